Context: an optimization exercise on an open-source flow, tuned for small area and a short achievable clock period. The choices shown serve that exercise and are no tape-out recipe. Where RTL was checked, it was by simulation tests only, not by an equivalence proof against the original. The runs stand in the order in which they began. Some may have run side by side, so a run need not build on the results above it, and the first need not be the original design. Not every run is shown, and edits may drop behaviour that the tests do not exercise. For runs 1 to 5 and 7 to 15, only the layout was checked, not whether the RTL still works.

==> design/flow/design.v <==
`timescale 1ns / 1ps
module display_comb(
	input wire [3:0] digit,
	output wire [7:0] segCode
);
reg[7:0]seven;
always @ (*) begin
	if(digit == 4'h0)
		seven = 8'b11000000;
	else if (digit == 4'h1)
		seven = 8'b11111001;
	else if (digit == 4'h2)
		seven = 8'b10100100;
	else if (digit == 4'h3)
		seven = 8'b10110000;
	else if (digit == 4'h4)
		seven = 8'b10011001;
	else if (digit == 4'h5)
		seven =8'b10010010;
	else if (digit == 4'h6)
		seven = 8'b10000010;
	else if (digit == 4'h7)
		seven = 8'b11111000;
	else if (digit == 4'h8)
		seven = 8'b10000000;
	else if (digit == 4'h9)
		seven = 8'b10010000;
	else
		seven=8'b11111111;
end
assign segCode = seven; 
endmodule
`timescale 1ns / 1ps
module scoreConverter( input wire [13:0] score,
	output wire [7:0] onesDis,
	output wire [7:0] tensDis,
	output wire [7:0] hundredsDis,
	output wire [7:0] thousandsDis
    );
reg [7:0] onesTemp;
reg [7:0] tensTemp;
reg [7:0] hundredsTemp;
reg [7:0] thousandsTemp;
reg [13:0] scoreTemp;
always @ (*)
begin
	thousandsTemp = score / 1000;
	scoreTemp = score - thousandsTemp*1000;
	hundredsTemp = scoreTemp/100;
	scoreTemp = scoreTemp - hundredsTemp*100;
	tensTemp = scoreTemp/10;
	onesTemp = scoreTemp - tensTemp * 10;
end
	assign onesDis = onesTemp;
	assign tensDis = tensTemp;
	assign hundredsDis = hundredsTemp;
	assign thousandsDis = thousandsTemp;
endmodule
`timescale 1ns / 1ps
module vga640x480(
	input wire clk,			 
	input wire reset,			 
	input wire [3:0] CatX,
	input wire [3:0] CatY,
	input wire [3:0] MouseX,
	input wire [3:0] MouseY,
	input wire [3:0] GoalX,
	input wire [3:0] GoalY,
	input wire GameOver,
	output wire hsync,		 
	output wire vsync,		 
	output reg [2:0] red,	 
	output reg [2:0] green,  
	output reg [1:0] blue	 
	);
parameter hpixels = 800; 
parameter vlines = 521;  
parameter hpulse = 96; 	 
parameter vpulse = 2; 	 
parameter hbp = 144; 	 
parameter hfp = 784; 	 
parameter vbp = 31; 		 
parameter vfp = 511; 	 
reg [9:0] hc;
reg [9:0] vc;
function [15:0] map_row;
	input [3:0] r;
	case (r)
		4'd0:  map_row = 16'b1111111111111111;
		4'd1:  map_row = 16'b1000000110000011;
		4'd2:  map_row = 16'b1100110000110001;
		4'd3:  map_row = 16'b1001100000011101;
		4'd4:  map_row = 16'b1000001011000001;
		4'd5:  map_row = 16'b1010100000010101;
		4'd6:  map_row = 16'b1000101001010001;
		4'd7:  map_row = 16'b1010100000010101;
		4'd8:  map_row = 16'b1000001101000001;
		4'd9:  map_row = 16'b1011100000011101;
		4'd10: map_row = 16'b1000100000110001;
		4'd11: map_row = 16'b1100000110000011;
		default: map_row = 16'b1111111111111111;
	endcase
endfunction
function map_bit;
	input [3:0] r;
	input [3:0] c;
	reg [15:0] row;
	begin
		row = map_row(r);
		map_bit = row[c];
	end
endfunction
always @(posedge clk or posedge reset)
begin
	if (reset == 1)
	begin
		hc <= 0;
		vc <= 0;
	end
	else
	begin
		if (hc < hpixels - 1)
			hc <= hc + 1;
		else
		begin
			hc <= 0;
			if (vc < vlines - 1)
				vc <= vc + 1;
			else
				vc <= 0;
		end
	end
end
assign hsync = (hc < hpulse) ? 0:1;
assign vsync = (vc < vpulse) ? 0:1;
always @(*)
begin
	if (vc >= vbp && vc < vfp)
	begin
		if(hc >= hbp || hc >= hfp)
			begin
				red = 3'b000;
				green = 3'b000;
				blue = 2'b00;
			end
		if(hc >= hbp && hc < (hbp+640)   && (hc-hbp)/40 == MouseX && vc/40 == MouseY)
		begin
			red = 3'b000;
			green = 3'b111;
			blue = 2'b00;
		end
		else if(hc >= hbp && hc < (hbp+640)   && (hc-hbp)/40 == CatX && vc/40 == CatY)
		begin
			red = 3'b111;
			green = 3'b000;
			blue = 2'b00;
		end
		else if(hc >= hbp && hc < (hbp+640)   && (hc-hbp)/40 == GoalX && vc/40 == GoalY)
		begin
			red = 3'b111;
			green = 3'b111;
			blue = 2'b00;
		end
		else if(hc >= hbp && hc < (hbp+640) && map_bit((vc)/40, (hc-hbp)/40) == 0)
		begin
		if(GameOver)
			begin
				red = 3'b111;
				green = 3'b000;
				blue = 2'b00;
			end
		else
			begin
				red = 3'b111;
				green = 3'b111;
				blue = 2'b11;
			end
		end
		else if(hc >= hbp && hc < (hbp+640) && map_bit((vc)/40, (hc-hbp)/40) == 1)
		begin
			red = 3'b000;
			green = 3'b000;
			blue = 2'b11;
		end
		else
			begin
			red = 0;
			green = 0;
			blue = 0;
			end
	end
	else
		begin
			red = 0;
			green = 0;
			blue = 0;
		end
end
endmodule
`timescale 1ns / 1ps
module Location( input wire rightBtn,
input wire leftBtn,
input wire upBtn,
input wire downBtn,
input wire crightBtn,
input wire cleftBtn,
input wire cupBtn,
input wire cdownBtn,
	input wire clock,
	input wire reset,
	output wire [3:0]CatX,
	output wire [3:0] CatY,
	output wire [3:0]MouseX,
	output wire [3:0] MouseY,
	output wire [3:0] GoalX,
	output wire [3:0] GoalY,
	output wire [13:0] Score,
	output wire GameOver
    );
reg[3:0] catX;
reg[3:0] catY;
reg[3:0] mouseX;
reg[3:0] mouseY;
reg[13:0] score;
reg gameOver;
reg[3:0] goalX;
reg[3:0] goalY;
reg[5:0] cheeseCount;
reg[32:0] count;
reg[3:0] catX_q;
reg[3:0] catY_q;
reg[3:0] mouseX_q;
reg[3:0] mouseY_q;
reg[13:0] score_q;
reg gameOver_q;
reg[3:0] goalX_q;
reg[3:0] goalY_q;
reg[5:0] cheeseCount_q;
function [15:0] map_row;
	input [3:0] r;
	case (r)
		4'd0:  map_row = 16'b1111111111111111;
		4'd1:  map_row = 16'b1000000110000011;
		4'd2:  map_row = 16'b1100110000110001;
		4'd3:  map_row = 16'b1001100000011101;
		4'd4:  map_row = 16'b1000001011000001;
		4'd5:  map_row = 16'b1010100000010101;
		4'd6:  map_row = 16'b1000101001010001;
		4'd7:  map_row = 16'b1010100000010101;
		4'd8:  map_row = 16'b1000001101000001;
		4'd9:  map_row = 16'b1011100000011101;
		4'd10: map_row = 16'b1000100000110001;
		4'd11: map_row = 16'b1100000110000011;
		default: map_row = 16'b1111111111111111;
	endcase
endfunction
function map_bit;
	input [3:0] r;
	input [3:0] c;
	reg [15:0] row;
	begin
		row = map_row(r);
		map_bit = row[c];
	end
endfunction
always @(posedge clock or posedge reset)
	begin
		if(reset)
		begin
			mouseX = 5;
			mouseY = 3;
			catX = 9;
			catY = 11;
			goalX = 14;
			goalY = 10;
			count <= 0;
			cheeseCount = 0;
			gameOver = 0;
			score = 0;
			mouseX_q <= mouseX;
			mouseY_q <= mouseY;
			catX_q <= catX;
			catY_q <= catY;
			goalX_q <= goalX;
			goalY_q <= goalY;
			cheeseCount_q <= cheeseCount;
			gameOver_q <= gameOver;
			score_q <= score;
		end
		else
			begin
				mouseX = mouseX_q;
				mouseY = mouseY_q;
				catX = catX_q;
				catY = catY_q;
				goalX = goalX_q;
				goalY = goalY_q;
				cheeseCount = cheeseCount_q;
				gameOver = gameOver_q;
				score = score_q;
				if (!gameOver)
					begin
					if(count%(cheeseCount+65) == 0)
							begin
								if(score > 0) 
									score = score -1;
								if(upBtn)
									begin
										if(!map_bit(mouseY-1, mouseX))
											begin
												mouseY = mouseY - 1;
											end
									end
								else if(rightBtn)
									begin
										if(!map_bit(mouseY, mouseX+1))
											begin
												mouseX = mouseX + 1;
											end
									end
								else if(downBtn)
									begin
										if(!map_bit(mouseY+1, mouseX))
											begin
												mouseY = mouseY + 1;
											end
										end
								else if(leftBtn)
									begin
										if(!map_bit(mouseY, mouseX-1))
											begin
												mouseX = mouseX - 1;
											end
									end
								else  
									begin
										if(score > 0)
											score = score +1; 
									end
							end	
						if(count%(65 - cheeseCount) == 0)
							begin
								if(cupBtn)
									begin
									if(!map_bit(catY-1, catX))
										begin
											catY = catY - 1;
										end
									end
								else if(crightBtn)
									begin 
									if(!map_bit(catY, catX+1))
										begin
											catX = catX + 1;
										end
									end
								else if(cdownBtn)
									begin
									if(!map_bit(catY+1, catX))
										begin
											catY = catY + 1;
										end
										end
								else if(cleftBtn)
									begin
									if(!map_bit(catY, catX-1))
										begin
											catX = catX - 1;
										end
									end
								else  
									begin
										score = score;
									end
								if(catX == mouseX && mouseY == catY)
										gameOver = 1;
									end
							end
						if((catX <= goalX+1 || goalX+1 < goalX) && (catX >= goalX-1 || goalX<goalX-1)  && (catY <= goalY +1 || goalY > goalY +1) && (catY >= goalY-1 || goalY  < goalY-1))
							begin
								goalX = count%15;
								goalY = count%12;
							end
						if(mouseX == goalX && mouseY == goalY)
							begin
								score = 50+score+goalX+goalY;
								if(cheeseCount < 64)
									cheeseCount = cheeseCount + 1;
								goalX = count%15;
								goalY = count%12;
							end
						if(map_bit(goalY, goalX))  
							begin
								goalX = count%15;
								goalY = count%12;
							end
						count <= count+1;
				mouseX_q <= mouseX;
				mouseY_q <= mouseY;
				catX_q <= catX;
				catY_q <= catY;
				goalX_q <= goalX;
				goalY_q <= goalY;
				cheeseCount_q <= cheeseCount;
				gameOver_q <= gameOver;
				score_q <= score;
			end
	end
	assign CatX = catX_q;
	assign  CatY = catY_q;
	assign MouseX = mouseX_q;
	assign  MouseY = mouseY_q;
	assign GoalX = goalX_q;
	assign  GoalY = goalY_q;
	assign Score = score_q;
	assign GameOver = gameOver_q;
endmodule
`timescale 1ns / 1ps
module top_fsm(
	input clk,
	input reset,
	input rightBtn,
	input leftBtn,
	input upBtn,
	input downBtn,
	input crightBtn,
	input cleftBtn,
	input cupBtn,
	input cdownBtn,
	output reg [7:0] segCode,
	output reg [3:0] an,
	output wire [2:0] red,	 
	output wire [2:0] green, 
	output wire [1:0] blue,	 
	output wire hsync,		 
	output wire vsync,
	output wire [3:0] catX,
	output wire [3:0] catY,
	output wire [3:0] mouseX,
	output wire [3:0] mouseY,
	output wire [3:0] goalX,
	output wire [3:0] goalY,
	output wire [13:0] score,
	output wire gameOver
);
wire [3:0] thousands;
wire [3:0] hundreds;
wire [3:0] tens;
wire [3:0] ones;
wire [7:0] thousandsDis;
wire [7:0] hundredsDis;
wire [7:0] tensDis;
wire [7:0] onesDis;
wire [3:0]CatX;
wire [3:0] CatY;
wire [3:0]MouseX;
wire [3:0] MouseY;
wire [3:0] GoalX;
wire [3:0] GoalY;
wire [13:0] Score;
wire GameOver;
Location locate(
	.rightBtn(rightBtn),
	.leftBtn(leftBtn),
	.upBtn(upBtn),
	.downBtn(downBtn),
	.crightBtn(crightBtn),
	.cleftBtn(cleftBtn),
	.cupBtn(cupBtn),
	.cdownBtn(cdownBtn),
	.clock(clk),
	.reset(reset),
	.CatX(CatX),
	.CatY(CatY),
	.MouseX(MouseX),
	.MouseY(MouseY),
	.GoalX(GoalX),
	.GoalY(GoalY),
	.Score(Score),
	.GameOver(GameOver)
);
assign catX = CatX;
assign catY = CatY;
assign mouseX = MouseX;
assign mouseY = MouseY;
assign goalX = GoalX;
assign goalY = GoalY;
assign score = Score;
assign gameOver = GameOver;
wire [7:0] ones8, tens8, hundreds8, thousands8;
scoreConverter converter(
	.score(Score),
	.onesDis(ones8),
	.tensDis(tens8),
	.hundredsDis(hundreds8),
	.thousandsDis(thousands8)
	);
assign ones = ones8[3:0];
assign tens = tens8[3:0];
assign hundreds = hundreds8[3:0];
assign thousands = thousands8[3:0];
display_comb thousandsPlace(
	.digit(thousands),
	.segCode(thousandsDis)
	);
display_comb hundredsPlace(
	.digit(hundreds),
	.segCode(hundredsDis)
	);
display_comb tensPlace(
	.digit(tens),
	.segCode(tensDis)
	);
display_comb onesPlace(
	.digit(ones),
	.segCode(onesDis)
	);
vga640x480 drawScreen(
	.clk(clk),
	.reset(reset),
	.CatX(CatX),
	.CatY(CatY),
	.MouseX(MouseX),
	.MouseY(MouseY),
	.GoalX(GoalX),
	.GoalY(GoalY),
	.GameOver(GameOver),
	.hsync(hsync),
	.vsync(vsync),
	.red(red),
	.green(green),
	.blue(blue)
);	
reg [1:0] count;
always @ (posedge clk or posedge reset)
begin
	if (reset)
		count <= 2'b00;
	else
		count <= count + 1;
end
always @ (posedge clk)
begin
	if (count == 0) begin
		an <= 4'b1110;
		segCode = onesDis;
	end
	else if (count == 1) begin
		an <= 4'b1101;
		segCode = tensDis;
	end
	else if (count == 2) begin
		an <= 4'b1011;
		segCode = hundredsDis;
	end
	else begin
		an <= 4'b0111;
		segCode = thousandsDis;
	end		
end
endmodule
==> design/flow/run.sh <==
#!/bin/bash
# synth_recipe.tcl (not shown) runs the flow's synth.tcl, then flattens the netlist and writes it again
# the make line also repeats each setting of config.mk as NAME=value (left out here)
make -C /OpenROAD-flow-scripts/flow DESIGN_CONFIG=/design/flow/config.mk WORK_HOME=/design/flow/orfs CLKGATE_MAP_FILE= SYNTH_SCRIPT=/design/flow/synth_recipe.tcl finish
==> design/flow/config.mk <==
export PLATFORM = sky130hd
export DESIGN_NAME = top_fsm
export DESIGN_NICKNAME = top_fsm
export VERILOG_FILES = /design/flow/design.v
export SDC_FILE = /design/flow/constraint.sdc
export NUM_CORES = 4
export LEC_CHECK = 0
export CAP_MARGIN = 20
export CORE_MARGIN = 2
export CORE_UTILIZATION = 40
export SLEW_MARGIN = 20
==> design/flow/constraint.sdc <==
create_clock -name core_clock -period 90.0 [get_ports {clk}]
set_input_delay 18.0000 -clock core_clock [delete_from_list [all_inputs] [get_ports {clk}]]
set_output_delay 18.0000 -clock core_clock [all_outputs]
set_load 0.01 [all_outputs]
==> run_results.csv, run 1 <==
group,metric,value,unit
run_status,status,"finished clean",
layout,drive_gt1_share,9.823,%
sta,drv_slew,0,
die,die_height,400.2,µm
yosys,synth.area.top_cells,"ha_1, xnor2_1, nor2_1",
grt,overflow,0,
yosys,yosysWarnings,5,
sta,holdWs,477.2,ps
hold_path,hold-path-cell-count,1,
sta,finalClockSkew,20.37,ps
routing,drt_iter0_markers,5818,
clock_network,h-tree-depth,3,
critical_path,rr_worst_depth,418,
die,ioPinCount,71,
yosys,synth-async-reset-ratio,90.09,%
yosys,synth_edf_count,0,
grt,grt_pass1_wl,323.8,mm
critical_path,path_delay_family,"compound AO/OA/AOI/OAI gates",
clock_network,numCtsBuffers,9,
yosys,synth_most_common_cell,"nor2_1",
layout,fin_nets,9793,
critical_path,cp_slowest_cell,"or4_4",
layout,area_growth,7.988,%
critical_path,worstPathRequired,90340,ps
clock_network,cts_tree,"built",
grt,grt_usage,23.56,%
clock_network,ctsLongestPathBuffers,2,
yosys,ys.flop_type,"dfrtp_1",
routing,wirelength,199.3,mm
routing,drc_errors,0,
die,core,156000,µm²
critical_path,rr_startpoint,"locate.count[1]",
clock_network,cts.sinks,111,
yosys,yosys.cell_types.count,147,
clock_network,ctsHoldBuffers,0,
die,row_count,145,
clock_network,cts_root_buf,"clkbuf_16",
routing,routed-wl-met3,8.756,mm
sta,max_freq,11.92,MHz
critical_path,crit_start,"locate.count[1]",
yosys,yosysSeqAreaShare,4.365,%
run,maxCapViolations,0,
yosys,synth_top_cell_area_share,12.26,%
critical_path,path_max_fanout,19,
hold_path,hp-class,"flip-flop to flip-flop",
sta,slew_headroom,26.14,%
grt,grt_pass1_vias,63900,
critical_path,max_stage_delay,570,ps
yosys,synth_area_leader_cell,"ha_1",
yosys,syn-cell-area,62780,µm²
sta,worst_pin_slew,1098,ps
routing,first_pass_iters,6,
routing,vias_per_cell,6.213,
sta,hold_viol,0,
routing,detail-route-antenna-nets,0,
routing,drt-wirelength-per-cell,17.78,µm
critical_path,path_depth,418,
die,start_util,40.24,%
die,die_area,160100,µm²
yosys,avgSynthCellArea,6.833,µm²
placement,dp_hpwl,159.2,mm
critical_path,cp-start-kind,"flip-flop",
sta,period_minus_slack,83880,ps
die,die_x,400.2,µm
hold_path,hold_start,"count[0]",
yosys,synth_common_cells,"nor2_1, nand2_1, ha_1",
routing,highest_layer,"met4",
clock_network,clkTransAtPathRegs,100,ps
yosys,synthCells,9188,
grt,grt_max_degree,62,
critical_path,critPathMostFrequentCell,"o21a_1",
yosys,synth-seq-cells,111,
critical_path,arrival,84230,ps
routing,via_count,69660,
grt,antenna_found_initial,1,
critical_path,path_buf_inv,16,
routing,met2_length,91.58,mm
clock_network,clkLatencyLatePin,430,ps
placement,placement.io_buffers,69,
sta,final-setup-viol-count,0,
placement,globalplace.congestion,0.9644,
routing,met1_length,95.73,mm
critical_path,critPathKind,"flip-flop to flip-flop",
sta,period_share,93.20,%
critical_path,critPathCaptureType,"flip-flop",
-- worst register-to-register path, delay by kind of cell (launching register included) --
kind / cells / cell delay (ps)
buf+inv: 16 / 2440
flops: 1 / 400
simple gates: 149 / 29120
compound gates: 204 / 37380
fa+ha+maj: 35 / 10440
xor+xnor: 1 / 200
mux: 13 / 3890
-- kinds of logic (layout without fill, tap and decap cells) --
group | count (synthesis) | after routing | share of synthesized area (%)
AOI/OAI and AO/OA | 2921 | 2921 | 31.90
xor gates and xnor gates | 683 | 683 | 9.599
adders and majority gates | 664 | 664 | 13.37
buffers and inverters | 702 | 665 | 4.405
DFF | 111 | 111 | 4.365
muxes | 325 | 325 | 5.680
other | 1 | 3 | 0.005973
and+or+nand+nor | 3781 | 3781 | 30.68
-- sequential cells by signal, summed over array words and instances, names as in the netlist --
register              count
count                     2
drawScreen.vc            10
locate.mouseY_q           4
locate.mouseX_q           4
locate.score_q           14
locate.goalX_q            4
segCode                   7
locate.catY_q             4
locate.gameOver_q         1
locate.goalY_q            4
locate.catX_q             4
an                        4
locate.cheeseCount_q      6
locate.count             33
drawScreen.hc            10
-- layout make-up --
cell class / instances / area (µm²)
clock buffers: 9 / 225.2
repair buffers: 341 / 2784
inverters: 308 / 1170
clock inverters: 7 / 76.32
diodes: 1 / 2.502
fillers: 16200 / 88230
well taps: 2058 / 2575
flip-flops and latches: 111 / 2745
multi-input cells: 8376 / 58210
-- timing repair --
item | in CTS | in global routing
pin swaps | 3 | 32
gates resized for setup | 11 | 204
setup buffers | 5 | 64
endpoints found under the setup margin | 28 | 45
-- layout by cell type, fill, tap and decap left out, types with 86 or more instances in the layout --
cell type	synthesis	routed
nand3_1	296	288
nor4_1	93	86
mux2_2	125	125
mux2i_1	179	171
xnor2_1	433	429
nor2b_1	104	97
o21a_1	329	327
a21o_1	149	149
ha_1	615	615
nor3_1	508	500
o31ai_1	139	139
nand2_1	812	805
nor2_1	926	905
inv_1	289	283
a31oi_1	114	114
o21ai_0	520	507
o211ai_1	116	116
xor2_1	246	242
nand2b_1	128	125
a21oi_1	606	578
and2_1	133	134
and3_1	109	106
buf_4	20	264
a211oi_1	107	99
or2_2	112	112
or3_1	108	104
nand4_1	130	130
-- worst paths after layout --
kind | end | slack (ps)
worst max-delay path | locate.goalY_q[3] | 6120
worst min-delay path | count[0] | 480
worst max register to register | locate.goalY_q[3] | 6120
worst min register to register | count[0] | 480
max in group asynchronous | count[0] | 70590
min in group asynchronous | locate.cheeseCount_q[5] | 18060
-- metrics by stage --
stage / std cells / setup WS, ps / util, % / TNS [ps] / instance area (µm²)
detailed placement: 11130 / -1823 / 42.37 / -20620 / 66100
floorplan: 9189 / 1628 / - / 0 / 62780
CTS: 11150 / 24.05 / 42.62 / 0 / 66500
finish: 11210 / 6117 / 43.45 / 0 / 67790
global route: 11210 / -533.3 / 43.45 / -4316 / 67790
global placement: 11130 / 176.2 / 42.37 / 0 / 66100
-- per-layer routing --
metal  track usage, %  vias up
met5                0        -
met4            4.782        0
met3            1.276      223
met2            39.89     1880
met1            32.87    32950
li1                 -    34610
Power of run 1 is not shown: default switching activity piles up to over one toggle a cycle in this logic, so the estimate is an artifact.
==> run 2: changes to the inputs <==
==> design/flow/design.v (replaced) <==
module display_comb(
	input wire [3:0] digit,
	output reg [7:0] segCode
);
always @(*) begin
	case (digit)
		4'h0: segCode = 8'b11000000;
		4'h1: segCode = 8'b11111001;
		4'h2: segCode = 8'b10100100;
		4'h3: segCode = 8'b10110000;
		4'h4: segCode = 8'b10011001;
		4'h5: segCode = 8'b10010010;
		4'h6: segCode = 8'b10000010;
		4'h7: segCode = 8'b11111000;
		4'h8: segCode = 8'b10000000;
		4'h9: segCode = 8'b10010000;
		default: segCode = 8'b11111111;
	endcase
end
endmodule
module scoreConverter(
	input wire [13:0] score,
	output wire [3:0] ones,
	output wire [3:0] tens,
	output wire [3:0] hundreds,
	output wire [3:0] thousands
);
reg [17:0] bcd;
integer i;
always @(*) begin
	bcd = 18'd0;
	for (i = 13; i >= 0; i = i - 1) begin
		if (bcd[3:0] >= 4'd5) bcd[3:0] = bcd[3:0] + 4'd3;
		if (bcd[7:4] >= 4'd5) bcd[7:4] = bcd[7:4] + 4'd3;
		if (bcd[11:8] >= 4'd5) bcd[11:8] = bcd[11:8] + 4'd3;
		if (bcd[15:12] >= 4'd5) bcd[15:12] = bcd[15:12] + 4'd3;
		bcd = {bcd[16:0], score[i]};
	end
end
assign ones = bcd[3:0];
assign tens = bcd[7:4];
assign hundreds = bcd[11:8];
assign thousands = bcd[16] ? bcd[15:12] + 4'd10 : bcd[15:12];
endmodule
module vga640x480(
	input wire clk,
	input wire reset,
	input wire [3:0] CatX,
	input wire [3:0] CatY,
	input wire [3:0] MouseX,
	input wire [3:0] MouseY,
	input wire [3:0] GoalX,
	input wire [3:0] GoalY,
	input wire GameOver,
	output wire hsync,
	output wire vsync,
	output reg [2:0] red,
	output reg [2:0] green,
	output reg [1:0] blue
);
reg [4:0] hcol;
reg [5:0] hsub;
reg [3:0] vrow;
reg [5:0] vsub;
function [15:0] map_row;
	input [3:0] r;
	case (r)
		4'd0:  map_row = 16'b1111111111111111;
		4'd1:  map_row = 16'b1000000110000011;
		4'd2:  map_row = 16'b1100110000110001;
		4'd3:  map_row = 16'b1001100000011101;
		4'd4:  map_row = 16'b1000001011000001;
		4'd5:  map_row = 16'b1010100000010101;
		4'd6:  map_row = 16'b1000101001010001;
		4'd7:  map_row = 16'b1010100000010101;
		4'd8:  map_row = 16'b1000001101000001;
		4'd9:  map_row = 16'b1011100000011101;
		4'd10: map_row = 16'b1000100000110001;
		4'd11: map_row = 16'b1100000110000011;
		default: map_row = 16'b1111111111111111;
	endcase
endfunction
wire hsub_end = (hsub == 6'd39);
wire line_end = (hcol == 5'd16) & (hsub == 6'd15);    
wire vsub_end = (vsub == 6'd39);
wire frame_end = (vrow == 4'd13);                       
always @(posedge clk or posedge reset) begin
	if (reset) begin
		hcol <= 5'd16;
		hsub <= 6'd16;
		vrow <= 4'd0;
		vsub <= 6'd0;
	end else begin
		if (hsub_end) begin
			hsub <= 6'd0;
			hcol <= (hcol == 5'd19) ? 5'd0 : hcol + 5'd1;
		end else
			hsub <= hsub + 6'd1;
		if (line_end) begin
			if (frame_end) begin
				vrow <= 4'd0;
				vsub <= 6'd0;
			end else if (vsub_end) begin
				vrow <= vrow + 4'd1;
				vsub <= 6'd0;
			end else
				vsub <= vsub + 6'd1;
		end
	end
end
assign hsync = ~(((hcol == 5'd16) & (hsub >= 6'd16)) | (hcol == 5'd17) |
                 ((hcol == 5'd18) & (hsub < 6'd32)));
assign vsync = ~((vrow == 4'd0) & (vsub < 6'd2));
wire vact = ~((vrow == 4'd0) & (vsub < 6'd31)) & ~((vrow == 4'd12) & (vsub >= 6'd31)) & (vrow != 4'd13);
wire hact = ~hcol[4];
wire [3:0] col = hcol[3:0];
wire [15:0] mrow = map_row(vrow);
wire wallpix = mrow[col];
always @(*) begin
	red = 3'b000;
	green = 3'b000;
	blue = 2'b00;
	if (vact & hact) begin
		if (col == MouseX && vrow == MouseY) begin
			green = 3'b111;
		end else if (col == CatX && vrow == CatY) begin
			red = 3'b111;
		end else if (col == GoalX && vrow == GoalY) begin
			red = 3'b111;
			green = 3'b111;
		end else if (!wallpix) begin
			if (GameOver) begin
				red = 3'b111;
			end else begin
				red = 3'b111;
				green = 3'b111;
				blue = 2'b11;
			end
		end else begin
			blue = 2'b11;
		end
	end
end
endmodule
module step_slots(
	input wire clk,
	input wire reset,
	input wire [5:0] cc,
	output wire mslot,
	output wire cslot,
	output reg [3:0] r15,
	output reg [3:0] r12
);
reg [6:0] b2;
reg [1:0] d3_0;
reg [1:0] d3_1;
reg [1:0] d3_2;
reg [1:0] d3_3;
reg [2:0] d5_0;
reg [2:0] d5_1;
reg [2:0] d5_2;
reg [2:0] d7_0;
reg [2:0] d7_1;
reg [3:0] d11_0;
reg [3:0] d11_1;
reg [3:0] q13;
reg [4:0] q17;
reg [4:0] q19;
reg [4:0] q23;
reg [4:0] q29;
reg [4:0] q31;
reg [5:0] q37;
reg [5:0] q41;
reg [5:0] q43;
reg [5:0] q47;
reg [5:0] q53;
reg [5:0] q59;
reg [5:0] q61;
reg [6:0] q67;
reg [6:0] q71;
reg [6:0] q73;
reg [6:0] q79;
reg [6:0] q83;
reg [6:0] q89;
reg [6:0] q97;
reg [6:0] q101;
reg [6:0] q103;
reg [6:0] q107;
reg [6:0] q109;
reg [6:0] q113;
reg [6:0] q127;
wire wrap = (b2 == 7'd127) & (d3_0 == 2'd1) & (d3_1 == 2'd2) & (d3_2 == 2'd1) & (d3_3 == 2'd0) & (d5_0 == 3'd1) & (d5_1 == 3'd3) & (d5_2 == 3'd3) & (d7_0 == 3'd0) & (d7_1 == 3'd4) & (d11_0 == 4'd7) & (d11_1 == 4'd10) & (q13 == 4'd4);
always @(posedge clk or posedge reset) begin
	if (reset) begin
		b2 <= 0;
		d3_0 <= 0;
		d3_1 <= 0;
		d3_2 <= 0;
		d3_3 <= 0;
		d5_0 <= 0;
		d5_1 <= 0;
		d5_2 <= 0;
		d7_0 <= 0;
		d7_1 <= 0;
		d11_0 <= 0;
		d11_1 <= 0;
		q13 <= 0;
		q17 <= 0;
		q19 <= 0;
		q23 <= 0;
		q29 <= 0;
		q31 <= 0;
		q37 <= 0;
		q41 <= 0;
		q43 <= 0;
		q47 <= 0;
		q53 <= 0;
		q59 <= 0;
		q61 <= 0;
		q67 <= 0;
		q71 <= 0;
		q73 <= 0;
		q79 <= 0;
		q83 <= 0;
		q89 <= 0;
		q97 <= 0;
		q101 <= 0;
		q103 <= 0;
		q107 <= 0;
		q109 <= 0;
		q113 <= 0;
		q127 <= 0;
	end else if (wrap) begin
		b2 <= 0;
		d3_0 <= 0;
		d3_1 <= 0;
		d3_2 <= 0;
		d3_3 <= 0;
		d5_0 <= 0;
		d5_1 <= 0;
		d5_2 <= 0;
		d7_0 <= 0;
		d7_1 <= 0;
		d11_0 <= 0;
		d11_1 <= 0;
		q13 <= 0;
		q17 <= 0;
		q19 <= 0;
		q23 <= 0;
		q29 <= 0;
		q31 <= 0;
		q37 <= 0;
		q41 <= 0;
		q43 <= 0;
		q47 <= 0;
		q53 <= 0;
		q59 <= 0;
		q61 <= 0;
		q67 <= 0;
		q71 <= 0;
		q73 <= 0;
		q79 <= 0;
		q83 <= 0;
		q89 <= 0;
		q97 <= 0;
		q101 <= 0;
		q103 <= 0;
		q107 <= 0;
		q109 <= 0;
		q113 <= 0;
		q127 <= 0;
	end else begin
		b2 <= b2 + 7'd1;
		if (1'b1) d3_0 <= (d3_0 == 2'd2) ? 2'd0 : d3_0 + 2'd1;
		if ((d3_0 == 2'd2)) d3_1 <= (d3_1 == 2'd2) ? 2'd0 : d3_1 + 2'd1;
		if ((d3_0 == 2'd2) & (d3_1 == 2'd2)) d3_2 <= (d3_2 == 2'd2) ? 2'd0 : d3_2 + 2'd1;
		if ((d3_0 == 2'd2) & (d3_1 == 2'd2) & (d3_2 == 2'd2)) d3_3 <= (d3_3 == 2'd2) ? 2'd0 : d3_3 + 2'd1;
		if (1'b1) d5_0 <= (d5_0 == 3'd4) ? 3'd0 : d5_0 + 3'd1;
		if ((d5_0 == 3'd4)) d5_1 <= (d5_1 == 3'd4) ? 3'd0 : d5_1 + 3'd1;
		if ((d5_0 == 3'd4) & (d5_1 == 3'd4)) d5_2 <= (d5_2 == 3'd4) ? 3'd0 : d5_2 + 3'd1;
		if (1'b1) d7_0 <= (d7_0 == 3'd6) ? 3'd0 : d7_0 + 3'd1;
		if ((d7_0 == 3'd6)) d7_1 <= (d7_1 == 3'd6) ? 3'd0 : d7_1 + 3'd1;
		if (1'b1) d11_0 <= (d11_0 == 4'd10) ? 4'd0 : d11_0 + 4'd1;
		if ((d11_0 == 4'd10)) d11_1 <= (d11_1 == 4'd10) ? 4'd0 : d11_1 + 4'd1;
		q13 <= (q13 == 4'd12) ? 4'd0 : q13 + 4'd1;
		q17 <= (q17 == 5'd16) ? 5'd0 : q17 + 5'd1;
		q19 <= (q19 == 5'd18) ? 5'd0 : q19 + 5'd1;
		q23 <= (q23 == 5'd22) ? 5'd0 : q23 + 5'd1;
		q29 <= (q29 == 5'd28) ? 5'd0 : q29 + 5'd1;
		q31 <= (q31 == 5'd30) ? 5'd0 : q31 + 5'd1;
		q37 <= (q37 == 6'd36) ? 6'd0 : q37 + 6'd1;
		q41 <= (q41 == 6'd40) ? 6'd0 : q41 + 6'd1;
		q43 <= (q43 == 6'd42) ? 6'd0 : q43 + 6'd1;
		q47 <= (q47 == 6'd46) ? 6'd0 : q47 + 6'd1;
		q53 <= (q53 == 6'd52) ? 6'd0 : q53 + 6'd1;
		q59 <= (q59 == 6'd58) ? 6'd0 : q59 + 6'd1;
		q61 <= (q61 == 6'd60) ? 6'd0 : q61 + 6'd1;
		q67 <= (q67 == 7'd66) ? 7'd0 : q67 + 7'd1;
		q71 <= (q71 == 7'd70) ? 7'd0 : q71 + 7'd1;
		q73 <= (q73 == 7'd72) ? 7'd0 : q73 + 7'd1;
		q79 <= (q79 == 7'd78) ? 7'd0 : q79 + 7'd1;
		q83 <= (q83 == 7'd82) ? 7'd0 : q83 + 7'd1;
		q89 <= (q89 == 7'd88) ? 7'd0 : q89 + 7'd1;
		q97 <= (q97 == 7'd96) ? 7'd0 : q97 + 7'd1;
		q101 <= (q101 == 7'd100) ? 7'd0 : q101 + 7'd1;
		q103 <= (q103 == 7'd102) ? 7'd0 : q103 + 7'd1;
		q107 <= (q107 == 7'd106) ? 7'd0 : q107 + 7'd1;
		q109 <= (q109 == 7'd108) ? 7'd0 : q109 + 7'd1;
		q113 <= (q113 == 7'd112) ? 7'd0 : q113 + 7'd1;
		q127 <= (q127 == 7'd126) ? 7'd0 : q127 + 7'd1;
	end
end
reg ms, cs;
always @(*) begin
	case (cc)
		6'd0: begin ms = ((d5_0 == 0)) & (q13 == 0); cs = ((d5_0 == 0)) & (q13 == 0); end
		6'd1: begin ms = (b2[0:0] == 0) & ((d3_0 == 0)) & ((d11_0 == 0)); cs = (b2[5:0] == 0); end
		6'd2: begin ms = (q67 == 0); cs = ((d3_0 == 0) & (d3_1 == 0)) & ((d7_0 == 0)); end
		6'd3: begin ms = (b2[1:0] == 0) & (q17 == 0); cs = (b2[0:0] == 0) & (q31 == 0); end
		6'd4: begin ms = ((d3_0 == 0)) & (q23 == 0); cs = (q61 == 0); end
		6'd5: begin ms = (b2[0:0] == 0) & ((d5_0 == 0)) & ((d7_0 == 0)); cs = (b2[1:0] == 0) & ((d3_0 == 0)) & ((d5_0 == 0)); end
		6'd6: begin ms = (q71 == 0); cs = (q59 == 0); end
		6'd7: begin ms = (b2[2:0] == 0) & ((d3_0 == 0) & (d3_1 == 0)); cs = (b2[0:0] == 0) & (q29 == 0); end
		6'd8: begin ms = (q73 == 0); cs = ((d3_0 == 0)) & (q19 == 0); end
		6'd9: begin ms = (b2[0:0] == 0) & (q37 == 0); cs = (b2[2:0] == 0) & ((d7_0 == 0)); end
		6'd10: begin ms = ((d3_0 == 0)) & ((d5_0 == 0) & (d5_1 == 0)); cs = ((d5_0 == 0)) & ((d11_0 == 0)); end
		6'd11: begin ms = (b2[1:0] == 0) & (q19 == 0); cs = (b2[0:0] == 0) & ((d3_0 == 0) & (d3_1 == 0) & (d3_2 == 0)); end
		6'd12: begin ms = ((d7_0 == 0)) & ((d11_0 == 0)); cs = (q53 == 0); end
		6'd13: begin ms = (b2[0:0] == 0) & ((d3_0 == 0)) & (q13 == 0); cs = (b2[1:0] == 0) & (q13 == 0); end
		6'd14: begin ms = (q79 == 0); cs = ((d3_0 == 0)) & (q17 == 0); end
		6'd15: begin ms = (b2[3:0] == 0) & ((d5_0 == 0)); cs = (b2[0:0] == 0) & ((d5_0 == 0) & (d5_1 == 0)); end
		6'd16: begin ms = ((d3_0 == 0) & (d3_1 == 0) & (d3_2 == 0) & (d3_3 == 0)); cs = ((d7_0 == 0) & (d7_1 == 0)); end
		6'd17: begin ms = (b2[0:0] == 0) & (q41 == 0); cs = (b2[3:0] == 0) & ((d3_0 == 0)); end
		6'd18: begin ms = (q83 == 0); cs = (q47 == 0); end
		6'd19: begin ms = (b2[1:0] == 0) & ((d3_0 == 0)) & ((d7_0 == 0)); cs = (b2[0:0] == 0) & (q23 == 0); end
		6'd20: begin ms = ((d5_0 == 0)) & (q17 == 0); cs = ((d3_0 == 0) & (d3_1 == 0)) & ((d5_0 == 0)); end
		6'd21: begin ms = (b2[0:0] == 0) & (q43 == 0); cs = (b2[1:0] == 0) & ((d11_0 == 0)); end
		6'd22: begin ms = ((d3_0 == 0)) & (q29 == 0); cs = (q43 == 0); end
		6'd23: begin ms = (b2[2:0] == 0) & ((d11_0 == 0)); cs = (b2[0:0] == 0) & ((d3_0 == 0)) & ((d7_0 == 0)); end
		6'd24: begin ms = (q89 == 0); cs = (q41 == 0); end
		6'd25: begin ms = (b2[0:0] == 0) & ((d3_0 == 0) & (d3_1 == 0)) & ((d5_0 == 0)); cs = (b2[2:0] == 0) & ((d5_0 == 0)); end
		6'd26: begin ms = ((d7_0 == 0)) & (q13 == 0); cs = ((d3_0 == 0)) & (q13 == 0); end
		6'd27: begin ms = (b2[1:0] == 0) & (q23 == 0); cs = (b2[0:0] == 0) & (q19 == 0); end
		6'd28: begin ms = ((d3_0 == 0)) & (q31 == 0); cs = (q37 == 0); end
		6'd29: begin ms = (b2[0:0] == 0) & (q47 == 0); cs = (b2[1:0] == 0) & ((d3_0 == 0) & (d3_1 == 0)); end
		6'd30: begin ms = ((d5_0 == 0)) & (q19 == 0); cs = ((d5_0 == 0)) & ((d7_0 == 0)); end
		6'd31: begin ms = (b2[4:0] == 0) & ((d3_0 == 0)); cs = (b2[0:0] == 0) & (q17 == 0); end
		6'd32: begin ms = (q97 == 0); cs = ((d3_0 == 0)) & ((d11_0 == 0)); end
		6'd33: begin ms = (b2[0:0] == 0) & ((d7_0 == 0) & (d7_1 == 0)); cs = (b2[4:0] == 0); end
		6'd34: begin ms = ((d3_0 == 0) & (d3_1 == 0)) & ((d11_0 == 0)); cs = (q31 == 0); end
		6'd35: begin ms = (b2[1:0] == 0) & ((d5_0 == 0) & (d5_1 == 0)); cs = (b2[0:0] == 0) & ((d3_0 == 0)) & ((d5_0 == 0)); end
		6'd36: begin ms = (q101 == 0); cs = (q29 == 0); end
		6'd37: begin ms = (b2[0:0] == 0) & ((d3_0 == 0)) & (q17 == 0); cs = (b2[1:0] == 0) & ((d7_0 == 0)); end
		6'd38: begin ms = (q103 == 0); cs = ((d3_0 == 0) & (d3_1 == 0) & (d3_2 == 0)); end
		6'd39: begin ms = (b2[2:0] == 0) & (q13 == 0); cs = (b2[0:0] == 0) & (q13 == 0); end
		6'd40: begin ms = ((d3_0 == 0)) & ((d5_0 == 0)) & ((d7_0 == 0)); cs = ((d5_0 == 0) & (d5_1 == 0)); end
		6'd41: begin ms = (b2[0:0] == 0) & (q53 == 0); cs = (b2[2:0] == 0) & ((d3_0 == 0)); end
		6'd42: begin ms = (q107 == 0); cs = (q23 == 0); end
		6'd43: begin ms = (b2[1:0] == 0) & ((d3_0 == 0) & (d3_1 == 0) & (d3_2 == 0)); cs = (b2[0:0] == 0) & ((d11_0 == 0)); end
		6'd44: begin ms = (q109 == 0); cs = ((d3_0 == 0)) & ((d7_0 == 0)); end
		6'd45: begin ms = (b2[0:0] == 0) & ((d5_0 == 0)) & ((d11_0 == 0)); cs = (b2[1:0] == 0) & ((d5_0 == 0)); end
		6'd46: begin ms = ((d3_0 == 0)) & (q37 == 0); cs = (q19 == 0); end
		6'd47: begin ms = (b2[3:0] == 0) & ((d7_0 == 0)); cs = (b2[0:0] == 0) & ((d3_0 == 0) & (d3_1 == 0)); end
		6'd48: begin ms = (q113 == 0); cs = (q17 == 0); end
		6'd49: begin ms = (b2[0:0] == 0) & ((d3_0 == 0)) & (q19 == 0); cs = (b2[3:0] == 0); end
		6'd50: begin ms = ((d5_0 == 0)) & (q23 == 0); cs = ((d3_0 == 0)) & ((d5_0 == 0)); end
		6'd51: begin ms = (b2[1:0] == 0) & (q29 == 0); cs = (b2[0:0] == 0) & ((d7_0 == 0)); end
		6'd52: begin ms = ((d3_0 == 0) & (d3_1 == 0)) & (q13 == 0); cs = (q13 == 0); end
		6'd53: begin ms = (b2[0:0] == 0) & (q59 == 0); cs = (b2[1:0] == 0) & ((d3_0 == 0)); end
		6'd54: begin ms = ((d7_0 == 0)) & (q17 == 0); cs = ((d11_0 == 0)); end
		6'd55: begin ms = (b2[2:0] == 0) & ((d3_0 == 0)) & ((d5_0 == 0)); cs = (b2[0:0] == 0) & ((d5_0 == 0)); end
		6'd56: begin ms = ((d11_0 == 0) & (d11_1 == 0)); cs = ((d3_0 == 0) & (d3_1 == 0)); end
		6'd57: begin ms = (b2[0:0] == 0) & (q61 == 0); cs = (b2[2:0] == 0); end
		6'd58: begin ms = ((d3_0 == 0)) & (q41 == 0); cs = ((d7_0 == 0)); end
		6'd59: begin ms = (b2[1:0] == 0) & (q31 == 0); cs = (b2[0:0] == 0) & ((d3_0 == 0)); end
		6'd60: begin ms = ((d5_0 == 0) & (d5_1 == 0) & (d5_2 == 0)); cs = ((d5_0 == 0)); end
		6'd61: begin ms = (b2[0:0] == 0) & ((d3_0 == 0) & (d3_1 == 0)) & ((d7_0 == 0)); cs = (b2[1:0] == 0); end
		6'd62: begin ms = (q127 == 0); cs = ((d3_0 == 0)); end
		6'd63: begin ms = (b2[6:0] == 0); cs = (b2[0:0] == 0); end
		default: begin ms = 1'b0; cs = 1'b0; end
	endcase
end
assign mslot = ms;
assign cslot = cs;
always @(*) begin
	case ({d3_0, d5_0})
		{2'd0, 3'd0}: r15 = 4'd0;
		{2'd0, 3'd1}: r15 = 4'd6;
		{2'd0, 3'd2}: r15 = 4'd12;
		{2'd0, 3'd3}: r15 = 4'd3;
		{2'd0, 3'd4}: r15 = 4'd9;
		{2'd1, 3'd0}: r15 = 4'd10;
		{2'd1, 3'd1}: r15 = 4'd1;
		{2'd1, 3'd2}: r15 = 4'd7;
		{2'd1, 3'd3}: r15 = 4'd13;
		{2'd1, 3'd4}: r15 = 4'd4;
		{2'd2, 3'd0}: r15 = 4'd5;
		{2'd2, 3'd1}: r15 = 4'd11;
		{2'd2, 3'd2}: r15 = 4'd2;
		{2'd2, 3'd3}: r15 = 4'd8;
		{2'd2, 3'd4}: r15 = 4'd14;
		default: r15 = 4'd0;
	endcase
	case ({d3_0, b2[1:0]})
		{2'd0, 2'd0}: r12 = 4'd0;
		{2'd0, 2'd1}: r12 = 4'd9;
		{2'd0, 2'd2}: r12 = 4'd6;
		{2'd0, 2'd3}: r12 = 4'd3;
		{2'd1, 2'd0}: r12 = 4'd4;
		{2'd1, 2'd1}: r12 = 4'd1;
		{2'd1, 2'd2}: r12 = 4'd10;
		{2'd1, 2'd3}: r12 = 4'd7;
		{2'd2, 2'd0}: r12 = 4'd8;
		{2'd2, 2'd1}: r12 = 4'd5;
		{2'd2, 2'd2}: r12 = 4'd2;
		{2'd2, 2'd3}: r12 = 4'd11;
		default: r12 = 4'd0;
	endcase
end
endmodule
module Location(
	input wire rightBtn,
	input wire leftBtn,
	input wire upBtn,
	input wire downBtn,
	input wire crightBtn,
	input wire cleftBtn,
	input wire cupBtn,
	input wire cdownBtn,
	input wire clock,
	input wire reset,
	output wire [3:0] CatX,
	output wire [3:0] CatY,
	output wire [3:0] MouseX,
	output wire [3:0] MouseY,
	output wire [3:0] GoalX,
	output wire [3:0] GoalY,
	output wire [13:0] Score,
	output wire GameOver
);
reg [3:0] mx, my, cx, cy, gx, gy;
reg [13:0] sc;
reg go;
reg [5:0] cc;
wire mslot, cslot;
wire [3:0] r15, r12;
step_slots steps(
	.clk(clock),
	.reset(reset),
	.cc(cc),
	.mslot(mslot),
	.cslot(cslot),
	.r15(r15),
	.r12(r12)
);
function [15:0] map_row;
	input [3:0] r;
	case (r)
		4'd0:  map_row = 16'b1111111111111111;
		4'd1:  map_row = 16'b1000000110000011;
		4'd2:  map_row = 16'b1100110000110001;
		4'd3:  map_row = 16'b1001100000011101;
		4'd4:  map_row = 16'b1000001011000001;
		4'd5:  map_row = 16'b1010100000010101;
		4'd6:  map_row = 16'b1000101001010001;
		4'd7:  map_row = 16'b1010100000010101;
		4'd8:  map_row = 16'b1000001101000001;
		4'd9:  map_row = 16'b1011100000011101;
		4'd10: map_row = 16'b1000100000110001;
		4'd11: map_row = 16'b1100000110000011;
		default: map_row = 16'b1111111111111111;
	endcase
endfunction
function map_bit;
	input [3:0] r;
	input [3:0] c;
	reg [15:0] row;
	begin
		row = map_row(r);
		map_bit = row[c];
	end
endfunction
wire mact = mslot & ~go;
wire [3:0] myU = my - 4'd1, myD = my + 4'd1, mxR = mx + 4'd1, mxL = mx - 4'd1;
wire mokU = ~map_bit(myU, mx);
wire mokR = ~map_bit(my, mxR);
wire mokD = ~map_bit(myD, mx);
wire mokL = ~map_bit(my, mxL);
wire mbtn = upBtn | rightBtn | downBtn | leftBtn;
wire mgoU = mact & upBtn & mokU;
wire mgoR = mact & ~upBtn & rightBtn & mokR;
wire mgoD = mact & ~upBtn & ~rightBtn & downBtn & mokD;
wire mgoL = mact & ~upBtn & ~rightBtn & ~downBtn & leftBtn & mokL;
wire [3:0] mxn = mgoR ? mxR : (mgoL ? mxL : mx);
wire [3:0] myn = mgoU ? myU : (mgoD ? myD : my);
wire cact = cslot & ~go;
wire [3:0] cyU = cy - 4'd1, cyD = cy + 4'd1, cxR = cx + 4'd1, cxL = cx - 4'd1;
wire cokU = ~map_bit(cyU, cx);
wire cokR = ~map_bit(cy, cxR);
wire cokD = ~map_bit(cyD, cx);
wire cokL = ~map_bit(cy, cxL);
wire cgoU = cact & cupBtn & cokU;
wire cgoR = cact & ~cupBtn & crightBtn & cokR;
wire cgoD = cact & ~cupBtn & ~crightBtn & cdownBtn & cokD;
wire cgoL = cact & ~cupBtn & ~crightBtn & ~cdownBtn & cleftBtn & cokL;
wire [3:0] cxn = cgoR ? cxR : (cgoL ? cxL : cx);
wire [3:0] cyn = cgoU ? cyU : (cgoD ? cyD : cy);
wire caught = cact & (cxn == mxn) & (cyn == myn);
wire near = ({1'b0, cxn} <= {1'b0, gx} + 5'd1) & ({1'b0, cxn} + 5'd1 >= {1'b0, gx}) &
            ({1'b0, cyn} <= {1'b0, gy} + 5'd1) & ({1'b0, cyn} + 5'd1 >= {1'b0, gy});
wire [3:0] g1x = near ? r15 : gx;
wire [3:0] g1y = near ? r12 : gy;
wire eat = (mxn == g1x) & (myn == g1y);
wire dec = mact & (sc != 14'd0) & (mbtn | (sc == 14'd1));
wire [13:0] sc1 = sc - {13'd0, dec};
wire [13:0] sc2 = eat ? sc1 + 14'd50 + {10'd0, g1x} + {10'd0, g1y} : sc1;
wire gmove = near | eat | map_bit(gy, gx);
always @(posedge clock or posedge reset) begin
	if (reset) begin
		mx <= 4'd5;
		my <= 4'd3;
		cx <= 4'd9;
		cy <= 4'd11;
		gx <= 4'd14;
		gy <= 4'd10;
		sc <= 14'd0;
		go <= 1'b0;
		cc <= 6'd0;
	end else begin
		mx <= mxn;
		my <= myn;
		cx <= cxn;
		cy <= cyn;
		if (gmove) begin
			gx <= r15;
			gy <= r12;
		end
		sc <= sc2;
		go <= go | caught;
		cc <= cc + {5'd0, eat};
	end
end
assign CatX = cx;
assign CatY = cy;
assign MouseX = mx;
assign MouseY = my;
assign GoalX = gx;
assign GoalY = gy;
assign Score = sc;
assign GameOver = go;
endmodule
module top_fsm(
	input clk,
	input reset,
	input rightBtn,
	input leftBtn,
	input upBtn,
	input downBtn,
	input crightBtn,
	input cleftBtn,
	input cupBtn,
	input cdownBtn,
	output reg [7:0] segCode,
	output wire [3:0] an,
	output wire [2:0] red,
	output wire [2:0] green,
	output wire [1:0] blue,
	output wire hsync,
	output wire vsync,
	output wire [3:0] catX,
	output wire [3:0] catY,
	output wire [3:0] mouseX,
	output wire [3:0] mouseY,
	output wire [3:0] goalX,
	output wire [3:0] goalY,
	output wire [13:0] score,
	output wire gameOver
);
Location locate(
	.rightBtn(rightBtn),
	.leftBtn(leftBtn),
	.upBtn(upBtn),
	.downBtn(downBtn),
	.crightBtn(crightBtn),
	.cleftBtn(cleftBtn),
	.cupBtn(cupBtn),
	.cdownBtn(cdownBtn),
	.clock(clk),
	.reset(reset),
	.CatX(catX),
	.CatY(catY),
	.MouseX(mouseX),
	.MouseY(mouseY),
	.GoalX(goalX),
	.GoalY(goalY),
	.Score(score),
	.GameOver(gameOver)
);
wire [3:0] ones, tens, hundreds, thousands;
scoreConverter converter(
	.score(score),
	.ones(ones),
	.tens(tens),
	.hundreds(hundreds),
	.thousands(thousands)
);
vga640x480 drawScreen(
	.clk(clk),
	.reset(reset),
	.CatX(catX),
	.CatY(catY),
	.MouseX(mouseX),
	.MouseY(mouseY),
	.GoalX(goalX),
	.GoalY(goalY),
	.GameOver(gameOver),
	.hsync(hsync),
	.vsync(vsync),
	.red(red),
	.green(green),
	.blue(blue)
);
reg [1:0] count;
always @(posedge clk or posedge reset) begin
	if (reset)
		count <= 2'b00;
	else
		count <= count + 2'b01;
end
reg [3:0] digit;
always @(*) begin
	case (count)
		2'd0: digit = ones;
		2'd1: digit = tens;
		2'd2: digit = hundreds;
		default: digit = thousands;
	endcase
end
wire [7:0] seg;
display_comb decode(
	.digit(digit),
	.segCode(seg)
);
reg [1:0] shown;
always @(posedge clk) begin
	segCode <= seg;
	shown <= count;
end
assign an = (shown == 2'd0) ? 4'b1110 :
            (shown == 2'd1) ? 4'b1101 :
            (shown == 2'd2) ? 4'b1011 : 4'b0111;
endmodule
==> run_results.csv, run 2 <==
group,metric,value,unit
run_status,status,"finished clean",
sta,worst_pin_slew,1029,ps
clock_network,cts_root_buf,"clkbuf_16",
die,die_area,62440,µm²
routing,detail-route-antenna-nets,0,
clock_network,cts_resized,0,
yosys,synth_top_family_by_area,"simple AND/OR/NAND/NOR gates",
routing,drc_errors,0,
yosys,syn-cell-area,24180,µm²
layout,final_cell_mix,"nor2_1, dfrtp_1, nand2_1",
grt,grt_pass1_vias,20520,
yosys,yosys.cell_types.count,115,
critical_path,path_max_fanout,16,
yosys,yosysWarnings,6,
critical_path,max_stage_delay,850,ps
critical_path,rr_startpoint,"locate.sc[12]",
yosys,synthAdderAreaFrac,10.21,%
grt,overflow,0,
yosys,synth_area_leader_cell,"dfrtp_1",
yosys,synth-seq-cells,277,
die,die_x,249.9,µm
yosys,synthSimpleGateAreaFrac,23.35,%
routing,drt-wirelength-per-cell,16.83,µm
sta,setup_tns,0,ps
routing,highest_layer,"met4",
yosys,synth_most_common_cell,"nor2_1",
clock_network,cts_tree,"built",
layout,largest_register,"locate.sc",
critical_path,cp-start-kind,"primary input",
grt,grt_max_degree,143,
critical_path,arrival,24640,ps
die,ioPinCount,71,
layout,drive_gt1_share,6.319,%
layout,diodes,0,
yosys,avgSynthCellArea,8.117,µm²
grt,antenna_found_initial,0,
yosys,ys.flop_type,"dfrtp_1",
grt,grt_usage,19.84,%
sta,drv_slew,0,
routing,met2_length,29.96,mm
yosys,synth-async-reset-ratio,96.75,%
routing,first_pass_iters,5,
yosys,yosysSeqAreaShare,28.56,%
yosys,synth.area.top_cells,"dfrtp_1, ha_1, nor2_1",
sta,hold_viol,0,
routing,vias_per_cell,5.747,
yosys,synth_compound_area_share,19.46,%
routing,routed-wl-met3,2.891,mm
yosys,synth_mux_area_share,4.388,%
sta,finalClockSkew,40.92,ps
placement,dp_hpwl,45.90,mm
hold_path,hold_start,"count[0]",
die,die_height,249.9,µm
critical_path,worstPathRequired,90420,ps
critical_path,critPathMostFrequentCell,"a21oi_1",
die,core,60020,µm²
layout,area_growth,9.262,%
routing,drt_iter0_markers,1543,
die,start_util,40.29,%
sta,max_freq,41.30,MHz
clock_network,ctsLongestPathBuffers,3,
yosys,synth_edf_count,0,
sta,period_share,26.91,%
critical_path,crit_start,"cupBtn",
clock_network,clkTransAtPathRegs,60,ps
sta,rsz0062_at_grt,"no",
critical_path,critPathCaptureType,"flip-flop",
yosys,synthCells,2979,
routing,wirelength,63.23,mm
layout,post-route-util,44.02,%
clock_network,h-tree-depth,1,
clock_network,numCtsBuffers,30,
placement,placement.io_buffers,69,
layout,largest_reg_flops,14,
critical_path,critPathKind,"primary input to flip-flop",
clock_network,ctsHoldBuffers,0,
sta,slew_headroom,31.42,%
grt,grt_pass1_wl,105.3,mm
clock_network,cts.sinks,277,
layout,fin_nets,3158,
sta,final-setup-viol-count,0,
routing,via_count,21590,
yosys,synth-xor-area-share,8.475,%
hold_path,hp-class,"flip-flop to flip-flop",
layout,n_fill_cell,5893,
yosys,synth_common_cells,"nor2_1, dfrtp_1, nand2_1",
yosys,synth_top_cell_area_share,26.08,%
critical_path,cp_slowest_cell,"a221oi_2",
layout,final_common_cell,"nor2_1",
run,maxCapViolations,0,
die,row_count,90,
placement,globalplace.congestion,0.9383,
clock_network,cts_setup_buffers,0,
routing,met1_length,29.01,mm
sta,period_minus_slack,24220,ps
clock_network,clkLatencyLatePin,600,ps
[run 2: critical path, delay by kind of cell]
family	cells	cell delay (ps)
compound gates	13	3170
fa+ha+maj	4	1450
simple gates	5	720
xor+xnor	2	690
buf+inv	2	600
[run 2: cells by family after synthesis]
family / count (synthesis)
AO/OA/AOI/OAI: 707
adder cells (fa/ha/maj): 195
multiplexers: 86
buffers and inverters: 346
AND/OR/NAND/NOR: 1138
other: 1
XOR/XNOR: 229
flip-flops: 277
[run 2: routing by layer]
| layer | GRT usage [%] | vias to the layer above |
|---|---|---|
| met2 | 33.82 | 510 |
| met1 | 26.99 | 10420 |
| li1 | - | 10570 |
| met4 | 4.836 | 0 |
| met3 | 1.929 | 101 |
| met5 | 0 | - |
[run 2: layout make-up]
type	count	area, µm²	area share [%]
multi-input cells	2356	15940	60.33
flip-flops and latches	277	6907	26.14
well taps	782	978.4	3.703
repair buffers	89	860.8	3.258
clock buffers	46	850.8	3.220
inverters	199	754.5	2.856
clock inverters	8	130.1	0.4925
[run 2: worst paths after layout]
check,to,slack [ps],cells after the start
min in group asynchronous,locate.steps.q67[4],17790,2
min,shown[0],440,0
max reg2reg,segCode[6],76790,56
min reg2reg,shown[0],440,0
max,locate.sc[8],65780,26
max in group asynchronous,count[0],70240,4
[run 2: metrics by stage]
step	setup slack, ps	instance area (µm²)	hold slack [ps]	std cells
3_5_place_dp	65330	25410	430.4	3702
2_1_floorplan	64640	24180	394.6	2979
6_report	65780	26420	441.1	3757
3_3_place_gp	65510	25410	421.8	3702
5_1_grt	65320	26420	459.3	3757
4_1_cts	65880	26390	447.2	3756
Power of run 2 is not shown: the default activity estimate is doubtful for this run.
==> run 3: changes to the inputs <==
==> design/flow/design.v (replaced) <==
module display_comb(
	input wire [3:0] digit,
	output reg [7:0] segCode
);
always @(*) begin
	case (digit)
		4'h0: segCode = 8'b11000000;
		4'h1: segCode = 8'b11111001;
		4'h2: segCode = 8'b10100100;
		4'h3: segCode = 8'b10110000;
		4'h4: segCode = 8'b10011001;
		4'h5: segCode = 8'b10010010;
		4'h6: segCode = 8'b10000010;
		4'h7: segCode = 8'b11111000;
		4'h8: segCode = 8'b10000000;
		4'h9: segCode = 8'b10010000;
		default: segCode = 8'b11111111;
	endcase
end
endmodule
module scoreConverter(
	input wire [13:0] score,
	output wire [3:0] ones,
	output wire [3:0] tens,
	output wire [3:0] hundreds,
	output wire [3:0] thousands
);
function [3:0] add3;
	input [3:0] d;
	case (d)
		4'd5: add3 = 4'd8;
		4'd6: add3 = 4'd9;
		4'd7: add3 = 4'd10;
		4'd8: add3 = 4'd11;
		4'd9: add3 = 4'd12;
		4'd10: add3 = 4'd13;
		4'd11: add3 = 4'd14;
		4'd12: add3 = 4'd15;
		4'd13: add3 = 4'd0;
		4'd14: add3 = 4'd1;
		4'd15: add3 = 4'd2;
		default: add3 = d;
	endcase
endfunction
reg [17:0] bcd;
integer i;
always @(*) begin
	bcd = 18'd0;
	for (i = 13; i >= 0; i = i - 1) begin
		bcd[3:0] = add3(bcd[3:0]);
		bcd[7:4] = add3(bcd[7:4]);
		bcd[11:8] = add3(bcd[11:8]);
		bcd[15:12] = add3(bcd[15:12]);
		bcd = {bcd[16:0], score[i]};
	end
end
assign ones = bcd[3:0];
assign tens = bcd[7:4];
assign hundreds = bcd[11:8];
reg [3:0] th10;
always @(*) begin
	case (bcd[15:12])
		4'd0: th10 = 4'd10;
		4'd1: th10 = 4'd11;
		4'd2: th10 = 4'd12;
		4'd3: th10 = 4'd13;
		4'd4: th10 = 4'd14;
		4'd5: th10 = 4'd15;
		4'd6: th10 = 4'd0;
		4'd7: th10 = 4'd1;
		4'd8: th10 = 4'd2;
		default: th10 = 4'd3;
	endcase
end
assign thousands = bcd[16] ? th10 : bcd[15:12];
endmodule
module vga640x480(
	input wire clk,
	input wire reset,
	input wire [3:0] CatX,
	input wire [3:0] CatY,
	input wire [3:0] MouseX,
	input wire [3:0] MouseY,
	input wire [3:0] GoalX,
	input wire [3:0] GoalY,
	input wire GameOver,
	output wire hsync,
	output wire vsync,
	output reg [2:0] red,
	output reg [2:0] green,
	output reg [1:0] blue
);
reg [4:0] hcol;
reg [5:0] hsub;
reg [3:0] vrow;
reg [5:0] vsub;
function [15:0] map_row;
	input [3:0] r;
	case (r)
		4'd0:  map_row = 16'b1111111111111111;
		4'd1:  map_row = 16'b1000000110000011;
		4'd2:  map_row = 16'b1100110000110001;
		4'd3:  map_row = 16'b1001100000011101;
		4'd4:  map_row = 16'b1000001011000001;
		4'd5:  map_row = 16'b1010100000010101;
		4'd6:  map_row = 16'b1000101001010001;
		4'd7:  map_row = 16'b1010100000010101;
		4'd8:  map_row = 16'b1000001101000001;
		4'd9:  map_row = 16'b1011100000011101;
		4'd10: map_row = 16'b1000100000110001;
		4'd11: map_row = 16'b1100000110000011;
		default: map_row = 16'b1111111111111111;
	endcase
endfunction
function [5:0] inc6;
	input [5:0] a;
	inc6 = a ^ {&a[4:0], &a[3:0], &a[2:0], &a[1:0], a[0], 1'b1};
endfunction
wire hsub_end = (hsub == 6'd39);
wire line_end = (hcol == 5'd16) & (hsub == 6'd15);    
wire vsub_end = (vsub == 6'd39);
wire frame_end = (vrow == 4'd13);                       
always @(posedge clk or posedge reset) begin
	if (reset) begin
		hcol <= 5'd16;
		hsub <= 6'd16;
		vrow <= 4'd0;
		vsub <= 6'd0;
	end else begin
		if (hsub_end) begin
			hsub <= 6'd0;
			hcol <= (hcol == 5'd19) ? 5'd0 : hcol ^ {&hcol[3:0], &hcol[2:0], &hcol[1:0], hcol[0], 1'b1};
		end else
			hsub <= inc6(hsub);
		if (line_end) begin
			if (frame_end) begin
				vrow <= 4'd0;
				vsub <= 6'd0;
			end else if (vsub_end) begin
				vrow <= vrow ^ {&vrow[2:0], &vrow[1:0], vrow[0], 1'b1};
				vsub <= 6'd0;
			end else
				vsub <= inc6(vsub);
		end
	end
end
assign hsync = ~(((hcol == 5'd16) & (hsub[5] | hsub[4])) | (hcol == 5'd17) |
                 ((hcol == 5'd18) & ~hsub[5]));
assign vsync = ~((vrow == 4'd0) & (vsub[5:1] == 5'd0));
wire vsub_ge31 = vsub[5] | (&vsub[4:0]);
wire vact = ~((vrow == 4'd0) & ~vsub_ge31) & ~((vrow == 4'd12) & vsub_ge31) & (vrow != 4'd13);
wire hact = ~hcol[4];
wire [3:0] col = hcol[3:0];
wire [15:0] mrow = map_row(vrow);
wire wallpix = mrow[col];
always @(*) begin
	red = 3'b000;
	green = 3'b000;
	blue = 2'b00;
	if (vact & hact) begin
		if (col == MouseX && vrow == MouseY) begin
			green = 3'b111;
		end else if (col == CatX && vrow == CatY) begin
			red = 3'b111;
		end else if (col == GoalX && vrow == GoalY) begin
			red = 3'b111;
			green = 3'b111;
		end else if (!wallpix) begin
			if (GameOver) begin
				red = 3'b111;
			end else begin
				red = 3'b111;
				green = 3'b111;
				blue = 2'b11;
			end
		end else begin
			blue = 2'b11;
		end
	end
end
endmodule
module step_slots(
	input wire clk,
	input wire reset,
	input wire [5:0] cc,
	output wire mslot,
	output wire cslot,
	output reg [3:0] r15,
	output reg [3:0] r12
);
reg [6:0] b2;
reg [1:0] d3_0;
reg [1:0] d3_1;
reg [1:0] d3_2;
reg [1:0] d3_3;
reg [2:0] d5_0;
reg [2:0] d5_1;
reg [2:0] d5_2;
reg [2:0] d7_0;
reg [2:0] d7_1;
reg [3:0] d11_0;
reg [3:0] d11_1;
reg [3:0] q13;
wire q13_fb = ~(q13[3] ^ q13[2]) ^ (q13 == 4'd2);
reg [4:0] q17;
wire q17_fb = ~(q17[4] ^ q17[3]) ^ (q17 == 5'd30);
reg [4:0] q19;
wire q19_fb = ~(q19[4] ^ q19[3]) ^ (q19 == 5'd26);
reg [4:0] q23;
wire q23_fb = ~(q23[4] ^ q23[2]) ^ (q23 == 5'd12);
reg [4:0] q29;
wire q29_fb = ~(q29[4] ^ q29[2]) ^ (q29 == 5'd5);
reg [4:0] q31;
wire q31_fb = ~(q31[4] ^ q31[2]);
reg [5:0] q37;
wire q37_fb = ~(q37[5] ^ q37[4]) ^ (q37 == 6'd16);
reg [5:0] q41;
wire q41_fb = ~(q41[5] ^ q41[4]) ^ (q41 == 6'd58);
reg [5:0] q43;
wire q43_fb = ~(q43[5] ^ q43[4]) ^ (q43 == 6'd55);
reg [5:0] q47;
wire q47_fb = ~(q47[5] ^ q47[4]) ^ (q47 == 6'd6);
reg [5:0] q53;
wire q53_fb = ~(q53[5] ^ q53[4]) ^ (q53 == 6'd61);
reg [5:0] q59;
wire q59_fb = ~(q59[5] ^ q59[4]) ^ (q59 == 6'd36);
reg [5:0] q61;
wire q61_fb = ~(q61[5] ^ q61[4]) ^ (q61 == 6'd10);
reg [6:0] q67;
wire q67_fb = ~(q67[6] ^ q67[5]) ^ (q67 == 7'd123);
reg [6:0] q71;
wire q71_fb = ~(q71[6] ^ q71[3]) ^ (q71 == 7'd60);
reg [6:0] q73;
wire q73_fb = ~(q73[6] ^ q73[5]) ^ (q73 == 7'd1);
reg [6:0] q79;
wire q79_fb = ~(q79[6] ^ q79[5]) ^ (q79 == 7'd124);
reg [6:0] q83;
wire q83_fb = ~(q83[6] ^ q83[5]) ^ (q83 == 7'd105);
reg [6:0] q89;
wire q89_fb = ~(q89[6] ^ q89[5]) ^ (q89 == 7'd89);
reg [6:0] q97;
wire q97_fb = ~(q97[6] ^ q97[5]) ^ (q97 == 7'd109);
reg [6:0] q101;
wire q101_fb = ~(q101[6] ^ q101[5]) ^ (q101 == 7'd107);
reg [6:0] q103;
wire q103_fb = ~(q103[6] ^ q103[5]) ^ (q103 == 7'd119);
reg [6:0] q107;
wire q107_fb = ~(q107[6] ^ q107[5]) ^ (q107 == 7'd49);
reg [6:0] q109;
wire q109_fb = ~(q109[6] ^ q109[5]) ^ (q109 == 7'd37);
reg [6:0] q113;
wire q113_fb = ~(q113[6] ^ q113[5]) ^ (q113 == 7'd15);
reg [6:0] q127;
wire q127_fb = ~(q127[6] ^ q127[5]);
function [1:0] next3;
	input [1:0] d;
	case (d)
		2'd0: next3 = 2'd1;
		2'd1: next3 = 2'd2;
		2'd2: next3 = 2'd0;
		default: next3 = 2'd0;
	endcase
endfunction
function [2:0] next5;
	input [2:0] d;
	case (d)
		3'd0: next5 = 3'd1;
		3'd1: next5 = 3'd2;
		3'd2: next5 = 3'd3;
		3'd3: next5 = 3'd4;
		3'd4: next5 = 3'd0;
		default: next5 = 3'd0;
	endcase
endfunction
function [2:0] next7;
	input [2:0] d;
	case (d)
		3'd0: next7 = 3'd1;
		3'd1: next7 = 3'd2;
		3'd2: next7 = 3'd3;
		3'd3: next7 = 3'd4;
		3'd4: next7 = 3'd5;
		3'd5: next7 = 3'd6;
		3'd6: next7 = 3'd0;
		default: next7 = 3'd0;
	endcase
endfunction
function [3:0] next11;
	input [3:0] d;
	case (d)
		4'd0: next11 = 4'd1;
		4'd1: next11 = 4'd2;
		4'd2: next11 = 4'd3;
		4'd3: next11 = 4'd4;
		4'd4: next11 = 4'd5;
		4'd5: next11 = 4'd6;
		4'd6: next11 = 4'd7;
		4'd7: next11 = 4'd8;
		4'd8: next11 = 4'd9;
		4'd9: next11 = 4'd10;
		4'd10: next11 = 4'd0;
		default: next11 = 4'd0;
	endcase
endfunction
wire wrap = (b2 == 7'd127) & (d3_0 == 2'd1) & (d3_1 == 2'd2) & (d3_2 == 2'd1) & (d3_3 == 2'd0) & (d5_0 == 3'd1) & (d5_1 == 3'd3) & (d5_2 == 3'd3) & (d7_0 == 3'd0) & (d7_1 == 3'd4) & (d11_0 == 4'd7) & (d11_1 == 4'd10) & (q13 == 4'd14);
always @(posedge clk or posedge reset) begin
	if (reset) begin
		b2 <= 7'd0;
		d3_0 <= 2'd0;
		d3_1 <= 2'd0;
		d3_2 <= 2'd0;
		d3_3 <= 2'd0;
		d5_0 <= 3'd0;
		d5_1 <= 3'd0;
		d5_2 <= 3'd0;
		d7_0 <= 3'd0;
		d7_1 <= 3'd0;
		d11_0 <= 4'd0;
		d11_1 <= 4'd0;
		q13 <= 4'd0;
		q17 <= 5'd0;
		q19 <= 5'd0;
		q23 <= 5'd4;
		q29 <= 5'd0;
		q31 <= 5'd0;
		q37 <= 6'd2;
		q41 <= 6'd0;
		q43 <= 6'd0;
		q47 <= 6'd0;
		q53 <= 6'd0;
		q59 <= 6'd0;
		q61 <= 6'd0;
		q67 <= 7'd0;
		q71 <= 7'd0;
		q73 <= 7'd0;
		q79 <= 7'd0;
		q83 <= 7'd0;
		q89 <= 7'd0;
		q97 <= 7'd0;
		q101 <= 7'd0;
		q103 <= 7'd0;
		q107 <= 7'd0;
		q109 <= 7'd0;
		q113 <= 7'd0;
		q127 <= 7'd0;
	end else if (wrap) begin
		b2 <= 7'd0;
		d3_0 <= 2'd0;
		d3_1 <= 2'd0;
		d3_2 <= 2'd0;
		d3_3 <= 2'd0;
		d5_0 <= 3'd0;
		d5_1 <= 3'd0;
		d5_2 <= 3'd0;
		d7_0 <= 3'd0;
		d7_1 <= 3'd0;
		d11_0 <= 4'd0;
		d11_1 <= 4'd0;
		q13 <= 4'd0;
		q17 <= 5'd0;
		q19 <= 5'd0;
		q23 <= 5'd4;
		q29 <= 5'd0;
		q31 <= 5'd0;
		q37 <= 6'd2;
		q41 <= 6'd0;
		q43 <= 6'd0;
		q47 <= 6'd0;
		q53 <= 6'd0;
		q59 <= 6'd0;
		q61 <= 6'd0;
		q67 <= 7'd0;
		q71 <= 7'd0;
		q73 <= 7'd0;
		q79 <= 7'd0;
		q83 <= 7'd0;
		q89 <= 7'd0;
		q97 <= 7'd0;
		q101 <= 7'd0;
		q103 <= 7'd0;
		q107 <= 7'd0;
		q109 <= 7'd0;
		q113 <= 7'd0;
		q127 <= 7'd0;
	end else begin
		b2 <= b2 ^ {&b2[5:0], &b2[4:0], &b2[3:0], &b2[2:0], &b2[1:0], b2[0], 1'b1};
		d3_0 <= next3(d3_0);
		if ((d3_0 == 2'd2)) d3_1 <= next3(d3_1);
		if ((d3_0 == 2'd2) & (d3_1 == 2'd2)) d3_2 <= next3(d3_2);
		if ((d3_0 == 2'd2) & (d3_1 == 2'd2) & (d3_2 == 2'd2)) d3_3 <= next3(d3_3);
		d5_0 <= next5(d5_0);
		if ((d5_0 == 3'd4)) d5_1 <= next5(d5_1);
		if ((d5_0 == 3'd4) & (d5_1 == 3'd4)) d5_2 <= next5(d5_2);
		d7_0 <= next7(d7_0);
		if ((d7_0 == 3'd6)) d7_1 <= next7(d7_1);
		d11_0 <= next11(d11_0);
		if ((d11_0 == 4'd10)) d11_1 <= next11(d11_1);
		q13 <= {q13[2:0], q13_fb};
		q17 <= {q17[3:0], q17_fb};
		q19 <= {q19[3:0], q19_fb};
		q23 <= {q23[3:0], q23_fb};
		q29 <= {q29[3:0], q29_fb};
		q31 <= {q31[3:0], q31_fb};
		q37 <= {q37[4:0], q37_fb};
		q41 <= {q41[4:0], q41_fb};
		q43 <= {q43[4:0], q43_fb};
		q47 <= {q47[4:0], q47_fb};
		q53 <= {q53[4:0], q53_fb};
		q59 <= {q59[4:0], q59_fb};
		q61 <= {q61[4:0], q61_fb};
		q67 <= {q67[5:0], q67_fb};
		q71 <= {q71[5:0], q71_fb};
		q73 <= {q73[5:0], q73_fb};
		q79 <= {q79[5:0], q79_fb};
		q83 <= {q83[5:0], q83_fb};
		q89 <= {q89[5:0], q89_fb};
		q97 <= {q97[5:0], q97_fb};
		q101 <= {q101[5:0], q101_fb};
		q103 <= {q103[5:0], q103_fb};
		q107 <= {q107[5:0], q107_fb};
		q109 <= {q109[5:0], q109_fb};
		q113 <= {q113[5:0], q113_fb};
		q127 <= {q127[5:0], q127_fb};
	end
end
reg ms, cs;
always @(*) begin
	case (cc)
		6'd0: begin ms = ((d5_0 == 3'd0)) & (q13 == 4'd0); cs = ((d5_0 == 3'd0)) & (q13 == 4'd0); end
		6'd1: begin ms = (b2[0:0] == 1'd0) & ((d3_0 == 2'd0)) & ((d11_0 == 4'd0)); cs = (b2[5:0] == 6'd0); end
		6'd2: begin ms = (q67 == 7'd0); cs = ((d3_0 == 2'd0) & (d3_1 == 2'd0)) & ((d7_0 == 3'd0)); end
		6'd3: begin ms = (b2[1:0] == 2'd0) & (q17 == 5'd0); cs = (b2[0:0] == 1'd0) & (q31 == 5'd0); end
		6'd4: begin ms = ((d3_0 == 2'd0)) & (q23 == 5'd4); cs = (q61 == 6'd0); end
		6'd5: begin ms = (b2[0:0] == 1'd0) & ((d5_0 == 3'd0)) & ((d7_0 == 3'd0)); cs = (b2[1:0] == 2'd0) & ((d3_0 == 2'd0)) & ((d5_0 == 3'd0)); end
		6'd6: begin ms = (q71 == 7'd0); cs = (q59 == 6'd0); end
		6'd7: begin ms = (b2[2:0] == 3'd0) & ((d3_0 == 2'd0) & (d3_1 == 2'd0)); cs = (b2[0:0] == 1'd0) & (q29 == 5'd0); end
		6'd8: begin ms = (q73 == 7'd0); cs = ((d3_0 == 2'd0)) & (q19 == 5'd0); end
		6'd9: begin ms = (b2[0:0] == 1'd0) & (q37 == 6'd2); cs = (b2[2:0] == 3'd0) & ((d7_0 == 3'd0)); end
		6'd10: begin ms = ((d3_0 == 2'd0)) & ((d5_0 == 3'd0) & (d5_1 == 3'd0)); cs = ((d5_0 == 3'd0)) & ((d11_0 == 4'd0)); end
		6'd11: begin ms = (b2[1:0] == 2'd0) & (q19 == 5'd0); cs = (b2[0:0] == 1'd0) & ((d3_0 == 2'd0) & (d3_1 == 2'd0) & (d3_2 == 2'd0)); end
		6'd12: begin ms = ((d7_0 == 3'd0)) & ((d11_0 == 4'd0)); cs = (q53 == 6'd0); end
		6'd13: begin ms = (b2[0:0] == 1'd0) & ((d3_0 == 2'd0)) & (q13 == 4'd0); cs = (b2[1:0] == 2'd0) & (q13 == 4'd0); end
		6'd14: begin ms = (q79 == 7'd0); cs = ((d3_0 == 2'd0)) & (q17 == 5'd0); end
		6'd15: begin ms = (b2[3:0] == 4'd0) & ((d5_0 == 3'd0)); cs = (b2[0:0] == 1'd0) & ((d5_0 == 3'd0) & (d5_1 == 3'd0)); end
		6'd16: begin ms = ((d3_0 == 2'd0) & (d3_1 == 2'd0) & (d3_2 == 2'd0) & (d3_3 == 2'd0)); cs = ((d7_0 == 3'd0) & (d7_1 == 3'd0)); end
		6'd17: begin ms = (b2[0:0] == 1'd0) & (q41 == 6'd0); cs = (b2[3:0] == 4'd0) & ((d3_0 == 2'd0)); end
		6'd18: begin ms = (q83 == 7'd0); cs = (q47 == 6'd0); end
		6'd19: begin ms = (b2[1:0] == 2'd0) & ((d3_0 == 2'd0)) & ((d7_0 == 3'd0)); cs = (b2[0:0] == 1'd0) & (q23 == 5'd4); end
		6'd20: begin ms = ((d5_0 == 3'd0)) & (q17 == 5'd0); cs = ((d3_0 == 2'd0) & (d3_1 == 2'd0)) & ((d5_0 == 3'd0)); end
		6'd21: begin ms = (b2[0:0] == 1'd0) & (q43 == 6'd0); cs = (b2[1:0] == 2'd0) & ((d11_0 == 4'd0)); end
		6'd22: begin ms = ((d3_0 == 2'd0)) & (q29 == 5'd0); cs = (q43 == 6'd0); end
		6'd23: begin ms = (b2[2:0] == 3'd0) & ((d11_0 == 4'd0)); cs = (b2[0:0] == 1'd0) & ((d3_0 == 2'd0)) & ((d7_0 == 3'd0)); end
		6'd24: begin ms = (q89 == 7'd0); cs = (q41 == 6'd0); end
		6'd25: begin ms = (b2[0:0] == 1'd0) & ((d3_0 == 2'd0) & (d3_1 == 2'd0)) & ((d5_0 == 3'd0)); cs = (b2[2:0] == 3'd0) & ((d5_0 == 3'd0)); end
		6'd26: begin ms = ((d7_0 == 3'd0)) & (q13 == 4'd0); cs = ((d3_0 == 2'd0)) & (q13 == 4'd0); end
		6'd27: begin ms = (b2[1:0] == 2'd0) & (q23 == 5'd4); cs = (b2[0:0] == 1'd0) & (q19 == 5'd0); end
		6'd28: begin ms = ((d3_0 == 2'd0)) & (q31 == 5'd0); cs = (q37 == 6'd2); end
		6'd29: begin ms = (b2[0:0] == 1'd0) & (q47 == 6'd0); cs = (b2[1:0] == 2'd0) & ((d3_0 == 2'd0) & (d3_1 == 2'd0)); end
		6'd30: begin ms = ((d5_0 == 3'd0)) & (q19 == 5'd0); cs = ((d5_0 == 3'd0)) & ((d7_0 == 3'd0)); end
		6'd31: begin ms = (b2[4:0] == 5'd0) & ((d3_0 == 2'd0)); cs = (b2[0:0] == 1'd0) & (q17 == 5'd0); end
		6'd32: begin ms = (q97 == 7'd0); cs = ((d3_0 == 2'd0)) & ((d11_0 == 4'd0)); end
		6'd33: begin ms = (b2[0:0] == 1'd0) & ((d7_0 == 3'd0) & (d7_1 == 3'd0)); cs = (b2[4:0] == 5'd0); end
		6'd34: begin ms = ((d3_0 == 2'd0) & (d3_1 == 2'd0)) & ((d11_0 == 4'd0)); cs = (q31 == 5'd0); end
		6'd35: begin ms = (b2[1:0] == 2'd0) & ((d5_0 == 3'd0) & (d5_1 == 3'd0)); cs = (b2[0:0] == 1'd0) & ((d3_0 == 2'd0)) & ((d5_0 == 3'd0)); end
		6'd36: begin ms = (q101 == 7'd0); cs = (q29 == 5'd0); end
		6'd37: begin ms = (b2[0:0] == 1'd0) & ((d3_0 == 2'd0)) & (q17 == 5'd0); cs = (b2[1:0] == 2'd0) & ((d7_0 == 3'd0)); end
		6'd38: begin ms = (q103 == 7'd0); cs = ((d3_0 == 2'd0) & (d3_1 == 2'd0) & (d3_2 == 2'd0)); end
		6'd39: begin ms = (b2[2:0] == 3'd0) & (q13 == 4'd0); cs = (b2[0:0] == 1'd0) & (q13 == 4'd0); end
		6'd40: begin ms = ((d3_0 == 2'd0)) & ((d5_0 == 3'd0)) & ((d7_0 == 3'd0)); cs = ((d5_0 == 3'd0) & (d5_1 == 3'd0)); end
		6'd41: begin ms = (b2[0:0] == 1'd0) & (q53 == 6'd0); cs = (b2[2:0] == 3'd0) & ((d3_0 == 2'd0)); end
		6'd42: begin ms = (q107 == 7'd0); cs = (q23 == 5'd4); end
		6'd43: begin ms = (b2[1:0] == 2'd0) & ((d3_0 == 2'd0) & (d3_1 == 2'd0) & (d3_2 == 2'd0)); cs = (b2[0:0] == 1'd0) & ((d11_0 == 4'd0)); end
		6'd44: begin ms = (q109 == 7'd0); cs = ((d3_0 == 2'd0)) & ((d7_0 == 3'd0)); end
		6'd45: begin ms = (b2[0:0] == 1'd0) & ((d5_0 == 3'd0)) & ((d11_0 == 4'd0)); cs = (b2[1:0] == 2'd0) & ((d5_0 == 3'd0)); end
		6'd46: begin ms = ((d3_0 == 2'd0)) & (q37 == 6'd2); cs = (q19 == 5'd0); end
		6'd47: begin ms = (b2[3:0] == 4'd0) & ((d7_0 == 3'd0)); cs = (b2[0:0] == 1'd0) & ((d3_0 == 2'd0) & (d3_1 == 2'd0)); end
		6'd48: begin ms = (q113 == 7'd0); cs = (q17 == 5'd0); end
		6'd49: begin ms = (b2[0:0] == 1'd0) & ((d3_0 == 2'd0)) & (q19 == 5'd0); cs = (b2[3:0] == 4'd0); end
		6'd50: begin ms = ((d5_0 == 3'd0)) & (q23 == 5'd4); cs = ((d3_0 == 2'd0)) & ((d5_0 == 3'd0)); end
		6'd51: begin ms = (b2[1:0] == 2'd0) & (q29 == 5'd0); cs = (b2[0:0] == 1'd0) & ((d7_0 == 3'd0)); end
		6'd52: begin ms = ((d3_0 == 2'd0) & (d3_1 == 2'd0)) & (q13 == 4'd0); cs = (q13 == 4'd0); end
		6'd53: begin ms = (b2[0:0] == 1'd0) & (q59 == 6'd0); cs = (b2[1:0] == 2'd0) & ((d3_0 == 2'd0)); end
		6'd54: begin ms = ((d7_0 == 3'd0)) & (q17 == 5'd0); cs = ((d11_0 == 4'd0)); end
		6'd55: begin ms = (b2[2:0] == 3'd0) & ((d3_0 == 2'd0)) & ((d5_0 == 3'd0)); cs = (b2[0:0] == 1'd0) & ((d5_0 == 3'd0)); end
		6'd56: begin ms = ((d11_0 == 4'd0) & (d11_1 == 4'd0)); cs = ((d3_0 == 2'd0) & (d3_1 == 2'd0)); end
		6'd57: begin ms = (b2[0:0] == 1'd0) & (q61 == 6'd0); cs = (b2[2:0] == 3'd0); end
		6'd58: begin ms = ((d3_0 == 2'd0)) & (q41 == 6'd0); cs = ((d7_0 == 3'd0)); end
		6'd59: begin ms = (b2[1:0] == 2'd0) & (q31 == 5'd0); cs = (b2[0:0] == 1'd0) & ((d3_0 == 2'd0)); end
		6'd60: begin ms = ((d5_0 == 3'd0) & (d5_1 == 3'd0) & (d5_2 == 3'd0)); cs = ((d5_0 == 3'd0)); end
		6'd61: begin ms = (b2[0:0] == 1'd0) & ((d3_0 == 2'd0) & (d3_1 == 2'd0)) & ((d7_0 == 3'd0)); cs = (b2[1:0] == 2'd0); end
		6'd62: begin ms = (q127 == 7'd0); cs = ((d3_0 == 2'd0)); end
		6'd63: begin ms = (b2[6:0] == 7'd0); cs = (b2[0:0] == 1'd0); end
		default: begin ms = 1'b0; cs = 1'b0; end
	endcase
end
assign mslot = ms;
assign cslot = cs;
always @(*) begin
	case ({d3_0, d5_0})
		{2'd0, 3'd0}: r15 = 4'd0;
		{2'd0, 3'd1}: r15 = 4'd6;
		{2'd0, 3'd2}: r15 = 4'd12;
		{2'd0, 3'd3}: r15 = 4'd3;
		{2'd0, 3'd4}: r15 = 4'd9;
		{2'd1, 3'd0}: r15 = 4'd10;
		{2'd1, 3'd1}: r15 = 4'd1;
		{2'd1, 3'd2}: r15 = 4'd7;
		{2'd1, 3'd3}: r15 = 4'd13;
		{2'd1, 3'd4}: r15 = 4'd4;
		{2'd2, 3'd0}: r15 = 4'd5;
		{2'd2, 3'd1}: r15 = 4'd11;
		{2'd2, 3'd2}: r15 = 4'd2;
		{2'd2, 3'd3}: r15 = 4'd8;
		{2'd2, 3'd4}: r15 = 4'd14;
		default: r15 = 4'd0;
	endcase
	case ({d3_0, b2[1:0]})
		{2'd0, 2'd0}: r12 = 4'd0;
		{2'd0, 2'd1}: r12 = 4'd9;
		{2'd0, 2'd2}: r12 = 4'd6;
		{2'd0, 2'd3}: r12 = 4'd3;
		{2'd1, 2'd0}: r12 = 4'd4;
		{2'd1, 2'd1}: r12 = 4'd1;
		{2'd1, 2'd2}: r12 = 4'd10;
		{2'd1, 2'd3}: r12 = 4'd7;
		{2'd2, 2'd0}: r12 = 4'd8;
		{2'd2, 2'd1}: r12 = 4'd5;
		{2'd2, 2'd2}: r12 = 4'd2;
		{2'd2, 2'd3}: r12 = 4'd11;
		default: r12 = 4'd0;
	endcase
end
endmodule
module Location(
	input wire rightBtn,
	input wire leftBtn,
	input wire upBtn,
	input wire downBtn,
	input wire crightBtn,
	input wire cleftBtn,
	input wire cupBtn,
	input wire cdownBtn,
	input wire clock,
	input wire reset,
	output wire [3:0] CatX,
	output wire [3:0] CatY,
	output wire [3:0] MouseX,
	output wire [3:0] MouseY,
	output wire [3:0] GoalX,
	output wire [3:0] GoalY,
	output wire [13:0] Score,
	output wire GameOver
);
reg [3:0] mx, my, cx, cy, gx, gy;
reg [13:0] sc;
reg go;
reg [5:0] cc;
wire mslot, cslot;
wire [3:0] r15, r12;
step_slots steps(
	.clk(clock),
	.reset(reset),
	.cc(cc),
	.mslot(mslot),
	.cslot(cslot),
	.r15(r15),
	.r12(r12)
);
function [15:0] map_row;
	input [3:0] r;
	case (r)
		4'd0:  map_row = 16'b1111111111111111;
		4'd1:  map_row = 16'b1000000110000011;
		4'd2:  map_row = 16'b1100110000110001;
		4'd3:  map_row = 16'b1001100000011101;
		4'd4:  map_row = 16'b1000001011000001;
		4'd5:  map_row = 16'b1010100000010101;
		4'd6:  map_row = 16'b1000101001010001;
		4'd7:  map_row = 16'b1010100000010101;
		4'd8:  map_row = 16'b1000001101000001;
		4'd9:  map_row = 16'b1011100000011101;
		4'd10: map_row = 16'b1000100000110001;
		4'd11: map_row = 16'b1100000110000011;
		default: map_row = 16'b1111111111111111;
	endcase
endfunction
function map_bit;
	input [3:0] r;
	input [3:0] c;
	reg [15:0] row;
	begin
		row = map_row(r);
		map_bit = row[c];
	end
endfunction
function [3:0] inc4;
	input [3:0] a;
	inc4 = a ^ {&a[2:0], &a[1:0], a[0], 1'b1};
endfunction
function [3:0] dec4;
	input [3:0] a;
	dec4 = a ^ {~|a[2:0], ~|a[1:0], ~a[0], 1'b1};
endfunction
function [13:0] add14;
	input [13:0] a;
	input [13:0] b;
	integer i;
	reg c;
	begin
		c = 1'b0;
		for (i = 0; i < 14; i = i + 1) begin
			add14[i] = a[i] ^ b[i] ^ c;
			c = (a[i] & b[i]) | (c & (a[i] ^ b[i]));
		end
	end
endfunction
function [13:0] dec14;
	input [13:0] a;
	integer i;
	reg b;
	begin
		b = 1'b1;
		for (i = 0; i < 14; i = i + 1) begin
			dec14[i] = a[i] ^ b;
			b = b & ~a[i];
		end
	end
endfunction
function [13:0] bonus;
	input [3:0] x;
	input [3:0] y;
	bonus = add14(add14(14'd50, {10'd0, x}), {10'd0, y});
endfunction
wire mact = mslot & ~go;
wire [3:0] myU = dec4(my), myD = inc4(my), mxR = inc4(mx), mxL = dec4(mx);
wire mokU = ~map_bit(myU, mx);
wire mokR = ~map_bit(my, mxR);
wire mokD = ~map_bit(myD, mx);
wire mokL = ~map_bit(my, mxL);
wire mbtn = upBtn | rightBtn | downBtn | leftBtn;
wire mgoU = mact & upBtn & mokU;
wire mgoR = mact & ~upBtn & rightBtn & mokR;
wire mgoD = mact & ~upBtn & ~rightBtn & downBtn & mokD;
wire mgoL = mact & ~upBtn & ~rightBtn & ~downBtn & leftBtn & mokL;
wire mstx = ~(mgoR | mgoL);
wire msty = ~(mgoU | mgoD);
wire [3:0] mxn = mgoR ? mxR : (mgoL ? mxL : mx);
wire [3:0] myn = mgoU ? myU : (mgoD ? myD : my);
wire cact = cslot & ~go;
wire [3:0] cyU = dec4(cy), cyD = inc4(cy), cxR = inc4(cx), cxL = dec4(cx);
wire cokU = ~map_bit(cyU, cx);
wire cokR = ~map_bit(cy, cxR);
wire cokD = ~map_bit(cyD, cx);
wire cokL = ~map_bit(cy, cxL);
wire cgoU = cact & cupBtn & cokU;
wire cgoR = cact & ~cupBtn & crightBtn & cokR;
wire cgoD = cact & ~cupBtn & ~crightBtn & cdownBtn & cokD;
wire cgoL = cact & ~cupBtn & ~crightBtn & ~cdownBtn & cleftBtn & cokL;
wire cstx = ~(cgoR | cgoL);
wire csty = ~(cgoU | cgoD);
wire [3:0] cxn = cgoR ? cxR : (cgoL ? cxL : cx);
wire [3:0] cyn = cgoU ? cyU : (cgoD ? cyD : cy);
wire eqx = ((mstx & cstx | mgoR & cgoR | mgoL & cgoL) & (mx == cx)) |
           (mstx & cgoR & (mx == cxR)) | (mgoL & cstx & (mxL == cx)) | (mgoL & cgoR & (mxL == cxR)) |
           (mstx & cgoL & (mx == cxL)) | (mgoR & cstx & (mxR == cx)) | (mgoR & cgoL & (mxR == cxL));
wire eqy = ((msty & csty | mgoD & cgoD | mgoU & cgoU) & (my == cy)) |
           (msty & cgoD & (my == cyD)) | (mgoU & csty & (myU == cy)) | (mgoU & cgoD & (myU == cyD)) |
           (msty & cgoU & (my == cyU)) | (mgoD & csty & (myD == cy)) | (mgoD & cgoU & (myD == cyU));
wire caught = cact & eqx & eqy;
function within1;
	input [3:0] a;
	input [3:0] b;
	within1 = (a == b) | ((a == inc4(b)) & (b != 4'd15)) | ((inc4(a) == b) & (a != 4'd15));
endfunction
wire nearx = (cstx & within1(cx, gx)) | (cgoR & within1(cxR, gx)) | (cgoL & within1(cxL, gx));
wire neary = (csty & within1(cy, gy)) | (cgoU & within1(cyU, gy)) | (cgoD & within1(cyD, gy));
wire near = nearx & neary;
wire eatgx = (mstx & (mx == gx)) | (mgoR & (mxR == gx)) | (mgoL & (mxL == gx));
wire eatgy = (msty & (my == gy)) | (mgoU & (myU == gy)) | (mgoD & (myD == gy));
wire eatrx = (mstx & (mx == r15)) | (mgoR & (mxR == r15)) | (mgoL & (mxL == r15));
wire eatry = (msty & (my == r12)) | (mgoU & (myU == r12)) | (mgoD & (myD == r12));
wire eat = near ? (eatrx & eatry) : (eatgx & eatgy);
wire dec = mact & (|sc) & (mbtn | (sc == 14'd1));
wire [13:0] scm1 = dec14(sc);
wire [13:0] addg = add14(sc, bonus(gx, gy));
wire [13:0] addr = add14(sc, bonus(r15, r12));
wire [13:0] addg1 = dec14(addg);
wire [13:0] addr1 = dec14(addr);
wire [13:0] sc2 = eat ? (near ? (dec ? addr1 : addr) : (dec ? addg1 : addg)) : (dec ? scm1 : sc);
wire gmove = near | eat | map_bit(gy, gx);
always @(posedge clock or posedge reset) begin
	if (reset) begin
		mx <= 4'd5;
		my <= 4'd3;
		cx <= 4'd9;
		cy <= 4'd11;
		gx <= 4'd14;
		gy <= 4'd10;
		sc <= 14'd0;
		go <= 1'b0;
		cc <= 6'd0;
	end else begin
		mx <= mxn;
		my <= myn;
		cx <= cxn;
		cy <= cyn;
		if (gmove) begin
			gx <= r15;
			gy <= r12;
		end
		sc <= sc2;
		go <= go | caught;
		if (eat) cc <= cc ^ {&cc[4:0], &cc[3:0], &cc[2:0], &cc[1:0], cc[0], 1'b1};
	end
end
assign CatX = cx;
assign CatY = cy;
assign MouseX = mx;
assign MouseY = my;
assign GoalX = gx;
assign GoalY = gy;
assign Score = sc;
assign GameOver = go;
endmodule
module top_fsm(
	input clk,
	input reset,
	input rightBtn,
	input leftBtn,
	input upBtn,
	input downBtn,
	input crightBtn,
	input cleftBtn,
	input cupBtn,
	input cdownBtn,
	output reg [7:0] segCode,
	output wire [3:0] an,
	output wire [2:0] red,
	output wire [2:0] green,
	output wire [1:0] blue,
	output wire hsync,
	output wire vsync,
	output wire [3:0] catX,
	output wire [3:0] catY,
	output wire [3:0] mouseX,
	output wire [3:0] mouseY,
	output wire [3:0] goalX,
	output wire [3:0] goalY,
	output wire [13:0] score,
	output wire gameOver
);
Location locate(
	.rightBtn(rightBtn),
	.leftBtn(leftBtn),
	.upBtn(upBtn),
	.downBtn(downBtn),
	.crightBtn(crightBtn),
	.cleftBtn(cleftBtn),
	.cupBtn(cupBtn),
	.cdownBtn(cdownBtn),
	.clock(clk),
	.reset(reset),
	.CatX(catX),
	.CatY(catY),
	.MouseX(mouseX),
	.MouseY(mouseY),
	.GoalX(goalX),
	.GoalY(goalY),
	.Score(score),
	.GameOver(gameOver)
);
wire [3:0] ones, tens, hundreds, thousands;
scoreConverter converter(
	.score(score),
	.ones(ones),
	.tens(tens),
	.hundreds(hundreds),
	.thousands(thousands)
);
vga640x480 drawScreen(
	.clk(clk),
	.reset(reset),
	.CatX(catX),
	.CatY(catY),
	.MouseX(mouseX),
	.MouseY(mouseY),
	.GoalX(goalX),
	.GoalY(goalY),
	.GameOver(gameOver),
	.hsync(hsync),
	.vsync(vsync),
	.red(red),
	.green(green),
	.blue(blue)
);
reg [1:0] count;
always @(posedge clk or posedge reset) begin
	if (reset)
		count <= 2'b00;
	else
		count <= {count[1] ^ count[0], ~count[0]};
end
reg [3:0] digit;
always @(*) begin
	case (count)
		2'd0: digit = ones;
		2'd1: digit = tens;
		2'd2: digit = hundreds;
		default: digit = thousands;
	endcase
end
wire [7:0] seg;
display_comb decode(
	.digit(digit),
	.segCode(seg)
);
reg [1:0] shown;
always @(posedge clk) begin
	segCode <= seg;
	shown <= count;
end
assign an = (shown == 2'd0) ? 4'b1110 :
            (shown == 2'd1) ? 4'b1101 :
            (shown == 2'd2) ? 4'b1011 : 4'b0111;
endmodule
==> run_results.csv, run 3 <==
group,metric,value,unit
clock_network,h-tree-depth,1,
sta,period_share,24.45,%
clock_network,cts.sinks,277,
run_status,status,"finished clean",
clock_network,cts_resized,0,
yosys,synth_most_common_cell,"dfrtp_1",
clock_network,ctsHoldBuffers,0,
sta,setup_tns,0,ps
routing,detail-route-antenna-nets,0,
sta,final-setup-viol-count,0,
layout,largest_reg_flops,14,
critical_path,cp-start-kind,"flip-flop",
routing,drc_errors,0,
placement,globalplace.congestion,0.9512,
sta,holdWs,434.9,ps
placement,place_area,25160,µm²
die,ioPinCount,71,
grt,grtUsageMet2,35.08,%
clock_network,numCtsBuffers,31,
grt,grt_max_degree,131,
sta,rsz0062_at_grt,"no",
critical_path,critPathKind,"flip-flop to output port",
yosys,yosysSeqAreaShare,28.72,%
grt,busiest_layer,"met2",
grt,grt_usage,21.83,%
grt,use_met3,2.602,%
sta,finalClockSkew,24.07,ps
run,maxCapViolations,0,
clock_network,clkTransAtPathRegs,50,ps
yosys,synth-seq-cells,277,
clock_network,clkLatencyLatePin,610,ps
critical_path,critPathCaptureType,"output port",
routing,drt-wirelength-per-cell,19.16,µm
die,row_count,89,
critical_path,arrival,4000,ps
grt,grt.met1_usage,30.99,%
yosys,synth_top_cell_area_share,26.01,%
routing,drt_iter0_markers,1639,
layout,largest_register,"locate.sc",
layout,n_fill_cell,5854,
yosys,synth_edf_count,0,
critical_path,rr_startpoint,"locate.steps.d5_0[0]",
yosys,synthCells,2895,
grt,grt_pass1_vias,20710,
hold_path,hold-path-cell-count,0,
grt,antenna_found_initial,1,
layout,final_cell_mix,"dfrtp_1, nor2_1, nand2_1",
yosys,synth_common_cells,"dfrtp_1, nor2_1, nand2_1",
sta,drv_slew,0,
sta,period_minus_slack,22000,ps
layout,multi_input_area,15740,µm²
sta,slew_headroom,26.80,%
critical_path,r2r_slack,82920,ps
yosys,synth_area_leader_cell,"dfrtp_1",
hold_path,hold_start,"count[1]",
layout,diodes,0,
yosys,yosysWarnings,6,
clock_network,ctsLongestPathBuffers,3,
clock_network,cts_setup_buffers,0,
die,start_util,40.61,%
grt,grt_pass1_wl,113.1,mm
clock_network,cts_root_buf,"clkbuf_16",
yosys,syn-cell-area,24060,µm²
die,die_area,62120,µm²
placement,dp_hpwl,49.20,mm
routing,vias_per_cell,5.941,
layout,design_area,26100,µm²
die,die_height,249.2,µm
clock_network,cts_tree,"built",
layout,area_growth,8.509,%
layout,final_common_cell,"dfrtp_1",
critical_path,regToRegEndpoint,"locate.sc[12]",
hold_path,hp-class,"flip-flop to flip-flop",
critical_path,path_max_fanout,12,
sta,hold_viol,0,
yosys,synth.area.top_cells,"dfrtp_1, ha_1, xnor2_1",
routing,first_pass_iters,5,
yosys,ys.flop_type,"dfrtp_1",
placement,placement.io_buffers,69,
die,core,59240,µm²
routing,wirelength,69.48,mm
hold_path,hold_end,"shown[1]",
die,die_x,249.2,µm
grt,overflow,0,
layout,fin_nets,3033,
critical_path,rr_worst_depth,25,
yosys,avgSynthCellArea,8.310,µm²
yosys,yosys.cell_types.count,116,
sta,worst_pin_slew,1090,ps
routing,via_count,21540,
layout,drive_gt1_share,7.010,%
sta,max_freq,45.45,MHz
yosys,synth-async-reset-ratio,96.75,%
layout,seq_area,6909,µm²
critical_path,worstPathRequired,72000,ps
run 3: cell families (layout without fill, tap and decap cells):
group / count (synthesis) / in the layout / share of synthesized area (%)
other cells: 1 / 1 / 0.01559
fa+ha+maj: 200 / 200 / 10.97
mux: 85 / 85 / 4.228
simple gates: 1066 / 1066 / 22.99
flops: 277 / 277 / 28.72
buf+inv: 358 / 316 / 6.038
compound gates: 713 / 713 / 19.94
xor+xnor: 195 / 195 / 7.099
run 3: how the worst max path moves through the flow:
stage	cells after the start	end	slack, ps	from
after floorplan	1	count[0]	64650	reset
after global placement	10	locate.cc[1]	68480	upBtn
after detailed placement	10	locate.cc[1]	68340	upBtn
after CTS	13	green[2]	67940	drawScreen.vrow[0]
after global routing	13	blue[1]	67590	drawScreen.vrow[0]
final	13	green[2]	68000	drawScreen.vrow[0]
run 3: area by class of cell:
cell class                      count  area share, %
Clock buffer                       47          3.317
Clock inverter                     10         0.2924
Timing Repair Buffer              105          3.681
Multi-Input combinational cell   2260          60.29
Sequential cell                   277          26.47
Tap cell                          773          3.705
Inverter                          154          2.243
run 3: metal layers:
metal | wire length, µm | up-vias | share of wire [%]
li1 | - | 10230 | -
met1 | 32370 | 10550 | 47
met2 | 31670 | 659 | 46
met3 | 3715 | 103 | 5.3
met4 | 1720 | 0 | 2.5
met5 | 0 | - | 0
run 3: stage by stage:
stage | cells | utilization, % | worst slack, ps
3_5_place_dp | 3569 | 42.47 | 68340
2_1_floorplan | 2895 | - | 64650
4_1_cts | 3626 | 44.06 | 67940
3_3_place_gp | 3569 | 42.47 | 68480
6_report | 3626 | 44.06 | 68000
5_1_grt | 3626 | 44.06 | 67590
run 3: critical path, cell delays in order, from the launching register on:
cell	delay (ps)
dfrtp_1	640
inv_1	160
ha_1	370
nand2b_1	180
a21oi_1	150
a31o_2	140
o21ai_0	70
mux4_2	460
nor2_1	100
a21oi_1	90
o21ai_0	210
a22oi_1	90
nor2_1	180
clkdlybuf4s50_1	570
Power of run 3 is not shown: the default activity estimate is doubtful for this run.
==> run 4: changes to the inputs <==
--- a/design/flow/design.v
+++ b/design/flow/design.v
@@ -86,7 +86,7 @@
 	input wire GameOver,
-	output wire hsync,
-	output wire vsync,
-	output reg [2:0] red,
-	output reg [2:0] green,
-	output reg [1:0] blue
+	output reg hsync,
+	output reg vsync,
+	output wire [2:0] red,
+	output wire [2:0] green,
+	output wire [1:0] blue
 );
@@ -122,2 +122,38 @@
 wire frame_end = (vrow == 4'd13);                       
+wire [5:0] nhsub = hsub_end ? 6'd0 : inc6(hsub);
+wire [4:0] nhcol = ~hsub_end ? hcol : (hcol == 5'd19) ? 5'd0 : hcol ^ {&hcol[3:0], &hcol[2:0], &hcol[1:0], hcol[0], 1'b1};
+wire [5:0] nvsub = ~line_end ? vsub : (frame_end | vsub_end) ? 6'd0 : inc6(vsub);
+wire [3:0] nvrow = ~line_end ? vrow : frame_end ? 4'd0 : vsub_end ? vrow ^ {&vrow[2:0], &vrow[1:0], vrow[0], 1'b1} : vrow;
+wire nhsync = ~(((nhcol == 5'd16) & (nhsub[5] | nhsub[4])) | (nhcol == 5'd17) |
+                ((nhcol == 5'd18) & ~nhsub[5]));
+wire nvsync = ~((nvrow == 4'd0) & (nvsub[5:1] == 5'd0));
+wire nvsub_ge31 = nvsub[5] | (&nvsub[4:0]);
+wire nvact = ~((nvrow == 4'd0) & ~nvsub_ge31) & ~((nvrow == 4'd12) & nvsub_ge31) & (nvrow != 4'd13);
+wire nhact = ~nhcol[4];
+wire [3:0] ncol = nhcol[3:0];
+wire [15:0] nmrow = map_row(nvrow);
+wire nwallpix = nmrow[ncol];
+reg r, g, b;
+always @(*) begin
+	r = 1'b0;
+	g = 1'b0;
+	b = 1'b0;
+	if (nvact & nhact) begin
+		if (ncol == MouseX && nvrow == MouseY) begin
+			g = 1'b1;
+		end else if (ncol == CatX && nvrow == CatY) begin
+			r = 1'b1;
+		end else if (ncol == GoalX && nvrow == GoalY) begin
+			r = 1'b1;
+			g = 1'b1;
+		end else if (!nwallpix) begin
+			r = 1'b1;
+			g = ~GameOver;
+			b = ~GameOver;
+		end else begin
+			b = 1'b1;
+		end
+	end
+end
+reg red1, green1, blue1;
 always @(posedge clk or posedge reset) begin
@@ -128,54 +164,22 @@
 		vsub <= 6'd0;
+		hsync <= 1'b0;
+		vsync <= 1'b0;
+		red1 <= 1'b0;
+		green1 <= 1'b0;
+		blue1 <= 1'b0;
 	end else begin
-		if (hsub_end) begin
-			hsub <= 6'd0;
-			hcol <= (hcol == 5'd19) ? 5'd0 : hcol ^ {&hcol[3:0], &hcol[2:0], &hcol[1:0], hcol[0], 1'b1};
-		end else
-			hsub <= inc6(hsub);
-		if (line_end) begin
-			if (frame_end) begin
-				vrow <= 4'd0;
-				vsub <= 6'd0;
-			end else if (vsub_end) begin
-				vrow <= vrow ^ {&vrow[2:0], &vrow[1:0], vrow[0], 1'b1};
-				vsub <= 6'd0;
-			end else
-				vsub <= inc6(vsub);
-		end
-	end
-end
-assign hsync = ~(((hcol == 5'd16) & (hsub[5] | hsub[4])) | (hcol == 5'd17) |
-                 ((hcol == 5'd18) & ~hsub[5]));
-assign vsync = ~((vrow == 4'd0) & (vsub[5:1] == 5'd0));
-wire vsub_ge31 = vsub[5] | (&vsub[4:0]);
-wire vact = ~((vrow == 4'd0) & ~vsub_ge31) & ~((vrow == 4'd12) & vsub_ge31) & (vrow != 4'd13);
-wire hact = ~hcol[4];
-wire [3:0] col = hcol[3:0];
-wire [15:0] mrow = map_row(vrow);
-wire wallpix = mrow[col];
-always @(*) begin
-	red = 3'b000;
-	green = 3'b000;
-	blue = 2'b00;
-	if (vact & hact) begin
-		if (col == MouseX && vrow == MouseY) begin
-			green = 3'b111;
-		end else if (col == CatX && vrow == CatY) begin
-			red = 3'b111;
-		end else if (col == GoalX && vrow == GoalY) begin
-			red = 3'b111;
-			green = 3'b111;
-		end else if (!wallpix) begin
-			if (GameOver) begin
-				red = 3'b111;
-			end else begin
-				red = 3'b111;
-				green = 3'b111;
-				blue = 2'b11;
-			end
-		end else begin
-			blue = 2'b11;
-		end
+		hcol <= nhcol;
+		hsub <= nhsub;
+		vrow <= nvrow;
+		vsub <= nvsub;
+		hsync <= nhsync;
+		vsync <= nvsync;
+		red1 <= r;
+		green1 <= g;
+		blue1 <= b;
 	end
 end
+assign red = {3{red1}};
+assign green = {3{green1}};
+assign blue = {2{blue1}};
 endmodule
@@ -551,3 +555,10 @@
 	output wire [13:0] Score,
-	output wire GameOver
+	output wire GameOver,
+	output wire [3:0] nCatX,
+	output wire [3:0] nCatY,
+	output wire [3:0] nMouseX,
+	output wire [3:0] nMouseY,
+	output wire [3:0] nGoalX,
+	output wire [3:0] nGoalY,
+	output wire nGameOver
 );
@@ -723,2 +734,9 @@
 assign GameOver = go;
+assign nCatX = cxn;
+assign nCatY = cyn;
+assign nMouseX = mxn;
+assign nMouseY = myn;
+assign nGoalX = gmove ? r15 : gx;
+assign nGoalY = gmove ? r12 : gy;
+assign nGameOver = go | caught;
 endmodule
@@ -751,2 +769,4 @@
 );
+wire [3:0] nCatX, nCatY, nMouseX, nMouseY, nGoalX, nGoalY;
+wire nGameOver;
 Location locate(
@@ -769,3 +789,10 @@
 	.Score(score),
-	.GameOver(gameOver)
+	.GameOver(gameOver),
+	.nCatX(nCatX),
+	.nCatY(nCatY),
+	.nMouseX(nMouseX),
+	.nMouseY(nMouseY),
+	.nGoalX(nGoalX),
+	.nGoalY(nGoalY),
+	.nGameOver(nGameOver)
 );
@@ -782,9 +809,9 @@
 	.reset(reset),
-	.CatX(catX),
-	.CatY(catY),
-	.MouseX(mouseX),
-	.MouseY(mouseY),
-	.GoalX(goalX),
-	.GoalY(goalY),
-	.GameOver(gameOver),
+	.CatX(nCatX),
+	.CatY(nCatY),
+	.MouseX(nMouseX),
+	.MouseY(nMouseY),
+	.GoalX(nGoalX),
+	.GoalY(nGoalY),
+	.GameOver(nGameOver),
 	.hsync(hsync),
--- a/design/flow/config.mk
+++ b/design/flow/config.mk
@@ -7,2 +7,3 @@
 export LEC_CHECK = 0
+export ABC_AREA = 1
 export CAP_MARGIN = 20
==> run_results.csv, run 4 <==
group,metric,value,unit
clock_network,h-tree-depth,2,
yosys,syn-cell-area,23070,µm²
grt,grt_usage,21.37,%
layout,final_common_cell,"nand2_1",
grt,overflow,0,
sta,period_share,23.79,%
critical_path,critPathCaptureType,"flip-flop",
yosys,synth_top_cell_area_share,27.66,%
routing,drc_errors,0,
sta,rsz0062_at_grt,"no",
yosys,synth.area.top_cells,"dfrtp_1, ha_1, nand2_1",
sta,hold_viol,0,
layout,post-route-util,44.74,%
routing,drt-wirelength-per-cell,15.80,µm
routing,drt_iter0_markers,1517,
die,row_count,88,
sta,drv_slew,0,
yosys,yosys.cell_types.count,74,
layout,diodes,0,
yosys,ys.flop_type,"dfrtp_1",
sta,holdWs,408.5,ps
routing,first_pass_iters,6,
hold_path,hp-class,"flip-flop to flip-flop",
placement,globalplace.congestion,0.9675,
sta,period_minus_slack,21410,ps
sta,slew_headroom,33.60,%
clock_network,cts_tree,"built",
run_status,status,"finished clean",
layout,largest_reg_flops,14,
critical_path,cp-start-kind,"primary input",
yosys,avgSynthCellArea,7.097,µm²
grt,grt_pass1_wl,104.8,mm
yosys,yosysWarnings,6,
sta,finalClockSkew,48.75,ps
die,die_x,244.2,µm
clock_network,cts_root_buf,"clkbuf_16",
yosys,synth_edf_count,0,
placement,place_area,24440,µm²
clock_network,cts.sinks,282,
die,die_area,59620,µm²
routing,via_count,21480,
clock_network,clkLatencyLatePin,570,ps
clock_network,ctsLongestPathBuffers,3,
layout,fin_nets,3475,
placement,placement.io_buffers,69,
grt,grt_pass1_vias,20150,
clock_network,cts_resized,0,
sta,final-setup-viol-count,0,
layout,drive_gt1_share,6.883,%
yosys,synthCells,3251,
routing,detail-route-antenna-nets,0,
sta,worst_pin_slew,996.0,ps
yosys,synth_area_leader_cell,"dfrtp_1",
layout,area_growth,11.24,%
routing,vias_per_cell,5.287,
run,maxCapViolations,0,
die,ioPinCount,71,
clock_network,clkTransAtPathRegs,60,ps
layout,largest_register,"locate.sc",
critical_path,worstPathRequired,90420,ps
sta,setup_tns,0,ps
grt,grt_max_degree,86,
clock_network,cts_setup_buffers,0,
critical_path,arrival,21830,ps
clock_network,numCtsBuffers,36,
layout,final_cell_mix,"nand2_1, inv_1, nor2_1",
critical_path,critPathKind,"primary input to flip-flop",
clock_network,ctsHoldBuffers,0,
yosys,synth-async-reset-ratio,96.81,%
critical_path,path_max_fanout,35,
layout,design_area,25670,µm²
yosys,synth-seq-cells,282,
yosys,synth_most_common_cell,"nand2_1",
die,die_height,244.2,µm
die,core,57370,µm²
routing,wirelength,64.21,mm
die,start_util,40.22,%
grt,antenna_found_initial,0,
placement,dp_hpwl,48.34,mm
sta,max_freq,46.71,MHz
yosys,yosysSeqAreaShare,30.49,%
yosys,synth_common_cells,"nand2_1, inv_1, nor2_1",
[run 4: cell types whose count changed after synthesis, sizes merged, moves of 24 or more]
| cell | change |
|---|---|
| nand4 | +24 |
| nor2 | +199 |
| nand2b | -33 |
| buf | -31 |
| mux2i | -50 |
| xnor2 | -64 |
| inv | +384 |
| and2 | -139 |
| nand3 | +192 |
| a211oi | -27 |
| clkbuf | -71 |
| a21oi | -61 |
| nand2 | +365 |
| nor2b | -29 |
[run 4: kinds of logic (layout without fill, tap and decap cells)]
family / after synthesis / after routing / share of synthesized area [%]
AND/OR/NAND/NOR: 1508 / 1508 / 29.30
buffers and inverters: 645 / 692 / 10.70
AO/OA/AOI/OAI: 484 / 484 / 13.15
flip-flops: 282 / 282 / 30.49
adder cells (fa/ha/maj): 192 / 192 / 11.06
XOR/XNOR: 138 / 138 / 5.238
other: 1 / 1 / 0.01625
multiplexers: 1 / 1 / 0.04338
[run 4: per-stage QoR]
step / setup slack, ps / cells
floorplan: 64510 / 3251
global placement: 68170 / 4000
detailed placement: 68080 / 4000
CTS: 68640 / 4063
global route: 68150 / 4063
finish: 68590 / 4063
[run 4: path summary, 6_finish.rpt]
kind                                      startpoint                  end  slack, ps  depth (start not counted)
worst min-delay path             locate.steps.q13[0]  locate.steps.q13[1]        410                          0
min in group asynchronous                      reset  locate.steps.q19[1]      17870                          2
max in group asynchronous                      reset         locate.my[2]      70000                          4
worst max-delay path                          cupBtn        locate.sc[13]      68590                         12
worst min register to register   locate.steps.q13[0]  locate.steps.q13[1]        410                          0
worst max register to register  locate.steps.d5_0[0]        locate.sc[13]      83030                         27
[run 4: cell type report]
cell class / instances / area (µm²)
multi-input cells: 2324 / 13570
flip-flops and latches: 282 / 7034
inverters: 543 / 2054
clock buffers: 53 / 1045
clock inverters: 10 / 182.7
repair buffers: 86 / 818.3
fillers: 5837 / 31700
well taps: 765 / 957.2
[run 4: critical path, stage by stage]
cell and delay (ps):
clkdlybuf4s50_1 560, inv_1 60, a211oi_1 260, nand2_1 210, nand3_1 160, o211ai_2 340, nand2_2 430, nand2_1 180
nand2_1 220, clkinv_1 730, o311ai_0 580, inv_1 70
[run 4: layer usage]
metal / routed length [µm] / vias to the layer above / GRT usage [%]
met5: 0 / - / 0
met4: 2341 / 0 / 8.232
met3: 3883 / 164 / 2.963
met2: 28400 / 695 / 34.23
met1: 29590 / 9912 / 29.19
li1: - / 10710 / -
Power of run 4 is left out: the tool's default activity adds up to more than one toggle a clock period on the data nets, which glitch-free logic cannot reach.
==> run 5: changes to the inputs <==
--- a/design/flow/config.mk
+++ b/design/flow/config.mk
@@ -7,3 +7,2 @@
 export LEC_CHECK = 0
-export ABC_AREA = 1
 export CAP_MARGIN = 20
==> run_results.csv, run 5 <==
group,metric,value,unit
run_status,status,"finished clean",
critical_path,critPathCaptureType,"flip-flop",
sta,drv_slew,0,
die,ioPinCount,71,
placement,place_area,26120,µm²
yosys,synth-seq-cells,282,
sta,finalClockSkew,29.71,ps
die,die_area,64250,µm²
critical_path,cp_slowest_cell,"clkdlybuf4s50_1",
critical_path,path_max_fanout,33,
critical_path,worstPathRequired,90500,ps
routing,drc_errors,0,
grt,grt_pass1_wl,119.8,mm
critical_path,path_buf_inv,3,
placement,dp_hpwl,52.54,mm
sta,period_share,23.60,%
yosys,synth-async-reset-ratio,96.81,%
grt,grt_usage,22.78,%
placement,place_worst_setup_slack,68180,ps
die,core,61600,µm²
routing,first_pass_iters,6,
sta,max_freq,47.08,MHz
die,row_count,91,
hold_path,hp-class,"flip-flop to flip-flop",
yosys,synth_common_cells,"dfrtp_1, nor2_1, nand2_1",
sta,final-setup-viol-count,0,
layout,final_cell_mix,"dfrtp_1, nor2_1, nand2_1",
critical_path,cp_cell_sequence,"clkdlybuf4s50_1 > inv_1 > a311oi_1 > o21ai_0 > o21a_1 > o22ai_2 > buf_4 > nand2_1 > a21oi_2 > mux2_2 > xnor2_1 > nor4_1 > nand4_1 > nor4bb_1",
grt,overflow,0,
routing,drt-wirelength-per-cell,19.70,µm
yosys,synthCells,2992,
layout,largest_register,"locate.sc",
layout,final_common_cell,"dfrtp_1",
yosys,syn-cell-area,24900,µm²
sta,worst_pin_slew,1051,ps
routing,wirelength,74.74,mm
routing,detail-route-antenna-nets,0,
die,start_util,40.42,%
clock_network,numCtsBuffers,31,
sta,period_minus_slack,21240,ps
yosys,synth_area_leader_cell,"dfrtp_1",
clock_network,h-tree-depth,1,
clock_network,cts_resized,0,
clock_network,cts_tree,"built",
clock_network,ctsHoldBuffers,0,
layout,post-route-util,44.11,%
yosys,ys.flop_type,"dfrtp_1",
critical_path,cp-start-kind,"primary input",
layout,largest_reg_flops,14,
sta,slew_headroom,29.45,%
yosys,synth_top_cell_area_share,25.63,%
critical_path,arrival,21740,ps
critical_path,path_delay_family,"compound AO/OA/AOI/OAI gates",
sta,layout_setup_ws,68760,ps
placement,placement.io_buffers,69,
placement,globalplace.congestion,0.9527,
layout,drive_gt1_share,8.085,%
routing,via_count,22730,
sta,setup_tns,0,ps
clock_network,clkTransAtPathRegs,60,ps
die,die_x,253.5,µm
layout,area_growth,9.141,%
yosys,synth_edf_count,0,
routing,drt_iter0_markers,2006,
grt,grt_pass1_vias,21530,
clock_network,cts_setup_buffers,0,
yosys,yosys.cell_types.count,117,
layout,design_area,27170,µm²
sta,rsz0062_at_grt,"no",
yosys,yosysWarnings,6,
clock_network,cts.sinks,282,
die,die_height,253.5,µm
critical_path,max_stage_delay,470,ps
yosys,yosysSeqAreaShare,28.25,%
clock_network,clkLatencyLatePin,620,ps
clock_network,cts_root_buf,"clkbuf_16",
routing,vias_per_cell,5.992,
layout,diodes,0,
yosys,avgSynthCellArea,8.321,µm²
layout,fin_nets,3133,
grt,grt_max_degree,133,
yosys,synth_most_common_cell,"dfrtp_1",
sta,hold_viol,0,
yosys,synth.area.top_cells,"dfrtp_1, ha_1, xnor2_1",
run,maxCapViolations,0,
clock_network,ctsLongestPathBuffers,3,
critical_path,critPathKind,"primary input to flip-flop",
grt,antenna_found_initial,0,
==> run 5: final cells by class <==
| cell class | count | area, µm² |
|---|---|---|
| Fill cell | 6026 | 34420 |
| Multi-Input combinational cell | 2333 | 16360 |
| Sequential cell | 282 | 7034 |
| Timing Repair Buffer | 117 | 1075 |
| Tap cell | 837 | 1047 |
| Clock buffer | 42 | 877.1 |
| Inverter | 166 | 630.6 |
| Clock inverter | 16 | 146.4 |
==> run 5: through the flow <==
step           hold slack, ps  instances
2_1_floorplan           394.6       2992
3_3_place_gp            422.0       3734
3_5_place_dp            426.9       3734
4_1_cts                 434.7       3792
5_1_grt                 466.2       3793
6_report                428.9       3793
==> run 5: logic make-up (layout without fill, tap and decap cells) <==
logic type / Yosys count / after routing / share of synthesized area [%]
buffers and inverters: 377 / 341 / 6.216
AND/OR/NAND/NOR: 1120 / 1120 / 23.70
AO/OA/AOI/OAI: 761 / 761 / 21.27
flip-flops: 282 / 282 / 28.25
multiplexers: 71 / 71 / 3.669
adder cells (fa/ha/maj): 193 / 193 / 10.30
XOR/XNOR: 187 / 187 / 6.578
other: 1 / 1 / 0.01506
==> run 5: final timing paths <==
check / slack, ps / cells after the start / from / to
min in group asynchronous: 18020 / 2 / reset / locate.steps.q59[2]
hold / removal: 430 / 1 / drawScreen.hsub[0] / drawScreen.hsub[0]
hold reg to reg: 430 / 1 / drawScreen.hsub[0] / drawScreen.hsub[0]
setup reg to reg: 82640 / 25 / locate.steps.d5_0[0] / locate.sc[13]
max in group asynchronous: 70580 / 3 / reset / locate.steps.d5_1[0]
setup / recovery: 68760 / 14 / cupBtn / drawScreen.blue1
==> run 5: per-layer routing <==
layer,wire length (µm),track usage (%)
met3,4139,1.997
met5,0,0
met2,34200,36.53
met1,34630,32.71
met4,1770,6.407
==> run 5: worst register-to-register path, stage by stage (launching register included) <==
cell	delay, ps
dfrtp_1	460
inv_1	130
ha_1	270
nand2_1	240
o21ai_0	160
a21oi_1	90
o22ai_1	510
inv_1	160
fa_1	540
fa_1	450
fa_1	410
fa_1	400
fa_1	410
fa_1	400
fa_1	390
fa_1	510
inv_1	50
ha_1	190
ha_1	210
ha_1	210
ha_1	200
ha_1	200
ha_1	200
a211o_1	270
nand4_1	90
o21ai_0	80
Power of run 5 is not shown: the default activity estimate is doubtful for this run.
==> run 6: changes to the inputs <==
--- a/design/flow/design.v
+++ b/design/flow/design.v
@@ -209,5 +209,5 @@
 reg [4:0] q17;
-wire q17_fb = ~(q17[4] ^ q17[3]) ^ (q17 == 5'd30);
+wire q17_fb = ~(q17[4] ^ q17[2]) ^ (q17 == 5'd14);
 reg [4:0] q19;
-wire q19_fb = ~(q19[4] ^ q19[3]) ^ (q19 == 5'd26);
+wire q19_fb = ~(q19[4] ^ q19[2]) ^ (q19 == 5'd9);
 reg [4:0] q23;
@@ -221,5 +221,5 @@
 reg [5:0] q41;
-wire q41_fb = ~(q41[5] ^ q41[4]) ^ (q41 == 6'd58);
+wire q41_fb = ~(q41[5] ^ q41[0]) ^ (q41 == 6'd11);
 reg [5:0] q43;
-wire q43_fb = ~(q43[5] ^ q43[4]) ^ (q43 == 6'd55);
+wire q43_fb = ~(q43[5] ^ q43[0]) ^ (q43 == 6'd29);
 reg [5:0] q47;
@@ -227,3 +227,3 @@
 reg [5:0] q53;
-wire q53_fb = ~(q53[5] ^ q53[4]) ^ (q53 == 6'd61);
+wire q53_fb = ~(q53[5] ^ q53[0]) ^ (q53 == 6'd23);
 reg [5:0] q59;
@@ -233,5 +233,5 @@
 reg [6:0] q67;
-wire q67_fb = ~(q67[6] ^ q67[5]) ^ (q67 == 7'd123);
+wire q67_fb = ~(q67[6] ^ q67[4]) ^ (q67 == 7'd102);
 reg [6:0] q71;
-wire q71_fb = ~(q71[6] ^ q71[3]) ^ (q71 == 7'd60);
+wire q71_fb = ~(q71[6] ^ q71[5]) ^ (q71 == 7'd32);
 reg [6:0] q73;
@@ -239,15 +239,15 @@
 reg [6:0] q79;
-wire q79_fb = ~(q79[6] ^ q79[5]) ^ (q79 == 7'd124);
+wire q79_fb = ~(q79[6] ^ q79[4]) ^ (q79 == 7'd43);
 reg [6:0] q83;
-wire q83_fb = ~(q83[6] ^ q83[5]) ^ (q83 == 7'd105);
+wire q83_fb = ~(q83[6] ^ q83[3]) ^ (q83 == 7'd38);
 reg [6:0] q89;
-wire q89_fb = ~(q89[6] ^ q89[5]) ^ (q89 == 7'd89);
+wire q89_fb = ~(q89[6] ^ q89[4]) ^ (q89 == 7'd98);
 reg [6:0] q97;
-wire q97_fb = ~(q97[6] ^ q97[5]) ^ (q97 == 7'd109);
+wire q97_fb = ~(q97[6] ^ q97[0]) ^ (q97 == 7'd45);
 reg [6:0] q101;
-wire q101_fb = ~(q101[6] ^ q101[5]) ^ (q101 == 7'd107);
+wire q101_fb = ~(q101[6] ^ q101[3]) ^ (q101 == 7'd65);
 reg [6:0] q103;
-wire q103_fb = ~(q103[6] ^ q103[5]) ^ (q103 == 7'd119);
+wire q103_fb = ~(q103[6] ^ q103[3]) ^ (q103 == 7'd32);
 reg [6:0] q107;
-wire q107_fb = ~(q107[6] ^ q107[5]) ^ (q107 == 7'd49);
+wire q107_fb = ~(q107[6] ^ q107[3]) ^ (q107 == 7'd66);
 reg [6:0] q109;
@@ -308,3 +308,3 @@
 endfunction
-wire wrap = (b2 == 7'd127) & (d3_0 == 2'd1) & (d3_1 == 2'd2) & (d3_2 == 2'd1) & (d3_3 == 2'd0) & (d5_0 == 3'd1) & (d5_1 == 3'd3) & (d5_2 == 3'd3) & (d7_0 == 3'd0) & (d7_1 == 3'd4) & (d11_0 == 4'd7) & (d11_1 == 4'd10) & (q13 == 4'd14);
+wire wrap = (b2 == 7'd127) & (d3_0 == 2'd1) & (d3_1 == 2'd2) & (d3_2 == 2'd1) & (d3_3 == 2'd0) & (d5_0 == 3'd1) & (d5_1 == 3'd3) & (d5_2 == 3'd3) & (d7_0 == 3'd0) & (d7_1 == 3'd4) & (d11_0 == 4'd7) & (d11_1 == 4'd10) & (q13 == 4'd1);
 always @(posedge clk or posedge reset) begin
@@ -323,27 +323,27 @@
 		d11_1 <= 4'd0;
-		q13 <= 4'd0;
-		q17 <= 5'd0;
-		q19 <= 5'd0;
-		q23 <= 5'd4;
-		q29 <= 5'd0;
+		q13 <= 4'd2;
+		q17 <= 5'd14;
+		q19 <= 5'd9;
+		q23 <= 5'd12;
+		q29 <= 5'd5;
 		q31 <= 5'd0;
-		q37 <= 6'd2;
-		q41 <= 6'd0;
-		q43 <= 6'd0;
-		q47 <= 6'd0;
-		q53 <= 6'd0;
-		q59 <= 6'd0;
-		q61 <= 6'd0;
-		q67 <= 7'd0;
-		q71 <= 7'd0;
-		q73 <= 7'd0;
-		q79 <= 7'd0;
-		q83 <= 7'd0;
-		q89 <= 7'd0;
-		q97 <= 7'd0;
-		q101 <= 7'd0;
-		q103 <= 7'd0;
-		q107 <= 7'd0;
-		q109 <= 7'd0;
-		q113 <= 7'd0;
+		q37 <= 6'd16;
+		q41 <= 6'd11;
+		q43 <= 6'd29;
+		q47 <= 6'd6;
+		q53 <= 6'd23;
+		q59 <= 6'd36;
+		q61 <= 6'd10;
+		q67 <= 7'd102;
+		q71 <= 7'd32;
+		q73 <= 7'd1;
+		q79 <= 7'd43;
+		q83 <= 7'd38;
+		q89 <= 7'd98;
+		q97 <= 7'd45;
+		q101 <= 7'd65;
+		q103 <= 7'd32;
+		q107 <= 7'd66;
+		q109 <= 7'd37;
+		q113 <= 7'd15;
 		q127 <= 7'd0;
@@ -362,27 +362,27 @@
 		d11_1 <= 4'd0;
-		q13 <= 4'd0;
-		q17 <= 5'd0;
-		q19 <= 5'd0;
-		q23 <= 5'd4;
-		q29 <= 5'd0;
+		q13 <= 4'd2;
+		q17 <= 5'd14;
+		q19 <= 5'd9;
+		q23 <= 5'd12;
+		q29 <= 5'd5;
 		q31 <= 5'd0;
-		q37 <= 6'd2;
-		q41 <= 6'd0;
-		q43 <= 6'd0;
-		q47 <= 6'd0;
-		q53 <= 6'd0;
-		q59 <= 6'd0;
-		q61 <= 6'd0;
-		q67 <= 7'd0;
-		q71 <= 7'd0;
-		q73 <= 7'd0;
-		q79 <= 7'd0;
-		q83 <= 7'd0;
-		q89 <= 7'd0;
-		q97 <= 7'd0;
-		q101 <= 7'd0;
-		q103 <= 7'd0;
-		q107 <= 7'd0;
-		q109 <= 7'd0;
-		q113 <= 7'd0;
+		q37 <= 6'd16;
+		q41 <= 6'd11;
+		q43 <= 6'd29;
+		q47 <= 6'd6;
+		q53 <= 6'd23;
+		q59 <= 6'd36;
+		q61 <= 6'd10;
+		q67 <= 7'd102;
+		q71 <= 7'd32;
+		q73 <= 7'd1;
+		q79 <= 7'd43;
+		q83 <= 7'd38;
+		q89 <= 7'd98;
+		q97 <= 7'd45;
+		q101 <= 7'd65;
+		q103 <= 7'd32;
+		q107 <= 7'd66;
+		q109 <= 7'd37;
+		q113 <= 7'd15;
 		q127 <= 7'd0;
@@ -432,35 +432,35 @@
 	case (cc)
-		6'd0: begin ms = ((d5_0 == 3'd0)) & (q13 == 4'd0); cs = ((d5_0 == 3'd0)) & (q13 == 4'd0); end
+		6'd0: begin ms = ((d5_0 == 3'd0)) & (q13 == 4'd2); cs = ((d5_0 == 3'd0)) & (q13 == 4'd2); end
 		6'd1: begin ms = (b2[0:0] == 1'd0) & ((d3_0 == 2'd0)) & ((d11_0 == 4'd0)); cs = (b2[5:0] == 6'd0); end
-		6'd2: begin ms = (q67 == 7'd0); cs = ((d3_0 == 2'd0) & (d3_1 == 2'd0)) & ((d7_0 == 3'd0)); end
-		6'd3: begin ms = (b2[1:0] == 2'd0) & (q17 == 5'd0); cs = (b2[0:0] == 1'd0) & (q31 == 5'd0); end
-		6'd4: begin ms = ((d3_0 == 2'd0)) & (q23 == 5'd4); cs = (q61 == 6'd0); end
+		6'd2: begin ms = (q67 == 7'd102); cs = ((d3_0 == 2'd0) & (d3_1 == 2'd0)) & ((d7_0 == 3'd0)); end
+		6'd3: begin ms = (b2[1:0] == 2'd0) & (q17 == 5'd14); cs = (b2[0:0] == 1'd0) & (q31 == 5'd0); end
+		6'd4: begin ms = ((d3_0 == 2'd0)) & (q23 == 5'd12); cs = (q61 == 6'd10); end
 		6'd5: begin ms = (b2[0:0] == 1'd0) & ((d5_0 == 3'd0)) & ((d7_0 == 3'd0)); cs = (b2[1:0] == 2'd0) & ((d3_0 == 2'd0)) & ((d5_0 == 3'd0)); end
-		6'd6: begin ms = (q71 == 7'd0); cs = (q59 == 6'd0); end
-		6'd7: begin ms = (b2[2:0] == 3'd0) & ((d3_0 == 2'd0) & (d3_1 == 2'd0)); cs = (b2[0:0] == 1'd0) & (q29 == 5'd0); end
-		6'd8: begin ms = (q73 == 7'd0); cs = ((d3_0 == 2'd0)) & (q19 == 5'd0); end
-		6'd9: begin ms = (b2[0:0] == 1'd0) & (q37 == 6'd2); cs = (b2[2:0] == 3'd0) & ((d7_0 == 3'd0)); end
+		6'd6: begin ms = (q71 == 7'd32); cs = (q59 == 6'd36); end
+		6'd7: begin ms = (b2[2:0] == 3'd0) & ((d3_0 == 2'd0) & (d3_1 == 2'd0)); cs = (b2[0:0] == 1'd0) & (q29 == 5'd5); end
+		6'd8: begin ms = (q73 == 7'd1); cs = ((d3_0 == 2'd0)) & (q19 == 5'd9); end
+		6'd9: begin ms = (b2[0:0] == 1'd0) & (q37 == 6'd16); cs = (b2[2:0] == 3'd0) & ((d7_0 == 3'd0)); end
 		6'd10: begin ms = ((d3_0 == 2'd0)) & ((d5_0 == 3'd0) & (d5_1 == 3'd0)); cs = ((d5_0 == 3'd0)) & ((d11_0 == 4'd0)); end
-		6'd11: begin ms = (b2[1:0] == 2'd0) & (q19 == 5'd0); cs = (b2[0:0] == 1'd0) & ((d3_0 == 2'd0) & (d3_1 == 2'd0) & (d3_2 == 2'd0)); end
-		6'd12: begin ms = ((d7_0 == 3'd0)) & ((d11_0 == 4'd0)); cs = (q53 == 6'd0); end
-		6'd13: begin ms = (b2[0:0] == 1'd0) & ((d3_0 == 2'd0)) & (q13 == 4'd0); cs = (b2[1:0] == 2'd0) & (q13 == 4'd0); end
-		6'd14: begin ms = (q79 == 7'd0); cs = ((d3_0 == 2'd0)) & (q17 == 5'd0); end
+		6'd11: begin ms = (b2[1:0] == 2'd0) & (q19 == 5'd9); cs = (b2[0:0] == 1'd0) & ((d3_0 == 2'd0) & (d3_1 == 2'd0) & (d3_2 == 2'd0)); end
+		6'd12: begin ms = ((d7_0 == 3'd0)) & ((d11_0 == 4'd0)); cs = (q53 == 6'd23); end
+		6'd13: begin ms = (b2[0:0] == 1'd0) & ((d3_0 == 2'd0)) & (q13 == 4'd2); cs = (b2[1:0] == 2'd0) & (q13 == 4'd2); end
+		6'd14: begin ms = (q79 == 7'd43); cs = ((d3_0 == 2'd0)) & (q17 == 5'd14); end
 		6'd15: begin ms = (b2[3:0] == 4'd0) & ((d5_0 == 3'd0)); cs = (b2[0:0] == 1'd0) & ((d5_0 == 3'd0) & (d5_1 == 3'd0)); end
 		6'd16: begin ms = ((d3_0 == 2'd0) & (d3_1 == 2'd0) & (d3_2 == 2'd0) & (d3_3 == 2'd0)); cs = ((d7_0 == 3'd0) & (d7_1 == 3'd0)); end
-		6'd17: begin ms = (b2[0:0] == 1'd0) & (q41 == 6'd0); cs = (b2[3:0] == 4'd0) & ((d3_0 == 2'd0)); end
-		6'd18: begin ms = (q83 == 7'd0); cs = (q47 == 6'd0); end
-		6'd19: begin ms = (b2[1:0] == 2'd0) & ((d3_0 == 2'd0)) & ((d7_0 == 3'd0)); cs = (b2[0:0] == 1'd0) & (q23 == 5'd4); end
-		6'd20: begin ms = ((d5_0 == 3'd0)) & (q17 == 5'd0); cs = ((d3_0 == 2'd0) & (d3_1 == 2'd0)) & ((d5_0 == 3'd0)); end
-		6'd21: begin ms = (b2[0:0] == 1'd0) & (q43 == 6'd0); cs = (b2[1:0] == 2'd0) & ((d11_0 == 4'd0)); end
-		6'd22: begin ms = ((d3_0 == 2'd0)) & (q29 == 5'd0); cs = (q43 == 6'd0); end
+		6'd17: begin ms = (b2[0:0] == 1'd0) & (q41 == 6'd11); cs = (b2[3:0] == 4'd0) & ((d3_0 == 2'd0)); end
+		6'd18: begin ms = (q83 == 7'd38); cs = (q47 == 6'd6); end
+		6'd19: begin ms = (b2[1:0] == 2'd0) & ((d3_0 == 2'd0)) & ((d7_0 == 3'd0)); cs = (b2[0:0] == 1'd0) & (q23 == 5'd12); end
+		6'd20: begin ms = ((d5_0 == 3'd0)) & (q17 == 5'd14); cs = ((d3_0 == 2'd0) & (d3_1 == 2'd0)) & ((d5_0 == 3'd0)); end
+		6'd21: begin ms = (b2[0:0] == 1'd0) & (q43 == 6'd29); cs = (b2[1:0] == 2'd0) & ((d11_0 == 4'd0)); end
+		6'd22: begin ms = ((d3_0 == 2'd0)) & (q29 == 5'd5); cs = (q43 == 6'd29); end
 		6'd23: begin ms = (b2[2:0] == 3'd0) & ((d11_0 == 4'd0)); cs = (b2[0:0] == 1'd0) & ((d3_0 == 2'd0)) & ((d7_0 == 3'd0)); end
-		6'd24: begin ms = (q89 == 7'd0); cs = (q41 == 6'd0); end
+		6'd24: begin ms = (q89 == 7'd98); cs = (q41 == 6'd11); end
 		6'd25: begin ms = (b2[0:0] == 1'd0) & ((d3_0 == 2'd0) & (d3_1 == 2'd0)) & ((d5_0 == 3'd0)); cs = (b2[2:0] == 3'd0) & ((d5_0 == 3'd0)); end
-		6'd26: begin ms = ((d7_0 == 3'd0)) & (q13 == 4'd0); cs = ((d3_0 == 2'd0)) & (q13 == 4'd0); end
-		6'd27: begin ms = (b2[1:0] == 2'd0) & (q23 == 5'd4); cs = (b2[0:0] == 1'd0) & (q19 == 5'd0); end
-		6'd28: begin ms = ((d3_0 == 2'd0)) & (q31 == 5'd0); cs = (q37 == 6'd2); end
-		6'd29: begin ms = (b2[0:0] == 1'd0) & (q47 == 6'd0); cs = (b2[1:0] == 2'd0) & ((d3_0 == 2'd0) & (d3_1 == 2'd0)); end
-		6'd30: begin ms = ((d5_0 == 3'd0)) & (q19 == 5'd0); cs = ((d5_0 == 3'd0)) & ((d7_0 == 3'd0)); end
-		6'd31: begin ms = (b2[4:0] == 5'd0) & ((d3_0 == 2'd0)); cs = (b2[0:0] == 1'd0) & (q17 == 5'd0); end
-		6'd32: begin ms = (q97 == 7'd0); cs = ((d3_0 == 2'd0)) & ((d11_0 == 4'd0)); end
+		6'd26: begin ms = ((d7_0 == 3'd0)) & (q13 == 4'd2); cs = ((d3_0 == 2'd0)) & (q13 == 4'd2); end
+		6'd27: begin ms = (b2[1:0] == 2'd0) & (q23 == 5'd12); cs = (b2[0:0] == 1'd0) & (q19 == 5'd9); end
+		6'd28: begin ms = ((d3_0 == 2'd0)) & (q31 == 5'd0); cs = (q37 == 6'd16); end
+		6'd29: begin ms = (b2[0:0] == 1'd0) & (q47 == 6'd6); cs = (b2[1:0] == 2'd0) & ((d3_0 == 2'd0) & (d3_1 == 2'd0)); end
+		6'd30: begin ms = ((d5_0 == 3'd0)) & (q19 == 5'd9); cs = ((d5_0 == 3'd0)) & ((d7_0 == 3'd0)); end
+		6'd31: begin ms = (b2[4:0] == 5'd0) & ((d3_0 == 2'd0)); cs = (b2[0:0] == 1'd0) & (q17 == 5'd14); end
+		6'd32: begin ms = (q97 == 7'd45); cs = ((d3_0 == 2'd0)) & ((d11_0 == 4'd0)); end
 		6'd33: begin ms = (b2[0:0] == 1'd0) & ((d7_0 == 3'd0) & (d7_1 == 3'd0)); cs = (b2[4:0] == 5'd0); end
@@ -468,25 +468,25 @@
 		6'd35: begin ms = (b2[1:0] == 2'd0) & ((d5_0 == 3'd0) & (d5_1 == 3'd0)); cs = (b2[0:0] == 1'd0) & ((d3_0 == 2'd0)) & ((d5_0 == 3'd0)); end
-		6'd36: begin ms = (q101 == 7'd0); cs = (q29 == 5'd0); end
-		6'd37: begin ms = (b2[0:0] == 1'd0) & ((d3_0 == 2'd0)) & (q17 == 5'd0); cs = (b2[1:0] == 2'd0) & ((d7_0 == 3'd0)); end
-		6'd38: begin ms = (q103 == 7'd0); cs = ((d3_0 == 2'd0) & (d3_1 == 2'd0) & (d3_2 == 2'd0)); end
-		6'd39: begin ms = (b2[2:0] == 3'd0) & (q13 == 4'd0); cs = (b2[0:0] == 1'd0) & (q13 == 4'd0); end
+		6'd36: begin ms = (q101 == 7'd65); cs = (q29 == 5'd5); end
+		6'd37: begin ms = (b2[0:0] == 1'd0) & ((d3_0 == 2'd0)) & (q17 == 5'd14); cs = (b2[1:0] == 2'd0) & ((d7_0 == 3'd0)); end
+		6'd38: begin ms = (q103 == 7'd32); cs = ((d3_0 == 2'd0) & (d3_1 == 2'd0) & (d3_2 == 2'd0)); end
+		6'd39: begin ms = (b2[2:0] == 3'd0) & (q13 == 4'd2); cs = (b2[0:0] == 1'd0) & (q13 == 4'd2); end
 		6'd40: begin ms = ((d3_0 == 2'd0)) & ((d5_0 == 3'd0)) & ((d7_0 == 3'd0)); cs = ((d5_0 == 3'd0) & (d5_1 == 3'd0)); end
-		6'd41: begin ms = (b2[0:0] == 1'd0) & (q53 == 6'd0); cs = (b2[2:0] == 3'd0) & ((d3_0 == 2'd0)); end
-		6'd42: begin ms = (q107 == 7'd0); cs = (q23 == 5'd4); end
+		6'd41: begin ms = (b2[0:0] == 1'd0) & (q53 == 6'd23); cs = (b2[2:0] == 3'd0) & ((d3_0 == 2'd0)); end
+		6'd42: begin ms = (q107 == 7'd66); cs = (q23 == 5'd12); end
 		6'd43: begin ms = (b2[1:0] == 2'd0) & ((d3_0 == 2'd0) & (d3_1 == 2'd0) & (d3_2 == 2'd0)); cs = (b2[0:0] == 1'd0) & ((d11_0 == 4'd0)); end
-		6'd44: begin ms = (q109 == 7'd0); cs = ((d3_0 == 2'd0)) & ((d7_0 == 3'd0)); end
+		6'd44: begin ms = (q109 == 7'd37); cs = ((d3_0 == 2'd0)) & ((d7_0 == 3'd0)); end
 		6'd45: begin ms = (b2[0:0] == 1'd0) & ((d5_0 == 3'd0)) & ((d11_0 == 4'd0)); cs = (b2[1:0] == 2'd0) & ((d5_0 == 3'd0)); end
-		6'd46: begin ms = ((d3_0 == 2'd0)) & (q37 == 6'd2); cs = (q19 == 5'd0); end
+		6'd46: begin ms = ((d3_0 == 2'd0)) & (q37 == 6'd16); cs = (q19 == 5'd9); end
 		6'd47: begin ms = (b2[3:0] == 4'd0) & ((d7_0 == 3'd0)); cs = (b2[0:0] == 1'd0) & ((d3_0 == 2'd0) & (d3_1 == 2'd0)); end
-		6'd48: begin ms = (q113 == 7'd0); cs = (q17 == 5'd0); end
-		6'd49: begin ms = (b2[0:0] == 1'd0) & ((d3_0 == 2'd0)) & (q19 == 5'd0); cs = (b2[3:0] == 4'd0); end
-		6'd50: begin ms = ((d5_0 == 3'd0)) & (q23 == 5'd4); cs = ((d3_0 == 2'd0)) & ((d5_0 == 3'd0)); end
-		6'd51: begin ms = (b2[1:0] == 2'd0) & (q29 == 5'd0); cs = (b2[0:0] == 1'd0) & ((d7_0 == 3'd0)); end
-		6'd52: begin ms = ((d3_0 == 2'd0) & (d3_1 == 2'd0)) & (q13 == 4'd0); cs = (q13 == 4'd0); end
-		6'd53: begin ms = (b2[0:0] == 1'd0) & (q59 == 6'd0); cs = (b2[1:0] == 2'd0) & ((d3_0 == 2'd0)); end
-		6'd54: begin ms = ((d7_0 == 3'd0)) & (q17 == 5'd0); cs = ((d11_0 == 4'd0)); end
+		6'd48: begin ms = (q113 == 7'd15); cs = (q17 == 5'd14); end
+		6'd49: begin ms = (b2[0:0] == 1'd0) & ((d3_0 == 2'd0)) & (q19 == 5'd9); cs = (b2[3:0] == 4'd0); end
+		6'd50: begin ms = ((d5_0 == 3'd0)) & (q23 == 5'd12); cs = ((d3_0 == 2'd0)) & ((d5_0 == 3'd0)); end
+		6'd51: begin ms = (b2[1:0] == 2'd0) & (q29 == 5'd5); cs = (b2[0:0] == 1'd0) & ((d7_0 == 3'd0)); end
+		6'd52: begin ms = ((d3_0 == 2'd0) & (d3_1 == 2'd0)) & (q13 == 4'd2); cs = (q13 == 4'd2); end
+		6'd53: begin ms = (b2[0:0] == 1'd0) & (q59 == 6'd36); cs = (b2[1:0] == 2'd0) & ((d3_0 == 2'd0)); end
+		6'd54: begin ms = ((d7_0 == 3'd0)) & (q17 == 5'd14); cs = ((d11_0 == 4'd0)); end
 		6'd55: begin ms = (b2[2:0] == 3'd0) & ((d3_0 == 2'd0)) & ((d5_0 == 3'd0)); cs = (b2[0:0] == 1'd0) & ((d5_0 == 3'd0)); end
 		6'd56: begin ms = ((d11_0 == 4'd0) & (d11_1 == 4'd0)); cs = ((d3_0 == 2'd0) & (d3_1 == 2'd0)); end
-		6'd57: begin ms = (b2[0:0] == 1'd0) & (q61 == 6'd0); cs = (b2[2:0] == 3'd0); end
-		6'd58: begin ms = ((d3_0 == 2'd0)) & (q41 == 6'd0); cs = ((d7_0 == 3'd0)); end
+		6'd57: begin ms = (b2[0:0] == 1'd0) & (q61 == 6'd10); cs = (b2[2:0] == 3'd0); end
+		6'd58: begin ms = ((d3_0 == 2'd0)) & (q41 == 6'd11); cs = ((d7_0 == 3'd0)); end
 		6'd59: begin ms = (b2[1:0] == 2'd0) & (q31 == 5'd0); cs = (b2[0:0] == 1'd0) & ((d3_0 == 2'd0)); end
@@ -537,2 +537,22 @@
 endmodule
+module walls4(
+	input wire [3:0] x,
+	input wire [3:0] y,
+	output wire wU,
+	output wire wR,
+	output wire wD,
+	output wire wL
+);
+assign wU = ~((x[0] & ~x[1] & ~x[3] & y[2]) | (~x[0] & x[3] & y[0] & y[2]) | (~x[0] & x[1] & x[3] & ~y[0]) | (x[0] & ~x[3] & ~y[1] & y[3]) | (~x[1] & x[3] & y[0] & y[1] & ~y[2]) | (x[1] & ~x[3] & y[0] & y[1] & ~y[2]) | (x[0] & ~x[3] & y[1] & y[2]) | (~x[0] & x[1] & x[3] & y[3]) | (~x[1] & ~x[2] & y[1] & y[3]) | (~x[0] & x[2] & ~y[0] & y[1] & ~y[3]) | (~x[1] & ~x[2] & ~y[0] & y[2]) | (x[1] & x[2] & y[1] & y[3]) | (x[1] & ~x[2] & ~y[0] & ~y[2] & ~y[3]) | (x[0] & x[3] & ~y[0] & ~y[2] & ~y[3]) | (~x[2] & ~x[3] & y[0] & y[1]) | (~x[2] & ~x[3] & y[0] & y[2]) | (x[0] & x[2] & ~y[0] & ~y[1] & ~y[3]) | (~x[0] & x[2] & x[3] & ~y[1] & y[3]));
+assign wR = ~((~x[0] & ~x[1] & ~y[2]) | (x[0] & x[2] & ~x[3] & y[0]) | (x[0] & x[3] & ~y[1]) | (~x[0] & ~x[3] & ~y[0]) | (~x[1] & ~x[2] & x[3] & y[0]) | (~x[1] & ~x[2] & ~x[3] & ~y[0]) | (~x[2] & y[0] & y[1] & y[3]) | (x[1] & ~x[2] & ~y[0] & ~y[1]) | (x[1] & x[2] & ~x[3] & y[1] & ~y[3]) | (~x[2] & ~y[1] & ~y[2] & ~y[3]) | (~x[1] & x[2] & x[3] & ~y[0] & y[2]) | (x[0] & x[3] & ~y[0] & y[3]) | (~x[0] & ~x[3] & y[2]) | (x[0] & x[1] & x[2] & y[1]) | (~x[0] & ~x[3] & ~y[1] & y[3]) | (x[0] & x[2] & y[0] & ~y[3]));
+assign wD = (y[0] & y[1] & y[3]) | (x[0] & x[3] & y[2]) | (~x[0] & ~x[3] & y[2]) | (x[1] & x[3] & ~y[1] & ~y[2] & ~y[3]) | (~x[1] & x[2] & ~x[3] & y[0] & ~y[1] & ~y[2]) | (x[0] & x[3] & ~y[0] & ~y[1]) | (~x[0] & ~x[3] & ~y[0] & ~y[1]) | (x[1] & ~x[2] & ~y[0] & ~y[2] & ~y[3]) | (x[1] & ~x[3] & y[0] & y[1] & ~y[2]) | (~x[1] & ~x[3] & y[1] & y[3]) | (x[0] & x[1] & x[2] & y[1] & y[3]) | (~x[0] & ~x[1] & x[2] & ~y[1] & y[3]) | (x[1] & x[2] & x[3] & y[1] & y[3]) | (~x[0] & ~x[1] & ~x[2] & y[1] & y[3]) | (x[0] & ~x[2] & x[3] & y[0] & y[1]) | (x[1] & ~x[2] & ~x[3] & ~y[1] & y[3]) | (~x[1] & ~x[2] & x[3] & y[0] & y[1] & y[2]) | (~x[0] & x[2] & x[3] & ~y[0] & ~y[2] & ~y[3]);
+assign wL = ~((x[1] & ~x[2] & ~x[3] & ~y[0]) | (~x[0] & ~x[2] & x[3] & y[0]) | (x[1] & x[2] & ~x[3] & y[0]) | (x[0] & x[3] & ~y[0]) | (~x[1] & x[2] & ~y[0] & ~y[1]) | (x[2] & ~y[1] & ~y[2] & ~y[3]) | (x[0] & x[1] & ~x[2] & ~y[2]) | (x[2] & y[0] & y[1] & y[3]) | (x[1] & x[2] & x[3] & ~y[0]) | (~x[1] & ~x[2] & x[3] & y[1] & ~y[3]) | (x[0] & x[1] & y[1] & ~y[2]) | (x[1] & x[3] & y[1] & ~y[2]) | (x[0] & x[3] & y[2]) | (~x[1] & x[3] & ~y[1] & y[3]) | (~x[0] & ~x[1] & ~x[2] & y[3]));
+endmodule
+module wallg(
+	input wire [3:0] x,
+	input wire [3:0] y,
+	output wire w
+);
+assign w = ~((~x[0] & x[3] & y[2]) | (x[0] & ~x[1] & ~x[3] & y[2]) | (x[0] & ~x[1] & x[3] & y[1] & ~y[2]) | (x[1] & ~x[3] & ~y[0] & y[1] & ~y[2]) | (~x[0] & x[1] & x[2] & ~x[3] & y[0]) | (x[2] & x[3] & ~y[0] & y[3]) | (x[0] & ~x[3] & y[0] & y[2]) | (x[0] & ~x[1] & ~x[2] & x[3] & y[0]) | (~x[0] & x[1] & x[3] & y[0] & ~y[3]) | (~x[0] & x[1] & ~x[2] & x[3] & y[3]) | (x[0] & ~x[1] & ~x[3] & ~y[1] & y[3]) | (x[1] & ~x[2] & ~x[3] & ~y[0] & y[2]) | (~x[1] & x[2] & y[0] & ~y[1] & ~y[2] & ~y[3]) | (~x[1] & x[2] & y[0] & y[1] & y[3]) | (~x[0] & ~x[1] & x[3] & ~y[0] & y[1]) | (x[0] & x[1] & ~y[0] & ~y[1] & y[3]) | (x[1] & ~x[2] & y[0] & y[1] & y[3]) | (x[1] & ~x[2] & y[0] & ~y[1] & ~y[2] & ~y[3]) | (x[2] & x[3] & ~y[0] & y[2]) | (x[0] & x[1] & x[2] & y[1] & ~y[3]) | (x[0] & ~x[2] & ~x[3] & ~y[0] & y[1]) | (x[1] & x[2] & y[0] & ~y[1] & y[3]) | (x[0] & ~x[1] & ~x[3] & y[0] & y[1] & ~y[3]) | (x[1] & ~x[2] & ~x[3] & ~y[0] & y[3]) | (x[1] & ~x[2] & ~y[0] & ~y[1] & y[2]) | (~x[1] & x[2] & ~y[0] & ~y[1] & y[3]) | (~x[1] & x[2] & ~y[0] & ~y[1] & y[2]) | (~x[1] & ~x[2] & x[3] & y[1] & ~y[2] & ~y[3]) | (~x[1] & ~x[2] & x[3] & y[0] & ~y[1] & y[3]));
+endmodule
 module Location(
@@ -579,29 +599,2 @@
 );
-function [15:0] map_row;
-	input [3:0] r;
-	case (r)
-		4'd0:  map_row = 16'b1111111111111111;
-		4'd1:  map_row = 16'b1000000110000011;
-		4'd2:  map_row = 16'b1100110000110001;
-		4'd3:  map_row = 16'b1001100000011101;
-		4'd4:  map_row = 16'b1000001011000001;
-		4'd5:  map_row = 16'b1010100000010101;
-		4'd6:  map_row = 16'b1000101001010001;
-		4'd7:  map_row = 16'b1010100000010101;
-		4'd8:  map_row = 16'b1000001101000001;
-		4'd9:  map_row = 16'b1011100000011101;
-		4'd10: map_row = 16'b1000100000110001;
-		4'd11: map_row = 16'b1100000110000011;
-		default: map_row = 16'b1111111111111111;
-	endcase
-endfunction
-function map_bit;
-	input [3:0] r;
-	input [3:0] c;
-	reg [15:0] row;
-	begin
-		row = map_row(r);
-		map_bit = row[c];
-	end
-endfunction
 function [3:0] inc4;
@@ -646,6 +639,5 @@
 wire [3:0] myU = dec4(my), myD = inc4(my), mxR = inc4(mx), mxL = dec4(mx);
-wire mokU = ~map_bit(myU, mx);
-wire mokR = ~map_bit(my, mxR);
-wire mokD = ~map_bit(myD, mx);
-wire mokL = ~map_bit(my, mxL);
+wire mwU, mwR, mwD, mwL;
+walls4 mwalls(.x(mx), .y(my), .wU(mwU), .wR(mwR), .wD(mwD), .wL(mwL));
+wire mokU = ~mwU, mokR = ~mwR, mokD = ~mwD, mokL = ~mwL;
 wire mbtn = upBtn | rightBtn | downBtn | leftBtn;
@@ -661,6 +653,5 @@
 wire [3:0] cyU = dec4(cy), cyD = inc4(cy), cxR = inc4(cx), cxL = dec4(cx);
-wire cokU = ~map_bit(cyU, cx);
-wire cokR = ~map_bit(cy, cxR);
-wire cokD = ~map_bit(cyD, cx);
-wire cokL = ~map_bit(cy, cxL);
+wire cwU, cwR, cwD, cwL;
+walls4 cwalls(.x(cx), .y(cy), .wU(cwU), .wR(cwR), .wD(cwD), .wL(cwL));
+wire cokU = ~cwU, cokR = ~cwR, cokD = ~cwD, cokL = ~cwL;
 wire cgoU = cact & cupBtn & cokU;
@@ -700,3 +691,5 @@
 wire [13:0] sc2 = eat ? (near ? (dec ? addr1 : addr) : (dec ? addg1 : addg)) : (dec ? scm1 : sc);
-wire gmove = near | eat | map_bit(gy, gx);
+wire gwall;
+wallg gwalls(.x(gx), .y(gy), .w(gwall));
+wire gmove = near | eat | gwall;
 always @(posedge clock or posedge reset) begin
--- a/design/flow/config.mk
+++ b/design/flow/config.mk
@@ -7,2 +7,3 @@
 export LEC_CHECK = 0
+export ABC_AREA = 1
 export CAP_MARGIN = 20
==> run_results.csv, run 6 <==
group,metric,value,unit
yosys,syn-cell-area,21930,µm²
die,core,54030,µm²
clock_network,cts_root_buf,"clkbuf_16",
yosys,yosys.cell_types.count,72,
layout,final_common_cell,"nand2_1",
yosys,synth_top_cell_area_share,22.48,%
layout,diodes,0,
grt,grt_pass1_vias,20100,
yosys,synth_edf_count,0,
sta,slew_headroom,34.95,%
sta,drv_slew,0,
placement,globalplace.congestion,0.9938,
sta,finalClockSkew,30.19,ps
yosys,yosysWarnings,6,
routing,drt_iter0_markers,1792,
sta,final-setup-viol-count,0,
yosys,ys.flop_type,"dfrtp_1",
routing,detail-route-antenna-nets,0,
grt,grt_pass1_wl,106.3,mm
clock_network,cts_tree,"built",
yosys,synth-async-reset-ratio,96.81,%
routing,drc_errors,0,
clock_network,cts_resized,0,
layout,n_fill_cell,5432,
grt,overflow,0,
critical_path,worstPathRequired,90450,ps
sta,max_freq,46.94,MHz
routing,via_count,20440,
critical_path,critPathCaptureType,"flip-flop",
yosys,yosysSeqAreaShare,32.41,%
layout,largest_reg_flops,14,
placement,dp_cells,3723,
clock_network,cts_setup_buffers,0,
die,die_area,56710,µm²
yosys,synth-seq-cells,282,
sta,hold_viol,0,
clock_network,numCtsBuffers,37,
placement,placement.io_buffers,69,
clock_network,clkLatencyLatePin,570,ps
critical_path,path_max_fanout,13,
sta,setup_tns,0,ps
routing,first_pass_iters,6,
layout,drive_gt1_share,10.02,%
hold_path,hp-class,"flip-flop to flip-flop",
layout,fin_nets,3256,
die,row_count,85,
layout,final_cell_mix,"nand2_1, inv_1, nor2_1",
yosys,avgSynthCellArea,7.223,µm²
die,die_height,238.1,µm
die,die_x,238.1,µm
layout,largest_register,"locate.sc",
yosys,synth_common_cells,"nand2_1, inv_1, nor2_1",
run_status,status,"finished clean",
sta,period_minus_slack,21300,ps
yosys,synth_area_leader_cell,"dfrtp_1",
placement,dp_hpwl,48.66,mm
clock_network,ctsLongestPathBuffers,3,
placement,place_worst_setup_slack,68320,ps
critical_path,arrival,21750,ps
yosys,synthCells,3036,
clock_network,clkTransAtPathRegs,60,ps
clock_network,h-tree-depth,2,
routing,wirelength,64.82,mm
grt,antenna_found_initial,0,
critical_path,cp-start-kind,"primary input",
sta,period_share,23.67,%
critical_path,critPathKind,"primary input to flip-flop",
die,ioPinCount,71,
sta,layout_setup_ws,68700,ps
clock_network,ctsHoldBuffers,0,
layout,fin_cells,3791,
sta,worst_pin_slew,975.8,ps
clock_network,cts.sinks,282,
layout,area_growth,11.92,%
layout,post-route-util,45.43,%
grt,grt_max_degree,135,
routing,vias_per_cell,5.393,
run,maxCapViolations,0,
yosys,synth.area.top_cells,"dfrtp_1, nand2_1, ha_1",
grt,grt_usage,23.13,%
yosys,synth_most_common_cell,"nand2_1",
die,start_util,40.59,%
sta,rsz0062_at_grt,"no",
routing,drt-wirelength-per-cell,17.10,µm
run 6: changes by cell type in the layout (fill, tap and decap cells not counted), sizes merged, moves of 58 or more:
| cell | delta |
|---|---|
| and2 | -148 |
| xnor2 | -72 |
| dfstp | +58 |
| nand2 | +406 |
| inv | +300 |
| nor2 | +155 |
| a21oi | -75 |
| dfrtp | -58 |
| nand3 | +127 |
run 6: worst max-delay path: stages:
cell and delay [ps]:
clkdlybuf4s50_1 450, or2_2 320, nor3b_1 210, o2111ai_1 160, a2111oi_0 350, nand2_1 300
inv_2 160, nor2_2 90, nand2_1 70, nand3_1 70, o21ai_0 230, nand3_2 390
o21ai_2 270, xor2_1 170, nand2_1 80, nor2_1 110, nand2_1 110, and3_1 190
run 6: worst paths after layout:
| path | from | end | slack [ps] | depth (start not counted) |
|---|---|---|---|---|
| min reg2reg | locate.steps.q13[1] | locate.steps.q13[2] | 410 | 0 |
| min | locate.steps.q13[1] | locate.steps.q13[2] | 410 | 0 |
| max reg2reg | locate.steps.d3_0[1] | locate.sc[13] | 83050 | 24 |
| min in group asynchronous | reset | locate.steps.q79[2] | 18030 | 2 |
| max in group asynchronous | reset | locate.steps.q37[2] | 69640 | 4 |
| max | upBtn | drawScreen.blue1 | 68700 | 18 |
run 6: metrics by stage:
step,hold WS (ps),instance area (µm²)
after CTS,411.7,24540
after global placement,391.3,23210
after global routing,411.5,24540
final,408.2,24540
after detailed placement,402.8,23220
after floorplan,394.6,21930
run 6: layer usage:
metal | share of wire [%] | GRT usage, % | up-vias
met3 | 6.0 | 3.124 | 137
li1 | - | - | 9943
met1 | 45 | 31.43 | 9716
met4 | 3.1 | 7.879 | 0
met5 | 0 | 0 | -
met2 | 46 | 37.89 | 648
run 6: final cells by class:
cell class / instances / area (µm²) / area share [%]
Timing Repair Buffer: 85 / 810.8 / 3.303
Tap cell: 696 / 870.8 / 3.548
Clock buffer: 51 / 1070 / 4.359
Multi-Input combinational cell: 2190 / 12650 / 51.55
Inverter: 470 / 1777 / 7.239
Sequential cell: 282 / 7107 / 28.96
Clock inverter: 17 / 255.2 / 1.040
run 6: cell families (layout without fill, tap and decap cells):
logic type	after synthesis	in the layout	share of synthesized area (%)
adder cells (fa/ha/maj)	180	180	10.95
flip-flops	282	282	32.41
buffers and inverters	564	623	9.962
AO/OA/AOI/OAI	410	410	11.55
AND/OR/NAND/NOR	1453	1453	29.28
XOR/XNOR	146	146	5.831
other	1	1	0.01710
Power of run 6 is not shown: the default activity estimate is doubtful for this run.
==> run 7: changes to the inputs <==
--- a/design/flow/design.v
+++ b/design/flow/design.v
@@ -664,9 +664,3 @@
 wire [3:0] cyn = cgoU ? cyU : (cgoD ? cyD : cy);
-wire eqx = ((mstx & cstx | mgoR & cgoR | mgoL & cgoL) & (mx == cx)) |
-           (mstx & cgoR & (mx == cxR)) | (mgoL & cstx & (mxL == cx)) | (mgoL & cgoR & (mxL == cxR)) |
-           (mstx & cgoL & (mx == cxL)) | (mgoR & cstx & (mxR == cx)) | (mgoR & cgoL & (mxR == cxL));
-wire eqy = ((msty & csty | mgoD & cgoD | mgoU & cgoU) & (my == cy)) |
-           (msty & cgoD & (my == cyD)) | (mgoU & csty & (myU == cy)) | (mgoU & cgoD & (myU == cyD)) |
-           (msty & cgoU & (my == cyU)) | (mgoD & csty & (myD == cy)) | (mgoD & cgoU & (myD == cyU));
-wire caught = cact & eqx & eqy;
+wire caught = cact & (cxn == mxn) & (cyn == myn);
 function within1;
@@ -676,10 +670,4 @@
 endfunction
-wire nearx = (cstx & within1(cx, gx)) | (cgoR & within1(cxR, gx)) | (cgoL & within1(cxL, gx));
-wire neary = (csty & within1(cy, gy)) | (cgoU & within1(cyU, gy)) | (cgoD & within1(cyD, gy));
-wire near = nearx & neary;
-wire eatgx = (mstx & (mx == gx)) | (mgoR & (mxR == gx)) | (mgoL & (mxL == gx));
-wire eatgy = (msty & (my == gy)) | (mgoU & (myU == gy)) | (mgoD & (myD == gy));
-wire eatrx = (mstx & (mx == r15)) | (mgoR & (mxR == r15)) | (mgoL & (mxL == r15));
-wire eatry = (msty & (my == r12)) | (mgoU & (myU == r12)) | (mgoD & (myD == r12));
-wire eat = near ? (eatrx & eatry) : (eatgx & eatgy);
+wire near = within1(cxn, gx) & within1(cyn, gy);
+wire eat = near ? ((mxn == r15) & (myn == r12)) : ((mxn == gx) & (myn == gy));
 wire dec = mact & (|sc) & (mbtn | (sc == 14'd1));
==> run_results.csv, run 7 <==
group,metric,value,unit
clock_network,numCtsBuffers,34,
yosys,synth_top_cell_area_share,23.72,%
die,ioPinCount,71,
layout,final_cell_mix,"nand2_1, inv_1, nor2_1",
yosys,synthCells,2860,
sta,drv_slew,0,
yosys,syn-cell-area,20780,µm²
sta,slew_headroom,26.57,%
run,maxCapViolations,0,
grt,grt_max_degree,144,
yosys,synth_most_common_cell,"nand2_1",
layout,n_fill_cell,5204,
hold_path,hp-class,"flip-flop to flip-flop",
die,die_area,53790,µm²
routing,drc_errors,0,
routing,wirelength,58.48,mm
clock_network,cts.sinks,282,
clock_network,ctsHoldBuffers,0,
clock_network,cts_root_buf,"clkbuf_16",
layout,largest_reg_flops,14,
yosys,synth_area_leader_cell,"dfrtp_1",
placement,place_area,22060,µm²
layout,seq_area,7107,µm²
grt,grt_usage,21.92,%
die,core,51300,µm²
sta,period_minus_slack,22140,ps
routing,drt_iter0_markers,1243,
yosys,synth-async-reset-ratio,96.81,%
critical_path,critPathMostFrequentCell,"nand2_1",
grt,overflow,0,
placement,placement.io_buffers,69,
sta,worst_pin_slew,1091,ps
layout,multi_input_area,11570,µm²
layout,area_growth,12.19,%
sta,hold_viol,0,
yosys,ys.flop_type,"dfrtp_1",
routing,vias_per_cell,5.326,
critical_path,cp-start-kind,"primary input",
critical_path,critPathCaptureType,"flip-flop",
routing,first_pass_iters,6,
layout,diodes,0,
critical_path,critPathKind,"primary input to flip-flop",
layout,largest_register,"locate.sc",
placement,globalplace.congestion,0.9729,
routing,drt-wirelength-per-cell,16.22,µm
critical_path,rr_startpoint,"locate.steps.b2[0]",
critical_path,rr_worst_depth,35,
placement,dp_hpwl,43.78,mm
yosys,synth_common_cells,"nand2_1, inv_1, nor2_1",
yosys,synth-seq-cells,282,
sta,holdWs,412.2,ps
clock_network,cts_tree,"built",
yosys,synth_edf_count,0,
clock_network,cts_setup_buffers,0,
yosys,yosysWarnings,6,
critical_path,path_delay_family,"buffers and inverters",
critical_path,path_buf_inv,6,
grt,grt_pass1_wl,96.10,mm
clock_network,clkLatencyLatePin,540,ps
layout,drive_gt1_share,9.915,%
critical_path,max_stage_delay,490,ps
critical_path,r2r_slack,82900,ps
layout,design_area,23310,µm²
layout,final_common_cell,"nand2_1",
clock_network,cts_resized,0,
sta,rsz0062_at_grt,"no",
die,die_height,231.9,µm
critical_path,crit_end,"locate.cc[4]",
routing,detail-route-antenna-nets,0,
yosys,synth.area.top_cells,"dfrtp_1, nand2_1, dfstp_2",
grt,antenna_found_initial,0,
sta,setup_tns,0,ps
critical_path,regToRegEndpoint,"locate.cc[4]",
die,die_x,231.9,µm
run_status,status,"finished clean",
critical_path,path_max_fanout,38,
yosys,yosysSeqAreaShare,34.20,%
critical_path,path_depth,25,
sta,period_share,24.59,%
yosys,yosys.cell_types.count,68,
grt,grt_pass1_vias,18740,
critical_path,cp_slowest_cell,"clkdlybuf4s50_1",
sta,max_freq,45.18,MHz
routing,via_count,19200,
clock_network,h-tree-depth,2,
sta,finalClockSkew,14.30,ps
die,start_util,40.51,%
yosys,avgSynthCellArea,7.266,µm²
clock_network,clkTransAtPathRegs,60,ps
clock_network,ctsLongestPathBuffers,3,
critical_path,arrival,22550,ps
sta,final-setup-viol-count,0,
critical_path,crit_start,"cdownBtn",
die,row_count,83,
critical_path,worstPathRequired,90410,ps
layout,fin_nets,3085,
-- run 7: cells by family (layout without fill, tap and decap cells) --
family	after synthesis	count (layout)	synth area share, %
AND/OR/NAND/NOR	1443	1443	30.95
buffers and inverters	546	611	10.19
AO/OA/AOI/OAI	357	357	10.99
flip-flops	282	282	34.20
adder cells (fa/ha/maj)	176	176	11.32
XOR/XNOR	53	53	2.234
multiplexers	2	2	0.1084
other	1	1	0.01805
-- run 7: how the worst min path moves through the flow --
stage / from / end / slack (ps) / cells past startpoint
final: locate.steps.q13[1] / locate.steps.q13[2] / 410 / 0
after global routing: locate.steps.q13[0] / locate.steps.q13[1] / 420 / 0
after CTS: locate.steps.q13[1] / locate.steps.q13[2] / 410 / 0
after detailed placement: locate.steps.q13[0] / locate.steps.q13[1] / 390 / 0
after global placement: locate.steps.q13[0] / locate.steps.q13[1] / 390 / 0
after floorplan: count[1] / shown[1] / 390 / 0
-- run 7: metrics by stage --
stage / utilization [%] / std cells / worst slack (ps)
after floorplan: - / 2860 / 64600
after global placement: 43.00 / 3542 / 67430
after detailed placement: 43.00 / 3542 / 67330
after CTS: 45.39 / 3604 / 67880
after global routing: 45.45 / 3605 / 67420
final: 45.45 / 3605 / 67860
-- run 7: cell type report --
type,count,share of cell area (%)
Tap cell,680,3.649
Sequential cell,282,30.48
Clock buffer,44,4.116
Multi-Input combinational cell,2032,49.61
Timing Repair Buffer,80,3.402
Inverter,469,7.583
Clock inverter,18,1.159
-- run 7: metal layers --
layer	wire [µm]	vias to the layer above	global-route usage [%]
li1	-	9415	-
met1	26490	9156	29.28
met2	27380	503	36.66
met3	2765	125	2.640
met4	1841	0	7.532
met5	0	-	0
Power of run 7 is not shown: the default activity estimate is doubtful for this run.
==> run 8: changes to the inputs <==
--- a/design/flow/design.v
+++ b/design/flow/design.v
@@ -209,5 +209,5 @@
 reg [4:0] q17;
-wire q17_fb = ~(q17[4] ^ q17[2]) ^ (q17 == 5'd14);
+wire q17_fb = ~(q17[4] ^ q17[0]) ^ (q17 == 5'd7);
 reg [4:0] q19;
-wire q19_fb = ~(q19[4] ^ q19[2]) ^ (q19 == 5'd9);
+wire q19_fb = ~(q19[4] ^ q19[1]) ^ (q19 == 5'd9);
 reg [4:0] q23;
@@ -221,3 +221,3 @@
 reg [5:0] q41;
-wire q41_fb = ~(q41[5] ^ q41[0]) ^ (q41 == 6'd11);
+wire q41_fb = ~(q41[5] ^ q41[4]) ^ (q41 == 6'd58);
 reg [5:0] q43;
@@ -229,13 +229,13 @@
 reg [5:0] q59;
-wire q59_fb = ~(q59[5] ^ q59[4]) ^ (q59 == 6'd36);
+wire q59_fb = ~(q59[5] ^ q59[0]) ^ (q59 == 6'd36);
 reg [5:0] q61;
-wire q61_fb = ~(q61[5] ^ q61[4]) ^ (q61 == 6'd10);
+wire q61_fb = ~(q61[5] ^ q61[0]) ^ (q61 == 6'd10);
 reg [6:0] q67;
-wire q67_fb = ~(q67[6] ^ q67[4]) ^ (q67 == 7'd102);
+wire q67_fb = ~(q67[6] ^ q67[5]) ^ (q67 == 7'd123);
 reg [6:0] q71;
-wire q71_fb = ~(q71[6] ^ q71[5]) ^ (q71 == 7'd32);
+wire q71_fb = ~(q71[6] ^ q71[4]) ^ (q71 == 7'd71);
 reg [6:0] q73;
-wire q73_fb = ~(q73[6] ^ q73[5]) ^ (q73 == 7'd1);
+wire q73_fb = ~(q73[6] ^ q73[1]) ^ (q73 == 7'd23);
 reg [6:0] q79;
-wire q79_fb = ~(q79[6] ^ q79[4]) ^ (q79 == 7'd43);
+wire q79_fb = ~(q79[6] ^ q79[3]) ^ (q79 == 7'd58);
 reg [6:0] q83;
@@ -243,17 +243,17 @@
 reg [6:0] q89;
-wire q89_fb = ~(q89[6] ^ q89[4]) ^ (q89 == 7'd98);
+wire q89_fb = ~(q89[6] ^ q89[5]) ^ (q89 == 7'd89);
 reg [6:0] q97;
-wire q97_fb = ~(q97[6] ^ q97[0]) ^ (q97 == 7'd45);
+wire q97_fb = ~(q97[6] ^ q97[3]) ^ (q97 == 7'd126);
 reg [6:0] q101;
-wire q101_fb = ~(q101[6] ^ q101[3]) ^ (q101 == 7'd65);
+wire q101_fb = ~(q101[6] ^ q101[2]) ^ (q101 == 7'd96);
 reg [6:0] q103;
-wire q103_fb = ~(q103[6] ^ q103[3]) ^ (q103 == 7'd32);
+wire q103_fb = ~(q103[6] ^ q103[0]) ^ (q103 == 7'd59);
 reg [6:0] q107;
-wire q107_fb = ~(q107[6] ^ q107[3]) ^ (q107 == 7'd66);
+wire q107_fb = ~(q107[6] ^ q107[0]) ^ (q107 == 7'd99);
 reg [6:0] q109;
-wire q109_fb = ~(q109[6] ^ q109[5]) ^ (q109 == 7'd37);
+wire q109_fb = ~(q109[6] ^ q109[2]) ^ (q109 == 7'd105);
 reg [6:0] q113;
-wire q113_fb = ~(q113[6] ^ q113[5]) ^ (q113 == 7'd15);
+wire q113_fb = ~(q113[6] ^ q113[0]) ^ (q113 == 7'd60);
 reg [6:0] q127;
-wire q127_fb = ~(q127[6] ^ q127[5]);
+wire q127_fb = ~(q127[6] ^ q127[2]);
 function [1:0] next3;
@@ -324,3 +324,3 @@
 		q13 <= 4'd2;
-		q17 <= 5'd14;
+		q17 <= 5'd0;
 		q19 <= 5'd9;
@@ -330,99 +330,60 @@
 		q37 <= 6'd16;
-		q41 <= 6'd11;
-		q43 <= 6'd29;
-		q47 <= 6'd6;
+		q41 <= 6'd58;
+		q43 <= 6'd8;
+		q47 <= 6'd22;
 		q53 <= 6'd23;
 		q59 <= 6'd36;
-		q61 <= 6'd10;
-		q67 <= 7'd102;
-		q71 <= 7'd32;
-		q73 <= 7'd1;
-		q79 <= 7'd43;
+		q61 <= 6'd33;
+		q67 <= 7'd0;
+		q71 <= 7'd71;
+		q73 <= 7'd23;
+		q79 <= 7'd58;
 		q83 <= 7'd38;
-		q89 <= 7'd98;
-		q97 <= 7'd45;
-		q101 <= 7'd65;
-		q103 <= 7'd32;
-		q107 <= 7'd66;
-		q109 <= 7'd37;
-		q113 <= 7'd15;
-		q127 <= 7'd0;
-	end else if (wrap) begin
-		b2 <= 7'd0;
-		d3_0 <= 2'd0;
-		d3_1 <= 2'd0;
-		d3_2 <= 2'd0;
-		d3_3 <= 2'd0;
-		d5_0 <= 3'd0;
-		d5_1 <= 3'd0;
-		d5_2 <= 3'd0;
-		d7_0 <= 3'd0;
-		d7_1 <= 3'd0;
-		d11_0 <= 4'd0;
-		d11_1 <= 4'd0;
-		q13 <= 4'd2;
-		q17 <= 5'd14;
-		q19 <= 5'd9;
-		q23 <= 5'd12;
-		q29 <= 5'd5;
-		q31 <= 5'd0;
-		q37 <= 6'd16;
-		q41 <= 6'd11;
-		q43 <= 6'd29;
-		q47 <= 6'd6;
-		q53 <= 6'd23;
-		q59 <= 6'd36;
-		q61 <= 6'd10;
-		q67 <= 7'd102;
-		q71 <= 7'd32;
-		q73 <= 7'd1;
-		q79 <= 7'd43;
-		q83 <= 7'd38;
-		q89 <= 7'd98;
-		q97 <= 7'd45;
-		q101 <= 7'd65;
-		q103 <= 7'd32;
-		q107 <= 7'd66;
-		q109 <= 7'd37;
-		q113 <= 7'd15;
-		q127 <= 7'd0;
+		q89 <= 7'd0;
+		q97 <= 7'd0;
+		q101 <= 7'd49;
+		q103 <= 7'd59;
+		q107 <= 7'd99;
+		q109 <= 7'd105;
+		q113 <= 7'd60;
+		q127 <= 7'd16;
 	end else begin
 		b2 <= b2 ^ {&b2[5:0], &b2[4:0], &b2[3:0], &b2[2:0], &b2[1:0], b2[0], 1'b1};
-		d3_0 <= next3(d3_0);
-		if ((d3_0 == 2'd2)) d3_1 <= next3(d3_1);
-		if ((d3_0 == 2'd2) & (d3_1 == 2'd2)) d3_2 <= next3(d3_2);
-		if ((d3_0 == 2'd2) & (d3_1 == 2'd2) & (d3_2 == 2'd2)) d3_3 <= next3(d3_3);
-		d5_0 <= next5(d5_0);
-		if ((d5_0 == 3'd4)) d5_1 <= next5(d5_1);
-		if ((d5_0 == 3'd4) & (d5_1 == 3'd4)) d5_2 <= next5(d5_2);
-		d7_0 <= next7(d7_0);
-		if ((d7_0 == 3'd6)) d7_1 <= next7(d7_1);
-		d11_0 <= next11(d11_0);
-		if ((d11_0 == 4'd10)) d11_1 <= next11(d11_1);
-		q13 <= {q13[2:0], q13_fb};
-		q17 <= {q17[3:0], q17_fb};
-		q19 <= {q19[3:0], q19_fb};
-		q23 <= {q23[3:0], q23_fb};
-		q29 <= {q29[3:0], q29_fb};
-		q31 <= {q31[3:0], q31_fb};
-		q37 <= {q37[4:0], q37_fb};
-		q41 <= {q41[4:0], q41_fb};
-		q43 <= {q43[4:0], q43_fb};
-		q47 <= {q47[4:0], q47_fb};
-		q53 <= {q53[4:0], q53_fb};
-		q59 <= {q59[4:0], q59_fb};
-		q61 <= {q61[4:0], q61_fb};
-		q67 <= {q67[5:0], q67_fb};
-		q71 <= {q71[5:0], q71_fb};
-		q73 <= {q73[5:0], q73_fb};
-		q79 <= {q79[5:0], q79_fb};
-		q83 <= {q83[5:0], q83_fb};
-		q89 <= {q89[5:0], q89_fb};
-		q97 <= {q97[5:0], q97_fb};
-		q101 <= {q101[5:0], q101_fb};
-		q103 <= {q103[5:0], q103_fb};
-		q107 <= {q107[5:0], q107_fb};
-		q109 <= {q109[5:0], q109_fb};
-		q113 <= {q113[5:0], q113_fb};
-		q127 <= {q127[5:0], q127_fb};
+		d3_0 <= next3(d3_0) ^ ({2{wrap}} & 2'd2);
+		d3_1 <= (((d3_0 == 2'd2)) ? next3(d3_1) : d3_1) ^ ({2{wrap}} & 2'd2);
+		d3_2 <= (((d3_0 == 2'd2) & (d3_1 == 2'd2)) ? next3(d3_2) : d3_2) ^ ({2{wrap}} & 2'd1);
+		d3_3 <= (((d3_0 == 2'd2) & (d3_1 == 2'd2) & (d3_2 == 2'd2)) ? next3(d3_3) : d3_3);
+		d5_0 <= next5(d5_0) ^ ({3{wrap}} & 3'd2);
+		d5_1 <= (((d5_0 == 3'd4)) ? next5(d5_1) : d5_1) ^ ({3{wrap}} & 3'd3);
+		d5_2 <= (((d5_0 == 3'd4) & (d5_1 == 3'd4)) ? next5(d5_2) : d5_2) ^ ({3{wrap}} & 3'd3);
+		d7_0 <= next7(d7_0) ^ ({3{wrap}} & 3'd1);
+		d7_1 <= (((d7_0 == 3'd6)) ? next7(d7_1) : d7_1) ^ ({3{wrap}} & 3'd4);
+		d11_0 <= next11(d11_0) ^ ({4{wrap}} & 4'd8);
+		d11_1 <= (((d11_0 == 4'd10)) ? next11(d11_1) : d11_1) ^ ({4{wrap}} & 4'd10);
+		q13 <= {q13[2:0], q13_fb} ^ ({4{wrap}} & 4'd1);
+		q17 <= {q17[3:0], q17_fb} ^ ({5{wrap}} & 5'd2);
+		q19 <= {q19[3:0], q19_fb} ^ ({5{wrap}} & 5'd28);
+		q23 <= {q23[3:0], q23_fb} ^ ({5{wrap}} & 5'd21);
+		q29 <= {q29[3:0], q29_fb} ^ ({5{wrap}} & 5'd10);
+		q31 <= {q31[3:0], q31_fb} ^ ({5{wrap}} & 5'd4);
+		q37 <= {q37[4:0], q37_fb} ^ ({6{wrap}} & 6'd38);
+		q41 <= {q41[4:0], q41_fb} ^ ({6{wrap}} & 6'd21);
+		q43 <= {q43[4:0], q43_fb} ^ ({6{wrap}} & 6'd2);
+		q47 <= {q47[4:0], q47_fb} ^ ({6{wrap}} & 6'd8);
+		q53 <= {q53[4:0], q53_fb} ^ ({6{wrap}} & 6'd1);
+		q59 <= {q59[4:0], q59_fb} ^ ({6{wrap}} & 6'd20);
+		q61 <= {q61[4:0], q61_fb} ^ ({6{wrap}} & 6'd2);
+		q67 <= {q67[5:0], q67_fb} ^ ({7{wrap}} & 7'd64);
+		q71 <= {q71[5:0], q71_fb} ^ ({7{wrap}} & 7'd10);
+		q73 <= {q73[5:0], q73_fb} ^ ({7{wrap}} & 7'd36);
+		q79 <= {q79[5:0], q79_fb} ^ ({7{wrap}} & 7'd3);
+		q83 <= {q83[5:0], q83_fb} ^ ({7{wrap}} & 7'd68);
+		q89 <= {q89[5:0], q89_fb} ^ ({7{wrap}} & 7'd1);
+		q97 <= {q97[5:0], q97_fb} ^ ({7{wrap}} & 7'd80);
+		q101 <= {q101[5:0], q101_fb} ^ ({7{wrap}} & 7'd8);
+		q103 <= {q103[5:0], q103_fb} ^ ({7{wrap}} & 7'd8);
+		q107 <= {q107[5:0], q107_fb} ^ ({7{wrap}} & 7'd5);
+		q109 <= {q109[5:0], q109_fb} ^ ({7{wrap}} & 7'd20);
+		q113 <= {q113[5:0], q113_fb} ^ ({7{wrap}} & 7'd8);
+		q127 <= {q127[5:0], q127_fb} ^ ({7{wrap}} & 7'd4);
 	end
@@ -434,9 +395,9 @@
 		6'd1: begin ms = (b2[0:0] == 1'd0) & ((d3_0 == 2'd0)) & ((d11_0 == 4'd0)); cs = (b2[5:0] == 6'd0); end
-		6'd2: begin ms = (q67 == 7'd102); cs = ((d3_0 == 2'd0) & (d3_1 == 2'd0)) & ((d7_0 == 3'd0)); end
-		6'd3: begin ms = (b2[1:0] == 2'd0) & (q17 == 5'd14); cs = (b2[0:0] == 1'd0) & (q31 == 5'd0); end
-		6'd4: begin ms = ((d3_0 == 2'd0)) & (q23 == 5'd12); cs = (q61 == 6'd10); end
+		6'd2: begin ms = (q67 == 7'd0); cs = ((d3_0 == 2'd0) & (d3_1 == 2'd0)) & ((d7_0 == 3'd0)); end
+		6'd3: begin ms = (b2[1:0] == 2'd0) & (q17 == 5'd0); cs = (b2[0:0] == 1'd0) & (q31 == 5'd0); end
+		6'd4: begin ms = ((d3_0 == 2'd0)) & (q23 == 5'd12); cs = (q61 == 6'd33); end
 		6'd5: begin ms = (b2[0:0] == 1'd0) & ((d5_0 == 3'd0)) & ((d7_0 == 3'd0)); cs = (b2[1:0] == 2'd0) & ((d3_0 == 2'd0)) & ((d5_0 == 3'd0)); end
-		6'd6: begin ms = (q71 == 7'd32); cs = (q59 == 6'd36); end
+		6'd6: begin ms = (q71 == 7'd71); cs = (q59 == 6'd36); end
 		6'd7: begin ms = (b2[2:0] == 3'd0) & ((d3_0 == 2'd0) & (d3_1 == 2'd0)); cs = (b2[0:0] == 1'd0) & (q29 == 5'd5); end
-		6'd8: begin ms = (q73 == 7'd1); cs = ((d3_0 == 2'd0)) & (q19 == 5'd9); end
+		6'd8: begin ms = (q73 == 7'd23); cs = ((d3_0 == 2'd0)) & (q19 == 5'd9); end
 		6'd9: begin ms = (b2[0:0] == 1'd0) & (q37 == 6'd16); cs = (b2[2:0] == 3'd0) & ((d7_0 == 3'd0)); end
@@ -446,13 +407,13 @@
 		6'd13: begin ms = (b2[0:0] == 1'd0) & ((d3_0 == 2'd0)) & (q13 == 4'd2); cs = (b2[1:0] == 2'd0) & (q13 == 4'd2); end
-		6'd14: begin ms = (q79 == 7'd43); cs = ((d3_0 == 2'd0)) & (q17 == 5'd14); end
+		6'd14: begin ms = (q79 == 7'd58); cs = ((d3_0 == 2'd0)) & (q17 == 5'd0); end
 		6'd15: begin ms = (b2[3:0] == 4'd0) & ((d5_0 == 3'd0)); cs = (b2[0:0] == 1'd0) & ((d5_0 == 3'd0) & (d5_1 == 3'd0)); end
 		6'd16: begin ms = ((d3_0 == 2'd0) & (d3_1 == 2'd0) & (d3_2 == 2'd0) & (d3_3 == 2'd0)); cs = ((d7_0 == 3'd0) & (d7_1 == 3'd0)); end
-		6'd17: begin ms = (b2[0:0] == 1'd0) & (q41 == 6'd11); cs = (b2[3:0] == 4'd0) & ((d3_0 == 2'd0)); end
-		6'd18: begin ms = (q83 == 7'd38); cs = (q47 == 6'd6); end
+		6'd17: begin ms = (b2[0:0] == 1'd0) & (q41 == 6'd58); cs = (b2[3:0] == 4'd0) & ((d3_0 == 2'd0)); end
+		6'd18: begin ms = (q83 == 7'd38); cs = (q47 == 6'd22); end
 		6'd19: begin ms = (b2[1:0] == 2'd0) & ((d3_0 == 2'd0)) & ((d7_0 == 3'd0)); cs = (b2[0:0] == 1'd0) & (q23 == 5'd12); end
-		6'd20: begin ms = ((d5_0 == 3'd0)) & (q17 == 5'd14); cs = ((d3_0 == 2'd0) & (d3_1 == 2'd0)) & ((d5_0 == 3'd0)); end
-		6'd21: begin ms = (b2[0:0] == 1'd0) & (q43 == 6'd29); cs = (b2[1:0] == 2'd0) & ((d11_0 == 4'd0)); end
-		6'd22: begin ms = ((d3_0 == 2'd0)) & (q29 == 5'd5); cs = (q43 == 6'd29); end
+		6'd20: begin ms = ((d5_0 == 3'd0)) & (q17 == 5'd0); cs = ((d3_0 == 2'd0) & (d3_1 == 2'd0)) & ((d5_0 == 3'd0)); end
+		6'd21: begin ms = (b2[0:0] == 1'd0) & (q43 == 6'd8); cs = (b2[1:0] == 2'd0) & ((d11_0 == 4'd0)); end
+		6'd22: begin ms = ((d3_0 == 2'd0)) & (q29 == 5'd5); cs = (q43 == 6'd8); end
 		6'd23: begin ms = (b2[2:0] == 3'd0) & ((d11_0 == 4'd0)); cs = (b2[0:0] == 1'd0) & ((d3_0 == 2'd0)) & ((d7_0 == 3'd0)); end
-		6'd24: begin ms = (q89 == 7'd98); cs = (q41 == 6'd11); end
+		6'd24: begin ms = (q89 == 7'd0); cs = (q41 == 6'd58); end
 		6'd25: begin ms = (b2[0:0] == 1'd0) & ((d3_0 == 2'd0) & (d3_1 == 2'd0)) & ((d5_0 == 3'd0)); cs = (b2[2:0] == 3'd0) & ((d5_0 == 3'd0)); end
@@ -461,6 +422,6 @@
 		6'd28: begin ms = ((d3_0 == 2'd0)) & (q31 == 5'd0); cs = (q37 == 6'd16); end
-		6'd29: begin ms = (b2[0:0] == 1'd0) & (q47 == 6'd6); cs = (b2[1:0] == 2'd0) & ((d3_0 == 2'd0) & (d3_1 == 2'd0)); end
+		6'd29: begin ms = (b2[0:0] == 1'd0) & (q47 == 6'd22); cs = (b2[1:0] == 2'd0) & ((d3_0 == 2'd0) & (d3_1 == 2'd0)); end
 		6'd30: begin ms = ((d5_0 == 3'd0)) & (q19 == 5'd9); cs = ((d5_0 == 3'd0)) & ((d7_0 == 3'd0)); end
-		6'd31: begin ms = (b2[4:0] == 5'd0) & ((d3_0 == 2'd0)); cs = (b2[0:0] == 1'd0) & (q17 == 5'd14); end
-		6'd32: begin ms = (q97 == 7'd45); cs = ((d3_0 == 2'd0)) & ((d11_0 == 4'd0)); end
+		6'd31: begin ms = (b2[4:0] == 5'd0) & ((d3_0 == 2'd0)); cs = (b2[0:0] == 1'd0) & (q17 == 5'd0); end
+		6'd32: begin ms = (q97 == 7'd0); cs = ((d3_0 == 2'd0)) & ((d11_0 == 4'd0)); end
 		6'd33: begin ms = (b2[0:0] == 1'd0) & ((d7_0 == 3'd0) & (d7_1 == 3'd0)); cs = (b2[4:0] == 5'd0); end
@@ -468,5 +429,5 @@
 		6'd35: begin ms = (b2[1:0] == 2'd0) & ((d5_0 == 3'd0) & (d5_1 == 3'd0)); cs = (b2[0:0] == 1'd0) & ((d3_0 == 2'd0)) & ((d5_0 == 3'd0)); end
-		6'd36: begin ms = (q101 == 7'd65); cs = (q29 == 5'd5); end
-		6'd37: begin ms = (b2[0:0] == 1'd0) & ((d3_0 == 2'd0)) & (q17 == 5'd14); cs = (b2[1:0] == 2'd0) & ((d7_0 == 3'd0)); end
-		6'd38: begin ms = (q103 == 7'd32); cs = ((d3_0 == 2'd0) & (d3_1 == 2'd0) & (d3_2 == 2'd0)); end
+		6'd36: begin ms = (q101 == 7'd49); cs = (q29 == 5'd5); end
+		6'd37: begin ms = (b2[0:0] == 1'd0) & ((d3_0 == 2'd0)) & (q17 == 5'd0); cs = (b2[1:0] == 2'd0) & ((d7_0 == 3'd0)); end
+		6'd38: begin ms = (q103 == 7'd59); cs = ((d3_0 == 2'd0) & (d3_1 == 2'd0) & (d3_2 == 2'd0)); end
 		6'd39: begin ms = (b2[2:0] == 3'd0) & (q13 == 4'd2); cs = (b2[0:0] == 1'd0) & (q13 == 4'd2); end
@@ -474,5 +435,5 @@
 		6'd41: begin ms = (b2[0:0] == 1'd0) & (q53 == 6'd23); cs = (b2[2:0] == 3'd0) & ((d3_0 == 2'd0)); end
-		6'd42: begin ms = (q107 == 7'd66); cs = (q23 == 5'd12); end
+		6'd42: begin ms = (q107 == 7'd99); cs = (q23 == 5'd12); end
 		6'd43: begin ms = (b2[1:0] == 2'd0) & ((d3_0 == 2'd0) & (d3_1 == 2'd0) & (d3_2 == 2'd0)); cs = (b2[0:0] == 1'd0) & ((d11_0 == 4'd0)); end
-		6'd44: begin ms = (q109 == 7'd37); cs = ((d3_0 == 2'd0)) & ((d7_0 == 3'd0)); end
+		6'd44: begin ms = (q109 == 7'd105); cs = ((d3_0 == 2'd0)) & ((d7_0 == 3'd0)); end
 		6'd45: begin ms = (b2[0:0] == 1'd0) & ((d5_0 == 3'd0)) & ((d11_0 == 4'd0)); cs = (b2[1:0] == 2'd0) & ((d5_0 == 3'd0)); end
@@ -480,3 +441,3 @@
 		6'd47: begin ms = (b2[3:0] == 4'd0) & ((d7_0 == 3'd0)); cs = (b2[0:0] == 1'd0) & ((d3_0 == 2'd0) & (d3_1 == 2'd0)); end
-		6'd48: begin ms = (q113 == 7'd15); cs = (q17 == 5'd14); end
+		6'd48: begin ms = (q113 == 7'd60); cs = (q17 == 5'd0); end
 		6'd49: begin ms = (b2[0:0] == 1'd0) & ((d3_0 == 2'd0)) & (q19 == 5'd9); cs = (b2[3:0] == 4'd0); end
@@ -486,7 +447,7 @@
 		6'd53: begin ms = (b2[0:0] == 1'd0) & (q59 == 6'd36); cs = (b2[1:0] == 2'd0) & ((d3_0 == 2'd0)); end
-		6'd54: begin ms = ((d7_0 == 3'd0)) & (q17 == 5'd14); cs = ((d11_0 == 4'd0)); end
+		6'd54: begin ms = ((d7_0 == 3'd0)) & (q17 == 5'd0); cs = ((d11_0 == 4'd0)); end
 		6'd55: begin ms = (b2[2:0] == 3'd0) & ((d3_0 == 2'd0)) & ((d5_0 == 3'd0)); cs = (b2[0:0] == 1'd0) & ((d5_0 == 3'd0)); end
 		6'd56: begin ms = ((d11_0 == 4'd0) & (d11_1 == 4'd0)); cs = ((d3_0 == 2'd0) & (d3_1 == 2'd0)); end
-		6'd57: begin ms = (b2[0:0] == 1'd0) & (q61 == 6'd10); cs = (b2[2:0] == 3'd0); end
-		6'd58: begin ms = ((d3_0 == 2'd0)) & (q41 == 6'd11); cs = ((d7_0 == 3'd0)); end
+		6'd57: begin ms = (b2[0:0] == 1'd0) & (q61 == 6'd33); cs = (b2[2:0] == 3'd0); end
+		6'd58: begin ms = ((d3_0 == 2'd0)) & (q41 == 6'd58); cs = ((d7_0 == 3'd0)); end
 		6'd59: begin ms = (b2[1:0] == 2'd0) & (q31 == 5'd0); cs = (b2[0:0] == 1'd0) & ((d3_0 == 2'd0)); end
@@ -494,3 +455,3 @@
 		6'd61: begin ms = (b2[0:0] == 1'd0) & ((d3_0 == 2'd0) & (d3_1 == 2'd0)) & ((d7_0 == 3'd0)); cs = (b2[1:0] == 2'd0); end
-		6'd62: begin ms = (q127 == 7'd0); cs = ((d3_0 == 2'd0)); end
+		6'd62: begin ms = (q127 == 7'd16); cs = ((d3_0 == 2'd0)); end
 		6'd63: begin ms = (b2[6:0] == 7'd0); cs = (b2[0:0] == 1'd0); end
@@ -664,10 +625,40 @@
 wire [3:0] cyn = cgoU ? cyU : (cgoD ? cyD : cy);
-wire caught = cact & (cxn == mxn) & (cyn == myn);
-function within1;
+function [4:0] diff;
 	input [3:0] a;
 	input [3:0] b;
-	within1 = (a == b) | ((a == inc4(b)) & (b != 4'd15)) | ((inc4(a) == b) & (a != 4'd15));
+	integer i;
+	reg c;
+	begin
+		c = 1'b1;
+		for (i = 0; i < 4; i = i + 1) begin
+			diff[i] = a[i] ^ ~b[i] ^ c;
+			c = (a[i] & ~b[i]) | (c & (a[i] ^ ~b[i]));
+		end
+		diff[4] = ~c;
+	end
 endfunction
-wire near = within1(cxn, gx) & within1(cyn, gy);
-wire eat = near ? ((mxn == r15) & (myn == r12)) : ((mxn == gx) & (myn == gy));
+wire [4:0] dmcx = diff(mx, cx), dmcy = diff(my, cy);
+wire eqx = (((mstx & cstx) | (mgoR & cgoR) | (mgoL & cgoL)) & (dmcx == 5'd0)) |
+           (((mstx & cgoR) | (mgoL & cstx)) & (dmcx == 5'd1)) |
+           (((mstx & cgoL) | (mgoR & cstx)) & (dmcx == 5'd31)) |
+           (mgoL & cgoR & (dmcx == 5'd2)) | (mgoR & cgoL & (dmcx == 5'd30));
+wire eqy = (((msty & csty) | (mgoD & cgoD) | (mgoU & cgoU)) & (dmcy == 5'd0)) |
+           (((msty & cgoD) | (mgoU & csty)) & (dmcy == 5'd1)) |
+           (((msty & cgoU) | (mgoD & csty)) & (dmcy == 5'd31)) |
+           (mgoU & cgoD & (dmcy == 5'd2)) | (mgoD & cgoU & (dmcy == 5'd30));
+wire caught = cact & eqx & eqy;
+wire [4:0] dcgx = diff(cx, gx), dcgy = diff(cy, gy);
+wire cg0x = (dcgx == 5'd0), cgpx = (dcgx == 5'd1), cgmx = (dcgx == 5'd31);
+wire cg0y = (dcgy == 5'd0), cgpy = (dcgy == 5'd1), cgmy = (dcgy == 5'd31);
+wire nearx = (cstx & (cg0x | cgpx | cgmx)) | (cgoR & (cg0x | cgmx | (dcgx == 5'd30))) |
+             (cgoL & (cg0x | cgpx | (dcgx == 5'd2)));
+wire neary = (csty & (cg0y | cgpy | cgmy)) | (cgoD & (cg0y | cgmy | (dcgy == 5'd30))) |
+             (cgoU & (cg0y | cgpy | (dcgy == 5'd2)));
+wire near = nearx & neary;
+wire [4:0] dmgx = diff(mx, gx), dmgy = diff(my, gy), dmrx = diff(mx, r15), dmry = diff(my, r12);
+wire eatgx = (mstx & (dmgx == 5'd0)) | (mgoR & (dmgx == 5'd31)) | (mgoL & (dmgx == 5'd1));
+wire eatgy = (msty & (dmgy == 5'd0)) | (mgoD & (dmgy == 5'd31)) | (mgoU & (dmgy == 5'd1));
+wire eatrx = (mstx & (dmrx == 5'd0)) | (mgoR & (dmrx == 5'd31)) | (mgoL & (dmrx == 5'd1));
+wire eatry = (msty & (dmry == 5'd0)) | (mgoD & (dmry == 5'd31)) | (mgoU & (dmry == 5'd1));
+wire eat = near ? (eatrx & eatry) : (eatgx & eatgy);
 wire dec = mact & (|sc) & (mbtn | (sc == 14'd1));
==> run_results.csv, run 8 <==
group,metric,value,unit
run_status,status,"finished clean",
critical_path,crit_end,"locate.sc[13]",
critical_path,cp_cell_sequence,"clkdlybuf4s50_1 > nand4_1 > a21oi_1 > o2111ai_1 > nor2_2 > nor2_1 > nand2_1 > nand3_1 > nand2_2 > clkinv_1 > nand2_1 > nand2_1 > inv_1 > o21ai_0 > o211ai_1 > inv_1",
yosys,yosys.cell_types.count,71,
run,maxCapViolations,0,
yosys,synth_area_leader_cell,"dfrtp_1",
layout,drive_gt1_share,10.48,%
clock_network,clkTransAtPathRegs,60,ps
yosys,synth_edf_count,0,
clock_network,cts_resized,0,
layout,final_cell_mix,"nand2_1, inv_1, nor2_1",
routing,wirelength,58.60,mm
critical_path,rr_worst_depth,32,
sta,period_share,23.74,%
critical_path,critPathCaptureType,"flip-flop",
clock_network,cts.sinks,282,
grt,grt_pass1_vias,17890,
placement,placement.io_buffers,69,
layout,final_common_cell,"nand2_1",
critical_path,r2r_slack,82730,ps
critical_path,critPathMostFrequentCell,"nand2_1",
clock_network,h-tree-depth,2,
yosys,synth-seq-cells,282,
layout,multi_input_area,11720,µm²
clock_network,numCtsBuffers,35,
critical_path,rr_startpoint,"locate.steps.d5_0[0]",
layout,largest_register,"locate.sc",
routing,detail-route-antenna-nets,0,
die,ioPinCount,71,
grt,grt_max_degree,120,
yosys,synthCells,2648,
yosys,synth_most_common_cell,"nand2_1",
critical_path,crit_start,"cdownBtn",
clock_network,ctsHoldBuffers,0,
yosys,yosysWarnings,6,
die,start_util,40.34,%
hold_path,hp-class,"flip-flop to flip-flop",
layout,diodes,0,
grt,overflow,0,
clock_network,cts_tree,"built",
critical_path,cp-start-kind,"primary input",
die,die_x,231.2,µm
critical_path,max_stage_delay,560,ps
critical_path,arrival,21800,ps
sta,setup_tns,0,ps
critical_path,path_delay_family,"buffers and inverters",
die,core,51200,µm²
yosys,syn-cell-area,20650,µm²
critical_path,path_max_fanout,18,
clock_network,cts_root_buf,"clkbuf_16",
grt,grt_usage,22.01,%
yosys,avgSynthCellArea,7.799,µm²
yosys,synth-async-reset-ratio,96.81,%
sta,period_minus_slack,21370,ps
critical_path,path_depth,16,
critical_path,regToRegEndpoint,"locate.sc[12]",
sta,finalClockSkew,21.25,ps
sta,worst_pin_slew,1207,ps
die,row_count,83,
critical_path,critPathKind,"primary input to flip-flop",
clock_network,ctsLongestPathBuffers,3,
routing,drc_errors,0,
layout,largest_reg_flops,14,
yosys,synth.area.top_cells,"dfrtp_1, dfstp_2, ha_1",
critical_path,worstPathRequired,90430,ps
sta,hold_viol,0,
hold_path,hold_start,"locate.steps.q53[1]",
routing,drt-wirelength-per-cell,17.14,µm
yosys,synth_top_cell_area_share,23.87,%
critical_path,path_buf_inv,4,
sta,slew_headroom,18.71,%
routing,drt_iter0_markers,1628,
sta,drv_slew,0,
die,die_height,231.2,µm
yosys,ys.flop_type,"dfrtp_1",
clock_network,cts_setup_buffers,0,
layout,area_growth,12.32,%
sta,rsz0062_at_grt,"no",
routing,vias_per_cell,5.407,
sta,max_freq,46.80,MHz
layout,seq_area,7107,µm²
placement,dp_hpwl,44.48,mm
layout,n_fill_cell,4996,
layout,fin_nets,2921,
routing,first_pass_iters,6,
grt,grt_pass1_wl,94.65,mm
yosys,synth_common_cells,"nand2_1, inv_1, nor2_1",
grt,antenna_found_initial,0,
yosys,yosysSeqAreaShare,34.41,%
clock_network,clkLatencyLatePin,560,ps
sta,final-setup-viol-count,0,
placement,globalplace.congestion,1.029,
die,die_area,53470,µm²
routing,via_count,18490,
critical_path,cp_slowest_cell,"inv_1",
-- run 8: stage by stage --
stage	area (µm²)	instances	util [%]	hold WS (ps)	setup slack (ps)
3_5_place_dp	22040	3355	43.05	356.6	68080
2_1_floorplan	20650	2648	-	347.1	64600
4_1_cts	23190	3419	45.30	364.5	68660
5_1_grt	23200	3419	45.31	367.4	68250
3_3_place_gp	22040	3355	43.05	352.6	68230
6_report	23200	3419	45.31	364.5	68630
-- run 8: worst min path at each step --
| stage | endpoint | slack [ps] | cells past startpoint |
|---|---|---|---|
| CTS | locate.steps.q109[6] | 360 | 0 |
| global placement | locate.steps.q29[2] | 350 | 0 |
| global route | locate.steps.q53[2] | 370 | 0 |
| finish | locate.steps.q53[2] | 360 | 0 |
| floorplan | locate.steps.q29[4] | 350 | 0 |
| detailed placement | locate.steps.q109[6] | 360 | 0 |
-- run 8: final cells by class --
type | instances | share of cell area (%)
clock inverters | 15 | 0.6634
flip-flops and latches | 282 | 30.64
multi-input cells | 1892 | 50.54
inverters | 422 | 6.872
clock buffers | 49 | 4.304
well taps | 680 | 3.668
repair buffers | 79 | 3.317
-- run 8: cell families after synthesis --
group | count (synthesis) | synth area share [%]
AO/OA/AOI/OAI | 384 | 11.92
XOR/XNOR | 95 | 4.029
adder cells (fa/ha/maj) | 199 | 13.66
buffers and inverters | 474 | 8.876
flip-flops | 282 | 34.41
multiplexers | 2 | 0.09694
other | 1 | 0.01816
AND/OR/NAND/NOR | 1211 | 26.99
-- run 8: layer usage --
layer | up-vias | global-route usage, % | share of wire (%) | wire length [µm]
met5 | - | 0 | 0 | 0
met4 | 0 | 8.065 | 3.4 | 1997
met3 | 149 | 3.162 | 6.4 | 3744
met2 | 640 | 34.96 | 45 | 26290
met1 | 8760 | 30.44 | 45 | 26570
li1 | 8937 | - | - | -
Power of run 8 is not shown: the default activity estimate is doubtful for this run.
==> run 9: changes to the inputs <==
==> design/flow/flow/run.sh (new file) <==
#!/bin/bash
# The standard layout (standard.sh, all steps), except that the
# ports are buffered with a plain buffer instead of ORFS's default pick, a
# delay cell. Every port still gets its own buffer.
set -euo pipefail
export BUFFER_PORTS_ARGS="-buffer_cell sky130_fd_sc_hd__buf_2"
bash standard.sh > standard.log 2>&1
==> design/flow/standard.sh (new file) <==
#!/bin/bash
# synth_recipe.tcl (not shown) runs the flow's synth.tcl, then flattens the netlist and writes it again
# the make line also repeats each setting of config.mk as NAME=value (left out here)
make -C /OpenROAD-flow-scripts/flow DESIGN_CONFIG=/design/flow/config.mk WORK_HOME=/design/flow/orfs CLKGATE_MAP_FILE= SYNTH_SCRIPT=/design/flow/synth_recipe.tcl "${@:-finish}"
removed: design/flow/run.sh
==> run_results.csv, run 9 <==
group,metric,value,unit
run_status,status,"finished clean",
die,die_x,231.2,µm
routing,detail-route-antenna-nets,0,
sta,period_share,23.26,%
yosys,syn-cell-area,20650,µm²
sta,slew_headroom,22.14,%
die,start_util,40.34,%
layout,multi_input_area,11720,µm²
grt,grt_usage,22.53,%
layout,area_growth,10.95,%
placement,dp_cells,3358,
yosys,synthCells,2648,
clock_network,cts_setup_buffers,0,
grt,antenna_found_initial,0,
die,die_area,53470,µm²
critical_path,cp-start-kind,"primary input",
hold_path,hold_start,"locate.steps.q103[3]",
sta,hold_viol,0,
clock_network,ctsLongestPathBuffers,3,
yosys,synth.area.top_cells,"dfrtp_1, dfstp_2, ha_1",
placement,globalplace.congestion,0.9688,
clock_network,numCtsBuffers,35,
clock_network,clkTransAtPathRegs,50,ps
run,maxCapViolations,0,
critical_path,critPathCaptureType,"flip-flop",
placement,dp_hpwl,45.21,mm
layout,diodes,0,
die,die_height,231.2,µm
clock_network,cts_resized,0,
routing,wirelength,59.51,mm
hold_path,hold_end,"locate.steps.q103[4]",
layout,largest_register,"locate.sc",
sta,setup_tns,0,ps
die,ioPinCount,71,
grt,grt_pass1_wl,96.74,mm
layout,fin_cells,3420,
layout,fin_nets,2924,
placement,placement.io_buffers,69,
sta,max_freq,47.77,MHz
yosys,ys.flop_type,"dfrtp_1",
clock_network,cts.sinks,282,
clock_network,h-tree-depth,2,
die,row_count,83,
routing,drt_iter0_markers,1726,
hold_path,hold-path-cell-count,0,
sta,period_minus_slack,20930,ps
critical_path,rr_startpoint,"locate.steps.d5_0[0]",
yosys,yosys.cell_types.count,71,
sta,rsz0062_at_grt,"no",
yosys,synth-async-reset-ratio,96.81,%
layout,drive_gt1_share,12.85,%
critical_path,worstPathRequired,90420,ps
yosys,avgSynthCellArea,7.799,µm²
yosys,synth_common_cells,"nand2_1, inv_1, nor2_1",
clock_network,cts_tree,"built",
yosys,synth_area_leader_cell,"dfrtp_1",
grt,grt_max_degree,137,
routing,via_count,18510,
routing,drt-wirelength-per-cell,17.40,µm
clock_network,cts_root_buf,"clkbuf_16",
layout,final_common_cell,"nand2_1",
layout,largest_reg_flops,14,
critical_path,rr_worst_depth,33,
critical_path,critPathKind,"primary input to flip-flop",
routing,first_pass_iters,7,
yosys,synth_edf_count,0,
sta,finalClockSkew,22.83,ps
grt,grt_pass1_vias,18040,
yosys,yosysWarnings,6,
yosys,synth_top_cell_area_share,23.87,%
critical_path,path_max_fanout,18,
routing,vias_per_cell,5.413,
layout,seq_area,7107,µm²
critical_path,arrival,21350,ps
sta,final-setup-viol-count,0,
critical_path,regToRegEndpoint,"locate.sc[13]",
routing,drc_errors,0,
layout,n_fill_cell,5061,
sta,worst_pin_slew,1156,ps
yosys,yosysSeqAreaShare,34.41,%
layout,final_cell_mix,"nand2_1, inv_1, nor2_1",
sta,drv_slew,0,
clock_network,ctsHoldBuffers,0,
yosys,synth_most_common_cell,"nand2_1",
yosys,synth-seq-cells,282,
grt,overflow,0,
clock_network,clkLatencyLatePin,550,ps
critical_path,r2r_slack,82750,ps
hold_path,hp-class,"flip-flop to flip-flop",
die,core,51200,µm²
[run 9: cell count changes in the layout (fill, tap and decap cells not counted)]
| cell | change |
|---|---|
| clkinv_4 | -1 |
| buf_2 | +69 |
| bufinv_16 | +3 |
| buf_4 | +4 |
| clkbuf_8 | -1 |
| clkbuf_1 | +5 |
| inv_6 | +1 |
| clkdlybuf4s50_1 | -69 |
| buf_6 | -1 |
| clkinvlp_4 | -3 |
| clkinv_2 | -6 |
[run 9: cells by family (layout without fill, tap and decap cells)]
logic type	Yosys count	in the layout	share of synthesized area, %
fa+ha+maj	199	199	13.66
simple gates	1211	1211	26.99
xor+xnor	95	95	4.029
other cells	1	1	0.01816
buf+inv	474	566	8.876
compound gates	384	384	11.92
flops	282	282	34.41
mux	2	2	0.09694
[run 9: stage by stage]
step	setup WS [ps]	utilization, %	area (µm²)	hold WS, ps
finish	69070	44.75	22910	364.8
global route	68640	44.75	22910	368.0
detailed placement	68550	42.42	21720	357.6
global placement	68660	42.42	21720	351.9
CTS	69090	44.75	22910	365.9
floorplan	64600	-	20650	347.1
[run 9: area by class of cell]
class | instances | share of cell area (%)
Multi-Input combinational cell | 1892 | 51.17
Tap cell | 680 | 3.713
Clock inverter | 9 | 0.8355
Inverter | 422 | 6.957
Sequential cell | 282 | 31.02
Timing Repair Buffer | 82 | 1.933
Clock buffer | 53 | 4.379
[run 9: critical path, stage by stage]
cell       delay, ps
buf_2             90
nand4_1           80
a21oi_1          150
o2111ai_1        150
nor2_2           280
nor2_1           130
nand2_1           80
nand3_1          100
nand2_2          320
clkinv_1         460
nand2_1          180
nand2_1          350
inv_1            550
o21ai_0          200
o211ai_1         140
inv_1             50
[run 9: routing by layer]
| layer | track usage (%) | vias to the layer above | wire [µm] | share of wire, % |
|---|---|---|---|---|
| met4 | 8.347 | 0 | 2163 | 3.6 |
| met5 | 0 | - | 0 | 0 |
| met3 | 3.482 | 146 | 3601 | 6.1 |
| met2 | 34.88 | 654 | 26140 | 44 |
| li1 | - | 8943 | - | - |
| met1 | 31.75 | 8768 | 27610 | 46 |
[run 9: how the worst max path moves through the flow]
stage | cells past startpoint | end | from
after floorplan | 1 | count[0] | reset
after global placement | 16 | locate.sc[13] | cdownBtn
after detailed placement | 16 | locate.sc[13] | cdownBtn
after CTS | 16 | locate.sc[13] | cdownBtn
after global routing | 16 | locate.sc[13] | cdownBtn
final | 16 | locate.sc[13] | cdownBtn
Power of run 9 is not shown: the default activity estimate is doubtful for this run.
==> run 10: changes to the inputs <==
==> design/flow/flow/run.sh (replaced) <==
#!/bin/bash
# The standard layout (standard.sh, all steps), with two changes in
# how it is made, not in what it is held to:
# - the ports are buffered with a plain buffer instead of ORFS's default
#   pick, a delay cell (every port still gets its own buffer);
# - ORFS's timing repair aims for 69.5 ns of setup slack at the design's
#   90 ns clock, so that it speeds up the paths that set the achieved period.
set -euo pipefail
export BUFFER_PORTS_ARGS="-buffer_cell sky130_fd_sc_hd__buf_2"
export SETUP_SLACK_MARGIN=69.5
bash standard.sh > standard.log 2>&1
==> run_results.csv, run 10 <==
group,metric,value,unit
critical_path,rr_startpoint,"locate.steps.d5_0[0]",
grt,grt_max_degree,149,
hold_path,hp-class,"flip-flop to flip-flop",
die,die_x,231.2,µm
placement,place_area,21710,µm²
clock_network,ctsLongestPathBuffers,3,
critical_path,cp_cell_sequence,"buf_2 > nand4_1 > a21oi_1 > o2111ai_1 > nor2_2 > nor2_1 > nand2_1 > nand3_1 > nand2_4 > nand3_2 > o21ai_0 > xor2_1 > nand2_1 > nor2_1 > nand2_1 > nand2_1 > a21oi_1 > nor2_1",
sta,final-setup-viol-count,0,
yosys,synthAdderAreaFrac,13.66,%
critical_path,worstPathRequired,90480,ps
layout,area_growth,11.04,%
clock_network,numCtsBuffers,35,
layout,fin_nets,2924,
critical_path,regToRegEndpoint,"locate.sc[13]",
layout,final_cell_mix,"nand2_1, inv_1, nor2_1",
die,core,51200,µm²
layout,design_area,22930,µm²
critical_path,cp-start-kind,"primary input",
yosys,synth_compound_area_share,11.92,%
placement,placement.io_buffers,69,
yosys,avgSynthCellArea,7.799,µm²
critical_path,r2r_slack,82670,ps
yosys,synth-async-reset-ratio,96.81,%
yosys,synth_common_cells,"nand2_1, inv_1, nor2_1",
placement,place_worst_setup_slack,68560,ps
sta,finalClockSkew,25.23,ps
routing,vias_per_cell,5.430,
sta,rsz0062_at_grt,"no",
yosys,yosys.cell_types.count,71,
yosys,synth_mux_area_share,0.09693,%
clock_network,cts.sinks,282,
layout,drive_gt1_share,13.38,%
yosys,yosysWarnings,6,
die,row_count,83,
routing,drc_errors,0,
sta,layout_setup_ws,69740,ps
die,die_height,231.2,µm
yosys,synth_area_leader_cell,"dfrtp_1",
yosys,synth-xor-area-share,4.029,%
layout,diodes,0,
yosys,synth_edf_count,0,
clock_network,clkLatencyLatePin,560,ps
grt,antenna_found_initial,0,
placement,dp_hpwl,45.30,mm
die,ioPinCount,71,
sta,worst_pin_slew,1092,ps
yosys,synthCells,2648,
sta,hold_viol,0,
hold_path,hold-path-cell-count,0,
yosys,synthSimpleGateAreaFrac,26.99,%
yosys,synth_top_cell_area_share,23.87,%
yosys,ys.flop_type,"dfrtp_1",
layout,final_common_cell,"nand2_1",
clock_network,cts_tree,"built",
clock_network,clkTransAtPathRegs,60,ps
layout,largest_register,"locate.sc",
run_status,status,"finished clean",
critical_path,arrival,20740,ps
clock_network,cts_root_buf,"clkbuf_16",
hold_path,hold_start,"locate.steps.q103[3]",
grt,grt_usage,22.52,%
routing,drt-wirelength-per-cell,17.46,µm
die,die_area,53470,µm²
yosys,synth_top_family_by_area,"simple AND/OR/NAND/NOR gates",
yosys,yosysSeqAreaShare,34.41,%
layout,largest_reg_flops,14,
yosys,syn-cell-area,20650,µm²
yosys,synth-seq-cells,282,
hold_path,hold_end,"locate.steps.q103[4]",
die,start_util,40.34,%
critical_path,critPathCaptureType,"flip-flop",
sta,drv_slew,0,
sta,slew_headroom,26.63,%
critical_path,critPathMostFrequentCell,"nand2_1",
critical_path,rr_worst_depth,33,
grt,grt_pass1_vias,18100,
sta,holdWs,358.2,ps
critical_path,critPathKind,"primary input to flip-flop",
run,maxCapViolations,0,
sta,setup_tns,0,ps
yosys,synth_most_common_cell,"nand2_1",
critical_path,max_stage_delay,350,ps
sta,period_share,22.52,%
critical_path,crit_start,"cdownBtn",
grt,grt_pass1_wl,96.82,mm
critical_path,path_max_fanout,16,
routing,first_pass_iters,6,
yosys,synth.area.top_cells,"dfrtp_1, dfstp_2, ha_1",
routing,wirelength,59.75,mm
placement,globalplace.congestion,0.9615,
routing,via_count,18580,
sta,period_minus_slack,20260,ps
critical_path,cp_slowest_cell,"o21ai_0",
grt,overflow,0,
routing,detail-route-antenna-nets,0,
routing,drt_iter0_markers,1708,
clock_network,h-tree-depth,2,
sta,max_freq,49.35,MHz
==> run 10: cell type report <==
type / count / area (µm²)
clock buffers: 48 / 1005
clock inverters: 16 / 163.9
fillers: 5041 / 28260
inverters: 422 / 1595
multi-input cells: 1892 / 11750
flip-flops and latches: 282 / 7107
well taps: 680 / 850.8
repair buffers: 82 / 465.4
==> run 10: worst max-delay path by stage <==
stage	end	slack [ps]	cells past startpoint
after floorplan	count[0]	68450	1
after global placement	locate.sc[13]	68690	16
after detailed placement	locate.sc[13]	68560	16
after CTS	locate.sc[7]	69510	16
after global routing	drawScreen.green1	69550	18
final	drawScreen.green1	69740	18
==> run 10: what timing repair did <==
item	4_1_cts	5_1_grt
hold endpoints to repair	0	0
hold buffers	0	0
gates resized for setup	2	6
buffers inserted	0	1
endpoints found under the setup margin	16	18
==> run 10: worst max-delay path: cells and delay by family <==
| family | cells | cell delay [ps] |
|---|---|---|
| xor gates and xnor gates | 1 | 180 |
| and+or+nand+nor | 12 | 1760 |
| AOI/OAI and AO/OA | 4 | 690 |
| buffers and inverters | 1 | 90 |
==> run 10: layer usage <==
metal / vias up / global-route usage (%) / part of all wire [%]
met2: 639 / 35.39 / 44
met3: 134 / 3.002 / 6.1
met1: 8882 / 31.78 / 46
met4: 0 / 7.923 / 3.1
li1: 8928 / - / -
met5: - / 0 / 0
==> run 10: through the flow <==
stage,cells,utilization [%]
5_1_grt,3422,44.79
4_1_cts,3420,44.70
6_report,3422,44.79
3_3_place_gp,3356,42.41
2_1_floorplan,2648,-
3_5_place_dp,3356,42.41
==> run 10: kinds of logic after synthesis <==
group | count (synthesis)
buffers and inverters | 474
and+or+nand+nor | 1211
other | 1
AOI/OAI and AO/OA | 384
adders and majority gates | 199
xor gates and xnor gates | 95
DFF | 282
muxes | 2
Power of run 10 is not shown: the default activity estimate is doubtful for this run.
==> run 11: changes to the inputs <==
--- a/design/flow/design.v
+++ b/design/flow/design.v
@@ -79,8 +79,7 @@
 	input wire reset,
-	input wire [3:0] CatX,
-	input wire [3:0] CatY,
-	input wire [3:0] MouseX,
-	input wire [3:0] MouseY,
-	input wire [3:0] GoalX,
-	input wire [3:0] GoalY,
+	output wire [3:0] pcol,
+	output wire [3:0] prow,
+	input wire pMouse,
+	input wire pCat,
+	input wire pGoal,
 	input wire GameOver,
@@ -133,2 +132,4 @@
 wire [3:0] ncol = nhcol[3:0];
+assign pcol = ncol;
+assign prow = nvrow;
 wire [15:0] nmrow = map_row(nvrow);
@@ -141,7 +142,7 @@
 	if (nvact & nhact) begin
-		if (ncol == MouseX && nvrow == MouseY) begin
+		if (pMouse) begin
 			g = 1'b1;
-		end else if (ncol == CatX && nvrow == CatY) begin
+		end else if (pCat) begin
 			r = 1'b1;
-		end else if (ncol == GoalX && nvrow == GoalY) begin
+		end else if (pGoal) begin
 			r = 1'b1;
@@ -537,8 +538,7 @@
 	output wire GameOver,
-	output wire [3:0] nCatX,
-	output wire [3:0] nCatY,
-	output wire [3:0] nMouseX,
-	output wire [3:0] nMouseY,
-	output wire [3:0] nGoalX,
-	output wire [3:0] nGoalY,
+	input wire [3:0] pcol,
+	input wire [3:0] prow,
+	output wire pMouse,
+	output wire pCat,
+	output wire pGoal,
 	output wire nGameOver
@@ -662,3 +662,4 @@
 wire eatry = (msty & (dmry == 5'd0)) | (mgoD & (dmry == 5'd31)) | (mgoU & (dmry == 5'd1));
-wire eat = near ? (eatrx & eatry) : (eatgx & eatgy);
+wire eatg = eatgx & eatgy, eatr = eatrx & eatry;
+wire eat = near ? eatr : eatg;
 wire dec = mact & (|sc) & (mbtn | (sc == 14'd1));
@@ -669,6 +670,7 @@
 wire [13:0] addr1 = dec14(addr);
-wire [13:0] sc2 = eat ? (near ? (dec ? addr1 : addr) : (dec ? addg1 : addg)) : (dec ? scm1 : sc);
+wire [13:0] scd = dec ? scm1 : sc;
+wire [13:0] sc2 = near ? (eatr ? (dec ? addr1 : addr) : scd) : (eatg ? (dec ? addg1 : addg) : scd);
 wire gwall;
 wallg gwalls(.x(gx), .y(gy), .w(gwall));
-wire gmove = near | eat | gwall;
+wire gmove = near | eatg | gwall;
 always @(posedge clock or posedge reset) begin
@@ -706,8 +708,8 @@
 assign GameOver = go;
-assign nCatX = cxn;
-assign nCatY = cyn;
-assign nMouseX = mxn;
-assign nMouseY = myn;
-assign nGoalX = gmove ? r15 : gx;
-assign nGoalY = gmove ? r12 : gy;
+wire [4:0] dpmx = diff(pcol, mx), dpmy = diff(prow, my), dpcx = diff(pcol, cx), dpcy = diff(prow, cy);
+assign pMouse = ((mstx & (dpmx == 5'd0)) | (mgoR & (dpmx == 5'd1)) | (mgoL & (dpmx == 5'd31))) &
+                ((msty & (dpmy == 5'd0)) | (mgoD & (dpmy == 5'd1)) | (mgoU & (dpmy == 5'd31)));
+assign pCat = ((cstx & (dpcx == 5'd0)) | (cgoR & (dpcx == 5'd1)) | (cgoL & (dpcx == 5'd31))) &
+              ((csty & (dpcy == 5'd0)) | (cgoD & (dpcy == 5'd1)) | (cgoU & (dpcy == 5'd31)));
+assign pGoal = gmove ? ((pcol == r15) & (prow == r12)) : ((pcol == gx) & (prow == gy));
 assign nGameOver = go | caught;
@@ -741,4 +743,4 @@
 );
-wire [3:0] nCatX, nCatY, nMouseX, nMouseY, nGoalX, nGoalY;
-wire nGameOver;
+wire [3:0] pcol, prow;
+wire pMouse, pCat, pGoal, nGameOver;
 Location locate(
@@ -762,8 +764,7 @@
 	.GameOver(gameOver),
-	.nCatX(nCatX),
-	.nCatY(nCatY),
-	.nMouseX(nMouseX),
-	.nMouseY(nMouseY),
-	.nGoalX(nGoalX),
-	.nGoalY(nGoalY),
+	.pcol(pcol),
+	.prow(prow),
+	.pMouse(pMouse),
+	.pCat(pCat),
+	.pGoal(pGoal),
 	.nGameOver(nGameOver)
@@ -781,8 +782,7 @@
 	.reset(reset),
-	.CatX(nCatX),
-	.CatY(nCatY),
-	.MouseX(nMouseX),
-	.MouseY(nMouseY),
-	.GoalX(nGoalX),
-	.GoalY(nGoalY),
+	.pcol(pcol),
+	.prow(prow),
+	.pMouse(pMouse),
+	.pCat(pCat),
+	.pGoal(pGoal),
 	.GameOver(nGameOver),
--- a/design/flow/flow/run.sh
+++ b/design/flow/flow/run.sh
@@ -5,3 +5,3 @@
 #   pick, a delay cell (every port still gets its own buffer);
-# - ORFS's timing repair aims for 69.5 ns of setup slack at the design's
+# - ORFS's timing repair aims for 70.2 ns of setup slack at the design's
 #   90 ns clock, so that it speeds up the paths that set the achieved period.
@@ -9,3 +9,3 @@
 export BUFFER_PORTS_ARGS="-buffer_cell sky130_fd_sc_hd__buf_2"
-export SETUP_SLACK_MARGIN=69.5
+export SETUP_SLACK_MARGIN=70.2
 bash standard.sh > standard.log 2>&1
==> run_results.csv, run 11 <==
group,metric,value,unit
die,die_x,230.2,µm
die,die_area,53000,µm²
critical_path,cp_slowest_cell,"mux2_4",
clock_network,numCtsBuffers,36,
routing,detail-route-antenna-nets,0,
layout,drive_gt1_share,13.92,%
yosys,synth_area_leader_cell,"dfrtp_1",
placement,dp_hpwl,44.16,mm
grt,grt_pass1_wl,96.52,mm
yosys,synth_edf_count,0,
critical_path,cp_cell_sequence,"buf_6 > or2_4 > nor3b_2 > nand3_1 > a211o_1 > nor2_4 > buf_4 > nand2_1 > nand3_1 > nand2_1 > inv_2 > nand2_8 > nand2_8 > mux2_4",
sta,finalClockSkew,39.77,ps
clock_network,cts.sinks,282,
yosys,synth_common_cells,"nand2_1, inv_1, nor2_1",
yosys,syn-cell-area,20470,µm²
run,maxCapViolations,0,
sta,slew_headroom,23.73,%
routing,drt-wirelength-per-cell,17.41,µm
yosys,synth_top_cell_area_share,24.08,%
die,row_count,82,
routing,wirelength,59.48,mm
sta,period_minus_slack,19760,ps
layout,fin_nets,2917,
sta,rsz0062_at_grt,"yes",
yosys,synthCells,2629,
sta,period_share,21.95,%
grt,grt_pass1_vias,17930,
critical_path,r2r_slack,82790,ps
critical_path,cp-start-kind,"primary input",
yosys,ys.flop_type,"dfrtp_1",
clock_network,cts_root_buf,"clkbuf_16",
critical_path,arrival,20190,ps
yosys,synth.area.top_cells,"dfrtp_1, dfstp_2, ha_1",
yosys,avgSynthCellArea,7.786,µm²
routing,vias_per_cell,5.447,
grt,overflow,0,
layout,area_growth,13.84,%
critical_path,max_stage_delay,300,ps
yosys,synth_most_common_cell,"nand2_1",
grt,antenna_found_initial,0,
yosys,yosysSeqAreaShare,34.72,%
routing,drt_iter0_markers,1745,
sta,final-setup-viol-count,0,
sta,drv_slew,0,
critical_path,critPathCaptureType,"flip-flop",
critical_path,path_delay_family,"simple AND/OR/NAND/NOR gates",
placement,globalplace.congestion,0.9771,
routing,drc_errors,0,
layout,final_common_cell,"nand2_1",
die,start_util,40.63,%
hold_path,hp-class,"flip-flop to flip-flop",
clock_network,h-tree-depth,2,
clock_network,clkLatencyLatePin,570,ps
sta,max_freq,50.62,MHz
sta,setup_tns,0,ps
critical_path,path_buf_inv,3,
yosys,synth-async-reset-ratio,96.81,%
grt,grt_max_degree,79,
critical_path,critPathKind,"primary input to flip-flop",
clock_network,clkTransAtPathRegs,60,ps
clock_network,cts_tree,"built",
layout,largest_reg_flops,14,
yosys,yosysWarnings,6,
yosys,yosys.cell_types.count,70,
die,ioPinCount,71,
layout,diodes,0,
critical_path,worstPathRequired,90440,ps
layout,n_fill_cell,4933,
grt,grt_usage,22.42,%
critical_path,path_max_fanout,12,
routing,first_pass_iters,6,
die,core,50380,µm²
yosys,synth-seq-cells,282,
sta,hold_viol,0,
layout,largest_register,"locate.sc",
clock_network,ctsLongestPathBuffers,3,
run_status,status,"finished clean",
layout,final_cell_mix,"nand2_1, inv_1, nor2_1",
placement,placement.io_buffers,69,
sta,worst_pin_slew,1132,ps
die,die_height,230.2,µm
routing,via_count,18610,
-- run 11: timing repair --
action	CTS	global route
pin swaps	9	10
endpoints found under the hold margin	0	0
hold buffers	0	0
buffers inserted	8	15
cloned	2	2
endpoints found under the setup margin	99	30
gates resized for setup	15	24
-- run 11: per-stage QoR --
stage	worst slack (ps)	hold WS (ps)	util [%]	cell area, µm²	std cells
finish	70240	361.4	46.26	23300	3417
CTS	70160	362.9	45.73	23040	3399
detailed placement	69020	355.0	42.91	21620	3323
global route	70110	368.4	46.26	23300	3417
floorplan	68450	346.5	-	20620	2629
global placement	69110	353.2	42.89	21610	3323
-- run 11: routing by layer --
metal / up-vias / wire, µm / global-route usage [%]
met5: - / 0 / 0
met4: 0 / 1630 / 6.855
met3: 117 / 3763 / 2.790
met1: 8916 / 26870 / 31.74
met2: 613 / 27210 / 35.75
li1: 8968 / - / -
-- run 11: cell families after synthesis --
group	count (synthesis)	share of synthesized area [%]
DFF	282	34.72
buffers and inverters	476	8.949
adders and majority gates	190	13.67
other	1	0.01832
xor gates and xnor gates	104	4.450
and+or+nand+nor	1216	26.92
AOI/OAI and AO/OA	358	11.17
muxes	2	0.1100
-- run 11: cell type report --
class	count	area, µm²	share of cell area [%]
multi-input combinational	1874	11830	50.78
sequential	282	7107	30.50
inverter	418	1582	6.787
clock buffer	52	1031	4.424
tap	672	840.8	3.608
timing repair buffer	105	703.2	3.018
clock inverter	14	205.2	0.8806
-- run 11: path summary, 6_finish.rpt --
check,end,start,depth (start not counted)
hold / removal,locate.steps.q109[6],locate.steps.q109[5],0
setup / recovery,locate.cc[4],rightBtn,14
max in group asynchronous,locate.sc[9],reset,4
setup reg to reg,locate.sc[13],locate.steps.d5_0[1],26
min in group asynchronous,locate.steps.q97[1],reset,2
hold reg to reg,locate.steps.q109[6],locate.steps.q109[5],0
Power of run 11 is not shown: the default activity estimate is doubtful for this run.
==> run 12: changes to the inputs <==
--- a/design/flow/flow/run.sh
+++ b/design/flow/flow/run.sh
@@ -5,3 +5,3 @@
 #   pick, a delay cell (every port still gets its own buffer);
-# - ORFS's timing repair aims for 70.2 ns of setup slack at the design's
+# - ORFS's timing repair aims for 69.8 ns of setup slack at the design's
 #   90 ns clock, so that it speeds up the paths that set the achieved period.
@@ -9,3 +9,3 @@
 export BUFFER_PORTS_ARGS="-buffer_cell sky130_fd_sc_hd__buf_2"
-export SETUP_SLACK_MARGIN=70.2
+export SETUP_SLACK_MARGIN=69.8
 bash standard.sh > standard.log 2>&1
==> run_results.csv, run 12 <==
group,metric,value,unit
routing,via_count,18410,
yosys,synth_common_cells,"nand2_1, inv_1, nor2_1",
grt,grt_pass1_vias,18110,
grt,grt_max_degree,174,
sta,slew_headroom,23.88,%
grt,overflow,0,
critical_path,rr_worst_depth,24,
run_status,status,"finished clean",
grt,grt_usage,21.49,%
yosys,yosysWarnings,6,
critical_path,rr_startpoint,"locate.steps.d3_0[0]",
grt,antenna_found_initial,0,
routing,drc_errors,0,
yosys,synth.area.top_cells,"dfrtp_1, dfstp_2, ha_1",
layout,fin_nets,2890,
sta,drv_slew,0,
hold_path,hold_start,"locate.steps.q113[4]",
layout,diodes,0,
run,maxCapViolations,0,
critical_path,critPathKind,"primary input to flip-flop",
clock_network,numCtsBuffers,35,
routing,detail-route-antenna-nets,0,
layout,largest_reg_flops,14,
hold_path,hp-class,"flip-flop to flip-flop",
yosys,yosysSeqAreaShare,34.72,%
critical_path,regToRegEndpoint,"locate.sc[13]",
die,die_x,230.2,µm
yosys,yosys.cell_types.count,70,
yosys,synth_top_cell_area_share,24.08,%
die,die_area,53000,µm²
routing,first_pass_iters,6,
critical_path,path_max_fanout,16,
die,core,50380,µm²
sta,final-setup-viol-count,0,
yosys,synth-seq-cells,282,
yosys,synthCells,2629,
yosys,synth-async-reset-ratio,96.81,%
grt,grt_pass1_wl,92.87,mm
clock_network,ctsLongestPathBuffers,3,
sta,rsz0062_at_grt,"no",
sta,hold_viol,0,
sta,worst_pin_slew,1138,ps
layout,final_common_cell,"nand2_1",
clock_network,cts.sinks,282,
die,ioPinCount,71,
layout,largest_register,"locate.sc",
critical_path,cp-start-kind,"primary input",
layout,drive_gt1_share,12.00,%
critical_path,arrival,20510,ps
critical_path,r2r_slack,82540,ps
clock_network,cts_root_buf,"clkbuf_16",
sta,setup_tns,0,ps
layout,final_cell_mix,"nand2_1, inv_1, nor2_1",
sta,period_minus_slack,20090,ps
routing,vias_per_cell,5.432,
yosys,avgSynthCellArea,7.786,µm²
routing,drt_iter0_markers,1380,
clock_network,h-tree-depth,2,
routing,drt-wirelength-per-cell,16.85,µm
yosys,synth_most_common_cell,"nand2_1",
clock_network,clkLatencyLatePin,540,ps
critical_path,worstPathRequired,90420,ps
yosys,ys.flop_type,"dfrtp_1",
clock_network,clkTransAtPathRegs,60,ps
placement,placement.io_buffers,69,
sta,finalClockSkew,15.93,ps
critical_path,critPathCaptureType,"flip-flop",
die,die_height,230.2,µm
yosys,synth_area_leader_cell,"dfrtp_1",
critical_path,crit_start,"rightBtn",
sta,max_freq,49.77,MHz
sta,period_share,22.33,%
routing,wirelength,57.12,mm
critical_path,crit_end,"locate.cc[4]",
yosys,syn-cell-area,20470,µm²
die,start_util,40.63,%
placement,globalplace.congestion,0.9809,
placement,dp_hpwl,42.62,mm
die,row_count,82,
layout,area_growth,11.71,%
yosys,synth_edf_count,0,
clock_network,cts_tree,"built",
run 12: cell counts after synthesis:
No cell type changed its count.
run 12: cells by family after synthesis:
kind of cell	count (synthesis)	share of synthesized area, %
xor+xnor	104	4.450
mux	2	0.1100
fa+ha+maj	190	13.67
simple gates	1216	26.92
other cells	1	0.01832
flops	282	34.72
buf+inv	476	8.949
compound gates	358	11.17
run 12: final cells by class:
| class | count | area, µm² |
|---|---|---|
| clock buffer | 50 | 993.5 |
| tap | 672 | 840.8 |
| sequential | 282 | 7107 |
| timing repair buffer | 81 | 447.9 |
| clock inverter | 14 | 229.0 |
| inverter | 418 | 1578 |
| fill | 4922 | 27510 |
| multi-input combinational | 1872 | 11670 |
run 12: worst min-delay path by stage:
stage	end	cells past startpoint
final	locate.steps.q113[5]	0
after global routing	locate.steps.q53[2]	0
after CTS	locate.steps.q53[2]	0
after detailed placement	locate.steps.q23[3]	0
after global placement	locate.steps.q103[5]	0
after floorplan	locate.steps.q59[5]	0
run 12: layer usage:
layer / part of all wire (%) / vias up / GRT usage, %
li1: - / 8882 / -
met1: 45 / 8749 / 29.16
met4: 3.3 / 0 / 7.964
met2: 45 / 646 / 34.34
met3: 6.3 / 132 / 3.708
met5: 0 / - / 0
run 12: repair_timing:
item	in CTS	in global routing
gates resized for setup	11	19
setup endpoints to repair	29	30
buffers inserted	1	3
hold endpoints to repair	0	0
pin swaps	3	8
gates cloned	1	0
hold buffers	0	0
run 12: stage by stage:
stage                     setup slack (ps)  area (µm²)  utilization (%)  std cells  hold WS, ps
after floorplan                      68450       20480                -       2629        346.5
final                                69910       22870            45.39       3389        363.1
after global placement               68590       21480            42.64       3320        355.6
after detailed placement             68520       21480            42.64       3320        357.7
after global routing                 69790       22870            45.39       3389        369.8
after CTS                            69800       22780            45.22       3386        367.0
run 12: critical path, cell delays in order:
cell and delay (ps):
buf_2 110, or2_4 260, nor3b_2 150, nand3_1 80
a211o_1 350, nor2_4 220, inv_4 80, o41ai_4 360
nand2_2 140, inv_4 130, nand2_8 130, nand2_8 160
mux2_1 330
Power of run 12 is not shown: the default activity estimate is doubtful for this run.
==> run 13: changes to the inputs <==
--- a/design/flow/flow/run.sh
+++ b/design/flow/flow/run.sh
@@ -5,3 +5,3 @@
 #   pick, a delay cell (every port still gets its own buffer);
-# - ORFS's timing repair aims for 69.8 ns of setup slack at the design's
+# - ORFS's timing repair aims for 69.9 ns of setup slack at the design's
 #   90 ns clock, so that it speeds up the paths that set the achieved period.
@@ -9,3 +9,3 @@
 export BUFFER_PORTS_ARGS="-buffer_cell sky130_fd_sc_hd__buf_2"
-export SETUP_SLACK_MARGIN=69.8
+export SETUP_SLACK_MARGIN=69.9
 bash standard.sh > standard.log 2>&1
--- a/design/flow/config.mk
+++ b/design/flow/config.mk
@@ -10,3 +10,3 @@
 export CORE_MARGIN = 2
-export CORE_UTILIZATION = 40
+export CORE_UTILIZATION = 65
 export SLEW_MARGIN = 20
==> run_results.csv, run 13 <==
group,metric,value,unit
run_status,status,"finished clean",
yosys,yosys.cell_types.count,70,
die,die_area,32930,µm²
clock_network,numCtsBuffers,31,
clock_network,h-tree-depth,1,
placement,dp_cells,3048,
critical_path,worstPathRequired,90460,ps
grt,overflow,0,
clock_network,clkLatencyLatePin,590,ps
die,row_count,64,
yosys,synth_edf_count,0,
yosys,synth_area_leader_cell,"dfrtp_1",
yosys,yosysWarnings,6,
yosys,synth_top_cell_area_share,24.08,%
sta,slew_headroom,26.68,%
sta,max_freq,50.05,MHz
clock_network,ctsLongestPathBuffers,3,
sta,setup_tns,0,ps
yosys,avgSynthCellArea,7.786,µm²
clock_network,cts.sinks,282,
critical_path,arrival,20440,ps
sta,drv_slew,0,
die,core,30830,µm²
yosys,synth.area.top_cells,"dfrtp_1, dfstp_2, ha_1",
clock_network,cts_root_buf,"clkbuf_16",
grt,grt_pass1_vias,18860,
routing,drc_errors,0,
yosys,yosysSeqAreaShare,34.72,%
sta,final-setup-viol-count,0,
yosys,synthCells,2629,
clock_network,clkTransAtPathRegs,60,ps
placement,dp_hpwl,42.84,mm
layout,final_cell_mix,"nand2_1, inv_1, nor2_1",
sta,hold_viol,0,
grt,busiest_layer,"met2",
clock_network,ctsHoldBuffers,0,
routing,vias_per_cell,6.123,
die,die_height,181.5,µm
layout,fin_cells,3109,
critical_path,critPathCaptureType,"flip-flop",
layout,area_growth,9.156,%
critical_path,cp-start-kind,"primary input",
critical_path,path_max_fanout,16,
layout,final_common_cell,"nand2_1",
routing,via_count,19040,
layout,fin_nets,2888,
die,die_x,181.5,µm
yosys,synth-seq-cells,282,
grt,grt_pass1_wl,94.10,mm
hold_path,hp-class,"flip-flop to flip-flop",
sta,worst_pin_slew,1096,ps
grt,antenna_found_initial,0,
routing,first_pass_iters,7,
grt,grt_max_degree,91,
sta,rsz0062_at_grt,"yes",
sta,period_minus_slack,19980,ps
yosys,synth_common_cells,"nand2_1, inv_1, nor2_1",
yosys,syn-cell-area,20470,µm²
routing,drt_iter0_markers,1719,
grt,grtUsageMet2,58.94,%
grt,grt.met1_usage,46.27,%
grt,grt_usage,35.13,%
yosys,synth-async-reset-ratio,96.81,%
yosys,ys.flop_type,"dfrtp_1",
sta,period_share,22.20,%
die,ioPinCount,71,
grt,use_met3,5.977,%
clock_network,cts_tree,"built",
layout,drive_gt1_share,12.05,%
layout,diodes,0,
routing,wirelength,57.48,mm
routing,drt-wirelength-per-cell,18.49,µm
sta,finalClockSkew,16.22,ps
run,maxCapViolations,0,
layout,largest_reg_flops,14,
placement,globalplace.congestion,1.075,
placement,placement.io_buffers,69,
die,start_util,66.40,%
routing,detail-route-antenna-nets,0,
layout,largest_register,"locate.sc",
yosys,synth_most_common_cell,"nand2_1",
critical_path,critPathKind,"primary input to flip-flop",
==> run 13: cell count changes in the layout (fill, tap and decap cells not counted), moves of 3 or more <==
cell,change
clkbuf_16,-5
clkinv_2,+4
bufinv_16,-3
clkinv_4,+7
clkbuf_1,-7
==> run 13: per-stage QoR <==
| stage | setup slack, ps | hold WS [ps] | instance area (µm²) | utilization (%) |
|---|---|---|---|---|
| 6_report | 70020 | 363.9 | 22340 | 72.48 |
| 5_1_grt | 69860 | 368.5 | 22340 | 72.48 |
| 4_1_cts | 69900 | 364.6 | 22280 | 72.26 |
| 3_5_place_dp | 68520 | 356.1 | 21190 | 68.74 |
| 3_3_place_gp | 68700 | 348.6 | 21190 | 68.74 |
| 2_1_floorplan | 68450 | 346.5 | 20520 | - |
==> run 13: cells by family after synthesis <==
group	synth area share, %
AOI/OAI and AO/OA	11.17
xor gates and xnor gates	4.450
adders and majority gates	13.67
buffers and inverters	8.949
DFF	34.72
muxes	0.1100
other	0.01832
and+or+nand+nor	26.92
==> run 13: critical path, stage by stage <==
cell	delay [ps]
buf_2	120
or2_4	280
nor3b_4	230
nand3_1	90
a211o_1	310
nor2_4	160
inv_2	110
o41ai_4	240
nand2_2	150
inv_4	130
nand2_8	120
nand2_8	150
mux2_1	330
==> run 13: what timing repair did <==
| item | in CTS | in global routing |
|---|---|---|
| setup endpoints to repair | 119 | 22 |
| setup buffers | 1 | 0 |
| gates cloned | 1 | 0 |
| gates resized for setup | 6 | 10 |
| pin swaps | 2 | 2 |
| hold endpoints to repair | 0 | 0 |
==> run 13: layout make-up <==
class | instances | area (µm²)
Fill cell | 2407 | 8486
Inverter | 418 | 1575
Clock inverter | 22 | 219.0
Sequential cell | 282 | 7107
Multi-Input combinational cell | 1872 | 11660
Clock buffer | 36 | 814.5
Timing Repair Buffer | 83 | 470.5
Tap cell | 396 | 495.5
==> run 13: worst paths after layout <==
kind	from	end	slack [ps]	cells past startpoint
max in group asynchronous	reset	locate.steps.q43[0]	70810	4
min in group asynchronous	reset	locate.steps.q67[2]	17390	2
max	rightBtn	locate.cc[4]	70020	13
max reg2reg	locate.steps.d3_0[0]	locate.sc[13]	82400	24
min	locate.steps.q103[3]	locate.steps.q103[4]	360	0
min reg2reg	locate.steps.q103[3]	locate.steps.q103[4]	360	0
==> run 13: per-layer routing <==
layer  vias up  share of wire (%)
met4         0                3.8
met1      9048                 41
met2       906                 47
li1       8884                  -
met5         -                  0
met3       199                8.5
Power of run 13 is not shown: the default activity estimate is doubtful for this run.
==> run 14: changes to the inputs <==
--- a/design/flow/config.mk
+++ b/design/flow/config.mk
@@ -11,2 +11,3 @@
 export CORE_UTILIZATION = 65
+export CTS_BUF_LIST = sky130_fd_sc_hd__clkbuf_4 sky130_fd_sc_hd__clkbuf_8
 export SLEW_MARGIN = 20
==> run_results.csv, run 14 <==
group,metric,value,unit
run_status,status,"finished clean",
critical_path,path_max_fanout,16,
grt,grt_pass1_wl,94.07,mm
critical_path,rr_worst_depth,24,
layout,diodes,0,
layout,final_common_cell,"nand2_1",
die,row_count,64,
sta,finalClockSkew,34.35,ps
layout,drive_gt1_share,13.12,%
sta,period_share,22.24,%
die,die_area,32930,µm²
sta,final-setup-viol-count,0,
yosys,synth_area_leader_cell,"dfrtp_1",
clock_network,cts_tree,"built",
sta,rsz0062_at_grt,"yes",
placement,globalplace.congestion,1.075,
critical_path,arrival,20460,ps
yosys,synth-seq-cells,282,
grt,antenna_found_initial,0,
routing,first_pass_iters,6,
critical_path,worstPathRequired,90440,ps
critical_path,critPathMostFrequentCell,"nand2_8",
yosys,syn-cell-area,20470,µm²
critical_path,r2r_slack,82420,ps
critical_path,cp-start-kind,"primary input",
die,start_util,66.40,%
clock_network,cts_root_buf,"clkbuf_8",
sta,period_minus_slack,20010,ps
critical_path,critPathKind,"primary input to flip-flop",
yosys,yosys.cell_types.count,70,
yosys,yosysWarnings,6,
hold_path,hold-path-cell-count,0,
yosys,synth_common_cells,"nand2_1, inv_1, nor2_1",
clock_network,ctsLongestPathBuffers,3,
routing,drc_errors,0,
routing,wirelength,57.50,mm
grt,overflow,0,
yosys,synth_most_common_cell,"nand2_1",
yosys,yosysSeqAreaShare,34.72,%
grt,grt_usage,35.27,%
yosys,ys.flop_type,"dfrtp_1",
routing,detail-route-antenna-nets,0,
sta,worst_pin_slew,1094,ps
layout,area_growth,9.407,%
routing,vias_per_cell,6.074,
die,die_x,181.5,µm
critical_path,critPathCaptureType,"flip-flop",
placement,placement.io_buffers,69,
layout,post-route-util,72.64,%
layout,largest_register,"locate.sc",
yosys,synthCells,2629,
routing,drt_iter0_markers,1962,
layout,final_cell_mix,"nand2_1, inv_1, nor2_1",
hold_path,hp-class,"flip-flop to flip-flop",
critical_path,regToRegEndpoint,"locate.sc[13]",
grt,grt_pass1_vias,18800,
critical_path,cp_cell_sequence,"buf_2 > or2_4 > nor3b_4 > nand3_1 > a211o_1 > nor2_4 > inv_2 > o41ai_4 > nand2_2 > inv_4 > nand2_8 > nand2_8 > mux2_1",
critical_path,rr_startpoint,"locate.steps.d3_0[0]",
yosys,synth_top_cell_area_share,24.08,%
sta,slew_headroom,26.82,%
layout,fin_nets,2904,
sta,drv_slew,0,
yosys,avgSynthCellArea,7.786,µm²
clock_network,ctsHoldBuffers,0,
sta,hold_viol,0,
yosys,synth.area.top_cells,"dfrtp_1, dfstp_2, ha_1",
clock_network,clkTransAtPathRegs,60,ps
die,ioPinCount,71,
grt,grt_max_degree,91,
placement,dp_hpwl,42.84,mm
critical_path,cp_slowest_cell,"a211o_1",
routing,drt-wirelength-per-cell,18.32,µm
layout,n_fill_cell,2409,
layout,largest_reg_flops,14,
routing,via_count,19070,
die,core,30830,µm²
clock_network,numCtsBuffers,47,
critical_path,max_stage_delay,320,ps
clock_network,cts.sinks,282,
yosys,synth_edf_count,0,
clock_network,h-tree-depth,2,
yosys,synth-async-reset-ratio,96.81,%
clock_network,clkLatencyLatePin,590,ps
sta,max_freq,49.97,MHz
die,die_height,181.5,µm
hold_path,hold_end,"locate.steps.q23[3]",
sta,setup_tns,0,ps
run,maxCapViolations,0,
hold_path,hold_start,"locate.steps.q23[2]",
## run 14: cell counts after synthesis
No cell type changed its count.
## run 14: worst max path at each step
stage / startpoint / endpoint / slack (ps) / cells after the start
after global routing: rightBtn / drawScreen.blue1 / 69890 / 16
after global placement: rightBtn / drawScreen.red1 / 68700 / 17
after CTS: rightBtn / drawScreen.blue1 / 69900 / 16
final: rightBtn / locate.cc[4] / 69990 / 13
after floorplan: reset / count[0] / 68450 / 1
after detailed placement: rightBtn / drawScreen.blue1 / 68520 / 16
## run 14: metal layers
layer / share of wire, % / GRT usage, % / up-vias / wire length (µm)
met5: 0 / 0 / - / 0
met4: 3.3 / 12.33 / 0 / 1893
met3: 8.6 / 6.318 / 165 / 4948
met2: 47 / 58.53 / 902 / 27110
met1: 41 / 46.83 / 9083 / 23550
li1: - / - / 8917 / -
## run 14: area by class of cell
| cell class | instances | area [µm²] | area share, % |
|---|---|---|---|
| Clock buffer | 74 | 905.9 | 4.045 |
| Clock inverter | 14 | 178.9 | 0.7989 |
| Inverter | 418 | 1575 | 7.034 |
| Multi-Input combinational cell | 1872 | 11660 | 52.08 |
| Sequential cell | 282 | 7107 | 31.73 |
| Tap cell | 396 | 495.5 | 2.212 |
| Timing Repair Buffer | 83 | 470.5 | 2.101 |
## run 14: critical path, delay by kind of cell
family | cells | cell delay (ps)
muxes | 1 | 320
AOI/OAI and AO/OA | 2 | 580
and+or+nand+nor | 7 | 1170
buffers and inverters | 3 | 360
## run 14: cell families (layout without fill, tap and decap cells)
logic type                 Yosys count  in the layout  synth area share [%]
DFF                                282            282                 34.72
xor gates and xnor gates           104            104                 4.450
AOI/OAI and AO/OA                  358            358                 11.17
buffers and inverters              476            589                 8.949
adders and majority gates          190            190                 13.67
other                                1              1               0.01832
muxes                                2              2                0.1100
and+or+nand+nor                   1216           1217                 26.92
## run 14: what timing repair did
action / 4_1_cts / 5_1_grt
gates cloned: 1 / 0
resized for setup: 8 / 8
setup buffers: 1 / 0
endpoints found under the setup margin: 119 / 21
pin swaps: 2 / 3
## run 14: metrics by stage
stage / std cells / setup WS, ps / hold slack, ps / area (µm²)
finish: 3139 / 69990 / 366.0 / 22400
global placement: 3048 / 68700 / 348.6 / 21190
CTS: 3138 / 69900 / 362.4 / 22340
global route: 3139 / 69890 / 369.3 / 22400
detailed placement: 3048 / 68520 / 356.1 / 21190
floorplan: 2629 / 68450 / 346.5 / 20520
Power of run 14 is not shown: the default activity estimate is doubtful for this run.
==> run 15: changes to the inputs <==
--- a/design/flow/config.mk
+++ b/design/flow/config.mk
@@ -11,3 +11,4 @@
 export CORE_UTILIZATION = 65
-export CTS_BUF_LIST = sky130_fd_sc_hd__clkbuf_4 sky130_fd_sc_hd__clkbuf_8
+export CTS_CLUSTER_DIAMETER = 80
+export CTS_CLUSTER_SIZE = 25
 export SLEW_MARGIN = 20
==> run_results.csv, run 15 <==
group,metric,value,unit
layout,final_cell_mix,"nand2_1, inv_1, nor2_1",
routing,drc_errors,0,
critical_path,cp-start-kind,"primary input",
run,maxCapViolations,0,
grt,grt_max_degree,91,
critical_path,cp_cell_sequence,"buf_6 > or2_4 > nor3b_4 > nand3_1 > a211o_1 > nor2_4 > inv_4 > o41ai_4 > nand2_2 > inv_4 > nor3_4 > inv_2 > nand2_2 > o21ai_4 > nand2_1 > nand2_1 > nand2_1",
sta,rsz0062_at_grt,"no",
yosys,yosys.cell_types.count,70,
routing,drt-wirelength-per-cell,18.35,µm
hold_path,hp-class,"flip-flop to flip-flop",
sta,max_freq,50.05,MHz
grt,grt_pass1_wl,92.57,mm
yosys,synth_edf_count,0,
placement,globalplace.congestion,1.075,
sta,hold_viol,0,
die,ioPinCount,71,
layout,area_growth,7.867,%
grt,grt_pass1_vias,18460,
sta,period_share,22.20,%
die,die_x,181.5,µm
clock_network,h-tree-depth,1,
layout,drive_gt1_share,11.67,%
critical_path,critPathMostFrequentCell,"nand2_1",
clock_network,clkLatencyLatePin,530,ps
run_status,status,"finished clean",
clock_network,cts_root_buf,"clkbuf_16",
yosys,ys.flop_type,"dfrtp_1",
routing,drt_iter0_markers,1861,
grt,overflow,0,
layout,diodes,0,
grt,antenna_found_initial,0,
routing,via_count,18920,
sta,setup_tns,0,ps
layout,fin_nets,2888,
sta,period_minus_slack,19980,ps
grt,grt_usage,34.48,%
yosys,synth_area_leader_cell,"dfrtp_1",
yosys,synth_top_cell_area_share,24.08,%
die,row_count,64,
critical_path,arrival,20390,ps
die,die_height,181.5,µm
yosys,avgSynthCellArea,7.786,µm²
yosys,yosysSeqAreaShare,34.72,%
routing,first_pass_iters,7,
yosys,syn-cell-area,20470,µm²
yosys,synth_common_cells,"nand2_1, inv_1, nor2_1",
sta,finalClockSkew,25.71,ps
clock_network,ctsHoldBuffers,0,
yosys,synth-async-reset-ratio,96.81,%
die,die_area,32930,µm²
routing,detail-route-antenna-nets,0,
die,start_util,66.40,%
clock_network,cts_tree,"built",
critical_path,cp_slowest_cell,"o41ai_4",
critical_path,max_stage_delay,330,ps
sta,drv_slew,0,
critical_path,path_max_fanout,7,
yosys,synthCells,2629,
yosys,synth.area.top_cells,"dfrtp_1, dfstp_2, ha_1",
layout,final_common_cell,"nand2_1",
clock_network,cts.sinks,282,
yosys,synth_most_common_cell,"nand2_1",
die,core,30830,µm²
clock_network,ctsLongestPathBuffers,3,
routing,wirelength,56.79,mm
critical_path,critPathKind,"primary input to flip-flop",
critical_path,critPathCaptureType,"flip-flop",
placement,placement.io_buffers,69,
yosys,yosysWarnings,6,
routing,vias_per_cell,6.113,
yosys,synth-seq-cells,282,
sta,worst_pin_slew,1065,ps
sta,final-setup-viol-count,0,
clock_network,clkTransAtPathRegs,90,ps
layout,largest_register,"locate.sc",
layout,largest_reg_flops,14,
sta,slew_headroom,28.76,%
critical_path,worstPathRequired,90410,ps
placement,dp_hpwl,42.84,mm
clock_network,numCtsBuffers,19,
==> run 15: logic make-up after synthesis <==
logic type | Yosys count | share of synthesized area (%)
simple gates | 1216 | 26.92
buf+inv | 476 | 8.949
compound gates | 358 | 11.17
flops | 282 | 34.72
fa+ha+maj | 190 | 13.67
xor+xnor | 104 | 4.450
mux | 2 | 0.1100
other cells | 1 | 0.01832
==> run 15: area by class of cell <==
type	count	area, µm²
well taps	396	495.5
flip-flops and latches	282	7107
multi-input cells	1872	11680
repair buffers	95	585.6
fillers	2450	8750
inverters	418	1578
clock buffers	23	490.5
clock inverters	9	141.4
==> run 15: worst paths after layout <==
kind	from	end	slack, ps	depth (start not counted)
worst min-delay path	locate.steps.q79[4]	locate.steps.q79[5]	360	0
worst min register to register	locate.steps.q79[4]	locate.steps.q79[5]	360	0
min in group asynchronous	reset	locate.steps.d7_0[0]	17440	2
worst max register to register	locate.steps.d3_0[0]	locate.sc[13]	82340	24
worst max-delay path	upBtn	drawScreen.green1	70020	17
max in group asynchronous	reset	locate.steps.q43[5]	70730	4
==> run 15: metal layers <==
layer	share of wire [%]	GRT usage, %
met1	41	46.41
met2	47	57.52
met3	8.5	5.215
met4	3.6	11.38
met5	0.041	0
==> run 15: timing repair <==
action | CTS | global route
setup buffers | 1 | 12
gates resized for setup | 11 | 14
endpoints found under the setup margin | 127 | 26
pin swaps | 3 | 14
cloned | 1 | 0
==> run 15: critical path: cells and delay by family <==
family	cells	cell delay [ps]
and+or+nand+nor	10	1250
AOI/OAI and AO/OA	3	680
buffers and inverters	4	460
==> run 15: per-stage QoR <==
step / area, µm² / cells / setup WS, ps / hold slack [ps] / utilization (%)
global route: 22080 / 3095 / 69890 / 372.6 / 71.62
finish: 22080 / 3095 / 70020 / 364.4 / 71.62
detailed placement: 21190 / 3048 / 68520 / 356.1 / 68.74
CTS: 21900 / 3082 / 69900 / 369.8 / 71.03
global placement: 21190 / 3048 / 68700 / 348.6 / 68.74
floorplan: 20520 / 2629 / 68450 / 346.5 / -
Power of run 15 is not shown: the default activity estimate is doubtful for this run.
==> run 16: changes to the inputs <==
--- a/design/flow/design.v
+++ b/design/flow/design.v
@@ -193,3 +193,4 @@
 	output reg [3:0] r15,
-	output reg [3:0] r12
+	output reg [3:0] r12,
+	output wire rwall
 );
@@ -498,2 +499,3 @@
 end
+wallr rwalls(.d3(d3_0), .d5(d5_0), .b4(b2[1:0]), .w(rwall));
 endmodule
@@ -512,8 +514,9 @@
 endmodule
-module wallg(
-	input wire [3:0] x,
-	input wire [3:0] y,
+module wallr(
+	input wire [1:0] d3,
+	input wire [2:0] d5,
+	input wire [1:0] b4,
 	output wire w
 );
-assign w = ~((~x[0] & x[3] & y[2]) | (x[0] & ~x[1] & ~x[3] & y[2]) | (x[0] & ~x[1] & x[3] & y[1] & ~y[2]) | (x[1] & ~x[3] & ~y[0] & y[1] & ~y[2]) | (~x[0] & x[1] & x[2] & ~x[3] & y[0]) | (x[2] & x[3] & ~y[0] & y[3]) | (x[0] & ~x[3] & y[0] & y[2]) | (x[0] & ~x[1] & ~x[2] & x[3] & y[0]) | (~x[0] & x[1] & x[3] & y[0] & ~y[3]) | (~x[0] & x[1] & ~x[2] & x[3] & y[3]) | (x[0] & ~x[1] & ~x[3] & ~y[1] & y[3]) | (x[1] & ~x[2] & ~x[3] & ~y[0] & y[2]) | (~x[1] & x[2] & y[0] & ~y[1] & ~y[2] & ~y[3]) | (~x[1] & x[2] & y[0] & y[1] & y[3]) | (~x[0] & ~x[1] & x[3] & ~y[0] & y[1]) | (x[0] & x[1] & ~y[0] & ~y[1] & y[3]) | (x[1] & ~x[2] & y[0] & y[1] & y[3]) | (x[1] & ~x[2] & y[0] & ~y[1] & ~y[2] & ~y[3]) | (x[2] & x[3] & ~y[0] & y[2]) | (x[0] & x[1] & x[2] & y[1] & ~y[3]) | (x[0] & ~x[2] & ~x[3] & ~y[0] & y[1]) | (x[1] & x[2] & y[0] & ~y[1] & y[3]) | (x[0] & ~x[1] & ~x[3] & y[0] & y[1] & ~y[3]) | (x[1] & ~x[2] & ~x[3] & ~y[0] & y[3]) | (x[1] & ~x[2] & ~y[0] & ~y[1] & y[2]) | (~x[1] & x[2] & ~y[0] & ~y[1] & y[3]) | (~x[1] & x[2] & ~y[0] & ~y[1] & y[2]) | (~x[1] & ~x[2] & x[3] & y[1] & ~y[2] & ~y[3]) | (~x[1] & ~x[2] & x[3] & y[0] & ~y[1] & y[3]));
+assign w = (~d3[0] & ~d3[1] & ~d5[1] & ~b4[0]) | (~d3[1] & ~d5[0] & d5[1] & ~b4[1]) | (d5[0] & d5[1] & b4[0] & b4[1]) | (d3[1] & ~d5[1] & ~b4[0] & b4[1]) | (~d3[0] & ~d3[1] & ~d5[0] & ~d5[2] & b4[0]) | (d3[0] & d5[2] & b4[1]) | (~d3[0] & ~d3[1] & d5[1] & ~b4[1]) | (d3[1] & d5[2] & b4[1]) | (~d5[0] & d5[1] & b4[0] & ~b4[1]) | (d3[0] & d5[0] & ~d5[1] & b4[0] & ~b4[1]) | (d3[1] & d5[0] & d5[1] & ~b4[0] & ~b4[1]) | (d3[1] & d5[0] & ~d5[1] & b4[0] & ~b4[1]);
 endmodule
@@ -551,2 +554,3 @@
 wire [3:0] r15, r12;
+wire rwall;
 step_slots steps(
@@ -558,3 +562,4 @@
 	.r15(r15),
-	.r12(r12)
+	.r12(r12),
+	.rwall(rwall)
 );
@@ -672,4 +677,4 @@
 wire [13:0] sc2 = near ? (eatr ? (dec ? addr1 : addr) : scd) : (eatg ? (dec ? addg1 : addg) : scd);
-wire gwall;
-wallg gwalls(.x(gx), .y(gy), .w(gwall));
+reg gw;
+wire gwall = gw;
 wire gmove = near | eatg | gwall;
@@ -685,2 +690,3 @@
 		go <= 1'b0;
+		gw <= 1'b0;
 		cc <= 6'd0;
@@ -693,2 +699,3 @@
 			gx <= r15;
+			gw <= rwall;
 			gy <= r12;
--- a/design/flow/config.mk
+++ b/design/flow/config.mk
@@ -11,4 +11,2 @@
 export CORE_UTILIZATION = 65
-export CTS_CLUSTER_DIAMETER = 80
-export CTS_CLUSTER_SIZE = 25
 export SLEW_MARGIN = 20
==> run_results.csv, run 16 <==
group,metric,value,unit
run_status,status,"finished clean",
critical_path,cp-start-kind,"primary input",
routing,drt-wirelength-per-cell,19.14,µm
sta,final-setup-viol-count,0,
yosys,synthCells,2582,
layout,final_cell_mix,"nand2_1, inv_1, nor2_1",
critical_path,cp_cell_sequence,"buf_2 > nand2_1 > nor4_1 > o221ai_1 > a21oi_1 > nand2_1 > inv_1 > nor2_1 > nand2_1 > nand3_1 > nand2_2 > clkinvlp_4 > nor2_4 > inv_2 > nand2_8 > nand2_1 > xor2_1",
clock_network,clkLatencyLatePin,580,ps
sta,max_freq,50.19,MHz
layout,drive_gt1_share,13.18,%
critical_path,cp_slowest_cell,"nor4_1",
critical_path,worstPathRequired,90460,ps
routing,via_count,19000,
critical_path,path_buf_inv,4,
sta,worst_pin_slew,1132,ps
yosys,yosys.cell_types.count,76,
die,start_util,66.11,%
grt,grt_max_degree,192,
clock_network,clkTransAtPathRegs,60,ps
run,maxCapViolations,0,
yosys,synth_common_cells,"nand2_1, inv_1, nor2_1",
sta,period_minus_slack,19930,ps
layout,post-route-util,72.41,%
clock_network,cts_tree,"built",
critical_path,arrival,20390,ps
placement,globalplace.congestion,1.034,
yosys,synth_most_common_cell,"nand2_1",
yosys,yosysWarnings,6,
die,ioPinCount,71,
yosys,ys.flop_type,"dfrtp_1",
sta,period_share,22.14,%
critical_path,critPathKind,"primary input to flip-flop",
die,die_height,180.6,µm
yosys,synth_edf_count,0,
placement,dp_cells,3007,
layout,largest_register,"locate.sc",
layout,largest_reg_flops,14,
grt,antenna_found_initial,0,
critical_path,path_max_fanout,18,
placement,dp_hpwl,42.91,mm
hold_path,hp-class,"flip-flop to flip-flop",
grt,grt_pass1_wl,95.14,mm
placement,placement.io_buffers,69,
layout,fin_cells,3082,
routing,wirelength,59.00,mm
clock_network,cts.sinks,283,
sta,hold_viol,0,
yosys,synth.area.top_cells,"dfrtp_1, dfstp_2, nand2_1",
yosys,syn-cell-area,20270,µm²
yosys,yosysSeqAreaShare,35.18,%
yosys,synth-seq-cells,283,
clock_network,ctsLongestPathBuffers,3,
clock_network,numCtsBuffers,31,
die,row_count,64,
yosys,avgSynthCellArea,7.852,µm²
layout,fin_nets,2858,
routing,drc_errors,0,
die,core,30670,µm²
critical_path,critPathMostFrequentCell,"nand2_1",
yosys,synth-async-reset-ratio,96.82,%
layout,diodes,0,
sta,drv_slew,0,
grt,grt_usage,35.79,%
yosys,synth_area_leader_cell,"dfrtp_1",
routing,first_pass_iters,7,
sta,slew_headroom,23.83,%
routing,drt_iter0_markers,1715,
grt,grt_pass1_vias,18790,
routing,detail-route-antenna-nets,0,
yosys,synth_top_cell_area_share,24.44,%
die,die_area,32620,µm²
critical_path,critPathCaptureType,"flip-flop",
sta,finalClockSkew,22.21,ps
die,die_x,180.6,µm
sta,rsz0062_at_grt,"no",
clock_network,cts_root_buf,"clkbuf_16",
sta,setup_tns,0,ps
routing,vias_per_cell,6.165,
clock_network,h-tree-depth,1,
layout,final_common_cell,"nand2_1",
critical_path,path_delay_family,"simple AND/OR/NAND/NOR gates",
layout,area_growth,9.541,%
grt,overflow,0,
critical_path,max_stage_delay,250,ps
run 16: cell type report:
type                    count  area (µm²)
clock buffers              39       825.8
clock inverters            19       183.9
fillers                  2261        8461
inverters                 411        1551
multi-input cells        1832       11390
flip-flops and latches    283        7132
well taps                 396       495.5
repair buffers            102       626.9
run 16: path summary, 6_finish.rpt:
check                                      from                   to  slack [ps]  cells after the start
hold / removal              locate.steps.q47[1]  locate.steps.q47[2]         360                      0
setup / recovery                       cdownBtn         locate.cc[5]       70070                     17
setup reg to reg           locate.steps.d5_0[0]        locate.sc[13]       82800                     26
max in group asynchronous                 reset         locate.gy[0]       70910                      5
hold reg to reg             locate.steps.q47[1]  locate.steps.q47[2]         360                      0
min in group asynchronous                 reset  locate.steps.q71[5]       17630                      3
run 16: cells by family after synthesis:
logic type                 after synthesis  share of synthesized area, %
adders and majority gates              187                         13.61
AOI/OAI and AO/OA                      382                         12.08
xor gates and xnor gates                97                         4.190
DFF                                    283                         35.18
buffers and inverters                  467                         8.887
other                                    1                       0.01850
and+or+nand+nor                       1163                         25.93
muxes                                    2                        0.1049
run 16: repair_timing:
item / in CTS / in global routing
hold endpoints to repair: 0 / 0
hold buffers: 0 / 0
resized for setup: 5 / 8
endpoints found under the setup margin: 18 / 22
pin swaps: 1 / 2
setup buffers: 0 / 16
run 16: through the flow:
stage / cell area, µm² / setup WS, ps / hold WS [ps]
final: 22210 / 70070 / 363.3
after global routing: 22210 / 69860 / 366.1
after CTS: 22030 / 69910 / 364.5
after detailed placement: 21000 / 68590 / 355.8
after global placement: 21000 / 68700 / 353.7
after floorplan: 20280 / 68440 / 350.8
run 16: metal layers:
layer / track usage [%] / vias up / wire length (µm)
met5: 0 / - / 0
met4: 12.52 / 0 / 2101
li1: - / 8781 / -
met1: 48.63 / 9018 / 24170
met2: 57.77 / 1001 / 27210
met3: 6.710 / 201 / 5513
Power of run 16 is not shown: the default activity estimate is doubtful for this run.
==> run 17: changes to the inputs <==
--- a/design/flow/flow/run.sh
+++ b/design/flow/flow/run.sh
@@ -1,4 +1,7 @@
 #!/bin/bash
-# The standard layout (standard.sh, all steps), with two changes in
-# how it is made, not in what it is held to:
+# The standard layout (standard.sh), with these changes in how it is
+# made, not in what it is held to:
+# - synthesis maps the logic with flow/abc_area.script, an area-oriented ABC
+#   script (registers are mapped before ABC, so they are as in the standard
+#   synthesis); the rest of the flow uses ORFS's own scripts unchanged;
 # - the ports are buffered with a plain buffer instead of ORFS's default
@@ -10,2 +13,6 @@
 export SETUP_SLACK_MARGIN=69.9
+rm -rf synth_scripts
+cp -r "$FLOW_HOME/scripts" synth_scripts
+cp flow/abc_area.script synth_scripts/abc_area.script
+SCRIPTS_DIR="$PWD/synth_scripts" bash standard.sh synth > synth.log 2>&1
 bash standard.sh > standard.log 2>&1
==> design/flow/flow/abc_area.script (new file) <==
strash
dc2
strash
dch -f
amap
mfs2
strash
dch -f
amap
topo
stime -c
--- a/design/flow/config.mk
+++ b/design/flow/config.mk
@@ -11,2 +11,4 @@
 export CORE_UTILIZATION = 65
+export CTS_CLUSTER_DIAMETER = 80
+export CTS_CLUSTER_SIZE = 25
 export SLEW_MARGIN = 20
==> run_results.csv, run 17 <==
group,metric,value,unit
run_status,status,"finished clean",
critical_path,cp-start-kind,"primary input",
routing,wirelength,52.38,mm
clock_network,cts_tree,"built",
critical_path,max_stage_delay,440,ps
layout,fin_cells,2771,
grt,grt_pass1_wl,86.13,mm
die,die_area,30250,µm²
die,row_count,62,
placement,dp_hpwl,39.00,mm
grt,use_met3,5.577,%
sta,worst_pin_slew,1002,ps
yosys,synth.area.top_cells,"dfrtp_1, dfstp_2, ha_1",
routing,via_count,17650,
clock_network,h-tree-depth,1,
grt,grt.met1_usage,44.80,%
yosys,yosysSeqAreaShare,38.00,%
yosys,synth_top_cell_area_share,26.40,%
routing,vias_per_cell,6.371,
sta,rsz0062_at_grt,"yes",
routing,first_pass_iters,7,
critical_path,path_max_fanout,2,
yosys,avgSynthCellArea,8.333,µm²
sta,final-setup-viol-count,0,
placement,place_worst_setup_slack,68970,ps
layout,largest_register,"locate.sc",
layout,final_cell_mix,"nor2_1, clkinv_1, dfrtp_1",
sta,hold_viol,0,
yosys,synth-async-reset-ratio,96.82,%
clock_network,cts.sinks,283,
clock_network,ctsHoldBuffers,0,
critical_path,cp_cell_sequence,"buf_8 > o211ai_1 > or4_4 > nor4_4 > buf_4 > nor2_4 > a222oi_1 > nor2_1 > a2111o_1 > a31oi_4 > clkinv_2 > a2111oi_4",
critical_path,critPathCaptureType,"flip-flop",
yosys,synth_most_common_cell,"nor2_1",
yosys,synth_area_leader_cell,"dfrtp_1",
grt,grtUsageMet2,59.40,%
sta,setup_tns,0,ps
layout,largest_reg_flops,14,
hold_path,hold_start,"locate.steps.q109[5]",
layout,area_growth,11.07,%
hold_path,hold-path-cell-count,0,
layout,fin_nets,2572,
sta,period_minus_slack,20070,ps
yosys,synth-seq-cells,283,
routing,drc_errors,0,
run,maxCapViolations,0,
die,die_height,173.9,µm
sta,slew_headroom,32.36,%
routing,drt_iter0_markers,1597,
layout,final_common_cell,"nor2_1",
grt,overflow,0,
die,core,28550,µm²
sta,drv_slew,0,
yosys,synth_edf_count,0,
placement,globalplace.congestion,1.040,
clock_network,clkLatencyLatePin,540,ps
layout,drive_gt1_share,10.98,%
critical_path,arrival,20490,ps
yosys,synthCells,2252,
sta,max_freq,49.82,MHz
yosys,ys.flop_type,"dfrtp_1",
placement,placement.io_buffers,69,
hold_path,hold_end,"locate.steps.q109[6]",
critical_path,regToRegEndpoint,"segCode[0]",
critical_path,worstPathRequired,90420,ps
yosys,syn-cell-area,18770,µm²
sta,period_share,22.30,%
routing,detail-route-antenna-nets,0,
layout,diodes,0,
critical_path,r2r_slack,79940,ps
die,start_util,65.74,%
yosys,yosys.cell_types.count,64,
grt,grt_usage,34.86,%
hold_path,hp-class,"flip-flop to flip-flop",
critical_path,cp_slowest_cell,"or4_4",
routing,drt-wirelength-per-cell,18.90,µm
clock_network,numCtsBuffers,18,
critical_path,rr_startpoint,"locate.sc[13]",
critical_path,critPathKind,"primary input to flip-flop",
yosys,synth_common_cells,"nor2_1, clkinv_1, dfrtp_1",
clock_network,clkTransAtPathRegs,90,ps
sta,layout_setup_ws,69930,ps
grt,busiest_layer,"met2",
grt,grt_max_degree,123,
grt,grt_pass1_vias,17180,
placement,dp_cells,2711,
sta,holdWs,369.0,ps
critical_path,rr_worst_depth,44,
grt,antenna_found_initial,0,
die,ioPinCount,71,
clock_network,ctsLongestPathBuffers,3,
clock_network,cts_root_buf,"clkbuf_16",
die,die_x,173.9,µm
sta,finalClockSkew,30.88,ps
yosys,yosysWarnings,6,
## run 17: worst max path at each step
stage | from | to | slack [ps] | cells past startpoint
2_1_floorplan | crightBtn | drawScreen.blue1 | 69660 | 12
3_3_place_gp | rightBtn | drawScreen.blue1 | 69010 | 11
3_5_place_dp | rightBtn | drawScreen.blue1 | 68970 | 11
4_1_cts | downBtn | drawScreen.blue1 | 69750 | 12
5_1_grt | downBtn | drawScreen.blue1 | 69800 | 12
6_report | downBtn | drawScreen.blue1 | 69930 | 12
## run 17: final cells by class
class	count	area [µm²]
flip-flops and latches	283	7132
repair buffers	112	694.4
multi-input cells	1622	10630
well taps	384	480.5
inverters	338	1310
clock buffers	24	483.0
fillers	2163	7702
clock inverters	8	120.1
## run 17: routing by layer
metal | vias to the layer above | wire [µm]
met4 | 0 | 2499
met3 | 214 | 4361
met5 | - | 0
met2 | 904 | 24930
li1 | 8216 | -
met1 | 8320 | 20590
## run 17: cell families (layout without fill, tap and decap cells)
kind of cell,count (synthesis),count (layout),synth area share (%)
AO/OA/AOI/OAI,569,569,19.33
buffers and inverters,347,482,7.120
adder cells (fa/ha/maj),187,187,14.71
flip-flops,283,283,38.00
XOR/XNOR,1,1,0.04668
AND/OR/NAND/NOR,864,864,20.77
other,1,1,0.01998
## run 17: per-stage QoR
| stage | util [%] | cell area (µm²) |
|---|---|---|
| 2_1_floorplan | - | 18950 |
| 3_3_place_gp | 69.51 | 19840 |
| 3_5_place_dp | 69.51 | 19840 |
| 4_1_cts | 72.35 | 20650 |
| 5_1_grt | 73.02 | 20850 |
| 6_report | 73.02 | 20850 |
## run 17: critical path: cells and delay by family
family | cells | cell delay [ps]
AND/OR/NAND/NOR | 4 | 770
AO/OA/AOI/OAI | 5 | 1340
buffers and inverters | 3 | 370
## run 17: timing repair
item,4_1_cts,5_1_grt
endpoints found under the setup margin,22,22
resized for setup,19,15
gates cloned,0,0
buffers inserted,13,15
pin swaps,14,18
Power of run 17 is not shown: default switching activity piles up to over one toggle a cycle in this logic, so the estimate is an artifact.
==> run 18: changes to the inputs <==
==> design/flow/flow/abc_area.script (replaced) <==
strash
dc2
strash
dch -f
amap
mfs2 -W 4 -M 5000
strash
dch -f
amap
topo
stime -c
--- a/design/flow/config.mk
+++ b/design/flow/config.mk
@@ -10,3 +10,3 @@
 export CORE_MARGIN = 2
-export CORE_UTILIZATION = 65
+export CORE_UTILIZATION = 72
 export CTS_CLUSTER_DIAMETER = 80
==> run_results.csv, run 18 <==
group,metric,value,unit
sta,period_share,22.35,%
yosys,synth_most_common_cell,"nor2_1",
routing,drc_errors,0,
layout,largest_reg_flops,14,
critical_path,cp_cell_sequence,"buf_2 > or3_4 > or4_4 > nand2_4 > o22ai_2 > o32ai_2 > buf_4 > inv_8 > nor2_4 > clkinv_4 > a221oi_1 > a21oi_1 > o21ai_0",
clock_network,numCtsBuffers,17,
yosys,synth-seq-cells,283,
yosys,yosysSeqAreaShare,38.20,%
clock_network,clkTransAtPathRegs,100,ps
die,start_util,73.72,%
grt,grt_pass1_wl,90.81,mm
yosys,synth.area.top_cells,"dfrtp_1, dfstp_2, ha_1",
yosys,synth_top_cell_area_share,26.54,%
grt,antenna_found_initial,1,
placement,place_area,19580,µm²
placement,place_worst_setup_slack,68800,ps
grt,overflow,0,
run_status,status,"finished clean",
yosys,ys.flop_type,"dfrtp_1",
yosys,synth_area_leader_cell,"dfrtp_1",
yosys,avgSynthCellArea,8.414,µm²
yosys,yosys.cell_types.count,65,
layout,fin_nets,2535,
grt,grt_usage,42.44,%
routing,wirelength,59.35,mm
yosys,syn-cell-area,18670,µm²
layout,diodes,0,
routing,first_pass_iters,18,
critical_path,max_stage_delay,480,ps
critical_path,critPathKind,"primary input to flip-flop",
yosys,synth_common_cells,"nor2_1, clkinv_1, dfrtp_1",
layout,area_growth,10.02,%
critical_path,cp_slowest_cell,"or4_4",
die,row_count,58,
clock_network,ctsLongestPathBuffers,3,
sta,worst_pin_slew,1226,ps
critical_path,cp-start-kind,"primary input",
run,maxCapViolations,0,
die,die_height,165.0,µm
hold_path,hp-class,"flip-flop to flip-flop",
clock_network,ctsHoldBuffers,0,
placement,globalplace.congestion,1.075,
die,die_x,165.0,µm
routing,drt-wirelength-per-cell,22.16,µm
clock_network,h-tree-depth,1,
grt,grt_pass1_vias,18230,
critical_path,path_max_fanout,13,
die,ioPinCount,71,
critical_path,arrival,20570,ps
layout,final_common_cell,"nor2_1",
critical_path,worstPathRequired,90450,ps
sta,rsz0062_at_grt,"no",
grt,grt_max_degree,198,
sta,drv_slew,0,
critical_path,critPathCaptureType,"flip-flop",
yosys,yosysWarnings,6,
clock_network,cts_root_buf,"clkbuf_16",
yosys,synth-async-reset-ratio,96.82,%
sta,period_minus_slack,20120,ps
yosys,synth_edf_count,0,
clock_network,cts_tree,"built",
sta,finalClockSkew,18.91,ps
critical_path,rr_worst_depth,42,
sta,hold_viol,0,
layout,post-route-util,81.11,%
clock_network,cts.sinks,283,
routing,drt_iter0_markers,2655,
layout,final_cell_mix,"nor2_1, clkinv_1, dfrtp_1",
die,core,25330,µm²
critical_path,regToRegEndpoint,"segCode[5]",
layout,drive_gt1_share,11.03,%
hold_path,hold_end,"locate.steps.q73[1]",
layout,design_area,20540,µm²
routing,vias_per_cell,7.078,
sta,max_freq,49.70,MHz
hold_path,hold-path-cell-count,0,
critical_path,r2r_slack,79910,ps
placement,placement.io_buffers,69,
die,die_area,27240,µm²
sta,final-setup-viol-count,0,
yosys,synthCells,2219,
layout,largest_register,"locate.sc",
routing,via_count,18960,
placement,dp_hpwl,40.29,mm
sta,setup_tns,0,ps
critical_path,path_buf_inv,4,
critical_path,path_delay_family,"simple AND/OR/NAND/NOR gates",
clock_network,clkLatencyLatePin,540,ps
hold_path,hold_start,"locate.steps.q73[0]",
sta,slew_headroom,17.51,%
sta,layout_setup_ws,69880,ps
routing,detail-route-antenna-nets,0,
critical_path,rr_startpoint,"locate.sc[13]",
==> run 18: routing by layer <==
| layer | up-vias | track usage [%] | wire length [µm] |
|---|---|---|---|
| met5 | - | 0 | 0 |
| li1 | 8153 | - | - |
| met2 | 1450 | 70.72 | 27790 |
| met4 | 0 | 25.49 | 4670 |
| met1 | 8853 | 51.83 | 20790 |
| met3 | 506 | 7.383 | 6104 |
==> run 18: how the worst max path moves through the flow <==
stage / from / endpoint / slack, ps / cells past startpoint
final: cupBtn / locate.sc[11] / 69880 / 13
after global placement: cdownBtn / locate.sc[12] / 68900 / 16
after detailed placement: cdownBtn / locate.sc[12] / 68800 / 16
after CTS: cupBtn / drawScreen.blue1 / 69880 / 13
after floorplan: cupBtn / locate.sc[10] / 69620 / 12
after global routing: cdownBtn / locate.sc[10] / 69810 / 17
==> run 18: cell type report <==
| cell class | instances | area, µm² |
|---|---|---|
| clock buffers | 24 | 451.7 |
| clock inverters | 6 | 106.4 |
| fillers | 1559 | 4785 |
| inverters | 319 | 1251 |
| multi-input cells | 1609 | 10530 |
| flip-flops and latches | 283 | 7132 |
| well taps | 330 | 412.9 |
| repair buffers | 108 | 661.9 |
==> run 18: cell families (layout without fill, tap and decap cells) <==
kind of cell | after synthesis | in the layout | synth area share, %
adder cells (fa/ha/maj) | 187 | 187 | 14.78
other | 1 | 1 | 0.02008
buffers and inverters | 328 | 457 | 6.775
flip-flops | 283 | 283 | 38.20
XOR/XNOR | 1 | 1 | 0.04692
AO/OA/AOI/OAI | 569 | 569 | 19.67
AND/OR/NAND/NOR | 850 | 851 | 20.51
==> run 18: metrics by stage <==
step | hold slack [ps] | instances
3_3_place_gp | 352.6 | 2620
3_5_place_dp | 357.0 | 2620
4_1_cts | 371.4 | 2663
6_report | 366.3 | 2679
5_1_grt | 372.0 | 2679
2_1_floorplan | 347.0 | 2219
==> run 18: what timing repair did <==
item / CTS / global route
buffers inserted: 12 / 15
resized for setup: 16 / 27
pin swaps: 6 / 8
setup endpoints to repair: 22 / 21
gates cloned: 1 / 0
Power of run 18 is left out for the same reason.
==> run 19: changes to the inputs <==
--- a/design/flow/flow/run.sh
+++ b/design/flow/flow/run.sh
@@ -3,5 +3,6 @@
 # made, not in what it is held to:
-# - synthesis maps the logic with flow/abc_area.script, an area-oriented ABC
-#   script (registers are mapped before ABC, so they are as in the standard
-#   synthesis); the rest of the flow uses ORFS's own scripts unchanged;
+# - synthesis leaves adders as plain gates for ABC (no full/half-adder cell
+#   extraction) and maps the logic with flow/abc_area.script, an
+#   area-oriented ABC script; registers are mapped before ABC, so they are as
+#   in the standard synthesis; the rest of the flow uses ORFS's own scripts;
 # - the ports are buffered with a plain buffer instead of ORFS's default
@@ -16,3 +17,3 @@
 cp flow/abc_area.script synth_scripts/abc_area.script
-SCRIPTS_DIR="$PWD/synth_scripts" bash standard.sh synth > synth.log 2>&1
+ADDER_MAP_FILE= SCRIPTS_DIR="$PWD/synth_scripts" bash standard.sh synth > synth.log 2>&1
 bash standard.sh > standard.log 2>&1
--- a/design/flow/config.mk
+++ b/design/flow/config.mk
@@ -10,3 +10,3 @@
 export CORE_MARGIN = 2
-export CORE_UTILIZATION = 72
+export CORE_UTILIZATION = 65
 export CTS_CLUSTER_DIAMETER = 80
==> run_results.csv, run 19 <==
group,metric,value,unit
yosys,synth-seq-cells,283,
yosys,synth_top_cell_area_share,28.64,%
yosys,avgSynthCellArea,7.447,µm²
yosys,syn-cell-area,17300,µm²
layout,fin_nets,2478,
run,maxCapViolations,0,
routing,vias_per_cell,6.583,
yosys,synth-xor-area-share,0,%
critical_path,critPathKind,"primary input to flip-flop",
yosys,synth_top_family_by_area,"simple AND/OR/NAND/NOR gates",
layout,largest_reg_flops,14,
layout,diodes,0,
grt,antenna_found_initial,0,
critical_path,rr_worst_depth,52,
layout,largest_register,"locate.sc",
placement,place_worst_setup_slack,68790,ps
critical_path,r2r_slack,81490,ps
clock_network,numCtsBuffers,17,
yosys,synth_mux_area_share,0,%
critical_path,path_max_fanout,4,
die,start_util,66.38,%
clock_network,cts_root_buf,"clkbuf_16",
routing,via_count,18520,
placement,globalplace.congestion,1.019,
yosys,synth_common_cells,"nor2_1, clkinv_1, o21ai_0",
clock_network,cts.sinks,283,
sta,drv_slew,0,
yosys,synthCells,2323,
yosys,synth_most_common_cell,"nor2_1",
yosys,yosys.cell_types.count,55,
routing,detail-route-antenna-nets,0,
layout,drive_gt1_share,12.51,%
yosys,synth_compound_area_share,25.01,%
grt,grt_usage,36.35,%
die,row_count,59,
critical_path,worstPathRequired,90430,ps
clock_network,ctsLongestPathBuffers,3,
sta,period_minus_slack,20180,ps
clock_network,cts_tree,"built",
run_status,status,"finished clean",
yosys,yosysSeqAreaShare,41.23,%
sta,rsz0062_at_grt,"yes",
routing,wirelength,51.99,mm
yosys,synth.area.top_cells,"dfrtp_1, dfstp_2, nor2_1",
critical_path,arrival,20610,ps
grt,overflow,0,
layout,area_growth,13.33,%
routing,drt_iter0_markers,2325,
die,die_x,167.1,µm
hold_path,hold-path-cell-count,0,
routing,drt-wirelength-per-cell,18.48,µm
critical_path,rr_startpoint,"locate.sc[13]",
sta,worst_pin_slew,1209,ps
critical_path,regToRegEndpoint,"segCode[3]",
yosys,synthAdderAreaFrac,0,%
grt,grt_pass1_vias,17380,
placement,dp_hpwl,36.29,mm
placement,placement.io_buffers,69,
sta,finalClockSkew,15.49,ps
layout,final_cell_mix,"nor2_1, clkinv_1, o21ai_0",
die,die_height,167.1,µm
sta,slew_headroom,19.39,%
routing,drc_errors,0,
critical_path,critPathCaptureType,"flip-flop",
yosys,synth_area_leader_cell,"dfrtp_1",
yosys,synth_edf_count,0,
hold_path,hold_end,"locate.steps.q103[5]",
routing,first_pass_iters,9,
sta,layout_setup_ws,69820,ps
sta,hold_viol,0,
grt,grt_pass1_wl,84.55,mm
hold_path,hp-class,"flip-flop to flip-flop",
die,die_area,27930,µm²
hold_path,hold_start,"locate.steps.q103[4]",
die,core,26060,µm²
yosys,yosysWarnings,6,
sta,period_share,22.42,%
sta,final-setup-viol-count,0,
clock_network,clkTransAtPathRegs,100,ps
clock_network,clkLatencyLatePin,510,ps
sta,setup_tns,0,ps
sta,max_freq,49.56,MHz
yosys,synthSimpleGateAreaFrac,27.43,%
yosys,synth-async-reset-ratio,96.82,%
grt,grt_max_degree,113,
die,ioPinCount,71,
yosys,ys.flop_type,"dfrtp_1",
critical_path,cp-start-kind,"primary input",
clock_network,h-tree-depth,1,
layout,final_common_cell,"nor2_1",
-- run 19: cell count changes in the layout (fill, tap and decap cells not counted), sizes merged, moves of 41 or more --
cell,before,now
clkinv,312,271
nor2,366,461
fa,56,0
nand2,177,224
o21ai,143,244
ha,131,0
-- run 19: metal layers --
| layer | track usage, % | part of all wire, % | vias to the layer above |
|---|---|---|---|
| met2 | 59.49 | 46 | 1078 |
| met3 | 5.483 | 9.8 | 277 |
| met4 | 14.75 | 5.1 | 0 |
| met1 | 49.04 | 39 | 8499 |
| met5 | 0 | 0 | - |
| li1 | - | - | 8663 |
-- run 19: cells by family after synthesis --
family	after synthesis
other	1
DFF	283
AOI/OAI and AO/OA	703
and+or+nand+nor	1054
buffers and inverters	282
-- run 19: how the worst max path moves through the flow --
stage	endpoint	slack (ps)	depth (start not counted)	startpoint
CTS	drawScreen.green1	69890	17	downBtn
global route	drawScreen.green1	69700	17	cdownBtn
detailed placement	drawScreen.green1	68790	16	downBtn
floorplan	drawScreen.green1	69610	13	crightBtn
global placement	drawScreen.green1	69000	17	downBtn
finish	drawScreen.green1	69820	14	cupBtn
-- run 19: through the flow --
stage	utilization (%)	cell area, µm²	instances	hold WS [ps]
floorplan	-	17550	2323	347.1
finish	75.23	19610	2813	364.9
global placement	70.41	18350	2730	349.2
detailed placement	70.41	18350	2730	354.5
CTS	73.86	19250	2792	363.8
global route	75.23	19610	2813	376.1
-- run 19: area by class of cell --
| cell class | count | area (µm²) |
|---|---|---|
| inverter | 273 | 1090 |
| tap | 335 | 419.2 |
| clock inverter | 5 | 85.08 |
| fill | 1940 | 6454 |
| clock buffer | 24 | 451.7 |
| timing repair buffer | 135 | 897.1 |
| multi-input combinational | 1758 | 9530 |
| sequential | 283 | 7132 |
-- run 19: what timing repair did --
item                                    CTS  global route
hold buffers                              0             0
gates cloned                              0             0
endpoints found under the setup margin   22            22
pin swaps                                22            32
resized for setup                        30            40
setup buffers                            33            21
-- run 19: worst max-delay path: stages --
cell	delay [ps]
buf_6	100
or3_4	410
nor2_2	220
o21ai_1	120
a22oi_2	250
a31oi_4	90
inv_4	130
nand2_8	60
nor2_4	200
o2111ai_4	140
o41ai_4	430
nand2b_1	230
a21oi_2	70
nor2_1	160
Power of run 19 is not shown: the default activity estimate is doubtful for this run.
==> run 20: changes to the inputs <==
--- a/design/flow/config.mk
+++ b/design/flow/config.mk
@@ -10,3 +10,3 @@
 export CORE_MARGIN = 2
-export CORE_UTILIZATION = 65
+export CORE_UTILIZATION = 72
 export CTS_CLUSTER_DIAMETER = 80
==> run_results.csv, run 20 <==
group,metric,value,unit
clock_network,h-tree-depth,1,
routing,vias_per_cell,6.897,
routing,via_count,19190,
clock_network,numCtsBuffers,18,
critical_path,r2r_slack,81230,ps
placement,globalplace.congestion,1.015,
layout,final_common_cell,"nor2_1",
yosys,synth_common_cells,"nor2_1, clkinv_1, o21ai_0",
routing,wirelength,55.36,mm
layout,largest_register,"locate.sc",
die,die_x,159.0,µm
yosys,synth_area_leader_cell,"dfrtp_1",
yosys,synth_top_cell_area_share,28.64,%
yosys,synth-async-reset-ratio,96.82,%
yosys,yosys.cell_types.count,55,
sta,max_freq,49.55,MHz
grt,grt_max_degree,193,
grt,overflow,0,
layout,post-route-util,82.45,%
grt,grt_usage,42.14,%
sta,worst_pin_slew,1179,ps
sta,rsz0062_at_grt,"yes",
sta,holdWs,374.7,ps
yosys,synthSimpleGateAreaFrac,27.43,%
yosys,ys.flop_type,"dfrtp_1",
die,row_count,56,
hold_path,hp-class,"flip-flop to flip-flop",
routing,drt-wirelength-per-cell,19.90,µm
routing,first_pass_iters,6,
run,maxCapViolations,0,
routing,drt_iter0_markers,2831,
yosys,synth_edf_count,0,
yosys,synth_compound_area_share,25.01,%
yosys,synth.area.top_cells,"dfrtp_1, dfstp_2, nor2_1",
critical_path,cp-start-kind,"primary input",
hold_path,hold-path-cell-count,0,
critical_path,rr_worst_depth,52,
sta,drv_slew,0,
clock_network,cts_root_buf,"clkbuf_16",
layout,drive_gt1_share,11.90,%
layout,diodes,0,
placement,dp_hpwl,38.46,mm
die,die_area,25280,µm²
sta,slew_headroom,19.38,%
die,core,23540,µm²
yosys,synth_mux_area_share,0,%
layout,fin_nets,2461,
clock_network,ctsHoldBuffers,0,
yosys,synth-seq-cells,283,
critical_path,critPathCaptureType,"flip-flop",
sta,period_minus_slack,20180,ps
hold_path,hold_start,"locate.steps.q53[1]",
critical_path,arrival,20630,ps
sta,setup_tns,0,ps
critical_path,path_max_fanout,7,
clock_network,clkLatencyLatePin,520,ps
grt,grt_pass1_vias,18230,
die,start_util,73.48,%
layout,largest_reg_flops,14,
die,die_height,159.0,µm
die,ioPinCount,71,
critical_path,regToRegEndpoint,"segCode[3]",
layout,area_growth,12.20,%
routing,detail-route-antenna-nets,0,
sta,final-setup-viol-count,0,
sta,finalClockSkew,20.96,ps
clock_network,clkTransAtPathRegs,100,ps
clock_network,cts.sinks,283,
yosys,synth_most_common_cell,"nor2_1",
yosys,synth_top_family_by_area,"simple AND/OR/NAND/NOR gates",
layout,final_cell_mix,"nor2_1, clkinv_1, o21ai_0",
run_status,status,"finished clean",
clock_network,ctsLongestPathBuffers,3,
critical_path,worstPathRequired,90450,ps
routing,drc_errors,0,
hold_path,hold_end,"locate.steps.q53[2]",
yosys,yosysWarnings,6,
yosys,synthCells,2323,
yosys,yosysSeqAreaShare,41.23,%
critical_path,rr_startpoint,"locate.sc[13]",
placement,dp_cells,2714,
clock_network,cts_tree,"built",
critical_path,critPathKind,"primary input to flip-flop",
layout,fin_cells,2782,
yosys,avgSynthCellArea,7.447,µm²
yosys,syn-cell-area,17300,µm²
sta,hold_viol,0,
grt,grt_pass1_wl,88.53,mm
sta,period_share,22.42,%
yosys,synthAdderAreaFrac,0,%
yosys,synth-xor-area-share,0,%
placement,placement.io_buffers,69,
grt,antenna_found_initial,0,
## run 20: cell counts after synthesis
Identical to the previous run, type by type.
## run 20: cells by family after synthesis
family,Yosys count
other cells,1
buf+inv,282
simple gates,1054
flops,283
compound gates,703
## run 20: what timing repair did
action | 4_1_cts | 5_1_grt
gates resized for setup | 30 | 31
pin swaps | 15 | 29
endpoints found under the setup margin | 22 | 22
setup buffers | 20 | 16
## run 20: layout make-up
type | count | area (µm²)
inverter | 273 | 1090
sequential | 283 | 7132
clock inverter | 7 | 101.3
tap | 319 | 399.1
timing repair buffer | 117 | 764.5
multi-input combinational | 1758 | 9425
clock buffer | 25 | 498.0
fill | 1496 | 4133
## run 20: worst max-delay path by stage
stage | cells after the start | to | slack [ps] | startpoint
3_3_place_gp | 17 | drawScreen.green1 | 69000 | downBtn
4_1_cts | 17 | locate.cc[3] | 69850 | cdownBtn
6_report | 13 | locate.sc[0] | 69820 | crightBtn
2_1_floorplan | 13 | drawScreen.green1 | 69610 | crightBtn
3_5_place_dp | 15 | locate.cc[3] | 68890 | upBtn
5_1_grt | 15 | drawScreen.green1 | 69770 | crightBtn
## run 20: per-stage QoR
stage	setup WS, ps	instance area (µm²)
6_report	69820	19410
5_1_grt	69770	19410
4_1_cts	69850	19190
3_5_place_dp	68890	18330
3_3_place_gp	69000	18330
2_1_floorplan	69610	17550
## run 20: worst max-delay path: stages
cell	delay, ps
buf_2	110
or3_4	420
a211oi_4	350
o21ai_1	140
a31oi_2	360
clkinv_2	160
buf_4	180
nor2_4	140
buf_4	180
clkinvlp_4	160
o22ai_2	200
nor2_1	80
a21oi_1	140
## run 20: per-layer routing
layer  track usage (%)  wire (µm)
met1             53.98      20380
met2             68.70      25580
met3             7.736       6129
met4             22.56       3268
met5                 0          0
Power of run 20 is left out: the tool's default activity adds up to more than one toggle a clock period on the data nets, which glitch-free logic cannot reach.
==> run 21: changes to the inputs <==
--- a/design/flow/design.v
+++ b/design/flow/design.v
@@ -392,74 +392,73 @@
 end
-reg ms, cs;
-always @(*) begin
-	case (cc)
-		6'd0: begin ms = ((d5_0 == 3'd0)) & (q13 == 4'd2); cs = ((d5_0 == 3'd0)) & (q13 == 4'd2); end
-		6'd1: begin ms = (b2[0:0] == 1'd0) & ((d3_0 == 2'd0)) & ((d11_0 == 4'd0)); cs = (b2[5:0] == 6'd0); end
-		6'd2: begin ms = (q67 == 7'd0); cs = ((d3_0 == 2'd0) & (d3_1 == 2'd0)) & ((d7_0 == 3'd0)); end
-		6'd3: begin ms = (b2[1:0] == 2'd0) & (q17 == 5'd0); cs = (b2[0:0] == 1'd0) & (q31 == 5'd0); end
-		6'd4: begin ms = ((d3_0 == 2'd0)) & (q23 == 5'd12); cs = (q61 == 6'd33); end
-		6'd5: begin ms = (b2[0:0] == 1'd0) & ((d5_0 == 3'd0)) & ((d7_0 == 3'd0)); cs = (b2[1:0] == 2'd0) & ((d3_0 == 2'd0)) & ((d5_0 == 3'd0)); end
-		6'd6: begin ms = (q71 == 7'd71); cs = (q59 == 6'd36); end
-		6'd7: begin ms = (b2[2:0] == 3'd0) & ((d3_0 == 2'd0) & (d3_1 == 2'd0)); cs = (b2[0:0] == 1'd0) & (q29 == 5'd5); end
-		6'd8: begin ms = (q73 == 7'd23); cs = ((d3_0 == 2'd0)) & (q19 == 5'd9); end
-		6'd9: begin ms = (b2[0:0] == 1'd0) & (q37 == 6'd16); cs = (b2[2:0] == 3'd0) & ((d7_0 == 3'd0)); end
-		6'd10: begin ms = ((d3_0 == 2'd0)) & ((d5_0 == 3'd0) & (d5_1 == 3'd0)); cs = ((d5_0 == 3'd0)) & ((d11_0 == 4'd0)); end
-		6'd11: begin ms = (b2[1:0] == 2'd0) & (q19 == 5'd9); cs = (b2[0:0] == 1'd0) & ((d3_0 == 2'd0) & (d3_1 == 2'd0) & (d3_2 == 2'd0)); end
-		6'd12: begin ms = ((d7_0 == 3'd0)) & ((d11_0 == 4'd0)); cs = (q53 == 6'd23); end
-		6'd13: begin ms = (b2[0:0] == 1'd0) & ((d3_0 == 2'd0)) & (q13 == 4'd2); cs = (b2[1:0] == 2'd0) & (q13 == 4'd2); end
-		6'd14: begin ms = (q79 == 7'd58); cs = ((d3_0 == 2'd0)) & (q17 == 5'd0); end
-		6'd15: begin ms = (b2[3:0] == 4'd0) & ((d5_0 == 3'd0)); cs = (b2[0:0] == 1'd0) & ((d5_0 == 3'd0) & (d5_1 == 3'd0)); end
-		6'd16: begin ms = ((d3_0 == 2'd0) & (d3_1 == 2'd0) & (d3_2 == 2'd0) & (d3_3 == 2'd0)); cs = ((d7_0 == 3'd0) & (d7_1 == 3'd0)); end
-		6'd17: begin ms = (b2[0:0] == 1'd0) & (q41 == 6'd58); cs = (b2[3:0] == 4'd0) & ((d3_0 == 2'd0)); end
-		6'd18: begin ms = (q83 == 7'd38); cs = (q47 == 6'd22); end
-		6'd19: begin ms = (b2[1:0] == 2'd0) & ((d3_0 == 2'd0)) & ((d7_0 == 3'd0)); cs = (b2[0:0] == 1'd0) & (q23 == 5'd12); end
-		6'd20: begin ms = ((d5_0 == 3'd0)) & (q17 == 5'd0); cs = ((d3_0 == 2'd0) & (d3_1 == 2'd0)) & ((d5_0 == 3'd0)); end
-		6'd21: begin ms = (b2[0:0] == 1'd0) & (q43 == 6'd8); cs = (b2[1:0] == 2'd0) & ((d11_0 == 4'd0)); end
-		6'd22: begin ms = ((d3_0 == 2'd0)) & (q29 == 5'd5); cs = (q43 == 6'd8); end
-		6'd23: begin ms = (b2[2:0] == 3'd0) & ((d11_0 == 4'd0)); cs = (b2[0:0] == 1'd0) & ((d3_0 == 2'd0)) & ((d7_0 == 3'd0)); end
-		6'd24: begin ms = (q89 == 7'd0); cs = (q41 == 6'd58); end
-		6'd25: begin ms = (b2[0:0] == 1'd0) & ((d3_0 == 2'd0) & (d3_1 == 2'd0)) & ((d5_0 == 3'd0)); cs = (b2[2:0] == 3'd0) & ((d5_0 == 3'd0)); end
-		6'd26: begin ms = ((d7_0 == 3'd0)) & (q13 == 4'd2); cs = ((d3_0 == 2'd0)) & (q13 == 4'd2); end
-		6'd27: begin ms = (b2[1:0] == 2'd0) & (q23 == 5'd12); cs = (b2[0:0] == 1'd0) & (q19 == 5'd9); end
-		6'd28: begin ms = ((d3_0 == 2'd0)) & (q31 == 5'd0); cs = (q37 == 6'd16); end
-		6'd29: begin ms = (b2[0:0] == 1'd0) & (q47 == 6'd22); cs = (b2[1:0] == 2'd0) & ((d3_0 == 2'd0) & (d3_1 == 2'd0)); end
-		6'd30: begin ms = ((d5_0 == 3'd0)) & (q19 == 5'd9); cs = ((d5_0 == 3'd0)) & ((d7_0 == 3'd0)); end
-		6'd31: begin ms = (b2[4:0] == 5'd0) & ((d3_0 == 2'd0)); cs = (b2[0:0] == 1'd0) & (q17 == 5'd0); end
-		6'd32: begin ms = (q97 == 7'd0); cs = ((d3_0 == 2'd0)) & ((d11_0 == 4'd0)); end
-		6'd33: begin ms = (b2[0:0] == 1'd0) & ((d7_0 == 3'd0) & (d7_1 == 3'd0)); cs = (b2[4:0] == 5'd0); end
-		6'd34: begin ms = ((d3_0 == 2'd0) & (d3_1 == 2'd0)) & ((d11_0 == 4'd0)); cs = (q31 == 5'd0); end
-		6'd35: begin ms = (b2[1:0] == 2'd0) & ((d5_0 == 3'd0) & (d5_1 == 3'd0)); cs = (b2[0:0] == 1'd0) & ((d3_0 == 2'd0)) & ((d5_0 == 3'd0)); end
-		6'd36: begin ms = (q101 == 7'd49); cs = (q29 == 5'd5); end
-		6'd37: begin ms = (b2[0:0] == 1'd0) & ((d3_0 == 2'd0)) & (q17 == 5'd0); cs = (b2[1:0] == 2'd0) & ((d7_0 == 3'd0)); end
-		6'd38: begin ms = (q103 == 7'd59); cs = ((d3_0 == 2'd0) & (d3_1 == 2'd0) & (d3_2 == 2'd0)); end
-		6'd39: begin ms = (b2[2:0] == 3'd0) & (q13 == 4'd2); cs = (b2[0:0] == 1'd0) & (q13 == 4'd2); end
-		6'd40: begin ms = ((d3_0 == 2'd0)) & ((d5_0 == 3'd0)) & ((d7_0 == 3'd0)); cs = ((d5_0 == 3'd0) & (d5_1 == 3'd0)); end
-		6'd41: begin ms = (b2[0:0] == 1'd0) & (q53 == 6'd23); cs = (b2[2:0] == 3'd0) & ((d3_0 == 2'd0)); end
-		6'd42: begin ms = (q107 == 7'd99); cs = (q23 == 5'd12); end
-		6'd43: begin ms = (b2[1:0] == 2'd0) & ((d3_0 == 2'd0) & (d3_1 == 2'd0) & (d3_2 == 2'd0)); cs = (b2[0:0] == 1'd0) & ((d11_0 == 4'd0)); end
-		6'd44: begin ms = (q109 == 7'd105); cs = ((d3_0 == 2'd0)) & ((d7_0 == 3'd0)); end
-		6'd45: begin ms = (b2[0:0] == 1'd0) & ((d5_0 == 3'd0)) & ((d11_0 == 4'd0)); cs = (b2[1:0] == 2'd0) & ((d5_0 == 3'd0)); end
-		6'd46: begin ms = ((d3_0 == 2'd0)) & (q37 == 6'd16); cs = (q19 == 5'd9); end
-		6'd47: begin ms = (b2[3:0] == 4'd0) & ((d7_0 == 3'd0)); cs = (b2[0:0] == 1'd0) & ((d3_0 == 2'd0) & (d3_1 == 2'd0)); end
-		6'd48: begin ms = (q113 == 7'd60); cs = (q17 == 5'd0); end
-		6'd49: begin ms = (b2[0:0] == 1'd0) & ((d3_0 == 2'd0)) & (q19 == 5'd9); cs = (b2[3:0] == 4'd0); end
-		6'd50: begin ms = ((d5_0 == 3'd0)) & (q23 == 5'd12); cs = ((d3_0 == 2'd0)) & ((d5_0 == 3'd0)); end
-		6'd51: begin ms = (b2[1:0] == 2'd0) & (q29 == 5'd5); cs = (b2[0:0] == 1'd0) & ((d7_0 == 3'd0)); end
-		6'd52: begin ms = ((d3_0 == 2'd0) & (d3_1 == 2'd0)) & (q13 == 4'd2); cs = (q13 == 4'd2); end
-		6'd53: begin ms = (b2[0:0] == 1'd0) & (q59 == 6'd36); cs = (b2[1:0] == 2'd0) & ((d3_0 == 2'd0)); end
-		6'd54: begin ms = ((d7_0 == 3'd0)) & (q17 == 5'd0); cs = ((d11_0 == 4'd0)); end
-		6'd55: begin ms = (b2[2:0] == 3'd0) & ((d3_0 == 2'd0)) & ((d5_0 == 3'd0)); cs = (b2[0:0] == 1'd0) & ((d5_0 == 3'd0)); end
-		6'd56: begin ms = ((d11_0 == 4'd0) & (d11_1 == 4'd0)); cs = ((d3_0 == 2'd0) & (d3_1 == 2'd0)); end
-		6'd57: begin ms = (b2[0:0] == 1'd0) & (q61 == 6'd33); cs = (b2[2:0] == 3'd0); end
-		6'd58: begin ms = ((d3_0 == 2'd0)) & (q41 == 6'd58); cs = ((d7_0 == 3'd0)); end
-		6'd59: begin ms = (b2[1:0] == 2'd0) & (q31 == 5'd0); cs = (b2[0:0] == 1'd0) & ((d3_0 == 2'd0)); end
-		6'd60: begin ms = ((d5_0 == 3'd0) & (d5_1 == 3'd0) & (d5_2 == 3'd0)); cs = ((d5_0 == 3'd0)); end
-		6'd61: begin ms = (b2[0:0] == 1'd0) & ((d3_0 == 2'd0) & (d3_1 == 2'd0)) & ((d7_0 == 3'd0)); cs = (b2[1:0] == 2'd0); end
-		6'd62: begin ms = (q127 == 7'd16); cs = ((d3_0 == 2'd0)); end
-		6'd63: begin ms = (b2[6:0] == 7'd0); cs = (b2[0:0] == 1'd0); end
-		default: begin ms = 1'b0; cs = 1'b0; end
-	endcase
-end
-assign mslot = ms;
-assign cslot = cs;
+assign mslot = (~((cc == 6'd1) | (cc == 6'd3) | (cc == 6'd5) | (cc == 6'd7) | (cc == 6'd9) | (cc == 6'd11) | (cc == 6'd13) | (cc == 6'd15) | (cc == 6'd17) | (cc == 6'd19) | (cc == 6'd21) | (cc == 6'd23) | (cc == 6'd25) | (cc == 6'd27) | (cc == 6'd29) | (cc == 6'd31) | (cc == 6'd33) | (cc == 6'd35) | (cc == 6'd37) | (cc == 6'd39) | (cc == 6'd41) | (cc == 6'd43) | (cc == 6'd45) | (cc == 6'd47) | (cc == 6'd49) | (cc == 6'd51) | (cc == 6'd53) | (cc == 6'd55) | (cc == 6'd57) | (cc == 6'd59) | (cc == 6'd61) | (cc == 6'd63)) | (b2[0:0] == 1'd0)) &
+	(~((cc == 6'd3) | (cc == 6'd7) | (cc == 6'd11) | (cc == 6'd15) | (cc == 6'd19) | (cc == 6'd23) | (cc == 6'd27) | (cc == 6'd31) | (cc == 6'd35) | (cc == 6'd39) | (cc == 6'd43) | (cc == 6'd47) | (cc == 6'd51) | (cc == 6'd55) | (cc == 6'd59) | (cc == 6'd63)) | (b2[1:0] == 2'd0)) &
+	(~((cc == 6'd7) | (cc == 6'd15) | (cc == 6'd23) | (cc == 6'd31) | (cc == 6'd39) | (cc == 6'd47) | (cc == 6'd55) | (cc == 6'd63)) | (b2[2:0] == 3'd0)) &
+	(~((cc == 6'd15) | (cc == 6'd31) | (cc == 6'd47) | (cc == 6'd63)) | (b2[3:0] == 4'd0)) &
+	(~((cc == 6'd31) | (cc == 6'd63)) | (b2[4:0] == 5'd0)) &
+	(~((cc == 6'd63)) | (b2[5:0] == 6'd0)) &
+	(~((cc == 6'd63)) | (b2[6:0] == 7'd0)) &
+	(~((cc == 6'd1) | (cc == 6'd4) | (cc == 6'd7) | (cc == 6'd10) | (cc == 6'd13) | (cc == 6'd16) | (cc == 6'd19) | (cc == 6'd22) | (cc == 6'd25) | (cc == 6'd28) | (cc == 6'd31) | (cc == 6'd34) | (cc == 6'd37) | (cc == 6'd40) | (cc == 6'd43) | (cc == 6'd46) | (cc == 6'd49) | (cc == 6'd52) | (cc == 6'd55) | (cc == 6'd58) | (cc == 6'd61)) | ((d3_0 == 2'd0))) &
+	(~((cc == 6'd7) | (cc == 6'd16) | (cc == 6'd25) | (cc == 6'd34) | (cc == 6'd43) | (cc == 6'd52) | (cc == 6'd61)) | ((d3_0 == 2'd0) & (d3_1 == 2'd0))) &
+	(~((cc == 6'd16) | (cc == 6'd43)) | ((d3_0 == 2'd0) & (d3_1 == 2'd0) & (d3_2 == 2'd0))) &
+	(~((cc == 6'd16)) | ((d3_0 == 2'd0) & (d3_1 == 2'd0) & (d3_2 == 2'd0) & (d3_3 == 2'd0))) &
+	(~((cc == 6'd0) | (cc == 6'd5) | (cc == 6'd10) | (cc == 6'd15) | (cc == 6'd20) | (cc == 6'd25) | (cc == 6'd30) | (cc == 6'd35) | (cc == 6'd40) | (cc == 6'd45) | (cc == 6'd50) | (cc == 6'd55) | (cc == 6'd60)) | ((d5_0 == 3'd0))) &
+	(~((cc == 6'd10) | (cc == 6'd35) | (cc == 6'd60)) | ((d5_0 == 3'd0) & (d5_1 == 3'd0))) &
+	(~((cc == 6'd60)) | ((d5_0 == 3'd0) & (d5_1 == 3'd0) & (d5_2 == 3'd0))) &
+	(~((cc == 6'd5) | (cc == 6'd12) | (cc == 6'd19) | (cc == 6'd26) | (cc == 6'd33) | (cc == 6'd40) | (cc == 6'd47) | (cc == 6'd54) | (cc == 6'd61)) | ((d7_0 == 3'd0))) &
+	(~((cc == 6'd33)) | ((d7_0 == 3'd0) & (d7_1 == 3'd0))) &
+	(~((cc == 6'd1) | (cc == 6'd12) | (cc == 6'd23) | (cc == 6'd34) | (cc == 6'd45) | (cc == 6'd56)) | ((d11_0 == 4'd0))) &
+	(~((cc == 6'd56)) | ((d11_0 == 4'd0) & (d11_1 == 4'd0))) &
+	(~((cc == 6'd0) | (cc == 6'd13) | (cc == 6'd26) | (cc == 6'd39) | (cc == 6'd52)) | (q13 == 4'd2)) &
+	(~((cc == 6'd3) | (cc == 6'd20) | (cc == 6'd37) | (cc == 6'd54)) | (q17 == 5'd0)) &
+	(~((cc == 6'd11) | (cc == 6'd30) | (cc == 6'd49)) | (q19 == 5'd9)) &
+	(~((cc == 6'd4) | (cc == 6'd27) | (cc == 6'd50)) | (q23 == 5'd12)) &
+	(~((cc == 6'd22) | (cc == 6'd51)) | (q29 == 5'd5)) &
+	(~((cc == 6'd28) | (cc == 6'd59)) | (q31 == 5'd0)) &
+	(~((cc == 6'd9) | (cc == 6'd46)) | (q37 == 6'd16)) &
+	(~((cc == 6'd17) | (cc == 6'd58)) | (q41 == 6'd58)) &
+	(~((cc == 6'd21)) | (q43 == 6'd8)) &
+	(~((cc == 6'd29)) | (q47 == 6'd22)) &
+	(~((cc == 6'd41)) | (q53 == 6'd23)) &
+	(~((cc == 6'd53)) | (q59 == 6'd36)) &
+	(~((cc == 6'd57)) | (q61 == 6'd33)) &
+	(~((cc == 6'd2)) | (q67 == 7'd0)) &
+	(~((cc == 6'd6)) | (q71 == 7'd71)) &
+	(~((cc == 6'd8)) | (q73 == 7'd23)) &
+	(~((cc == 6'd14)) | (q79 == 7'd58)) &
+	(~((cc == 6'd18)) | (q83 == 7'd38)) &
+	(~((cc == 6'd24)) | (q89 == 7'd0)) &
+	(~((cc == 6'd32)) | (q97 == 7'd0)) &
+	(~((cc == 6'd36)) | (q101 == 7'd49)) &
+	(~((cc == 6'd38)) | (q103 == 7'd59)) &
+	(~((cc == 6'd42)) | (q107 == 7'd99)) &
+	(~((cc == 6'd44)) | (q109 == 7'd105)) &
+	(~((cc == 6'd48)) | (q113 == 7'd60)) &
+	(~((cc == 6'd62)) | (q127 == 7'd16));
+assign cslot = (~((cc == 6'd1) | (cc == 6'd3) | (cc == 6'd5) | (cc == 6'd7) | (cc == 6'd9) | (cc == 6'd11) | (cc == 6'd13) | (cc == 6'd15) | (cc == 6'd17) | (cc == 6'd19) | (cc == 6'd21) | (cc == 6'd23) | (cc == 6'd25) | (cc == 6'd27) | (cc == 6'd29) | (cc == 6'd31) | (cc == 6'd33) | (cc == 6'd35) | (cc == 6'd37) | (cc == 6'd39) | (cc == 6'd41) | (cc == 6'd43) | (cc == 6'd45) | (cc == 6'd47) | (cc == 6'd49) | (cc == 6'd51) | (cc == 6'd53) | (cc == 6'd55) | (cc == 6'd57) | (cc == 6'd59) | (cc == 6'd61) | (cc == 6'd63)) | (b2[0:0] == 1'd0)) &
+	(~((cc == 6'd1) | (cc == 6'd5) | (cc == 6'd9) | (cc == 6'd13) | (cc == 6'd17) | (cc == 6'd21) | (cc == 6'd25) | (cc == 6'd29) | (cc == 6'd33) | (cc == 6'd37) | (cc == 6'd41) | (cc == 6'd45) | (cc == 6'd49) | (cc == 6'd53) | (cc == 6'd57) | (cc == 6'd61)) | (b2[1:0] == 2'd0)) &
+	(~((cc == 6'd1) | (cc == 6'd9) | (cc == 6'd17) | (cc == 6'd25) | (cc == 6'd33) | (cc == 6'd41) | (cc == 6'd49) | (cc == 6'd57)) | (b2[2:0] == 3'd0)) &
+	(~((cc == 6'd1) | (cc == 6'd17) | (cc == 6'd33) | (cc == 6'd49)) | (b2[3:0] == 4'd0)) &
+	(~((cc == 6'd1) | (cc == 6'd33)) | (b2[4:0] == 5'd0)) &
+	(~((cc == 6'd1)) | (b2[5:0] == 6'd0)) &
+	(~((cc == 6'd2) | (cc == 6'd5) | (cc == 6'd8) | (cc == 6'd11) | (cc == 6'd14) | (cc == 6'd17) | (cc == 6'd20) | (cc == 6'd23) | (cc == 6'd26) | (cc == 6'd29) | (cc == 6'd32) | (cc == 6'd35) | (cc == 6'd38) | (cc == 6'd41) | (cc == 6'd44) | (cc == 6'd47) | (cc == 6'd50) | (cc == 6'd53) | (cc == 6'd56) | (cc == 6'd59) | (cc == 6'd62)) | ((d3_0 == 2'd0))) &
+	(~((cc == 6'd2) | (cc == 6'd11) | (cc == 6'd20) | (cc == 6'd29) | (cc == 6'd38) | (cc == 6'd47) | (cc == 6'd56)) | ((d3_0 == 2'd0) & (d3_1 == 2'd0))) &
+	(~((cc == 6'd11) | (cc == 6'd38)) | ((d3_0 == 2'd0) & (d3_1 == 2'd0) & (d3_2 == 2'd0))) &
+	(~((cc == 6'd0) | (cc == 6'd5) | (cc == 6'd10) | (cc == 6'd15) | (cc == 6'd20) | (cc == 6'd25) | (cc == 6'd30) | (cc == 6'd35) | (cc == 6'd40) | (cc == 6'd45) | (cc == 6'd50) | (cc == 6'd55) | (cc == 6'd60)) | ((d5_0 == 3'd0))) &
+	(~((cc == 6'd15) | (cc == 6'd40)) | ((d5_0 == 3'd0) & (d5_1 == 3'd0))) &
+	(~((cc == 6'd2) | (cc == 6'd9) | (cc == 6'd16) | (cc == 6'd23) | (cc == 6'd30) | (cc == 6'd37) | (cc == 6'd44) | (cc == 6'd51) | (cc == 6'd58)) | ((d7_0 == 3'd0))) &
+	(~((cc == 6'd16)) | ((d7_0 == 3'd0) & (d7_1 == 3'd0))) &
+	(~((cc == 6'd10) | (cc == 6'd21) | (cc == 6'd32) | (cc == 6'd43) | (cc == 6'd54)) | ((d11_0 == 4'd0))) &
+	(~((cc == 6'd0) | (cc == 6'd13) | (cc == 6'd26) | (cc == 6'd39) | (cc == 6'd52)) | (q13 == 4'd2)) &
+	(~((cc == 6'd14) | (cc == 6'd31) | (cc == 6'd48)) | (q17 == 5'd0)) &
+	(~((cc == 6'd8) | (cc == 6'd27) | (cc == 6'd46)) | (q19 == 5'd9)) &
+	(~((cc == 6'd19) | (cc == 6'd42)) | (q23 == 5'd12)) &
+	(~((cc == 6'd7) | (cc == 6'd36)) | (q29 == 5'd5)) &
+	(~((cc == 6'd3) | (cc == 6'd34)) | (q31 == 5'd0)) &
+	(~((cc == 6'd28)) | (q37 == 6'd16)) &
+	(~((cc == 6'd24)) | (q41 == 6'd58)) &
+	(~((cc == 6'd22)) | (q43 == 6'd8)) &
+	(~((cc == 6'd18)) | (q47 == 6'd22)) &
+	(~((cc == 6'd12)) | (q53 == 6'd23)) &
+	(~((cc == 6'd6)) | (q59 == 6'd36)) &
+	(~((cc == 6'd4)) | (q61 == 6'd33));
 always @(*) begin
--- a/design/flow/config.mk
+++ b/design/flow/config.mk
@@ -10,3 +10,3 @@
 export CORE_MARGIN = 2
-export CORE_UTILIZATION = 72
+export CORE_UTILIZATION = 65
 export CTS_CLUSTER_DIAMETER = 80
==> run_results.csv, run 21 <==
group,metric,value,unit
run_status,status,"finished clean",
sta,finalClockSkew,23.29,ps
yosys,synth-async-reset-ratio,96.82,%
sta,slew_headroom,27.71,%
critical_path,critPathCaptureType,"flip-flop",
sta,setup_tns,0,ps
layout,largest_reg_flops,14,
die,die_height,165.9,µm
grt,antenna_found_initial,0,
clock_network,h-tree-depth,1,
layout,drive_gt1_share,12.56,%
die,die_x,165.9,µm
placement,dp_hpwl,37.88,mm
hold_path,hold-path-cell-count,0,
critical_path,cp_cell_sequence,"buf_6 > or3_4 > nor3_4 > buf_6 > nor2_4 > a32oi_1 > nand4b_1 > o41ai_2 > o211ai_1 > nand2_2 > nor2_4 > buf_12 > o22ai_4 > or2_1 > a211oi_2",
hold_path,hold_end,"locate.steps.q47[2]",
run,maxCapViolations,0,
layout,final_cell_mix,"nor2_1, clkinv_1, nand2_1",
die,row_count,59,
critical_path,arrival,20650,ps
critical_path,path_buf_inv,3,
grt,overflow,0,
yosys,synth_most_common_cell,"nor2_1",
routing,drt-wirelength-per-cell,19.45,µm
critical_path,max_stage_delay,410,ps
routing,wirelength,53.75,mm
routing,first_pass_iters,8,
die,ioPinCount,71,
grt,grt_max_degree,196,
sta,layout_setup_ws,69780,ps
layout,fin_nets,2429,
yosys,synth.area.top_cells,"dfrtp_1, dfstp_2, nor2_1",
routing,detail-route-antenna-nets,0,
yosys,synthCells,2282,
critical_path,rr_worst_depth,52,
routing,via_count,18430,
clock_network,ctsHoldBuffers,0,
grt,grt_pass1_vias,17180,
clock_network,cts_tree,"built",
sta,hold_viol,0,
yosys,ys.flop_type,"dfrtp_1",
critical_path,path_max_fanout,5,
clock_network,clkTransAtPathRegs,90,ps
layout,final_common_cell,"nor2_1",
routing,met2_length,24.74,mm
sta,period_minus_slack,20220,ps
routing,drt_iter0_markers,2452,
yosys,synth_top_cell_area_share,29.07,%
critical_path,regToRegEndpoint,"segCode[3]",
yosys,yosysWarnings,6,
yosys,yosys.cell_types.count,57,
routing,routed-wl-met3,5.538,mm
die,core,25910,µm²
hold_path,hp-class,"flip-flop to flip-flop",
placement,place_worst_setup_slack,69010,ps
critical_path,worstPathRequired,90430,ps
yosys,synth_edf_count,0,
sta,holdWs,366.4,ps
die,start_util,65.77,%
clock_network,numCtsBuffers,18,
routing,highest_layer,"met5",
placement,globalplace.congestion,1.009,
routing,vias_per_cell,6.668,
routing,met1_length,21.37,mm
critical_path,critPathKind,"primary input to flip-flop",
clock_network,clkLatencyLatePin,520,ps
grt,grt_pass1_wl,85.51,mm
routing,drc_errors,0,
clock_network,ctsLongestPathBuffers,3,
critical_path,r2r_slack,79900,ps
critical_path,cp-start-kind,"primary input",
critical_path,cp_slowest_cell,"or3_4",
sta,worst_pin_slew,1076,ps
yosys,syn-cell-area,17040,µm²
yosys,synth_area_leader_cell,"dfrtp_1",
layout,area_growth,13.05,%
grt,grt_usage,37.32,%
yosys,yosysSeqAreaShare,41.85,%
critical_path,path_delay_family,"simple AND/OR/NAND/NOR gates",
yosys,avgSynthCellArea,7.468,µm²
yosys,synth_common_cells,"nor2_1, clkinv_1, nand2_1",
sta,period_share,22.47,%
hold_path,hold_start,"locate.steps.q47[1]",
clock_network,cts.sinks,283,
sta,max_freq,49.46,MHz
sta,rsz0062_at_grt,"yes",
sta,final-setup-viol-count,0,
layout,diodes,0,
clock_network,cts_root_buf,"clkbuf_16",
layout,largest_register,"locate.sc",
placement,placement.io_buffers,69,
die,die_area,27530,µm²
critical_path,rr_startpoint,"locate.sc[13]",
yosys,synth-seq-cells,283,
sta,drv_slew,0,
[run 21: logic make-up (layout without fill, tap and decap cells)]
group,Yosys count,count (layout),synth area share [%]
buffers and inverters,260,407,5.925
xor gates and xnor gates,2,2,0.1028
other,1,1,0.02201
AOI/OAI and AO/OA,694,694,25.37
DFF,283,283,41.85
and+or+nand+nor,1042,1042,26.73
[run 21: cell type report]
class                      count  area [µm²]
clock buffer                  23       490.5
clock inverter                 7       105.1
fill                        1888        6646
inverter                     251       978.4
multi-input combinational   1739        9301
sequential                   283        7132
tap                          335       419.2
timing repair buffer         126       838.3
[run 21: timing repair]
item                                    CTS  global route
gates resized for setup                  14            39
setup buffers                            13            31
pin swaps                                10            28
endpoints found under the setup margin   21            22
[run 21: routing by layer]
metal	GRT usage, %	vias to the layer above
met5	0.8696	-
li1	-	8510
met3	6.387	234
met2	61.12	1148
met4	12.59	2
met1	50.71	8535
[run 21: worst max path at each step]
stage	from	to	slack, ps	cells past startpoint
floorplan	rightBtn	locate.cc[5]	69670	15
global placement	rightBtn	drawScreen.green1	69180	16
detailed placement	cdownBtn	drawScreen.blue1	69010	15
CTS	upBtn	locate.sc[0]	69900	12
global route	rightBtn	drawScreen.red1	69690	16
finish	rightBtn	drawScreen.blue1	69780	15
[run 21: per-stage QoR]
stage	cell area, µm²	instances	utilization, %
global route	19260	2764	74.35
CTS	18820	2732	72.64
global placement	18070	2689	69.73
finish	19260	2764	74.35
floorplan	17270	2282	-
detailed placement	18070	2689	69.73
[run 21: worst register-to-register path, delay by kind of cell, from the launching register on]
family,cells,cell delay [ps]
and+or+nand+nor,19,2770
buffers and inverters,11,1760
DFF,1,480
AOI/OAI and AO/OA,22,5020
Power of run 21 is left out for the same reason.
==> run 22: changes to the inputs <==
--- a/design/flow/config.mk
+++ b/design/flow/config.mk
@@ -10,3 +10,3 @@
 export CORE_MARGIN = 2
-export CORE_UTILIZATION = 65
+export CORE_UTILIZATION = 72
 export CTS_CLUSTER_DIAMETER = 80
==> run_results.csv, run 22 <==
group,metric,value,unit
sta,drv_slew,0,
critical_path,regToRegEndpoint,"segCode[5]",
layout,n_fill_cell,1448,
clock_network,clkTransAtPathRegs,100,ps
routing,wirelength,55.71,mm
routing,via_count,19310,
sta,setup_tns,0,ps
sta,final-setup-viol-count,0,
clock_network,ctsHoldBuffers,0,
sta,period_minus_slack,20210,ps
layout,area_growth,12.79,%
routing,drc_errors,0,
grt,grt_pass1_wl,86.65,mm
grt,antenna_found_initial,1,
critical_path,r2r_slack,79530,ps
yosys,avgSynthCellArea,7.468,µm²
yosys,synth_common_cells,"nor2_1, clkinv_1, nand2_1",
sta,rsz0062_at_grt,"yes",
grt,grt_max_degree,189,
yosys,synth_most_common_cell,"nor2_1",
clock_network,numCtsBuffers,18,
layout,drive_gt1_share,12.28,%
clock_network,cts.sinks,283,
routing,first_pass_iters,9,
placement,placement.io_buffers,69,
sta,finalClockSkew,16.49,ps
run,maxCapViolations,0,
hold_path,hold_start,"locate.steps.q103[3]",
sta,max_freq,49.49,MHz
routing,detail-route-antenna-nets,0,
clock_network,ctsLongestPathBuffers,3,
yosys,synth_edf_count,0,
placement,dp_hpwl,37.50,mm
routing,drt_iter0_markers,3278,
layout,final_common_cell,"nor2_1",
yosys,synthCells,2282,
yosys,ys.flop_type,"dfrtp_1",
yosys,synth-seq-cells,283,
layout,fin_nets,2424,
sta,slew_headroom,25.07,%
critical_path,rr_startpoint,"locate.sc[13]",
die,ioPinCount,71,
critical_path,worstPathRequired,90440,ps
sta,worst_pin_slew,1115,ps
critical_path,critPathKind,"primary input to flip-flop",
yosys,yosysWarnings,6,
sta,hold_viol,0,
die,die_height,157.8,µm
clock_network,cts_root_buf,"clkbuf_16",
grt,grt_usage,43.14,%
hold_path,hold-path-cell-count,0,
routing,drt-wirelength-per-cell,20.29,µm
hold_path,hp-class,"flip-flop to flip-flop",
yosys,synth_area_leader_cell,"dfrtp_1",
die,start_util,73.04,%
critical_path,rr_worst_depth,50,
yosys,yosysSeqAreaShare,41.85,%
yosys,synth-async-reset-ratio,96.82,%
critical_path,path_max_fanout,7,
die,core,23330,µm²
grt,overflow,0,
yosys,yosys.cell_types.count,57,
grt,grt_pass1_vias,17710,
run_status,status,"finished clean",
clock_network,clkLatencyLatePin,530,ps
critical_path,critPathCaptureType,"flip-flop",
die,die_area,24920,µm²
layout,largest_register,"locate.sc",
layout,final_cell_mix,"nor2_1, clkinv_1, nand2_1",
clock_network,cts_tree,"built",
die,die_x,157.8,µm
yosys,synth.area.top_cells,"dfrtp_1, dfstp_2, nor2_1",
critical_path,arrival,20650,ps
die,row_count,56,
yosys,syn-cell-area,17040,µm²
layout,largest_reg_flops,14,
critical_path,cp-start-kind,"primary input",
hold_path,hold_end,"locate.steps.q103[4]",
yosys,synth_top_cell_area_share,29.07,%
sta,period_share,22.45,%
clock_network,h-tree-depth,1,
placement,globalplace.congestion,1.035,
routing,vias_per_cell,7.033,
==> run 22: cell counts after synthesis <==
Identical to the previous run, type by type.
==> run 22: worst max-delay path: stages <==
cell and delay [ps]:
buf_8 100, or3_4 400, nor3_4 310, clkinv_2 160, nor2_1 120, a32oi_1 60, nand4b_1 200, o41ai_2 80
o211ai_1 250, buf_4 230, nand2_4 70, nor2_4 60, clkinv_4 80, o22ai_4 80, or2_1 270, a211oi_1 170
==> run 22: what timing repair did <==
item / in CTS / in global routing
setup buffers: 12 / 27
resized for setup: 6 / 53
pin swaps: 9 / 33
endpoints found under the setup margin: 19 / 31
==> run 22: metrics by stage <==
stage | hold WS, ps | setup slack, ps | util, % | cells | area (µm²)
final | 365.2 | 69790 | 82.38 | 2746 | 19220
after global routing | 366.9 | 69740 | 82.37 | 2745 | 19220
after CTS | 370.2 | 69860 | 80.52 | 2718 | 18790
after detailed placement | 357.3 | 69060 | 77.39 | 2674 | 18060
after global placement | 354.5 | 69170 | 77.39 | 2674 | 18060
after floorplan | 347.1 | 69670 | - | 2282 | 17270
==> run 22: worst max-delay path by stage <==
stage                         from           endpoint  slack, ps  cells after the start
after floorplan           rightBtn       locate.cc[5]      69670                     15
final                        upBtn   drawScreen.blue1      69790                     16
after global routing         upBtn    drawScreen.red1      69740                     16
after CTS                 cdownBtn    drawScreen.red1      69860                     18
after global placement    rightBtn  drawScreen.green1      69170                     16
after detailed placement   downBtn    drawScreen.red1      69060                     14
==> run 22: cell type report <==
| class | count | area, µm² | area share (%) |
|---|---|---|---|
| multi-input cells | 1739 | 9305 | 48.41 |
| flip-flops and latches | 283 | 7132 | 37.10 |
| inverters | 251 | 975.9 | 5.077 |
| repair buffers | 121 | 787.0 | 4.095 |
| clock buffers | 24 | 504.2 | 2.623 |
| well taps | 319 | 399.1 | 2.077 |
| clock inverters | 8 | 115.1 | 0.5989 |
| diodes | 1 | 2.502 | 0.01302 |
==> run 22: logic make-up (layout without fill, tap and decap cells) <==
| family | count (synthesis) | in the layout | synth area share (%) |
|---|---|---|---|
| AOI/OAI and AO/OA | 694 | 694 | 25.37 |
| xor gates and xnor gates | 2 | 2 | 0.1028 |
| other | 1 | 2 | 0.02201 |
| and+or+nand+nor | 1042 | 1042 | 26.73 |
| DFF | 283 | 283 | 41.85 |
| buffers and inverters | 260 | 404 | 5.925 |
==> run 22: routing by layer <==
metal / track usage [%] / up-vias / routed length, µm / part of all wire, %
met3: 9.280 / 455 / 6825 / 12
li1: - / 8470 / - / -
met5: 0.8282 / - / 0 / 0
met4: 20.35 / 0 / 3500 / 6.3
met1: 55.90 / 8765 / 20320 / 36
met2: 69.32 / 1623 / 25070 / 45
Power of run 22 is left out for the same reason.
==> run 23: changes to the inputs <==
--- a/design/flow/config.mk
+++ b/design/flow/config.mk
@@ -11,4 +11,4 @@
 export CORE_UTILIZATION = 72
-export CTS_CLUSTER_DIAMETER = 80
-export CTS_CLUSTER_SIZE = 25
+export CTS_CLUSTER_DIAMETER = 100
+export CTS_CLUSTER_SIZE = 30
 export SLEW_MARGIN = 20
==> run_results.csv, run 23 <==
group,metric,value,unit
sta,max_freq,49.37,MHz
yosys,syn-cell-area,17040,µm²
yosys,synth_area_leader_cell,"dfrtp_1",
critical_path,critPathMostFrequentCell,"nor2_1",
yosys,avgSynthCellArea,7.468,µm²
sta,final-setup-viol-count,0,
clock_network,ctsLongestPathBuffers,3,
yosys,synth_top_family_by_area,"simple AND/OR/NAND/NOR gates",
critical_path,rr_startpoint,"locate.sc[13]",
yosys,synth_mux_area_share,0,%
clock_network,cts_tree,"built",
sta,slew_headroom,26.94,%
yosys,synthAdderAreaFrac,0,%
routing,drt-wirelength-per-cell,20.56,µm
sta,hold_viol,0,
layout,final_common_cell,"nor2_1",
yosys,synthCells,2282,
clock_network,clkTransAtPathRegs,120,ps
die,core,23330,µm²
placement,dp_hpwl,37.50,mm
clock_network,cts.sinks,283,
sta,rsz0062_at_grt,"yes",
yosys,yosys.cell_types.count,57,
yosys,synth-xor-area-share,0.1028,%
layout,largest_reg_flops,14,
layout,post-route-util,81.84,%
sta,setup_tns,0,ps
yosys,yosysSeqAreaShare,41.85,%
critical_path,crit_end,"drawScreen.red1",
sta,worst_pin_slew,1088,ps
die,ioPinCount,71,
run_status,status,"finished clean",
critical_path,max_stage_delay,400,ps
placement,placement.io_buffers,69,
critical_path,worstPathRequired,90420,ps
critical_path,cp-start-kind,"primary input",
critical_path,path_max_fanout,7,
routing,vias_per_cell,7.053,
layout,area_growth,12.05,%
grt,grt_max_degree,189,
yosys,synthSimpleGateAreaFrac,26.73,%
critical_path,cp_slowest_cell,"or3_4",
layout,final_cell_mix,"nor2_1, clkinv_1, nand2_1",
die,start_util,73.04,%
layout,design_area,19090,µm²
grt,antenna_found_initial,1,
critical_path,critPathCaptureType,"flip-flop",
run,maxCapViolations,0,
yosys,synth_common_cells,"nor2_1, clkinv_1, nand2_1",
critical_path,cp_cell_sequence,"buf_8 > or3_4 > nor3_4 > clkinv_2 > nor2_1 > a32oi_1 > nand4b_1 > o41ai_2 > o211ai_1 > buf_4 > nand2_4 > nor2_4 > clkinv_4 > o22ai_4 > or2_1 > nor2_1 > nor2_1",
grt,overflow,0,
yosys,synth_most_common_cell,"nor2_1",
clock_network,cts_root_buf,"clkbuf_16",
die,die_area,24920,µm²
routing,via_count,19310,
grt,grt_pass1_vias,17740,
routing,wirelength,56.29,mm
clock_network,numCtsBuffers,15,
grt,grt_pass1_wl,86.68,mm
routing,drt_iter0_markers,3221,
placement,place_area,18060,µm²
placement,place_worst_setup_slack,69060,ps
layout,drive_gt1_share,12.00,%
grt,grt_usage,43.07,%
clock_network,h-tree-depth,1,
critical_path,path_buf_inv,4,
clock_network,clkLatencyLatePin,520,ps
yosys,synth_top_cell_area_share,29.07,%
yosys,synth_compound_area_share,25.37,%
die,die_height,157.8,µm
die,row_count,56,
sta,period_share,22.50,%
critical_path,arrival,20670,ps
critical_path,regToRegEndpoint,"segCode[5]",
critical_path,path_depth,17,
critical_path,critPathKind,"primary input to flip-flop",
critical_path,rr_worst_depth,50,
yosys,synth.area.top_cells,"dfrtp_1, dfstp_2, nor2_1",
routing,drc_errors,0,
die,die_x,157.8,µm
routing,first_pass_iters,9,
sta,drv_slew,0,
yosys,synth-seq-cells,283,
critical_path,r2r_slack,79600,ps
layout,fin_nets,2420,
sta,finalClockSkew,28.72,ps
critical_path,path_delay_family,"simple AND/OR/NAND/NOR gates",
yosys,ys.flop_type,"dfrtp_1",
sta,period_minus_slack,20250,ps
routing,detail-route-antenna-nets,0,
yosys,yosysWarnings,6,
critical_path,crit_start,"upBtn",
hold_path,hp-class,"flip-flop to flip-flop",
yosys,synth_edf_count,0,
placement,globalplace.congestion,1.035,
layout,largest_register,"locate.sc",
sta,layout_setup_ws,69750,ps
yosys,synth-async-reset-ratio,96.82,%
[run 23: cell types whose count changed in the layout (fill, tap and decap cells not counted), sizes merged]
cell	previous run	this run
clkbuf	24	19
inv	8	6
buf	121	119
[run 23: kinds of logic after synthesis]
kind of cell	count (synthesis)
buf+inv	260
compound gates	694
other cells	1
simple gates	1042
flops	283
xor+xnor	2
[run 23: area by class of cell]
cell class                      instances  area (µm²)
Multi-Input combinational cell       1739        9320
Sequential cell                       283        7132
Fill cell                            1472        4238
Inverter                              251       983.4
Timing Repair Buffer                  119       767.0
Tap cell                              319       399.1
Clock buffer                           19       390.4
Clock inverter                          5       95.09
Timing Repair inverter                  1       5.005
Antenna cell                            1       2.502
[run 23: what timing repair did]
action / in CTS / in global routing
hold endpoints to repair: 0 / 0
cloned: 0 / 1
hold buffers: 0 / 0
endpoints found under the setup margin: 20 / 31
buffers inserted: 11 / 26
gates resized for setup: 7 / 54
pin swaps: 9 / 32
[run 23: worst min-delay path by stage]
stage / from / end / slack [ps] / depth (start not counted)
after floorplan: locate.steps.q61[2] / locate.steps.q61[3] / 350 / 0
after global placement: locate.steps.q109[5] / locate.steps.q109[6] / 350 / 0
after detailed placement: locate.steps.q53[1] / locate.steps.q53[2] / 360 / 0
after CTS: locate.steps.q71[1] / locate.steps.q71[2] / 370 / 0
after global routing: locate.steps.q79[4] / locate.steps.q79[5] / 380 / 0
final: locate.steps.q71[1] / locate.steps.q71[2] / 370 / 0
[run 23: metrics by stage]
| step | instances | hold WS (ps) |
|---|---|---|
| finish | 2737 | 367.5 |
| floorplan | 2282 | 347.1 |
| CTS | 2709 | 371.7 |
| global route | 2736 | 379.3 |
| global placement | 2674 | 354.5 |
| detailed placement | 2674 | 357.3 |
[run 23: routing by layer]
layer  vias to the layer above  global-route usage (%)  wire length [µm]
met5                         -                  0.8282                 0
met4                         0                   21.30              3616
met3                       448                   8.103              6901
met2                      1642                   69.23             25380
met1                      8752                   56.13             20390
li1                       8463                       -                 -
Power of run 23 is left out for the same reason.
==> run 24: changes to the inputs <==
--- a/design/flow/flow/run.sh
+++ b/design/flow/flow/run.sh
@@ -9,3 +9,3 @@
 #   pick, a delay cell (every port still gets its own buffer);
-# - ORFS's timing repair aims for 69.9 ns of setup slack at the design's
+# - ORFS's timing repair aims for 69.3 ns of setup slack at the design's
 #   90 ns clock, so that it speeds up the paths that set the achieved period.
@@ -13,3 +13,3 @@
 export BUFFER_PORTS_ARGS="-buffer_cell sky130_fd_sc_hd__buf_2"
-export SETUP_SLACK_MARGIN=69.9
+export SETUP_SLACK_MARGIN=69.3
 rm -rf synth_scripts
--- a/design/flow/config.mk
+++ b/design/flow/config.mk
@@ -11,4 +11,4 @@
 export CORE_UTILIZATION = 72
-export CTS_CLUSTER_DIAMETER = 100
-export CTS_CLUSTER_SIZE = 30
+export CTS_CLUSTER_DIAMETER = 80
+export CTS_CLUSTER_SIZE = 25
 export SLEW_MARGIN = 20
==> run_results.csv, run 24 <==
group,metric,value,unit
sta,max_freq,48.71,MHz
sta,period_minus_slack,20530,ps
layout,largest_reg_flops,14,
layout,fin_cells,2714,
yosys,yosys.cell_types.count,57,
die,die_x,157.8,µm
critical_path,max_stage_delay,370,ps
routing,detail-route-antenna-nets,0,
sta,slew_headroom,27.63,%
clock_network,cts_root_buf,"clkbuf_16",
layout,fin_nets,2395,
placement,placement.io_buffers,69,
sta,layout_setup_ws,69470,ps
grt,grt_usage,43.59,%
yosys,yosysWarnings,6,
sta,worst_pin_slew,1071,ps
layout,largest_register,"locate.sc",
critical_path,rr_worst_depth,52,
clock_network,cts_tree,"built",
die,die_area,24920,µm²
clock_network,ctsLongestPathBuffers,3,
die,ioPinCount,71,
die,core,23330,µm²
routing,first_pass_iters,13,
critical_path,arrival,20960,ps
hold_path,hp-class,"flip-flop to flip-flop",
yosys,synth_area_leader_cell,"dfrtp_1",
sta,rsz0062_at_grt,"yes",
hold_path,hold-path-cell-count,0,
critical_path,worstPathRequired,90430,ps
routing,via_count,18730,
grt,grt_max_degree,194,
run_status,status,"finished clean",
placement,place_worst_setup_slack,68350,ps
sta,finalClockSkew,34.10,ps
placement,dp_cells,2671,
routing,wirelength,55.35,mm
placement,dp_hpwl,37.82,mm
yosys,synth.area.top_cells,"dfrtp_1, dfstp_2, nor2_1",
clock_network,cts.sinks,283,
routing,drt_iter0_markers,3017,
grt,grt_pass1_wl,86.60,mm
critical_path,cp_cell_sequence,"buf_2 > clkinv_1 > a2111oi_1 > o221ai_1 > nor3_4 > buf_4 > nand3_1 > o21ai_0 > o211ai_1 > buf_4 > nor2_2 > nor2_4 > clkinv_2 > nand2_1 > nor3_2 > nand2_1 > a22oi_1",
layout,drive_gt1_share,9.269,%
yosys,synthCells,2282,
critical_path,critPathKind,"primary input to flip-flop",
grt,grt_pass1_vias,17150,
sta,setup_tns,0,ps
yosys,synth-seq-cells,283,
clock_network,clkLatencyLatePin,530,ps
layout,diodes,0,
sta,period_share,22.81,%
run,maxCapViolations,0,
yosys,synth-async-reset-ratio,96.82,%
layout,final_cell_mix,"nor2_1, clkinv_1, nand2_1",
yosys,synth_most_common_cell,"nor2_1",
sta,hold_viol,0,
sta,drv_slew,0,
clock_network,numCtsBuffers,17,
layout,area_growth,9.354,%
critical_path,critPathCaptureType,"flip-flop",
critical_path,cp-start-kind,"primary input",
critical_path,path_max_fanout,8,
routing,vias_per_cell,6.903,
sta,final-setup-viol-count,0,
yosys,avgSynthCellArea,7.468,µm²
layout,post-route-util,79.87,%
die,start_util,73.04,%
critical_path,cp_slowest_cell,"a2111oi_1",
die,row_count,56,
grt,antenna_found_initial,0,
routing,drc_errors,0,
routing,drt-wirelength-per-cell,20.39,µm
critical_path,r2r_slack,78700,ps
yosys,yosysSeqAreaShare,41.85,%
yosys,synth_edf_count,0,
clock_network,clkTransAtPathRegs,100,ps
grt,overflow,0,
yosys,synth_top_cell_area_share,29.07,%
placement,globalplace.congestion,1.046,
clock_network,h-tree-depth,1,
yosys,ys.flop_type,"dfrtp_1",
yosys,synth_common_cells,"nor2_1, clkinv_1, nand2_1",
yosys,syn-cell-area,17040,µm²
die,die_height,157.8,µm
layout,final_common_cell,"nor2_1",
[run 24: cell count changes in the layout (fill, tap and decap cells not counted), sizes merged]
cell,before,now
buf,119,93
inv,6,7
clkbuf,19,21
diode,1,0
bufinv,0,2
clkinvlp,2,1
[run 24: cell type report]
cell class              count  area [µm²]
clock inverters             8       131.4
inverters                 251       962.2
multi-input cells        1739        9025
well taps                 319       399.1
clock buffers              21       440.4
repair buffers             93       545.5
flip-flops and latches    283        7132
fillers                  1530        4697
[run 24: worst paths after layout]
path	from	to
max	downBtn	locate.cc[5]
min	locate.steps.q109[5]	locate.steps.q109[6]
max reg2reg	locate.sc[13]	segCode[3]
min reg2reg	locate.steps.q109[5]	locate.steps.q109[6]
max in group asynchronous	reset	locate.steps.q79[2]
min in group asynchronous	reset	locate.steps.q89[5]
[run 24: through the flow]
stage,instance area [µm²],hold slack (ps)
floorplan,17070,347.1
global placement,17830,349.2
detailed placement,17830,357.1
CTS,18460,360.1
global route,18640,362.5
finish,18640,355.9
[run 24: routing by layer]
layer	track usage [%]	vias up	wire, µm
met4	17.71	0	2751
li1	-	8422	-
met1	57.25	8563	20120
met5	0	-	0
met3	11.88	349	7273
met2	68.78	1400	25200
[run 24: worst max-delay path, delay by kind of cell]
kind / cells / cell delay, ps
AO/OA/AOI/OAI: 5 / 1130
buffers and inverters: 5 / 660
AND/OR/NAND/NOR: 7 / 1170
[run 24: kinds of logic (layout without fill, tap and decap cells)]
kind of cell | Yosys count | in the layout | synth area share, %
and+or+nand+nor | 1042 | 1042 | 26.73
AOI/OAI and AO/OA | 694 | 694 | 25.37
DFF | 283 | 283 | 41.85
buffers and inverters | 260 | 373 | 5.925
xor gates and xnor gates | 2 | 2 | 0.1028
other | 1 | 1 | 0.02201
[run 24: repair_timing]
item | 4_1_cts | 5_1_grt
setup endpoints to repair | 18 | 18
pin swaps | 1 | 7
resized for setup | 10 | 18
setup buffers | 2 | 11
hold buffers | 0 | 0
Power of run 24 is left out for the same reason.
==> run 25: changes to the inputs <==
--- a/design/flow/flow/run.sh
+++ b/design/flow/flow/run.sh
@@ -9,3 +9,3 @@
 #   pick, a delay cell (every port still gets its own buffer);
-# - ORFS's timing repair aims for 69.3 ns of setup slack at the design's
+# - ORFS's timing repair aims for 69.0 ns of setup slack at the design's
 #   90 ns clock, so that it speeds up the paths that set the achieved period.
@@ -13,3 +13,3 @@
 export BUFFER_PORTS_ARGS="-buffer_cell sky130_fd_sc_hd__buf_2"
-export SETUP_SLACK_MARGIN=69.3
+export SETUP_SLACK_MARGIN=69.0
 rm -rf synth_scripts
==> run_results.csv, run 25 <==
group,metric,value,unit
yosys,synth_top_family_by_area,"simple AND/OR/NAND/NOR gates",
critical_path,cp-start-kind,"primary input",
grt,grt_pass1_vias,17210,
yosys,synth_common_cells,"nor2_1, clkinv_1, nand2_1",
critical_path,critPathCaptureType,"flip-flop",
yosys,synth-seq-cells,283,
routing,via_count,18800,
die,die_height,157.8,µm
placement,place_area,17830,µm²
clock_network,numCtsBuffers,18,
clock_network,cts_root_buf,"clkbuf_16",
clock_network,clkLatencyLatePin,540,ps
die,die_x,157.8,µm
layout,n_fill_cell,1566,
grt,overflow,0,
sta,hold_viol,0,
sta,max_freq,48.16,MHz
placement,dp_hpwl,37.99,mm
clock_network,ctsLongestPathBuffers,3,
grt,grt_usage,42.88,%
sta,period_minus_slack,20760,ps
sta,final-setup-viol-count,0,
routing,drt_iter0_markers,2912,
layout,drive_gt1_share,8.654,%
clock_network,clkTransAtPathRegs,110,ps
layout,largest_register,"locate.sc",
yosys,synth_area_leader_cell,"dfrtp_1",
run_status,status,"finished clean",
layout,final_cell_mix,"nor2_1, clkinv_1, nand2_1",
run,maxCapViolations,0,
layout,design_area,18570,µm²
layout,final_common_cell,"nor2_1",
critical_path,worstPathRequired,90450,ps
grt,antenna_found_initial,0,
layout,area_growth,8.950,%
routing,detail-route-antenna-nets,0,
layout,seq_area,7132,µm²
yosys,syn-cell-area,17040,µm²
layout,fin_nets,2390,
routing,drt-wirelength-per-cell,20.08,µm
layout,diodes,0,
die,row_count,56,
yosys,yosys.cell_types.count,57,
layout,largest_reg_flops,14,
routing,drc_errors,0,
die,start_util,73.04,%
hold_path,hold_start,"locate.steps.q71[1]",
sta,setup_tns,0,ps
clock_network,cts.sinks,283,
grt,grt_pass1_wl,85.13,mm
grt,grt_max_degree,198,
routing,wirelength,54.43,mm
die,core,23330,µm²
critical_path,path_max_fanout,8,
die,ioPinCount,71,
placement,placement.io_buffers,69,
yosys,yosysWarnings,6,
yosys,synth_edf_count,0,
placement,globalplace.congestion,1.082,
yosys,ys.flop_type,"dfrtp_1",
yosys,synth_top_cell_area_share,29.07,%
yosys,synth-async-reset-ratio,96.82,%
yosys,synth.area.top_cells,"dfrtp_1, dfstp_2, nor2_1",
yosys,synth_most_common_cell,"nor2_1",
hold_path,hp-class,"flip-flop to flip-flop",
routing,first_pass_iters,14,
sta,slew_headroom,30.37,%
die,die_area,24920,µm²
sta,drv_slew,0,
yosys,avgSynthCellArea,7.468,µm²
critical_path,arrival,21210,ps
yosys,synthCells,2282,
sta,rsz0062_at_grt,"no",
critical_path,rr_startpoint,"locate.sc[13]",
yosys,synthAdderAreaFrac,0,%
yosys,yosysSeqAreaShare,41.85,%
sta,worst_pin_slew,1030,ps
critical_path,crit_start,"rightBtn",
yosys,synthSimpleGateAreaFrac,26.73,%
yosys,synth_compound_area_share,25.37,%
clock_network,h-tree-depth,1,
yosys,synth_mux_area_share,0,%
routing,vias_per_cell,6.934,
layout,multi_input_area,8972,µm²
yosys,synth-xor-area-share,0.1028,%
sta,period_share,23.07,%
critical_path,critPathKind,"primary input to flip-flop",
clock_network,cts_tree,"built",
sta,finalClockSkew,30.90,ps
run 25: cells by family after synthesis:
| family | count (synthesis) |
|---|---|
| AO/OA/AOI/OAI | 694 |
| XOR/XNOR | 2 |
| other | 1 |
| AND/OR/NAND/NOR | 1042 |
| buffers and inverters | 260 |
| flip-flops | 283 |
run 25: repair_timing:
action | in CTS | in global routing
hold buffers | 0 | 0
setup endpoints to repair | 8 | 22
pin swaps | 0 | 4
resized for setup | 9 | 9
buffers inserted | 0 | 6
run 25: metrics by stage:
step | utilization [%] | instances | setup WS [ps] | hold WS (ps)
6_report | 79.57 | 2711 | 69240 | 364.0
4_1_cts | 79.23 | 2705 | 69020 | 369.9
5_1_grt | 79.57 | 2711 | 68970 | 370.4
3_5_place_dp | 76.43 | 2673 | 68110 | 352.2
3_3_place_gp | 76.43 | 2673 | 68260 | 349.7
2_1_floorplan | - | 2282 | 69100 | 347.1
run 25: area by class of cell:
cell class | count | area share (%)
flip-flops and latches | 283 | 38.41
inverters | 251 | 5.176
repair buffers | 87 | 2.608
well taps | 319 | 2.150
clock inverters | 7 | 0.5930
clock buffers | 25 | 2.736
multi-input cells | 1739 | 48.33
run 25: critical path, cell delays in order:
cell	delay, ps
buf_2	120
or3_1	480
nor3_4	270
clkinv_2	180
o32ai_1	320
a21oi_1	120
a21oi_1	290
clkinv_1	260
nor2_4	190
nor2_1	150
inv_2	180
nand2_1	130
nor3_2	210
nand2_1	110
a22oi_1	180
run 25: per-layer routing:
metal	vias up	track usage [%]	share of wire (%)
met5	-	0	0
met4	0	21.60	5.5
met3	347	10.05	12
met2	1431	68.55	45
met1	8598	54.86	37
li1	8422	-	-
run 25: worst paths after layout:
| path | end | slack [ps] | depth (start not counted) |
|---|---|---|---|
| setup / recovery | locate.cc[5] | 69240 | 15 |
| hold / removal | locate.steps.q71[2] | 360 | 0 |
| setup reg to reg | segCode[5] | 79820 | 50 |
| hold reg to reg | locate.steps.q71[2] | 360 | 0 |
| max in group asynchronous | locate.cx[1] | 70990 | 3 |
| min in group asynchronous | locate.steps.q97[6] | 17700 | 2 |
Power of run 25 is left out for the same reason.
==> run 26: changes to the inputs <==
--- a/design/flow/flow/run.sh
+++ b/design/flow/flow/run.sh
@@ -9,3 +9,3 @@
 #   pick, a delay cell (every port still gets its own buffer);
-# - ORFS's timing repair aims for 69.0 ns of setup slack at the design's
+# - ORFS's timing repair aims for 69.6 ns of setup slack at the design's
 #   90 ns clock, so that it speeds up the paths that set the achieved period.
@@ -13,3 +13,3 @@
 export BUFFER_PORTS_ARGS="-buffer_cell sky130_fd_sc_hd__buf_2"
-export SETUP_SLACK_MARGIN=69.0
+export SETUP_SLACK_MARGIN=69.6
 rm -rf synth_scripts
==> run_results.csv, run 26 <==
group,metric,value,unit
run_status,status,"finished clean",
clock_network,numCtsBuffers,17,
clock_network,clkLatencyLatePin,530,ps
sta,period_share,22.73,%
grt,grt_pass1_vias,16950,
critical_path,cp-start-kind,"primary input",
yosys,yosysWarnings,6,
sta,finalClockSkew,24.51,ps
yosys,avgSynthCellArea,7.468,µm²
die,core,23330,µm²
hold_path,hold_start,"locate.steps.q107[5]",
placement,place_worst_setup_slack,68880,ps
critical_path,arrival,20900,ps
sta,max_freq,48.89,MHz
layout,area_growth,9.860,%
die,ioPinCount,71,
layout,n_fill_cell,1543,
sta,final-setup-viol-count,0,
critical_path,rr_startpoint,"locate.sc[13]",
sta,slew_headroom,15.69,%
sta,layout_setup_ws,69550,ps
grt,grt_max_degree,195,
yosys,synthCells,2282,
critical_path,crit_start,"rightBtn",
layout,seq_area,7132,µm²
clock_network,h-tree-depth,1,
routing,wirelength,53.35,mm
sta,setup_tns,0,ps
sta,period_minus_slack,20450,ps
routing,drt_iter0_markers,2960,
yosys,synth_common_cells,"nor2_1, clkinv_1, nand2_1",
yosys,synth_top_cell_area_share,29.07,%
yosys,synth.area.top_cells,"dfrtp_1, dfstp_2, nor2_1",
yosys,synth_area_leader_cell,"dfrtp_1",
die,die_height,157.8,µm
layout,largest_reg_flops,14,
routing,drc_errors,0,
grt,overflow,0,
routing,first_pass_iters,9,
die,start_util,73.04,%
grt,antenna_found_initial,1,
sta,worst_pin_slew,1261,ps
routing,via_count,18750,
routing,drt-wirelength-per-cell,19.63,µm
clock_network,cts.sinks,283,
yosys,synth-seq-cells,283,
placement,placement.io_buffers,69,
layout,final_cell_mix,"nor2_1, clkinv_1, nand2_1",
run,maxCapViolations,0,
clock_network,clkTransAtPathRegs,100,ps
layout,post-route-util,80.24,%
sta,holdWs,370.7,ps
clock_network,cts_root_buf,"clkbuf_16",
die,row_count,56,
layout,multi_input_area,9121,µm²
routing,detail-route-antenna-nets,0,
clock_network,ctsLongestPathBuffers,3,
grt,grt_pass1_wl,82.69,mm
yosys,synth_most_common_cell,"nor2_1",
yosys,ys.flop_type,"dfrtp_1",
yosys,synth_edf_count,0,
layout,largest_register,"locate.sc",
critical_path,path_max_fanout,9,
sta,drv_slew,0,
yosys,yosys.cell_types.count,57,
routing,vias_per_cell,6.897,
sta,rsz0062_at_grt,"yes",
critical_path,critPathCaptureType,"flip-flop",
clock_network,cts_tree,"built",
layout,fin_nets,2399,
sta,hold_viol,0,
die,die_area,24920,µm²
placement,globalplace.congestion,1.076,
die,die_x,157.8,µm
hold_path,hp-class,"flip-flop to flip-flop",
layout,final_common_cell,"nor2_1",
critical_path,worstPathRequired,90450,ps
grt,grt_usage,41.44,%
yosys,synth-async-reset-ratio,96.82,%
layout,diodes,0,
layout,drive_gt1_share,10.25,%
yosys,yosysSeqAreaShare,41.85,%
critical_path,critPathKind,"primary input to flip-flop",
yosys,syn-cell-area,17040,µm²
placement,dp_hpwl,37.24,mm
run 26: worst paths after layout:
kind	to	slack (ps)	depth (start not counted)
max	drawScreen.red1	69550	17
min	locate.steps.q107[6]	370	0
max reg2reg	segCode[5]	79190	50
min reg2reg	locate.steps.q107[6]	370	0
max in group asynchronous	locate.steps.q31[2]	71310	3
min in group asynchronous	locate.steps.q23[4]	17440	2
run 26: cell type report:
| cell class | instances | share of cell area (%) |
|---|---|---|
| Clock buffer | 23 | 2.393 |
| Clock inverter | 6 | 0.4277 |
| Inverter | 251 | 5.159 |
| Multi-Input combinational cell | 1739 | 48.72 |
| Sequential cell | 283 | 38.09 |
| Tap cell | 319 | 2.132 |
| Timing Repair Buffer | 97 | 3.074 |
run 26: logic make-up after synthesis:
logic type,count (synthesis),share of synthesized area [%]
AO/OA/AOI/OAI,694,25.37
XOR/XNOR,2,0.1028
other,1,0.02201
AND/OR/NAND/NOR,1042,26.73
buffers and inverters,260,5.925
flip-flops,283,41.85
run 26: per-layer routing:
layer	GRT usage [%]	wire length [µm]	vias to the layer above
li1	-	-	8418
met1	57.46	20720	8559
met2	63.95	23340	1435
met3	8.459	6700	333
met4	17.23	2574	2
met5	0	12	-
run 26: worst max-delay path: stages:
cell and delay [ps]:
buf_2 130, or3_4 420, nor3_4 270, buf_4 180, nor2_4 50, a32oi_1 200
nand4b_1 140, o41ai_1 110, o211ai_1 230, buf_4 200, nand2_2 90, nor2_4 190
inv_4 90, o22ai_2 190, or2_0 200, nor2_1 70, nor2_1 150
run 26: metrics by stage:
stage	area (µm²)	instances
after floorplan	17120	2282
after global placement	17900	2673
after detailed placement	17900	2673
after CTS	18480	2706
after global routing	18720	2718
final	18720	2718
run 26: repair_timing:
action,in CTS,in global routing
setup endpoints to repair,10,20
pin swaps,3,13
hold endpoints to repair,0,0
hold buffers,0,0
buffers inserted,4,11
gates resized for setup,7,37
Power of run 26 is left out for the same reason.
==> run 27: changes to the inputs <==
--- a/design/flow/design.v
+++ b/design/flow/design.v
@@ -209,11 +209,11 @@
 reg [3:0] q13;
-wire q13_fb = ~(q13[3] ^ q13[2]) ^ (q13 == 4'd2);
+wire q13_fb = ~(q13[3] ^ q13[2]) ^ (~q13[2] & q13[1] & ~q13[0]);
 reg [4:0] q17;
-wire q17_fb = ~(q17[4] ^ q17[0]) ^ (q17 == 5'd7);
+wire q17_fb = ~(q17[4] ^ q17[0]) ^ (~q17[4] & ~q17[3] & q17[2] & q17[1]);
 reg [4:0] q19;
-wire q19_fb = ~(q19[4] ^ q19[1]) ^ (q19 == 5'd9);
+wire q19_fb = ~(q19[4] ^ q19[1]) ^ (~q19[4] & ~q19[2] & ~q19[1] & q19[0]);
 reg [4:0] q23;
-wire q23_fb = ~(q23[4] ^ q23[2]) ^ (q23 == 5'd12);
+wire q23_fb = ~(q23[4] ^ q23[2]) ^ (~q23[4] & q23[3] & q23[2] & ~q23[0]);
 reg [4:0] q29;
-wire q29_fb = ~(q29[4] ^ q29[2]) ^ (q29 == 5'd5);
+wire q29_fb = ~(q29[4] ^ q29[2]) ^ (~q29[3] & q29[2] & ~q29[1] & q29[0]);
 reg [4:0] q31;
@@ -221,39 +221,39 @@
 reg [5:0] q37;
-wire q37_fb = ~(q37[5] ^ q37[4]) ^ (q37 == 6'd16);
+wire q37_fb = ~(q37[5] ^ q37[4]) ^ (~q37[3] & ~q37[2] & ~q37[1] & ~q37[0]);
 reg [5:0] q41;
-wire q41_fb = ~(q41[5] ^ q41[4]) ^ (q41 == 6'd58);
+wire q41_fb = ~(q41[5] ^ q41[4]) ^ (q41[4] & q41[3] & ~q41[2] & ~q41[0]);
 reg [5:0] q43;
-wire q43_fb = ~(q43[5] ^ q43[0]) ^ (q43 == 6'd29);
+wire q43_fb = ~(q43[5] ^ q43[0]) ^ (~q43[5] & q43[4] & q43[3] & q43[2] & ~q43[1]);
 reg [5:0] q47;
-wire q47_fb = ~(q47[5] ^ q47[4]) ^ (q47 == 6'd6);
+wire q47_fb = ~(q47[5] ^ q47[4]) ^ (~q47[4] & ~q47[3] & q47[2] & ~q47[0]);
 reg [5:0] q53;
-wire q53_fb = ~(q53[5] ^ q53[0]) ^ (q53 == 6'd23);
+wire q53_fb = ~(q53[5] ^ q53[0]) ^ (q53[4] & ~q53[3] & q53[2] & q53[1] & q53[0]);
 reg [5:0] q59;
-wire q59_fb = ~(q59[5] ^ q59[0]) ^ (q59 == 6'd36);
+wire q59_fb = ~(q59[5] ^ q59[0]) ^ (~q59[4] & ~q59[3] & q59[2] & ~q59[1] & ~q59[0]);
 reg [5:0] q61;
-wire q61_fb = ~(q61[5] ^ q61[0]) ^ (q61 == 6'd10);
+wire q61_fb = ~(q61[5] ^ q61[0]) ^ (~q61[4] & q61[3] & ~q61[2] & q61[1] & ~q61[0]);
 reg [6:0] q67;
-wire q67_fb = ~(q67[6] ^ q67[5]) ^ (q67 == 7'd123);
+wire q67_fb = ~(q67[6] ^ q67[5]) ^ (q67[6] & q67[5] & ~q67[2] & q67[0]);
 reg [6:0] q71;
-wire q71_fb = ~(q71[6] ^ q71[4]) ^ (q71 == 7'd71);
+wire q71_fb = ~(q71[6] ^ q71[4]) ^ (q71[6] & ~q71[5] & ~q71[4] & ~q71[3] & q71[2] & q71[1]);
 reg [6:0] q73;
-wire q73_fb = ~(q73[6] ^ q73[1]) ^ (q73 == 7'd23);
+wire q73_fb = ~(q73[6] ^ q73[1]) ^ (~q73[6] & q73[4] & ~q73[3] & q73[2] & q73[0]);
 reg [6:0] q79;
-wire q79_fb = ~(q79[6] ^ q79[3]) ^ (q79 == 7'd58);
+wire q79_fb = ~(q79[6] ^ q79[3]) ^ (~q79[6] & q79[5] & q79[4] & q79[3] & q79[1] & ~q79[0]);
 reg [6:0] q83;
-wire q83_fb = ~(q83[6] ^ q83[3]) ^ (q83 == 7'd38);
+wire q83_fb = ~(q83[6] ^ q83[3]) ^ (q83[5] & ~q83[3] & q83[2] & q83[1]);
 reg [6:0] q89;
-wire q89_fb = ~(q89[6] ^ q89[5]) ^ (q89 == 7'd89);
+wire q89_fb = ~(q89[6] ^ q89[5]) ^ (~q89[5] & q89[4] & ~q89[2] & ~q89[1] & q89[0]);
 reg [6:0] q97;
-wire q97_fb = ~(q97[6] ^ q97[3]) ^ (q97 == 7'd126);
+wire q97_fb = ~(q97[6] ^ q97[3]) ^ (q97[6] & q97[5] & q97[4] & q97[2] & q97[1]);
 reg [6:0] q101;
-wire q101_fb = ~(q101[6] ^ q101[2]) ^ (q101 == 7'd96);
+wire q101_fb = ~(q101[6] ^ q101[2]) ^ (~q101[4] & ~q101[3] & ~q101[2] & ~q101[1] & ~q101[0]);
 reg [6:0] q103;
-wire q103_fb = ~(q103[6] ^ q103[0]) ^ (q103 == 7'd59);
+wire q103_fb = ~(q103[6] ^ q103[0]) ^ (~q103[6] & q103[5] & q103[4] & q103[3] & ~q103[2] & q103[1]);
 reg [6:0] q107;
-wire q107_fb = ~(q107[6] ^ q107[0]) ^ (q107 == 7'd99);
+wire q107_fb = ~(q107[6] ^ q107[0]) ^ (q107[5] & ~q107[4] & ~q107[3] & ~q107[2] & q107[1] & q107[0]);
 reg [6:0] q109;
-wire q109_fb = ~(q109[6] ^ q109[2]) ^ (q109 == 7'd105);
+wire q109_fb = ~(q109[6] ^ q109[2]) ^ (q109[5] & ~q109[4] & q109[3] & ~q109[2] & ~q109[1] & q109[0]);
 reg [6:0] q113;
-wire q113_fb = ~(q113[6] ^ q113[0]) ^ (q113 == 7'd60);
+wire q113_fb = ~(q113[6] ^ q113[0]) ^ (q113[5] & q113[4] & q113[3] & q113[2] & ~q113[0]);
 reg [6:0] q127;
@@ -410,28 +410,28 @@
 	(~((cc == 6'd56)) | ((d11_0 == 4'd0) & (d11_1 == 4'd0))) &
-	(~((cc == 6'd0) | (cc == 6'd13) | (cc == 6'd26) | (cc == 6'd39) | (cc == 6'd52)) | (q13 == 4'd2)) &
-	(~((cc == 6'd3) | (cc == 6'd20) | (cc == 6'd37) | (cc == 6'd54)) | (q17 == 5'd0)) &
-	(~((cc == 6'd11) | (cc == 6'd30) | (cc == 6'd49)) | (q19 == 5'd9)) &
-	(~((cc == 6'd4) | (cc == 6'd27) | (cc == 6'd50)) | (q23 == 5'd12)) &
-	(~((cc == 6'd22) | (cc == 6'd51)) | (q29 == 5'd5)) &
-	(~((cc == 6'd28) | (cc == 6'd59)) | (q31 == 5'd0)) &
-	(~((cc == 6'd9) | (cc == 6'd46)) | (q37 == 6'd16)) &
-	(~((cc == 6'd17) | (cc == 6'd58)) | (q41 == 6'd58)) &
-	(~((cc == 6'd21)) | (q43 == 6'd8)) &
-	(~((cc == 6'd29)) | (q47 == 6'd22)) &
-	(~((cc == 6'd41)) | (q53 == 6'd23)) &
-	(~((cc == 6'd53)) | (q59 == 6'd36)) &
-	(~((cc == 6'd57)) | (q61 == 6'd33)) &
-	(~((cc == 6'd2)) | (q67 == 7'd0)) &
-	(~((cc == 6'd6)) | (q71 == 7'd71)) &
-	(~((cc == 6'd8)) | (q73 == 7'd23)) &
-	(~((cc == 6'd14)) | (q79 == 7'd58)) &
-	(~((cc == 6'd18)) | (q83 == 7'd38)) &
-	(~((cc == 6'd24)) | (q89 == 7'd0)) &
-	(~((cc == 6'd32)) | (q97 == 7'd0)) &
-	(~((cc == 6'd36)) | (q101 == 7'd49)) &
-	(~((cc == 6'd38)) | (q103 == 7'd59)) &
-	(~((cc == 6'd42)) | (q107 == 7'd99)) &
-	(~((cc == 6'd44)) | (q109 == 7'd105)) &
-	(~((cc == 6'd48)) | (q113 == 7'd60)) &
-	(~((cc == 6'd62)) | (q127 == 7'd16));
+	(~((cc == 6'd0) | (cc == 6'd13) | (cc == 6'd26) | (cc == 6'd39) | (cc == 6'd52)) | (~q13[2] & q13[1] & ~q13[0])) &
+	(~((cc == 6'd3) | (cc == 6'd20) | (cc == 6'd37) | (cc == 6'd54)) | (~q17[4] & ~q17[3] & ~q17[1] & ~q17[0])) &
+	(~((cc == 6'd11) | (cc == 6'd30) | (cc == 6'd49)) | (~q19[4] & ~q19[2] & ~q19[1] & q19[0])) &
+	(~((cc == 6'd4) | (cc == 6'd27) | (cc == 6'd50)) | (~q23[4] & q23[3] & q23[2] & ~q23[0])) &
+	(~((cc == 6'd22) | (cc == 6'd51)) | (~q29[3] & q29[2] & ~q29[1] & q29[0])) &
+	(~((cc == 6'd28) | (cc == 6'd59)) | (~q31[4] & ~q31[3] & ~q31[2] & ~q31[1] & ~q31[0])) &
+	(~((cc == 6'd9) | (cc == 6'd46)) | (~q37[3] & ~q37[2] & ~q37[1] & ~q37[0])) &
+	(~((cc == 6'd17) | (cc == 6'd58)) | (q41[4] & q41[3] & ~q41[2] & ~q41[0])) &
+	(~((cc == 6'd21)) | (~q43[4] & q43[3] & ~q43[2] & ~q43[1] & ~q43[0])) &
+	(~((cc == 6'd29)) | (~q47[5] & q47[4] & ~q47[3] & q47[1] & ~q47[0])) &
+	(~((cc == 6'd41)) | (q53[4] & ~q53[3] & q53[2] & q53[1] & q53[0])) &
+	(~((cc == 6'd53)) | (~q59[4] & ~q59[3] & q59[2] & ~q59[1] & ~q59[0])) &
+	(~((cc == 6'd57)) | (q61[5] & ~q61[4] & ~q61[3] & ~q61[2] & ~q61[1] & q61[0])) &
+	(~((cc == 6'd2)) | (~q67[6] & ~q67[5] & ~q67[4] & ~q67[3] & ~q67[2] & ~q67[0])) &
+	(~((cc == 6'd6)) | (q71[6] & ~q71[5] & ~q71[4] & ~q71[3] & q71[2] & q71[1])) &
+	(~((cc == 6'd8)) | (~q73[6] & q73[4] & ~q73[3] & q73[2] & q73[0])) &
+	(~((cc == 6'd14)) | (~q79[6] & q79[5] & q79[4] & q79[3] & q79[1] & ~q79[0])) &
+	(~((cc == 6'd18)) | (q83[5] & ~q83[3] & q83[2] & q83[1])) &
+	(~((cc == 6'd24)) | (~q89[6] & ~q89[5] & ~q89[4] & ~q89[1] & ~q89[0])) &
+	(~((cc == 6'd32)) | (~q97[6] & ~q97[5] & ~q97[4] & ~q97[3] & ~q97[2] & ~q97[1] & ~q97[0])) &
+	(~((cc == 6'd36)) | (q101[5] & q101[4] & ~q101[3] & ~q101[2] & ~q101[1] & q101[0])) &
+	(~((cc == 6'd38)) | (~q103[6] & q103[5] & q103[4] & q103[3] & ~q103[2] & q103[1])) &
+	(~((cc == 6'd42)) | (q107[5] & ~q107[4] & ~q107[3] & ~q107[2] & q107[1] & q107[0])) &
+	(~((cc == 6'd44)) | (q109[5] & ~q109[4] & q109[3] & ~q109[2] & ~q109[1] & q109[0])) &
+	(~((cc == 6'd48)) | (q113[5] & q113[4] & q113[3] & q113[2] & ~q113[0])) &
+	(~((cc == 6'd62)) | (~q127[6] & ~q127[5] & q127[4] & ~q127[3] & ~q127[2] & ~q127[1] & ~q127[0]));
 assign cslot = (~((cc == 6'd1) | (cc == 6'd3) | (cc == 6'd5) | (cc == 6'd7) | (cc == 6'd9) | (cc == 6'd11) | (cc == 6'd13) | (cc == 6'd15) | (cc == 6'd17) | (cc == 6'd19) | (cc == 6'd21) | (cc == 6'd23) | (cc == 6'd25) | (cc == 6'd27) | (cc == 6'd29) | (cc == 6'd31) | (cc == 6'd33) | (cc == 6'd35) | (cc == 6'd37) | (cc == 6'd39) | (cc == 6'd41) | (cc == 6'd43) | (cc == 6'd45) | (cc == 6'd47) | (cc == 6'd49) | (cc == 6'd51) | (cc == 6'd53) | (cc == 6'd55) | (cc == 6'd57) | (cc == 6'd59) | (cc == 6'd61) | (cc == 6'd63)) | (b2[0:0] == 1'd0)) &
@@ -450,15 +450,15 @@
 	(~((cc == 6'd10) | (cc == 6'd21) | (cc == 6'd32) | (cc == 6'd43) | (cc == 6'd54)) | ((d11_0 == 4'd0))) &
-	(~((cc == 6'd0) | (cc == 6'd13) | (cc == 6'd26) | (cc == 6'd39) | (cc == 6'd52)) | (q13 == 4'd2)) &
-	(~((cc == 6'd14) | (cc == 6'd31) | (cc == 6'd48)) | (q17 == 5'd0)) &
-	(~((cc == 6'd8) | (cc == 6'd27) | (cc == 6'd46)) | (q19 == 5'd9)) &
-	(~((cc == 6'd19) | (cc == 6'd42)) | (q23 == 5'd12)) &
-	(~((cc == 6'd7) | (cc == 6'd36)) | (q29 == 5'd5)) &
-	(~((cc == 6'd3) | (cc == 6'd34)) | (q31 == 5'd0)) &
-	(~((cc == 6'd28)) | (q37 == 6'd16)) &
-	(~((cc == 6'd24)) | (q41 == 6'd58)) &
-	(~((cc == 6'd22)) | (q43 == 6'd8)) &
-	(~((cc == 6'd18)) | (q47 == 6'd22)) &
-	(~((cc == 6'd12)) | (q53 == 6'd23)) &
-	(~((cc == 6'd6)) | (q59 == 6'd36)) &
-	(~((cc == 6'd4)) | (q61 == 6'd33));
+	(~((cc == 6'd0) | (cc == 6'd13) | (cc == 6'd26) | (cc == 6'd39) | (cc == 6'd52)) | (~q13[2] & q13[1] & ~q13[0])) &
+	(~((cc == 6'd14) | (cc == 6'd31) | (cc == 6'd48)) | (~q17[4] & ~q17[3] & ~q17[1] & ~q17[0])) &
+	(~((cc == 6'd8) | (cc == 6'd27) | (cc == 6'd46)) | (~q19[4] & ~q19[2] & ~q19[1] & q19[0])) &
+	(~((cc == 6'd19) | (cc == 6'd42)) | (~q23[4] & q23[3] & q23[2] & ~q23[0])) &
+	(~((cc == 6'd7) | (cc == 6'd36)) | (~q29[3] & q29[2] & ~q29[1] & q29[0])) &
+	(~((cc == 6'd3) | (cc == 6'd34)) | (~q31[4] & ~q31[3] & ~q31[2] & ~q31[1] & ~q31[0])) &
+	(~((cc == 6'd28)) | (~q37[3] & ~q37[2] & ~q37[1] & ~q37[0])) &
+	(~((cc == 6'd24)) | (q41[4] & q41[3] & ~q41[2] & ~q41[0])) &
+	(~((cc == 6'd22)) | (~q43[4] & q43[3] & ~q43[2] & ~q43[1] & ~q43[0])) &
+	(~((cc == 6'd18)) | (~q47[5] & q47[4] & ~q47[3] & q47[1] & ~q47[0])) &
+	(~((cc == 6'd12)) | (q53[4] & ~q53[3] & q53[2] & q53[1] & q53[0])) &
+	(~((cc == 6'd6)) | (~q59[4] & ~q59[3] & q59[2] & ~q59[1] & ~q59[0])) &
+	(~((cc == 6'd4)) | (q61[5] & ~q61[4] & ~q61[3] & ~q61[2] & ~q61[1] & q61[0]));
 always @(*) begin
==> design/flow/flow/abc_area.script (replaced) <==
strash
dc2
strash
dch -f
amap
mfs2 -W 4 -M 5000
strash
dc2
strash
dch -f
amap
mfs2 -W 4 -M 5000
strash
dch -f
amap
topo
stime -c
==> run_results.csv, run 27 <==
group,metric,value,unit
run_status,status,"finished clean",
routing,drt_iter0_markers,2749,
die,ioPinCount,71,
yosys,synth_most_common_cell,"nor2_1",
routing,wirelength,51.43,mm
clock_network,clkLatencyLatePin,530,ps
layout,final_common_cell,"nor2_1",
critical_path,arrival,20890,ps
hold_path,hold-path-cell-count,0,
routing,via_count,18450,
layout,fin_cells,2733,
yosys,synth.area.top_cells,"dfrtp_1, nor2_1, dfstp_2",
sta,period_minus_slack,20430,ps
sta,worst_pin_slew,1062,ps
layout,largest_register,"locate.sc",
sta,max_freq,48.94,MHz
layout,seq_area,7132,µm²
sta,rsz0062_at_grt,"yes",
die,die_x,157.4,µm
critical_path,cp_slowest_cell,"nor4b_4",
die,core,23260,µm²
run,maxCapViolations,0,
layout,drive_gt1_share,10.60,%
yosys,yosysWarnings,6,
critical_path,cp-start-kind,"primary input",
routing,first_pass_iters,9,
routing,drc_errors,0,
hold_path,hp-class,"flip-flop to flip-flop",
placement,globalplace.congestion,1.046,
routing,detail-route-antenna-nets,0,
sta,period_share,22.70,%
critical_path,path_delay_family,"compound AO/OA/AOI/OAI gates",
yosys,synth-async-reset-ratio,96.82,%
yosys,synth_area_leader_cell,"dfrtp_1",
sta,drv_slew,0,
critical_path,rr_worst_depth,52,
clock_network,cts_root_buf,"clkbuf_16",
die,row_count,56,
layout,largest_reg_flops,14,
yosys,avgSynthCellArea,7.401,µm²
clock_network,ctsHoldBuffers,0,
layout,diodes,0,
grt,grt_pass1_wl,80.99,mm
grt,antenna_found_initial,0,
sta,finalClockSkew,21.84,ps
clock_network,cts_tree,"built",
layout,final_cell_mix,"nor2_1, clkinv_1, nand2_1",
placement,dp_hpwl,36.07,mm
clock_network,clkTransAtPathRegs,100,ps
yosys,ys.flop_type,"dfrtp_1",
critical_path,critPathCaptureType,"flip-flop",
critical_path,max_stage_delay,510,ps
critical_path,path_depth,10,
yosys,synth-seq-cells,283,
clock_network,h-tree-depth,1,
placement,dp_cells,2678,
layout,design_area,18790,µm²
layout,post-route-util,80.78,%
sta,hold_viol,0,
clock_network,ctsLongestPathBuffers,3,
placement,placement.io_buffers,69,
sta,slew_headroom,28.95,%
grt,grt_pass1_vias,16940,
yosys,synthCells,2289,
routing,vias_per_cell,6.751,
routing,drt-wirelength-per-cell,18.82,µm
grt,grt_max_degree,188,
layout,area_growth,10.92,%
clock_network,cts.sinks,283,
die,die_area,24770,µm²
yosys,yosysSeqAreaShare,42.10,%
sta,final-setup-viol-count,0,
clock_network,numCtsBuffers,17,
layout,fin_nets,2413,
yosys,synth_edf_count,0,
yosys,synth_top_cell_area_share,29.25,%
die,die_height,157.4,µm
critical_path,critPathMostFrequentCell,"clkinv_1",
yosys,synth_common_cells,"nor2_1, clkinv_1, nand2_1",
critical_path,path_buf_inv,3,
critical_path,cp_cell_sequence,"buf_2 > nor4b_4 > clkinv_1 > o41ai_2 > o2111ai_2 > nor2_4 > clkinv_1 > o22ai_1 > nor2_1 > a21oi_1",
yosys,syn-cell-area,16940,µm²
layout,n_fill_cell,1581,
placement,place_area,17790,µm²
critical_path,path_max_fanout,8,
layout,multi_input_area,9138,µm²
critical_path,critPathKind,"primary input to flip-flop",
critical_path,worstPathRequired,90460,ps
die,start_util,72.83,%
grt,overflow,0,
yosys,yosys.cell_types.count,55,
sta,setup_tns,0,ps
grt,grt_usage,40.60,%
==> run 27: area by class of cell <==
cell class	count	area share [%]
flip-flops and latches	283	37.95
clock buffers	22	2.364
inverters	242	4.954
multi-input cells	1755	48.62
well taps	319	2.124
repair buffers	104	3.369
clock inverters	8	0.6126
==> run 27: cells by family after synthesis <==
group	Yosys count	synth area share (%)
flops	283	42.10
other cells	1	0.02214
simple gates	1053	26.90
buf+inv	251	5.761
xor+xnor	3	0.1551
compound gates	698	25.07
==> run 27: final timing paths <==
| path | start | to | slack (ps) |
|---|---|---|---|
| max | upBtn | locate.sc[0] | 69570 |
| min | locate.steps.q89[3] | locate.steps.q89[4] | 340 |
| max reg2reg | locate.sc[11] | segCode[4] | 80500 |
| min reg2reg | locate.steps.q89[3] | locate.steps.q89[4] | 340 |
| max in group asynchronous | reset | locate.steps.q97[0] | 70970 |
| min in group asynchronous | reset | drawScreen.hsub[3] | 17650 |
==> run 27: worst reg2reg max path, delay by kind of cell (launching register included) <==
family	cells	cell delay, ps
AND/OR/NAND/NOR	24	3850
AO/OA/AOI/OAI	17	3300
buffers and inverters	11	1700
flip-flops	1	500
==> run 27: repair_timing <==
action,CTS,global route
cloned,0,0
setup endpoints to repair,24,23
pin swaps,10,12
hold endpoints to repair,0,0
gates resized for setup,13,47
buffers inserted,14,11
==> run 27: layer usage <==
layer | part of all wire, % | global-route usage [%] | vias to the layer above
met3 | 10 | 7.269 | 332
met5 | 0 | 0 | -
met4 | 6.8 | 25.19 | 0
met2 | 46 | 66.58 | 1284
li1 | - | - | 8405
met1 | 37 | 50.01 | 8429
==> run 27: per-stage QoR <==
step	hold WS, ps	worst slack, ps
2_1_floorplan	331.2	69360
3_3_place_gp	333.3	68590
3_5_place_dp	337.9	68300
4_1_cts	346.7	69570
5_1_grt	348.0	69380
6_report	344.1	69570
Power of run 27 is left out for the same reason.

## separate check: timing with driven ports
In the flow no input, the clock included, has a driving cell. The finished layouts below were timed again as built, in two steps. Step 1 assumes that a clkbuf_16 drives the clock port and a buf_2 every other input. Step 2 times the ports against the registers' clock, not the clock port: input delays grow and output delays shrink by t, the midpoint of the rising clock arrivals with the driver on. a / b / c = ideal / step 1 / step 2; a / b = the first two.
run	shift t [ns]	setup slack, ns	hold WS [ns]
run 1	0.486	6.117 / 6.117 / 6.117	0.477 / 0.477 / 0.477
run 2	0.629	65.785 / 65.803 / 65.174	0.441 / 0.441 / 0.441
run 3	0.654	67.999 / 67.941 / 68.292	0.435 / 0.435 / 0.435
run 4	0.609	68.589 / 68.625 / 68.016	0.408 / 0.408 / 0.408
run 5	0.659	68.759 / 68.775 / 68.116	0.429 / 0.429 / 0.429
run 6	0.607	68.696 / 68.718 / 68.111	0.408 / 0.408 / 0.408
run 7	0.591	67.865 / 67.897 / 67.306	0.412 / 0.412 / 0.412
run 8	0.606	68.631 / 68.668 / 68.062	0.365 / 0.365 / 0.365
run 9	0.599	69.068 / 69.100 / 68.502	0.365 / 0.365 / 0.365
run 10	0.609	69.736 / 69.773 / 69.164	0.358 / 0.358 / 0.358
run 11	0.599	70.244 / 70.250 / 69.665	0.361 / 0.361 / 0.361
run 12	0.587	69.907 / 69.936 / 69.349	0.363 / 0.363 / 0.363
run 13	0.636	70.022 / 70.050 / 69.414	0.364 / 0.364 / 0.364
run 14	0.621	69.987 / 70.008 / 69.387	0.366 / 0.366 / 0.366
run 15	0.568	70.020 / 70.021 / 69.453	0.364 / 0.364 / 0.364
run 16	0.626	70.074 / 70.112 / 69.486	0.363 / 0.363 / 0.363
run 17	0.569	69.926 / 69.918 / 69.349	0.369 / 0.369 / 0.369
run 18	0.579	69.881 / 69.914 / 69.335	0.366 / 0.366 / 0.366
run 19	0.555	69.821 / 69.842 / 69.286	0.365 / 0.365 / 0.365
run 20	0.560	69.820 / 69.846 / 69.285	0.375 / 0.375 / 0.375
run 21	0.562	69.780 / 69.792 / 69.230	0.366 / 0.366 / 0.366
run 22	0.573	69.793 / 69.801 / 69.228	0.365 / 0.365 / 0.365
run 23	0.555	69.747 / 69.755 / 69.200	0.368 / 0.368 / 0.368
run 24	0.565	69.469 / 69.503 / 68.938	0.356 / 0.356 / 0.356
run 25	0.573	69.236 / 69.271 / 68.698	0.364 / 0.364 / 0.364
run 26	0.568	69.546 / 69.577 / 69.009	0.371 / 0.371 / 0.371
run 27	0.571	69.568 / 69.577 / 69.006	0.344 / 0.344 / 0.344
After both steps every run listed still meets setup and hold. The setup slack of run 5, which loses most, moves by +0.016 ns with the drivers and by -0.643 ns with both steps.
